What follows belongs to an exercise in optimizing a design on an open flow for small area and a short achievable clock period; a production flow would make more cautious choices. RTL that was checked went through simulation tests only; none was proved equivalent to the original. Runs are listed by start time; runs that overlapped did not see each other's results, and the first one shown may already differ from the original design. The series may have gaps, and a smaller design here may also do less where the tests do not look. The RTL of runs 6, 7, 14 and 15 was laid out without a check of its function.

## flow/constraint.sdc

```tcl
create_clock -name core_clock -period 70.0 [get_ports {i_clk}]
set_input_delay 14.0000 -clock core_clock [delete_from_list [all_inputs] [get_ports {i_clk}]]
set_output_delay 14.0000 -clock core_clock [all_outputs]
set_load 0.01 [all_outputs]
```

## flow/run.sh

```bash
#!/bin/bash
# synth_recipe.tcl (not shown) runs the flow's synth.tcl, then flattens the netlist and writes it again
# the make line also repeats each setting of config.mk as NAME=value (left out here)
make -C /OpenROAD-flow-scripts/flow DESIGN_CONFIG=/design/flow/config.mk WORK_HOME=/design/flow/orfs CLKGATE_MAP_FILE= SYNTH_SCRIPT=/design/flow/synth_recipe.tcl finish
```

## flow/config.mk

```make
export PLATFORM = sky130hd
export DESIGN_NAME = fpu
export DESIGN_NICKNAME = fpu
export VERILOG_FILES = /design/flow/design.v
export SDC_FILE = /design/flow/constraint.sdc
export NUM_CORES = 4
export LEC_CHECK = 0
export CAP_MARGIN = 20
export CORE_MARGIN = 2
export CORE_UTILIZATION = 45
export PLACE_DENSITY = 0.6
export SLEW_MARGIN = 20
```

## flow/design.v

```verilog
module fpu #(
    parameter DATA_WIDTH = 32,
    parameter INST_WIDTH = 1
)(
    input                   i_clk,
    input                   i_rst_n,
    input  [DATA_WIDTH-1:0] i_data_a,
    input  [DATA_WIDTH-1:0] i_data_b,
    input  [INST_WIDTH-1:0] i_inst,
    input                   i_valid,
    output [DATA_WIDTH-1:0] o_data,
    output                  o_valid
);
    reg [DATA_WIDTH-1:0]    o_data_r;
    reg                     o_valid_r;
    reg                     o_sign;
    reg [7:0]               o_exponent;
    reg [24:0]              o_fraction;
    wire                    a_sign;
    wire [7:0]              a_exponent;
    wire [23:0]             a_fraction;
    wire                    b_sign;
    wire [7:0]              b_exponent;
    wire [23:0]             b_fraction; 
    reg [7:0]               exponent_diff;
    reg [23:0]              remain_fraction;
    reg [23:0]              tmp_fraction;
    integer                 k;
    assign o_data = o_data_r;
    assign o_valid = o_valid_r;
    assign a_sign = i_data_a[31];
    assign a_exponent = i_data_a[30:23];
    assign a_fraction = {1'b1, i_data_a[22:0]};
    assign b_sign = i_data_b[31];
    assign b_exponent = i_data_b[30:23];
    assign b_fraction = {1'b1, i_data_b[22:0]};
    always @(*) begin
        o_sign = 0;
        o_exponent = 0;
        o_fraction = 0;
        exponent_diff = 0;
        remain_fraction = 0;
        tmp_fraction = 0;
        k = 0;
        case(i_inst)
        1'd0: begin  
            if (a_exponent == b_exponent) begin     
                o_exponent = a_exponent;
                remain_fraction = 0;
                if (a_sign == b_sign) begin         
                    o_fraction = a_fraction + b_fraction;
                    o_sign = a_sign;
                end else begin                      
                    if( a_fraction > b_fraction) begin
                        o_fraction = a_fraction - b_fraction;
                        o_sign = a_sign;
                    end else begin              
                        o_fraction = b_fraction - a_fraction;
                        o_sign = b_sign;
                    end
                end
            end else begin                           
                if (a_exponent > b_exponent) begin   
                    o_exponent = a_exponent;
                    exponent_diff = a_exponent - b_exponent;
                    o_sign = a_sign;
                    tmp_fraction = b_fraction >> exponent_diff;
                    if (a_sign == b_sign) begin
                        o_fraction = a_fraction + tmp_fraction;
                        remain_fraction = b_fraction << (24 - exponent_diff);
                    end else begin
                        o_fraction = a_fraction - tmp_fraction - 1;
                        remain_fraction = ~(b_fraction << (24 - exponent_diff)) + 1;
                    end
                end else begin                       
                    o_exponent = b_exponent;
                    exponent_diff = b_exponent - a_exponent;
                    o_sign = b_sign;
                    tmp_fraction = a_fraction >> exponent_diff;
                    if (a_sign == b_sign) begin
                        o_fraction = tmp_fraction + b_fraction;
                        remain_fraction = a_fraction << (24 - exponent_diff);
                    end else begin
                        o_fraction = b_fraction - tmp_fraction - 1;
                        remain_fraction = ~(a_fraction << (24 - exponent_diff)) + 1;
                    end
                end
            end
            if (o_fraction[24] == 1) begin   
                o_exponent = o_exponent + 1;
                remain_fraction = remain_fraction >> 1;
                remain_fraction[23] = o_fraction[0];
                o_fraction = o_fraction >> 1;
            end else if(o_fraction[23] == 0 && o_exponent != 0) begin
                for (k = 0; k < 48; k = k + 1) begin
                    if (o_fraction[23] == 0 && o_exponent != 0) begin
                        o_exponent = o_exponent - 1;
                        o_fraction = o_fraction << 1;
                        o_fraction[0] = remain_fraction[23];
                        remain_fraction = remain_fraction << 1;
                    end
                end
                if (o_fraction[23] == 0)
                    o_exponent = 0;
            end
            if(remain_fraction[23] == 1 && remain_fraction[22:0] == 0 && o_fraction[0] == 1) begin   
                o_fraction = o_fraction + 1;
            end else if(remain_fraction[23] == 1 && remain_fraction[22:0] != 0) begin
                o_fraction = o_fraction + 1;
            end 
        end
        1'd1: begin  
            o_sign = a_sign ^ b_sign;
            o_exponent = a_exponent + b_exponent - 127;
            {o_fraction, remain_fraction[23:1]} = a_fraction * b_fraction;
            if (o_fraction[24] == 1) begin   
                o_exponent = o_exponent + 1;
                remain_fraction = remain_fraction >> 1;
                remain_fraction[23] = o_fraction[0];
                o_fraction = o_fraction >> 1;
            end else if(o_fraction[23] == 0 && o_exponent != 0) begin
                o_exponent = o_exponent - 1;
                o_fraction = o_fraction << 1;
                o_fraction[0] = remain_fraction[23];
                remain_fraction = remain_fraction << 1;
            end
            if(remain_fraction[23] == 1 && remain_fraction[22:0] == 0 && o_fraction[0] == 1) begin   
                o_fraction = o_fraction + 1;
            end else if(remain_fraction[23] == 1 && remain_fraction[22:0] != 0) begin
                o_fraction = o_fraction + 1;
            end
        end
        endcase
    end
    always @(posedge i_clk or negedge i_rst_n) begin
        if (~i_rst_n) begin
            o_data_r <= 0;
            o_valid_r <= 0;
        end else begin
            if (i_valid)
                o_data_r <= {o_sign, o_exponent, o_fraction[22:0]};
            o_valid_r <= i_valid;
        end
    end
endmodule
```

==> qor.txt, run 1 <==
R2R cell count -> 3
first-pass GRT wire length -> 504000 um
Die ar. -> 0.185 mm^2
H-tree levels -> 2
cells after synthesis -> 11800
MaxCap Viol Count -> 0
DR vias/cell -> 6.17
CP Launch Type -> input pin
commonest non-fill, non-tap cell in the layout -> nand2_1
crit-path max cell delay -> 0.67 ns
area of the multi-input gates -> 0.0777 mm^2
Critical R2R Capture -> o_data_r[11]
Final period util -> 97.3%
worst r2r src -> o_data_r[11]
vias in the first global route -> 86100
post-layout min period -> 68.10 ns
# setup viols final -> 0
initial antenna violation count -> 12
crit end category -> flip-flop
IO Count -> 101
drt wl/cell -> 22.7 um
# hold bufs at CTS -> 0
Via Count -> 89100
Core ar. -> 0.180 mm^2
Setup crit end -> o_data_r[18]
Finished Core Util -> 51.5%
Crit path top cell by count -> ha_4
Worst Path Required -> 70.12 ns
Total GRT Usage -> 33.9%
Synth Cell Area -> 0.0815 mm^2
initial DRC count -> 7022
CTS sink count -> 33
Synth cell types -> 150
total CTS buffers -> 5
First-pass DRT Iterations -> 6
reg2reg setup slack -> 69.16 ns
DP HPWL -> 269000 um
area share of the largest cell type after synthesis -> 14.0%
TritonCTS clock tree -> built
Synth area leaders -> mux2i_1, fa_1, ha_1, nand2_1, nor2_1
Post-synth EDFFs -> 0
most frequent cells in the layout -> nand2_1, nor2_1, mux2i_1, a21oi_1, inv_1
critical path launch point -> i_data_a[26]
DRC viols -> 0
largest net degree at the start of global routing -> 65
clk latency of the worst-skew pair -> 0.27 ns
FFs w/ async S/R, synth -> 100%
Layout Nets -> 13100
WS Path Type -> in2reg
Setup Skew -> 0 ns
sum of negative setup slack -> 0 ns
final wirelength -> 328000 um
Seq/Total Area, Yosys -> 1.01%
Worst-path clk slew -> 0.05 ns
Syn-to-layout area delta -> 14.0%
Synth Register Bits -> 33
f_max -> 14.7 MHz
# fillers -> 18300
DRT antenna net count -> 0
share of layout cells above drive strength 1 -> 15.7%
Root Buffer -> clkbuf_16
FF+latch area -> 826 um^2
number of port buffers -> 100
post-synth top area cell -> mux2i_1
Final Max Slew Viols -> 0
die height -> 430 um
chip width -> 430 um
starting density of the core -> 45.2%
Placer Congestion -> 1.01
YS warnings -> 1
Hold Violations, Final -> 0
worst min path class -> reg2reg
row count -> 156
main flop type after synthesis -> dfrtp_1
relative max-transition margin -> 18.3%
status -> no timing/DRC/antenna violations
Slew @ Worst Pin -> 1.22 ns
gr ovfl total -> 0
Worst path slowest cell -> or4b_2
Critical Path AT -> 68.22 ns
Mean Syn Cell Area -> 6.89 um^2
Crit Path Max Fanout -> 8
CTS max path bufs -> 2
kinds of logic (layout without fill, tap and decap cells):
logic type                 count (synthesis)  after routing  synth area share (%)
buffers and inverters                   1687           1921                  8.08
AOI/OAI and AO/OA                       3092           3093                  25.1
other                                      0             11                     0
xor gates and xnor gates                 417            417                  4.63
muxes                                   1423           1423                  18.4
DFF                                       33             33                  1.01
adders and majority gates                972            972                  19.5
and+or+nand+nor                         4205           4206                  23.3
per-stage QoR:
step,setup slack [ns],cell area (um^2),hold WS (ns),cells
after floorplan,-5.03,84200,0.528,11800
after global routing,-0.522,92900,0.543,14400
after global placement,-0.284,90200,0.494,14300
after detailed placement,-1.27,90200,0.498,14300
after CTS,0.00459,90600,0.516,14300
final,1.90,92900,0.514,14400
synthesized netlist by cell type (30+ instances only):
cell type  instances
o21ai_0          679
inv_1            905
o2111ai_1         40
a211oi_1         108
ha_1             480
nand4_1           96
nor2b_1           49
a21oi_1          907
nand3_1          195
o31a_1            30
a21o_1            92
o21a_1            66
o211a_1           30
mux2_2           228
o211ai_1         112
buf_1            143
nor4_1            76
a31oi_1          122
dfrtp_1           33
o22ai_1           52
mux4_2            31
nand2b_1          75
mux2i_1         1137
and4_1            31
o21ai_1           89
and2_1           100
or4_1             33
clkbuf_1         472
and3_1            79
a221oi_1          39
or2_2             56
nand2_1         1554
or3_1             74
nor3_1           184
nor2_1          1423
buf_2             99
o31ai_1           80
fa_1             492
xor2_1            89
xnor2_1          316
or2_1             30
o21bai_1          74
registers in the layout, indices dropped and copies added, names as in the netlist:
name       flops
o_valid_r      1
o_data_r      32
critical path: cells and delay by family:
family / cells / cell delay [ns]
adder cells (fa/ha/maj): 39 / 7.10
buffers and inverters: 42 / 4.74
XOR/XNOR: 19 / 3.40
multiplexers: 14 / 3.92
AO/OA/AOI/OAI: 88 / 20.46
AND/OR/NAND/NOR: 73 / 14.51
what timing repair did:
item / in CTS / in global routing
endpoints found under the setup margin: 31 / 31
setup buffers: 15 / 121
gates cloned: 1 / 2
pin swaps: 14 / 148
gates resized for setup: 26 / 281
worst min path at each step:
stage | startpoint | endpoint | slack [ns] | depth (start not counted)
3_5_place_dp | o_data_r[30] | o_data_r[30] | 0.50 | 1
4_1_cts | o_data_r[3] | o_data_r[3] | 0.52 | 1
2_1_floorplan | o_data_r[13] | o_data_r[13] | 0.53 | 2
5_1_grt | o_data_r[4] | o_data_r[4] | 0.54 | 1
3_3_place_gp | o_data_r[6] | o_data_r[6] | 0.49 | 1
6_report | o_data_r[3] | o_data_r[3] | 0.51 | 1
layer usage:
metal | wire, um | share of wire, % | up-vias | track usage [%]
met5 | 26 | 0.0079 | - | 0
met4 | 14700 | 4.5 | 4 | 12.8
met3 | 17000 | 5.2 | 572 | 2.79
met2 | 154000 | 47 | 2785 | 57.7
met1 | 142000 | 43 | 43400 | 44.5
li1 | - | - | 42300 | -
area by class of cell:
| cell class | instances | area share [%] |
|---|---|---|
| Antenna cell | 11 | 0.0296 |
| Timing Repair Buffer | 972 | 8.33 |
| Tap cell | 2370 | 3.19 |
| Inverter | 942 | 3.85 |
| Multi-Input combinational cell | 10100 | 83.6 |
| Clock buffer | 7 | 0.153 |
| Sequential cell | 33 | 0.889 |
Power of run 1 is not shown: the default activity estimate is doubtful for this run.
==> run 2, diff against run 1 <==
==> flow/design.v (replaced) <==
module fpu #(
    parameter DATA_WIDTH = 32,
    parameter INST_WIDTH = 1
)(
    input                   i_clk,
    input                   i_rst_n,
    input  [DATA_WIDTH-1:0] i_data_a,
    input  [DATA_WIDTH-1:0] i_data_b,
    input  [INST_WIDTH-1:0] i_inst,
    input                   i_valid,
    output [DATA_WIDTH-1:0] o_data,
    output                  o_valid
);
    reg [DATA_WIDTH-1:0]    o_data_r;
    reg                     o_valid_r;
    assign o_data  = o_data_r;
    assign o_valid = o_valid_r;
    wire        sa = i_data_a[31];
    wire        sb = i_data_b[31];
    wire [7:0]  ea = i_data_a[30:23];
    wire [7:0]  eb = i_data_b[30:23];
    wire [23:0] fa = {1'b1, i_data_a[22:0]};
    wire [23:0] fb = {1'b1, i_data_b[22:0]};
    wire        a_gt = i_data_a[30:0] > i_data_b[30:0];
    wire [8:0]  dab  = {1'b0, ea} - {1'b0, eb};
    wire [7:0]  dba  = eb - ea;
    wire [7:0]  d    = dab[8] ? dba : dab[7:0];
    wire [7:0]  ebig = a_gt ? ea : eb;
    wire [23:0] fbig = a_gt ? fa : fb;
    wire [23:0] fsml = a_gt ? fb : fa;
    wire        sbig = a_gt ? sa : sb;
    wire        sub  = sa ^ sb;
    wire        d0   = (d == 8'd0);
    wire        dv   = (d <= 8'd24);
    wire [25:0] al   = dv ? ({fsml, 2'b00} >> d[4:0]) : 26'd0;
    wire [23:0] t    = al[25:2];
    reg  [4:0]  tz;
    integer i;
    always @(*) begin
        tz = 5'd23;
        for (i = 22; i >= 0; i = i - 1)
            if (fsml[i]) tz = i;
    end
    wire        nzA  = dv & ({3'b0, tz} + 8'd1 < d);    
    wire        nzB  = dv & ({3'b0, tz} + 8'd2 < d);    
    wire        nzC  = dv & ({3'b0, tz} < d);           
    wire        rem23 = al[1] ^ (sub & nzA);
    wire        rem22 = al[0] ^ (sub & nzB);
    wire [24:0] fs   = {1'b0, fbig} + {1'b0, t ^ {24{sub}}} + {24'b0, sub & d0};
    wire [24:0] fsum = {fs[24] & ~sub, fs[23:0]};
    wire [24:0] v    = {fsum[23:0], rem23};
    reg  [4:0]  lz;
    always @(*) begin
        lz = 5'd25;
        for (i = 0; i < 25; i = i + 1)
            if (v[i]) lz = 24 - i;
    end
    wire        vz   = ~|fsum & ~rem23;
    wire [4:0]  kk   = (ebig < {3'b0, lz}) ? ebig[4:0] : lz;
    wire [4:0]  m    = fsum[24] ? 5'd0 : kk + 5'd1;
    wire [26:0] u    = {fsum, rem23, rem22};
    wire [26:0] us   = u << m;
    wire [23:0] af   = us[26:3];
    wire        ard  = us[2];
    wire        ast  = fsum[24] ? nzC : (kk == 5'd0) ? nzA : (kk == 5'd1) ? nzB : 1'b0;
    wire [7:0]  ae   = vz ? 8'd0 : ebig + 8'd1 - {3'b0, m};
    wire [47:0] p    = fa * fb;
    wire        ms   = sa ^ sb;
    wire [7:0]  me   = ea + eb - 8'd127 + {7'b0, p[47]};
    wire [23:0] mf   = p[47] ? p[47:24] : p[46:23];
    wire        mrd  = p[47] ? p[23] : p[22];
    wire        mst  = p[47] ? (|p[22:0]) : (|p[21:0]);
    wire        mul  = i_inst[0];
    wire [22:0] f    = mul ? mf[22:0] : af[22:0];
    wire        rd   = mul ? mrd : ard;
    wire        st   = mul ? mst : ast;
    wire        rnd  = rd & (st | f[0]);
    wire [22:0] fr   = f + {22'b0, rnd};
    wire [31:0] res  = {mul ? ms : sbig, mul ? me : ae, fr};
    always @(posedge i_clk or negedge i_rst_n) begin
        if (~i_rst_n) begin
            o_data_r  <= 0;
            o_valid_r <= 0;
        end else begin
            if (i_valid)
                o_data_r <= res;
            o_valid_r <= i_valid;
        end
    end
endmodule
--- a/flow/config.mk
+++ b/flow/config.mk
@@ -5,8 +5,9 @@
 export SDC_FILE = /design/flow/constraint.sdc
 export NUM_CORES = 4
 export LEC_CHECK = 0
+export ABC_AREA = 1
 export CAP_MARGIN = 20
 export CORE_MARGIN = 2
-export CORE_UTILIZATION = 45
-export PLACE_DENSITY = 0.6
+export CORE_UTILIZATION = 55
+export PLACE_DENSITY = 0.65
 export SLEW_MARGIN = 20
==> run 2 against run 1 <==
Synthesized cell count shrank 66%. Die area shrank 71%. Count of clock-buffer cells in the layout is the same. Sequential share of layout area grew 1.8 points. Worst setup slack gained 40 ns. Wire length shrank 74%. Final cell count shrank 67%. Final area shrank 67%. Area after synthesis shrank 65%. Non-clock buffer count shrank 814. Critical path depth shrank 204.
==> qor.txt, run 2 <==
Crit path top cell by count -> nand2_1
Synth area leaders -> fa_1, nand2_1, ha_1, inv_1, nand3_1
Die ar. -> 0.0536 mm^2
Layout Nets -> 4902
TritonCTS clock tree -> built
CTS max path bufs -> 2
Via Count -> 25200
clk latency of the worst-skew pair -> 0.27 ns
starting density of the core -> 55.5%
vias in the first global route -> 25200
Final Max Slew Viols -> 0
DP HPWL -> 64900 um
crit end category -> flip-flop
Critical Path AT -> 28.16 ns
crit-path max cell delay -> 0.93 ns
Reg with most FFs -> o_data_r
Root Buffer -> clkbuf_16
WS Path Type -> in2reg
initial antenna violation count -> 0
Slew @ Worst Pin -> 1.05 ns
YS warnings -> 1
Synth Cell Area -> 0.0285 mm^2
Setup Buffers After CTS -> 0
# setup viols final -> 0
Crit Path Max Fanout -> 107
Seq/Total Area, Yosys -> 2.90%
commonest non-fill, non-tap cell in the layout -> nand2_1
most frequent cells in the layout -> nand2_1, inv_1, fa_1, ha_1, nand3_1
reg2reg setup slack -> 69.31 ns
Worst-path clk slew -> 0.06 ns
DRT antenna net count -> 0
cells after synthesis -> 4041
area share of the largest cell type after synthesis -> 34.3%
f_max -> 35.7 MHz
H-tree levels -> 2
Worst path slowest cell -> clkinv_1
Post-synth EDFFs -> 0
Setup Skew -> 0 ns
synth cell count leaders -> nand2_1, inv_1, fa_1, ha_1, nand3_1
main flop type after synthesis -> dfrtp_1
# fillers -> 5141
Core ar. -> 0.0513 mm^2
Synth Register Bits -> 33
post-synth top area cell -> fa_1
CTS sink count -> 33
cell family with most CP delay -> simple AND/OR/NAND/NOR gates
worst min path class -> reg2reg
Largest register FFs -> 32
total CTS buffers -> 5
drt wl/cell -> 18.0 um
number of port buffers -> 100
Total GRT Usage -> 33.1%
top flop regs -> o_data_r (32), o_valid_r (1)
relative max-transition margin -> 30.2%
Worst Path Required -> 70.13 ns
post-layout min period -> 28.02 ns
DRC viols -> 0
share of layout cells above drive strength 1 -> 3.54%
IO Count -> 101
Final period util -> 40.0%
Antenna Cells -> 0
Mean Syn Cell Area -> 7.05 um^2
Placer Congestion -> 0.981
# hold bufs at CTS -> 0
FFs w/ async S/R, synth -> 100%
sum of negative setup slack -> 0 ns
RSZ-0062 raised after global routing -> false
Syn-to-layout area delta -> 6.17%
critical path buffer and inverter count -> 11
die height -> 232 um
row count -> 83
top-count cell post-synth -> nand2_1
DR vias/cell -> 5.33
Hold Violations, Final -> 0
final wirelength -> 85000 um
largest net degree at the start of global routing -> 108
Synth cell types -> 57
status -> no timing/DRC/antenna violations
initial DRC count -> 1955
gr ovfl total -> 0
MaxCap Viol Count -> 0
First-pass DRT Iterations -> 6
chip width -> 232 um
CP Launch Type -> input pin
CTS resizes -> 0
first-pass GRT wire length -> 139000 um
-- run 2: cell count changes after synthesis, sizes merged, moves of 293 or more --
cell and delta:
o21ai -607, nor2 -1257, nand2 -455, a21oi -767, mux2i -1137, clkbuf -338
xnor2 -293
-- run 2: routing by layer --
layer	vias up	wire length (um)	part of all wire [%]	track usage, %
met5	-	0	0	0
met4	0	2070	2.4	7.37
met3	135	7280	8.6	4.71
met2	969	38000	45	53.0
met1	12100	37600	44	47.7
li1	12000	-	-	-
-- run 2: logic make-up (layout without fill, tap and decap cells) --
kind of cell             after synthesis  count (layout)  share of synthesized area [%]
AND/OR/NAND/NOR                     1534            1534                           22.3
buffers and inverters               1167            1166                           15.7
adder cells (fa/ha/maj)              794             794                           47.7
AO/OA/AOI/OAI                        398             398                           7.80
XOR/XNOR                             111             111                           3.41
flip-flops                            33              33                           2.90
multiplexers                           3               3                          0.105
other                                  1               2                         0.0132
-- run 2: worst reg2reg max path: cells and delay by family, from the launching register on --
family | cells | cell delay (ns)
simple gates | 1 | 0.10
compound gates | 1 | 0.05
flops | 1 | 0.40
-- run 2: worst paths after layout --
path                                end         start  cells past startpoint
max reg2reg                o_data_r[26]  o_data_r[26]                      2
min in group asynchronous     o_valid_r       i_rst_n                      2
max                        o_data_r[30]  i_data_b[18]                     71
min reg2reg                 o_data_r[1]   o_data_r[1]                      2
max in group asynchronous   o_data_r[0]       i_rst_n                      2
min                         o_data_r[1]   o_data_r[1]                      2
-- run 2: layout make-up --
type	count	area [um^2]	share of cell area (%)
Sequential cell	33	826	2.73
Tap cell	680	851	2.81
Clock buffer	7	143	0.472
Timing Repair Buffer	158	1430	4.72
Clock inverter	1	30.0	0.0993
Multi-Input combinational cell	2842	23200	76.8
Inverter	1000	3750	12.4
-- run 2: stage by stage --
stage          cell area [um^2]  std cells  setup slack [ns]  hold slack (ns)  utilization [%]
3_3_place_gp              30100       4713             41.98            0.463             58.6
4_1_cts                   30200       4721             42.05            0.478             59.0
3_5_place_dp              30100       4713             41.77            0.464             58.6
2_1_floorplan             28500       4042             45.11            0.509                -
6_report                  30200       4721             41.98            0.470             58.9
5_1_grt                   30200       4721             40.18            0.487             58.9
Power of run 2 is not shown: default switching activity piles up to over one toggle a cycle in this logic, so the estimate is an artifact.
## Run 3: large edit since run 2, in outline
flow/design.v: 90 -> 1845 lines; modules unchanged: 0
  fpu: edited, 90 -> 96 lines
  fpu_mul: new, 1749 lines, shown in part
==> module fpu, changes in run 3 <==
@@ -34,13 +34,17 @@
     wire        dv   = (d <= 8'd24);
     wire [25:0] al   = dv ? ({fsml, 2'b00} >> d[4:0]) : 26'd0;
     wire [23:0] t    = al[25:2];
-    reg  [4:0]  tz;
+    reg  [4:0]  tza, tzb;
     integer i;
     always @(*) begin
-        tz = 5'd23;
-        for (i = 22; i >= 0; i = i - 1)
-            if (fsml[i]) tz = i;
+        tza = 5'd23;
+        tzb = 5'd23;
+        for (i = 22; i >= 0; i = i - 1) begin
+            if (fa[i]) tza = i;
+            if (fb[i]) tzb = i;
+        end
     end
+    wire [4:0]  tz   = a_gt ? tzb : tza;
     wire        nzA  = dv & ({3'b0, tz} + 8'd1 < d);    
     wire        nzB  = dv & ({3'b0, tz} + 8'd2 < d);    
     wire        nzC  = dv & ({3'b0, tz} < d);           
@@ -64,12 +68,14 @@
     wire        ard  = us[2];
     wire        ast  = fsum[24] ? nzC : (kk == 5'd0) ? nzA : (kk == 5'd1) ? nzB : 1'b0;
     wire [7:0]  ae   = vz ? 8'd0 : ebig + 8'd1 - {3'b0, m};
-    wire [47:0] p    = fa * fb;
+    wire [47:22] p;
+    fpu_mul u_mul (.a(i_data_a[22:0]), .b(i_data_b[22:0]), .p(p));
+    wire [5:0]  tzp  = {1'b0, tza} + {1'b0, tzb};
     wire        ms   = sa ^ sb;
     wire [7:0]  me   = ea + eb - 8'd127 + {7'b0, p[47]};
     wire [23:0] mf   = p[47] ? p[47:24] : p[46:23];
     wire        mrd  = p[47] ? p[23] : p[22];
-    wire        mst  = p[47] ? (|p[22:0]) : (|p[21:0]);
+    wire        mst  = p[47] ? (tzp < 6'd23) : (tzp < 6'd22);
     wire        mul  = i_inst[0];
     wire [22:0] f    = mul ? mf[22:0] : af[22:0];
     wire        rd   = mul ? mrd : ard;
==> module fpu_mul as of run 3, first 55 of 1749 lines <==
module fpu_mul(input [22:0] a, input [22:0] b, output [47:22] p);
    wire pp_0_0 = a[0] & b[0];
    wire pp_0_1 = a[0] & b[1];
    wire pp_0_2 = a[0] & b[2];
    wire pp_0_3 = a[0] & b[3];
    wire pp_0_4 = a[0] & b[4];
    wire pp_0_5 = a[0] & b[5];
    wire pp_0_6 = a[0] & b[6];
    wire pp_0_7 = a[0] & b[7];
    wire pp_0_8 = a[0] & b[8];
    wire pp_0_9 = a[0] & b[9];
    wire pp_0_10 = a[0] & b[10];
    wire pp_0_11 = a[0] & b[11];
    wire pp_0_12 = a[0] & b[12];
    wire pp_0_13 = a[0] & b[13];
    wire pp_0_14 = a[0] & b[14];
    wire pp_0_15 = a[0] & b[15];
    wire pp_0_16 = a[0] & b[16];
    wire pp_0_17 = a[0] & b[17];
    wire pp_0_18 = a[0] & b[18];
    wire pp_0_19 = a[0] & b[19];
    wire pp_0_20 = a[0] & b[20];
    wire pp_0_21 = a[0] & b[21];
    wire pp_0_22 = a[0] & b[22];
    wire pp_1_0 = a[1] & b[0];
    wire pp_1_1 = a[1] & b[1];
    wire pp_1_2 = a[1] & b[2];
    wire pp_1_3 = a[1] & b[3];
    wire pp_1_4 = a[1] & b[4];
    wire pp_1_5 = a[1] & b[5];
    wire pp_1_6 = a[1] & b[6];
    wire pp_1_7 = a[1] & b[7];
    wire pp_1_8 = a[1] & b[8];
    wire pp_1_9 = a[1] & b[9];
    wire pp_1_10 = a[1] & b[10];
    wire pp_1_11 = a[1] & b[11];
    wire pp_1_12 = a[1] & b[12];
    wire pp_1_13 = a[1] & b[13];
    wire pp_1_14 = a[1] & b[14];
    wire pp_1_15 = a[1] & b[15];
    wire pp_1_16 = a[1] & b[16];
    wire pp_1_17 = a[1] & b[17];
    wire pp_1_18 = a[1] & b[18];
    wire pp_1_19 = a[1] & b[19];
    wire pp_1_20 = a[1] & b[20];
    wire pp_1_21 = a[1] & b[21];
    wire pp_1_22 = a[1] & b[22];
    wire pp_2_0 = a[2] & b[0];
    wire pp_2_1 = a[2] & b[1];
    wire pp_2_2 = a[2] & b[2];
    wire pp_2_3 = a[2] & b[3];
    wire pp_2_4 = a[2] & b[4];
    wire pp_2_5 = a[2] & b[5];
    wire pp_2_6 = a[2] & b[6];
    wire pp_2_7 = a[2] & b[7];
==> run 3 against run 2 <==
Still clean. Maximum frequency rose by 1.4%. Utilization fell by 0.39 points. Synthesized cell count fell by 0.89%. Die area fell by 3.1%. Critical path depth rose by 1. First-iteration DRC count rose by 21%. Worst setup slack improved by 0.39 ns. Global-route usage rose by 1.4 points. Critical endpoint unchanged.
==> qor.txt, run 3 <==
DRC viols -> 0
sum of negative setup slack -> 0 ns
CTS resizes -> 0
first-pass GRT wire length -> 139000 um
Critical Path AT -> 27.79 ns
FFs w/ async S/R, synth -> 100%
Die ar. -> 0.0519 mm^2
Worst Path Required -> 70.16 ns
CTS max path bufs -> 2
Placer Congestion -> 0.963
# hold bufs at CTS -> 0
Post-synth EDFFs -> 0
Slew @ Worst Pin -> 0.980 ns
Via Count -> 24700
post-layout min period -> 27.63 ns
starting density of the core -> 55.3%
die height -> 228 um
final cell count without fillers -> 4642
Synth Register Bits -> 33
Synth Cell Area -> 0.0276 mm^2
most frequent cells in the layout -> nand2_1, inv_1, fa_1, nand3_1, ha_1
gr ovfl total -> 0
Antenna Cells -> 0
post-place setup slack -> 42.21 ns
vias in the first global route -> 24900
Seq/Total Area, Yosys -> 3.00%
WS Path Type -> in2reg
IO Count -> 101
Largest register FFs -> 32
DRT antenna net count -> 0
chip width -> 228 um
crit-path max cell delay -> 0.81 ns
initial antenna violation count -> 0
f_max -> 36.2 MHz
top flop regs -> o_data_r (32), o_valid_r (1)
share of layout cells above drive strength 1 -> 3.35%
row count -> 82
Crit path top cell by count -> nand2_1
# setup viols final -> 0
drt wl/cell -> 18.7 um
synth cell count leaders -> nand2_1, inv_1, fa_1, nand3_1, ha_1
Synth cell types -> 61
Setup WS post-layout -> 42.37 ns
area share of the largest cell type after synthesis -> 36.4%
total CTS buffers -> 5
Total GRT Usage -> 34.5%
YS warnings -> 1
Final period util -> 39.5%
Layout Nets -> 4744
Final Max Slew Viols -> 0
placed cells -> 4634
status -> no timing/DRC/antenna violations
CTS sink count -> 33
top-count cell post-synth -> nand2_1
Synth area leaders -> fa_1, nand2_1, inv_1, ha_1, nand3_1
crit end category -> flip-flop
First-pass DRT Iterations -> 6
cell family with most CP delay -> simple AND/OR/NAND/NOR gates
main flop type after synthesis -> dfrtp_1
Worst-path clk slew -> 0.06 ns
clk latency of the worst-skew pair -> 0.29 ns
Mean Syn Cell Area -> 6.88 um^2
largest net degree at the start of global routing -> 105
CP Launch Type -> input pin
critical path buffer and inverter count -> 12
Core ar. -> 0.0499 mm^2
DR vias/cell -> 5.33
Worst path slowest cell -> ha_1
Reg with most FFs -> o_data_r
cells after synthesis -> 4005
Root Buffer -> clkbuf_16
Syn-to-layout area delta -> 5.89%
worst min path class -> reg2reg
H-tree levels -> 2
Setup Skew -> 0 ns
number of port buffers -> 100
Hold Violations, Final -> 0
relative max-transition margin -> 34.2%
post-synth top area cell -> fa_1
initial DRC count -> 2360
commonest non-fill, non-tap cell in the layout -> nand2_1
RSZ-0062 raised after global routing -> false
final wirelength -> 87000 um
Setup Buffers After CTS -> 0
DP HPWL -> 63900 um
TritonCTS clock tree -> built
MaxCap Viol Count -> 0
Crit Path Max Fanout -> 104
## run 3: metrics by stage
step | hold WS, ns | utilization [%] | cell area (um^2)
after floorplan | 0.509 | - | 27600
after global placement | 0.467 | 58.2 | 29000
after detailed placement | 0.475 | 58.2 | 29000
after CTS | 0.487 | 58.6 | 29200
after global routing | 0.519 | 58.6 | 29200
final | 0.483 | 58.6 | 29200
## run 3: kinds of logic after synthesis
logic type      Yosys count  synth area share, %
simple gates           1540                 23.4
buf+inv                1274                 17.7
fa+ha+maj               707                 45.8
compound gates          366                 7.47
xor+xnor                 80                 2.57
flops                    33                 3.00
mux                       4                0.145
other cells               1               0.0136
## run 3: worst register-to-register path, delay by kind of cell (launching register included)
family,cells,cell delay [ns]
DFF,1,0.48
and+or+nand+nor,1,0.10
AOI/OAI and AO/OA,1,0.10
## run 3: metal layers
metal | vias up | track usage, % | part of all wire [%]
met2 | 1108 | 55.3 | 45
met1 | 11800 | 48.1 | 42
met4 | 0 | 10.5 | 3.8
li1 | 11700 | - | -
met5 | - | 0 | 0
met3 | 182 | 5.61 | 9.3
## run 3: worst paths after layout
path,startpoint,to,slack [ns],cells after the start
max in group asynchronous,i_rst_n,o_data_r[24],55.70,1
max reg2reg,o_data_r[24],o_data_r[24],69.17,2
min,o_data_r[17],o_data_r[17],0.48,2
min reg2reg,o_data_r[17],o_data_r[17],0.48,2
min in group asynchronous,i_rst_n,o_data_r[4],13.79,1
max,i_data_a[23],o_data_r[30],42.37,72
## run 3: area by class of cell
type | instances | area (um^2)
Fill cell | 4996 | 20700
Inverter | 1071 | 4020
Tap cell | 672 | 841
Clock inverter | 1 | 30.0
Clock buffer | 7 | 143
Timing Repair Buffer | 159 | 1440
Multi-Input combinational cell | 2699 | 21900
Sequential cell | 33 | 826
Power of run 3 is left out for the same reason.
==> run 4, diff against run 3 <==
==> flow/flow/run.sh (new file) <==
#!/bin/bash
# Standard synthesis, then an inverter clean-up around the full adders
# (flow/netopt.py), then the rest of the standard layout.
set -euo pipefail
R=orfs/results/${FLOW_PLATFORM}/fpu/base
LIB=${FLOW_HOME}/platforms/${FLOW_PLATFORM}/lib/sky130_fd_sc_hd__tt_025C_1v80.lib
bash standard.sh synth > synth.log 2>&1
cp $R/1_2_yosys.v 1_2_yosys_std.v
python3 flow/netopt.py "$LIB" 1_2_yosys_std.v $R/1_2_yosys.v > netopt.log 2>&1
rm -f $R/1_synth.odb $R/1_synth.sdc
bash standard.sh finish > layout.log 2>&1
==> flow/flow/netopt.py (new file) <==
#!/usr/bin/env python3
"""Remove inverters around full adders in a flat gate-level netlist.

A full adder is self-dual: fa(~a,~b,~c) = ~fa(a,b,c) for both outputs, so a
full-adder cell may be 'flipped' (fed its inputs' complements, it gives its
outputs' complements).  A gate with a complementary cell in the library
(nand2 / and2, xor2 / xnor2, a21oi / a21o, ...) may be swapped for it, which
complements its output.  The script collapses the inverters on internal
nets, chooses flips and swaps that minimise the cell area (one inverter per
net that still needs the complement), and writes the netlist back.
Usage: netopt.py LIBERTY IN.v OUT.v
"""
import re, sys, random
from collections import defaultdict

lib = open(sys.argv[1]).read()
AREA = {c: float(a) for c, a in re.findall(
    r'cell\s*\(\s*"?(sky130_fd_sc_hd__\w+)"?\s*\)\s*\{.*?\n\s*area\s*:\s*([\d.]+)', lib, re.S)}
P = 'sky130_fd_sc_hd__'
PAIRS = [('nand2', 'and2'), ('nor2', 'or2'), ('nand3', 'and3'), ('nor3', 'or3'),
         ('nand4', 'and4'), ('nor4', 'or4'), ('xor2', 'xnor2'), ('xor3', 'xnor3'),
         ('a21oi', 'a21o'), ('o21ai', 'o21a'), ('a22oi', 'a22o'), ('o22ai', 'o22a'),
         ('a211oi', 'a211o'), ('o211ai', 'o211a'), ('a31oi', 'a31o'), ('o31ai', 'o31a'),
         ('a221oi', 'a221o'), ('o221ai', 'o221a'), ('a32oi', 'a32o'), ('o32ai', 'o32a'),
         ('a311oi', 'a311o'), ('o311ai', 'o311a'), ('a2111oi', 'a2111o'), ('o2111ai', 'o2111a'),
         ('a41oi', 'a41o'), ('o41ai', 'o41a'), ('a21boi', 'a21bo'), ('o21bai', 'o21ba'),
         ('nand2b', 'and2b'), ('nor2b', 'or2b'), ('nand3b', 'and3b'), ('nor3b', 'or3b'),
         ('nand4b', 'and4b'), ('nor4b', 'or4b'), ('a2bb2oi', 'a2bb2o'), ('o2bb2ai', 'o2bb2a'),
         ('mux2i', 'mux2')]
COMP = {}
for x, y in PAIRS:
    for s in (0, 1, 2, 4):
        a, b = f'{P}{x}_{s}', f'{P}{y}_{s}'
        if a in AREA and b in AREA:
            COMP[a] = b; COMP[b] = a
# where the same size is missing, use size 1
for x, y in PAIRS:
    for s in (0, 1, 2, 4):
        a = f'{P}{x}_{s}'
        if a in AREA and a not in COMP and f'{P}{y}_1' in AREA: COMP[a] = f'{P}{y}_1'
        b = f'{P}{y}_{s}'
        if b in AREA and b not in COMP and f'{P}{x}_1' in AREA: COMP[b] = f'{P}{x}_1'
# output pin names differ: inverting cells use Y, the others X
def outpin(t):
    return 'Y' if re.search(r'(nand|nor|oi|ai|xnor|mux2i|inv)\w*_\d+$', t.replace(P, '')) and not t.replace(P,'').startswith('xnor') or t.replace(P,'').startswith('xnor') and False else 'X'
def outpin_of(t):
    n = t.replace(P, '').rsplit('_', 1)[0]
    if n.startswith('xnor') or n.startswith('xor'):
        return 'Y' if n.startswith('xnor') else 'X'
    if n in ('mux2i',) or n.startswith('nand') or n.startswith('nor') or n.endswith('oi') or n.endswith('ai') or n.startswith('inv') or n.startswith('clkinv'):
        return 'Y'
    return 'X'
INVA = AREA[P + 'inv_1']

src = re.sub(r"\(\*.*?\*\)", "", open(sys.argv[2]).read(), flags=re.S)
m = re.search(r'\bmodule\s+(\w+)\s*\((.*?)\);(.*)\bendmodule', src, re.S)
head_end = m.start(3)
stmts = [s.strip() for s in m.group(3).split(';')]
cell_re = re.compile(r'^(sky130_fd_sc_hd__\w+)\s+(\S+)\s*\((.*)\)$', re.S)
pin_re = re.compile(r'\.(\w+)\s*\(\s*(.*?)\s*\)\s*(?:,|$)', re.S)
OUTPINS = {'X', 'Y', 'SUM', 'COUT', 'Q', 'Q_N', 'HI', 'LO'}

decls, cells, others = [], [], []
for s in stmts:
    if not s: continue
    cm = cell_re.match(s)
    if cm:
        cells.append([cm.group(1), cm.group(2), [(p, n.strip()) for p, n in pin_re.findall(cm.group(3))]])
    elif re.match(r'^(wire|input|output|inout|reg)\b', s):
        decls.append(s)
    else:
        others.append(s)

portnames = set()
for s in decls:
    if re.match(r'^(input|output|inout)\b', s):
        portnames.add(s.split()[-1])
fixed = set()
for s in others:
    for tok in re.findall(r"\\\S+|[A-Za-z_][\w$]*(?:\s*\[\d+\])?", s):
        fixed.add(tok.replace(' ', ''))
def is_fixed(n):
    return n in fixed or n.split('[')[0].strip() in portnames or "'" in n

def isinv(t): return re.match(P + r'(inv|clkinv)_\d+$', t) is not None
def isfa(t): return re.match(P + r'fa_\d+$', t) is not None

inv_of, inv_cells = {}, set()
for i, (t, n, pins) in enumerate(cells):
    if isinv(t):
        d = dict(pins); a, y = d.get('A'), d.get('Y')
        if a and y and not is_fixed(a) and not is_fixed(y):
            inv_of[y] = a; inv_cells.add(i)
def root(net):
    pol = 0
    while net in inv_of:
        net = inv_of[net]; pol ^= 1
    return net, pol

driver = {}
for i, (t, n, pins) in enumerate(cells):
    if i in inv_cells: continue
    for p, net in pins:
        if p in OUTPINS: driver[net] = i
loads = defaultdict(list)
for i, (t, n, pins) in enumerate(cells):
    if i in inv_cells: continue
    for k, (p, net) in enumerate(pins):
        if p not in OUTPINS and net:
            b, pol = root(net)
            loads[b].append((i, k, pol))

# kind of each movable cell: 1 = full adder (inputs and output flip), 2 = gate swap (output flips)
kind = {}
for i, (t, n, pins) in enumerate(cells):
    if i in inv_cells: continue
    outs = [net for p, net in pins if p in OUTPINS]
    if any(is_fixed(o) for o in outs): continue
    if isfa(t): kind[i] = 1
    elif t in COMP and len(outs) == 1: kind[i] = 2
flip = defaultdict(int)

def ipar(l):  # input parity of load cell l
    return flip[l] if kind.get(l) == 1 else 0
def dpar(b):
    d = driver.get(b)
    return flip[d] if d is not None and d in kind else 0
def net_needs_inv(b):
    fd = dpar(b)
    for (l, k, pol) in loads[b]:
        if pol ^ fd ^ ipar(l): return True
    return False
def cell_area(i):
    t = cells[i][0]
    if kind.get(i) == 2 and flip[i]: t = COMP[t]
    return AREA[t]
def touched(i):
    s = set()
    for p, net in cells[i][2]:
        if p in OUTPINS: s.add(net)
        elif kind[i] == 1 and net: s.add(root(net)[0])
    return s
def local_cost(i, nets):
    return cell_area(i) + INVA * sum(1 for b in nets if net_needs_inv(b))
def total():
    return sum(cell_area(i) for i in kind) + INVA * sum(1 for b in loads if net_needs_inv(b))

movable = list(kind)
tnets = {i: touched(i) for i in movable}
c_start = total()
rng = random.Random(1)
best = c_start; best_flip = dict(flip)
cur = c_start
T = 2.0
for sweep in range(60):
    rng.shuffle(movable)
    for i in movable:
        nets = tnets[i]
        c0 = local_cost(i, nets)
        flip[i] ^= 1
        c1 = local_cost(i, nets)
        dc = c1 - c0
        if dc < -1e-9 or (T > 0.05 and rng.random() < pow(2.718, -dc / T) and dc > 1e-9) or (abs(dc) < 1e-9 and rng.random() < 0.3):
            cur += dc
            if cur < best - 1e-9:
                best = cur; best_flip = dict(flip)
        else:
            flip[i] ^= 1
    T *= 0.85
flip = defaultdict(int, best_flip)
# final greedy polish
for _ in range(5):
    for i in movable:
        nets = tnets[i]; c0 = local_cost(i, nets); flip[i] ^= 1
        if local_cost(i, nets) >= c0 - 1e-9: flip[i] ^= 1
c_end = total()
sys.stderr.write(f"netopt: {len(inv_cells)} inverters collapsed; area of movable cells + inverters {c_start:.1f} -> {c_end:.1f} "
                 f"({sum(1 for i in movable if kind[i]==1 and flip[i])} adders flipped, {sum(1 for i in movable if kind[i]==2 and flip[i])} gates swapped)\n")

inv_type = {}
for i in inv_cells:
    t, n, pins = cells[i]
    b, _ = root(dict(pins)['A'])
    if b not in inv_type or AREA[t] > AREA[inv_type[b]]: inv_type[b] = t
new_cells, new_wires = [], []
ninv = 0
for b, lst in loads.items():
    fd = dpar(b)
    nn = None
    for (l, k, pol) in lst:
        x = pol ^ fd ^ ipar(l)
        p, _ = cells[l][2][k]
        if x:
            if nn is None:
                ninv += 1
                nn = f'_ninv{ninv}_'
                new_wires.append(nn)
                new_cells.append((inv_type.get(b, P + 'inv_1'), f'_ninvc{ninv}_', [('A', b), ('Y', nn)]))
            cells[l][2][k] = (p, nn)
        else:
            cells[l][2][k] = (p, b)
for i in movable:
    if kind[i] == 2 and flip[i]:
        t = cells[i][0]; nt = COMP[t]
        op_old, op_new = outpin_of(t), outpin_of(nt)
        cells[i][0] = nt
        cells[i][2] = [((op_new if p == op_old else p), net) for p, net in cells[i][2]]

def esc(n):
    return n + ' ' if n.startswith('\\') else n
out = [src[:head_end]]
out += ['  ' + s + ' ;' for s in decls]
out += [f'  wire {w};' for w in new_wires]
for i, (t, n, pins) in enumerate(cells):
    if i in inv_cells: continue
    out.append(f'  {t} {n} (' + ', '.join(f'.{p}({esc(net)})' for p, net in pins) + ');')
for t, n, pins in new_cells:
    out.append(f'  {t} {n} (' + ', '.join(f'.{p}({esc(net)})' for p, net in pins) + ');')
out += ['  ' + s + ' ;' for s in others]
out.append('endmodule\n')
open(sys.argv[3], 'w').write('\n'.join(out))
sys.stderr.write(f"netopt: {ninv} inverters written\n")
==> flow/standard.sh (new file) <==
#!/bin/bash
# synth_recipe.tcl (not shown) runs the flow's synth.tcl, then flattens the netlist and writes it again
# the make line also repeats each setting of config.mk as NAME=value (left out here)
make -C /OpenROAD-flow-scripts/flow DESIGN_CONFIG=/design/flow/config.mk WORK_HOME=/design/flow/orfs CLKGATE_MAP_FILE= SYNTH_SCRIPT=/design/flow/synth_recipe.tcl "${@:-finish}"
removed: flow/run.sh
==> run 4 against run 3 <==
Flip-flop and latch count unchanged. Die area decreased by 7.1%. Critical path depth decreased by 1. Utilization increased by 0.12 points. Register-to-register slack improved by 0.14 ns. Synthesized cell count decreased by 18%. Final cell count decreased by 17%. First-iteration DRC count decreased by 12%. Wire length decreased by 2.7%. Global-route usage increased by 2.0 points. Largest cell class unchanged. Highest routed layer unchanged.
==> qor.txt, run 4 <==
status -> no timing/DRC/antenna violations
# setup viols final -> 0
Hold Violations, Final -> 0
CTS resizes -> 0
Die ar. -> 0.0483 mm^2
f_max -> 35.7 MHz
reg2reg setup slack -> 69.31 ns
CTS sink count -> 33
top flop regs -> o_data_r (32), o_valid_r (1)
IO Count -> 101
Layout Nets -> 4038
vias in the first global route -> 24000
MaxCap Viol Count -> 0
Core ar. -> 0.0463 mm^2
number of port buffers -> 100
H-tree levels -> 2
# hold bufs at CTS -> 0
# fillers -> 4313
cells after synthesis -> 3300
DP HPWL -> 60500 um
largest net degree at the start of global routing -> 104
Final period util -> 40.0%
Worst path slowest cell -> ha_1
Total GRT Usage -> 36.5%
TritonCTS clock tree -> built
post-layout min period -> 28.03 ns
Reg with most FFs -> o_data_r
Crit path top cell by count -> nand2_1
DR vias/cell -> 5.94
R2R cell count -> 2
most frequent cells in the layout -> nand2_1, fa_1, inv_1, and2_1, nand3_1
RSZ-0062 raised after global routing -> false
worst min path class -> reg2reg
final cell count without fillers -> 3873
post-place setup slack -> 41.94 ns
chip width -> 220 um
Slew @ Worst Pin -> 1.01 ns
Setup WS post-layout -> 41.97 ns
commonest non-fill, non-tap cell in the layout -> nand2_1
Mean Syn Cell Area -> 7.75 um^2
Setup Skew -> 0 ns
initial DRC count -> 2083
Worst Path Required -> 70.21 ns
DRC viols -> 0
area of the multi-input gates -> 0.0226 mm^2
share of layout cells above drive strength 1 -> 3.95%
Worst-path clk slew -> 0.06 ns
Crit Path Max Fanout -> 103
Critical Path AT -> 28.24 ns
CTS max path bufs -> 2
crit-path max cell delay -> 0.80 ns
Largest register FFs -> 32
sum of negative setup slack -> 0 ns
worst r2r src -> o_data_r[30]
Placer Congestion -> 0.956
Setup Buffers After CTS -> 0
drt wl/cell -> 21.8 um
final wirelength -> 84600 um
placed cells -> 3862
First-pass DRT Iterations -> 6
row count -> 79
DRT antenna net count -> 0
Critical R2R Capture -> o_data_r[30]
CP Launch Type -> input pin
Setup crit end -> o_data_r[30]
WS Path Type -> in2reg
total CTS buffers -> 5
Finished Core Util -> 58.7%
critical path launch point -> i_data_a[23]
YS warnings -> 1
relative max-transition margin -> 32.3%
crit end category -> flip-flop
starting density of the core -> 55.3%
gr ovfl total -> 0
clk latency of the worst-skew pair -> 0.29 ns
Syn-to-layout area delta -> 6.06%
first-pass GRT wire length -> 134000 um
Root Buffer -> clkbuf_16
die height -> 220 um
initial antenna violation count -> 2
Final Max Slew Viols -> 0
Synth Cell Area -> 0.0256 mm^2
Via Count -> 23000
FF+latch area -> 826 um^2
[run 4: metrics by stage]
stage / hold WS (ns) / instance area, um^2
floorplan: 0.509 / 25600
global placement: 0.464 / 26900
detailed placement: 0.466 / 26900
CTS: 0.481 / 27100
global route: 0.500 / 27100
finish: 0.476 / 27100
[run 4: layout make-up]
cell class / instances / area share (%)
Antenna cell: 2 / 0.0184
Clock buffer: 7 / 0.526
Clock inverter: 1 / 0.111
Inverter: 366 / 5.06
Multi-Input combinational cell: 2699 / 83.1
Sequential cell: 33 / 3.04
Tap cell: 607 / 2.80
Timing Repair Buffer: 158 / 5.34
[run 4: worst min-delay path by stage]
stage | start | to | slack (ns) | cells past startpoint
CTS | o_data_r[21] | o_data_r[21] | 0.48 | 2
floorplan | o_data_r[1] | o_data_r[1] | 0.51 | 2
detailed placement | o_data_r[21] | o_data_r[21] | 0.47 | 2
global placement | o_data_r[21] | o_data_r[21] | 0.46 | 2
finish | o_data_r[21] | o_data_r[21] | 0.48 | 2
global route | o_data_r[6] | o_data_r[6] | 0.50 | 2
[run 4: worst max-delay path: cells and delay by family]
kind	cells	cell delay (ns)
adders and majority gates	8	3.22
buffers and inverters	12	2.81
AOI/OAI and AO/OA	14	2.34
xor gates and xnor gates	3	0.67
and+or+nand+nor	34	5.10
[run 4: routing by layer]
metal / wire, um / GRT usage, % / vias up
met2: 38900 / 59.1 / 1175
met4: 3870 / 13.4 / 0
met1: 33400 / 47.8 / 11300
li1: - / - / 10300
met5: 0 / 0 / -
met3: 8510 / 8.72 / 256
Power of run 4 is left out for the same reason.
==> run 5, diff against run 4 <==
--- a/flow/flow/run.sh
+++ b/flow/flow/run.sh
@@ -8,4 +8,5 @@
 cp $R/1_2_yosys.v 1_2_yosys_std.v
 python3 flow/netopt.py "$LIB" 1_2_yosys_std.v $R/1_2_yosys.v > netopt.log 2>&1
 rm -f $R/1_synth.odb $R/1_synth.sdc
-bash standard.sh finish > layout.log 2>&1
+# over-fix setup: aim for slack well beyond what the clock period needs
+SETUP_SLACK_MARGIN=${MARGIN:-46} bash standard.sh finish > layout.log 2>&1
--- a/flow/flow/netopt.py
+++ b/flow/flow/netopt.py
@@ -148,11 +148,11 @@
 movable = list(kind)
 tnets = {i: touched(i) for i in movable}
 c_start = total()
-rng = random.Random(1)
+rng = random.Random(int(__import__("os").environ.get("NETOPT_SEED", "1")))
 best = c_start; best_flip = dict(flip)
 cur = c_start
-T = 2.0
-for sweep in range(60):
+T = float(__import__("os").environ.get("NETOPT_T", "2.0"))
+for sweep in range(int(__import__("os").environ.get("NETOPT_SWEEPS", "60"))):
     rng.shuffle(movable)
     for i in movable:
         nets = tnets[i]
==> run 5 against run 4 <==
Via count up 11%. Still clean on timing, DRC and antenna. Clock skew unchanged. Critical path type unchanged. Area after synthesis unchanged. Final cell count up 6.9%. First-iteration DRC count up 47%. Final area up 19%.
==> qor.txt, run 5 <==
status -> no timing/DRC/antenna violations
Total GRT Usage -> 41.2%
DRT antenna net count -> 0
Crit path top cell by count -> a21oi_2
CP Launch Type -> input pin
Core ar. -> 0.0463 mm^2
reg2reg setup slack -> 69.28 ns
cells after synthesis -> 3300
chip width -> 220 um
Final Max Slew Viols -> 0
most frequent cells in the layout -> nand2_1, fa_1, inv_1, and2_1, nand3_1
crit-path max cell delay -> 0.55 ns
IO Count -> 101
CTS max path bufs -> 2
R2R cell count -> 2
post-layout min period -> 23.75 ns
first-pass GRT wire length -> 148000 um
worst min path class -> reg2reg
Placer Congestion -> 0.965
f_max -> 42.1 MHz
Die ar. -> 0.0483 mm^2
Setup Skew -> 0 ns
Layout Nets -> 4307
crit end category -> flip-flop
share of layout cells above drive strength 1 -> 18.7%
Reg with most FFs -> o_data_r
die height -> 220 um
Syn-to-layout area delta -> 25.8%
MaxCap Viol Count -> 0
gr ovfl total -> 0
initial antenna violation count -> 2
total CTS buffers -> 5
final cell count without fillers -> 4140
FF+latch area -> 826 um^2
Root Buffer -> clkbuf_16
# fillers -> 3637
worst r2r src -> o_data_r[9]
sum of negative setup slack -> 0 ns
H-tree levels -> 2
Critical Path AT -> 23.96 ns
Worst-path clk slew -> 0.06 ns
WS Path Type -> in2reg
area of the multi-input gates -> 0.0237 mm^2
drt wl/cell -> 25.0 um
relative max-transition margin -> 27.3%
placed cells -> 3861
top flop regs -> o_data_r (32), o_valid_r (1)
starting density of the core -> 55.3%
TritonCTS clock tree -> built
number of port buffers -> 100
commonest non-fill, non-tap cell in the layout -> nand2_1
row count -> 79
CTS sink count -> 33
Worst Path Required -> 70.22 ns
Via Count -> 25600
clk latency of the worst-skew pair -> 0.29 ns
largest net degree at the start of global routing -> 52
initial DRC count -> 3057
# hold bufs at CTS -> 0
Worst path slowest cell -> fa_2
Antenna Cells -> 0
DRC viols -> 0
Largest register FFs -> 32
First-pass DRT Iterations -> 8
Critical R2R Capture -> o_data_r[9]
final wirelength -> 104000 um
DR vias/cell -> 6.18
critical path launch point -> i_data_a[12]
Synth Cell Area -> 0.0256 mm^2
vias in the first global route -> 24900
YS warnings -> 1
Hold Violations, Final -> 0
Final period util -> 33.9%
Setup crit end -> o_data_r[30]
Slew @ Worst Pin -> 1.08 ns
DP HPWL -> 60000 um
# setup viols final -> 0
Mean Syn Cell Area -> 7.75 um^2
RSZ-0062 raised after global routing -> true
Crit Path Max Fanout -> 14
[run 5: final cells by class]
cell class / count / area share [%]
Clock inverter: 1 / 0.0933
Timing Repair inverter: 4 / 0.0933
Inverter: 366 / 4.58
Clock buffer: 7 / 0.443
Timing Repair Buffer: 414 / 16.2
Multi-Input combinational cell: 2708 / 73.7
Sequential cell: 33 / 2.57
Tap cell: 607 / 2.36
[run 5: what timing repair did]
item,in CTS,in global routing
gates cloned,45,25
pin swaps,48,161
setup buffers,66,135
endpoints found under the setup margin,31,30
resized for setup,333,359
[run 5: critical path, delay by kind of cell]
kind	cells	cell delay [ns]
xor+xnor	1	0.24
simple gates	16	1.77
compound gates	19	3.00
fa+ha+maj	10	4.03
buf+inv	9	0.91
[run 5: layer usage]
metal  vias up  wire length, um  track usage [%]
met1     12400            37800             54.4
met4         4             6480             17.7
li1      10900                -                -
met2      1821            44700             63.4
met5         -               30                0
met3       466            14500             11.7
[run 5: through the flow]
stage | hold WS [ns] | cell area (um^2) | worst slack [ns] | utilization [%]
floorplan | 0.509 | 25600 | 46.05 | -
finish | 0.475 | 32200 | 46.25 | 69.6
global route | 0.504 | 32200 | 45.83 | 69.6
CTS | 0.481 | 29900 | 46.00 | 64.7
detailed placement | 0.467 | 26900 | 42.34 | 58.2
global placement | 0.465 | 26900 | 42.59 | 58.2
[run 5: worst min-delay path by stage]
stage,cells past startpoint,startpoint,end
4_1_cts,2,o_data_r[13],o_data_r[13]
6_report,2,o_data_r[13],o_data_r[13]
3_3_place_gp,2,o_data_r[21],o_data_r[21]
5_1_grt,2,o_data_r[19],o_data_r[19]
3_5_place_dp,2,o_data_r[13],o_data_r[13]
2_1_floorplan,2,o_data_r[1],o_data_r[1]
Power of run 5 is left out for the same reason.
==> run 6, diff against run 5 <==
--- a/flow/design.v
+++ b/flow/design.v
@@ -53,21 +53,21 @@
     wire [24:0] fs   = {1'b0, fbig} + {1'b0, t ^ {24{sub}}} + {24'b0, sub & d0};
     wire [24:0] fsum = {fs[24] & ~sub, fs[23:0]};
     wire [24:0] v    = {fsum[23:0], rem23};
-    reg  [4:0]  lz;
+    wire [24:0] mk   = (ebig <= 8'd24) ? (25'h1000000 >> ebig[4:0]) : 25'd0;
+    wire [24:0] vm   = v | mk;
+    reg  [4:0]  kk;
     always @(*) begin
-        lz = 5'd25;
+        kk = 5'd25;
         for (i = 0; i < 25; i = i + 1)
-            if (v[i]) lz = 24 - i;
+            if (vm[i]) kk = 24 - i;
     end
-    wire        vz   = ~|fsum & ~rem23;
-    wire [4:0]  kk   = (ebig < {3'b0, lz}) ? ebig[4:0] : lz;
-    wire [4:0]  m    = fsum[24] ? 5'd0 : kk + 5'd1;
-    wire [26:0] u    = {fsum, rem23, rem22};
-    wire [26:0] us   = u << m;
-    wire [23:0] af   = us[26:3];
-    wire        ard  = us[2];
+    wire        vz   = ~|v;
+    wire [25:0] w    = {v, rem22};
+    wire [25:0] ws   = w << kk;
+    wire [23:0] af   = fsum[24] ? fsum[24:1] : ws[25:2];
+    wire        ard  = fsum[24] ? fsum[0] : ws[1];
     wire        ast  = fsum[24] ? nzC : (kk == 5'd0) ? nzA : (kk == 5'd1) ? nzB : 1'b0;
-    wire [7:0]  ae   = vz ? 8'd0 : ebig + 8'd1 - {3'b0, m};
+    wire [7:0]  ae   = fsum[24] ? ebig + 8'd1 : vz ? 8'd0 : ebig - {3'b0, kk};
     wire [47:22] p;
     fpu_mul u_mul (.a(i_data_a[22:0]), .b(i_data_b[22:0]), .p(p));
     wire [5:0]  tzp  = {1'b0, tza} + {1'b0, tzb};
--- a/flow/flow/run.sh
+++ b/flow/flow/run.sh
@@ -9,4 +9,4 @@
 python3 flow/netopt.py "$LIB" 1_2_yosys_std.v $R/1_2_yosys.v > netopt.log 2>&1
 rm -f $R/1_synth.odb $R/1_synth.sdc
 # over-fix setup: aim for slack well beyond what the clock period needs
-SETUP_SLACK_MARGIN=${MARGIN:-46} bash standard.sh finish > layout.log 2>&1
+SETUP_SLACK_MARGIN=${MARGIN:-43} bash standard.sh finish > layout.log 2>&1
==> run 6 against run 5 <==
Register-to-register slack is essentially flat. Clock skew is the same. Non-clock buffer count shrank 248. Worst setup slack lost 1.4 ns. First-iteration DRC count shrank 16%. Utilization shrank 10 points. Maximum frequency shrank 5.6%. Final area shrank 14%. Final cell count shrank 3.5%. Highest routed layer is now met4.
==> qor.txt, run 6 <==
IO Count -> 101
Reg with most FFs -> o_data_r
share of layout cells above drive strength 1 -> 3.90%
CTS sink count -> 33
critical path launch point -> i_data_b[2]
Worst Path Required -> 70.18 ns
GR Util met1 -> 51.6%
RSZ-0062 raised after global routing -> false
sum of negative setup slack -> 0 ns
status -> no timing/DRC/antenna violations
area of the multi-input gates -> 0.0229 mm^2
initial antenna violation count -> 2
post-layout min period -> 25.17 ns
Mean Syn Cell Area -> 7.63 um^2
FF+latch area -> 826 um^2
H-tree levels -> 2
reg2reg setup slack -> 69.27 ns
total CTS buffers -> 5
crit-path max cell delay -> 0.77 ns
Slew @ Worst Pin -> 1.14 ns
initial DRC count -> 2582
commonest non-fill, non-tap cell in the layout -> nand2_1
final wirelength -> 92000 um
Final Max Slew Viols -> 0
Setup Buffers After CTS -> 0
Syn-to-layout area delta -> 6.27%
TritonCTS clock tree -> built
clk latency of the worst-skew pair -> 0.29 ns
YS warnings -> 1
MaxCap Viol Count -> 0
M3 GR Usage -> 8.81%
Placer Congestion -> 1.02
WS Path Type -> in2reg
Setup Skew -> 0 ns
DRT antenna net count -> 0
cell family with most CP delay -> simple AND/OR/NAND/NOR gates
# hold bufs at CTS -> 0
CP Launch Type -> input pin
Finished Core Util -> 59.3%
Root Buffer -> clkbuf_16
Setup WS post-layout -> 44.83 ns
Via Count -> 24200
CTS max path bufs -> 2
hold_sp -> o_data_r[1]
Synth Cell Area -> 0.0260 mm^2
f_max -> 39.7 MHz
vias in the first global route -> 25100
worst min path class -> reg2reg
starting density of the core -> 55.8%
die height -> 222 um
crit end category -> flip-flop
met2 GRT Util -> 59.8%
chip width -> 222 um
Die ar. -> 0.0491 mm^2
Core ar. -> 0.0467 mm^2
number of port buffers -> 100
Hold Violations, Final -> 0
# fillers -> 4360
# setup viols final -> 0
First-pass DRT Iterations -> 25
most frequent cells in the layout -> nand2_1, fa_1, inv_1, nand3_1, and2_1
largest net degree at the start of global routing -> 87
worst r2r src -> o_data_r[28]
first-pass GRT wire length -> 144000 um
final cell count without fillers -> 3996
CTS resizes -> 0
Worst-path clk slew -> 0.05 ns
DP HPWL -> 66500 um
post-place setup slack -> 44.68 ns
DRC viols -> 0
Crit path top cell by count -> nand2_1
Worst path slowest cell -> clkinv_1
drt wl/cell -> 23.0 um
cells after synthesis -> 3411
critical path buffer and inverter count -> 7
Layout Nets -> 4154
Final period util -> 36.0%
placed cells -> 3987
GRT Max-Usage Layer -> met2
gr ovfl total -> 0
Critical Path AT -> 25.35 ns
relative max-transition margin -> 23.0%
row count -> 79
Crit Path Max Fanout -> 86
Total GRT Usage -> 38.1%
Largest register FFs -> 32
top flop regs -> o_data_r (32), o_valid_r (1)
DR vias/cell -> 6.05
run 6: cell type report:
| class | instances | area share (%) |
|---|---|---|
| clock inverter | 3 | 0.167 |
| tap | 607 | 2.75 |
| antenna | 1 | 0.00905 |
| timing repair buffer | 166 | 5.39 |
| sequential | 33 | 2.99 |
| clock buffer | 5 | 0.452 |
| inverter | 400 | 5.43 |
| multi-input combinational | 2781 | 82.8 |
run 6: per-layer routing:
metal	part of all wire, %	routed length [um]	vias to the layer above
li1	-	-	10700
met1	40	36700	11800
met2	45	41200	1443
met3	11	10500	262
met4	3.9	3580	0
met5	0	0	-
run 6: worst paths after layout:
| check | end | depth (start not counted) |
|---|---|---|
| setup / recovery | o_data_r[13] | 52 |
| hold / removal | o_data_r[1] | 2 |
| setup reg to reg | o_data_r[28] | 2 |
| hold reg to reg | o_data_r[1] | 2 |
| max in group asynchronous | o_data_r[11] | 1 |
| min in group asynchronous | o_valid_r | 1 |
run 6: worst reg2reg max path: stages, from the launching register on:
cell	delay [ns]
dfrtp_1	0.46
nand2_1	0.11
nand2_1	0.05
run 6: stage by stage:
stage	hold slack [ns]	area [um^2]
5_1_grt	0.504	27700
2_1_floorplan	0.509	26000
3_5_place_dp	0.465	27500
4_1_cts	0.481	27700
3_3_place_gp	0.462	27500
6_report	0.475	27700
Power of run 6 is left out for the same reason.
==> run 7, diff against run 6 <==
==> flow/flow/run.sh (replaced) <==
#!/bin/bash
# Standard synthesis, then an inverter clean-up around the full adders
# (flow/netopt.py), then the rest of the standard layout with plain
# buffers on the ports and setup repair aimed beyond the clock period.
set -euo pipefail
R=orfs/results/${FLOW_PLATFORM}/fpu/base
LIB=${FLOW_HOME}/platforms/${FLOW_PLATFORM}/lib/sky130_fd_sc_hd__tt_025C_1v80.lib
bash standard.sh synth > synth.log 2>&1
cp $R/1_2_yosys.v 1_2_yosys_std.v
python3 flow/netopt.py "$LIB" 1_2_yosys_std.v $R/1_2_yosys.v > netopt.log 2>&1
rm -f $R/1_synth.odb $R/1_synth.sdc
export BUFFER_PORTS_ARGS="-buffer_cell sky130_fd_sc_hd__buf_2"
export SETUP_SLACK_MARGIN=${MARGIN:-43}
bash standard.sh finish > layout.log 2>&1
--- a/flow/config.mk
+++ b/flow/config.mk
@@ -8,6 +8,7 @@
 export ABC_AREA = 1
 export CAP_MARGIN = 20
 export CORE_MARGIN = 2
-export CORE_UTILIZATION = 55
-export PLACE_DENSITY = 0.65
+export CORE_UTILIZATION = 45
+export PLACE_DENSITY = 0.6
 export SLEW_MARGIN = 20
+export SYNTH_HIERARCHICAL = 1
==> run 7 against run 6 <==
Worst hold slack about the same. Count of clock-buffer cells in the layout unchanged. Final cell count up 3.2%. Critical endpoint is now o_data_r[22]. Final area down 2.1%. Via count fell by 2.1%. Critical path depth is 12 higher. Still clean on timing, DRC and antenna.
==> qor.txt, run 7 <==
clk latency of the worst-skew pair -> 0.29 ns
Critical Path AT -> 25.77 ns
Worst Path Required -> 70.23 ns
Setup Buffers After CTS -> 0
number of port buffers -> 100
row count -> 87
f_max -> 39.2 MHz
first-pass GRT wire length -> 140000 um
cell family with most CP delay -> simple AND/OR/NAND/NOR gates
Final Max Slew Viols -> 0
Placer Congestion -> 1.03
drt wl/cell -> 21.3 um
First-pass DRT Iterations -> 6
MaxCap Viol Count -> 0
Mean Syn Cell Area -> 7.62 um^2
Root Buffer -> clkbuf_16
RSZ-0062 raised after global routing -> false
DRC viols -> 0
H-tree levels -> 2
Total GRT Usage -> 30.3%
relative max-transition margin -> 32.0%
Final period util -> 36.5%
Crit Path Max Fanout -> 109
most frequent cells in the layout -> nand2_1, fa_1, inv_1, and2_1, nand3_1
vias in the first global route -> 25000
Hold Violations, Final -> 0
Syn-to-layout area delta -> 5.28%
CTS resizes -> 0
CTS max path bufs -> 2
Largest register FFs -> 32
Crit path top cell by count -> nand2_1
WL met1 -> 35900 um
worst min path class -> reg2reg
crit-path max cell delay -> 0.83 ns
starting density of the core -> 45.6%
initial antenna violation count -> 2
initial DRC count -> 1990
DP HPWL -> 64000 um
commonest non-fill, non-tap cell in the layout -> nand2_1
gr ovfl total -> 0
top flop regs -> o_data_r (32), o_valid_r (1)
Synth Cell Area -> 0.0257 mm^2
Reg with most FFs -> o_data_r
DRT antenna net count -> 0
Layout Nets -> 4118
# setup viols final -> 0
chip width -> 243 um
DR top layer -> met5
DR vias/cell -> 5.74
final wirelength -> 88000 um
Worst path slowest cell -> ha_1
post-layout min period -> 25.54 ns
sum of negative setup slack -> 0 ns
largest net degree at the start of global routing -> 110
YS warnings -> 7
Die ar. -> 0.0591 mm^2
WS Path Type -> in2reg
share of layout cells above drive strength 1 -> 6.89%
# hold bufs at CTS -> 0
IO Count -> 101
critical path buffer and inverter count -> 8
cells after synthesis -> 3375
Via Count -> 23700
CP Launch Type -> input pin
WL met2 -> 41000 um
Setup Skew -> 0 ns
Slew @ Worst Pin -> 1.01 ns
Core ar. -> 0.0564 mm^2
CTS sink count -> 33
total CTS buffers -> 5
Worst-path clk slew -> 0.06 ns
TritonCTS clock tree -> built
crit end category -> flip-flop
die height -> 243 um
Met3 Wirelength -> 6930 um
status -> no timing/DRC/antenna violations
==> run 7: path summary, 6_finish.rpt <==
path | start | slack, ns | to | depth (start not counted)
max in group asynchronous | i_rst_n | 55.71 | o_data_r[11] | 1
min in group asynchronous | i_rst_n | 13.78 | o_valid_r | 1
hold / removal | o_data_r[31] | 0.48 | o_data_r[31] | 2
setup / recovery | i_data_a[23] | 44.46 | o_data_r[22] | 64
setup reg to reg | o_data_r[0] | 69.29 | o_data_r[0] | 1
hold reg to reg | o_data_r[31] | 0.48 | o_data_r[31] | 2
==> run 7: layout make-up <==
cell class                 instances  area, um^2
fill                            5697       29300
multi-input combinational       2791       22800
inverter                         382        1430
tap                              756         946
timing repair buffer             151         883
sequential                        33         826
clock buffer                       5         125
clock inverter                     3        68.8
antenna                            2        5.00
==> run 7: layer usage <==
layer  track usage [%]  up-vias
met1              39.7    11700
met4              12.1        4
li1                  -    10600
met2              50.5     1108
met3              4.51      270
met5             0.245        -
==> run 7: per-stage QoR <==
stage,hold slack (ns),cell area (um^2),setup WS [ns],util [%],std cells
detailed placement,0.462,26900,44.12,47.6,4113
floorplan,0.509,25700,47.53,-,3376
CTS,0.479,27000,44.37,48.0,4121
finish,0.476,27100,44.46,48.0,4123
global route,0.511,27100,43.25,48.0,4121
global placement,0.456,26800,44.34,47.6,4113
Power of run 7 is left out for the same reason.
==> run 8, diff against run 7 <==
==> flow/design.v (replaced) <==
module fpu #(
    parameter DATA_WIDTH = 32,
    parameter INST_WIDTH = 1
)(
    input                   i_clk,
    input                   i_rst_n,
    input  [DATA_WIDTH-1:0] i_data_a,
    input  [DATA_WIDTH-1:0] i_data_b,
    input  [INST_WIDTH-1:0] i_inst,
    input                   i_valid,
    output [DATA_WIDTH-1:0] o_data,
    output                  o_valid
);
    reg [DATA_WIDTH-1:0]    o_data_r;
    reg                     o_valid_r;
    assign o_data  = o_data_r;
    assign o_valid = o_valid_r;
    wire        sa = i_data_a[31];
    wire        sb = i_data_b[31];
    wire [7:0]  ea = i_data_a[30:23];
    wire [7:0]  eb = i_data_b[30:23];
    wire [23:0] fa = {1'b1, i_data_a[22:0]};
    wire [23:0] fb = {1'b1, i_data_b[22:0]};
    wire        a_gt = i_data_a[30:0] > i_data_b[30:0];
    wire [8:0]  dab  = {1'b0, ea} - {1'b0, eb};
    wire [7:0]  dba  = eb - ea;
    wire [7:0]  d    = dab[8] ? dba : dab[7:0];
    wire [7:0]  ebig = a_gt ? ea : eb;
    wire [23:0] fbig = a_gt ? fa : fb;
    wire [23:0] fsml = a_gt ? fb : fa;
    wire        sbig = a_gt ? sa : sb;
    wire        sub  = sa ^ sb;
    wire        d0   = (d == 8'd0);
    wire        dv   = (d <= 8'd24);
    wire [25:0] al   = dv ? ({fsml, 2'b00} >> d[4:0]) : 26'd0;
    wire [23:0] t    = al[25:2];
    reg  [4:0]  tza, tzb;
    integer i;
    always @(*) begin
        tza = 5'd23;
        tzb = 5'd23;
        for (i = 22; i >= 0; i = i - 1) begin
            if (fa[i]) tza = i;
            if (fb[i]) tzb = i;
        end
    end
    wire [4:0]  tz   = a_gt ? tzb : tza;
    wire        nzA  = dv & ({3'b0, tz} + 8'd1 < d);    
    wire        nzB  = dv & ({3'b0, tz} + 8'd2 < d);    
    wire        nzC  = dv & ({3'b0, tz} < d);           
    wire        rem23 = al[1] ^ (sub & nzA);
    wire        rem22 = al[0] ^ (sub & nzB);
    wire [23:0] ta   = t ^ {24{sub}};
    wire        ci   = sub & d0;
    wire [8:0]  fs0  = {1'b0, fbig[7:0]} + {1'b0, ta[7:0]} + {8'd0, ci};
    wire [8:0]  fs10 = {1'b0, fbig[15:8]} + {1'b0, ta[15:8]};
    wire [8:0]  fs11 = {1'b0, fbig[15:8]} + {1'b0, ta[15:8]} + 9'd1;
    wire [8:0]  fs20 = {1'b0, fbig[23:16]} + {1'b0, ta[23:16]};
    wire [8:0]  fs21 = {1'b0, fbig[23:16]} + {1'b0, ta[23:16]} + 9'd1;
    wire [8:0]  fs1  = fs0[8] ? fs11 : fs10;
    wire [8:0]  fs2  = fs1[8] ? fs21 : fs20;
    wire [24:0] fs   = {fs2, fs1[7:0], fs0[7:0]};
    wire [24:0] fsum = {fs[24] & ~sub, fs[23:0]};
    wire [24:0] v    = {fsum[23:0], rem23};
    wire [24:0] mk   = (ebig <= 8'd24) ? (25'h1000000 >> ebig[4:0]) : 25'd0;
    wire [24:0] vm   = v | mk;
    reg  [4:0]  kk;
    always @(*) begin
        kk = 5'd25;
        for (i = 0; i < 25; i = i + 1)
            if (vm[i]) kk = 24 - i;
    end
    wire        vz   = ~|v;
    wire [25:0] w    = {v, rem22};
    wire [25:0] ws   = w << kk;
    wire [23:0] af   = fsum[24] ? fsum[24:1] : ws[25:2];
    wire        ard  = fsum[24] ? fsum[0] : ws[1];
    wire        ast  = fsum[24] ? nzC : (kk == 5'd0) ? nzA : (kk == 5'd1) ? nzB : 1'b0;
    wire [7:0]  ae   = fsum[24] ? ebig + 8'd1 : vz ? 8'd0 : ebig - {3'b0, kk};
    wire [47:22] p;
    fpu_mul u_mul (.a(i_data_a[22:0]), .b(i_data_b[22:0]), .p(p));
    wire [5:0]  tzp  = {1'b0, tza} + {1'b0, tzb};
    wire        ms   = sa ^ sb;
    wire [7:0]  me   = ea + eb - 8'd127 + {7'b0, p[47]};
    wire [23:0] mf   = p[47] ? p[47:24] : p[46:23];
    wire        mrd  = p[47] ? p[23] : p[22];
    wire        mst  = p[47] ? (tzp < 6'd23) : (tzp < 6'd22);
    wire        mul  = i_inst[0];
    wire [22:0] f    = mul ? mf[22:0] : af[22:0];
    wire        rd   = mul ? mrd : ard;
    wire        st   = mul ? mst : ast;
    wire        rnd  = rd & (st | f[0]);
    wire [22:0] fr   = f + {22'b0, rnd};
    wire [31:0] res  = {mul ? ms : sbig, mul ? me : ae, fr};
    always @(posedge i_clk or negedge i_rst_n) begin
        if (~i_rst_n) begin
            o_data_r  <= 0;
            o_valid_r <= 0;
        end else begin
            if (i_valid)
                o_data_r <= res;
            o_valid_r <= i_valid;
        end
    end
endmodule
module fpu_mul(input [22:0] a, input [22:0] b, output [47:22] p);
    wire neg_0 = b[1];
    wire one_0 = b[0] ^ 1'b0;
    wire two_0 = (b[1] & ~b[0] & ~1'b0) | (~b[1] & b[0] & 1'b0);
    wire bp_0_0 = ((one_0 & a[0]) | (two_0 & 1'b0)) ^ neg_0;
    wire bp_0_1 = ((one_0 & a[1]) | (two_0 & a[0])) ^ neg_0;
    wire bp_0_2 = ((one_0 & a[2]) | (two_0 & a[1])) ^ neg_0;
    wire bp_0_3 = ((one_0 & a[3]) | (two_0 & a[2])) ^ neg_0;
    wire bp_0_4 = ((one_0 & a[4]) | (two_0 & a[3])) ^ neg_0;
    wire bp_0_5 = ((one_0 & a[5]) | (two_0 & a[4])) ^ neg_0;
    wire bp_0_6 = ((one_0 & a[6]) | (two_0 & a[5])) ^ neg_0;
    wire bp_0_7 = ((one_0 & a[7]) | (two_0 & a[6])) ^ neg_0;
    wire bp_0_8 = ((one_0 & a[8]) | (two_0 & a[7])) ^ neg_0;
    wire bp_0_9 = ((one_0 & a[9]) | (two_0 & a[8])) ^ neg_0;
    wire bp_0_10 = ((one_0 & a[10]) | (two_0 & a[9])) ^ neg_0;
    wire bp_0_11 = ((one_0 & a[11]) | (two_0 & a[10])) ^ neg_0;
    wire bp_0_12 = ((one_0 & a[12]) | (two_0 & a[11])) ^ neg_0;
    wire bp_0_13 = ((one_0 & a[13]) | (two_0 & a[12])) ^ neg_0;
    wire bp_0_14 = ((one_0 & a[14]) | (two_0 & a[13])) ^ neg_0;
    wire bp_0_15 = ((one_0 & a[15]) | (two_0 & a[14])) ^ neg_0;
    wire bp_0_16 = ((one_0 & a[16]) | (two_0 & a[15])) ^ neg_0;
    wire bp_0_17 = ((one_0 & a[17]) | (two_0 & a[16])) ^ neg_0;
    wire bp_0_18 = ((one_0 & a[18]) | (two_0 & a[17])) ^ neg_0;
    wire bp_0_19 = ((one_0 & a[19]) | (two_0 & a[18])) ^ neg_0;
    wire bp_0_20 = ((one_0 & a[20]) | (two_0 & a[19])) ^ neg_0;
    wire bp_0_21 = ((one_0 & a[21]) | (two_0 & a[20])) ^ neg_0;
    wire bp_0_22 = ((one_0 & a[22]) | (two_0 & a[21])) ^ neg_0;
    wire bp_0_23 = ((one_0 & 1'b1) | (two_0 & a[22])) ^ neg_0;
    wire bp_0_24 = ((one_0 & 1'b0) | (two_0 & 1'b1)) ^ neg_0;
    wire neg_1 = b[3];
    wire one_1 = b[2] ^ b[1];
    wire two_1 = (b[3] & ~b[2] & ~b[1]) | (~b[3] & b[2] & b[1]);
    wire bp_1_0 = ((one_1 & a[0]) | (two_1 & 1'b0)) ^ neg_1;
    wire bp_1_1 = ((one_1 & a[1]) | (two_1 & a[0])) ^ neg_1;
    wire bp_1_2 = ((one_1 & a[2]) | (two_1 & a[1])) ^ neg_1;
    wire bp_1_3 = ((one_1 & a[3]) | (two_1 & a[2])) ^ neg_1;
    wire bp_1_4 = ((one_1 & a[4]) | (two_1 & a[3])) ^ neg_1;
    wire bp_1_5 = ((one_1 & a[5]) | (two_1 & a[4])) ^ neg_1;
    wire bp_1_6 = ((one_1 & a[6]) | (two_1 & a[5])) ^ neg_1;
    wire bp_1_7 = ((one_1 & a[7]) | (two_1 & a[6])) ^ neg_1;
    wire bp_1_8 = ((one_1 & a[8]) | (two_1 & a[7])) ^ neg_1;
    wire bp_1_9 = ((one_1 & a[9]) | (two_1 & a[8])) ^ neg_1;
    wire bp_1_10 = ((one_1 & a[10]) | (two_1 & a[9])) ^ neg_1;
    wire bp_1_11 = ((one_1 & a[11]) | (two_1 & a[10])) ^ neg_1;
    wire bp_1_12 = ((one_1 & a[12]) | (two_1 & a[11])) ^ neg_1;
    wire bp_1_13 = ((one_1 & a[13]) | (two_1 & a[12])) ^ neg_1;
    wire bp_1_14 = ((one_1 & a[14]) | (two_1 & a[13])) ^ neg_1;
    wire bp_1_15 = ((one_1 & a[15]) | (two_1 & a[14])) ^ neg_1;
    wire bp_1_16 = ((one_1 & a[16]) | (two_1 & a[15])) ^ neg_1;
    wire bp_1_17 = ((one_1 & a[17]) | (two_1 & a[16])) ^ neg_1;
    wire bp_1_18 = ((one_1 & a[18]) | (two_1 & a[17])) ^ neg_1;
    wire bp_1_19 = ((one_1 & a[19]) | (two_1 & a[18])) ^ neg_1;
    wire bp_1_20 = ((one_1 & a[20]) | (two_1 & a[19])) ^ neg_1;
    wire bp_1_21 = ((one_1 & a[21]) | (two_1 & a[20])) ^ neg_1;
    wire bp_1_22 = ((one_1 & a[22]) | (two_1 & a[21])) ^ neg_1;
    wire bp_1_23 = ((one_1 & 1'b1) | (two_1 & a[22])) ^ neg_1;
    wire bp_1_24 = ((one_1 & 1'b0) | (two_1 & 1'b1)) ^ neg_1;
    wire neg_2 = b[5];
    wire one_2 = b[4] ^ b[3];
    wire two_2 = (b[5] & ~b[4] & ~b[3]) | (~b[5] & b[4] & b[3]);
    wire bp_2_0 = ((one_2 & a[0]) | (two_2 & 1'b0)) ^ neg_2;
    wire bp_2_1 = ((one_2 & a[1]) | (two_2 & a[0])) ^ neg_2;
    wire bp_2_2 = ((one_2 & a[2]) | (two_2 & a[1])) ^ neg_2;
    wire bp_2_3 = ((one_2 & a[3]) | (two_2 & a[2])) ^ neg_2;
    wire bp_2_4 = ((one_2 & a[4]) | (two_2 & a[3])) ^ neg_2;
    wire bp_2_5 = ((one_2 & a[5]) | (two_2 & a[4])) ^ neg_2;
    wire bp_2_6 = ((one_2 & a[6]) | (two_2 & a[5])) ^ neg_2;
    wire bp_2_7 = ((one_2 & a[7]) | (two_2 & a[6])) ^ neg_2;
    wire bp_2_8 = ((one_2 & a[8]) | (two_2 & a[7])) ^ neg_2;
    wire bp_2_9 = ((one_2 & a[9]) | (two_2 & a[8])) ^ neg_2;
    wire bp_2_10 = ((one_2 & a[10]) | (two_2 & a[9])) ^ neg_2;
    wire bp_2_11 = ((one_2 & a[11]) | (two_2 & a[10])) ^ neg_2;
    wire bp_2_12 = ((one_2 & a[12]) | (two_2 & a[11])) ^ neg_2;
    wire bp_2_13 = ((one_2 & a[13]) | (two_2 & a[12])) ^ neg_2;
    wire bp_2_14 = ((one_2 & a[14]) | (two_2 & a[13])) ^ neg_2;
    wire bp_2_15 = ((one_2 & a[15]) | (two_2 & a[14])) ^ neg_2;
    wire bp_2_16 = ((one_2 & a[16]) | (two_2 & a[15])) ^ neg_2;
    wire bp_2_17 = ((one_2 & a[17]) | (two_2 & a[16])) ^ neg_2;
    wire bp_2_18 = ((one_2 & a[18]) | (two_2 & a[17])) ^ neg_2;
    wire bp_2_19 = ((one_2 & a[19]) | (two_2 & a[18])) ^ neg_2;
    wire bp_2_20 = ((one_2 & a[20]) | (two_2 & a[19])) ^ neg_2;
    wire bp_2_21 = ((one_2 & a[21]) | (two_2 & a[20])) ^ neg_2;
    wire bp_2_22 = ((one_2 & a[22]) | (two_2 & a[21])) ^ neg_2;
    wire bp_2_23 = ((one_2 & 1'b1) | (two_2 & a[22])) ^ neg_2;
    wire bp_2_24 = ((one_2 & 1'b0) | (two_2 & 1'b1)) ^ neg_2;
    wire neg_3 = b[7];
    wire one_3 = b[6] ^ b[5];
    wire two_3 = (b[7] & ~b[6] & ~b[5]) | (~b[7] & b[6] & b[5]);
    wire bp_3_0 = ((one_3 & a[0]) | (two_3 & 1'b0)) ^ neg_3;
    wire bp_3_1 = ((one_3 & a[1]) | (two_3 & a[0])) ^ neg_3;
    wire bp_3_2 = ((one_3 & a[2]) | (two_3 & a[1])) ^ neg_3;
    wire bp_3_3 = ((one_3 & a[3]) | (two_3 & a[2])) ^ neg_3;
    wire bp_3_4 = ((one_3 & a[4]) | (two_3 & a[3])) ^ neg_3;
    wire bp_3_5 = ((one_3 & a[5]) | (two_3 & a[4])) ^ neg_3;
    wire bp_3_6 = ((one_3 & a[6]) | (two_3 & a[5])) ^ neg_3;
    wire bp_3_7 = ((one_3 & a[7]) | (two_3 & a[6])) ^ neg_3;
    wire bp_3_8 = ((one_3 & a[8]) | (two_3 & a[7])) ^ neg_3;
    wire bp_3_9 = ((one_3 & a[9]) | (two_3 & a[8])) ^ neg_3;
    wire bp_3_10 = ((one_3 & a[10]) | (two_3 & a[9])) ^ neg_3;
    wire bp_3_11 = ((one_3 & a[11]) | (two_3 & a[10])) ^ neg_3;
    wire bp_3_12 = ((one_3 & a[12]) | (two_3 & a[11])) ^ neg_3;
    wire bp_3_13 = ((one_3 & a[13]) | (two_3 & a[12])) ^ neg_3;
    wire bp_3_14 = ((one_3 & a[14]) | (two_3 & a[13])) ^ neg_3;
    wire bp_3_15 = ((one_3 & a[15]) | (two_3 & a[14])) ^ neg_3;
    wire bp_3_16 = ((one_3 & a[16]) | (two_3 & a[15])) ^ neg_3;
    wire bp_3_17 = ((one_3 & a[17]) | (two_3 & a[16])) ^ neg_3;
    wire bp_3_18 = ((one_3 & a[18]) | (two_3 & a[17])) ^ neg_3;
    wire bp_3_19 = ((one_3 & a[19]) | (two_3 & a[18])) ^ neg_3;
    wire bp_3_20 = ((one_3 & a[20]) | (two_3 & a[19])) ^ neg_3;
    wire bp_3_21 = ((one_3 & a[21]) | (two_3 & a[20])) ^ neg_3;
    wire bp_3_22 = ((one_3 & a[22]) | (two_3 & a[21])) ^ neg_3;
    wire bp_3_23 = ((one_3 & 1'b1) | (two_3 & a[22])) ^ neg_3;
    wire bp_3_24 = ((one_3 & 1'b0) | (two_3 & 1'b1)) ^ neg_3;
    wire neg_4 = b[9];
    wire one_4 = b[8] ^ b[7];
    wire two_4 = (b[9] & ~b[8] & ~b[7]) | (~b[9] & b[8] & b[7]);
    wire bp_4_0 = ((one_4 & a[0]) | (two_4 & 1'b0)) ^ neg_4;
    wire bp_4_1 = ((one_4 & a[1]) | (two_4 & a[0])) ^ neg_4;
    wire bp_4_2 = ((one_4 & a[2]) | (two_4 & a[1])) ^ neg_4;
    wire bp_4_3 = ((one_4 & a[3]) | (two_4 & a[2])) ^ neg_4;
    wire bp_4_4 = ((one_4 & a[4]) | (two_4 & a[3])) ^ neg_4;
    wire bp_4_5 = ((one_4 & a[5]) | (two_4 & a[4])) ^ neg_4;
    wire bp_4_6 = ((one_4 & a[6]) | (two_4 & a[5])) ^ neg_4;
    wire bp_4_7 = ((one_4 & a[7]) | (two_4 & a[6])) ^ neg_4;
    wire bp_4_8 = ((one_4 & a[8]) | (two_4 & a[7])) ^ neg_4;
    wire bp_4_9 = ((one_4 & a[9]) | (two_4 & a[8])) ^ neg_4;
    wire bp_4_10 = ((one_4 & a[10]) | (two_4 & a[9])) ^ neg_4;
    wire bp_4_11 = ((one_4 & a[11]) | (two_4 & a[10])) ^ neg_4;
    wire bp_4_12 = ((one_4 & a[12]) | (two_4 & a[11])) ^ neg_4;
    wire bp_4_13 = ((one_4 & a[13]) | (two_4 & a[12])) ^ neg_4;
    wire bp_4_14 = ((one_4 & a[14]) | (two_4 & a[13])) ^ neg_4;
    wire bp_4_15 = ((one_4 & a[15]) | (two_4 & a[14])) ^ neg_4;
    wire bp_4_16 = ((one_4 & a[16]) | (two_4 & a[15])) ^ neg_4;
    wire bp_4_17 = ((one_4 & a[17]) | (two_4 & a[16])) ^ neg_4;
    wire bp_4_18 = ((one_4 & a[18]) | (two_4 & a[17])) ^ neg_4;
    wire bp_4_19 = ((one_4 & a[19]) | (two_4 & a[18])) ^ neg_4;
    wire bp_4_20 = ((one_4 & a[20]) | (two_4 & a[19])) ^ neg_4;
    wire bp_4_21 = ((one_4 & a[21]) | (two_4 & a[20])) ^ neg_4;
    wire bp_4_22 = ((one_4 & a[22]) | (two_4 & a[21])) ^ neg_4;
    wire bp_4_23 = ((one_4 & 1'b1) | (two_4 & a[22])) ^ neg_4;
    wire bp_4_24 = ((one_4 & 1'b0) | (two_4 & 1'b1)) ^ neg_4;
    wire neg_5 = b[11];
    wire one_5 = b[10] ^ b[9];
    wire two_5 = (b[11] & ~b[10] & ~b[9]) | (~b[11] & b[10] & b[9]);
    wire bp_5_0 = ((one_5 & a[0]) | (two_5 & 1'b0)) ^ neg_5;
    wire bp_5_1 = ((one_5 & a[1]) | (two_5 & a[0])) ^ neg_5;
    wire bp_5_2 = ((one_5 & a[2]) | (two_5 & a[1])) ^ neg_5;
    wire bp_5_3 = ((one_5 & a[3]) | (two_5 & a[2])) ^ neg_5;
    wire bp_5_4 = ((one_5 & a[4]) | (two_5 & a[3])) ^ neg_5;
    wire bp_5_5 = ((one_5 & a[5]) | (two_5 & a[4])) ^ neg_5;
    wire bp_5_6 = ((one_5 & a[6]) | (two_5 & a[5])) ^ neg_5;
    wire bp_5_7 = ((one_5 & a[7]) | (two_5 & a[6])) ^ neg_5;
    wire bp_5_8 = ((one_5 & a[8]) | (two_5 & a[7])) ^ neg_5;
    wire bp_5_9 = ((one_5 & a[9]) | (two_5 & a[8])) ^ neg_5;
    wire bp_5_10 = ((one_5 & a[10]) | (two_5 & a[9])) ^ neg_5;
    wire bp_5_11 = ((one_5 & a[11]) | (two_5 & a[10])) ^ neg_5;
    wire bp_5_12 = ((one_5 & a[12]) | (two_5 & a[11])) ^ neg_5;
    wire bp_5_13 = ((one_5 & a[13]) | (two_5 & a[12])) ^ neg_5;
    wire bp_5_14 = ((one_5 & a[14]) | (two_5 & a[13])) ^ neg_5;
    wire bp_5_15 = ((one_5 & a[15]) | (two_5 & a[14])) ^ neg_5;
    wire bp_5_16 = ((one_5 & a[16]) | (two_5 & a[15])) ^ neg_5;
    wire bp_5_17 = ((one_5 & a[17]) | (two_5 & a[16])) ^ neg_5;
    wire bp_5_18 = ((one_5 & a[18]) | (two_5 & a[17])) ^ neg_5;
    wire bp_5_19 = ((one_5 & a[19]) | (two_5 & a[18])) ^ neg_5;
    wire bp_5_20 = ((one_5 & a[20]) | (two_5 & a[19])) ^ neg_5;
    wire bp_5_21 = ((one_5 & a[21]) | (two_5 & a[20])) ^ neg_5;
    wire bp_5_22 = ((one_5 & a[22]) | (two_5 & a[21])) ^ neg_5;
    wire bp_5_23 = ((one_5 & 1'b1) | (two_5 & a[22])) ^ neg_5;
    wire bp_5_24 = ((one_5 & 1'b0) | (two_5 & 1'b1)) ^ neg_5;
    wire neg_6 = b[13];
    wire one_6 = b[12] ^ b[11];
    wire two_6 = (b[13] & ~b[12] & ~b[11]) | (~b[13] & b[12] & b[11]);
    wire bp_6_0 = ((one_6 & a[0]) | (two_6 & 1'b0)) ^ neg_6;
    wire bp_6_1 = ((one_6 & a[1]) | (two_6 & a[0])) ^ neg_6;
    wire bp_6_2 = ((one_6 & a[2]) | (two_6 & a[1])) ^ neg_6;
    wire bp_6_3 = ((one_6 & a[3]) | (two_6 & a[2])) ^ neg_6;
    wire bp_6_4 = ((one_6 & a[4]) | (two_6 & a[3])) ^ neg_6;
    wire bp_6_5 = ((one_6 & a[5]) | (two_6 & a[4])) ^ neg_6;
    wire bp_6_6 = ((one_6 & a[6]) | (two_6 & a[5])) ^ neg_6;
    wire bp_6_7 = ((one_6 & a[7]) | (two_6 & a[6])) ^ neg_6;
    wire bp_6_8 = ((one_6 & a[8]) | (two_6 & a[7])) ^ neg_6;
    wire bp_6_9 = ((one_6 & a[9]) | (two_6 & a[8])) ^ neg_6;
    wire bp_6_10 = ((one_6 & a[10]) | (two_6 & a[9])) ^ neg_6;
    wire bp_6_11 = ((one_6 & a[11]) | (two_6 & a[10])) ^ neg_6;
    wire bp_6_12 = ((one_6 & a[12]) | (two_6 & a[11])) ^ neg_6;
    wire bp_6_13 = ((one_6 & a[13]) | (two_6 & a[12])) ^ neg_6;
    wire bp_6_14 = ((one_6 & a[14]) | (two_6 & a[13])) ^ neg_6;
    wire bp_6_15 = ((one_6 & a[15]) | (two_6 & a[14])) ^ neg_6;
    wire bp_6_16 = ((one_6 & a[16]) | (two_6 & a[15])) ^ neg_6;
    wire bp_6_17 = ((one_6 & a[17]) | (two_6 & a[16])) ^ neg_6;
    wire bp_6_18 = ((one_6 & a[18]) | (two_6 & a[17])) ^ neg_6;
    wire bp_6_19 = ((one_6 & a[19]) | (two_6 & a[18])) ^ neg_6;
    wire bp_6_20 = ((one_6 & a[20]) | (two_6 & a[19])) ^ neg_6;
    wire bp_6_21 = ((one_6 & a[21]) | (two_6 & a[20])) ^ neg_6;
    wire bp_6_22 = ((one_6 & a[22]) | (two_6 & a[21])) ^ neg_6;
    wire bp_6_23 = ((one_6 & 1'b1) | (two_6 & a[22])) ^ neg_6;
    wire bp_6_24 = ((one_6 & 1'b0) | (two_6 & 1'b1)) ^ neg_6;
    wire neg_7 = b[15];
    wire one_7 = b[14] ^ b[13];
    wire two_7 = (b[15] & ~b[14] & ~b[13]) | (~b[15] & b[14] & b[13]);
    wire bp_7_0 = ((one_7 & a[0]) | (two_7 & 1'b0)) ^ neg_7;
    wire bp_7_1 = ((one_7 & a[1]) | (two_7 & a[0])) ^ neg_7;
    wire bp_7_2 = ((one_7 & a[2]) | (two_7 & a[1])) ^ neg_7;
    wire bp_7_3 = ((one_7 & a[3]) | (two_7 & a[2])) ^ neg_7;
    wire bp_7_4 = ((one_7 & a[4]) | (two_7 & a[3])) ^ neg_7;
    wire bp_7_5 = ((one_7 & a[5]) | (two_7 & a[4])) ^ neg_7;
    wire bp_7_6 = ((one_7 & a[6]) | (two_7 & a[5])) ^ neg_7;
    wire bp_7_7 = ((one_7 & a[7]) | (two_7 & a[6])) ^ neg_7;
    wire bp_7_8 = ((one_7 & a[8]) | (two_7 & a[7])) ^ neg_7;
    wire bp_7_9 = ((one_7 & a[9]) | (two_7 & a[8])) ^ neg_7;
    wire bp_7_10 = ((one_7 & a[10]) | (two_7 & a[9])) ^ neg_7;
    wire bp_7_11 = ((one_7 & a[11]) | (two_7 & a[10])) ^ neg_7;
    wire bp_7_12 = ((one_7 & a[12]) | (two_7 & a[11])) ^ neg_7;
    wire bp_7_13 = ((one_7 & a[13]) | (two_7 & a[12])) ^ neg_7;
    wire bp_7_14 = ((one_7 & a[14]) | (two_7 & a[13])) ^ neg_7;
    wire bp_7_15 = ((one_7 & a[15]) | (two_7 & a[14])) ^ neg_7;
    wire bp_7_16 = ((one_7 & a[16]) | (two_7 & a[15])) ^ neg_7;
    wire bp_7_17 = ((one_7 & a[17]) | (two_7 & a[16])) ^ neg_7;
    wire bp_7_18 = ((one_7 & a[18]) | (two_7 & a[17])) ^ neg_7;
    wire bp_7_19 = ((one_7 & a[19]) | (two_7 & a[18])) ^ neg_7;
    wire bp_7_20 = ((one_7 & a[20]) | (two_7 & a[19])) ^ neg_7;
    wire bp_7_21 = ((one_7 & a[21]) | (two_7 & a[20])) ^ neg_7;
    wire bp_7_22 = ((one_7 & a[22]) | (two_7 & a[21])) ^ neg_7;
    wire bp_7_23 = ((one_7 & 1'b1) | (two_7 & a[22])) ^ neg_7;
    wire bp_7_24 = ((one_7 & 1'b0) | (two_7 & 1'b1)) ^ neg_7;
    wire neg_8 = b[17];
    wire one_8 = b[16] ^ b[15];
    wire two_8 = (b[17] & ~b[16] & ~b[15]) | (~b[17] & b[16] & b[15]);
    wire bp_8_0 = ((one_8 & a[0]) | (two_8 & 1'b0)) ^ neg_8;
    wire bp_8_1 = ((one_8 & a[1]) | (two_8 & a[0])) ^ neg_8;
    wire bp_8_2 = ((one_8 & a[2]) | (two_8 & a[1])) ^ neg_8;
    wire bp_8_3 = ((one_8 & a[3]) | (two_8 & a[2])) ^ neg_8;
    wire bp_8_4 = ((one_8 & a[4]) | (two_8 & a[3])) ^ neg_8;
    wire bp_8_5 = ((one_8 & a[5]) | (two_8 & a[4])) ^ neg_8;
    wire bp_8_6 = ((one_8 & a[6]) | (two_8 & a[5])) ^ neg_8;
    wire bp_8_7 = ((one_8 & a[7]) | (two_8 & a[6])) ^ neg_8;
    wire bp_8_8 = ((one_8 & a[8]) | (two_8 & a[7])) ^ neg_8;
    wire bp_8_9 = ((one_8 & a[9]) | (two_8 & a[8])) ^ neg_8;
    wire bp_8_10 = ((one_8 & a[10]) | (two_8 & a[9])) ^ neg_8;
    wire bp_8_11 = ((one_8 & a[11]) | (two_8 & a[10])) ^ neg_8;
    wire bp_8_12 = ((one_8 & a[12]) | (two_8 & a[11])) ^ neg_8;
    wire bp_8_13 = ((one_8 & a[13]) | (two_8 & a[12])) ^ neg_8;
    wire bp_8_14 = ((one_8 & a[14]) | (two_8 & a[13])) ^ neg_8;
    wire bp_8_15 = ((one_8 & a[15]) | (two_8 & a[14])) ^ neg_8;
    wire bp_8_16 = ((one_8 & a[16]) | (two_8 & a[15])) ^ neg_8;
    wire bp_8_17 = ((one_8 & a[17]) | (two_8 & a[16])) ^ neg_8;
    wire bp_8_18 = ((one_8 & a[18]) | (two_8 & a[17])) ^ neg_8;
    wire bp_8_19 = ((one_8 & a[19]) | (two_8 & a[18])) ^ neg_8;
    wire bp_8_20 = ((one_8 & a[20]) | (two_8 & a[19])) ^ neg_8;
    wire bp_8_21 = ((one_8 & a[21]) | (two_8 & a[20])) ^ neg_8;
    wire bp_8_22 = ((one_8 & a[22]) | (two_8 & a[21])) ^ neg_8;
    wire bp_8_23 = ((one_8 & 1'b1) | (two_8 & a[22])) ^ neg_8;
    wire bp_8_24 = ((one_8 & 1'b0) | (two_8 & 1'b1)) ^ neg_8;
    wire neg_9 = b[19];
    wire one_9 = b[18] ^ b[17];
    wire two_9 = (b[19] & ~b[18] & ~b[17]) | (~b[19] & b[18] & b[17]);
    wire bp_9_0 = ((one_9 & a[0]) | (two_9 & 1'b0)) ^ neg_9;
    wire bp_9_1 = ((one_9 & a[1]) | (two_9 & a[0])) ^ neg_9;
    wire bp_9_2 = ((one_9 & a[2]) | (two_9 & a[1])) ^ neg_9;
    wire bp_9_3 = ((one_9 & a[3]) | (two_9 & a[2])) ^ neg_9;
    wire bp_9_4 = ((one_9 & a[4]) | (two_9 & a[3])) ^ neg_9;
    wire bp_9_5 = ((one_9 & a[5]) | (two_9 & a[4])) ^ neg_9;
    wire bp_9_6 = ((one_9 & a[6]) | (two_9 & a[5])) ^ neg_9;
    wire bp_9_7 = ((one_9 & a[7]) | (two_9 & a[6])) ^ neg_9;
    wire bp_9_8 = ((one_9 & a[8]) | (two_9 & a[7])) ^ neg_9;
    wire bp_9_9 = ((one_9 & a[9]) | (two_9 & a[8])) ^ neg_9;
    wire bp_9_10 = ((one_9 & a[10]) | (two_9 & a[9])) ^ neg_9;
    wire bp_9_11 = ((one_9 & a[11]) | (two_9 & a[10])) ^ neg_9;
    wire bp_9_12 = ((one_9 & a[12]) | (two_9 & a[11])) ^ neg_9;
    wire bp_9_13 = ((one_9 & a[13]) | (two_9 & a[12])) ^ neg_9;
    wire bp_9_14 = ((one_9 & a[14]) | (two_9 & a[13])) ^ neg_9;
    wire bp_9_15 = ((one_9 & a[15]) | (two_9 & a[14])) ^ neg_9;
    wire bp_9_16 = ((one_9 & a[16]) | (two_9 & a[15])) ^ neg_9;
    wire bp_9_17 = ((one_9 & a[17]) | (two_9 & a[16])) ^ neg_9;
    wire bp_9_18 = ((one_9 & a[18]) | (two_9 & a[17])) ^ neg_9;
    wire bp_9_19 = ((one_9 & a[19]) | (two_9 & a[18])) ^ neg_9;
    wire bp_9_20 = ((one_9 & a[20]) | (two_9 & a[19])) ^ neg_9;
    wire bp_9_21 = ((one_9 & a[21]) | (two_9 & a[20])) ^ neg_9;
    wire bp_9_22 = ((one_9 & a[22]) | (two_9 & a[21])) ^ neg_9;
    wire bp_9_23 = ((one_9 & 1'b1) | (two_9 & a[22])) ^ neg_9;
    wire bp_9_24 = ((one_9 & 1'b0) | (two_9 & 1'b1)) ^ neg_9;
    wire neg_10 = b[21];
    wire one_10 = b[20] ^ b[19];
    wire two_10 = (b[21] & ~b[20] & ~b[19]) | (~b[21] & b[20] & b[19]);
    wire bp_10_0 = ((one_10 & a[0]) | (two_10 & 1'b0)) ^ neg_10;
    wire bp_10_1 = ((one_10 & a[1]) | (two_10 & a[0])) ^ neg_10;
    wire bp_10_2 = ((one_10 & a[2]) | (two_10 & a[1])) ^ neg_10;
    wire bp_10_3 = ((one_10 & a[3]) | (two_10 & a[2])) ^ neg_10;
    wire bp_10_4 = ((one_10 & a[4]) | (two_10 & a[3])) ^ neg_10;
    wire bp_10_5 = ((one_10 & a[5]) | (two_10 & a[4])) ^ neg_10;
    wire bp_10_6 = ((one_10 & a[6]) | (two_10 & a[5])) ^ neg_10;
    wire bp_10_7 = ((one_10 & a[7]) | (two_10 & a[6])) ^ neg_10;
    wire bp_10_8 = ((one_10 & a[8]) | (two_10 & a[7])) ^ neg_10;
    wire bp_10_9 = ((one_10 & a[9]) | (two_10 & a[8])) ^ neg_10;
    wire bp_10_10 = ((one_10 & a[10]) | (two_10 & a[9])) ^ neg_10;
    wire bp_10_11 = ((one_10 & a[11]) | (two_10 & a[10])) ^ neg_10;
    wire bp_10_12 = ((one_10 & a[12]) | (two_10 & a[11])) ^ neg_10;
    wire bp_10_13 = ((one_10 & a[13]) | (two_10 & a[12])) ^ neg_10;
    wire bp_10_14 = ((one_10 & a[14]) | (two_10 & a[13])) ^ neg_10;
    wire bp_10_15 = ((one_10 & a[15]) | (two_10 & a[14])) ^ neg_10;
    wire bp_10_16 = ((one_10 & a[16]) | (two_10 & a[15])) ^ neg_10;
    wire bp_10_17 = ((one_10 & a[17]) | (two_10 & a[16])) ^ neg_10;
    wire bp_10_18 = ((one_10 & a[18]) | (two_10 & a[17])) ^ neg_10;
    wire bp_10_19 = ((one_10 & a[19]) | (two_10 & a[18])) ^ neg_10;
    wire bp_10_20 = ((one_10 & a[20]) | (two_10 & a[19])) ^ neg_10;
    wire bp_10_21 = ((one_10 & a[21]) | (two_10 & a[20])) ^ neg_10;
    wire bp_10_22 = ((one_10 & a[22]) | (two_10 & a[21])) ^ neg_10;
    wire bp_10_23 = ((one_10 & 1'b1) | (two_10 & a[22])) ^ neg_10;
    wire bp_10_24 = ((one_10 & 1'b0) | (two_10 & 1'b1)) ^ neg_10;
    wire neg_11 = 1'b1;
    wire one_11 = b[22] ^ b[21];
    wire two_11 = (1'b1 & ~b[22] & ~b[21]) | (~1'b1 & b[22] & b[21]);
    wire bp_11_0 = ((one_11 & a[0]) | (two_11 & 1'b0)) ^ neg_11;
    wire bp_11_1 = ((one_11 & a[1]) | (two_11 & a[0])) ^ neg_11;
    wire bp_11_2 = ((one_11 & a[2]) | (two_11 & a[1])) ^ neg_11;
    wire bp_11_3 = ((one_11 & a[3]) | (two_11 & a[2])) ^ neg_11;
    wire bp_11_4 = ((one_11 & a[4]) | (two_11 & a[3])) ^ neg_11;
    wire bp_11_5 = ((one_11 & a[5]) | (two_11 & a[4])) ^ neg_11;
    wire bp_11_6 = ((one_11 & a[6]) | (two_11 & a[5])) ^ neg_11;
    wire bp_11_7 = ((one_11 & a[7]) | (two_11 & a[6])) ^ neg_11;
    wire bp_11_8 = ((one_11 & a[8]) | (two_11 & a[7])) ^ neg_11;
    wire bp_11_9 = ((one_11 & a[9]) | (two_11 & a[8])) ^ neg_11;
    wire bp_11_10 = ((one_11 & a[10]) | (two_11 & a[9])) ^ neg_11;
    wire bp_11_11 = ((one_11 & a[11]) | (two_11 & a[10])) ^ neg_11;
    wire bp_11_12 = ((one_11 & a[12]) | (two_11 & a[11])) ^ neg_11;
    wire bp_11_13 = ((one_11 & a[13]) | (two_11 & a[12])) ^ neg_11;
    wire bp_11_14 = ((one_11 & a[14]) | (two_11 & a[13])) ^ neg_11;
    wire bp_11_15 = ((one_11 & a[15]) | (two_11 & a[14])) ^ neg_11;
    wire bp_11_16 = ((one_11 & a[16]) | (two_11 & a[15])) ^ neg_11;
    wire bp_11_17 = ((one_11 & a[17]) | (two_11 & a[16])) ^ neg_11;
    wire bp_11_18 = ((one_11 & a[18]) | (two_11 & a[17])) ^ neg_11;
    wire bp_11_19 = ((one_11 & a[19]) | (two_11 & a[18])) ^ neg_11;
    wire bp_11_20 = ((one_11 & a[20]) | (two_11 & a[19])) ^ neg_11;
    wire bp_11_21 = ((one_11 & a[21]) | (two_11 & a[20])) ^ neg_11;
    wire bp_11_22 = ((one_11 & a[22]) | (two_11 & a[21])) ^ neg_11;
    wire bp_11_23 = ((one_11 & 1'b1) | (two_11 & a[22])) ^ neg_11;
    wire bp_11_24 = ((one_11 & 1'b0) | (two_11 & 1'b1)) ^ neg_11;
    wire s1 = ~neg_0 ^ bp_1_23;
    wire c2 = ~neg_0 & bp_1_23;
    wire s3 = bp_1_24 ^ bp_2_22;
    wire c4 = bp_1_24 & bp_2_22;
    wire s5 = bp_0_16 ^ bp_1_14;
    wire c6 = bp_0_16 & bp_1_14;
    wire s7 = bp_0_17 ^ bp_1_15;
    wire c8 = bp_0_17 & bp_1_15;
    wire s9 = bp_0_18 ^ bp_1_16 ^ bp_2_14;
    wire c10 = (bp_0_18 & bp_1_16) | (bp_0_18 & bp_2_14) | (bp_1_16 & bp_2_14);
    wire s11 = bp_3_12 ^ bp_4_10;
    wire c12 = bp_3_12 & bp_4_10;
    wire s13 = bp_0_19 ^ bp_1_17 ^ bp_2_15;
    wire c14 = (bp_0_19 & bp_1_17) | (bp_0_19 & bp_2_15) | (bp_1_17 & bp_2_15);
    wire s15 = bp_3_13 ^ bp_4_11;
    wire c16 = bp_3_13 & bp_4_11;
    wire s17 = bp_0_20 ^ bp_1_18 ^ bp_2_16;
    wire c18 = (bp_0_20 & bp_1_18) | (bp_0_20 & bp_2_16) | (bp_1_18 & bp_2_16);
    wire s19 = bp_3_14 ^ bp_4_12 ^ bp_5_10;
    wire c20 = (bp_3_14 & bp_4_12) | (bp_3_14 & bp_5_10) | (bp_4_12 & bp_5_10);
    wire s21 = bp_6_8 ^ bp_7_6;
    wire c22 = bp_6_8 & bp_7_6;
    wire s23 = bp_0_21 ^ bp_1_19 ^ bp_2_17;
    wire c24 = (bp_0_21 & bp_1_19) | (bp_0_21 & bp_2_17) | (bp_1_19 & bp_2_17);
    wire s25 = bp_3_15 ^ bp_4_13 ^ bp_5_11;
    wire c26 = (bp_3_15 & bp_4_13) | (bp_3_15 & bp_5_11) | (bp_4_13 & bp_5_11);
    wire s27 = bp_6_9 ^ bp_7_7;
    wire c28 = bp_6_9 & bp_7_7;
    wire s29 = bp_0_22 ^ bp_1_20 ^ bp_2_18;
    wire c30 = (bp_0_22 & bp_1_20) | (bp_0_22 & bp_2_18) | (bp_1_20 & bp_2_18);
    wire s31 = bp_3_16 ^ bp_4_14 ^ bp_5_12;
    wire c32 = (bp_3_16 & bp_4_14) | (bp_3_16 & bp_5_12) | (bp_4_14 & bp_5_12);
    wire s33 = bp_6_10 ^ bp_7_8 ^ bp_8_6;
    wire c34 = (bp_6_10 & bp_7_8) | (bp_6_10 & bp_8_6) | (bp_7_8 & bp_8_6);
    wire s35 = bp_9_4 ^ bp_10_2;
    wire c36 = bp_9_4 & bp_10_2;
    wire s37 = bp_0_23 ^ bp_1_21 ^ bp_2_19;
    wire c38 = (bp_0_23 & bp_1_21) | (bp_0_23 & bp_2_19) | (bp_1_21 & bp_2_19);
    wire s39 = bp_3_17 ^ bp_4_15 ^ bp_5_13;
    wire c40 = (bp_3_17 & bp_4_15) | (bp_3_17 & bp_5_13) | (bp_4_15 & bp_5_13);
    wire s41 = bp_6_11 ^ bp_7_9 ^ bp_8_7;
    wire c42 = (bp_6_11 & bp_7_9) | (bp_6_11 & bp_8_7) | (bp_7_9 & bp_8_7);
    wire s43 = bp_9_5 ^ bp_10_3;
    wire c44 = bp_9_5 & bp_10_3;
    wire s45 = bp_0_24 ^ bp_1_22 ^ bp_2_20;
    wire c46 = (bp_0_24 & bp_1_22) | (bp_0_24 & bp_2_20) | (bp_1_22 & bp_2_20);
    wire s47 = bp_3_18 ^ bp_4_16 ^ bp_5_14;
    wire c48 = (bp_3_18 & bp_4_16) | (bp_3_18 & bp_5_14) | (bp_4_16 & bp_5_14);
    wire s49 = bp_6_12 ^ bp_7_10 ^ bp_8_8;
    wire c50 = (bp_6_12 & bp_7_10) | (bp_6_12 & bp_8_8) | (bp_7_10 & bp_8_8);
    wire s51 = bp_9_6 ^ bp_10_4 ^ bp_11_2;
    wire c52 = (bp_9_6 & bp_10_4) | (bp_9_6 & bp_11_2) | (bp_10_4 & bp_11_2);
    wire s53 = s1 ^ bp_2_21 ^ bp_3_19;
    wire c54 = (s1 & bp_2_21) | (s1 & bp_3_19) | (bp_2_21 & bp_3_19);
    wire s55 = bp_4_17 ^ bp_5_15 ^ bp_6_13;
    wire c56 = (bp_4_17 & bp_5_15) | (bp_4_17 & bp_6_13) | (bp_5_15 & bp_6_13);
    wire s57 = bp_7_11 ^ bp_8_9 ^ bp_9_7;
    wire c58 = (bp_7_11 & bp_8_9) | (bp_7_11 & bp_9_7) | (bp_8_9 & bp_9_7);
    wire s59 = bp_10_5 ^ bp_11_3 ^ a[1];
    wire c60 = (bp_10_5 & bp_11_3) | (bp_10_5 & a[1]) | (bp_11_3 & a[1]);
    wire s61 = s3 ^ bp_3_20 ^ bp_4_18;
    wire c62 = (s3 & bp_3_20) | (s3 & bp_4_18) | (bp_3_20 & bp_4_18);
    wire s63 = bp_5_16 ^ bp_6_14 ^ bp_7_12;
    wire c64 = (bp_5_16 & bp_6_14) | (bp_5_16 & bp_7_12) | (bp_6_14 & bp_7_12);
    wire s65 = bp_8_10 ^ bp_9_8 ^ bp_10_6;
    wire c66 = (bp_8_10 & bp_9_8) | (bp_8_10 & bp_10_6) | (bp_9_8 & bp_10_6);
    wire s67 = bp_11_4 ^ a[2] ^ 1'b1;
    wire c68 = (bp_11_4 & a[2]) | (bp_11_4 & 1'b1) | (a[2] & 1'b1);
    wire s69 = ~neg_1 ^ bp_2_23 ^ bp_3_21;
    wire c70 = (~neg_1 & bp_2_23) | (~neg_1 & bp_3_21) | (bp_2_23 & bp_3_21);
    wire s71 = bp_4_19 ^ bp_5_17 ^ bp_6_15;
    wire c72 = (bp_4_19 & bp_5_17) | (bp_4_19 & bp_6_15) | (bp_5_17 & bp_6_15);
    wire s73 = bp_7_13 ^ bp_8_11 ^ bp_9_9;
    wire c74 = (bp_7_13 & bp_8_11) | (bp_7_13 & bp_9_9) | (bp_8_11 & bp_9_9);
    wire s75 = bp_10_7 ^ bp_11_5 ^ a[3];
    wire c76 = (bp_10_7 & bp_11_5) | (bp_10_7 & a[3]) | (bp_11_5 & a[3]);
    wire s77 = bp_2_24 ^ bp_3_22 ^ bp_4_20;
    wire c78 = (bp_2_24 & bp_3_22) | (bp_2_24 & bp_4_20) | (bp_3_22 & bp_4_20);
    wire s79 = bp_5_18 ^ bp_6_16 ^ bp_7_14;
    wire c80 = (bp_5_18 & bp_6_16) | (bp_5_18 & bp_7_14) | (bp_6_16 & bp_7_14);
    wire s81 = bp_8_12 ^ bp_9_10 ^ bp_10_8;
    wire c82 = (bp_8_12 & bp_9_10) | (bp_8_12 & bp_10_8) | (bp_9_10 & bp_10_8);
    wire s83 = bp_11_6 ^ a[4];
    wire c84 = bp_11_6 & a[4];
    wire s85 = ~neg_2 ^ bp_3_23 ^ bp_4_21;
    wire c86 = (~neg_2 & bp_3_23) | (~neg_2 & bp_4_21) | (bp_3_23 & bp_4_21);
    wire s87 = bp_5_19 ^ bp_6_17 ^ bp_7_15;
    wire c88 = (bp_5_19 & bp_6_17) | (bp_5_19 & bp_7_15) | (bp_6_17 & bp_7_15);
    wire s89 = bp_8_13 ^ bp_9_11 ^ bp_10_9;
    wire c90 = (bp_8_13 & bp_9_11) | (bp_8_13 & bp_10_9) | (bp_9_11 & bp_10_9);
    wire s91 = bp_3_24 ^ bp_4_22 ^ bp_5_20;
    wire c92 = (bp_3_24 & bp_4_22) | (bp_3_24 & bp_5_20) | (bp_4_22 & bp_5_20);
    wire s93 = bp_6_18 ^ bp_7_16 ^ bp_8_14;
    wire c94 = (bp_6_18 & bp_7_16) | (bp_6_18 & bp_8_14) | (bp_7_16 & bp_8_14);
    wire s95 = bp_9_12 ^ bp_10_10;
    wire c96 = bp_9_12 & bp_10_10;
    wire s97 = ~neg_3 ^ bp_4_23 ^ bp_5_21;
    wire c98 = (~neg_3 & bp_4_23) | (~neg_3 & bp_5_21) | (bp_4_23 & bp_5_21);
    wire s99 = bp_6_19 ^ bp_7_17 ^ bp_8_15;
    wire c100 = (bp_6_19 & bp_7_17) | (bp_6_19 & bp_8_15) | (bp_7_17 & bp_8_15);
    wire s101 = bp_4_24 ^ bp_5_22 ^ bp_6_20;
    wire c102 = (bp_4_24 & bp_5_22) | (bp_4_24 & bp_6_20) | (bp_5_22 & bp_6_20);
    wire s103 = bp_7_18 ^ bp_8_16;
    wire c104 = bp_7_18 & bp_8_16;
    wire s105 = ~neg_4 ^ bp_5_23 ^ bp_6_21;
    wire c106 = (~neg_4 & bp_5_23) | (~neg_4 & bp_6_21) | (bp_5_23 & bp_6_21);
    wire s107 = bp_5_24 ^ bp_6_22;
    wire c108 = bp_5_24 & bp_6_22;
    wire s109 = bp_0_10 ^ bp_1_8;
    wire c110 = bp_0_10 & bp_1_8;
    wire s111 = bp_0_11 ^ bp_1_9;
    wire c112 = bp_0_11 & bp_1_9;
    wire s113 = bp_0_12 ^ bp_1_10 ^ bp_2_8;
    wire c114 = (bp_0_12 & bp_1_10) | (bp_0_12 & bp_2_8) | (bp_1_10 & bp_2_8);
    wire s115 = bp_3_6 ^ bp_4_4;
    wire c116 = bp_3_6 & bp_4_4;
    wire s117 = bp_0_13 ^ bp_1_11 ^ bp_2_9;
    wire c118 = (bp_0_13 & bp_1_11) | (bp_0_13 & bp_2_9) | (bp_1_11 & bp_2_9);
    wire s119 = bp_3_7 ^ bp_4_5;
    wire c120 = bp_3_7 & bp_4_5;
    wire s121 = bp_0_14 ^ bp_1_12 ^ bp_2_10;
    wire c122 = (bp_0_14 & bp_1_12) | (bp_0_14 & bp_2_10) | (bp_1_12 & bp_2_10);
    wire s123 = bp_3_8 ^ bp_4_6 ^ bp_5_4;
    wire c124 = (bp_3_8 & bp_4_6) | (bp_3_8 & bp_5_4) | (bp_4_6 & bp_5_4);
    wire s125 = bp_6_2 ^ bp_7_0;
    wire c126 = bp_6_2 & bp_7_0;
    wire s127 = bp_0_15 ^ bp_1_13 ^ bp_2_11;
    wire c128 = (bp_0_15 & bp_1_13) | (bp_0_15 & bp_2_11) | (bp_1_13 & bp_2_11);
    wire s129 = bp_3_9 ^ bp_4_7 ^ bp_5_5;
    wire c130 = (bp_3_9 & bp_4_7) | (bp_3_9 & bp_5_5) | (bp_4_7 & bp_5_5);
    wire s131 = bp_6_3 ^ bp_7_1;
    wire c132 = bp_6_3 & bp_7_1;
    wire s133 = s5 ^ bp_2_12 ^ bp_3_10;
    wire c134 = (s5 & bp_2_12) | (s5 & bp_3_10) | (bp_2_12 & bp_3_10);
    wire s135 = bp_4_8 ^ bp_5_6 ^ bp_6_4;
    wire c136 = (bp_4_8 & bp_5_6) | (bp_4_8 & bp_6_4) | (bp_5_6 & bp_6_4);
    wire s137 = bp_7_2 ^ bp_8_0 ^ neg_8;
    wire c138 = (bp_7_2 & bp_8_0) | (bp_7_2 & neg_8) | (bp_8_0 & neg_8);
    wire s139 = s7 ^ bp_2_13 ^ bp_3_11;
    wire c140 = (s7 & bp_2_13) | (s7 & bp_3_11) | (bp_2_13 & bp_3_11);
    wire s141 = bp_4_9 ^ bp_5_7 ^ bp_6_5;
    wire c142 = (bp_4_9 & bp_5_7) | (bp_4_9 & bp_6_5) | (bp_5_7 & bp_6_5);
    wire s143 = bp_7_3 ^ bp_8_1 ^ c6;
    wire c144 = (bp_7_3 & bp_8_1) | (bp_7_3 & c6) | (bp_8_1 & c6);
    wire s145 = s9 ^ s11 ^ bp_5_8;
    wire c146 = (s9 & s11) | (s9 & bp_5_8) | (s11 & bp_5_8);
    wire s147 = bp_6_6 ^ bp_7_4 ^ bp_8_2;
    wire c148 = (bp_6_6 & bp_7_4) | (bp_6_6 & bp_8_2) | (bp_7_4 & bp_8_2);
    wire s149 = bp_9_0 ^ neg_9 ^ c8;
    wire c150 = (bp_9_0 & neg_9) | (bp_9_0 & c8) | (neg_9 & c8);
    wire s151 = s13 ^ s15 ^ bp_5_9;
    wire c152 = (s13 & s15) | (s13 & bp_5_9) | (s15 & bp_5_9);
    wire s153 = bp_6_7 ^ bp_7_5 ^ bp_8_3;
    wire c154 = (bp_6_7 & bp_7_5) | (bp_6_7 & bp_8_3) | (bp_7_5 & bp_8_3);
    wire s155 = bp_9_1 ^ c10 ^ c12;
    wire c156 = (bp_9_1 & c10) | (bp_9_1 & c12) | (c10 & c12);
    wire s157 = s17 ^ s19 ^ s21;
    wire c158 = (s17 & s19) | (s17 & s21) | (s19 & s21);
    wire s159 = bp_8_4 ^ bp_9_2 ^ bp_10_0;
    wire c160 = (bp_8_4 & bp_9_2) | (bp_8_4 & bp_10_0) | (bp_9_2 & bp_10_0);
    wire s161 = neg_10 ^ c14 ^ c16;
    wire c162 = (neg_10 & c14) | (neg_10 & c16) | (c14 & c16);
    wire s163 = s23 ^ s25 ^ s27;
    wire c164 = (s23 & s25) | (s23 & s27) | (s25 & s27);
    wire s165 = bp_8_5 ^ bp_9_3 ^ bp_10_1;
    wire c166 = (bp_8_5 & bp_9_3) | (bp_8_5 & bp_10_1) | (bp_9_3 & bp_10_1);
    wire s167 = c18 ^ c20 ^ c22;
    wire c168 = (c18 & c20) | (c18 & c22) | (c20 & c22);
    wire s169 = s29 ^ s31 ^ s33;
    wire c170 = (s29 & s31) | (s29 & s33) | (s31 & s33);
    wire s171 = s35 ^ bp_11_0 ^ neg_11;
    wire c172 = (s35 & bp_11_0) | (s35 & neg_11) | (bp_11_0 & neg_11);
    wire s173 = c24 ^ c26 ^ c28;
    wire c174 = (c24 & c26) | (c24 & c28) | (c26 & c28);
    wire s175 = s37 ^ s39 ^ s41;
    wire c176 = (s37 & s39) | (s37 & s41) | (s39 & s41);
    wire s177 = s43 ^ bp_11_1 ^ c30;
    wire c178 = (s43 & bp_11_1) | (s43 & c30) | (bp_11_1 & c30);
    wire s179 = c32 ^ c34 ^ c36;
    wire c180 = (c32 & c34) | (c32 & c36) | (c34 & c36);
    wire s181 = s45 ^ s47 ^ s49;
    wire c182 = (s45 & s47) | (s45 & s49) | (s47 & s49);
    wire s183 = s51 ^ a[0] ^ c38;
    wire c184 = (s51 & a[0]) | (s51 & c38) | (a[0] & c38);
    wire s185 = c40 ^ c42 ^ c44;
    wire c186 = (c40 & c42) | (c40 & c44) | (c42 & c44);
    wire s187 = s53 ^ s55 ^ s57;
    wire c188 = (s53 & s55) | (s53 & s57) | (s55 & s57);
    wire s189 = s59 ^ 1'b1 ^ c46;
    wire c190 = (s59 & 1'b1) | (s59 & c46) | (1'b1 & c46);
    wire s191 = c48 ^ c50 ^ c52;
    wire c192 = (c48 & c50) | (c48 & c52) | (c50 & c52);
    wire s193 = s61 ^ s63 ^ s65;
    wire c194 = (s61 & s63) | (s61 & s65) | (s63 & s65);
    wire s195 = s67 ^ c2 ^ c54;
    wire c196 = (s67 & c2) | (s67 & c54) | (c2 & c54);
    wire s197 = c56 ^ c58 ^ c60;
    wire c198 = (c56 & c58) | (c56 & c60) | (c58 & c60);
    wire s199 = s69 ^ s71 ^ s73;
    wire c200 = (s69 & s71) | (s69 & s73) | (s71 & s73);
    wire s201 = s75 ^ c4 ^ c62;
    wire c202 = (s75 & c4) | (s75 & c62) | (c4 & c62);
    wire s203 = c64 ^ c66 ^ c68;
    wire c204 = (c64 & c66) | (c64 & c68) | (c66 & c68);
    wire s205 = s77 ^ s79 ^ s81;
    wire c206 = (s77 & s79) | (s77 & s81) | (s79 & s81);
    wire s207 = s83 ^ 1'b1 ^ c70;
    wire c208 = (s83 & 1'b1) | (s83 & c70) | (1'b1 & c70);
    wire s209 = c72 ^ c74 ^ c76;
    wire c210 = (c72 & c74) | (c72 & c76) | (c74 & c76);
    wire s211 = s85 ^ s87 ^ s89;
    wire c212 = (s85 & s87) | (s85 & s89) | (s87 & s89);
    wire s213 = bp_11_7 ^ a[5] ^ c78;
    wire c214 = (bp_11_7 & a[5]) | (bp_11_7 & c78) | (a[5] & c78);
    wire s215 = c80 ^ c82 ^ c84;
    wire c216 = (c80 & c82) | (c80 & c84) | (c82 & c84);
    wire s217 = s91 ^ s93 ^ s95;
    wire c218 = (s91 & s93) | (s91 & s95) | (s93 & s95);
    wire s219 = bp_11_8 ^ a[6] ^ 1'b1;
    wire c220 = (bp_11_8 & a[6]) | (bp_11_8 & 1'b1) | (a[6] & 1'b1);
    wire s221 = c86 ^ c88 ^ c90;
    wire c222 = (c86 & c88) | (c86 & c90) | (c88 & c90);
    wire s223 = s97 ^ s99 ^ bp_9_13;
    wire c224 = (s97 & s99) | (s97 & bp_9_13) | (s99 & bp_9_13);
    wire s225 = bp_10_11 ^ bp_11_9 ^ a[7];
    wire c226 = (bp_10_11 & bp_11_9) | (bp_10_11 & a[7]) | (bp_11_9 & a[7]);
    wire s227 = c92 ^ c94 ^ c96;
    wire c228 = (c92 & c94) | (c92 & c96) | (c94 & c96);
    wire s229 = s101 ^ s103 ^ bp_9_14;
    wire c230 = (s101 & s103) | (s101 & bp_9_14) | (s103 & bp_9_14);
    wire s231 = bp_10_12 ^ bp_11_10 ^ a[8];
    wire c232 = (bp_10_12 & bp_11_10) | (bp_10_12 & a[8]) | (bp_11_10 & a[8]);
    wire s233 = 1'b1 ^ c98 ^ c100;
    wire c234 = (1'b1 & c98) | (1'b1 & c100) | (c98 & c100);
    wire s235 = s105 ^ bp_7_19 ^ bp_8_17;
    wire c236 = (s105 & bp_7_19) | (s105 & bp_8_17) | (bp_7_19 & bp_8_17);
    wire s237 = bp_9_15 ^ bp_10_13 ^ bp_11_11;
    wire c238 = (bp_9_15 & bp_10_13) | (bp_9_15 & bp_11_11) | (bp_10_13 & bp_11_11);
    wire s239 = a[9] ^ c102 ^ c104;
    wire c240 = (a[9] & c102) | (a[9] & c104) | (c102 & c104);
    wire s241 = s107 ^ bp_7_20 ^ bp_8_18;
    wire c242 = (s107 & bp_7_20) | (s107 & bp_8_18) | (bp_7_20 & bp_8_18);
    wire s243 = bp_9_16 ^ bp_10_14 ^ bp_11_12;
    wire c244 = (bp_9_16 & bp_10_14) | (bp_9_16 & bp_11_12) | (bp_10_14 & bp_11_12);
    wire s245 = a[10] ^ 1'b1 ^ c106;
    wire c246 = (a[10] & 1'b1) | (a[10] & c106) | (1'b1 & c106);
    wire s247 = ~neg_5 ^ bp_6_23 ^ bp_7_21;
    wire c248 = (~neg_5 & bp_6_23) | (~neg_5 & bp_7_21) | (bp_6_23 & bp_7_21);
    wire s249 = bp_8_19 ^ bp_9_17 ^ bp_10_15;
    wire c250 = (bp_8_19 & bp_9_17) | (bp_8_19 & bp_10_15) | (bp_9_17 & bp_10_15);
    wire s251 = bp_11_13 ^ a[11] ^ c108;
    wire c252 = (bp_11_13 & a[11]) | (bp_11_13 & c108) | (a[11] & c108);
    wire s253 = bp_6_24 ^ bp_7_22 ^ bp_8_20;
    wire c254 = (bp_6_24 & bp_7_22) | (bp_6_24 & bp_8_20) | (bp_7_22 & bp_8_20);
    wire s255 = bp_9_18 ^ bp_10_16 ^ bp_11_14;
    wire c256 = (bp_9_18 & bp_10_16) | (bp_9_18 & bp_11_14) | (bp_10_16 & bp_11_14);
    wire s257 = a[12] ^ 1'b1;
    wire c258 = a[12] & 1'b1;
    wire s259 = ~neg_6 ^ bp_7_23 ^ bp_8_21;
    wire c260 = (~neg_6 & bp_7_23) | (~neg_6 & bp_8_21) | (bp_7_23 & bp_8_21);
    wire s261 = bp_9_19 ^ bp_10_17 ^ bp_11_15;
    wire c262 = (bp_9_19 & bp_10_17) | (bp_9_19 & bp_11_15) | (bp_10_17 & bp_11_15);
    wire s263 = bp_7_24 ^ bp_8_22 ^ bp_9_20;
    wire c264 = (bp_7_24 & bp_8_22) | (bp_7_24 & bp_9_20) | (bp_8_22 & bp_9_20);
    wire s265 = bp_10_18 ^ bp_11_16;
    wire c266 = bp_10_18 & bp_11_16;
    wire s267 = ~neg_7 ^ bp_8_23 ^ bp_9_21;
    wire c268 = (~neg_7 & bp_8_23) | (~neg_7 & bp_9_21) | (bp_8_23 & bp_9_21);
    wire s269 = bp_8_24 ^ bp_9_22;
    wire c270 = bp_8_24 & bp_9_22;
    wire s271 = bp_0_6 ^ bp_1_4;
    wire c272 = bp_0_6 & bp_1_4;
    wire s273 = bp_0_7 ^ bp_1_5;
    wire c274 = bp_0_7 & bp_1_5;
    wire s275 = bp_0_8 ^ bp_1_6 ^ bp_2_4;
    wire c276 = (bp_0_8 & bp_1_6) | (bp_0_8 & bp_2_4) | (bp_1_6 & bp_2_4);
    wire s277 = bp_3_2 ^ bp_4_0;
    wire c278 = bp_3_2 & bp_4_0;
    wire s279 = bp_0_9 ^ bp_1_7 ^ bp_2_5;
    wire c280 = (bp_0_9 & bp_1_7) | (bp_0_9 & bp_2_5) | (bp_1_7 & bp_2_5);
    wire s281 = bp_3_3 ^ bp_4_1;
    wire c282 = bp_3_3 & bp_4_1;
    wire s283 = s109 ^ bp_2_6 ^ bp_3_4;
    wire c284 = (s109 & bp_2_6) | (s109 & bp_3_4) | (bp_2_6 & bp_3_4);
    wire s285 = bp_4_2 ^ bp_5_0 ^ neg_5;
    wire c286 = (bp_4_2 & bp_5_0) | (bp_4_2 & neg_5) | (bp_5_0 & neg_5);
    wire s287 = s111 ^ bp_2_7 ^ bp_3_5;
    wire c288 = (s111 & bp_2_7) | (s111 & bp_3_5) | (bp_2_7 & bp_3_5);
    wire s289 = bp_4_3 ^ bp_5_1 ^ c110;
    wire c290 = (bp_4_3 & bp_5_1) | (bp_4_3 & c110) | (bp_5_1 & c110);
    wire s291 = s113 ^ s115 ^ bp_5_2;
    wire c292 = (s113 & s115) | (s113 & bp_5_2) | (s115 & bp_5_2);
    wire s293 = bp_6_0 ^ neg_6 ^ c112;
    wire c294 = (bp_6_0 & neg_6) | (bp_6_0 & c112) | (neg_6 & c112);
    wire s295 = s117 ^ s119 ^ bp_5_3;
    wire c296 = (s117 & s119) | (s117 & bp_5_3) | (s119 & bp_5_3);
    wire s297 = bp_6_1 ^ c114 ^ c116;
    wire c298 = (bp_6_1 & c114) | (bp_6_1 & c116) | (c114 & c116);
    wire s299 = s121 ^ s123 ^ s125;
    wire c300 = (s121 & s123) | (s121 & s125) | (s123 & s125);
    wire s301 = neg_7 ^ c118 ^ c120;
    wire c302 = (neg_7 & c118) | (neg_7 & c120) | (c118 & c120);
    wire s303 = s127 ^ s129 ^ s131;
    wire c304 = (s127 & s129) | (s127 & s131) | (s129 & s131);
    wire s305 = c122 ^ c124 ^ c126;
    wire c306 = (c122 & c124) | (c122 & c126) | (c124 & c126);
    wire s307 = s133 ^ s135 ^ s137;
    wire c308 = (s133 & s135) | (s133 & s137) | (s135 & s137);
    wire s309 = c128 ^ c130 ^ c132;
    wire c310 = (c128 & c130) | (c128 & c132) | (c130 & c132);
    wire s311 = s139 ^ s141 ^ s143;
    wire c312 = (s139 & s141) | (s139 & s143) | (s141 & s143);
    wire s313 = c134 ^ c136 ^ c138;
    wire c314 = (c134 & c136) | (c134 & c138) | (c136 & c138);
    wire s315 = s145 ^ s147 ^ s149;
    wire c316 = (s145 & s147) | (s145 & s149) | (s147 & s149);
    wire s317 = c140 ^ c142 ^ c144;
    wire c318 = (c140 & c142) | (c140 & c144) | (c142 & c144);
    wire s319 = s151 ^ s153 ^ s155;
    wire c320 = (s151 & s153) | (s151 & s155) | (s153 & s155);
    wire s321 = c146 ^ c148 ^ c150;
    wire c322 = (c146 & c148) | (c146 & c150) | (c148 & c150);
    wire s323 = s157 ^ s159 ^ s161;
    wire c324 = (s157 & s159) | (s157 & s161) | (s159 & s161);
    wire s325 = c152 ^ c154 ^ c156;
    wire c326 = (c152 & c154) | (c152 & c156) | (c154 & c156);
    wire s327 = s163 ^ s165 ^ s167;
    wire c328 = (s163 & s165) | (s163 & s167) | (s165 & s167);
    wire s329 = c158 ^ c160 ^ c162;
    wire c330 = (c158 & c160) | (c158 & c162) | (c160 & c162);
    wire s331 = s169 ^ s171 ^ s173;
    wire c332 = (s169 & s171) | (s169 & s173) | (s171 & s173);
    wire s333 = c164 ^ c166 ^ c168;
    wire c334 = (c164 & c166) | (c164 & c168) | (c166 & c168);
    wire s335 = s175 ^ s177 ^ s179;
    wire c336 = (s175 & s177) | (s175 & s179) | (s177 & s179);
    wire s337 = c170 ^ c172 ^ c174;
    wire c338 = (c170 & c172) | (c170 & c174) | (c172 & c174);
    wire s339 = s181 ^ s183 ^ s185;
    wire c340 = (s181 & s183) | (s181 & s185) | (s183 & s185);
    wire s341 = c176 ^ c178 ^ c180;
    wire c342 = (c176 & c178) | (c176 & c180) | (c178 & c180);
    wire s343 = s187 ^ s189 ^ s191;
    wire c344 = (s187 & s189) | (s187 & s191) | (s189 & s191);
    wire s345 = c182 ^ c184 ^ c186;
    wire c346 = (c182 & c184) | (c182 & c186) | (c184 & c186);
    wire s347 = s193 ^ s195 ^ s197;
    wire c348 = (s193 & s195) | (s193 & s197) | (s195 & s197);
    wire s349 = c188 ^ c190 ^ c192;
    wire c350 = (c188 & c190) | (c188 & c192) | (c190 & c192);
    wire s351 = s199 ^ s201 ^ s203;
    wire c352 = (s199 & s201) | (s199 & s203) | (s201 & s203);
    wire s353 = c194 ^ c196 ^ c198;
    wire c354 = (c194 & c196) | (c194 & c198) | (c196 & c198);
    wire s355 = s205 ^ s207 ^ s209;
    wire c356 = (s205 & s207) | (s205 & s209) | (s207 & s209);
    wire s357 = c200 ^ c202 ^ c204;
    wire c358 = (c200 & c202) | (c200 & c204) | (c202 & c204);
    wire s359 = s211 ^ s213 ^ s215;
    wire c360 = (s211 & s213) | (s211 & s215) | (s213 & s215);
    wire s361 = c206 ^ c208 ^ c210;
    wire c362 = (c206 & c208) | (c206 & c210) | (c208 & c210);
    wire s363 = s217 ^ s219 ^ s221;
    wire c364 = (s217 & s219) | (s217 & s221) | (s219 & s221);
    wire s365 = c212 ^ c214 ^ c216;
    wire c366 = (c212 & c214) | (c212 & c216) | (c214 & c216);
    wire s367 = s223 ^ s225 ^ s227;
    wire c368 = (s223 & s225) | (s223 & s227) | (s225 & s227);
    wire s369 = c218 ^ c220 ^ c222;
    wire c370 = (c218 & c220) | (c218 & c222) | (c220 & c222);
    wire s371 = s229 ^ s231 ^ s233;
    wire c372 = (s229 & s231) | (s229 & s233) | (s231 & s233);
    wire s373 = c224 ^ c226 ^ c228;
    wire c374 = (c224 & c226) | (c224 & c228) | (c226 & c228);
    wire s375 = s235 ^ s237 ^ s239;
    wire c376 = (s235 & s237) | (s235 & s239) | (s237 & s239);
    wire s377 = c230 ^ c232 ^ c234;
    wire c378 = (c230 & c232) | (c230 & c234) | (c232 & c234);
    wire s379 = s241 ^ s243 ^ s245;
    wire c380 = (s241 & s243) | (s241 & s245) | (s243 & s245);
    wire s381 = c236 ^ c238 ^ c240;
    wire c382 = (c236 & c238) | (c236 & c240) | (c238 & c240);
    wire s383 = s247 ^ s249 ^ s251;
    wire c384 = (s247 & s249) | (s247 & s251) | (s249 & s251);
    wire s385 = c242 ^ c244 ^ c246;
    wire c386 = (c242 & c244) | (c242 & c246) | (c244 & c246);
    wire s387 = s253 ^ s255 ^ s257;
    wire c388 = (s253 & s255) | (s253 & s257) | (s255 & s257);
    wire s389 = c248 ^ c250 ^ c252;
    wire c390 = (c248 & c250) | (c248 & c252) | (c250 & c252);
    wire s391 = s259 ^ s261 ^ a[13];
    wire c392 = (s259 & s261) | (s259 & a[13]) | (s261 & a[13]);
    wire s393 = c254 ^ c256 ^ c258;
    wire c394 = (c254 & c256) | (c254 & c258) | (c256 & c258);
    wire s395 = s263 ^ s265 ^ a[14];
    wire c396 = (s263 & s265) | (s263 & a[14]) | (s265 & a[14]);
    wire s397 = 1'b1 ^ c260 ^ c262;
    wire c398 = (1'b1 & c260) | (1'b1 & c262) | (c260 & c262);
    wire s399 = s267 ^ bp_10_19 ^ bp_11_17;
    wire c400 = (s267 & bp_10_19) | (s267 & bp_11_17) | (bp_10_19 & bp_11_17);
    wire s401 = a[15] ^ c264 ^ c266;
    wire c402 = (a[15] & c264) | (a[15] & c266) | (c264 & c266);
    wire s403 = s269 ^ bp_10_20 ^ bp_11_18;
    wire c404 = (s269 & bp_10_20) | (s269 & bp_11_18) | (bp_10_20 & bp_11_18);
    wire s405 = a[16] ^ 1'b1 ^ c268;
    wire c406 = (a[16] & 1'b1) | (a[16] & c268) | (1'b1 & c268);
    wire s407 = ~neg_8 ^ bp_9_23 ^ bp_10_21;
    wire c408 = (~neg_8 & bp_9_23) | (~neg_8 & bp_10_21) | (bp_9_23 & bp_10_21);
    wire s409 = bp_11_19 ^ a[17] ^ c270;
    wire c410 = (bp_11_19 & a[17]) | (bp_11_19 & c270) | (a[17] & c270);
    wire s411 = bp_9_24 ^ bp_10_22 ^ bp_11_20;
    wire c412 = (bp_9_24 & bp_10_22) | (bp_9_24 & bp_11_20) | (bp_10_22 & bp_11_20);
    wire s413 = a[18] ^ 1'b1;
    wire c414 = a[18] & 1'b1;
    wire s415 = ~neg_9 ^ bp_10_23 ^ bp_11_21;
    wire c416 = (~neg_9 & bp_10_23) | (~neg_9 & bp_11_21) | (bp_10_23 & bp_11_21);
    wire s417 = bp_10_24 ^ bp_11_22;
    wire c418 = bp_10_24 & bp_11_22;
    wire s419 = bp_0_4 ^ bp_1_2;
    wire c420 = bp_0_4 & bp_1_2;
    wire s421 = bp_0_5 ^ bp_1_3;
    wire c422 = bp_0_5 & bp_1_3;
    wire s423 = s271 ^ bp_2_2 ^ bp_3_0;
    wire c424 = (s271 & bp_2_2) | (s271 & bp_3_0) | (bp_2_2 & bp_3_0);
    wire s425 = s273 ^ bp_2_3 ^ bp_3_1;
    wire c426 = (s273 & bp_2_3) | (s273 & bp_3_1) | (bp_2_3 & bp_3_1);
    wire s427 = s275 ^ s277 ^ neg_4;
    wire c428 = (s275 & s277) | (s275 & neg_4) | (s277 & neg_4);
    wire s429 = s279 ^ s281 ^ c276;
    wire c430 = (s279 & s281) | (s279 & c276) | (s281 & c276);
    wire s431 = s283 ^ s285 ^ c280;
    wire c432 = (s283 & s285) | (s283 & c280) | (s285 & c280);
    wire s433 = s287 ^ s289 ^ c284;
    wire c434 = (s287 & s289) | (s287 & c284) | (s289 & c284);
    wire s435 = s291 ^ s293 ^ c288;
    wire c436 = (s291 & s293) | (s291 & c288) | (s293 & c288);
    wire s437 = s295 ^ s297 ^ c292;
    wire c438 = (s295 & s297) | (s295 & c292) | (s297 & c292);
    wire s439 = s299 ^ s301 ^ c296;
    wire c440 = (s299 & s301) | (s299 & c296) | (s301 & c296);
    wire s441 = s303 ^ s305 ^ c300;
    wire c442 = (s303 & s305) | (s303 & c300) | (s305 & c300);
    wire s443 = s307 ^ s309 ^ c304;
    wire c444 = (s307 & s309) | (s307 & c304) | (s309 & c304);
    wire s445 = s311 ^ s313 ^ c308;
    wire c446 = (s311 & s313) | (s311 & c308) | (s313 & c308);
    wire s447 = s315 ^ s317 ^ c312;
    wire c448 = (s315 & s317) | (s315 & c312) | (s317 & c312);
    wire s449 = s319 ^ s321 ^ c316;
    wire c450 = (s319 & s321) | (s319 & c316) | (s321 & c316);
    wire s451 = s323 ^ s325 ^ c320;
    wire c452 = (s323 & s325) | (s323 & c320) | (s325 & c320);
    wire s453 = s327 ^ s329 ^ c324;
    wire c454 = (s327 & s329) | (s327 & c324) | (s329 & c324);
    wire s455 = s331 ^ s333 ^ c328;
    wire c456 = (s331 & s333) | (s331 & c328) | (s333 & c328);
    wire s457 = s335 ^ s337 ^ c332;
    wire c458 = (s335 & s337) | (s335 & c332) | (s337 & c332);
    wire s459 = s339 ^ s341 ^ c336;
    wire c460 = (s339 & s341) | (s339 & c336) | (s341 & c336);
    wire s461 = s343 ^ s345 ^ c340;
    wire c462 = (s343 & s345) | (s343 & c340) | (s345 & c340);
    wire s463 = s347 ^ s349 ^ c344;
    wire c464 = (s347 & s349) | (s347 & c344) | (s349 & c344);
    wire s465 = s351 ^ s353 ^ c348;
    wire c466 = (s351 & s353) | (s351 & c348) | (s353 & c348);
    wire s467 = s355 ^ s357 ^ c352;
    wire c468 = (s355 & s357) | (s355 & c352) | (s357 & c352);
    wire s469 = s359 ^ s361 ^ c356;
    wire c470 = (s359 & s361) | (s359 & c356) | (s361 & c356);
    wire s471 = s363 ^ s365 ^ c360;
    wire c472 = (s363 & s365) | (s363 & c360) | (s365 & c360);
    wire s473 = s367 ^ s369 ^ c364;
    wire c474 = (s367 & s369) | (s367 & c364) | (s369 & c364);
    wire s475 = s371 ^ s373 ^ c368;
    wire c476 = (s371 & s373) | (s371 & c368) | (s373 & c368);
    wire s477 = s375 ^ s377 ^ c372;
    wire c478 = (s375 & s377) | (s375 & c372) | (s377 & c372);
    wire s479 = s379 ^ s381 ^ c376;
    wire c480 = (s379 & s381) | (s379 & c376) | (s381 & c376);
    wire s481 = s383 ^ s385 ^ c380;
    wire c482 = (s383 & s385) | (s383 & c380) | (s385 & c380);
    wire s483 = s387 ^ s389 ^ c384;
    wire c484 = (s387 & s389) | (s387 & c384) | (s389 & c384);
    wire s485 = s391 ^ s393 ^ c388;
    wire c486 = (s391 & s393) | (s391 & c388) | (s393 & c388);
    wire s487 = s395 ^ s397 ^ c392;
    wire c488 = (s395 & s397) | (s395 & c392) | (s397 & c392);
    wire s489 = s399 ^ s401 ^ c396;
    wire c490 = (s399 & s401) | (s399 & c396) | (s401 & c396);
    wire s491 = s403 ^ s405 ^ c400;
    wire c492 = (s403 & s405) | (s403 & c400) | (s405 & c400);
    wire s493 = s407 ^ s409 ^ c404;
    wire c494 = (s407 & s409) | (s407 & c404) | (s409 & c404);
    wire s495 = s411 ^ s413 ^ c408;
    wire c496 = (s411 & s413) | (s411 & c408) | (s413 & c408);
    wire s497 = s415 ^ a[19] ^ c412;
    wire c498 = (s415 & a[19]) | (s415 & c412) | (a[19] & c412);
    wire s499 = s417 ^ a[20] ^ 1'b1;
    wire c500 = (s417 & a[20]) | (s417 & 1'b1) | (a[20] & 1'b1);
    wire s501 = ~neg_10 ^ bp_11_23 ^ a[21];
    wire c502 = (~neg_10 & bp_11_23) | (~neg_10 & a[21]) | (bp_11_23 & a[21]);
    wire s503 = bp_11_24 ^ a[22];
    wire c504 = bp_11_24 & a[22];
    wire s505 = bp_0_2 ^ bp_1_0;
    wire c506 = bp_0_2 & bp_1_0;
    wire s507 = bp_0_3 ^ bp_1_1;
    wire c508 = bp_0_3 & bp_1_1;
    wire s509 = s419 ^ bp_2_0 ^ neg_2;
    wire c510 = (s419 & bp_2_0) | (s419 & neg_2) | (bp_2_0 & neg_2);
    wire s511 = s421 ^ bp_2_1 ^ c420;
    wire c512 = (s421 & bp_2_1) | (s421 & c420) | (bp_2_1 & c420);
    wire s513 = s423 ^ neg_3 ^ c422;
    wire c514 = (s423 & neg_3) | (s423 & c422) | (neg_3 & c422);
    wire s515 = s425 ^ c272 ^ c424;
    wire c516 = (s425 & c272) | (s425 & c424) | (c272 & c424);
    wire s517 = s427 ^ c274 ^ c426;
    wire c518 = (s427 & c274) | (s427 & c426) | (c274 & c426);
    wire s519 = s429 ^ c278 ^ c428;
    wire c520 = (s429 & c278) | (s429 & c428) | (c278 & c428);
    wire s521 = s431 ^ c282 ^ c430;
    wire c522 = (s431 & c282) | (s431 & c430) | (c282 & c430);
    wire s523 = s433 ^ c286 ^ c432;
    wire c524 = (s433 & c286) | (s433 & c432) | (c286 & c432);
    wire s525 = s435 ^ c290 ^ c434;
    wire c526 = (s435 & c290) | (s435 & c434) | (c290 & c434);
    wire s527 = s437 ^ c294 ^ c436;
    wire c528 = (s437 & c294) | (s437 & c436) | (c294 & c436);
    wire s529 = s439 ^ c298 ^ c438;
    wire c530 = (s439 & c298) | (s439 & c438) | (c298 & c438);
    wire s531 = s441 ^ c302 ^ c440;
    wire c532 = (s441 & c302) | (s441 & c440) | (c302 & c440);
    wire s533 = s443 ^ c306 ^ c442;
    wire c534 = (s443 & c306) | (s443 & c442) | (c306 & c442);
    wire s535 = s445 ^ c310 ^ c444;
    wire c536 = (s445 & c310) | (s445 & c444) | (c310 & c444);
    wire s537 = s447 ^ c314 ^ c446;
    wire c538 = (s447 & c314) | (s447 & c446) | (c314 & c446);
    wire s539 = s449 ^ c318 ^ c448;
    wire c540 = (s449 & c318) | (s449 & c448) | (c318 & c448);
    wire s541 = s451 ^ c322 ^ c450;
    wire c542 = (s451 & c322) | (s451 & c450) | (c322 & c450);
    wire s543 = s453 ^ c326 ^ c452;
    wire c544 = (s453 & c326) | (s453 & c452) | (c326 & c452);
    wire s545 = s455 ^ c330 ^ c454;
    wire c546 = (s455 & c330) | (s455 & c454) | (c330 & c454);
    wire s547 = s457 ^ c334 ^ c456;
    wire c548 = (s457 & c334) | (s457 & c456) | (c334 & c456);
    wire s549 = s459 ^ c338 ^ c458;
    wire c550 = (s459 & c338) | (s459 & c458) | (c338 & c458);
    wire s551 = s461 ^ c342 ^ c460;
    wire c552 = (s461 & c342) | (s461 & c460) | (c342 & c460);
    wire s553 = s463 ^ c346 ^ c462;
    wire c554 = (s463 & c346) | (s463 & c462) | (c346 & c462);
    wire s555 = s465 ^ c350 ^ c464;
    wire c556 = (s465 & c350) | (s465 & c464) | (c350 & c464);
    wire s557 = s467 ^ c354 ^ c466;
    wire c558 = (s467 & c354) | (s467 & c466) | (c354 & c466);
    wire s559 = s469 ^ c358 ^ c468;
    wire c560 = (s469 & c358) | (s469 & c468) | (c358 & c468);
    wire s561 = s471 ^ c362 ^ c470;
    wire c562 = (s471 & c362) | (s471 & c470) | (c362 & c470);
    wire s563 = s473 ^ c366 ^ c472;
    wire c564 = (s473 & c366) | (s473 & c472) | (c366 & c472);
    wire s565 = s475 ^ c370 ^ c474;
    wire c566 = (s475 & c370) | (s475 & c474) | (c370 & c474);
    wire s567 = s477 ^ c374 ^ c476;
    wire c568 = (s477 & c374) | (s477 & c476) | (c374 & c476);
    wire s569 = s479 ^ c378 ^ c478;
    wire c570 = (s479 & c378) | (s479 & c478) | (c378 & c478);
    wire s571 = s481 ^ c382 ^ c480;
    wire c572 = (s481 & c382) | (s481 & c480) | (c382 & c480);
    wire s573 = s483 ^ c386 ^ c482;
    wire c574 = (s483 & c386) | (s483 & c482) | (c386 & c482);
    wire s575 = s485 ^ c390 ^ c484;
    wire c576 = (s485 & c390) | (s485 & c484) | (c390 & c484);
    wire s577 = s487 ^ c394 ^ c486;
    wire c578 = (s487 & c394) | (s487 & c486) | (c394 & c486);
    wire s579 = s489 ^ c398 ^ c488;
    wire c580 = (s489 & c398) | (s489 & c488) | (c398 & c488);
    wire s581 = s491 ^ c402 ^ c490;
    wire c582 = (s491 & c402) | (s491 & c490) | (c402 & c490);
    wire s583 = s493 ^ c406 ^ c492;
    wire c584 = (s493 & c406) | (s493 & c492) | (c406 & c492);
    wire s585 = s495 ^ c410 ^ c494;
    wire c586 = (s495 & c410) | (s495 & c494) | (c410 & c494);
    wire s587 = s497 ^ c414 ^ c496;
    wire c588 = (s497 & c414) | (s497 & c496) | (c414 & c496);
    wire s589 = s499 ^ c416 ^ c498;
    wire c590 = (s499 & c416) | (s499 & c498) | (c416 & c498);
    wire s591 = s501 ^ c418 ^ c500;
    wire c592 = (s501 & c418) | (s501 & c500) | (c418 & c500);
    wire s593 = s503 ^ 1'b1 ^ c502;
    wire c594 = (s503 & 1'b1) | (s503 & c502) | (1'b1 & c502);
    wire s595 = ~neg_11 ^ 1'b1 ^ c504;
    wire c596 = (~neg_11 & 1'b1) | (~neg_11 & c504) | (1'b1 & c504);
    wire [47:0] x = {s595, s593, s591, s589, s587, s585, s583, s581, s579, s577, s575, s573, s571, s569, s567, s565, s563, s561, s559, s557, s555, s553, s551, s549, s547, s545, s543, s541, s539, s537, s535, s533, s531, s529, s527, s525, s523, s521, s519, s517, s515, s513, s511, s509, s507, s505, bp_0_1, bp_0_0};
    wire [47:0] y = {c594, c592, c590, c588, c586, c584, c582, c580, c578, c576, c574, c572, c570, c568, c566, c564, c562, c560, c558, c556, c554, c552, c550, c548, c546, c544, c542, c540, c538, c536, c534, c532, c530, c528, c526, c524, c522, c520, c518, c516, c514, c512, c510, c508, c506, neg_1, 1'b0, neg_0};
    wire [47:0] g0 = x & y;
    wire [47:0] p0 = x ^ y;
    wire G597 = g0[1] | (p0[1] & g0[0]);
    wire P598 = p0[1] & p0[0];
    wire G599 = g0[3] | (p0[3] & g0[2]);
    wire P600 = p0[3] & p0[2];
    wire G601 = g0[5] | (p0[5] & g0[4]);
    wire P602 = p0[5] & p0[4];
    wire G603 = g0[7] | (p0[7] & g0[6]);
    wire P604 = p0[7] & p0[6];
    wire G605 = g0[9] | (p0[9] & g0[8]);
    wire P606 = p0[9] & p0[8];
    wire G607 = g0[11] | (p0[11] & g0[10]);
    wire P608 = p0[11] & p0[10];
    wire G609 = g0[13] | (p0[13] & g0[12]);
    wire P610 = p0[13] & p0[12];
    wire G611 = g0[15] | (p0[15] & g0[14]);
    wire P612 = p0[15] & p0[14];
    wire G613 = g0[17] | (p0[17] & g0[16]);
    wire P614 = p0[17] & p0[16];
    wire G615 = g0[19] | (p0[19] & g0[18]);
    wire P616 = p0[19] & p0[18];
    wire G617 = g0[21] | (p0[21] & g0[20]);
    wire P618 = p0[21] & p0[20];
    wire G619 = g0[23] | (p0[23] & g0[22]);
    wire P620 = p0[23] & p0[22];
    wire G621 = g0[25] | (p0[25] & g0[24]);
    wire P622 = p0[25] & p0[24];
    wire G623 = g0[27] | (p0[27] & g0[26]);
    wire P624 = p0[27] & p0[26];
    wire G625 = g0[29] | (p0[29] & g0[28]);
    wire P626 = p0[29] & p0[28];
    wire G627 = g0[31] | (p0[31] & g0[30]);
    wire P628 = p0[31] & p0[30];
    wire G629 = g0[33] | (p0[33] & g0[32]);
    wire P630 = p0[33] & p0[32];
    wire G631 = g0[35] | (p0[35] & g0[34]);
    wire P632 = p0[35] & p0[34];
    wire G633 = g0[37] | (p0[37] & g0[36]);
    wire P634 = p0[37] & p0[36];
    wire G635 = g0[39] | (p0[39] & g0[38]);
    wire P636 = p0[39] & p0[38];
    wire G637 = g0[41] | (p0[41] & g0[40]);
    wire P638 = p0[41] & p0[40];
    wire G639 = g0[43] | (p0[43] & g0[42]);
    wire P640 = p0[43] & p0[42];
    wire G641 = g0[45] | (p0[45] & g0[44]);
    wire P642 = p0[45] & p0[44];
    wire G643 = g0[47] | (p0[47] & g0[46]);
    wire P644 = p0[47] & p0[46];
    wire G645 = G599 | (P600 & G597);
    wire P646 = P600 & P598;
    wire G647 = G603 | (P604 & G601);
    wire P648 = P604 & P602;
    wire G649 = G607 | (P608 & G605);
    wire P650 = P608 & P606;
    wire G651 = G611 | (P612 & G609);
    wire P652 = P612 & P610;
    wire G653 = G615 | (P616 & G613);
    wire P654 = P616 & P614;
    wire G655 = G619 | (P620 & G617);
    wire P656 = P620 & P618;
    wire G657 = G623 | (P624 & G621);
    wire P658 = P624 & P622;
    wire G659 = G627 | (P628 & G625);
    wire P660 = P628 & P626;
    wire G661 = G631 | (P632 & G629);
    wire P662 = P632 & P630;
    wire G663 = G635 | (P636 & G633);
    wire P664 = P636 & P634;
    wire G665 = G639 | (P640 & G637);
    wire P666 = P640 & P638;
    wire G667 = G643 | (P644 & G641);
    wire P668 = P644 & P642;
    wire G669 = G647 | (P648 & G645);
    wire P670 = P648 & P646;
    wire G671 = G651 | (P652 & G649);
    wire P672 = P652 & P650;
    wire G673 = G655 | (P656 & G653);
    wire P674 = P656 & P654;
    wire G675 = G659 | (P660 & G657);
    wire P676 = P660 & P658;
    wire G677 = G663 | (P664 & G661);
    wire P678 = P664 & P662;
    wire G679 = G667 | (P668 & G665);
    wire P680 = P668 & P666;
    wire G681 = G671 | (P672 & G669);
    wire P682 = P672 & P670;
    wire G683 = G675 | (P676 & G673);
    wire P684 = P676 & P674;
    wire G685 = G679 | (P680 & G677);
    wire P686 = P680 & P678;
    wire G687 = G683 | (P684 & G681);
    wire P688 = P684 & P682;
    wire G689 = G685 | (P686 & G687);
    wire P690 = P686 & P688;
    wire G691 = G673 | (P674 & G681);
    wire P692 = P674 & P682;
    wire G693 = G677 | (P678 & G687);
    wire P694 = P678 & P688;
    wire G695 = G649 | (P650 & G669);
    wire P696 = P650 & P670;
    wire G697 = G653 | (P654 & G681);
    wire P698 = P654 & P682;
    wire G699 = G657 | (P658 & G691);
    wire P700 = P658 & P692;
    wire G701 = G661 | (P662 & G687);
    wire P702 = P662 & P688;
    wire G703 = G665 | (P666 & G693);
    wire P704 = P666 & P694;
    wire G705 = G601 | (P602 & G645);
    wire P706 = P602 & P646;
    wire G707 = G605 | (P606 & G669);
    wire P708 = P606 & P670;
    wire G709 = G609 | (P610 & G695);
    wire P710 = P610 & P696;
    wire G711 = G613 | (P614 & G681);
    wire P712 = P614 & P682;
    wire G713 = G617 | (P618 & G697);
    wire P714 = P618 & P698;
    wire G715 = G621 | (P622 & G691);
    wire P716 = P622 & P692;
    wire G717 = G625 | (P626 & G699);
    wire P718 = P626 & P700;
    wire G719 = G629 | (P630 & G687);
    wire P720 = P630 & P688;
    wire G721 = G633 | (P634 & G701);
    wire P722 = P634 & P702;
    wire G723 = G637 | (P638 & G693);
    wire P724 = P638 & P694;
    wire G725 = G641 | (P642 & G703);
    wire P726 = P642 & P704;
    wire G727 = g0[2] | (p0[2] & G597);
    wire P728 = p0[2] & P598;
    wire G729 = g0[4] | (p0[4] & G645);
    wire P730 = p0[4] & P646;
    wire G731 = g0[6] | (p0[6] & G705);
    wire P732 = p0[6] & P706;
    wire G733 = g0[8] | (p0[8] & G669);
    wire P734 = p0[8] & P670;
    wire G735 = g0[10] | (p0[10] & G707);
    wire P736 = p0[10] & P708;
    wire G737 = g0[12] | (p0[12] & G695);
    wire P738 = p0[12] & P696;
    wire G739 = g0[14] | (p0[14] & G709);
    wire P740 = p0[14] & P710;
    wire G741 = g0[16] | (p0[16] & G681);
    wire P742 = p0[16] & P682;
    wire G743 = g0[18] | (p0[18] & G711);
    wire P744 = p0[18] & P712;
    wire G745 = g0[20] | (p0[20] & G697);
    wire P746 = p0[20] & P698;
    wire G747 = g0[22] | (p0[22] & G713);
    wire P748 = p0[22] & P714;
    wire G749 = g0[24] | (p0[24] & G691);
    wire P750 = p0[24] & P692;
    wire G751 = g0[26] | (p0[26] & G715);
    wire P752 = p0[26] & P716;
    wire G753 = g0[28] | (p0[28] & G699);
    wire P754 = p0[28] & P700;
    wire G755 = g0[30] | (p0[30] & G717);
    wire P756 = p0[30] & P718;
    wire G757 = g0[32] | (p0[32] & G687);
    wire P758 = p0[32] & P688;
    wire G759 = g0[34] | (p0[34] & G719);
    wire P760 = p0[34] & P720;
    wire G761 = g0[36] | (p0[36] & G701);
    wire P762 = p0[36] & P702;
    wire G763 = g0[38] | (p0[38] & G721);
    wire P764 = p0[38] & P722;
    wire G765 = g0[40] | (p0[40] & G693);
    wire P766 = p0[40] & P694;
    wire G767 = g0[42] | (p0[42] & G723);
    wire P768 = p0[42] & P724;
    wire G769 = g0[44] | (p0[44] & G703);
    wire P770 = p0[44] & P704;
    wire G771 = g0[46] | (p0[46] & G725);
    wire P772 = p0[46] & P726;
    assign p[22] = p0[22] ^ G713;
    assign p[23] = p0[23] ^ G747;
    assign p[24] = p0[24] ^ G691;
    assign p[25] = p0[25] ^ G749;
    assign p[26] = p0[26] ^ G715;
    assign p[27] = p0[27] ^ G751;
    assign p[28] = p0[28] ^ G699;
    assign p[29] = p0[29] ^ G753;
    assign p[30] = p0[30] ^ G717;
    assign p[31] = p0[31] ^ G755;
    assign p[32] = p0[32] ^ G687;
    assign p[33] = p0[33] ^ G757;
    assign p[34] = p0[34] ^ G719;
    assign p[35] = p0[35] ^ G759;
    assign p[36] = p0[36] ^ G701;
    assign p[37] = p0[37] ^ G761;
    assign p[38] = p0[38] ^ G721;
    assign p[39] = p0[39] ^ G763;
    assign p[40] = p0[40] ^ G693;
    assign p[41] = p0[41] ^ G765;
    assign p[42] = p0[42] ^ G723;
    assign p[43] = p0[43] ^ G767;
    assign p[44] = p0[44] ^ G703;
    assign p[45] = p0[45] ^ G769;
    assign p[46] = p0[46] ^ G725;
    assign p[47] = p0[47] ^ G771;
endmodule
==> run 8 against run 7 <==
Still clean on timing, DRC and antenna. Flip-flop and latch count stayed put. Worst setup slack got worse by 0.21 ns. Die area decreased by 8.4%. Maximum frequency fell by 0.80%. Synthesized cell count down 2.0%. Non-clock buffer count decreased by 19. Final cell count decreased by 4.7%. Global-route usage grew 2.5 points. Worst hold slack got worse by 0.0017 ns. Area after synthesis is 8.5% lower. Register-to-register slack about the same. Highest routed layer unchanged.
==> qor.txt, run 8 <==
Mean Syn Cell Area -> 7.11 um^2
Reg with most FFs -> o_data_r
vias in the first global route -> 23700
IO Count -> 101
sum of negative setup slack -> 0 ns
Syn-to-layout area delta -> 3.98%
top flop regs -> o_data_r (32), o_valid_r (1)
clk latency of the worst-skew pair -> 0.30 ns
Slew @ Worst Pin -> 1.17 ns
Via Count -> 23700
die height -> 233 um
Worst-path clk slew -> 0.06 ns
CTS max path bufs -> 2
Setup Skew -> 0 ns
Placer Congestion -> 0.982
Crit Path Max Fanout -> 93
DRC viols -> 0
starting density of the core -> 45.7%
RSZ-0062 raised after global routing -> false
Critical Path AT -> 25.98 ns
Largest register FFs -> 32
Die ar. -> 0.0541 mm^2
relative max-transition margin -> 21.6%
DRT antenna net count -> 0
drt wl/cell -> 22.6 um
CTS sink count -> 33
f_max -> 38.8 MHz
initial antenna violation count -> 1
Antenna Cells -> 0
largest net degree at the start of global routing -> 94
Layout Nets -> 3782
worst min path class -> reg2reg
post-layout min period -> 25.74 ns
Crit path top cell by count -> nand2_1
status -> no timing/DRC/antenna violations
# hold bufs at CTS -> 0
Total GRT Usage -> 32.8%
Worst Path Required -> 70.23 ns
Core ar. -> 0.0515 mm^2
crit-path max cell delay -> 0.77 ns
# setup viols final -> 0
cells after synthesis -> 3308
first-pass GRT wire length -> 138000 um
H-tree levels -> 2
Worst path slowest cell -> nand2_8
most frequent cells in the layout -> nand2_1, inv_1, nand3_1, fa_1, xor2_1
number of port buffers -> 100
YS warnings -> 7
cell family with most CP delay -> simple AND/OR/NAND/NOR gates
gr ovfl total -> 0
WS Path Type -> in2reg
Synth Cell Area -> 0.0235 mm^2
Final period util -> 36.8%
commonest non-fill, non-tap cell in the layout -> nand2_1
Final Max Slew Viols -> 0
Root Buffer -> clkbuf_16
Hold Violations, Final -> 0
initial DRC count -> 2477
Finished Core Util -> 47.5%
share of layout cells above drive strength 1 -> 8.19%
crit end category -> flip-flop
CP Launch Type -> input pin
row count -> 83
final wirelength -> 88700 um
DP HPWL -> 68700 um
chip width -> 233 um
DR vias/cell -> 6.04
total CTS buffers -> 5
TritonCTS clock tree -> built
critical path buffer and inverter count -> 6
MaxCap Viol Count -> 0
First-pass DRT Iterations -> 5
==> run 8: cell count changes in the layout (fill, tap and decap cells not counted), moves of 28 or more <==
cell,before,now
o22ai_1,2,255
xor2_1,61,267
fa_1,502,268
inv_1,368,306
nand3_1,227,278
and2_1,235,28
nand2_1,915,637
xnor2_1,23,85
inv_2,12,40
==> run 8: cell type report <==
| cell class | instances | area, um^2 |
|---|---|---|
| Timing Repair Buffer | 132 | 741 |
| Sequential cell | 33 | 826 |
| Inverter | 354 | 1330 |
| Multi-Input combinational cell | 2722 | 20500 |
| Fill cell | 5355 | 27100 |
| Clock buffer | 5 | 125 |
| Tap cell | 680 | 851 |
| Clock inverter | 3 | 46.3 |
==> run 8: final timing paths <==
check	from	endpoint	slack, ns	cells after the start
worst max-delay path	i_data_b[5]	o_data_r[20]	44.26	61
worst min-delay path	o_data_r[18]	o_data_r[18]	0.47	2
worst max register to register	o_data_r[26]	o_data_r[26]	69.30	2
worst min register to register	o_data_r[18]	o_data_r[18]	0.47	2
max in group asynchronous	i_rst_n	o_data_r[12]	55.72	1
min in group asynchronous	i_rst_n	o_data_r[23]	13.78	1
==> run 8: metal layers <==
| layer | vias to the layer above | global-route usage, % | wire, um |
|---|---|---|---|
| li1 | 10900 | - | - |
| met1 | 11400 | 42.0 | 36300 |
| met2 | 1137 | 54.8 | 40800 |
| met3 | 305 | 4.75 | 6760 |
| met4 | 2 | 14.6 | 4810 |
| met5 | - | 0 | 13 |
==> run 8: worst register-to-register path, delay by kind of cell (launching register included) <==
kind	cells	cell delay [ns]
DFF	1	0.38
and+or+nand+nor	1	0.07
AOI/OAI and AO/OA	1	0.11
==> run 8: through the flow <==
stage          setup WS (ns)  cell area [um^2]  cells  hold slack [ns]
3_5_place_dp           44.06             24300   3921            0.463
6_report               44.26             24500   3929            0.474
4_1_cts                44.34             24400   3929            0.479
3_3_place_gp           44.46             24300   3921            0.461
5_1_grt                43.17             24500   3929            0.517
2_1_floorplan          47.22             23500   3309            0.509
==> run 8: timing repair <==
item	4_1_cts	5_1_grt
setup buffers	0	0
endpoints found under the setup margin	0	3
resized for setup	0	1
Power of run 8 is left out for the same reason.
==> run 9, diff against run 8 <==
--- a/flow/flow/run.sh
+++ b/flow/flow/run.sh
@@ -10,5 +10,5 @@
 python3 flow/netopt.py "$LIB" 1_2_yosys_std.v $R/1_2_yosys.v > netopt.log 2>&1
 rm -f $R/1_synth.odb $R/1_synth.sdc
 export BUFFER_PORTS_ARGS="-buffer_cell sky130_fd_sc_hd__buf_2"
-export SETUP_SLACK_MARGIN=${MARGIN:-43}
+export SETUP_SLACK_MARGIN=${MARGIN:-50}
 bash standard.sh finish > layout.log 2>&1
==> run 9 against run 8 <==
Count of clock-buffer cells in the layout is 2 higher. Utilization is 8.9 points higher. Still clean on timing, DRC and antenna. Synthesized cell count stayed put. Die area stayed put. Largest cell class unchanged.
==> qor.txt, run 9 <==
Final Max Slew Viols -> 0
CTS sink count -> 33
Syn-to-layout area delta -> 23.4%
placed cells -> 3926
Worst Hold Path EP -> o_data_r[20]
DR vias/cell -> 6.12
CTS max path bufs -> 2
Core ar. -> 0.0515 mm^2
Largest register FFs -> 32
Worst-path clk slew -> 0.06 ns
Synth Cell Area -> 0.0235 mm^2
Worst path slowest cell -> fa_2
Worst Hold Slack -> 0.472 ns
f_max -> 44.8 MHz
clk latency of the worst-skew pair -> 0.30 ns
IO Count -> 101
reg2reg setup slack -> 69.29 ns
hold_sp -> o_data_r[20]
TritonCTS clock tree -> built
DP HPWL -> 69100 um
Reg with most FFs -> o_data_r
MaxCap Viol Count -> 0
CP Launch Type -> input pin
Hold Violations, Final -> 0
relative max-transition margin -> 20.6%
Slew @ Worst Pin -> 1.19 ns
chip width -> 233 um
post-layout min period -> 22.33 ns
sum of negative setup slack -> 0 ns
# fillers -> 4952
worst r2r src -> o_data_r[2]
WHS Path Cells -> 2
DRT antenna net count -> 0
Critical Path AT -> 22.52 ns
initial antenna violation count -> 1
drt wl/cell -> 23.8 um
Placer Congestion -> 1.00
number of port buffers -> 100
Worst Path Required -> 70.19 ns
First-pass DRT Iterations -> 7
vias in the first global route -> 25800
final wirelength -> 99800 um
# setup viols final -> 0
first-pass GRT wire length -> 152000 um
cells after synthesis -> 3308
crit-path max cell delay -> 0.37 ns
die height -> 233 um
area of the multi-input gates -> 0.0223 mm^2
initial DRC count -> 2820
Critical R2R Capture -> o_data_r[2]
total CTS buffers -> 5
H-tree levels -> 2
Mean Syn Cell Area -> 7.11 um^2
most frequent cells in the layout -> nand2_1, inv_1, fa_1, xor2_1, o22ai_1
final cell count without fillers -> 4190
top flop regs -> o_data_r (32), o_valid_r (1)
RSZ-0062 raised after global routing -> true
share of layout cells above drive strength 1 -> 22.5%
commonest non-fill, non-tap cell in the layout -> nand2_1
status -> no timing/DRC/antenna violations
Final period util -> 31.9%
Root Buffer -> clkbuf_16
Crit Path Max Fanout -> 5
crit end category -> flip-flop
critical path launch point -> i_data_b[21]
WS Path Type -> in2reg
Die ar. -> 0.0541 mm^2
gr ovfl total -> 0
Via Count -> 25700
Setup Skew -> 0 ns
Layout Nets -> 4043
starting density of the core -> 45.7%
FF+latch area -> 826 um^2
row count -> 83
Antenna Cells -> 0
YS warnings -> 7
R2R cell count -> 2
DRC viols -> 0
largest net degree at the start of global routing -> 47
worst min path class -> reg2reg
Total GRT Usage -> 36.4%
[run 9: worst max path at each step]
stage                     cells after the start           end  slack, ns
after floorplan                              60  o_data_r[29]      48.12
after global placement                       61  o_data_r[22]      45.30
after detailed placement                     61  o_data_r[22]      45.18
after CTS                                    60  o_data_r[22]      47.73
after global routing                         67  o_data_r[22]      47.23
final                                        67  o_data_r[22]      47.67
[run 9: metrics by stage]
step           instance area [um^2]  utilization [%]  setup WS, ns
5_1_grt                       29000             56.3         47.23
3_5_place_dp                  24600             47.8         45.18
4_1_cts                       27800             54.0         47.73
3_3_place_gp                  24600             47.8         45.30
2_1_floorplan                 23900                -         48.12
6_report                      29000             56.3         47.67
[run 9: per-layer routing]
metal | share of wire [%] | vias up | GRT usage, %
li1 | - | 11500 | -
met3 | 9.3 | 431 | 6.37
met4 | 7.0 | 2 | 20.6
met2 | 46 | 1440 | 59.6
met5 | 0.0090 | - | 0
met1 | 38 | 12300 | 45.2
[run 9: final cells by class]
| class | instances | area share [%] |
|---|---|---|
| Multi-Input combinational cell | 2735 | 77.0 |
| Timing Repair Buffer | 368 | 11.2 |
| Tap cell | 680 | 2.93 |
| Sequential cell | 33 | 2.85 |
| Clock inverter | 1 | 0.103 |
| Clock buffer | 7 | 0.492 |
| Inverter | 354 | 5.15 |
| Timing Repair inverter | 12 | 0.250 |
[run 9: timing repair]
| item | CTS | global route |
|---|---|---|
| setup buffers | 168 | 51 |
| cloned | 31 | 6 |
| resized for setup | 315 | 173 |
| pin swaps | 105 | 90 |
| hold buffers | 0 | 0 |
| endpoints found under the setup margin | 31 | 31 |
[run 9: worst max-delay path: cells and delay by family]
kind	cells	cell delay, ns
simple gates	35	3.40
compound gates	13	1.84
buf+inv	13	1.61
fa+ha+maj	3	1.01
xor+xnor	2	0.35
mux	1	0.28
Power of run 9 is left out for the same reason.
==> run 10, diff against run 9 <==
--- a/flow/flow/run.sh
+++ b/flow/flow/run.sh
@@ -10,5 +10,5 @@
 python3 flow/netopt.py "$LIB" 1_2_yosys_std.v $R/1_2_yosys.v > netopt.log 2>&1
 rm -f $R/1_synth.odb $R/1_synth.sdc
 export BUFFER_PORTS_ARGS="-buffer_cell sky130_fd_sc_hd__buf_2"
-export SETUP_SLACK_MARGIN=${MARGIN:-50}
+export SETUP_SLACK_MARGIN=${MARGIN:-46}
 bash standard.sh finish > layout.log 2>&1
--- a/flow/config.mk
+++ b/flow/config.mk
@@ -8,7 +8,7 @@
 export ABC_AREA = 1
 export CAP_MARGIN = 20
 export CORE_MARGIN = 2
-export CORE_UTILIZATION = 45
-export PLACE_DENSITY = 0.6
+export CORE_UTILIZATION = 55
+export PLACE_DENSITY = 0.72
 export SLEW_MARGIN = 20
 export SYNTH_HIERARCHICAL = 1
==> run 10 against run 9 <==
Sequential share of layout area increased by 0.47 points. Worst hold slack about the same. Die area decreased by 18%. Critical path type unchanged.
==> qor.txt, run 10 <==
Crit Path Max Fanout -> 31
placed cells -> 3779
Critical Path AT -> 23.73 ns
MaxCap Viol Count -> 0
largest net degree at the start of global routing -> 48
cells after synthesis -> 3308
Via Count -> 24700
First-pass DRT Iterations -> 9
Die ar. -> 0.0444 mm^2
Syn-to-layout area delta -> 5.99%
DR vias/cell -> 6.46
first-pass GRT wire length -> 136000 um
final wirelength -> 87600 um
DRC viols -> 0
H-tree levels -> 2
Synth Cell Area -> 0.0235 mm^2
Total GRT Usage -> 39.2%
Worst path slowest cell -> nand2_1
RSZ-0062 raised after global routing -> false
DP HPWL -> 65900 um
CTS max path bufs -> 2
Layout Nets -> 3823
area of placed instances -> 0.0241 mm^2
CP Launch Type -> input pin
Finished Core Util -> 59.3%
crit end category -> flip-flop
most frequent cells in the layout -> nand2_1, inv_1, nand3_1, fa_1, xor2_1
Core ar. -> 0.0420 mm^2
Root Buffer -> clkbuf_16
Largest register FFs -> 32
vias in the first global route -> 24700
post-layout min period -> 23.53 ns
die height -> 211 um
drt wl/cell -> 22.9 um
crit-path max cell delay -> 0.55 ns
share of layout cells above drive strength 1 -> 10.3%
final cell count without fillers -> 3830
f_max -> 42.5 MHz
status -> no timing/DRC/antenna violations
Final Max Slew Viols -> 0
Crit path top cell by count -> nand2_1
clk latency of the worst-skew pair -> 0.29 ns
Mean Syn Cell Area -> 7.11 um^2
# fillers -> 4061
Final period util -> 33.6%
Hold Violations, Final -> 0
CTS sink count -> 33
Reg with most FFs -> o_data_r
gr ovfl total -> 0
post-route cell area -> 0.0249 mm^2
DRT antenna net count -> 0
FF+latch area -> 826 um^2
row count -> 75
sum of negative setup slack -> 0 ns
# setup viols final -> 0
Worst-path clk slew -> 0.05 ns
Placer Congestion -> 1.05
IO Count -> 101
initial antenna violation count -> 0
number of port buffers -> 100
WS Path Type -> in2reg
YS warnings -> 7
top flop regs -> o_data_r (32), o_valid_r (1)
TritonCTS clock tree -> built
worst min path class -> reg2reg
Setup Skew -> 0 ns
relative max-transition margin -> 18.8%
total CTS buffers -> 5
Worst Path Required -> 70.20 ns
initial DRC count -> 3164
area of the multi-input gates -> 0.0208 mm^2
commonest non-fill, non-tap cell in the layout -> nand2_1
chip width -> 211 um
starting density of the core -> 55.9%
Slew @ Worst Pin -> 1.22 ns
run 10: cell types whose count changed in the layout (fill, tap and decap cells not counted), sizes merged:
| cell | change |
|---|---|
| inv | +11 |
| clkinvlp | -17 |
| nand2 | -6 |
| diode | +1 |
| nand4 | +1 |
| bufinv | -1 |
| clkinv | -3 |
| buf | -192 |
| clkbuf | -6 |
| bufbuf | -7 |
run 10: area by class of cell:
cell class	count	area share [%]
Multi-Input combinational cell	2730	83.5
Inverter	354	5.47
Timing Repair Buffer	163	4.27
Sequential cell	33	3.31
Tap cell	539	2.71
Clock buffer	7	0.572
Clock inverter	1	0.120
Timing Repair inverter	2	0.0402
Antenna cell	1	0.0100
run 10: per-stage QoR:
step / hold slack (ns) / setup WS (ns)
after global routing: 0.492 / 45.88
after CTS: 0.477 / 46.08
after global placement: 0.460 / 44.39
after detailed placement: 0.463 / 44.08
after floorplan: 0.509 / 47.22
final: 0.472 / 46.47
run 10: worst max-delay path, delay by kind of cell:
family	cells	cell delay, ns
compound gates	6	1.44
buf+inv	7	1.42
simple gates	14	1.90
xor+xnor	3	0.52
fa+ha+maj	11	4.39
run 10: per-layer routing:
metal | track usage [%] | routed length (um) | vias up
met3 | 7.05 | 9160 | 480
met1 | 48.9 | 32900 | 11600
met4 | 23.6 | 6590 | 0
li1 | - | - | 11000
met5 | 0 | 0 | -
met2 | 63.4 | 39000 | 1584
run 10: path summary, 6_finish.rpt:
kind                               from            to  slack (ns)  cells past startpoint
hold / removal             o_data_r[15]  o_data_r[15]        0.47                      2
setup / recovery            i_data_b[3]  o_data_r[29]       46.47                     41
hold reg to reg            o_data_r[15]  o_data_r[15]        0.47                      2
setup reg to reg           o_data_r[28]  o_data_r[28]       69.32                      2
max in group asynchronous       i_rst_n   o_data_r[2]       55.74                      1
min in group asynchronous       i_rst_n  o_data_r[31]       13.77                      1
run 10: repair_timing:
item                                    in CTS  in global routing
setup buffers                                4                 26
hold buffers                                 0                  0
gates cloned                                 5                  7
pin swaps                                    3                 13
resized for setup                           21                 52
endpoints found under the setup margin      30                 30
hold endpoints to repair                     0                  0
Power of run 10 is left out for the same reason.
==> run 11, diff against run 10 <==
--- a/flow/flow/run.sh
+++ b/flow/flow/run.sh
@@ -10,5 +10,5 @@
 python3 flow/netopt.py "$LIB" 1_2_yosys_std.v $R/1_2_yosys.v > netopt.log 2>&1
 rm -f $R/1_synth.odb $R/1_synth.sdc
 export BUFFER_PORTS_ARGS="-buffer_cell sky130_fd_sc_hd__buf_2"
-export SETUP_SLACK_MARGIN=${MARGIN:-46}
+export SETUP_SLACK_MARGIN=${MARGIN:-47}
 bash standard.sh finish > layout.log 2>&1
--- a/flow/config.mk
+++ b/flow/config.mk
@@ -8,7 +8,7 @@
 export ABC_AREA = 1
 export CAP_MARGIN = 20
 export CORE_MARGIN = 2
-export CORE_UTILIZATION = 55
-export PLACE_DENSITY = 0.72
+export CORE_UTILIZATION = 45
+export PLACE_DENSITY = 0.6
 export SLEW_MARGIN = 20
 export SYNTH_HIERARCHICAL = 1
==> run 11 against run 10 <==
Wire length is 6.9% higher. Final area increased by 8.1%. Global-route usage shrank 5.4 points. Non-clock buffer count rose by 80. Worst hold slack gained 0.0037 ns. Worst setup slack improved by 0.79 ns. Flip-flop and latch count is the same. Critical path type unchanged. Largest cell class unchanged.
==> qor.txt, run 11 <==
CTS max path bufs -> 2
Layout Nets -> 3907
Core ar. -> 0.0515 mm^2
Root Buffer -> clkbuf_16
CTS sink count -> 33
initial DRC count -> 2403
H-tree levels -> 2
commonest non-fill, non-tap cell in the layout -> nand2_1
initial antenna violation count -> 2
largest net degree at the start of global routing -> 47
Slew @ Worst Pin -> 1.14 ns
top flop regs -> o_data_r (32), o_valid_r (1)
Final period util -> 32.5%
TritonCTS clock tree -> built
Worst Hold Slack -> 0.476 ns
# setup viols final -> 0
Via Count -> 24800
worst min path class -> reg2reg
Reg with most FFs -> o_data_r
WS Path Type -> in2reg
DRC viols -> 0
gr ovfl total -> 0
DP HPWL -> 68700 um
post-layout min period -> 22.74 ns
DRT antenna net count -> 0
MaxCap Viol Count -> 0
first-pass GRT wire length -> 142000 um
area of the multi-input gates -> 0.0216 mm^2
Antenna Cells -> 0
CP Launch Type -> input pin
number of port buffers -> 100
Hold Violations, Final -> 0
f_max -> 44.0 MHz
Setup Skew -> 0 ns
final wirelength -> 93700 um
most frequent cells in the layout -> nand2_1, inv_1, fa_1, xor2_1, nand3_1
RSZ-0062 raised after global routing -> true
status -> no timing/DRC/antenna violations
FF+latch area -> 826 um^2
die height -> 233 um
crit end category -> flip-flop
crit-path max cell delay -> 0.34 ns
Die ar. -> 0.0541 mm^2
WHS Path Cells -> 2
Total GRT Usage -> 33.8%
# hold bufs at CTS -> 0
Largest register FFs -> 32
Placer Congestion -> 0.982
Syn-to-layout area delta -> 14.6%
vias in the first global route -> 24300
Worst Path Required -> 70.18 ns
Synth Cell Area -> 0.0235 mm^2
row count -> 83
First-pass DRT Iterations -> 6
sum of negative setup slack -> 0 ns
clk latency of the worst-skew pair -> 0.30 ns
cells after synthesis -> 3308
IO Count -> 101
YS warnings -> 7
starting density of the core -> 45.7%
Worst path slowest cell -> or3_4
Mean Syn Cell Area -> 7.11 um^2
share of layout cells above drive strength 1 -> 16.2%
drt wl/cell -> 23.1 um
chip width -> 233 um
# fillers -> 5179
total CTS buffers -> 5
Worst-path clk slew -> 0.06 ns
Final Max Slew Viols -> 0
relative max-transition margin -> 24.1%
Crit Path Max Fanout -> 15
R2R cell count -> 2
Critical Path AT -> 22.92 ns
DR vias/cell -> 6.13
## run 11: area by class of cell
class | instances | area share, %
multi-input cells | 2730 | 80.2
flip-flops and latches | 33 | 3.06
repair inverters | 6 | 0.135
clock buffers | 5 | 0.464
inverters | 354 | 5.30
well taps | 680 | 3.16
repair buffers | 243 | 7.51
clock inverters | 3 | 0.172
## run 11: worst max-delay path: cells and delay by family
kind / cells / cell delay, ns
AO/OA/AOI/OAI: 11 / 1.88
XOR/XNOR: 3 / 0.67
adder cells (fa/ha/maj): 2 / 0.58
buffers and inverters: 10 / 1.10
multiplexers: 1 / 0.30
AND/OR/NAND/NOR: 30 / 4.35
## run 11: stage by stage
| step | std cells | area [um^2] | utilization, % | setup slack, ns |
|---|---|---|---|---|
| final | 4054 | 26900 | 52.3 | 47.26 |
| after global routing | 4054 | 26900 | 52.3 | 46.79 |
| after CTS | 3973 | 25300 | 49.1 | 46.98 |
| after detailed placement | 3921 | 24300 | 47.1 | 44.06 |
| after global placement | 3921 | 24300 | 47.1 | 44.46 |
| after floorplan | 3309 | 23500 | - | 47.22 |
## run 11: layer usage
| layer | wire length, um | vias up | global-route usage [%] |
|---|---|---|---|
| li1 | - | 11200 | - |
| met1 | 36900 | 11900 | 43.1 |
| met2 | 42800 | 1364 | 55.9 |
| met3 | 8330 | 354 | 5.64 |
| met4 | 5640 | 2 | 15.5 |
| met5 | 13 | - | 0 |
## run 11: what timing repair did
item / in CTS / in global routing
setup buffers: 32 / 69
pin swaps: 14 / 56
resized for setup: 117 / 223
gates cloned: 12 / 12
setup endpoints to repair: 31 / 30
## run 11: final timing paths
check	start	slack, ns	to
setup / recovery	i_data_a[28]	47.26	o_data_r[22]
min in group asynchronous	i_rst_n	13.77	o_data_r[23]
max in group asynchronous	i_rst_n	55.73	o_data_r[12]
hold reg to reg	o_data_r[27]	0.48	o_data_r[27]
setup reg to reg	o_data_r[26]	69.30	o_data_r[26]
hold / removal	o_data_r[27]	0.48	o_data_r[27]
Power of run 11 is left out for the same reason.
==> run 12, diff against run 11 <==
--- a/flow/flow/run.sh
+++ b/flow/flow/run.sh
@@ -10,5 +10,5 @@
 python3 flow/netopt.py "$LIB" 1_2_yosys_std.v $R/1_2_yosys.v > netopt.log 2>&1
 rm -f $R/1_synth.odb $R/1_synth.sdc
 export BUFFER_PORTS_ARGS="-buffer_cell sky130_fd_sc_hd__buf_2"
-export SETUP_SLACK_MARGIN=${MARGIN:-47}
+export SETUP_SLACK_MARGIN=${MARGIN:-46}
 bash standard.sh finish > layout.log 2>&1
==> run 12 against run 11 <==
Final cell count fell by 1.9%. Register-to-register slack barely moved. Area after synthesis unchanged. Non-clock buffer count fell by 75. Critical path depth increased by 9. Die area unchanged. Flip-flop and latch count unchanged. Wire length shrank 3.4%. First-iteration DRC count rose by 7.0%. Global-route usage shrank 0.54 points. Utilization is 3.5 points lower. Maximum frequency fell by 2.8%. Largest cell class unchanged. Highest routed layer unchanged.
==> qor.txt, run 12 <==
status -> no timing/DRC/antenna violations
chip width -> 233 um
Final Max Slew Viols -> 0
WS Path Type -> in2reg
Worst Path Required -> 70.19 ns
DRC viols -> 0
area of the multi-input gates -> 0.0208 mm^2
row count -> 83
# hold bufs at CTS -> 0
DP HPWL -> 68700 um
FF+latch area -> 826 um^2
most frequent cells in the layout -> nand2_1, inv_1, nand3_1, fa_1, xor2_1
Crit path top cell by count -> nand2_1
# fillers -> 5314
Worst path slowest cell -> buf_4
total CTS buffers -> 5
Die ar. -> 0.0541 mm^2
First-pass DRT Iterations -> 5
initial antenna violation count -> 1
Mean Syn Cell Area -> 7.11 um^2
final wirelength -> 90500 um
share of layout cells above drive strength 1 -> 10.6%
placed cells -> 3921
sum of negative setup slack -> 0 ns
die height -> 233 um
Layout Nets -> 3828
YS warnings -> 7
Hold Violations, Final -> 0
DRT antenna net count -> 0
Worst-path clk slew -> 0.06 ns
H-tree levels -> 2
first-pass GRT wire length -> 140000 um
clk latency of the worst-skew pair -> 0.30 ns
TritonCTS clock tree -> built
vias in the first global route -> 24000
Syn-to-layout area delta -> 6.97%
CTS sink count -> 33
Root Buffer -> clkbuf_16
drt wl/cell -> 22.8 um
RSZ-0062 raised after global routing -> true
Reg with most FFs -> o_data_r
CTS max path bufs -> 2
Core ar. -> 0.0515 mm^2
crit end category -> flip-flop
number of port buffers -> 100
critical path buffer and inverter count -> 9
Placer Congestion -> 0.982
crit-path max cell delay -> 0.52 ns
Total GRT Usage -> 33.3%
Worst Hold Slack -> 0.473 ns
Via Count -> 24200
# setup viols final -> 0
largest net degree at the start of global routing -> 47
cells after synthesis -> 3308
Crit Path Max Fanout -> 30
top flop regs -> o_data_r (32), o_valid_r (1)
final cell count without fillers -> 3975
starting density of the core -> 45.7%
worst min path class -> reg2reg
Critical Path AT -> 23.58 ns
f_max -> 42.7 MHz
CP Launch Type -> input pin
Synth Cell Area -> 0.0235 mm^2
post-layout min period -> 23.40 ns
Final period util -> 33.4%
MaxCap Viol Count -> 0
commonest non-fill, non-tap cell in the layout -> nand2_1
gr ovfl total -> 0
relative max-transition margin -> 26.4%
cell family with most CP delay -> simple AND/OR/NAND/NOR gates
Slew @ Worst Pin -> 1.10 ns
Largest register FFs -> 32
IO Count -> 101
Antenna Cells -> 0
DR vias/cell -> 6.09
initial DRC count -> 2572
Setup Skew -> 0 ns
## run 12: cell types whose count changed in the layout (fill, tap and decap cells not counted), sizes merged
cell      change
buf          -63
clkbuf       -11
clkinvlp      -7
inv           +4
nand2         -2
a21o          +1
bufbuf        -1
## run 12: cell type report
| type | instances | share of cell area, % |
|---|---|---|
| flip-flops and latches | 33 | 3.28 |
| multi-input cells | 2729 | 82.7 |
| repair inverters | 3 | 0.0597 |
| clock buffers | 5 | 0.497 |
| inverters | 354 | 5.48 |
| clock inverters | 3 | 0.184 |
| repair buffers | 168 | 4.39 |
| well taps | 680 | 3.38 |
## run 12: repair_timing
item | 4_1_cts | 5_1_grt
gates resized for setup | 26 | 53
buffers inserted | 11 | 23
setup endpoints to repair | 30 | 27
pin swaps | 5 | 5
gates cloned | 8 | 3
## run 12: path summary, 6_finish.rpt
path / startpoint / end / slack [ns] / cells after the start
min in group asynchronous: i_rst_n / o_data_r[26] / 13.77 / 1
worst max-delay path: i_data_b[7] / o_data_r[22] / 46.60 / 66
max in group asynchronous: i_rst_n / o_data_r[12] / 55.73 / 1
worst min-delay path: o_data_r[18] / o_data_r[18] / 0.47 / 2
worst min register to register: o_data_r[18] / o_data_r[18] / 0.47 / 2
worst max register to register: o_data_r[26] / o_data_r[26] / 69.30 / 2
## run 12: tightest hold or removal path, cell delays in order (launching register included)
cell and delay, ns:
dfrtp_1 0.34, nand2_1 0.05, nand2_1 0.05
## run 12: per-stage QoR
step	instance area (um^2)	util (%)	setup slack (ns)
floorplan	23500	-	47.22
global route	25200	48.8	45.92
CTS	24700	48.0	46.07
detailed placement	24300	47.1	44.06
finish	25200	48.8	46.60
global placement	24300	47.1	44.46
## run 12: per-layer routing
metal	vias up	wire length [um]	share of wire, %	global-route usage (%)
li1	11000	-	-	-
met2	1290	41500	46	55.2
met4	2	5000	5.5	15.3
met1	11600	36400	40	42.4
met3	337	7530	8.3	5.33
met5	-	13	0.014	0
Power of run 12 is left out for the same reason.
==> run 13, diff against run 12 <==
--- a/flow/flow/run.sh
+++ b/flow/flow/run.sh
@@ -10,5 +10,5 @@
 python3 flow/netopt.py "$LIB" 1_2_yosys_std.v $R/1_2_yosys.v > netopt.log 2>&1
 rm -f $R/1_synth.odb $R/1_synth.sdc
 export BUFFER_PORTS_ARGS="-buffer_cell sky130_fd_sc_hd__buf_2"
-export SETUP_SLACK_MARGIN=${MARGIN:-46}
+export SETUP_SLACK_MARGIN=${MARGIN:-45}
 bash standard.sh finish > layout.log 2>&1
==> run 13 against run 12 <==
Still clean. Critical path depth shrank 9. Worst setup slack worse by 0.85 ns. Area after synthesis is the same. Non-clock buffer count shrank 21. Final cell count is 0.60% lower. Clock skew stayed put. Sequential share of layout area increased by 0.059 points. Maximum frequency shrank 3.5%. Highest routed layer unchanged.
==> qor.txt, run 13 <==
CTS sink count -> 33
DRT antenna net count -> 0
largest net degree at the start of global routing -> 48
CTS max path bufs -> 2
Critical Path AT -> 24.48 ns
Layout Nets -> 3804
crit-path max cell delay -> 0.86 ns
worst r2r src -> o_data_r[26]
Met3 Wirelength -> 7290 um
status -> no timing/DRC/antenna violations
chip width -> 233 um
drt wl/cell -> 22.7 um
IO Count -> 101
f_max -> 41.2 MHz
Root Buffer -> clkbuf_16
Reg with most FFs -> o_data_r
TritonCTS clock tree -> built
Via Count -> 23900
Final Max Slew Viols -> 0
initial DRC count -> 2472
initial antenna violation count -> 1
Worst Path Required -> 70.23 ns
DR top layer -> met5
Slew @ Worst Pin -> 1.14 ns
Die ar. -> 0.0541 mm^2
# fillers -> 5348
total CTS buffers -> 5
H-tree levels -> 2
Final period util -> 34.6%
starting density of the core -> 45.7%
YS warnings -> 7
First-pass DRT Iterations -> 9
row count -> 83
DP HPWL -> 68700 um
Hold Violations, Final -> 0
WL met2 -> 41400 um
Syn-to-layout area delta -> 5.08%
number of port buffers -> 100
most frequent cells in the layout -> nand2_1, inv_1, nand3_1, fa_1, xor2_1
Placer Congestion -> 0.982
relative max-transition margin -> 23.5%
Mean Syn Cell Area -> 7.11 um^2
final wirelength -> 89500 um
Crit path top cell by count -> nand2_1
worst min path class -> reg2reg
WS Path Type -> in2reg
sum of negative setup slack -> 0 ns
CP Launch Type -> input pin
reg2reg setup slack -> 69.30 ns
crit end category -> flip-flop
Worst-path clk slew -> 0.06 ns
Setup crit end -> o_data_r[20]
DRC viols -> 0
Total GRT Usage -> 32.9%
critical path launch point -> i_data_a[28]
clk latency of the worst-skew pair -> 0.30 ns
first-pass GRT wire length -> 138000 um
top flop regs -> o_data_r (32), o_valid_r (1)
MaxCap Viol Count -> 0
Synth Cell Area -> 0.0235 mm^2
Setup Skew -> 0 ns
WL met1 -> 36000 um
# setup viols final -> 0
DR vias/cell -> 6.05
gr ovfl total -> 0
die height -> 233 um
Antenna Cells -> 0
vias in the first global route -> 23800
Worst path slowest cell -> xnor2_1
Crit Path Max Fanout -> 29
cells after synthesis -> 3308
post-layout min period -> 24.25 ns
share of layout cells above drive strength 1 -> 9.08%
area of the multi-input gates -> 0.0206 mm^2
commonest non-fill, non-tap cell in the layout -> nand2_1
R2R cell count -> 2
Largest register FFs -> 32
Finished Core Util -> 48.0%
Critical R2R Capture -> o_data_r[26]
FF+latch area -> 826 um^2
Core ar. -> 0.0515 mm^2
RSZ-0062 raised after global routing -> false
run 13: final cells by class:
| class | instances | share of cell area [%] |
|---|---|---|
| multi-input combinational | 2726 | 83.5 |
| inverter | 354 | 5.44 |
| timing repair buffer | 147 | 3.51 |
| tap | 680 | 3.44 |
| sequential | 33 | 3.34 |
| clock buffer | 5 | 0.506 |
| clock inverter | 3 | 0.187 |
| timing repair inverter | 3 | 0.0709 |
run 13: worst min-delay path by stage:
stage | startpoint | to | cells past startpoint
finish | o_data_r[18] | o_data_r[18] | 2
global route | o_data_r[24] | o_data_r[24] | 1
CTS | o_data_r[18] | o_data_r[18] | 2
detailed placement | o_data_r[18] | o_data_r[18] | 2
global placement | o_data_r[20] | o_data_r[20] | 2
floorplan | o_data_r[1] | o_data_r[1] | 2
run 13: metal layers:
metal  GRT usage, %  up-vias
li1               -    11000
met1           41.9    11400
met2           55.0     1232
met3           5.06      298
met4           14.8        2
met5              0        -
run 13: repair_timing:
action	CTS	global route
endpoints found under the hold margin	0	0
endpoints found under the setup margin	23	28
pin swaps	2	5
resized for setup	3	22
hold buffers	0	0
setup buffers	0	15
gates cloned	2	5
run 13: per-stage QoR:
stage	hold slack (ns)	setup slack (ns)	cell area, um^2	cells
detailed placement	0.463	44.06	24300	3921
global route	0.517	45.04	24700	3951
global placement	0.461	44.46	24300	3921
CTS	0.479	45.03	24500	3931
floorplan	0.509	47.22	23500	3309
finish	0.474	45.75	24700	3951
run 13: worst max-delay path, delay by kind of cell:
kind / cells / cell delay, ns
xor+xnor: 3 / 1.57
compound gates: 11 / 1.85
fa+ha+maj: 3 / 1.01
buf+inv: 8 / 1.32
simple gates: 32 / 4.71
Power of run 13 is left out for the same reason.
==> run 14, diff against run 13 <==
--- a/flow/design.v
+++ b/flow/design.v
@@ -50,16 +50,8 @@
     wire        nzC  = dv & ({3'b0, tz} < d);           
     wire        rem23 = al[1] ^ (sub & nzA);
     wire        rem22 = al[0] ^ (sub & nzB);
-    wire [23:0] ta   = t ^ {24{sub}};
-    wire        ci   = sub & d0;
-    wire [8:0]  fs0  = {1'b0, fbig[7:0]} + {1'b0, ta[7:0]} + {8'd0, ci};
-    wire [8:0]  fs10 = {1'b0, fbig[15:8]} + {1'b0, ta[15:8]};
-    wire [8:0]  fs11 = {1'b0, fbig[15:8]} + {1'b0, ta[15:8]} + 9'd1;
-    wire [8:0]  fs20 = {1'b0, fbig[23:16]} + {1'b0, ta[23:16]};
-    wire [8:0]  fs21 = {1'b0, fbig[23:16]} + {1'b0, ta[23:16]} + 9'd1;
-    wire [8:0]  fs1  = fs0[8] ? fs11 : fs10;
-    wire [8:0]  fs2  = fs1[8] ? fs21 : fs20;
-    wire [24:0] fs   = {fs2, fs1[7:0], fs0[7:0]};
+    wire [24:0] fs;
+    fpu_add #(24) u_fadd (.a(fbig), .b(t ^ {24{sub}}), .cin(sub & d0), .s(fs[23:0]), .co(fs[24]));
     wire [24:0] fsum = {fs[24] & ~sub, fs[23:0]};
     wire [24:0] v    = {fsum[23:0], rem23};
     wire [24:0] mk   = (ebig <= 8'd24) ? (25'h1000000 >> ebig[4:0]) : 25'd0;
@@ -103,6 +95,35 @@
         end
     end
 endmodule
+module fpu_add #(parameter N = 8) (
+    input  [N-1:0] a,
+    input  [N-1:0] b,
+    input          cin,
+    output [N-1:0] s,
+    output         co
+);
+    localparam L = $clog2(N + 1);
+    wire [N:0] g [0:L];
+    wire [N:0] p [0:L];
+    assign g[0] = {a & b, cin};
+    assign p[0] = {a ^ b, 1'b0};
+    genvar lv, j;
+    generate
+        for (lv = 0; lv < L; lv = lv + 1) begin : lvl
+            for (j = 0; j <= N; j = j + 1) begin : bt
+                if ((j >> lv) & 1) begin : mrg
+                    assign g[lv+1][j] = g[lv][j] | (p[lv][j] & g[lv][((j >> lv) << lv) - 1]);
+                    assign p[lv+1][j] = p[lv][j] & p[lv][((j >> lv) << lv) - 1];
+                end else begin : pas
+                    assign g[lv+1][j] = g[lv][j];
+                    assign p[lv+1][j] = p[lv][j];
+                end
+            end
+        end
+    endgenerate
+    assign s  = (a ^ b) ^ g[L][N-1:0];
+    assign co = g[L][N];
+endmodule
 module fpu_mul(input [22:0] a, input [22:0] b, output [47:22] p);
     wire neg_0 = b[1];
     wire one_0 = b[0] ^ 1'b0;
--- a/flow/flow/run.sh
+++ b/flow/flow/run.sh
@@ -10,5 +10,5 @@
 python3 flow/netopt.py "$LIB" 1_2_yosys_std.v $R/1_2_yosys.v > netopt.log 2>&1
 rm -f $R/1_synth.odb $R/1_synth.sdc
 export BUFFER_PORTS_ARGS="-buffer_cell sky130_fd_sc_hd__buf_2"
-export SETUP_SLACK_MARGIN=${MARGIN:-45}
+export SETUP_SLACK_MARGIN=${MARGIN:-46}
 bash standard.sh finish > layout.log 2>&1
==> run 14 against run 13 <==
Non-clock buffer count up 14. Wire length grew 5.1%. Final cell count fell by 0.13%. Still clean on timing, DRC and antenna. Via count is 0.50% higher. Worst hold slack improved by 0.00080 ns. Count of clock-buffer cells in the layout rose by 2. Synthesized cell count decreased by 0.54%. Maximum frequency up 3.3%. Utilization grew 0.065 points. First-iteration DRC count decreased by 3.2%.
==> qor.txt, run 14 <==
Total GRT Usage -> 34.9%
Layout Nets -> 3798
Crit Path Max Fanout -> 30
commonest non-fill, non-tap cell in the layout -> nand2_1
Via Count -> 24000
WS Path Type -> in2reg
clk latency of the worst-skew pair -> 0.27 ns
f_max -> 42.6 MHz
Critical Path AT -> 23.66 ns
post-route cell area -> 0.0247 mm^2
Worst Path Required -> 70.19 ns
chip width -> 232 um
drt wl/cell -> 23.8 um
Syn-to-layout area delta -> 5.53%
share of layout cells above drive strength 1 -> 9.37%
first-pass GRT wire length -> 145000 um
TritonCTS clock tree -> built
CTS sink count -> 33
relative max-transition margin -> 28.7%
YS warnings -> 8
DRC viols -> 0
Final period util -> 33.5%
initial antenna violation count -> 2
Die ar. -> 0.0538 mm^2
Largest register FFs -> 32
DR vias/cell -> 6.09
die height -> 232 um
Placer Congestion -> 0.953
cells after synthesis -> 3290
area of placed instances -> 0.0243 mm^2
crit end category -> flip-flop
Slew @ Worst Pin -> 1.07 ns
DP HPWL -> 71000 um
DRT antenna net count -> 0
Crit path top cell by count -> nand2_1
# setup viols final -> 0
Core ar. -> 0.0514 mm^2
Antenna Cells -> 0
Final Max Slew Viols -> 0
top flop regs -> o_data_r (32), o_valid_r (1)
Reg with most FFs -> o_data_r
H-tree levels -> 2
Hold Violations, Final -> 0
Synth Cell Area -> 0.0234 mm^2
status -> no timing/DRC/antenna violations
CTS max path bufs -> 2
post-layout min period -> 23.47 ns
total CTS buffers -> 5
sum of negative setup slack -> 0 ns
starting density of the core -> 45.5%
most frequent cells in the layout -> nand2_1, inv_1, fa_1, xor2_1, o22ai_1
initial DRC count -> 2392
crit-path max cell delay -> 0.61 ns
vias in the first global route -> 24400
RSZ-0062 raised after global routing -> true
Mean Syn Cell Area -> 7.11 um^2
final wirelength -> 94100 um
Worst path slowest cell -> fa_1
Finished Core Util -> 48.0%
Root Buffer -> clkbuf_16
Worst-path clk slew -> 0.05 ns
worst min path class -> reg2reg
largest net degree at the start of global routing -> 89
First-pass DRT Iterations -> 6
gr ovfl total -> 0
row count -> 83
number of port buffers -> 100
# hold bufs at CTS -> 0
IO Count -> 101
CP Launch Type -> input pin
Setup Skew -> 0 ns
MaxCap Viol Count -> 0
[run 14: cell type report]
| type | count | area (um^2) |
|---|---|---|
| timing repair buffer | 161 | 1010 |
| sequential | 33 | 826 |
| timing repair inverter | 1 | 7.51 |
| fill | 5273 | 26700 |
| clock inverter | 1 | 30.0 |
| clock buffer | 7 | 143 |
| multi-input combinational | 2704 | 20500 |
| inverter | 359 | 1370 |
| tap | 680 | 851 |
[run 14: layer usage]
layer  vias up  share of wire [%]  global-route usage (%)
met4         4                6.5                    19.1
met2      1189                 46                    57.7
met3       357                7.8                    4.94
met5         -              0.034                       0
met1     11600                 39                    43.9
li1      10900                  -                       -
[run 14: final timing paths]
kind                              start      endpoint  slack (ns)  cells past startpoint
max                         i_data_b[3]  o_data_r[30]       46.53                     45
min                        o_data_r[23]  o_data_r[23]        0.47                      2
max reg2reg                 o_data_r[0]   o_data_r[0]       69.28                      1
min reg2reg                o_data_r[23]  o_data_r[23]        0.47                      2
max in group asynchronous       i_rst_n  o_data_r[16]       55.74                      1
min in group asynchronous       i_rst_n   o_data_r[4]       13.78                      1
[run 14: metrics by stage]
| step | setup WS, ns | std cells | hold WS (ns) |
|---|---|---|---|
| after CTS | 46.02 | 3933 | 0.478 |
| after global placement | 45.24 | 3925 | 0.455 |
| after global routing | 45.97 | 3946 | 0.499 |
| after detailed placement | 45.02 | 3925 | 0.465 |
| final | 46.53 | 3946 | 0.474 |
| after floorplan | 47.99 | 3291 | 0.509 |
[run 14: critical path, delay by kind of cell]
family / cells / cell delay [ns]
fa+ha+maj: 10 / 3.94
compound gates: 6 / 1.19
xor+xnor: 3 / 0.72
buf+inv: 9 / 1.72
simple gates: 17 / 1.99
[run 14: repair_timing]
| action | CTS | global route |
|---|---|---|
| gates cloned | 0 | 3 |
| resized for setup | 5 | 31 |
| setup endpoints to repair | 24 | 29 |
| buffers inserted | 0 | 10 |
| endpoints found under the hold margin | 0 | 0 |
| pin swaps | 0 | 1 |
Power of run 14 is left out for the same reason.
==> run 15, diff against run 14 <==
--- a/flow/design.v
+++ b/flow/design.v
@@ -50,8 +50,7 @@
     wire        nzC  = dv & ({3'b0, tz} < d);           
     wire        rem23 = al[1] ^ (sub & nzA);
     wire        rem22 = al[0] ^ (sub & nzB);
-    wire [24:0] fs;
-    fpu_add #(24) u_fadd (.a(fbig), .b(t ^ {24{sub}}), .cin(sub & d0), .s(fs[23:0]), .co(fs[24]));
+    wire [24:0] fs   = {1'b0, fbig} + {1'b0, t ^ {24{sub}}} + {24'b0, sub & d0};
     wire [24:0] fsum = {fs[24] & ~sub, fs[23:0]};
     wire [24:0] v    = {fsum[23:0], rem23};
     wire [24:0] mk   = (ebig <= 8'd24) ? (25'h1000000 >> ebig[4:0]) : 25'd0;
@@ -95,35 +94,6 @@
         end
     end
 endmodule
-module fpu_add #(parameter N = 8) (
-    input  [N-1:0] a,
-    input  [N-1:0] b,
-    input          cin,
-    output [N-1:0] s,
-    output         co
-);
-    localparam L = $clog2(N + 1);
-    wire [N:0] g [0:L];
-    wire [N:0] p [0:L];
-    assign g[0] = {a & b, cin};
-    assign p[0] = {a ^ b, 1'b0};
-    genvar lv, j;
-    generate
-        for (lv = 0; lv < L; lv = lv + 1) begin : lvl
-            for (j = 0; j <= N; j = j + 1) begin : bt
-                if ((j >> lv) & 1) begin : mrg
-                    assign g[lv+1][j] = g[lv][j] | (p[lv][j] & g[lv][((j >> lv) << lv) - 1]);
-                    assign p[lv+1][j] = p[lv][j] & p[lv][((j >> lv) << lv) - 1];
-                end else begin : pas
-                    assign g[lv+1][j] = g[lv][j];
-                    assign p[lv+1][j] = p[lv][j];
-                end
-            end
-        end
-    endgenerate
-    assign s  = (a ^ b) ^ g[L][N-1:0];
-    assign co = g[L][N];
-endmodule
 module fpu_mul(input [22:0] a, input [22:0] b, output [47:22] p);
     wire neg_0 = b[1];
     wire one_0 = b[0] ^ 1'b0;
==> run 15 against run 14 <==
Still clean on timing, DRC and antenna. Area after synthesis shrank 1.2%. Critical path depth is 21 higher. Synthesized cell count shrank 1.7%. Critical path type unchanged.
==> qor.txt, run 15 <==
worst min path class -> reg2reg
commonest non-fill, non-tap cell in the layout -> nand2_1
Hold Violations, Final -> 0
row count -> 83
most frequent cells in the layout -> nand2_1, inv_1, xor2_1, fa_1, o22ai_1
CP Launch Type -> input pin
chip width -> 231 um
IO Count -> 101
# fillers -> 5247
Syn-to-layout area delta -> 6.99%
Final Max Slew Viols -> 0
relative max-transition margin -> 20.7%
Final period util -> 33.4%
TritonCTS clock tree -> built
Worst path depth -> 66
post-layout min period -> 23.37 ns
WS Path Type -> in2reg
cell family with most CP delay -> simple AND/OR/NAND/NOR gates
Finished Core Util -> 48.4%
Antenna Cells -> 0
largest net degree at the start of global routing -> 56
critical path buffer and inverter count -> 13
Total GRT Usage -> 32.5%
Worst Path Required -> 70.19 ns
die height -> 231 um
# hold bufs at CTS -> 0
Largest register FFs -> 32
Crit Path Max Fanout -> 29
drt wl/cell -> 22.8 um
Setup Skew -> 0 ns
First-pass DRT Iterations -> 5
Layout Nets -> 3753
initial antenna violation count -> 0
crit end category -> flip-flop
total CTS buffers -> 5
Critical Path AT -> 23.56 ns
Worst-path clk slew -> 0.06 ns
DRT antenna net count -> 0
first-pass GRT wire length -> 135000 um
Root Buffer -> clkbuf_16
WHS Path Cells -> 2
RSZ-0062 raised after global routing -> false
share of layout cells above drive strength 1 -> 9.96%
crit-path max cell delay -> 0.51 ns
top flop regs -> o_data_r (32), o_valid_r (1)
R2R cell count -> 2
Mean Syn Cell Area -> 7.14 um^2
DRC viols -> 0
Placer Congestion -> 0.995
starting density of the core -> 45.2%
cells after synthesis -> 3235
MaxCap Viol Count -> 0
number of port buffers -> 100
Die ar. -> 0.0532 mm^2
Slew @ Worst Pin -> 1.19 ns
CTS max path bufs -> 2
gr ovfl total -> 0
DP HPWL -> 68400 um
CTS sink count -> 33
YS warnings -> 7
f_max -> 42.8 MHz
Core ar. -> 0.0511 mm^2
H-tree levels -> 2
# setup viols final -> 0
initial DRC count -> 2274
sum of negative setup slack -> 0 ns
final wirelength -> 89100 um
status -> no timing/DRC/antenna violations
Via Count -> 23500
Reg with most FFs -> o_data_r
clk latency of the worst-skew pair -> 0.30 ns
DR vias/cell -> 6.03
vias in the first global route -> 22800
Worst path slowest cell -> or3b_2
Synth Cell Area -> 0.0231 mm^2
==> run 15: cell types whose count changed in the layout (fill, tap and decap cells not counted), moves of 9 or more <==
cell     previous run  this run
nand4_1            20        29
a21oi_1           113       127
nand2_2            25        12
inv_1             317       282
o21a_1             25        13
nand2_1           692       656
o21ai_1            26        38
==> run 15: stage by stage <==
| step | cell area [um^2] | hold slack, ns | setup WS (ns) | cells |
|---|---|---|---|---|
| after floorplan | 23100 | 0.509 | 47.41 | 3236 |
| after global placement | 24000 | 0.459 | 45.36 | 3867 |
| after detailed placement | 24000 | 0.463 | 45.01 | 3867 |
| after CTS | 24200 | 0.480 | 46.03 | 3878 |
| after global routing | 24700 | 0.512 | 45.95 | 3904 |
| final | 24700 | 0.473 | 46.63 | 3904 |
==> run 15: routing by layer <==
metal,up-vias,track usage [%],part of all wire (%)
met5,-,0,0
li1,10800,-,-
met4,0,14.5,5.0
met3,239,3.50,7.2
met1,11400,42.9,41
met2,1116,53.6,47
==> run 15: worst paths after layout <==
path,startpoint,end,slack (ns)
max,i_data_a[30],o_data_r[18],46.63
min,o_data_r[31],o_data_r[31],0.47
max reg2reg,o_data_r[15],o_data_r[15],69.30
min reg2reg,o_data_r[31],o_data_r[31],0.47
max in group asynchronous,i_rst_n,o_data_r[27],55.73
min in group asynchronous,i_rst_n,o_data_r[20],13.78
==> run 15: what timing repair did <==
item	in CTS	in global routing
pin swaps	2	14
setup buffers	2	16
gates cloned	1	10
endpoints found under the setup margin	25	30
gates resized for setup	10	80
==> run 15: worst register-to-register path, delay by kind of cell (launching register included) <==
kind            cells  cell delay [ns]
compound gates      1             0.05
flops               1             0.41
simple gates        1             0.10
==> run 15: layout make-up <==
| type | instances | area [um^2] | area share (%) |
|---|---|---|---|
| multi-input combinational | 2689 | 20500 | 83.0 |
| inverter | 327 | 1250 | 5.04 |
| timing repair buffer | 166 | 1130 | 4.57 |
| tap | 680 | 851 | 3.44 |
| sequential | 33 | 826 | 3.34 |
| clock buffer | 6 | 139 | 0.562 |
| clock inverter | 2 | 13.8 | 0.0557 |
| timing repair inverter | 1 | 5.00 | 0.0202 |
Power of run 15 is left out for the same reason.
==> run 16, diff against run 15 <==
--- a/flow/design.v
+++ b/flow/design.v
@@ -50,7 +50,8 @@
     wire        nzC  = dv & ({3'b0, tz} < d);           
     wire        rem23 = al[1] ^ (sub & nzA);
     wire        rem22 = al[0] ^ (sub & nzB);
-    wire [24:0] fs   = {1'b0, fbig} + {1'b0, t ^ {24{sub}}} + {24'b0, sub & d0};
+    wire [24:0] fs;
+    fpu_add #(24) u_fadd (.a(fbig), .b(t ^ {24{sub}}), .cin(sub & d0), .s(fs[23:0]), .co(fs[24]));
     wire [24:0] fsum = {fs[24] & ~sub, fs[23:0]};
     wire [24:0] v    = {fsum[23:0], rem23};
     wire [24:0] mk   = (ebig <= 8'd24) ? (25'h1000000 >> ebig[4:0]) : 25'd0;
@@ -94,6 +95,34 @@
         end
     end
 endmodule
+module fpu_add #(parameter N = 24, parameter L = 5) (
+    input  [N-1:0] a,
+    input  [N-1:0] b,
+    input          cin,
+    output [N-1:0] s,
+    output         co
+);
+    wire [N:0] g [0:L];
+    wire [N:0] p [0:L];
+    assign g[0] = {a & b, cin};
+    assign p[0] = {a ^ b, 1'b0};
+    genvar lv, j;
+    generate
+        for (lv = 0; lv < L; lv = lv + 1) begin : lvl
+            for (j = 0; j <= N; j = j + 1) begin : bt
+                if ((j >> lv) & 1) begin : mrg
+                    assign g[lv+1][j] = g[lv][j] | (p[lv][j] & g[lv][((j >> lv) << lv) - 1]);
+                    assign p[lv+1][j] = p[lv][j] & p[lv][((j >> lv) << lv) - 1];
+                end else begin : pas
+                    assign g[lv+1][j] = g[lv][j];
+                    assign p[lv+1][j] = p[lv][j];
+                end
+            end
+        end
+    endgenerate
+    assign s  = (a ^ b) ^ g[L][N-1:0];
+    assign co = g[L][N];
+endmodule
 module fpu_mul(input [22:0] a, input [22:0] b, output [47:22] p);
     wire neg_0 = b[1];
     wire one_0 = b[0] ^ 1'b0;
==> run 16 against run 15 <==
Flip-flop and latch count did not move. Sequential share of layout area barely moved. Wire length rose by 5.5%. Final cell count rose by 1.1%. Clock skew did not move. Worst setup slack got worse by 0.10 ns. Critical path depth fell by 21. Critical path type unchanged. Critical endpoint is now o_data_r[30].
==> qor.txt, run 16 <==
# setup viols final -> 0
sum of negative setup slack -> 0 ns
drt wl/cell -> 23.8 um
hold_sp -> o_data_r[23]
Crit Path Max Fanout -> 30
status -> no timing/DRC/antenna violations
Via Count -> 24000
DR vias/cell -> 6.09
most frequent cells in the layout -> nand2_1, inv_1, fa_1, xor2_1, o22ai_1
Hold Violations, Final -> 0
Total GRT Usage -> 34.9%
first-pass GRT wire length -> 145000 um
Syn-to-layout area delta -> 5.53%
WS Path Type -> in2reg
Setup Skew -> 0 ns
Mean Syn Cell Area -> 7.11 um^2
Worst path slowest cell -> fa_1
DRT antenna net count -> 0
commonest non-fill, non-tap cell in the layout -> nand2_1
worst r2r src -> o_data_r[0]
die height -> 232 um
largest net degree at the start of global routing -> 89
Core ar. -> 0.0514 mm^2
Critical R2R Capture -> o_data_r[0]
Antenna Cells -> 0
relative max-transition margin -> 28.7%
row count -> 83
final wirelength -> 94100 um
Worst-path clk slew -> 0.05 ns
Layout Nets -> 3798
chip width -> 232 um
Worst Path Required -> 70.19 ns
Worst Hold Path EP -> o_data_r[23]
Crit path top cell by count -> nand2_1
share of layout cells above drive strength 1 -> 9.37%
gr ovfl total -> 0
number of port buffers -> 100
CP Launch Type -> input pin
H-tree levels -> 2
vias in the first global route -> 24400
# fillers -> 5273
initial antenna violation count -> 2
R2R cell count -> 1
DP HPWL -> 71000 um
First-pass DRT Iterations -> 6
Critical Path AT -> 23.66 ns
Reg with most FFs -> o_data_r
Largest register FFs -> 32
initial DRC count -> 2392
Final Max Slew Viols -> 0
clk latency of the worst-skew pair -> 0.27 ns
total CTS buffers -> 5
CTS max path bufs -> 2
crit-path max cell delay -> 0.61 ns
worst min path class -> reg2reg
Slew @ Worst Pin -> 1.07 ns
crit end category -> flip-flop
YS warnings -> 8
Final period util -> 33.5%
f_max -> 42.6 MHz
TritonCTS clock tree -> built
starting density of the core -> 45.5%
post-layout min period -> 23.47 ns
Root Buffer -> clkbuf_16
DRC viols -> 0
IO Count -> 101
RSZ-0062 raised after global routing -> true
Synth Cell Area -> 0.0234 mm^2
# hold bufs at CTS -> 0
Die ar. -> 0.0538 mm^2
WHS Path Cells -> 2
Placer Congestion -> 0.953
cells after synthesis -> 3290
top flop regs -> o_data_r (32), o_valid_r (1)
CTS sink count -> 33
MaxCap Viol Count -> 0
reg2reg setup slack -> 69.28 ns
==> run 16: cell types whose count changed in the layout (fill, tap and decap cells not counted), sizes merged, moves of 5 or more <==
cell | before | now
o21ai | 186 | 168
nand4 | 29 | 20
buf | 163 | 157
nand2 | 679 | 723
inv | 320 | 348
nor2 | 158 | 148
o211ai | 17 | 10
a21oi | 135 | 122
nor4 | 6 | 13
o311ai | 0 | 5
xor2 | 275 | 269
o22ai | 255 | 250
o21a | 14 | 29
nand3 | 239 | 227
==> run 16: per-stage QoR <==
step / std cells / utilization, % / area, um^2 / hold WS (ns) / worst slack (ns)
final: 3946 / 48.0 / 24700 / 0.474 / 46.53
after floorplan: 3291 / - / 23400 / 0.509 / 47.99
after global routing: 3946 / 48.0 / 24700 / 0.499 / 45.97
after global placement: 3925 / 47.2 / 24300 / 0.455 / 45.24
after CTS: 3933 / 47.6 / 24400 / 0.478 / 46.02
after detailed placement: 3925 / 47.2 / 24300 / 0.465 / 45.02
==> run 16: critical path, delay by kind of cell <==
kind | cells | cell delay [ns]
adder cells (fa/ha/maj) | 10 | 3.94
XOR/XNOR | 3 | 0.72
buffers and inverters | 9 | 1.72
AO/OA/AOI/OAI | 6 | 1.19
AND/OR/NAND/NOR | 17 | 1.99
==> run 16: worst max-delay path by stage <==
stage                               to          from
after floorplan           o_data_r[29]   i_data_b[3]
after global placement    o_data_r[22]  i_data_a[23]
after detailed placement  o_data_r[29]  i_data_a[23]
after CTS                 o_data_r[29]   i_data_b[3]
after global routing      o_data_r[18]  i_data_b[30]
final                     o_data_r[30]   i_data_b[3]
==> run 16: final cells by class <==
class	instances	area, um^2	area share (%)
clock buffers	7	143	0.578
clock inverters	1	30.0	0.122
inverters	359	1370	5.53
multi-input cells	2704	20500	82.9
flip-flops and latches	33	826	3.34
well taps	680	851	3.45
repair buffers	161	1010	4.09
repair inverters	1	7.51	0.0304
==> run 16: layer usage <==
layer / share of wire [%] / wire (um) / GRT usage (%) / vias to the layer above
met5: 0.034 / 32 / 0 / -
met4: 6.5 / 6080 / 19.1 / 4
met3: 7.8 / 7380 / 4.94 / 357
met2: 46 / 43500 / 57.7 / 1189
met1: 39 / 37100 / 43.9 / 11600
li1: - / - / - / 10900
==> run 16: what timing repair did <==
| action | CTS | global route |
|---|---|---|
| cloned | 0 | 3 |
| gates resized for setup | 5 | 31 |
| endpoints found under the setup margin | 24 | 29 |
| setup buffers | 0 | 10 |
| pin swaps | 0 | 1 |
Power of run 16 is left out for the same reason.
==> run 17, diff against run 16 <==
==> flow/design.v (replaced) <==
module fpu #(
    parameter DATA_WIDTH = 32,
    parameter INST_WIDTH = 1
)(
    input                   i_clk,
    input                   i_rst_n,
    input  [DATA_WIDTH-1:0] i_data_a,
    input  [DATA_WIDTH-1:0] i_data_b,
    input  [INST_WIDTH-1:0] i_inst,
    input                   i_valid,
    output [DATA_WIDTH-1:0] o_data,
    output                  o_valid
);
    reg [DATA_WIDTH-1:0]    o_data_r;
    reg                     o_valid_r;
    assign o_data  = o_data_r;
    assign o_valid = o_valid_r;
    wire        sa = i_data_a[31];
    wire        sb = i_data_b[31];
    wire [7:0]  ea = i_data_a[30:23];
    wire [7:0]  eb = i_data_b[30:23];
    wire [23:0] fa = {1'b1, i_data_a[22:0]};
    wire [23:0] fb = {1'b1, i_data_b[22:0]};
    wire        a_gt = i_data_a[30:0] > i_data_b[30:0];
    wire [8:0]  dab  = {1'b0, ea} - {1'b0, eb};
    wire [7:0]  dba  = eb - ea;
    wire [7:0]  d    = dab[8] ? dba : dab[7:0];
    wire [7:0]  ebig = a_gt ? ea : eb;
    wire [23:0] fbig = a_gt ? fa : fb;
    wire [23:0] fsml = a_gt ? fb : fa;
    wire        sbig = a_gt ? sa : sb;
    wire        sub  = sa ^ sb;
    wire        d0   = (d == 8'd0);
    wire        dv   = (d <= 8'd24);
    wire [25:0] al   = dv ? ({fsml, 2'b00} >> d[4:0]) : 26'd0;
    wire [23:0] t    = al[25:2];
    reg  [4:0]  tza, tzb;
    integer i;
    always @(*) begin
        tza = 5'd23;
        tzb = 5'd23;
        for (i = 22; i >= 0; i = i - 1) begin
            if (fa[i]) tza = i;
            if (fb[i]) tzb = i;
        end
    end
    wire [4:0]  tz   = a_gt ? tzb : tza;
    wire        nzA  = dv & ({3'b0, tz} + 8'd1 < d);    
    wire        nzB  = dv & ({3'b0, tz} + 8'd2 < d);    
    wire        nzC  = dv & ({3'b0, tz} < d);           
    wire        rem23 = al[1] ^ (sub & nzA);
    wire        rem22 = al[0] ^ (sub & nzB);
    wire [24:0] fs;
    fpu_add #(24) u_fadd (.a(fbig), .b(t ^ {24{sub}}), .cin(sub & d0), .s(fs[23:0]), .co(fs[24]));
    wire [24:0] fsum = {fs[24] & ~sub, fs[23:0]};
    wire [24:0] v    = {fsum[23:0], rem23};
    wire [24:0] mk   = (ebig <= 8'd24) ? (25'h1000000 >> ebig[4:0]) : 25'd0;
    wire [24:0] vm   = v | mk;
    reg  [4:0]  kk;
    always @(*) begin
        kk = 5'd25;
        for (i = 0; i < 25; i = i + 1)
            if (vm[i]) kk = 24 - i;
    end
    wire        vz   = ~|v;
    wire [25:0] w    = {v, rem22};
    wire [25:0] ws   = w << kk;
    wire [23:0] af   = fsum[24] ? fsum[24:1] : ws[25:2];
    wire        ard  = fsum[24] ? fsum[0] : ws[1];
    wire        ast  = fsum[24] ? nzC : (kk == 5'd0) ? nzA : (kk == 5'd1) ? nzB : 1'b0;
    wire [7:0]  ae   = fsum[24] ? ebig + 8'd1 : vz ? 8'd0 : ebig - {3'b0, kk};
    wire [47:22] p;
    fpu_mul u_mul (.a(i_data_a[22:0]), .b(i_data_b[22:0]), .p(p));
    wire [5:0]  tzp  = {1'b0, tza} + {1'b0, tzb};
    wire        ms   = sa ^ sb;
    wire [7:0]  me0  = ea + eb + 8'd129;                
    wire [7:0]  me1  = ea + eb + 8'd130;
    wire [7:0]  me   = p[47] ? me1 : me0;
    wire [23:0] mf   = p[47] ? p[47:24] : p[46:23];
    wire        mrd  = p[47] ? p[23] : p[22];
    wire        mst  = p[47] ? (tzp < 6'd23) : (tzp < 6'd22);
    wire        mul  = i_inst[0];
    wire [22:0] f    = mul ? mf[22:0] : af[22:0];
    wire        rd   = mul ? mrd : ard;
    wire        st   = mul ? mst : ast;
    wire        rnd  = rd & (st | f[0]);
    wire [22:0] fr   = f + {22'b0, rnd};
    wire [31:0] res  = {mul ? ms : sbig, mul ? me : ae, fr};
    always @(posedge i_clk or negedge i_rst_n) begin
        if (~i_rst_n) begin
            o_data_r  <= 0;
            o_valid_r <= 0;
        end else begin
            if (i_valid)
                o_data_r <= res;
            o_valid_r <= i_valid;
        end
    end
endmodule
module fpu_add #(parameter N = 24, parameter L = 5) (
    input  [N-1:0] a,
    input  [N-1:0] b,
    input          cin,
    output [N-1:0] s,
    output         co
);
    wire [N:0] g [0:L];
    wire [N:0] p [0:L];
    assign g[0] = {a & b, cin};
    assign p[0] = {a ^ b, 1'b0};
    genvar lv, j;
    generate
        for (lv = 0; lv < L; lv = lv + 1) begin : lvl
            for (j = 0; j <= N; j = j + 1) begin : bt
                if ((j >> lv) & 1) begin : mrg
                    assign g[lv+1][j] = g[lv][j] | (p[lv][j] & g[lv][((j >> lv) << lv) - 1]);
                    assign p[lv+1][j] = p[lv][j] & p[lv][((j >> lv) << lv) - 1];
                end else begin : pas
                    assign g[lv+1][j] = g[lv][j];
                    assign p[lv+1][j] = p[lv][j];
                end
            end
        end
    endgenerate
    assign s  = (a ^ b) ^ g[L][N-1:0];
    assign co = g[L][N];
endmodule
module fpu_mul(input [22:0] a, input [22:0] b, output [47:22] p);
    wire neg_0 = b[1];
    wire one_0 = b[0] ^ 1'b0;
    wire two_0 = (b[1] & ~b[0] & ~1'b0) | (~b[1] & b[0] & 1'b0);
    wire bp_0_0 = ((one_0 & a[0]) | (two_0 & 1'b0)) ^ neg_0;
    wire bp_0_1 = ((one_0 & a[1]) | (two_0 & a[0])) ^ neg_0;
    wire bp_0_2 = ((one_0 & a[2]) | (two_0 & a[1])) ^ neg_0;
    wire bp_0_3 = ((one_0 & a[3]) | (two_0 & a[2])) ^ neg_0;
    wire bp_0_4 = ((one_0 & a[4]) | (two_0 & a[3])) ^ neg_0;
    wire bp_0_5 = ((one_0 & a[5]) | (two_0 & a[4])) ^ neg_0;
    wire bp_0_6 = ((one_0 & a[6]) | (two_0 & a[5])) ^ neg_0;
    wire bp_0_7 = ((one_0 & a[7]) | (two_0 & a[6])) ^ neg_0;
    wire bp_0_8 = ((one_0 & a[8]) | (two_0 & a[7])) ^ neg_0;
    wire bp_0_9 = ((one_0 & a[9]) | (two_0 & a[8])) ^ neg_0;
    wire bp_0_10 = ((one_0 & a[10]) | (two_0 & a[9])) ^ neg_0;
    wire bp_0_11 = ((one_0 & a[11]) | (two_0 & a[10])) ^ neg_0;
    wire bp_0_12 = ((one_0 & a[12]) | (two_0 & a[11])) ^ neg_0;
    wire bp_0_13 = ((one_0 & a[13]) | (two_0 & a[12])) ^ neg_0;
    wire bp_0_14 = ((one_0 & a[14]) | (two_0 & a[13])) ^ neg_0;
    wire bp_0_15 = ((one_0 & a[15]) | (two_0 & a[14])) ^ neg_0;
    wire bp_0_16 = ((one_0 & a[16]) | (two_0 & a[15])) ^ neg_0;
    wire bp_0_17 = ((one_0 & a[17]) | (two_0 & a[16])) ^ neg_0;
    wire bp_0_18 = ((one_0 & a[18]) | (two_0 & a[17])) ^ neg_0;
    wire bp_0_19 = ((one_0 & a[19]) | (two_0 & a[18])) ^ neg_0;
    wire bp_0_20 = ((one_0 & a[20]) | (two_0 & a[19])) ^ neg_0;
    wire bp_0_21 = ((one_0 & a[21]) | (two_0 & a[20])) ^ neg_0;
    wire bp_0_22 = ((one_0 & a[22]) | (two_0 & a[21])) ^ neg_0;
    wire bp_0_23 = ((one_0 & 1'b1) | (two_0 & a[22])) ^ neg_0;
    wire bp_0_24 = ((one_0 & 1'b0) | (two_0 & 1'b1)) ^ neg_0;
    wire neg_1 = b[3];
    wire one_1 = b[2] ^ b[1];
    wire two_1 = (b[3] & ~b[2] & ~b[1]) | (~b[3] & b[2] & b[1]);
    wire bp_1_0 = ((one_1 & a[0]) | (two_1 & 1'b0)) ^ neg_1;
    wire bp_1_1 = ((one_1 & a[1]) | (two_1 & a[0])) ^ neg_1;
    wire bp_1_2 = ((one_1 & a[2]) | (two_1 & a[1])) ^ neg_1;
    wire bp_1_3 = ((one_1 & a[3]) | (two_1 & a[2])) ^ neg_1;
    wire bp_1_4 = ((one_1 & a[4]) | (two_1 & a[3])) ^ neg_1;
    wire bp_1_5 = ((one_1 & a[5]) | (two_1 & a[4])) ^ neg_1;
    wire bp_1_6 = ((one_1 & a[6]) | (two_1 & a[5])) ^ neg_1;
    wire bp_1_7 = ((one_1 & a[7]) | (two_1 & a[6])) ^ neg_1;
    wire bp_1_8 = ((one_1 & a[8]) | (two_1 & a[7])) ^ neg_1;
    wire bp_1_9 = ((one_1 & a[9]) | (two_1 & a[8])) ^ neg_1;
    wire bp_1_10 = ((one_1 & a[10]) | (two_1 & a[9])) ^ neg_1;
    wire bp_1_11 = ((one_1 & a[11]) | (two_1 & a[10])) ^ neg_1;
    wire bp_1_12 = ((one_1 & a[12]) | (two_1 & a[11])) ^ neg_1;
    wire bp_1_13 = ((one_1 & a[13]) | (two_1 & a[12])) ^ neg_1;
    wire bp_1_14 = ((one_1 & a[14]) | (two_1 & a[13])) ^ neg_1;
    wire bp_1_15 = ((one_1 & a[15]) | (two_1 & a[14])) ^ neg_1;
    wire bp_1_16 = ((one_1 & a[16]) | (two_1 & a[15])) ^ neg_1;
    wire bp_1_17 = ((one_1 & a[17]) | (two_1 & a[16])) ^ neg_1;
    wire bp_1_18 = ((one_1 & a[18]) | (two_1 & a[17])) ^ neg_1;
    wire bp_1_19 = ((one_1 & a[19]) | (two_1 & a[18])) ^ neg_1;
    wire bp_1_20 = ((one_1 & a[20]) | (two_1 & a[19])) ^ neg_1;
    wire bp_1_21 = ((one_1 & a[21]) | (two_1 & a[20])) ^ neg_1;
    wire bp_1_22 = ((one_1 & a[22]) | (two_1 & a[21])) ^ neg_1;
    wire bp_1_23 = ((one_1 & 1'b1) | (two_1 & a[22])) ^ neg_1;
    wire bp_1_24 = ((one_1 & 1'b0) | (two_1 & 1'b1)) ^ neg_1;
    wire neg_2 = b[5];
    wire one_2 = b[4] ^ b[3];
    wire two_2 = (b[5] & ~b[4] & ~b[3]) | (~b[5] & b[4] & b[3]);
    wire bp_2_0 = ((one_2 & a[0]) | (two_2 & 1'b0)) ^ neg_2;
    wire bp_2_1 = ((one_2 & a[1]) | (two_2 & a[0])) ^ neg_2;
    wire bp_2_2 = ((one_2 & a[2]) | (two_2 & a[1])) ^ neg_2;
    wire bp_2_3 = ((one_2 & a[3]) | (two_2 & a[2])) ^ neg_2;
    wire bp_2_4 = ((one_2 & a[4]) | (two_2 & a[3])) ^ neg_2;
    wire bp_2_5 = ((one_2 & a[5]) | (two_2 & a[4])) ^ neg_2;
    wire bp_2_6 = ((one_2 & a[6]) | (two_2 & a[5])) ^ neg_2;
    wire bp_2_7 = ((one_2 & a[7]) | (two_2 & a[6])) ^ neg_2;
    wire bp_2_8 = ((one_2 & a[8]) | (two_2 & a[7])) ^ neg_2;
    wire bp_2_9 = ((one_2 & a[9]) | (two_2 & a[8])) ^ neg_2;
    wire bp_2_10 = ((one_2 & a[10]) | (two_2 & a[9])) ^ neg_2;
    wire bp_2_11 = ((one_2 & a[11]) | (two_2 & a[10])) ^ neg_2;
    wire bp_2_12 = ((one_2 & a[12]) | (two_2 & a[11])) ^ neg_2;
    wire bp_2_13 = ((one_2 & a[13]) | (two_2 & a[12])) ^ neg_2;
    wire bp_2_14 = ((one_2 & a[14]) | (two_2 & a[13])) ^ neg_2;
    wire bp_2_15 = ((one_2 & a[15]) | (two_2 & a[14])) ^ neg_2;
    wire bp_2_16 = ((one_2 & a[16]) | (two_2 & a[15])) ^ neg_2;
    wire bp_2_17 = ((one_2 & a[17]) | (two_2 & a[16])) ^ neg_2;
    wire bp_2_18 = ((one_2 & a[18]) | (two_2 & a[17])) ^ neg_2;
    wire bp_2_19 = ((one_2 & a[19]) | (two_2 & a[18])) ^ neg_2;
    wire bp_2_20 = ((one_2 & a[20]) | (two_2 & a[19])) ^ neg_2;
    wire bp_2_21 = ((one_2 & a[21]) | (two_2 & a[20])) ^ neg_2;
    wire bp_2_22 = ((one_2 & a[22]) | (two_2 & a[21])) ^ neg_2;
    wire bp_2_23 = ((one_2 & 1'b1) | (two_2 & a[22])) ^ neg_2;
    wire bp_2_24 = ((one_2 & 1'b0) | (two_2 & 1'b1)) ^ neg_2;
    wire neg_3 = b[7];
    wire one_3 = b[6] ^ b[5];
    wire two_3 = (b[7] & ~b[6] & ~b[5]) | (~b[7] & b[6] & b[5]);
    wire bp_3_0 = ((one_3 & a[0]) | (two_3 & 1'b0)) ^ neg_3;
    wire bp_3_1 = ((one_3 & a[1]) | (two_3 & a[0])) ^ neg_3;
    wire bp_3_2 = ((one_3 & a[2]) | (two_3 & a[1])) ^ neg_3;
    wire bp_3_3 = ((one_3 & a[3]) | (two_3 & a[2])) ^ neg_3;
    wire bp_3_4 = ((one_3 & a[4]) | (two_3 & a[3])) ^ neg_3;
    wire bp_3_5 = ((one_3 & a[5]) | (two_3 & a[4])) ^ neg_3;
    wire bp_3_6 = ((one_3 & a[6]) | (two_3 & a[5])) ^ neg_3;
    wire bp_3_7 = ((one_3 & a[7]) | (two_3 & a[6])) ^ neg_3;
    wire bp_3_8 = ((one_3 & a[8]) | (two_3 & a[7])) ^ neg_3;
    wire bp_3_9 = ((one_3 & a[9]) | (two_3 & a[8])) ^ neg_3;
    wire bp_3_10 = ((one_3 & a[10]) | (two_3 & a[9])) ^ neg_3;
    wire bp_3_11 = ((one_3 & a[11]) | (two_3 & a[10])) ^ neg_3;
    wire bp_3_12 = ((one_3 & a[12]) | (two_3 & a[11])) ^ neg_3;
    wire bp_3_13 = ((one_3 & a[13]) | (two_3 & a[12])) ^ neg_3;
    wire bp_3_14 = ((one_3 & a[14]) | (two_3 & a[13])) ^ neg_3;
    wire bp_3_15 = ((one_3 & a[15]) | (two_3 & a[14])) ^ neg_3;
    wire bp_3_16 = ((one_3 & a[16]) | (two_3 & a[15])) ^ neg_3;
    wire bp_3_17 = ((one_3 & a[17]) | (two_3 & a[16])) ^ neg_3;
    wire bp_3_18 = ((one_3 & a[18]) | (two_3 & a[17])) ^ neg_3;
    wire bp_3_19 = ((one_3 & a[19]) | (two_3 & a[18])) ^ neg_3;
    wire bp_3_20 = ((one_3 & a[20]) | (two_3 & a[19])) ^ neg_3;
    wire bp_3_21 = ((one_3 & a[21]) | (two_3 & a[20])) ^ neg_3;
    wire bp_3_22 = ((one_3 & a[22]) | (two_3 & a[21])) ^ neg_3;
    wire bp_3_23 = ((one_3 & 1'b1) | (two_3 & a[22])) ^ neg_3;
    wire bp_3_24 = ((one_3 & 1'b0) | (two_3 & 1'b1)) ^ neg_3;
    wire neg_4 = b[9];
    wire one_4 = b[8] ^ b[7];
    wire two_4 = (b[9] & ~b[8] & ~b[7]) | (~b[9] & b[8] & b[7]);
    wire bp_4_0 = ((one_4 & a[0]) | (two_4 & 1'b0)) ^ neg_4;
    wire bp_4_1 = ((one_4 & a[1]) | (two_4 & a[0])) ^ neg_4;
    wire bp_4_2 = ((one_4 & a[2]) | (two_4 & a[1])) ^ neg_4;
    wire bp_4_3 = ((one_4 & a[3]) | (two_4 & a[2])) ^ neg_4;
    wire bp_4_4 = ((one_4 & a[4]) | (two_4 & a[3])) ^ neg_4;
    wire bp_4_5 = ((one_4 & a[5]) | (two_4 & a[4])) ^ neg_4;
    wire bp_4_6 = ((one_4 & a[6]) | (two_4 & a[5])) ^ neg_4;
    wire bp_4_7 = ((one_4 & a[7]) | (two_4 & a[6])) ^ neg_4;
    wire bp_4_8 = ((one_4 & a[8]) | (two_4 & a[7])) ^ neg_4;
    wire bp_4_9 = ((one_4 & a[9]) | (two_4 & a[8])) ^ neg_4;
    wire bp_4_10 = ((one_4 & a[10]) | (two_4 & a[9])) ^ neg_4;
    wire bp_4_11 = ((one_4 & a[11]) | (two_4 & a[10])) ^ neg_4;
    wire bp_4_12 = ((one_4 & a[12]) | (two_4 & a[11])) ^ neg_4;
    wire bp_4_13 = ((one_4 & a[13]) | (two_4 & a[12])) ^ neg_4;
    wire bp_4_14 = ((one_4 & a[14]) | (two_4 & a[13])) ^ neg_4;
    wire bp_4_15 = ((one_4 & a[15]) | (two_4 & a[14])) ^ neg_4;
    wire bp_4_16 = ((one_4 & a[16]) | (two_4 & a[15])) ^ neg_4;
    wire bp_4_17 = ((one_4 & a[17]) | (two_4 & a[16])) ^ neg_4;
    wire bp_4_18 = ((one_4 & a[18]) | (two_4 & a[17])) ^ neg_4;
    wire bp_4_19 = ((one_4 & a[19]) | (two_4 & a[18])) ^ neg_4;
    wire bp_4_20 = ((one_4 & a[20]) | (two_4 & a[19])) ^ neg_4;
    wire bp_4_21 = ((one_4 & a[21]) | (two_4 & a[20])) ^ neg_4;
    wire bp_4_22 = ((one_4 & a[22]) | (two_4 & a[21])) ^ neg_4;
    wire bp_4_23 = ((one_4 & 1'b1) | (two_4 & a[22])) ^ neg_4;
    wire bp_4_24 = ((one_4 & 1'b0) | (two_4 & 1'b1)) ^ neg_4;
    wire neg_5 = b[11];
    wire one_5 = b[10] ^ b[9];
    wire two_5 = (b[11] & ~b[10] & ~b[9]) | (~b[11] & b[10] & b[9]);
    wire bp_5_0 = ((one_5 & a[0]) | (two_5 & 1'b0)) ^ neg_5;
    wire bp_5_1 = ((one_5 & a[1]) | (two_5 & a[0])) ^ neg_5;
    wire bp_5_2 = ((one_5 & a[2]) | (two_5 & a[1])) ^ neg_5;
    wire bp_5_3 = ((one_5 & a[3]) | (two_5 & a[2])) ^ neg_5;
    wire bp_5_4 = ((one_5 & a[4]) | (two_5 & a[3])) ^ neg_5;
    wire bp_5_5 = ((one_5 & a[5]) | (two_5 & a[4])) ^ neg_5;
    wire bp_5_6 = ((one_5 & a[6]) | (two_5 & a[5])) ^ neg_5;
    wire bp_5_7 = ((one_5 & a[7]) | (two_5 & a[6])) ^ neg_5;
    wire bp_5_8 = ((one_5 & a[8]) | (two_5 & a[7])) ^ neg_5;
    wire bp_5_9 = ((one_5 & a[9]) | (two_5 & a[8])) ^ neg_5;
    wire bp_5_10 = ((one_5 & a[10]) | (two_5 & a[9])) ^ neg_5;
    wire bp_5_11 = ((one_5 & a[11]) | (two_5 & a[10])) ^ neg_5;
    wire bp_5_12 = ((one_5 & a[12]) | (two_5 & a[11])) ^ neg_5;
    wire bp_5_13 = ((one_5 & a[13]) | (two_5 & a[12])) ^ neg_5;
    wire bp_5_14 = ((one_5 & a[14]) | (two_5 & a[13])) ^ neg_5;
    wire bp_5_15 = ((one_5 & a[15]) | (two_5 & a[14])) ^ neg_5;
    wire bp_5_16 = ((one_5 & a[16]) | (two_5 & a[15])) ^ neg_5;
    wire bp_5_17 = ((one_5 & a[17]) | (two_5 & a[16])) ^ neg_5;
    wire bp_5_18 = ((one_5 & a[18]) | (two_5 & a[17])) ^ neg_5;
    wire bp_5_19 = ((one_5 & a[19]) | (two_5 & a[18])) ^ neg_5;
    wire bp_5_20 = ((one_5 & a[20]) | (two_5 & a[19])) ^ neg_5;
    wire bp_5_21 = ((one_5 & a[21]) | (two_5 & a[20])) ^ neg_5;
    wire bp_5_22 = ((one_5 & a[22]) | (two_5 & a[21])) ^ neg_5;
    wire bp_5_23 = ((one_5 & 1'b1) | (two_5 & a[22])) ^ neg_5;
    wire bp_5_24 = ((one_5 & 1'b0) | (two_5 & 1'b1)) ^ neg_5;
    wire neg_6 = b[13];
    wire one_6 = b[12] ^ b[11];
    wire two_6 = (b[13] & ~b[12] & ~b[11]) | (~b[13] & b[12] & b[11]);
    wire bp_6_0 = ((one_6 & a[0]) | (two_6 & 1'b0)) ^ neg_6;
    wire bp_6_1 = ((one_6 & a[1]) | (two_6 & a[0])) ^ neg_6;
    wire bp_6_2 = ((one_6 & a[2]) | (two_6 & a[1])) ^ neg_6;
    wire bp_6_3 = ((one_6 & a[3]) | (two_6 & a[2])) ^ neg_6;
    wire bp_6_4 = ((one_6 & a[4]) | (two_6 & a[3])) ^ neg_6;
    wire bp_6_5 = ((one_6 & a[5]) | (two_6 & a[4])) ^ neg_6;
    wire bp_6_6 = ((one_6 & a[6]) | (two_6 & a[5])) ^ neg_6;
    wire bp_6_7 = ((one_6 & a[7]) | (two_6 & a[6])) ^ neg_6;
    wire bp_6_8 = ((one_6 & a[8]) | (two_6 & a[7])) ^ neg_6;
    wire bp_6_9 = ((one_6 & a[9]) | (two_6 & a[8])) ^ neg_6;
    wire bp_6_10 = ((one_6 & a[10]) | (two_6 & a[9])) ^ neg_6;
    wire bp_6_11 = ((one_6 & a[11]) | (two_6 & a[10])) ^ neg_6;
    wire bp_6_12 = ((one_6 & a[12]) | (two_6 & a[11])) ^ neg_6;
    wire bp_6_13 = ((one_6 & a[13]) | (two_6 & a[12])) ^ neg_6;
    wire bp_6_14 = ((one_6 & a[14]) | (two_6 & a[13])) ^ neg_6;
    wire bp_6_15 = ((one_6 & a[15]) | (two_6 & a[14])) ^ neg_6;
    wire bp_6_16 = ((one_6 & a[16]) | (two_6 & a[15])) ^ neg_6;
    wire bp_6_17 = ((one_6 & a[17]) | (two_6 & a[16])) ^ neg_6;
    wire bp_6_18 = ((one_6 & a[18]) | (two_6 & a[17])) ^ neg_6;
    wire bp_6_19 = ((one_6 & a[19]) | (two_6 & a[18])) ^ neg_6;
    wire bp_6_20 = ((one_6 & a[20]) | (two_6 & a[19])) ^ neg_6;
    wire bp_6_21 = ((one_6 & a[21]) | (two_6 & a[20])) ^ neg_6;
    wire bp_6_22 = ((one_6 & a[22]) | (two_6 & a[21])) ^ neg_6;
    wire bp_6_23 = ((one_6 & 1'b1) | (two_6 & a[22])) ^ neg_6;
    wire bp_6_24 = ((one_6 & 1'b0) | (two_6 & 1'b1)) ^ neg_6;
    wire neg_7 = b[15];
    wire one_7 = b[14] ^ b[13];
    wire two_7 = (b[15] & ~b[14] & ~b[13]) | (~b[15] & b[14] & b[13]);
    wire bp_7_0 = ((one_7 & a[0]) | (two_7 & 1'b0)) ^ neg_7;
    wire bp_7_1 = ((one_7 & a[1]) | (two_7 & a[0])) ^ neg_7;
    wire bp_7_2 = ((one_7 & a[2]) | (two_7 & a[1])) ^ neg_7;
    wire bp_7_3 = ((one_7 & a[3]) | (two_7 & a[2])) ^ neg_7;
    wire bp_7_4 = ((one_7 & a[4]) | (two_7 & a[3])) ^ neg_7;
    wire bp_7_5 = ((one_7 & a[5]) | (two_7 & a[4])) ^ neg_7;
    wire bp_7_6 = ((one_7 & a[6]) | (two_7 & a[5])) ^ neg_7;
    wire bp_7_7 = ((one_7 & a[7]) | (two_7 & a[6])) ^ neg_7;
    wire bp_7_8 = ((one_7 & a[8]) | (two_7 & a[7])) ^ neg_7;
    wire bp_7_9 = ((one_7 & a[9]) | (two_7 & a[8])) ^ neg_7;
    wire bp_7_10 = ((one_7 & a[10]) | (two_7 & a[9])) ^ neg_7;
    wire bp_7_11 = ((one_7 & a[11]) | (two_7 & a[10])) ^ neg_7;
    wire bp_7_12 = ((one_7 & a[12]) | (two_7 & a[11])) ^ neg_7;
    wire bp_7_13 = ((one_7 & a[13]) | (two_7 & a[12])) ^ neg_7;
    wire bp_7_14 = ((one_7 & a[14]) | (two_7 & a[13])) ^ neg_7;
    wire bp_7_15 = ((one_7 & a[15]) | (two_7 & a[14])) ^ neg_7;
    wire bp_7_16 = ((one_7 & a[16]) | (two_7 & a[15])) ^ neg_7;
    wire bp_7_17 = ((one_7 & a[17]) | (two_7 & a[16])) ^ neg_7;
    wire bp_7_18 = ((one_7 & a[18]) | (two_7 & a[17])) ^ neg_7;
    wire bp_7_19 = ((one_7 & a[19]) | (two_7 & a[18])) ^ neg_7;
    wire bp_7_20 = ((one_7 & a[20]) | (two_7 & a[19])) ^ neg_7;
    wire bp_7_21 = ((one_7 & a[21]) | (two_7 & a[20])) ^ neg_7;
    wire bp_7_22 = ((one_7 & a[22]) | (two_7 & a[21])) ^ neg_7;
    wire bp_7_23 = ((one_7 & 1'b1) | (two_7 & a[22])) ^ neg_7;
    wire bp_7_24 = ((one_7 & 1'b0) | (two_7 & 1'b1)) ^ neg_7;
    wire neg_8 = b[17];
    wire one_8 = b[16] ^ b[15];
    wire two_8 = (b[17] & ~b[16] & ~b[15]) | (~b[17] & b[16] & b[15]);
    wire bp_8_0 = ((one_8 & a[0]) | (two_8 & 1'b0)) ^ neg_8;
    wire bp_8_1 = ((one_8 & a[1]) | (two_8 & a[0])) ^ neg_8;
    wire bp_8_2 = ((one_8 & a[2]) | (two_8 & a[1])) ^ neg_8;
    wire bp_8_3 = ((one_8 & a[3]) | (two_8 & a[2])) ^ neg_8;
    wire bp_8_4 = ((one_8 & a[4]) | (two_8 & a[3])) ^ neg_8;
    wire bp_8_5 = ((one_8 & a[5]) | (two_8 & a[4])) ^ neg_8;
    wire bp_8_6 = ((one_8 & a[6]) | (two_8 & a[5])) ^ neg_8;
    wire bp_8_7 = ((one_8 & a[7]) | (two_8 & a[6])) ^ neg_8;
    wire bp_8_8 = ((one_8 & a[8]) | (two_8 & a[7])) ^ neg_8;
    wire bp_8_9 = ((one_8 & a[9]) | (two_8 & a[8])) ^ neg_8;
    wire bp_8_10 = ((one_8 & a[10]) | (two_8 & a[9])) ^ neg_8;
    wire bp_8_11 = ((one_8 & a[11]) | (two_8 & a[10])) ^ neg_8;
    wire bp_8_12 = ((one_8 & a[12]) | (two_8 & a[11])) ^ neg_8;
    wire bp_8_13 = ((one_8 & a[13]) | (two_8 & a[12])) ^ neg_8;
    wire bp_8_14 = ((one_8 & a[14]) | (two_8 & a[13])) ^ neg_8;
    wire bp_8_15 = ((one_8 & a[15]) | (two_8 & a[14])) ^ neg_8;
    wire bp_8_16 = ((one_8 & a[16]) | (two_8 & a[15])) ^ neg_8;
    wire bp_8_17 = ((one_8 & a[17]) | (two_8 & a[16])) ^ neg_8;
    wire bp_8_18 = ((one_8 & a[18]) | (two_8 & a[17])) ^ neg_8;
    wire bp_8_19 = ((one_8 & a[19]) | (two_8 & a[18])) ^ neg_8;
    wire bp_8_20 = ((one_8 & a[20]) | (two_8 & a[19])) ^ neg_8;
    wire bp_8_21 = ((one_8 & a[21]) | (two_8 & a[20])) ^ neg_8;
    wire bp_8_22 = ((one_8 & a[22]) | (two_8 & a[21])) ^ neg_8;
    wire bp_8_23 = ((one_8 & 1'b1) | (two_8 & a[22])) ^ neg_8;
    wire bp_8_24 = ((one_8 & 1'b0) | (two_8 & 1'b1)) ^ neg_8;
    wire neg_9 = b[19];
    wire one_9 = b[18] ^ b[17];
    wire two_9 = (b[19] & ~b[18] & ~b[17]) | (~b[19] & b[18] & b[17]);
    wire bp_9_0 = ((one_9 & a[0]) | (two_9 & 1'b0)) ^ neg_9;
    wire bp_9_1 = ((one_9 & a[1]) | (two_9 & a[0])) ^ neg_9;
    wire bp_9_2 = ((one_9 & a[2]) | (two_9 & a[1])) ^ neg_9;
    wire bp_9_3 = ((one_9 & a[3]) | (two_9 & a[2])) ^ neg_9;
    wire bp_9_4 = ((one_9 & a[4]) | (two_9 & a[3])) ^ neg_9;
    wire bp_9_5 = ((one_9 & a[5]) | (two_9 & a[4])) ^ neg_9;
    wire bp_9_6 = ((one_9 & a[6]) | (two_9 & a[5])) ^ neg_9;
    wire bp_9_7 = ((one_9 & a[7]) | (two_9 & a[6])) ^ neg_9;
    wire bp_9_8 = ((one_9 & a[8]) | (two_9 & a[7])) ^ neg_9;
    wire bp_9_9 = ((one_9 & a[9]) | (two_9 & a[8])) ^ neg_9;
    wire bp_9_10 = ((one_9 & a[10]) | (two_9 & a[9])) ^ neg_9;
    wire bp_9_11 = ((one_9 & a[11]) | (two_9 & a[10])) ^ neg_9;
    wire bp_9_12 = ((one_9 & a[12]) | (two_9 & a[11])) ^ neg_9;
    wire bp_9_13 = ((one_9 & a[13]) | (two_9 & a[12])) ^ neg_9;
    wire bp_9_14 = ((one_9 & a[14]) | (two_9 & a[13])) ^ neg_9;
    wire bp_9_15 = ((one_9 & a[15]) | (two_9 & a[14])) ^ neg_9;
    wire bp_9_16 = ((one_9 & a[16]) | (two_9 & a[15])) ^ neg_9;
    wire bp_9_17 = ((one_9 & a[17]) | (two_9 & a[16])) ^ neg_9;
    wire bp_9_18 = ((one_9 & a[18]) | (two_9 & a[17])) ^ neg_9;
    wire bp_9_19 = ((one_9 & a[19]) | (two_9 & a[18])) ^ neg_9;
    wire bp_9_20 = ((one_9 & a[20]) | (two_9 & a[19])) ^ neg_9;
    wire bp_9_21 = ((one_9 & a[21]) | (two_9 & a[20])) ^ neg_9;
    wire bp_9_22 = ((one_9 & a[22]) | (two_9 & a[21])) ^ neg_9;
    wire bp_9_23 = ((one_9 & 1'b1) | (two_9 & a[22])) ^ neg_9;
    wire bp_9_24 = ((one_9 & 1'b0) | (two_9 & 1'b1)) ^ neg_9;
    wire neg_10 = b[21];
    wire one_10 = b[20] ^ b[19];
    wire two_10 = (b[21] & ~b[20] & ~b[19]) | (~b[21] & b[20] & b[19]);
    wire bp_10_0 = ((one_10 & a[0]) | (two_10 & 1'b0)) ^ neg_10;
    wire bp_10_1 = ((one_10 & a[1]) | (two_10 & a[0])) ^ neg_10;
    wire bp_10_2 = ((one_10 & a[2]) | (two_10 & a[1])) ^ neg_10;
    wire bp_10_3 = ((one_10 & a[3]) | (two_10 & a[2])) ^ neg_10;
    wire bp_10_4 = ((one_10 & a[4]) | (two_10 & a[3])) ^ neg_10;
    wire bp_10_5 = ((one_10 & a[5]) | (two_10 & a[4])) ^ neg_10;
    wire bp_10_6 = ((one_10 & a[6]) | (two_10 & a[5])) ^ neg_10;
    wire bp_10_7 = ((one_10 & a[7]) | (two_10 & a[6])) ^ neg_10;
    wire bp_10_8 = ((one_10 & a[8]) | (two_10 & a[7])) ^ neg_10;
    wire bp_10_9 = ((one_10 & a[9]) | (two_10 & a[8])) ^ neg_10;
    wire bp_10_10 = ((one_10 & a[10]) | (two_10 & a[9])) ^ neg_10;
    wire bp_10_11 = ((one_10 & a[11]) | (two_10 & a[10])) ^ neg_10;
    wire bp_10_12 = ((one_10 & a[12]) | (two_10 & a[11])) ^ neg_10;
    wire bp_10_13 = ((one_10 & a[13]) | (two_10 & a[12])) ^ neg_10;
    wire bp_10_14 = ((one_10 & a[14]) | (two_10 & a[13])) ^ neg_10;
    wire bp_10_15 = ((one_10 & a[15]) | (two_10 & a[14])) ^ neg_10;
    wire bp_10_16 = ((one_10 & a[16]) | (two_10 & a[15])) ^ neg_10;
    wire bp_10_17 = ((one_10 & a[17]) | (two_10 & a[16])) ^ neg_10;
    wire bp_10_18 = ((one_10 & a[18]) | (two_10 & a[17])) ^ neg_10;
    wire bp_10_19 = ((one_10 & a[19]) | (two_10 & a[18])) ^ neg_10;
    wire bp_10_20 = ((one_10 & a[20]) | (two_10 & a[19])) ^ neg_10;
    wire bp_10_21 = ((one_10 & a[21]) | (two_10 & a[20])) ^ neg_10;
    wire bp_10_22 = ((one_10 & a[22]) | (two_10 & a[21])) ^ neg_10;
    wire bp_10_23 = ((one_10 & 1'b1) | (two_10 & a[22])) ^ neg_10;
    wire bp_10_24 = ((one_10 & 1'b0) | (two_10 & 1'b1)) ^ neg_10;
    wire neg_11 = 1'b1;
    wire one_11 = b[22] ^ b[21];
    wire two_11 = (1'b1 & ~b[22] & ~b[21]) | (~1'b1 & b[22] & b[21]);
    wire bp_11_0 = ((one_11 & a[0]) | (two_11 & 1'b0)) ^ neg_11;
    wire bp_11_1 = ((one_11 & a[1]) | (two_11 & a[0])) ^ neg_11;
    wire bp_11_2 = ((one_11 & a[2]) | (two_11 & a[1])) ^ neg_11;
    wire bp_11_3 = ((one_11 & a[3]) | (two_11 & a[2])) ^ neg_11;
    wire bp_11_4 = ((one_11 & a[4]) | (two_11 & a[3])) ^ neg_11;
    wire bp_11_5 = ((one_11 & a[5]) | (two_11 & a[4])) ^ neg_11;
    wire bp_11_6 = ((one_11 & a[6]) | (two_11 & a[5])) ^ neg_11;
    wire bp_11_7 = ((one_11 & a[7]) | (two_11 & a[6])) ^ neg_11;
    wire bp_11_8 = ((one_11 & a[8]) | (two_11 & a[7])) ^ neg_11;
    wire bp_11_9 = ((one_11 & a[9]) | (two_11 & a[8])) ^ neg_11;
    wire bp_11_10 = ((one_11 & a[10]) | (two_11 & a[9])) ^ neg_11;
    wire bp_11_11 = ((one_11 & a[11]) | (two_11 & a[10])) ^ neg_11;
    wire bp_11_12 = ((one_11 & a[12]) | (two_11 & a[11])) ^ neg_11;
    wire bp_11_13 = ((one_11 & a[13]) | (two_11 & a[12])) ^ neg_11;
    wire bp_11_14 = ((one_11 & a[14]) | (two_11 & a[13])) ^ neg_11;
    wire bp_11_15 = ((one_11 & a[15]) | (two_11 & a[14])) ^ neg_11;
    wire bp_11_16 = ((one_11 & a[16]) | (two_11 & a[15])) ^ neg_11;
    wire bp_11_17 = ((one_11 & a[17]) | (two_11 & a[16])) ^ neg_11;
    wire bp_11_18 = ((one_11 & a[18]) | (two_11 & a[17])) ^ neg_11;
    wire bp_11_19 = ((one_11 & a[19]) | (two_11 & a[18])) ^ neg_11;
    wire bp_11_20 = ((one_11 & a[20]) | (two_11 & a[19])) ^ neg_11;
    wire bp_11_21 = ((one_11 & a[21]) | (two_11 & a[20])) ^ neg_11;
    wire bp_11_22 = ((one_11 & a[22]) | (two_11 & a[21])) ^ neg_11;
    wire bp_11_23 = ((one_11 & 1'b1) | (two_11 & a[22])) ^ neg_11;
    wire bp_11_24 = ((one_11 & 1'b0) | (two_11 & 1'b1)) ^ neg_11;
    wire s1 = bp_0_16 ^ bp_1_14;
    wire c2 = bp_0_16 & bp_1_14;
    wire s3 = bp_0_17 ^ bp_1_15;
    wire c4 = bp_0_17 & bp_1_15;
    wire s5 = bp_0_18 ^ bp_1_16 ^ bp_2_14;
    wire c6 = (bp_0_18 & bp_1_16) | (bp_0_18 & bp_2_14) | (bp_1_16 & bp_2_14);
    wire s7 = bp_3_12 ^ bp_4_10;
    wire c8 = bp_3_12 & bp_4_10;
    wire s9 = bp_0_19 ^ bp_1_17 ^ bp_2_15;
    wire c10 = (bp_0_19 & bp_1_17) | (bp_0_19 & bp_2_15) | (bp_1_17 & bp_2_15);
    wire s11 = bp_3_13 ^ bp_4_11;
    wire c12 = bp_3_13 & bp_4_11;
    wire s13 = bp_0_20 ^ bp_1_18 ^ bp_2_16;
    wire c14 = (bp_0_20 & bp_1_18) | (bp_0_20 & bp_2_16) | (bp_1_18 & bp_2_16);
    wire s15 = bp_3_14 ^ bp_4_12 ^ bp_5_10;
    wire c16 = (bp_3_14 & bp_4_12) | (bp_3_14 & bp_5_10) | (bp_4_12 & bp_5_10);
    wire s17 = bp_6_8 ^ bp_7_6;
    wire c18 = bp_6_8 & bp_7_6;
    wire s19 = bp_0_21 ^ bp_1_19 ^ bp_2_17;
    wire c20 = (bp_0_21 & bp_1_19) | (bp_0_21 & bp_2_17) | (bp_1_19 & bp_2_17);
    wire s21 = bp_3_15 ^ bp_4_13 ^ bp_5_11;
    wire c22 = (bp_3_15 & bp_4_13) | (bp_3_15 & bp_5_11) | (bp_4_13 & bp_5_11);
    wire s23 = bp_6_9 ^ bp_7_7;
    wire c24 = bp_6_9 & bp_7_7;
    wire s25 = bp_0_22 ^ bp_1_20 ^ bp_2_18;
    wire c26 = (bp_0_22 & bp_1_20) | (bp_0_22 & bp_2_18) | (bp_1_20 & bp_2_18);
    wire s27 = bp_3_16 ^ bp_4_14 ^ bp_5_12;
    wire c28 = (bp_3_16 & bp_4_14) | (bp_3_16 & bp_5_12) | (bp_4_14 & bp_5_12);
    wire s29 = bp_6_10 ^ bp_7_8 ^ bp_8_6;
    wire c30 = (bp_6_10 & bp_7_8) | (bp_6_10 & bp_8_6) | (bp_7_8 & bp_8_6);
    wire s31 = bp_9_4 ^ bp_10_2;
    wire c32 = bp_9_4 & bp_10_2;
    wire s33 = bp_0_23 ^ bp_1_21 ^ bp_2_19;
    wire c34 = (bp_0_23 & bp_1_21) | (bp_0_23 & bp_2_19) | (bp_1_21 & bp_2_19);
    wire s35 = bp_3_17 ^ bp_4_15 ^ bp_5_13;
    wire c36 = (bp_3_17 & bp_4_15) | (bp_3_17 & bp_5_13) | (bp_4_15 & bp_5_13);
    wire s37 = bp_6_11 ^ bp_7_9 ^ bp_8_7;
    wire c38 = (bp_6_11 & bp_7_9) | (bp_6_11 & bp_8_7) | (bp_7_9 & bp_8_7);
    wire s39 = bp_9_5 ^ bp_10_3;
    wire c40 = bp_9_5 & bp_10_3;
    wire s41 = bp_0_24 ^ bp_1_22 ^ bp_2_20;
    wire c42 = (bp_0_24 & bp_1_22) | (bp_0_24 & bp_2_20) | (bp_1_22 & bp_2_20);
    wire s43 = bp_3_18 ^ bp_4_16 ^ bp_5_14;
    wire c44 = (bp_3_18 & bp_4_16) | (bp_3_18 & bp_5_14) | (bp_4_16 & bp_5_14);
    wire s45 = bp_6_12 ^ bp_7_10 ^ bp_8_8;
    wire c46 = (bp_6_12 & bp_7_10) | (bp_6_12 & bp_8_8) | (bp_7_10 & bp_8_8);
    wire s47 = bp_9_6 ^ bp_10_4 ^ bp_11_2;
    wire c48 = (bp_9_6 & bp_10_4) | (bp_9_6 & bp_11_2) | (bp_10_4 & bp_11_2);
    wire s49 = neg_0 ^ bp_1_23 ^ bp_2_21;
    wire c50 = (neg_0 & bp_1_23) | (neg_0 & bp_2_21) | (bp_1_23 & bp_2_21);
    wire s51 = bp_3_19 ^ bp_4_17 ^ bp_5_15;
    wire c52 = (bp_3_19 & bp_4_17) | (bp_3_19 & bp_5_15) | (bp_4_17 & bp_5_15);
    wire s53 = bp_6_13 ^ bp_7_11 ^ bp_8_9;
    wire c54 = (bp_6_13 & bp_7_11) | (bp_6_13 & bp_8_9) | (bp_7_11 & bp_8_9);
    wire s55 = bp_9_7 ^ bp_10_5 ^ bp_11_3;
    wire c56 = (bp_9_7 & bp_10_5) | (bp_9_7 & bp_11_3) | (bp_10_5 & bp_11_3);
    wire s57 = neg_0 ^ bp_1_24 ^ bp_2_22;
    wire c58 = (neg_0 & bp_1_24) | (neg_0 & bp_2_22) | (bp_1_24 & bp_2_22);
    wire s59 = bp_3_20 ^ bp_4_18 ^ bp_5_16;
    wire c60 = (bp_3_20 & bp_4_18) | (bp_3_20 & bp_5_16) | (bp_4_18 & bp_5_16);
    wire s61 = bp_6_14 ^ bp_7_12 ^ bp_8_10;
    wire c62 = (bp_6_14 & bp_7_12) | (bp_6_14 & bp_8_10) | (bp_7_12 & bp_8_10);
    wire s63 = bp_9_8 ^ bp_10_6 ^ bp_11_4;
    wire c64 = (bp_9_8 & bp_10_6) | (bp_9_8 & bp_11_4) | (bp_10_6 & bp_11_4);
    wire s65 = ~neg_0 ^ ~neg_1 ^ bp_2_23;
    wire c66 = (~neg_0 & ~neg_1) | (~neg_0 & bp_2_23) | (~neg_1 & bp_2_23);
    wire s67 = bp_3_21 ^ bp_4_19 ^ bp_5_17;
    wire c68 = (bp_3_21 & bp_4_19) | (bp_3_21 & bp_5_17) | (bp_4_19 & bp_5_17);
    wire s69 = bp_6_15 ^ bp_7_13 ^ bp_8_11;
    wire c70 = (bp_6_15 & bp_7_13) | (bp_6_15 & bp_8_11) | (bp_7_13 & bp_8_11);
    wire s71 = bp_9_9 ^ bp_10_7 ^ bp_11_5;
    wire c72 = (bp_9_9 & bp_10_7) | (bp_9_9 & bp_11_5) | (bp_10_7 & bp_11_5);
    wire s73 = 1'b1 ^ bp_2_24 ^ bp_3_22;
    wire c74 = (1'b1 & bp_2_24) | (1'b1 & bp_3_22) | (bp_2_24 & bp_3_22);
    wire s75 = bp_4_20 ^ bp_5_18 ^ bp_6_16;
    wire c76 = (bp_4_20 & bp_5_18) | (bp_4_20 & bp_6_16) | (bp_5_18 & bp_6_16);
    wire s77 = bp_7_14 ^ bp_8_12 ^ bp_9_10;
    wire c78 = (bp_7_14 & bp_8_12) | (bp_7_14 & bp_9_10) | (bp_8_12 & bp_9_10);
    wire s79 = bp_10_8 ^ bp_11_6;
    wire c80 = bp_10_8 & bp_11_6;
    wire s81 = ~neg_2 ^ bp_3_23 ^ bp_4_21;
    wire c82 = (~neg_2 & bp_3_23) | (~neg_2 & bp_4_21) | (bp_3_23 & bp_4_21);
    wire s83 = bp_5_19 ^ bp_6_17 ^ bp_7_15;
    wire c84 = (bp_5_19 & bp_6_17) | (bp_5_19 & bp_7_15) | (bp_6_17 & bp_7_15);
    wire s85 = bp_8_13 ^ bp_9_11 ^ bp_10_9;
    wire c86 = (bp_8_13 & bp_9_11) | (bp_8_13 & bp_10_9) | (bp_9_11 & bp_10_9);
    wire s87 = 1'b1 ^ bp_3_24 ^ bp_4_22;
    wire c88 = (1'b1 & bp_3_24) | (1'b1 & bp_4_22) | (bp_3_24 & bp_4_22);
    wire s89 = bp_5_20 ^ bp_6_18 ^ bp_7_16;
    wire c90 = (bp_5_20 & bp_6_18) | (bp_5_20 & bp_7_16) | (bp_6_18 & bp_7_16);
    wire s91 = bp_8_14 ^ bp_9_12;
    wire c92 = bp_8_14 & bp_9_12;
    wire s93 = ~neg_3 ^ bp_4_23 ^ bp_5_21;
    wire c94 = (~neg_3 & bp_4_23) | (~neg_3 & bp_5_21) | (bp_4_23 & bp_5_21);
    wire s95 = bp_6_19 ^ bp_7_17 ^ bp_8_15;
    wire c96 = (bp_6_19 & bp_7_17) | (bp_6_19 & bp_8_15) | (bp_7_17 & bp_8_15);
    wire s97 = 1'b1 ^ bp_4_24 ^ bp_5_22;
    wire c98 = (1'b1 & bp_4_24) | (1'b1 & bp_5_22) | (bp_4_24 & bp_5_22);
    wire s99 = bp_6_20 ^ bp_7_18;
    wire c100 = bp_6_20 & bp_7_18;
    wire s101 = ~neg_4 ^ bp_5_23 ^ bp_6_21;
    wire c102 = (~neg_4 & bp_5_23) | (~neg_4 & bp_6_21) | (bp_5_23 & bp_6_21);
    wire s103 = 1'b1 ^ bp_5_24;
    wire c104 = 1'b1 & bp_5_24;
    wire s105 = bp_0_10 ^ bp_1_8;
    wire c106 = bp_0_10 & bp_1_8;
    wire s107 = bp_0_11 ^ bp_1_9;
    wire c108 = bp_0_11 & bp_1_9;
    wire s109 = bp_0_12 ^ bp_1_10 ^ bp_2_8;
    wire c110 = (bp_0_12 & bp_1_10) | (bp_0_12 & bp_2_8) | (bp_1_10 & bp_2_8);
    wire s111 = bp_3_6 ^ bp_4_4;
    wire c112 = bp_3_6 & bp_4_4;
    wire s113 = bp_0_13 ^ bp_1_11 ^ bp_2_9;
    wire c114 = (bp_0_13 & bp_1_11) | (bp_0_13 & bp_2_9) | (bp_1_11 & bp_2_9);
    wire s115 = bp_3_7 ^ bp_4_5;
    wire c116 = bp_3_7 & bp_4_5;
    wire s117 = bp_0_14 ^ bp_1_12 ^ bp_2_10;
    wire c118 = (bp_0_14 & bp_1_12) | (bp_0_14 & bp_2_10) | (bp_1_12 & bp_2_10);
    wire s119 = bp_3_8 ^ bp_4_6 ^ bp_5_4;
    wire c120 = (bp_3_8 & bp_4_6) | (bp_3_8 & bp_5_4) | (bp_4_6 & bp_5_4);
    wire s121 = bp_6_2 ^ bp_7_0;
    wire c122 = bp_6_2 & bp_7_0;
    wire s123 = bp_0_15 ^ bp_1_13 ^ bp_2_11;
    wire c124 = (bp_0_15 & bp_1_13) | (bp_0_15 & bp_2_11) | (bp_1_13 & bp_2_11);
    wire s125 = bp_3_9 ^ bp_4_7 ^ bp_5_5;
    wire c126 = (bp_3_9 & bp_4_7) | (bp_3_9 & bp_5_5) | (bp_4_7 & bp_5_5);
    wire s127 = bp_6_3 ^ bp_7_1;
    wire c128 = bp_6_3 & bp_7_1;
    wire s129 = s1 ^ bp_2_12 ^ bp_3_10;
    wire c130 = (s1 & bp_2_12) | (s1 & bp_3_10) | (bp_2_12 & bp_3_10);
    wire s131 = bp_4_8 ^ bp_5_6 ^ bp_6_4;
    wire c132 = (bp_4_8 & bp_5_6) | (bp_4_8 & bp_6_4) | (bp_5_6 & bp_6_4);
    wire s133 = bp_7_2 ^ bp_8_0 ^ neg_8;
    wire c134 = (bp_7_2 & bp_8_0) | (bp_7_2 & neg_8) | (bp_8_0 & neg_8);
    wire s135 = s3 ^ bp_2_13 ^ bp_3_11;
    wire c136 = (s3 & bp_2_13) | (s3 & bp_3_11) | (bp_2_13 & bp_3_11);
    wire s137 = bp_4_9 ^ bp_5_7 ^ bp_6_5;
    wire c138 = (bp_4_9 & bp_5_7) | (bp_4_9 & bp_6_5) | (bp_5_7 & bp_6_5);
    wire s139 = bp_7_3 ^ bp_8_1 ^ c2;
    wire c140 = (bp_7_3 & bp_8_1) | (bp_7_3 & c2) | (bp_8_1 & c2);
    wire s141 = s5 ^ s7 ^ bp_5_8;
    wire c142 = (s5 & s7) | (s5 & bp_5_8) | (s7 & bp_5_8);
    wire s143 = bp_6_6 ^ bp_7_4 ^ bp_8_2;
    wire c144 = (bp_6_6 & bp_7_4) | (bp_6_6 & bp_8_2) | (bp_7_4 & bp_8_2);
    wire s145 = bp_9_0 ^ neg_9 ^ c4;
    wire c146 = (bp_9_0 & neg_9) | (bp_9_0 & c4) | (neg_9 & c4);
    wire s147 = s9 ^ s11 ^ bp_5_9;
    wire c148 = (s9 & s11) | (s9 & bp_5_9) | (s11 & bp_5_9);
    wire s149 = bp_6_7 ^ bp_7_5 ^ bp_8_3;
    wire c150 = (bp_6_7 & bp_7_5) | (bp_6_7 & bp_8_3) | (bp_7_5 & bp_8_3);
    wire s151 = bp_9_1 ^ c6 ^ c8;
    wire c152 = (bp_9_1 & c6) | (bp_9_1 & c8) | (c6 & c8);
    wire s153 = s13 ^ s15 ^ s17;
    wire c154 = (s13 & s15) | (s13 & s17) | (s15 & s17);
    wire s155 = bp_8_4 ^ bp_9_2 ^ bp_10_0;
    wire c156 = (bp_8_4 & bp_9_2) | (bp_8_4 & bp_10_0) | (bp_9_2 & bp_10_0);
    wire s157 = neg_10 ^ c10 ^ c12;
    wire c158 = (neg_10 & c10) | (neg_10 & c12) | (c10 & c12);
    wire s159 = s19 ^ s21 ^ s23;
    wire c160 = (s19 & s21) | (s19 & s23) | (s21 & s23);
    wire s161 = bp_8_5 ^ bp_9_3 ^ bp_10_1;
    wire c162 = (bp_8_5 & bp_9_3) | (bp_8_5 & bp_10_1) | (bp_9_3 & bp_10_1);
    wire s163 = c14 ^ c16 ^ c18;
    wire c164 = (c14 & c16) | (c14 & c18) | (c16 & c18);
    wire s165 = s25 ^ s27 ^ s29;
    wire c166 = (s25 & s27) | (s25 & s29) | (s27 & s29);
    wire s167 = s31 ^ bp_11_0 ^ neg_11;
    wire c168 = (s31 & bp_11_0) | (s31 & neg_11) | (bp_11_0 & neg_11);
    wire s169 = c20 ^ c22 ^ c24;
    wire c170 = (c20 & c22) | (c20 & c24) | (c22 & c24);
    wire s171 = s33 ^ s35 ^ s37;
    wire c172 = (s33 & s35) | (s33 & s37) | (s35 & s37);
    wire s173 = s39 ^ bp_11_1 ^ c26;
    wire c174 = (s39 & bp_11_1) | (s39 & c26) | (bp_11_1 & c26);
    wire s175 = c28 ^ c30 ^ c32;
    wire c176 = (c28 & c30) | (c28 & c32) | (c30 & c32);
    wire s177 = s41 ^ s43 ^ s45;
    wire c178 = (s41 & s43) | (s41 & s45) | (s43 & s45);
    wire s179 = s47 ^ a[0] ^ c34;
    wire c180 = (s47 & a[0]) | (s47 & c34) | (a[0] & c34);
    wire s181 = c36 ^ c38 ^ c40;
    wire c182 = (c36 & c38) | (c36 & c40) | (c38 & c40);
    wire s183 = s49 ^ s51 ^ s53;
    wire c184 = (s49 & s51) | (s49 & s53) | (s51 & s53);
    wire s185 = s55 ^ a[1] ^ c42;
    wire c186 = (s55 & a[1]) | (s55 & c42) | (a[1] & c42);
    wire s187 = c44 ^ c46 ^ c48;
    wire c188 = (c44 & c46) | (c44 & c48) | (c46 & c48);
    wire s189 = s57 ^ s59 ^ s61;
    wire c190 = (s57 & s59) | (s57 & s61) | (s59 & s61);
    wire s191 = s63 ^ a[2] ^ c50;
    wire c192 = (s63 & a[2]) | (s63 & c50) | (a[2] & c50);
    wire s193 = c52 ^ c54 ^ c56;
    wire c194 = (c52 & c54) | (c52 & c56) | (c54 & c56);
    wire s195 = s65 ^ s67 ^ s69;
    wire c196 = (s65 & s67) | (s65 & s69) | (s67 & s69);
    wire s197 = s71 ^ a[3] ^ c58;
    wire c198 = (s71 & a[3]) | (s71 & c58) | (a[3] & c58);
    wire s199 = c60 ^ c62 ^ c64;
    wire c200 = (c60 & c62) | (c60 & c64) | (c62 & c64);
    wire s201 = s73 ^ s75 ^ s77;
    wire c202 = (s73 & s75) | (s73 & s77) | (s75 & s77);
    wire s203 = s79 ^ a[4] ^ c66;
    wire c204 = (s79 & a[4]) | (s79 & c66) | (a[4] & c66);
    wire s205 = c68 ^ c70 ^ c72;
    wire c206 = (c68 & c70) | (c68 & c72) | (c70 & c72);
    wire s207 = s81 ^ s83 ^ s85;
    wire c208 = (s81 & s83) | (s81 & s85) | (s83 & s85);
    wire s209 = bp_11_7 ^ a[5] ^ c74;
    wire c210 = (bp_11_7 & a[5]) | (bp_11_7 & c74) | (a[5] & c74);
    wire s211 = c76 ^ c78 ^ c80;
    wire c212 = (c76 & c78) | (c76 & c80) | (c78 & c80);
    wire s213 = s87 ^ s89 ^ s91;
    wire c214 = (s87 & s89) | (s87 & s91) | (s89 & s91);
    wire s215 = bp_10_10 ^ bp_11_8 ^ a[6];
    wire c216 = (bp_10_10 & bp_11_8) | (bp_10_10 & a[6]) | (bp_11_8 & a[6]);
    wire s217 = c82 ^ c84 ^ c86;
    wire c218 = (c82 & c84) | (c82 & c86) | (c84 & c86);
    wire s219 = s93 ^ s95 ^ bp_9_13;
    wire c220 = (s93 & s95) | (s93 & bp_9_13) | (s95 & bp_9_13);
    wire s221 = bp_10_11 ^ bp_11_9 ^ a[7];
    wire c222 = (bp_10_11 & bp_11_9) | (bp_10_11 & a[7]) | (bp_11_9 & a[7]);
    wire s223 = c88 ^ c90 ^ c92;
    wire c224 = (c88 & c90) | (c88 & c92) | (c90 & c92);
    wire s225 = s97 ^ s99 ^ bp_8_16;
    wire c226 = (s97 & s99) | (s97 & bp_8_16) | (s99 & bp_8_16);
    wire s227 = bp_9_14 ^ bp_10_12 ^ bp_11_10;
    wire c228 = (bp_9_14 & bp_10_12) | (bp_9_14 & bp_11_10) | (bp_10_12 & bp_11_10);
    wire s229 = a[8] ^ c94 ^ c96;
    wire c230 = (a[8] & c94) | (a[8] & c96) | (c94 & c96);
    wire s231 = s101 ^ bp_7_19 ^ bp_8_17;
    wire c232 = (s101 & bp_7_19) | (s101 & bp_8_17) | (bp_7_19 & bp_8_17);
    wire s233 = bp_9_15 ^ bp_10_13 ^ bp_11_11;
    wire c234 = (bp_9_15 & bp_10_13) | (bp_9_15 & bp_11_11) | (bp_10_13 & bp_11_11);
    wire s235 = a[9] ^ c98 ^ c100;
    wire c236 = (a[9] & c98) | (a[9] & c100) | (c98 & c100);
    wire s237 = s103 ^ bp_6_22 ^ bp_7_20;
    wire c238 = (s103 & bp_6_22) | (s103 & bp_7_20) | (bp_6_22 & bp_7_20);
    wire s239 = bp_8_18 ^ bp_9_16 ^ bp_10_14;
    wire c240 = (bp_8_18 & bp_9_16) | (bp_8_18 & bp_10_14) | (bp_9_16 & bp_10_14);
    wire s241 = bp_11_12 ^ a[10] ^ c102;
    wire c242 = (bp_11_12 & a[10]) | (bp_11_12 & c102) | (a[10] & c102);
    wire s243 = ~neg_5 ^ bp_6_23 ^ bp_7_21;
    wire c244 = (~neg_5 & bp_6_23) | (~neg_5 & bp_7_21) | (bp_6_23 & bp_7_21);
    wire s245 = bp_8_19 ^ bp_9_17 ^ bp_10_15;
    wire c246 = (bp_8_19 & bp_9_17) | (bp_8_19 & bp_10_15) | (bp_9_17 & bp_10_15);
    wire s247 = bp_11_13 ^ a[11] ^ c104;
    wire c248 = (bp_11_13 & a[11]) | (bp_11_13 & c104) | (a[11] & c104);
    wire s249 = 1'b1 ^ bp_6_24 ^ bp_7_22;
    wire c250 = (1'b1 & bp_6_24) | (1'b1 & bp_7_22) | (bp_6_24 & bp_7_22);
    wire s251 = bp_8_20 ^ bp_9_18 ^ bp_10_16;
    wire c252 = (bp_8_20 & bp_9_18) | (bp_8_20 & bp_10_16) | (bp_9_18 & bp_10_16);
    wire s253 = bp_11_14 ^ a[12];
    wire c254 = bp_11_14 & a[12];
    wire s255 = ~neg_6 ^ bp_7_23 ^ bp_8_21;
    wire c256 = (~neg_6 & bp_7_23) | (~neg_6 & bp_8_21) | (bp_7_23 & bp_8_21);
    wire s257 = bp_9_19 ^ bp_10_17 ^ bp_11_15;
    wire c258 = (bp_9_19 & bp_10_17) | (bp_9_19 & bp_11_15) | (bp_10_17 & bp_11_15);
    wire s259 = 1'b1 ^ bp_7_24 ^ bp_8_22;
    wire c260 = (1'b1 & bp_7_24) | (1'b1 & bp_8_22) | (bp_7_24 & bp_8_22);
    wire s261 = bp_9_20 ^ bp_10_18;
    wire c262 = bp_9_20 & bp_10_18;
    wire s263 = ~neg_7 ^ bp_8_23 ^ bp_9_21;
    wire c264 = (~neg_7 & bp_8_23) | (~neg_7 & bp_9_21) | (bp_8_23 & bp_9_21);
    wire s265 = 1'b1 ^ bp_8_24;
    wire c266 = 1'b1 & bp_8_24;
    wire s267 = bp_0_6 ^ bp_1_4;
    wire c268 = bp_0_6 & bp_1_4;
    wire s269 = bp_0_7 ^ bp_1_5;
    wire c270 = bp_0_7 & bp_1_5;
    wire s271 = bp_0_8 ^ bp_1_6 ^ bp_2_4;
    wire c272 = (bp_0_8 & bp_1_6) | (bp_0_8 & bp_2_4) | (bp_1_6 & bp_2_4);
    wire s273 = bp_3_2 ^ bp_4_0;
    wire c274 = bp_3_2 & bp_4_0;
    wire s275 = bp_0_9 ^ bp_1_7 ^ bp_2_5;
    wire c276 = (bp_0_9 & bp_1_7) | (bp_0_9 & bp_2_5) | (bp_1_7 & bp_2_5);
    wire s277 = bp_3_3 ^ bp_4_1;
    wire c278 = bp_3_3 & bp_4_1;
    wire s279 = s105 ^ bp_2_6 ^ bp_3_4;
    wire c280 = (s105 & bp_2_6) | (s105 & bp_3_4) | (bp_2_6 & bp_3_4);
    wire s281 = bp_4_2 ^ bp_5_0 ^ neg_5;
    wire c282 = (bp_4_2 & bp_5_0) | (bp_4_2 & neg_5) | (bp_5_0 & neg_5);
    wire s283 = s107 ^ bp_2_7 ^ bp_3_5;
    wire c284 = (s107 & bp_2_7) | (s107 & bp_3_5) | (bp_2_7 & bp_3_5);
    wire s285 = bp_4_3 ^ bp_5_1 ^ c106;
    wire c286 = (bp_4_3 & bp_5_1) | (bp_4_3 & c106) | (bp_5_1 & c106);
    wire s287 = s109 ^ s111 ^ bp_5_2;
    wire c288 = (s109 & s111) | (s109 & bp_5_2) | (s111 & bp_5_2);
    wire s289 = bp_6_0 ^ neg_6 ^ c108;
    wire c290 = (bp_6_0 & neg_6) | (bp_6_0 & c108) | (neg_6 & c108);
    wire s291 = s113 ^ s115 ^ bp_5_3;
    wire c292 = (s113 & s115) | (s113 & bp_5_3) | (s115 & bp_5_3);
    wire s293 = bp_6_1 ^ c110 ^ c112;
    wire c294 = (bp_6_1 & c110) | (bp_6_1 & c112) | (c110 & c112);
    wire s295 = s117 ^ s119 ^ s121;
    wire c296 = (s117 & s119) | (s117 & s121) | (s119 & s121);
    wire s297 = neg_7 ^ c114 ^ c116;
    wire c298 = (neg_7 & c114) | (neg_7 & c116) | (c114 & c116);
    wire s299 = s123 ^ s125 ^ s127;
    wire c300 = (s123 & s125) | (s123 & s127) | (s125 & s127);
    wire s301 = c118 ^ c120 ^ c122;
    wire c302 = (c118 & c120) | (c118 & c122) | (c120 & c122);
    wire s303 = s129 ^ s131 ^ s133;
    wire c304 = (s129 & s131) | (s129 & s133) | (s131 & s133);
    wire s305 = c124 ^ c126 ^ c128;
    wire c306 = (c124 & c126) | (c124 & c128) | (c126 & c128);
    wire s307 = s135 ^ s137 ^ s139;
    wire c308 = (s135 & s137) | (s135 & s139) | (s137 & s139);
    wire s309 = c130 ^ c132 ^ c134;
    wire c310 = (c130 & c132) | (c130 & c134) | (c132 & c134);
    wire s311 = s141 ^ s143 ^ s145;
    wire c312 = (s141 & s143) | (s141 & s145) | (s143 & s145);
    wire s313 = c136 ^ c138 ^ c140;
    wire c314 = (c136 & c138) | (c136 & c140) | (c138 & c140);
    wire s315 = s147 ^ s149 ^ s151;
    wire c316 = (s147 & s149) | (s147 & s151) | (s149 & s151);
    wire s317 = c142 ^ c144 ^ c146;
    wire c318 = (c142 & c144) | (c142 & c146) | (c144 & c146);
    wire s319 = s153 ^ s155 ^ s157;
    wire c320 = (s153 & s155) | (s153 & s157) | (s155 & s157);
    wire s321 = c148 ^ c150 ^ c152;
    wire c322 = (c148 & c150) | (c148 & c152) | (c150 & c152);
    wire s323 = s159 ^ s161 ^ s163;
    wire c324 = (s159 & s161) | (s159 & s163) | (s161 & s163);
    wire s325 = c154 ^ c156 ^ c158;
    wire c326 = (c154 & c156) | (c154 & c158) | (c156 & c158);
    wire s327 = s165 ^ s167 ^ s169;
    wire c328 = (s165 & s167) | (s165 & s169) | (s167 & s169);
    wire s329 = c160 ^ c162 ^ c164;
    wire c330 = (c160 & c162) | (c160 & c164) | (c162 & c164);
    wire s331 = s171 ^ s173 ^ s175;
    wire c332 = (s171 & s173) | (s171 & s175) | (s173 & s175);
    wire s333 = c166 ^ c168 ^ c170;
    wire c334 = (c166 & c168) | (c166 & c170) | (c168 & c170);
    wire s335 = s177 ^ s179 ^ s181;
    wire c336 = (s177 & s179) | (s177 & s181) | (s179 & s181);
    wire s337 = c172 ^ c174 ^ c176;
    wire c338 = (c172 & c174) | (c172 & c176) | (c174 & c176);
    wire s339 = s183 ^ s185 ^ s187;
    wire c340 = (s183 & s185) | (s183 & s187) | (s185 & s187);
    wire s341 = c178 ^ c180 ^ c182;
    wire c342 = (c178 & c180) | (c178 & c182) | (c180 & c182);
    wire s343 = s189 ^ s191 ^ s193;
    wire c344 = (s189 & s191) | (s189 & s193) | (s191 & s193);
    wire s345 = c184 ^ c186 ^ c188;
    wire c346 = (c184 & c186) | (c184 & c188) | (c186 & c188);
    wire s347 = s195 ^ s197 ^ s199;
    wire c348 = (s195 & s197) | (s195 & s199) | (s197 & s199);
    wire s349 = c190 ^ c192 ^ c194;
    wire c350 = (c190 & c192) | (c190 & c194) | (c192 & c194);
    wire s351 = s201 ^ s203 ^ s205;
    wire c352 = (s201 & s203) | (s201 & s205) | (s203 & s205);
    wire s353 = c196 ^ c198 ^ c200;
    wire c354 = (c196 & c198) | (c196 & c200) | (c198 & c200);
    wire s355 = s207 ^ s209 ^ s211;
    wire c356 = (s207 & s209) | (s207 & s211) | (s209 & s211);
    wire s357 = c202 ^ c204 ^ c206;
    wire c358 = (c202 & c204) | (c202 & c206) | (c204 & c206);
    wire s359 = s213 ^ s215 ^ s217;
    wire c360 = (s213 & s215) | (s213 & s217) | (s215 & s217);
    wire s361 = c208 ^ c210 ^ c212;
    wire c362 = (c208 & c210) | (c208 & c212) | (c210 & c212);
    wire s363 = s219 ^ s221 ^ s223;
    wire c364 = (s219 & s221) | (s219 & s223) | (s221 & s223);
    wire s365 = c214 ^ c216 ^ c218;
    wire c366 = (c214 & c216) | (c214 & c218) | (c216 & c218);
    wire s367 = s225 ^ s227 ^ s229;
    wire c368 = (s225 & s227) | (s225 & s229) | (s227 & s229);
    wire s369 = c220 ^ c222 ^ c224;
    wire c370 = (c220 & c222) | (c220 & c224) | (c222 & c224);
    wire s371 = s231 ^ s233 ^ s235;
    wire c372 = (s231 & s233) | (s231 & s235) | (s233 & s235);
    wire s373 = c226 ^ c228 ^ c230;
    wire c374 = (c226 & c228) | (c226 & c230) | (c228 & c230);
    wire s375 = s237 ^ s239 ^ s241;
    wire c376 = (s237 & s239) | (s237 & s241) | (s239 & s241);
    wire s377 = c232 ^ c234 ^ c236;
    wire c378 = (c232 & c234) | (c232 & c236) | (c234 & c236);
    wire s379 = s243 ^ s245 ^ s247;
    wire c380 = (s243 & s245) | (s243 & s247) | (s245 & s247);
    wire s381 = c238 ^ c240 ^ c242;
    wire c382 = (c238 & c240) | (c238 & c242) | (c240 & c242);
    wire s383 = s249 ^ s251 ^ s253;
    wire c384 = (s249 & s251) | (s249 & s253) | (s251 & s253);
    wire s385 = c244 ^ c246 ^ c248;
    wire c386 = (c244 & c246) | (c244 & c248) | (c246 & c248);
    wire s387 = s255 ^ s257 ^ a[13];
    wire c388 = (s255 & s257) | (s255 & a[13]) | (s257 & a[13]);
    wire s389 = c250 ^ c252 ^ c254;
    wire c390 = (c250 & c252) | (c250 & c254) | (c252 & c254);
    wire s391 = s259 ^ s261 ^ bp_11_16;
    wire c392 = (s259 & s261) | (s259 & bp_11_16) | (s261 & bp_11_16);
    wire s393 = a[14] ^ c256 ^ c258;
    wire c394 = (a[14] & c256) | (a[14] & c258) | (c256 & c258);
    wire s395 = s263 ^ bp_10_19 ^ bp_11_17;
    wire c396 = (s263 & bp_10_19) | (s263 & bp_11_17) | (bp_10_19 & bp_11_17);
    wire s397 = a[15] ^ c260 ^ c262;
    wire c398 = (a[15] & c260) | (a[15] & c262) | (c260 & c262);
    wire s399 = s265 ^ bp_9_22 ^ bp_10_20;
    wire c400 = (s265 & bp_9_22) | (s265 & bp_10_20) | (bp_9_22 & bp_10_20);
    wire s401 = bp_11_18 ^ a[16] ^ c264;
    wire c402 = (bp_11_18 & a[16]) | (bp_11_18 & c264) | (a[16] & c264);
    wire s403 = ~neg_8 ^ bp_9_23 ^ bp_10_21;
    wire c404 = (~neg_8 & bp_9_23) | (~neg_8 & bp_10_21) | (bp_9_23 & bp_10_21);
    wire s405 = bp_11_19 ^ a[17] ^ c266;
    wire c406 = (bp_11_19 & a[17]) | (bp_11_19 & c266) | (a[17] & c266);
    wire s407 = 1'b1 ^ bp_9_24 ^ bp_10_22;
    wire c408 = (1'b1 & bp_9_24) | (1'b1 & bp_10_22) | (bp_9_24 & bp_10_22);
    wire s409 = bp_11_20 ^ a[18];
    wire c410 = bp_11_20 & a[18];
    wire s411 = ~neg_9 ^ bp_10_23 ^ bp_11_21;
    wire c412 = (~neg_9 & bp_10_23) | (~neg_9 & bp_11_21) | (bp_10_23 & bp_11_21);
    wire s413 = 1'b1 ^ bp_10_24;
    wire c414 = 1'b1 & bp_10_24;
    wire s415 = bp_0_4 ^ bp_1_2;
    wire c416 = bp_0_4 & bp_1_2;
    wire s417 = bp_0_5 ^ bp_1_3;
    wire c418 = bp_0_5 & bp_1_3;
    wire s419 = s267 ^ bp_2_2 ^ bp_3_0;
    wire c420 = (s267 & bp_2_2) | (s267 & bp_3_0) | (bp_2_2 & bp_3_0);
    wire s421 = s269 ^ bp_2_3 ^ bp_3_1;
    wire c422 = (s269 & bp_2_3) | (s269 & bp_3_1) | (bp_2_3 & bp_3_1);
    wire s423 = s271 ^ s273 ^ neg_4;
    wire c424 = (s271 & s273) | (s271 & neg_4) | (s273 & neg_4);
    wire s425 = s275 ^ s277 ^ c272;
    wire c426 = (s275 & s277) | (s275 & c272) | (s277 & c272);
    wire s427 = s279 ^ s281 ^ c276;
    wire c428 = (s279 & s281) | (s279 & c276) | (s281 & c276);
    wire s429 = s283 ^ s285 ^ c280;
    wire c430 = (s283 & s285) | (s283 & c280) | (s285 & c280);
    wire s431 = s287 ^ s289 ^ c284;
    wire c432 = (s287 & s289) | (s287 & c284) | (s289 & c284);
    wire s433 = s291 ^ s293 ^ c288;
    wire c434 = (s291 & s293) | (s291 & c288) | (s293 & c288);
    wire s435 = s295 ^ s297 ^ c292;
    wire c436 = (s295 & s297) | (s295 & c292) | (s297 & c292);
    wire s437 = s299 ^ s301 ^ c296;
    wire c438 = (s299 & s301) | (s299 & c296) | (s301 & c296);
    wire s439 = s303 ^ s305 ^ c300;
    wire c440 = (s303 & s305) | (s303 & c300) | (s305 & c300);
    wire s441 = s307 ^ s309 ^ c304;
    wire c442 = (s307 & s309) | (s307 & c304) | (s309 & c304);
    wire s443 = s311 ^ s313 ^ c308;
    wire c444 = (s311 & s313) | (s311 & c308) | (s313 & c308);
    wire s445 = s315 ^ s317 ^ c312;
    wire c446 = (s315 & s317) | (s315 & c312) | (s317 & c312);
    wire s447 = s319 ^ s321 ^ c316;
    wire c448 = (s319 & s321) | (s319 & c316) | (s321 & c316);
    wire s449 = s323 ^ s325 ^ c320;
    wire c450 = (s323 & s325) | (s323 & c320) | (s325 & c320);
    wire s451 = s327 ^ s329 ^ c324;
    wire c452 = (s327 & s329) | (s327 & c324) | (s329 & c324);
    wire s453 = s331 ^ s333 ^ c328;
    wire c454 = (s331 & s333) | (s331 & c328) | (s333 & c328);
    wire s455 = s335 ^ s337 ^ c332;
    wire c456 = (s335 & s337) | (s335 & c332) | (s337 & c332);
    wire s457 = s339 ^ s341 ^ c336;
    wire c458 = (s339 & s341) | (s339 & c336) | (s341 & c336);
    wire s459 = s343 ^ s345 ^ c340;
    wire c460 = (s343 & s345) | (s343 & c340) | (s345 & c340);
    wire s461 = s347 ^ s349 ^ c344;
    wire c462 = (s347 & s349) | (s347 & c344) | (s349 & c344);
    wire s463 = s351 ^ s353 ^ c348;
    wire c464 = (s351 & s353) | (s351 & c348) | (s353 & c348);
    wire s465 = s355 ^ s357 ^ c352;
    wire c466 = (s355 & s357) | (s355 & c352) | (s357 & c352);
    wire s467 = s359 ^ s361 ^ c356;
    wire c468 = (s359 & s361) | (s359 & c356) | (s361 & c356);
    wire s469 = s363 ^ s365 ^ c360;
    wire c470 = (s363 & s365) | (s363 & c360) | (s365 & c360);
    wire s471 = s367 ^ s369 ^ c364;
    wire c472 = (s367 & s369) | (s367 & c364) | (s369 & c364);
    wire s473 = s371 ^ s373 ^ c368;
    wire c474 = (s371 & s373) | (s371 & c368) | (s373 & c368);
    wire s475 = s375 ^ s377 ^ c372;
    wire c476 = (s375 & s377) | (s375 & c372) | (s377 & c372);
    wire s477 = s379 ^ s381 ^ c376;
    wire c478 = (s379 & s381) | (s379 & c376) | (s381 & c376);
    wire s479 = s383 ^ s385 ^ c380;
    wire c480 = (s383 & s385) | (s383 & c380) | (s385 & c380);
    wire s481 = s387 ^ s389 ^ c384;
    wire c482 = (s387 & s389) | (s387 & c384) | (s389 & c384);
    wire s483 = s391 ^ s393 ^ c388;
    wire c484 = (s391 & s393) | (s391 & c388) | (s393 & c388);
    wire s485 = s395 ^ s397 ^ c392;
    wire c486 = (s395 & s397) | (s395 & c392) | (s397 & c392);
    wire s487 = s399 ^ s401 ^ c396;
    wire c488 = (s399 & s401) | (s399 & c396) | (s401 & c396);
    wire s489 = s403 ^ s405 ^ c400;
    wire c490 = (s403 & s405) | (s403 & c400) | (s405 & c400);
    wire s491 = s407 ^ s409 ^ c404;
    wire c492 = (s407 & s409) | (s407 & c404) | (s409 & c404);
    wire s493 = s411 ^ a[19] ^ c408;
    wire c494 = (s411 & a[19]) | (s411 & c408) | (a[19] & c408);
    wire s495 = s413 ^ bp_11_22 ^ a[20];
    wire c496 = (s413 & bp_11_22) | (s413 & a[20]) | (bp_11_22 & a[20]);
    wire s497 = ~neg_10 ^ bp_11_23 ^ a[21];
    wire c498 = (~neg_10 & bp_11_23) | (~neg_10 & a[21]) | (bp_11_23 & a[21]);
    wire s499 = 1'b1 ^ bp_11_24;
    wire c500 = 1'b1 & bp_11_24;
    wire s501 = bp_0_2 ^ bp_1_0;
    wire c502 = bp_0_2 & bp_1_0;
    wire s503 = bp_0_3 ^ bp_1_1;
    wire c504 = bp_0_3 & bp_1_1;
    wire s505 = s415 ^ bp_2_0 ^ neg_2;
    wire c506 = (s415 & bp_2_0) | (s415 & neg_2) | (bp_2_0 & neg_2);
    wire s507 = s417 ^ bp_2_1 ^ c416;
    wire c508 = (s417 & bp_2_1) | (s417 & c416) | (bp_2_1 & c416);
    wire s509 = s419 ^ neg_3 ^ c418;
    wire c510 = (s419 & neg_3) | (s419 & c418) | (neg_3 & c418);
    wire s511 = s421 ^ c268 ^ c420;
    wire c512 = (s421 & c268) | (s421 & c420) | (c268 & c420);
    wire s513 = s423 ^ c270 ^ c422;
    wire c514 = (s423 & c270) | (s423 & c422) | (c270 & c422);
    wire s515 = s425 ^ c274 ^ c424;
    wire c516 = (s425 & c274) | (s425 & c424) | (c274 & c424);
    wire s517 = s427 ^ c278 ^ c426;
    wire c518 = (s427 & c278) | (s427 & c426) | (c278 & c426);
    wire s519 = s429 ^ c282 ^ c428;
    wire c520 = (s429 & c282) | (s429 & c428) | (c282 & c428);
    wire s521 = s431 ^ c286 ^ c430;
    wire c522 = (s431 & c286) | (s431 & c430) | (c286 & c430);
    wire s523 = s433 ^ c290 ^ c432;
    wire c524 = (s433 & c290) | (s433 & c432) | (c290 & c432);
    wire s525 = s435 ^ c294 ^ c434;
    wire c526 = (s435 & c294) | (s435 & c434) | (c294 & c434);
    wire s527 = s437 ^ c298 ^ c436;
    wire c528 = (s437 & c298) | (s437 & c436) | (c298 & c436);
    wire s529 = s439 ^ c302 ^ c438;
    wire c530 = (s439 & c302) | (s439 & c438) | (c302 & c438);
    wire s531 = s441 ^ c306 ^ c440;
    wire c532 = (s441 & c306) | (s441 & c440) | (c306 & c440);
    wire s533 = s443 ^ c310 ^ c442;
    wire c534 = (s443 & c310) | (s443 & c442) | (c310 & c442);
    wire s535 = s445 ^ c314 ^ c444;
    wire c536 = (s445 & c314) | (s445 & c444) | (c314 & c444);
    wire s537 = s447 ^ c318 ^ c446;
    wire c538 = (s447 & c318) | (s447 & c446) | (c318 & c446);
    wire s539 = s449 ^ c322 ^ c448;
    wire c540 = (s449 & c322) | (s449 & c448) | (c322 & c448);
    wire s541 = s451 ^ c326 ^ c450;
    wire c542 = (s451 & c326) | (s451 & c450) | (c326 & c450);
    wire s543 = s453 ^ c330 ^ c452;
    wire c544 = (s453 & c330) | (s453 & c452) | (c330 & c452);
    wire s545 = s455 ^ c334 ^ c454;
    wire c546 = (s455 & c334) | (s455 & c454) | (c334 & c454);
    wire s547 = s457 ^ c338 ^ c456;
    wire c548 = (s457 & c338) | (s457 & c456) | (c338 & c456);
    wire s549 = s459 ^ c342 ^ c458;
    wire c550 = (s459 & c342) | (s459 & c458) | (c342 & c458);
    wire s551 = s461 ^ c346 ^ c460;
    wire c552 = (s461 & c346) | (s461 & c460) | (c346 & c460);
    wire s553 = s463 ^ c350 ^ c462;
    wire c554 = (s463 & c350) | (s463 & c462) | (c350 & c462);
    wire s555 = s465 ^ c354 ^ c464;
    wire c556 = (s465 & c354) | (s465 & c464) | (c354 & c464);
    wire s557 = s467 ^ c358 ^ c466;
    wire c558 = (s467 & c358) | (s467 & c466) | (c358 & c466);
    wire s559 = s469 ^ c362 ^ c468;
    wire c560 = (s469 & c362) | (s469 & c468) | (c362 & c468);
    wire s561 = s471 ^ c366 ^ c470;
    wire c562 = (s471 & c366) | (s471 & c470) | (c366 & c470);
    wire s563 = s473 ^ c370 ^ c472;
    wire c564 = (s473 & c370) | (s473 & c472) | (c370 & c472);
    wire s565 = s475 ^ c374 ^ c474;
    wire c566 = (s475 & c374) | (s475 & c474) | (c374 & c474);
    wire s567 = s477 ^ c378 ^ c476;
    wire c568 = (s477 & c378) | (s477 & c476) | (c378 & c476);
    wire s569 = s479 ^ c382 ^ c478;
    wire c570 = (s479 & c382) | (s479 & c478) | (c382 & c478);
    wire s571 = s481 ^ c386 ^ c480;
    wire c572 = (s481 & c386) | (s481 & c480) | (c386 & c480);
    wire s573 = s483 ^ c390 ^ c482;
    wire c574 = (s483 & c390) | (s483 & c482) | (c390 & c482);
    wire s575 = s485 ^ c394 ^ c484;
    wire c576 = (s485 & c394) | (s485 & c484) | (c394 & c484);
    wire s577 = s487 ^ c398 ^ c486;
    wire c578 = (s487 & c398) | (s487 & c486) | (c398 & c486);
    wire s579 = s489 ^ c402 ^ c488;
    wire c580 = (s489 & c402) | (s489 & c488) | (c402 & c488);
    wire s581 = s491 ^ c406 ^ c490;
    wire c582 = (s491 & c406) | (s491 & c490) | (c406 & c490);
    wire s583 = s493 ^ c410 ^ c492;
    wire c584 = (s493 & c410) | (s493 & c492) | (c410 & c492);
    wire s585 = s495 ^ c412 ^ c494;
    wire c586 = (s495 & c412) | (s495 & c494) | (c412 & c494);
    wire s587 = s497 ^ c414 ^ c496;
    wire c588 = (s497 & c414) | (s497 & c496) | (c414 & c496);
    wire s589 = s499 ^ a[22] ^ c498;
    wire c590 = (s499 & a[22]) | (s499 & c498) | (a[22] & c498);
    wire s591 = ~neg_11 ^ 1'b1 ^ c500;
    wire c592 = (~neg_11 & 1'b1) | (~neg_11 & c500) | (1'b1 & c500);
    wire [47:0] x = {s591, s589, s587, s585, s583, s581, s579, s577, s575, s573, s571, s569, s567, s565, s563, s561, s559, s557, s555, s553, s551, s549, s547, s545, s543, s541, s539, s537, s535, s533, s531, s529, s527, s525, s523, s521, s519, s517, s515, s513, s511, s509, s507, s505, s503, s501, bp_0_1, bp_0_0};
    wire [47:0] y = {c590, c588, c586, c584, c582, c580, c578, c576, c574, c572, c570, c568, c566, c564, c562, c560, c558, c556, c554, c552, c550, c548, c546, c544, c542, c540, c538, c536, c534, c532, c530, c528, c526, c524, c522, c520, c518, c516, c514, c512, c510, c508, c506, c504, c502, neg_1, 1'b0, neg_0};
    wire [47:0] g0 = x & y;
    wire [47:0] p0 = x ^ y;
    wire G593 = g0[1] | (p0[1] & g0[0]);
    wire P594 = p0[1] & p0[0];
    wire G595 = g0[3] | (p0[3] & g0[2]);
    wire P596 = p0[3] & p0[2];
    wire G597 = g0[5] | (p0[5] & g0[4]);
    wire P598 = p0[5] & p0[4];
    wire G599 = g0[7] | (p0[7] & g0[6]);
    wire P600 = p0[7] & p0[6];
    wire G601 = g0[9] | (p0[9] & g0[8]);
    wire P602 = p0[9] & p0[8];
    wire G603 = g0[11] | (p0[11] & g0[10]);
    wire P604 = p0[11] & p0[10];
    wire G605 = g0[13] | (p0[13] & g0[12]);
    wire P606 = p0[13] & p0[12];
    wire G607 = g0[15] | (p0[15] & g0[14]);
    wire P608 = p0[15] & p0[14];
    wire G609 = g0[17] | (p0[17] & g0[16]);
    wire P610 = p0[17] & p0[16];
    wire G611 = g0[19] | (p0[19] & g0[18]);
    wire P612 = p0[19] & p0[18];
    wire G613 = g0[21] | (p0[21] & g0[20]);
    wire P614 = p0[21] & p0[20];
    wire G615 = g0[23] | (p0[23] & g0[22]);
    wire P616 = p0[23] & p0[22];
    wire G617 = g0[25] | (p0[25] & g0[24]);
    wire P618 = p0[25] & p0[24];
    wire G619 = g0[27] | (p0[27] & g0[26]);
    wire P620 = p0[27] & p0[26];
    wire G621 = g0[29] | (p0[29] & g0[28]);
    wire P622 = p0[29] & p0[28];
    wire G623 = g0[31] | (p0[31] & g0[30]);
    wire P624 = p0[31] & p0[30];
    wire G625 = g0[33] | (p0[33] & g0[32]);
    wire P626 = p0[33] & p0[32];
    wire G627 = g0[35] | (p0[35] & g0[34]);
    wire P628 = p0[35] & p0[34];
    wire G629 = g0[37] | (p0[37] & g0[36]);
    wire P630 = p0[37] & p0[36];
    wire G631 = g0[39] | (p0[39] & g0[38]);
    wire P632 = p0[39] & p0[38];
    wire G633 = g0[41] | (p0[41] & g0[40]);
    wire P634 = p0[41] & p0[40];
    wire G635 = g0[43] | (p0[43] & g0[42]);
    wire P636 = p0[43] & p0[42];
    wire G637 = g0[45] | (p0[45] & g0[44]);
    wire P638 = p0[45] & p0[44];
    wire G639 = g0[47] | (p0[47] & g0[46]);
    wire P640 = p0[47] & p0[46];
    wire G641 = G595 | (P596 & G593);
    wire P642 = P596 & P594;
    wire G643 = G599 | (P600 & G597);
    wire P644 = P600 & P598;
    wire G645 = G603 | (P604 & G601);
    wire P646 = P604 & P602;
    wire G647 = G607 | (P608 & G605);
    wire P648 = P608 & P606;
    wire G649 = G611 | (P612 & G609);
    wire P650 = P612 & P610;
    wire G651 = G615 | (P616 & G613);
    wire P652 = P616 & P614;
    wire G653 = G619 | (P620 & G617);
    wire P654 = P620 & P618;
    wire G655 = G623 | (P624 & G621);
    wire P656 = P624 & P622;
    wire G657 = G627 | (P628 & G625);
    wire P658 = P628 & P626;
    wire G659 = G631 | (P632 & G629);
    wire P660 = P632 & P630;
    wire G661 = G635 | (P636 & G633);
    wire P662 = P636 & P634;
    wire G663 = G639 | (P640 & G637);
    wire P664 = P640 & P638;
    wire G665 = G643 | (P644 & G641);
    wire P666 = P644 & P642;
    wire G667 = G647 | (P648 & G645);
    wire P668 = P648 & P646;
    wire G669 = G651 | (P652 & G649);
    wire P670 = P652 & P650;
    wire G671 = G655 | (P656 & G653);
    wire P672 = P656 & P654;
    wire G673 = G659 | (P660 & G657);
    wire P674 = P660 & P658;
    wire G675 = G663 | (P664 & G661);
    wire P676 = P664 & P662;
    wire G677 = G667 | (P668 & G665);
    wire P678 = P668 & P666;
    wire G679 = G671 | (P672 & G669);
    wire P680 = P672 & P670;
    wire G681 = G675 | (P676 & G673);
    wire P682 = P676 & P674;
    wire G683 = G679 | (P680 & G677);
    wire P684 = P680 & P678;
    wire G685 = G681 | (P682 & G683);
    wire P686 = P682 & P684;
    wire G687 = G669 | (P670 & G677);
    wire P688 = P670 & P678;
    wire G689 = G673 | (P674 & G683);
    wire P690 = P674 & P684;
    wire G691 = G645 | (P646 & G665);
    wire P692 = P646 & P666;
    wire G693 = G649 | (P650 & G677);
    wire P694 = P650 & P678;
    wire G695 = G653 | (P654 & G687);
    wire P696 = P654 & P688;
    wire G697 = G657 | (P658 & G683);
    wire P698 = P658 & P684;
    wire G699 = G661 | (P662 & G689);
    wire P700 = P662 & P690;
    wire G701 = G597 | (P598 & G641);
    wire P702 = P598 & P642;
    wire G703 = G601 | (P602 & G665);
    wire P704 = P602 & P666;
    wire G705 = G605 | (P606 & G691);
    wire P706 = P606 & P692;
    wire G707 = G609 | (P610 & G677);
    wire P708 = P610 & P678;
    wire G709 = G613 | (P614 & G693);
    wire P710 = P614 & P694;
    wire G711 = G617 | (P618 & G687);
    wire P712 = P618 & P688;
    wire G713 = G621 | (P622 & G695);
    wire P714 = P622 & P696;
    wire G715 = G625 | (P626 & G683);
    wire P716 = P626 & P684;
    wire G717 = G629 | (P630 & G697);
    wire P718 = P630 & P698;
    wire G719 = G633 | (P634 & G689);
    wire P720 = P634 & P690;
    wire G721 = G637 | (P638 & G699);
    wire P722 = P638 & P700;
    wire G723 = g0[2] | (p0[2] & G593);
    wire P724 = p0[2] & P594;
    wire G725 = g0[4] | (p0[4] & G641);
    wire P726 = p0[4] & P642;
    wire G727 = g0[6] | (p0[6] & G701);
    wire P728 = p0[6] & P702;
    wire G729 = g0[8] | (p0[8] & G665);
    wire P730 = p0[8] & P666;
    wire G731 = g0[10] | (p0[10] & G703);
    wire P732 = p0[10] & P704;
    wire G733 = g0[12] | (p0[12] & G691);
    wire P734 = p0[12] & P692;
    wire G735 = g0[14] | (p0[14] & G705);
    wire P736 = p0[14] & P706;
    wire G737 = g0[16] | (p0[16] & G677);
    wire P738 = p0[16] & P678;
    wire G739 = g0[18] | (p0[18] & G707);
    wire P740 = p0[18] & P708;
    wire G741 = g0[20] | (p0[20] & G693);
    wire P742 = p0[20] & P694;
    wire G743 = g0[22] | (p0[22] & G709);
    wire P744 = p0[22] & P710;
    wire G745 = g0[24] | (p0[24] & G687);
    wire P746 = p0[24] & P688;
    wire G747 = g0[26] | (p0[26] & G711);
    wire P748 = p0[26] & P712;
    wire G749 = g0[28] | (p0[28] & G695);
    wire P750 = p0[28] & P696;
    wire G751 = g0[30] | (p0[30] & G713);
    wire P752 = p0[30] & P714;
    wire G753 = g0[32] | (p0[32] & G683);
    wire P754 = p0[32] & P684;
    wire G755 = g0[34] | (p0[34] & G715);
    wire P756 = p0[34] & P716;
    wire G757 = g0[36] | (p0[36] & G697);
    wire P758 = p0[36] & P698;
    wire G759 = g0[38] | (p0[38] & G717);
    wire P760 = p0[38] & P718;
    wire G761 = g0[40] | (p0[40] & G689);
    wire P762 = p0[40] & P690;
    wire G763 = g0[42] | (p0[42] & G719);
    wire P764 = p0[42] & P720;
    wire G765 = g0[44] | (p0[44] & G699);
    wire P766 = p0[44] & P700;
    wire G767 = g0[46] | (p0[46] & G721);
    wire P768 = p0[46] & P722;
    assign p[22] = p0[22] ^ G709;
    assign p[23] = p0[23] ^ G743;
    assign p[24] = p0[24] ^ G687;
    assign p[25] = p0[25] ^ G745;
    assign p[26] = p0[26] ^ G711;
    assign p[27] = p0[27] ^ G747;
    assign p[28] = p0[28] ^ G695;
    assign p[29] = p0[29] ^ G749;
    assign p[30] = p0[30] ^ G713;
    assign p[31] = p0[31] ^ G751;
    assign p[32] = p0[32] ^ G683;
    assign p[33] = p0[33] ^ G753;
    assign p[34] = p0[34] ^ G715;
    assign p[35] = p0[35] ^ G755;
    assign p[36] = p0[36] ^ G697;
    assign p[37] = p0[37] ^ G757;
    assign p[38] = p0[38] ^ G717;
    assign p[39] = p0[39] ^ G759;
    assign p[40] = p0[40] ^ G689;
    assign p[41] = p0[41] ^ G761;
    assign p[42] = p0[42] ^ G719;
    assign p[43] = p0[43] ^ G763;
    assign p[44] = p0[44] ^ G699;
    assign p[45] = p0[45] ^ G765;
    assign p[46] = p0[46] ^ G721;
    assign p[47] = p0[47] ^ G767;
endmodule
--- a/flow/flow/netopt.py
+++ b/flow/flow/netopt.py
@@ -84,12 +84,13 @@
 
 def isinv(t): return re.match(P + r'(inv|clkinv)_\d+$', t) is not None
 def isfa(t): return re.match(P + r'fa_\d+$', t) is not None
+def isxor(t): return re.match(P + r'x(n)?or[23]_\d+$', t) is not None and t in COMP
 
 inv_of, inv_cells = {}, set()
 for i, (t, n, pins) in enumerate(cells):
     if isinv(t):
         d = dict(pins); a, y = d.get('A'), d.get('Y')
-        if a and y and not is_fixed(a) and not is_fixed(y):
+        if a and y and not is_fixed(y) and "'" not in a:
             inv_of[y] = a; inv_cells.add(i)
 def root(net):
     pol = 0
@@ -125,9 +126,11 @@
 def dpar(b):
     d = driver.get(b)
     return flip[d] if d is not None and d in kind else 0
+xorcells = set(i for i, c in enumerate(cells) if i not in inv_cells and isxor(c[0]))
 def net_needs_inv(b):
     fd = dpar(b)
     for (l, k, pol) in loads[b]:
+        if l in xorcells: continue
         if pol ^ fd ^ ipar(l): return True
     return False
 def cell_area(i):
@@ -183,6 +186,7 @@
     b, _ = root(dict(pins)['A'])
     if b not in inv_type or AREA[t] > AREA[inv_type[b]]: inv_type[b] = t
 new_cells, new_wires = [], []
+xpar = defaultdict(int)
 ninv = 0
 for b, lst in loads.items():
     fd = dpar(b)
@@ -190,6 +194,10 @@
     for (l, k, pol) in lst:
         x = pol ^ fd ^ ipar(l)
         p, _ = cells[l][2][k]
+        if l in xorcells:
+            xpar[l] ^= x
+            cells[l][2][k] = (p, b)
+            continue
         if x:
             if nn is None:
                 ninv += 1
@@ -199,7 +207,14 @@
             cells[l][2][k] = (p, nn)
         else:
             cells[l][2][k] = (p, b)
+for i in xorcells:
+    if xpar[i] ^ (flip[i] if kind.get(i) == 2 else 0):
+        t = cells[i][0]; nt = COMP[t]
+        op_old, op_new = outpin_of(t), outpin_of(nt)
+        cells[i][0] = nt
+        cells[i][2] = [((op_new if p == op_old else p), net) for p, net in cells[i][2]]
 for i in movable:
+    if i in xorcells: continue
     if kind[i] == 2 and flip[i]:
         t = cells[i][0]; nt = COMP[t]
         op_old, op_new = outpin_of(t), outpin_of(nt)
==> run 17 against run 16 <==
Still clean on timing, DRC and antenna. Critical path depth is 3 lower. First-iteration DRC count is 7.5% lower. Wire length down 4.8%. Maximum frequency grew 0.17%. Synthesized cell count grew 0.43%. Final area fell by 0.12%. Global-route usage down 1.5 points.
==> qor.txt, run 17 <==
placed cells -> 3942
RSZ-0062 raised after global routing -> true
# hold bufs at CTS -> 0
YS warnings -> 8
reg2reg setup slack -> 69.30 ns
hold_sp -> o_data_r[28]
critical path buffer and inverter count -> 9
DRC viols -> 0
final wirelength -> 89600 um
commonest non-fill, non-tap cell in the layout -> nand2_1
final cell count without fillers -> 3955
drt wl/cell -> 22.6 um
number of port buffers -> 100
post-place setup slack -> 45.82 ns
clk latency of the worst-skew pair -> 0.30 ns
met2 GRT Util -> 55.0%
Setup WS post-layout -> 46.57 ns
WS Path Type -> in2reg
Worst Path Required -> 70.24 ns
total CTS buffers -> 5
initial DRC count -> 2212
Placer Congestion -> 1.00
Via Count -> 24000
critical path launch point -> i_data_b[21]
Core ar. -> 0.0514 mm^2
Final Max Slew Viols -> 0
Critical Path AT -> 23.67 ns
Crit Path Max Fanout -> 28
Worst-path clk slew -> 0.06 ns
starting density of the core -> 45.6%
Mean Syn Cell Area -> 7.10 um^2
cell family with most CP delay -> adder cells
Worst Hold Path EP -> o_data_r[28]
Finished Core Util -> 48.0%
# fillers -> 5224
DP HPWL -> 68400 um
share of layout cells above drive strength 1 -> 8.80%
Syn-to-layout area delta -> 5.20%
worst r2r src -> o_data_r[26]
Setup Skew -> 0 ns
cells after synthesis -> 3304
relative max-transition margin -> 27.8%
Reg with most FFs -> o_data_r
crit end category -> flip-flop
chip width -> 232 um
Critical R2R Capture -> o_data_r[26]
CP Launch Type -> input pin
Die ar. -> 0.0539 mm^2
first-pass GRT wire length -> 139000 um
Root Buffer -> clkbuf_16
H-tree levels -> 2
sum of negative setup slack -> 0 ns
Layout Nets -> 3797
CTS max path bufs -> 2
post-layout min period -> 23.43 ns
gr ovfl total -> 0
Total GRT Usage -> 33.4%
crit-path max cell delay -> 0.65 ns
top flop regs -> o_data_r (32), o_valid_r (1)
GRT Max-Usage Layer -> met2
GR Util met1 -> 43.3%
initial antenna violation count -> 1
Largest register FFs -> 32
R2R cell count -> 1
Synth Cell Area -> 0.0234 mm^2
First-pass DRT Iterations -> 5
MaxCap Viol Count -> 0
M3 GR Usage -> 3.83%
f_max -> 42.7 MHz
Crit path top cell by count -> nand2_1
worst min path class -> reg2reg
most frequent cells in the layout -> nand2_1, inv_1, nand3_1, fa_1, o22ai_1
Hold Violations, Final -> 0
TritonCTS clock tree -> built
DRT antenna net count -> 0
DR vias/cell -> 6.07
Slew @ Worst Pin -> 1.06 ns
IO Count -> 101
status -> no timing/DRC/antenna violations
Worst path slowest cell -> ha_1
Final period util -> 33.5%
FF+latch area -> 826 um^2
# setup viols final -> 0
WHS Path Cells -> 2
area of the multi-input gates -> 0.0205 mm^2
vias in the first global route -> 24000
row count -> 83
largest net degree at the start of global routing -> 68
die height -> 232 um
CTS sink count -> 33
run 17: metal layers:
metal  vias up  routed length (um)
met5         -                   9
met4         2                5110
met3       250                6580
met2      1130               41500
met1     11600               36400
li1      11000                   -
run 17: final cells by class:
class	instances	area share, %
Clock buffer	5	0.507
Timing Repair inverter	1	0.0304
Timing Repair Buffer	165	4.06
Multi-Input combinational cell	2740	83.3
Clock inverter	3	0.279
Antenna cell	1	0.0101
Tap cell	680	3.45
Sequential cell	33	3.35
Inverter	327	5.05
run 17: repair_timing:
item | CTS | global route
endpoints found under the setup margin | 0 | 30
gates resized for setup | 0 | 15
endpoints found under the hold margin | 0 | 0
setup buffers | 0 | 3
run 17: how the worst max path moves through the flow:
stage              endpoint  slack (ns)  cells past startpoint
6_report        o_data_r[0]       46.57                     42
5_1_grt        o_data_r[20]       45.99                     59
4_1_cts        o_data_r[29]       46.10                     48
3_5_place_dp   o_data_r[29]       45.82                     48
3_3_place_gp   o_data_r[29]       45.88                     47
2_1_floorplan  o_data_r[12]       48.06                     44
run 17: tightest hold or removal path, cell delays in order, from the launching register on:
cell     delay (ns)
dfrtp_1        0.33
nand2_1        0.05
nand2_1        0.06
run 17: metrics by stage:
step	area, um^2	hold slack (ns)
after floorplan	23400	0.509
after global placement	24400	0.463
after detailed placement	24400	0.467
after CTS	24600	0.481
after global routing	24700	0.506
final	24700	0.473
Power of run 17 is left out for the same reason.
==> run 18, diff against run 17 <==
==> flow/design.v: back to that of run 16 <==
==> run 18 against run 17 <==
Synthesized cell count fell by 1.6%. First-iteration DRC count rose by 1.8%. Sequential share of layout area about the same. Non-clock buffer count down 4. Worst setup slack better by 0.0023 ns. Die area shrank 0.84%. Global-route usage grew 0.49 points. Critical path depth decreased by 3. Register-to-register slack lost 0.07 ns. Wire length increased by 0.98%. Utilization is 0.13 points lower. Critical path type unchanged. Critical endpoint is now o_data_r[29].
==> qor.txt, run 18 <==
WS Path Type -> in2reg
final wirelength -> 90400 um
Root Buffer -> clkbuf_16
First-pass DRT Iterations -> 6
hold_sp -> o_data_r[21]
Reg with most FFs -> o_data_r
largest net degree at the start of global routing -> 60
Slew @ Worst Pin -> 1.17 ns
most frequent cells in the layout -> nand2_1, inv_1, fa_1, o22ai_1, xor2_1
# setup viols final -> 0
H-tree levels -> 2
Setup Skew -> 0 ns
Worst Hold Path EP -> o_data_r[21]
Layout Nets -> 3758
WHS Path Cells -> 2
Worst path slowest cell -> nand2_1
RSZ-0062 raised after global routing -> false
f_max -> 42.7 MHz
commonest non-fill, non-tap cell in the layout -> nand2_1
DRT antenna net count -> 0
relative max-transition margin -> 22.0%
Worst Path Required -> 70.21 ns
share of layout cells above drive strength 1 -> 8.93%
Total GRT Usage -> 33.9%
Critical Path AT -> 23.64 ns
Hold Violations, Final -> 0
Via Count -> 24000
initial antenna violation count -> 2
Die ar. -> 0.0535 mm^2
YS warnings -> 8
cells after synthesis -> 3252
TritonCTS clock tree -> built
Crit Path Max Fanout -> 31
# hold bufs at CTS -> 0
CTS max path bufs -> 2
Placer Congestion -> 0.950
row count -> 83
Crit path top cell by count -> nand2_1
starting density of the core -> 45.4%
vias in the first global route -> 24300
CP Launch Type -> input pin
die height -> 231 um
chip width -> 231 um
MaxCap Viol Count -> 0
status -> no timing/DRC/antenna violations
worst min path class -> reg2reg
initial DRC count -> 2252
gr ovfl total -> 0
sum of negative setup slack -> 0 ns
drt wl/cell -> 23.2 um
DR vias/cell -> 6.13
Final period util -> 33.5%
Worst-path clk slew -> 0.06 ns
Syn-to-layout area delta -> 5.40%
DP HPWL -> 66000 um
clk latency of the worst-skew pair -> 0.30 ns
top flop regs -> o_data_r (32), o_valid_r (1)
Critical R2R Capture -> o_data_r[0]
crit end category -> flip-flop
Antenna Cells -> 0
R2R cell count -> 1
number of port buffers -> 100
Synth Cell Area -> 0.0232 mm^2
# fillers -> 5210
total CTS buffers -> 5
reg2reg setup slack -> 69.23 ns
IO Count -> 101
Mean Syn Cell Area -> 7.15 um^2
CTS sink count -> 33
Final Max Slew Viols -> 0
DRC viols -> 0
crit-path max cell delay -> 0.62 ns
Largest register FFs -> 32
worst r2r src -> o_data_r[0]
first-pass GRT wire length -> 140000 um
Core ar. -> 0.0512 mm^2
post-layout min period -> 23.43 ns
[run 18: layout make-up]
cell class	count	area [um^2]	share of cell area [%]
Inverter	321	1220	4.96
Clock buffer	5	125	0.511
Clock inverter	3	22.5	0.0919
Tap cell	680	851	3.47
Timing Repair Buffer	161	1030	4.21
Sequential cell	33	826	3.37
Multi-Input combinational cell	2703	20400	83.4
[run 18: metrics by stage]
| step | std cells | area, um^2 | utilization, % | worst slack [ns] | hold slack [ns] |
|---|---|---|---|---|---|
| 4_1_cts | 3902 | 24300 | 47.5 | 46.10 | 0.482 |
| 3_5_place_dp | 3894 | 24200 | 47.2 | 44.41 | 0.465 |
| 6_report | 3906 | 24500 | 47.9 | 46.57 | 0.477 |
| 2_1_floorplan | 3253 | 23200 | - | 47.90 | 0.509 |
| 3_3_place_gp | 3893 | 24100 | 47.2 | 44.50 | 0.463 |
| 5_1_grt | 3906 | 24500 | 47.9 | 46.06 | 0.498 |
[run 18: per-layer routing]
layer | routed length, um | GRT usage [%] | share of wire, %
met5 | 11 | 0 | 0.012
met1 | 35600 | 43.0 | 39
met4 | 4900 | 15.3 | 5.4
met2 | 42000 | 56.8 | 46
met3 | 7950 | 5.03 | 8.8
[run 18: worst max-delay path by stage]
stage	endpoint	start	cells past startpoint	slack (ns)
5_1_grt	o_data_r[29]	i_data_b[5]	39	46.06
3_5_place_dp	o_data_r[28]	i_data_a[23]	47	44.41
2_1_floorplan	o_data_r[29]	i_data_b[5]	42	47.90
6_report	o_data_r[29]	i_data_b[5]	39	46.57
3_3_place_gp	o_data_r[28]	i_data_a[23]	47	44.50
4_1_cts	o_data_r[28]	i_data_a[23]	48	46.10
[run 18: timing repair]
item	in CTS	in global routing
setup endpoints to repair	22	29
setup buffers	0	3
resized for setup	5	27
pin swaps	0	0
[run 18: critical path: cells and delay by family]
kind / cells / cell delay, ns
buf+inv: 7 / 1.28
simple gates: 11 / 1.70
fa+ha+maj: 10 / 4.13
xor+xnor: 3 / 0.64
compound gates: 8 / 1.79
Power of run 18 is left out for the same reason.
==> run 19, diff against run 18 <==
==> flow/design.v: back to that of run 17 <==
--- a/flow/flow/run.sh
+++ b/flow/flow/run.sh
@@ -10,5 +10,5 @@
 python3 flow/netopt.py "$LIB" 1_2_yosys_std.v $R/1_2_yosys.v > netopt.log 2>&1
 rm -f $R/1_synth.odb $R/1_synth.sdc
 export BUFFER_PORTS_ARGS="-buffer_cell sky130_fd_sc_hd__buf_2"
-export SETUP_SLACK_MARGIN=${MARGIN:-46}
+export SETUP_SLACK_MARGIN=${MARGIN:-48}
 bash standard.sh finish > layout.log 2>&1
==> run 19 against run 18 <==
First-iteration DRC count is 13% higher. Still clean on timing, DRC and antenna. Worst hold slack lost 0.0038 ns. Wire length rose by 6.8%. Via count increased by 5.1%. Critical path depth rose by 8. Die area grew 0.85%. Utilization up 5.0 points. Final area grew 11%. Maximum frequency grew 7.9%. Clock skew is the same.
==> qor.txt, run 19 <==
final cell count without fillers -> 4074
Final Max Slew Viols -> 0
DP HPWL -> 68400 um
final wirelength -> 96500 um
gr ovfl total -> 0
die height -> 232 um
number of port buffers -> 100
IO Count -> 101
Synth Cell Area -> 0.0234 mm^2
FF+latch area -> 826 um^2
Die ar. -> 0.0539 mm^2
Slew @ Worst Pin -> 1.21 ns
DR vias/cell -> 6.18
Worst path slowest cell -> fa_1
Final period util -> 31.0%
starting density of the core -> 45.6%
share of layout cells above drive strength 1 -> 16.2%
cells after synthesis -> 3304
largest net degree at the start of global routing -> 39
CP Launch Type -> input pin
chip width -> 232 um
status -> no timing/DRC/antenna violations
Via Count -> 25200
TritonCTS clock tree -> built
Setup Skew -> 0 ns
Largest register FFs -> 32
Reg with most FFs -> o_data_r
vias in the first global route -> 24400
H-tree levels -> 2
worst min path class -> reg2reg
Hold Violations, Final -> 0
area of the multi-input gates -> 0.0214 mm^2
crit end category -> flip-flop
Crit Path Max Fanout -> 8
total CTS buffers -> 5
DRT antenna net count -> 0
f_max -> 46.1 MHz
MaxCap Viol Count -> 0
Layout Nets -> 3917
clk latency of the worst-skew pair -> 0.30 ns
initial DRC count -> 2548
First-pass DRT Iterations -> 6
# fillers -> 5010
YS warnings -> 8
# setup viols final -> 0
post-layout min period -> 21.71 ns
top flop regs -> o_data_r (32), o_valid_r (1)
Core ar. -> 0.0514 mm^2
Critical Path AT -> 21.91 ns
worst r2r src -> o_data_r[26]
RSZ-0062 raised after global routing -> true
Placer Congestion -> 1.00
Syn-to-layout area delta -> 15.8%
Crit path top cell by count -> nand2_2
hold_sp -> o_data_r[28]
CTS sink count -> 33
Worst Path Required -> 70.19 ns
Antenna Cells -> 0
first-pass GRT wire length -> 143000 um
DRC viols -> 0
CTS max path bufs -> 2
relative max-transition margin -> 17.5%
Root Buffer -> clkbuf_16
# hold bufs at CTS -> 0
commonest non-fill, non-tap cell in the layout -> nand2_1
initial antenna violation count -> 0
most frequent cells in the layout -> nand2_1, inv_1, nand3_1, fa_1, o22ai_1
Worst Hold Slack -> 0.473 ns
Mean Syn Cell Area -> 7.10 um^2
crit-path max cell delay -> 0.58 ns
Total GRT Usage -> 34.4%
WS Path Type -> in2reg
placed cells -> 3942
row count -> 83
drt wl/cell -> 23.7 um
sum of negative setup slack -> 0 ns
Worst-path clk slew -> 0.06 ns
critical path launch point -> i_data_b[15]
run 19: final timing paths:
check / slack (ns) / endpoint / cells past startpoint
min in group asynchronous: 13.78 / o_data_r[27] / 1
setup / recovery: 48.29 / o_data_r[18] / 47
hold reg to reg: 0.47 / o_data_r[28] / 2
hold / removal: 0.47 / o_data_r[28] / 2
max in group asynchronous: 55.71 / o_data_r[0] / 1
setup reg to reg: 69.30 / o_data_r[26] / 1
run 19: layer usage:
metal / GRT usage, % / up-vias / wire length (um)
met1: 44.7 / 12100 / 37600
met2: 56.0 / 1456 / 43800
met3: 4.11 / 363 / 8610
met4: 17.8 / 0 / 6510
li1: - / 11200 / -
met5: 0 / - / 0
run 19: metrics by stage:
stage | instance area (um^2) | utilization [%] | setup slack (ns)
2_1_floorplan | 23400 | - | 48.06
3_3_place_gp | 24400 | 47.4 | 45.88
3_5_place_dp | 24400 | 47.4 | 45.82
4_1_cts | 25400 | 49.4 | 48.01
5_1_grt | 27100 | 52.8 | 47.77
6_report | 27100 | 52.8 | 48.29
run 19: worst max-delay path, delay by kind of cell:
kind	cells	cell delay, ns
buffers and inverters	11	1.27
and+or+nand+nor	20	2.01
AOI/OAI and AO/OA	5	0.64
adders and majority gates	8	3.30
xor gates and xnor gates	3	0.65
run 19: layout make-up:
type | instances | area share [%]
Sequential cell | 33 | 3.04
Multi-Input combinational cell | 2747 | 79.0
Timing Repair Buffer | 276 | 9.23
Tap cell | 680 | 3.13
Clock buffer | 5 | 0.461
Clock inverter | 3 | 0.253
Inverter | 327 | 4.83
Timing Repair inverter | 3 | 0.0737
run 19: repair_timing:
item	in CTS	in global routing
resized for setup	112	214
endpoints found under the hold margin	0	0
setup buffers	18	73
gates cloned	11	22
endpoints found under the setup margin	31	30
pin swaps	17	55
Power of run 19 is left out for the same reason.
==> run 20, diff against run 19 <==
--- a/flow/flow/run.sh
+++ b/flow/flow/run.sh
@@ -10,5 +10,5 @@
 python3 flow/netopt.py "$LIB" 1_2_yosys_std.v $R/1_2_yosys.v > netopt.log 2>&1
 rm -f $R/1_synth.odb $R/1_synth.sdc
 export BUFFER_PORTS_ARGS="-buffer_cell sky130_fd_sc_hd__buf_2"
-export SETUP_SLACK_MARGIN=${MARGIN:-48}
+export SETUP_SLACK_MARGIN=${MARGIN:-47}
 bash standard.sh finish > layout.log 2>&1
==> run 20 against run 19 <==
Register-to-register slack about the same. Sequential share of layout area increased by 0.25 points. Worst setup slack got worse by 0.80 ns. Final cell count decreased by 2.7%. Worst hold slack about the same. Final area decreased by 7.7%. Still clean.
==> qor.txt, run 20 <==
Setup Skew -> 0 ns
gr ovfl total -> 0
# setup viols final -> 0
largest net degree at the start of global routing -> 68
area of the multi-input gates -> 0.0207 mm^2
final wirelength -> 91100 um
die height -> 232 um
number of port buffers -> 100
first-pass GRT wire length -> 139000 um
clk latency of the worst-skew pair -> 0.30 ns
H-tree levels -> 2
Crit path top cell by count -> nand2_1
Core ar. -> 0.0514 mm^2
Worst Path Required -> 70.19 ns
CTS sink count -> 33
most frequent cells in the layout -> nand2_1, inv_1, nand3_1, fa_1, o22ai_1
cell family with most CP delay -> simple AND/OR/NAND/NOR gates
R2R cell count -> 1
worst r2r src -> o_data_r[26]
Worst-path clk slew -> 0.06 ns
area of placed instances -> 0.0244 mm^2
starting density of the core -> 45.6%
top flop regs -> o_data_r (32), o_valid_r (1)
hold_sp -> o_data_r[28]
CP Launch Type -> input pin
Critical R2R Capture -> o_data_r[26]
CTS max path bufs -> 2
Total GRT Usage -> 33.4%
post-place setup slack -> 45.82 ns
relative max-transition margin -> 28.1%
Worst path depth -> 62
Largest register FFs -> 32
YS warnings -> 8
Worst Hold Path EP -> o_data_r[28]
Setup WS post-layout -> 47.49 ns
Mean Syn Cell Area -> 7.10 um^2
Final Max Slew Viols -> 0
share of layout cells above drive strength 1 -> 9.86%
sum of negative setup slack -> 0 ns
DRC viols -> 0
TritonCTS clock tree -> built
critical path buffer and inverter count -> 9
row count -> 83
IO Count -> 101
Syn-to-layout area delta -> 6.92%
cells after synthesis -> 3304
Antenna Cells -> 0
status -> no timing/DRC/antenna violations
initial antenna violation count -> 1
Die ar. -> 0.0539 mm^2
Slew @ Worst Pin -> 1.05 ns
chip width -> 232 um
drt wl/cell -> 23.0 um
Final period util -> 32.2%
WS Path Type -> in2reg
Crit Path Max Fanout -> 17
worst min path class -> reg2reg
Reg with most FFs -> o_data_r
Placer Congestion -> 1.00
placed cells -> 3942
Critical Path AT -> 22.70 ns
Worst path slowest cell -> xor2_1
commonest non-fill, non-tap cell in the layout -> nand2_1
Hold Violations, Final -> 0
total CTS buffers -> 5
First-pass DRT Iterations -> 6
final cell count without fillers -> 3966
post-route cell area -> 0.0251 mm^2
Synth Cell Area -> 0.0234 mm^2
initial DRC count -> 2197
reg2reg setup slack -> 69.30 ns
DRT antenna net count -> 0
Via Count -> 24200
MaxCap Viol Count -> 0
# fillers -> 5178
WHS Path Cells -> 2
post-layout min period -> 22.51 ns
FF+latch area -> 826 um^2
RSZ-0062 raised after global routing -> false
crit end category -> flip-flop
f_max -> 44.4 MHz
DR vias/cell -> 6.10
Root Buffer -> clkbuf_16
vias in the first global route -> 24000
Layout Nets -> 3809
DP HPWL -> 68400 um
crit-path max cell delay -> 0.55 ns
-- run 20: cell type report --
cell class | count | share of cell area (%)
Multi-Input combinational cell | 2744 | 82.7
Timing Repair Buffer | 173 | 4.82
Clock inverter | 3 | 0.275
Sequential cell | 33 | 3.29
Timing Repair inverter | 1 | 0.0200
Tap cell | 680 | 3.39
Inverter | 327 | 5.03
Clock buffer | 5 | 0.499
-- run 20: worst max path at each step --
stage / slack [ns] / to / start
2_1_floorplan: 48.06 / o_data_r[12] / i_data_b[21]
3_3_place_gp: 45.88 / o_data_r[29] / i_data_b[30]
3_5_place_dp: 45.82 / o_data_r[29] / i_data_a[28]
4_1_cts: 47.01 / o_data_r[0] / i_data_b[21]
5_1_grt: 46.98 / o_data_r[20] / i_data_b[11]
6_report: 47.49 / o_data_r[22] / i_data_a[29]
-- run 20: metal layers --
metal	share of wire, %	track usage [%]	vias up	wire [um]
li1	-	-	11000	-
met1	41	43.3	11800	37000
met2	46	55.0	1152	42100
met3	7.4	3.95	254	6790
met4	5.8	16.7	2	5270
met5	0.011	0	-	10
-- run 20: worst min-delay path, cell delays in order (launching register included) --
cell and delay [ns]:
dfrtp_1 0.33, nand2_1 0.05, nand2_1 0.06
-- run 20: what timing repair did --
| item | 4_1_cts | 5_1_grt |
|---|---|---|
| gates cloned | 0 | 8 |
| hold buffers | 0 | 0 |
| buffers inserted | 1 | 7 |
| hold endpoints to repair | 0 | 0 |
| pin swaps | 0 | 4 |
| setup endpoints to repair | 29 | 31 |
| gates resized for setup | 13 | 71 |
-- run 20: per-stage QoR --
step | util [%] | hold WS [ns]
after detailed placement | 47.4 | 0.467
after floorplan | - | 0.509
after global routing | 48.8 | 0.506
final | 48.8 | 0.473
after CTS | 47.9 | 0.481
after global placement | 47.4 | 0.463
Power of run 20 is left out for the same reason.
==> run 21, diff against run 20 <==
--- a/flow/config.mk
+++ b/flow/config.mk
@@ -9,6 +9,7 @@
 export CAP_MARGIN = 20
 export CORE_MARGIN = 2
 export CORE_UTILIZATION = 45
+export GPL_TIMING_DRIVEN = 1
 export PLACE_DENSITY = 0.6
 export SLEW_MARGIN = 20
 export SYNTH_HIERARCHICAL = 1
==> run 21 against run 20 <==
Still clean. Worst hold slack stayed put. Via count did not move. Clock skew unchanged. Sequential share of layout area did not move. Area after synthesis is the same. Register-to-register slack hardly changed. Wire length stayed put. Synthesized cell count is the same. Utilization unchanged. Critical path type unchanged. Critical endpoint unchanged. Highest routed layer unchanged.
==> qor.txt, run 21 <==
status -> no timing/DRC/antenna violations
starting density of the core -> 45.6%
DRT antenna net count -> 0
Root Buffer -> clkbuf_16
gr ovfl total -> 0
relative max-transition margin -> 28.1%
Crit Path Max Fanout -> 17
H-tree levels -> 2
Finished Core Util -> 48.8%
Critical Path AT -> 22.70 ns
chip width -> 232 um
row count -> 83
# hold bufs at CTS -> 0
crit-path max cell delay -> 0.55 ns
WS Path Type -> in2reg
clk latency of the worst-skew pair -> 0.30 ns
top flop regs -> o_data_r (32), o_valid_r (1)
f_max -> 44.4 MHz
Worst-path clk slew -> 0.06 ns
crit end category -> flip-flop
# setup viols final -> 0
Core ar. -> 0.0514 mm^2
# fillers -> 5178
Via Count -> 24200
number of port buffers -> 100
Die ar. -> 0.0539 mm^2
First-pass DRT Iterations -> 6
DRC viols -> 0
sum of negative setup slack -> 0 ns
CTS sink count -> 33
Final Max Slew Viols -> 0
Final period util -> 32.2%
total CTS buffers -> 5
initial DRC count -> 2197
largest net degree at the start of global routing -> 68
Worst Path Required -> 70.19 ns
Mean Syn Cell Area -> 7.10 um^2
initial antenna violation count -> 1
Hold Violations, Final -> 0
worst min path class -> reg2reg
Largest register FFs -> 32
Synth Cell Area -> 0.0234 mm^2
CTS max path bufs -> 2
Antenna Cells -> 0
cells after synthesis -> 3304
TritonCTS clock tree -> built
Layout Nets -> 3809
DP HPWL -> 68400 um
Setup Skew -> 0 ns
Worst path slowest cell -> xor2_1
vias in the first global route -> 24000
CP Launch Type -> input pin
Crit path top cell by count -> nand2_1
Syn-to-layout area delta -> 6.92%
die height -> 232 um
Reg with most FFs -> o_data_r
drt wl/cell -> 23.0 um
final wirelength -> 91100 um
Placer Congestion -> 1.00
Slew @ Worst Pin -> 1.05 ns
share of layout cells above drive strength 1 -> 9.86%
RSZ-0062 raised after global routing -> false
post-layout min period -> 22.51 ns
first-pass GRT wire length -> 139000 um
YS warnings -> 8
Total GRT Usage -> 33.4%
commonest non-fill, non-tap cell in the layout -> nand2_1
IO Count -> 101
MaxCap Viol Count -> 0
DR vias/cell -> 6.10
most frequent cells in the layout -> nand2_1, inv_1, nand3_1, fa_1, o22ai_1
## run 21: cell counts in the layout (fill, tap and decap cells not counted)
Identical to the previous run, type by type.
## run 21: cell type report
class	instances	area, um^2	share of cell area, %
Inverter	327	1260	5.03
Sequential cell	33	826	3.29
Timing Repair Buffer	173	1210	4.82
Tap cell	680	851	3.39
Clock inverter	3	68.8	0.275
Multi-Input combinational cell	2744	20700	82.7
Clock buffer	5	125	0.499
Timing Repair inverter	1	5.00	0.0200
## run 21: path summary, 6_finish.rpt
path	start	to	slack, ns	cells past startpoint
worst min-delay path	o_data_r[28]	o_data_r[28]	0.47	2
max in group asynchronous	i_rst_n	o_data_r[0]	55.72	1
min in group asynchronous	i_rst_n	o_data_r[27]	13.78	1
worst max register to register	o_data_r[26]	o_data_r[26]	69.30	1
worst min register to register	o_data_r[28]	o_data_r[28]	0.47	2
worst max-delay path	i_data_a[29]	o_data_r[22]	47.49	62
## run 21: stage by stage
step	hold slack, ns	area, um^2	cells	worst slack (ns)
global route	0.506	25100	3966	46.98
CTS	0.481	24600	3951	47.01
finish	0.473	25100	3966	47.49
global placement	0.463	24400	3942	45.88
detailed placement	0.467	24400	3942	45.82
floorplan	0.509	23400	3305	48.06
## run 21: critical path, delay by kind of cell
| kind | cells | cell delay [ns] |
|---|---|---|
| buffers and inverters | 9 | 1.01 |
| xor gates and xnor gates | 3 | 0.83 |
| AOI/OAI and AO/OA | 5 | 0.93 |
| adders and majority gates | 3 | 1.00 |
| and+or+nand+nor | 42 | 4.90 |
## run 21: routing by layer
metal | GRT usage [%] | vias up | share of wire [%]
met5 | 0 | - | 0.011
met1 | 43.3 | 11800 | 41
met3 | 3.95 | 254 | 7.4
met2 | 55.0 | 1152 | 46
li1 | - | 11000 | -
met4 | 16.7 | 2 | 5.8
## run 21: what timing repair did
action	CTS	global route
resized for setup	13	71
setup endpoints to repair	29	31
pin swaps	0	4
buffers inserted	1	7
cloned	0	8
Power of run 21 is left out for the same reason.

==> re-timing with driven ports <==
In the flow no input, the clock included, has a driving cell. The finished layouts below were timed again as built, in two steps.
Step 1: set_driving_cell puts a clkbuf_16 on i_clk and a buf_2 on each other input, an assumption about the parent block.
Step 2 also shifts input and output timing later by t, the mid clock arrival at the registers, as if the neighbouring blocks saw the same clock.
Three values: no drivers, after step 1, after step 2; two values: the first two.
run | t (ns) | setup slack, ns | worst setup path after step 2 | latest minus earliest clock arrival (ns) | worst data-port slew with drivers (ns)
run 1 | 0.298 | 1.898 / 1.795 / 1.497 | input to register | 0.004 / 0.005 | 0.15
run 2 | 0.310 | 41.978 / 41.992 / 41.681 | input to register | 0.009 / 0.009 | 0.05
run 3 | 0.329 | 42.370 / 42.374 / 42.045 | input to register | 0.005 / 0.005 | 0.07
run 4 | 0.335 | 41.972 / 41.988 / 41.654 | input to register | 0.004 / 0.005 | 0.04
run 5 | 0.335 | 46.253 / 46.276 / 45.941 | input to register | 0.010 / 0.010 | 0.05
run 6 | 0.341 | 44.831 / 44.855 / 44.514 | input to register | 0.012 / 0.011 | 0.05
run 7 | 0.328 | 44.463 / 44.457 / 44.129 | input to register | 0.005 / 0.006 | 0.05
run 8 | 0.338 | 44.257 / 44.271 / 43.934 | input to register | 0.010 / 0.009 | 0.04
run 9 | 0.341 | 47.673 / 47.666 / 47.325 | input to register | 0.004 / 0.004 | 0.07
run 10 | 0.330 | 46.473 / 46.492 / 46.162 | input to register | 0.007 / 0.007 | 0.04
run 11 | 0.343 | 47.261 / 47.279 / 46.937 | input to register | 0.010 / 0.010 | 0.14
run 12 | 0.339 | 46.603 / 46.612 / 46.273 | input to register | 0.011 / 0.010 | 0.04
run 13 | 0.338 | 45.751 / 45.765 / 45.427 | input to register | 0.009 / 0.009 | 0.04
run 14 | 0.302 | 46.529 / 46.535 / 46.233 | input to register | 0.004 / 0.004 | 0.07
run 15 | 0.333 | 46.629 / 46.640 / 46.307 | input to register | 0.005 / 0.005 | 0.05
run 16 | 0.302 | 46.529 / 46.535 / 46.233 | input to register | 0.004 / 0.004 | 0.07
run 17 | 0.341 | 46.570 / 46.594 / 46.253 | input to register | 0.010 / 0.010 | 0.11
run 18 | 0.338 | 46.572 / 46.591 / 46.253 | input to register | 0.013 / 0.013 | 0.10
run 19 | 0.342 | 48.289 / 48.225 / 47.884 | input to register | 0.009 / 0.009 | 0.27
run 20 | 0.341 | 47.494 / 47.475 / 47.134 | input to register | 0.010 / 0.010 | 0.11
run 21 | 0.341 | 47.494 / 47.475 / 47.134 | input to register | 0.010 / 0.010 | 0.11
After both steps every run listed still meets setup and hold. The setup slack of run 19, which loses most, moves by -0.064 ns with the drivers and by -0.405 ns with both steps.
